What follows belongs to an exercise in optimizing a design on an open flow for small area, a short achievable clock period and few clock cycles per item; a production flow would make more cautious choices. Function was checked by simulation only, so behaviour that the tests miss may differ from the original. Runs are listed by start time; runs that overlapped did not see each other's results, and the first one shown may already differ from the original design. The series may have gaps, and a smaller design here may also do less where the tests do not look.

==> flow/constraint.sdc <==
create_clock -name core_clock -period 9.5 [get_ports {clk}]
set_input_delay 1.9000 -clock core_clock [delete_from_list [all_inputs] [get_ports {clk}]]
set_output_delay 1.9000 -clock core_clock [all_outputs]
set_load 0.01 [all_outputs]
==> flow/design.v <==
module sin_coeff_lut #(parameter WIDTH = 16, parameter DEPTH = 8) (
    input  logic [$clog2(DEPTH)-1:0] addr,
    output logic [WIDTH-1:0]         data
);
logic  [WIDTH-1:0] data_temp;
always_comb begin 
    case (addr)
        0: data_temp = 16'h7FFF; 
        1: data_temp = 16'h1555; 
        2: data_temp = 16'h0666; 
        3: data_temp = 16'h030B; 
        4: data_temp = 16'h01C4; 
        5: data_temp = 16'h0126; 
        6: data_temp = 16'h00D1; 
        7: data_temp = 16'h009A; 
        default: data_temp = 16'h0000;
    endcase
end
assign data = data_temp;
endmodule
module sin_controller (
    input  logic        clk,
    input  logic        rst_n,
    input  logic        start,
    input  logic        co,
    output logic        done,
    output logic        load_xpowertwo,
    output logic        init_xpowertwo,
    output logic        load_mult_reg,
    output logic        init_mult_reg,
    output logic        load_result,
    output logic        init_result,
    output logic        inc_counter,
    output logic        init_counter,
    output logic        sel_mult_in
);
typedef enum logic [2:0] {
    idle,
    starting,
    init,
    mult1,
    mult2,
    add_sub
} state_t;
state_t current_state, next_state;
always_ff @(posedge clk or negedge rst_n) begin
    if (!rst_n) begin
        current_state <= idle;
    end else begin
        current_state <= next_state;
    end
end
always_comb begin
    next_state = idle;
    case (current_state)
        idle: next_state = start ? starting : idle;
        starting: next_state = start ? starting : init;
        init: next_state = mult1;
        mult1: next_state = mult2;
        mult2: next_state = add_sub;
        add_sub: next_state = co ? idle : mult1;
        default: next_state = idle;
    endcase
end
always_comb begin
    load_xpowertwo = 1'b0;
    init_xpowertwo = 1'b0;
    load_mult_reg = 1'b0;
    init_mult_reg = 1'b0;
    load_result = 1'b0;
    init_result = 1'b0;
    inc_counter = 1'b0;
    init_counter = 1'b0;
    sel_mult_in = 1'b0;
    done = 1'b0;
    case (current_state)
        idle: begin
            done = 1'b1;
            init_counter = 1'b1; 
            init_xpowertwo = 1'b1; 
        end
        starting: begin
            done = 1'b0;
        end
        init: begin
            init_mult_reg = 1'b1; 
            init_result = 1'b1;
            inc_counter = 1'b1;
            load_xpowertwo = 1'b1; 
        end
        mult1: begin
            load_mult_reg = 1'b1; 
            sel_mult_in = 1'b1;   
        end
        mult2: begin
            load_mult_reg = 1'b1; 
            sel_mult_in = 1'b0;   
        end
        add_sub: begin
            load_result = 1'b1;   
            inc_counter = 1'b1;
        end
        default: begin
            load_xpowertwo = 1'b0;
            init_xpowertwo = 1'b0;
            load_mult_reg = 1'b0;
            init_mult_reg = 1'b0;
            load_result = 1'b0;
            init_result = 1'b0;
            inc_counter = 1'b0;
            init_counter = 1'b0;
            sel_mult_in = 1'b0;
            done = 1'b0;
        end
    endcase
end
endmodule
module sin_datapath (
    input  logic                    clk,
    input  logic                    rst_n,
    input  logic                    load_xpowertwo,
    input  logic                    init_xpowertwo,
    input  logic                    load_mult_reg,
    input  logic                    init_mult_reg,
    input  logic                    load_result,
    input  logic                    init_result,
    input  logic                    inc_counter,
    input  logic                    init_counter,
    input  logic                    sel_mult_in,
    output logic                    co,
    input  logic [15:0]             x,
    output logic [15:0]             result
); 
logic [15:0] x_reg;
logic [15:0] xpowertwo_reg;
logic [15:0] mult_reg, mult_out,muxout;
logic [15:0] add_sub_out;
logic        add_sub;
logic [15:0] result_reg;
logic [2:0]  counter;
logic [15:0] coeff;
logic [31:0] xpowertwo, mult;
sin_coeff_lut #(.WIDTH(16), .DEPTH(8)) lut (
    .addr(counter),
    .data(coeff)
);
always_ff @(posedge clk or negedge rst_n) begin
    if (!rst_n) begin
        xpowertwo_reg <= 16'h0000;
    end else if (init_xpowertwo) begin
        xpowertwo_reg <= 16'h0000;
    end else if (load_xpowertwo) begin
        xpowertwo_reg <= xpowertwo[30:15];
    end
end
assign xpowertwo = x * x;
always_ff @(posedge clk or negedge rst_n) begin
    if (!rst_n) begin
        mult_reg <= 16'h0000;
    end else if (init_mult_reg) begin
        mult_reg <= x;
    end else if (load_mult_reg) begin
        mult_reg <= mult_out;
    end
end
always_ff @(posedge clk or negedge rst_n) begin
    if (!rst_n) begin
        result_reg <= 16'h0000;
    end else if (init_result) begin
        result_reg <= x;
    end else if (load_result) begin
        result_reg <= add_sub_out;
    end
end
always_ff @(posedge clk or negedge rst_n) begin
    if (!rst_n) begin
        counter <= 3'b000;
    end else if (init_counter) begin
        counter <= 3'b000;
    end else if (inc_counter) begin
        counter <= counter + 1;
    end
end 
assign co = &counter;
assign add_sub = counter[0];
assign muxout = (sel_mult_in) ? coeff : xpowertwo_reg;
assign mult = mult_reg * muxout;
assign add_sub_out = (~add_sub) ? (result_reg + mult_reg) : (result_reg - mult_reg);
assign mult_out = mult[30:15];
assign result = result_reg;
endmodule
module sin (
    input  logic        clk,
    input  logic        rst_n,
    input  logic [15:0] x,
    input  logic        start,
    output logic [15:0] result,
    output logic        done
);
logic        load_xpowertwo;
logic        init_xpowertwo;
logic        load_mult_reg;
logic        init_mult_reg;
logic        load_result;
logic        init_result;
logic        inc_counter;
logic        init_counter;
logic        sel_mult_in;
logic        co;
sin_controller controller (
    .clk(clk),
    .rst_n(rst_n),
    .start(start),
    .co(co),
    .done(done),
    .load_xpowertwo(load_xpowertwo),
    .init_xpowertwo(init_xpowertwo),
    .load_mult_reg(load_mult_reg),
    .init_mult_reg(init_mult_reg),
    .load_result(load_result),
    .init_result(init_result),
    .inc_counter(inc_counter),
    .init_counter(init_counter),
    .sel_mult_in(sel_mult_in)
);
sin_datapath datapath (
    .clk(clk),
    .rst_n(rst_n),
    .load_xpowertwo(load_xpowertwo),
    .init_xpowertwo(init_xpowertwo),
    .load_mult_reg(load_mult_reg),
    .init_mult_reg(init_mult_reg),
    .load_result(load_result),
    .init_result(init_result),
    .inc_counter(inc_counter),
    .init_counter(init_counter),
    .sel_mult_in(sel_mult_in),
    .co(co),
    .x(x),
    .result(result)
);
endmodule
==> flow/config.mk <==
export PLATFORM = sky130hd
export DESIGN_NAME = sin
export DESIGN_NICKNAME = sin
export VERILOG_FILES = /design/flow/design.v
export SDC_FILE = /design/flow/constraint.sdc
export NUM_CORES = 4
export LEC_CHECK = 0
export CAP_MARGIN = 20
export CORE_MARGIN = 2
export CORE_UTILIZATION = 40
export SLEW_MARGIN = 20
==> flow/run.sh <==
#!/bin/bash
# synth_recipe.tcl (not shown) runs the flow's synth.tcl, then flattens the netlist and writes it again
# the make line also repeats each setting of config.mk as NAME=value (left out here)
make -C /OpenROAD-flow-scripts/flow DESIGN_CONFIG=/design/flow/config.mk WORK_HOME=/design/flow/orfs CLKGATE_MAP_FILE= SYNTH_SCRIPT=/design/flow/synth_recipe.tcl finish
==> flow_results.org, run 1 <==
** Yosys
- Counting flops with a built-in enable in the synthesized netlist gives 0.
- For this run, the leading register cell type out of synthesis is sky130_fd_sc_hd__dfrtp_1.
- Avg Inst Size Synth :: 8.85 µm²
- Yosys mapped the design onto 62 distinct sky130hd cell types.
- After synthesis, the most frequently instantiated cells are sky130_fd_sc_hd__inv_1 (490), sky130_fd_sc_hd__fa_1 (357), sky130_fd_sc_hd__nand2_1 (243).
- Post-synth top area cell :: sky130_fd_sc_hd__fa_1
- For this run, the number of Yosys warnings is 3.
- For this run, asynchronously set or reset flops after synthesis account for 1.00.
- Most used standard cell by instance count after synthesis :: sky130_fd_sc_hd__inv_1
- Syn nets :: 2665
- Top area cells in the synthesized netlist :: sky130_fd_sc_hd__fa_1 (39%), sky130_fd_sc_hd__ha_1 (15%), sky130_fd_sc_hd__inv_1 (10%)
- Counting flops and latches in the post-synthesis netlist gives 54.
- Sequential area share after synthesis :: 0.0737
- Yosys top cell area share :: 0.390
- After synthesis the cells add up to 18300 µm².
- Cell count after synthesis :: 2070

** Critical path
- Across all register-to-register paths, the minimum setup slack is 1440 ps.
- Class of the most critical setup path :: in2reg
- Traced cell by cell, the critical path runs through clkdlybuf4s50_1 > nand2_1 > fa_1 > inv_1 > fa_1 > fa_1 > fa_1 > inv_1 > fa_1 > fa_1 > inv_1 > ha_1 > a211oi_2 > a32oi_1 > and4_1 > o21a_1 > o21ai_2 > a21oi_1 > or3_1 > and4_1 > a221o_1.
- Startpoint of the most critical register-to-register path :: datapath.counter[0]
- Cell mode on critical path :: sky130_fd_sc_hd__fa_1
- Counting both buffers and inverters, the worst setup path holds a total of 4.
- In this design, the largest share of critical-path delay is due to adder cells.
- The endpoint identified for the worst register-to-register timing path is datapath.mult_reg[11].
- Crit. path cell count :: 21
- Cells on worst reg2reg path :: 25
- The worst setup path is captured at a register.
- STA puts the critical path data required time at 9690 ps.
- Delay of the slowest critical-path stage :: 850 ps
- Crit path DAT :: 8530 ps
- Slowest stage cell, crit path :: sky130_fd_sc_hd__clkdlybuf4s50_1
- Top fanout value on the critical path :: 8
- Critical path origin :: x[3]
- Sort of element at the start of the critical path :: input port

** Clock tree
- TritonCTS created 5 clock buffers.
- The tree is rooted in a sky130_fd_sc_hd__clkbuf_16.
- Counting every sink on the clock net gives 54.
- After clock tree synthesis, the clock-pin slew on the worst setup and hold paths is 70 ps.
- The H-tree was split into 2 levels.
- In this run, post-CTS hold repair placed 0 buffers.
- Count of cells resized by post-cts repair :: 0
- Worst-case clock buffer depth :: 2
- The later pin in the worst-skew pair is clocked with a latency of 300 ps.
- TritonCTS clock tree :: yes
- Buffer count from post-CTS setup fixing :: 0

** Outcome
- Run status :: no timing/DRC/antenna violations

** Cells and area
- Syn-to-layout area delta :: 6.77%
- Summing all multi-input logic gate instances after layout gives 14800 µm².
- Fraction of final layout cells sized beyond drive strength 1 :: 0.0344
- Net count reported at finish :: 2656
- Across the whole layout, storage elements account for 1350 µm².
- The repair_antennas step left the layout with diodes totalling 0.
- Number of fill cells :: 4478

** Detailed routing
- The first routing iteration left 648 violations.
- Via count :: 13600
- In this run the remaining antenna-violating nets after routing total 0.
- After detailed routing, the average wire length per cell comes to 17.8 µm.
- DRC viols :: 0
- DR pass1 iterations :: 5
- In the routed layout, each cell is associated on average with a via count of 5.12.
- For this block, the routed nets add up to 47500 µm of wire.

** Timing
- Max Transition Viols Final :: 0
- For the final routed database, the setup TNS stands at 0 ps.
- The worst pin sits at a relative slew slack of 0.353.
- Number of failing hold endpoints at the final stage :: 0
- Derived from the worst setup path, the maximum achievable clock frequency is 120 MHz.
- Unrepaired setup endpoints after global routing :: no
- For the finished layout, the period the worst path requires is 8340 ps.
- Setup violations remaining at the end of the flow were counted as 0.
- For the final database, setup skew stands at 8.54 ps.
- Worst-margin pin slew :: 970 ps
- Final critical-path share of the clock period :: 0.878

** Floorplanning
- The die covers 47600 µm².
- Starting density of the core :: 0.405
- The floorplan has 78 rows.
- DIE HEIGHT :: 218 µm
- In this run the horizontal extent of the chip is 218 µm.
- Number of top-level pins :: 36
- Core Region :: 45300 µm²

** Min path
- Endpoint of the worst hold path :: datapath.xpowertwo_reg[1]
- The path class of the tightest hold or removal check is reg2reg.
- The worst hold path was traced through 2 stages.
- Hold Startpoint :: datapath.xpowertwo_reg[1]

** Placement
- GPL Wtd Cong :: 0.871
- Count of buffers from port buffering :: 35
- Summed over all nets, the half-perimeter wirelength after detailed placement is 38700 µm.

** Global route
- Wire length of the first global-routing pass :: 79300 µm
- The number of antenna violations at the first check in global routing is 0.
- The total overflow left after global routing is 0.
- Entering global routing, the biggest net connects 55 pins.
- The number of global-route vias before repair is 15000.
- Across every metal layer, demand over resource in global routing totals 0.210.

** Job
- Number of max-capacitance violations reported :: 0
area by class of cell:
class                           count  share of cell area
Clock buffer                        5             0.00639
Clock inverter                      3             0.00224
Inverter                          490              0.0940
Multi-Input combinational cell   1438               0.758
Sequential cell                    54              0.0690
Tap cell                          600              0.0384
Timing Repair Buffer               72              0.0318
worst max path at each step:
stage | endpoint | slack, ps
global placement | datapath.xpowertwo_reg[15] | 890
finish | datapath.xpowertwo_reg[15] | 1160
global route | datapath.xpowertwo_reg[15] | 840
floorplan | datapath.xpowertwo_reg[15] | 1750
CTS | datapath.xpowertwo_reg[15] | 1150
detailed placement | datapath.xpowertwo_reg[15] | 830
worst min-delay path, cell delays in order, from the launching register on:
cell                      delay [ps]
sky130_fd_sc_hd__dfrtp_1         350
sky130_fd_sc_hd__nand2_1          50
sky130_fd_sc_hd__o21ai_0          60
cell usage in the layout, fill, tap and decap left out, types with 3 or more instances in the layout:
master                            instances
sky130_fd_sc_hd__o21ai_0                 44
sky130_fd_sc_hd__ha_1                   219
sky130_fd_sc_hd__and4_1                   3
sky130_fd_sc_hd__o21ai_1                  9
sky130_fd_sc_hd__clkbuf_16                5
sky130_fd_sc_hd__o21a_1                   8
sky130_fd_sc_hd__a22oi_1                 27
sky130_fd_sc_hd__o31ai_4                  4
sky130_fd_sc_hd__a221oi_1                 3
sky130_fd_sc_hd__xor2_1                  21
sky130_fd_sc_hd__and2_1                 127
sky130_fd_sc_hd__a31oi_1                  8
sky130_fd_sc_hd__dfrtp_1                 54
sky130_fd_sc_hd__nand4_1                  5
sky130_fd_sc_hd__inv_1                  490
sky130_fd_sc_hd__mux2i_1                  4
sky130_fd_sc_hd__or3_1                    7
sky130_fd_sc_hd__o21bai_1                 3
sky130_fd_sc_hd__nand2b_1                12
sky130_fd_sc_hd__nor2b_1                 34
sky130_fd_sc_hd__xnor2_1                 46
sky130_fd_sc_hd__a211oi_1                 9
sky130_fd_sc_hd__and3_1                  11
sky130_fd_sc_hd__nor2_1                  76
sky130_fd_sc_hd__clkdlybuf4s50_1         34
sky130_fd_sc_hd__a21oi_1                 45
sky130_fd_sc_hd__buf_4                   37
sky130_fd_sc_hd__fa_1                   357
sky130_fd_sc_hd__nor3_1                  14
sky130_fd_sc_hd__o211ai_1                 7
sky130_fd_sc_hd__a21o_1                  31
sky130_fd_sc_hd__or2_2                    7
sky130_fd_sc_hd__o31ai_1                  4
sky130_fd_sc_hd__nand3_1                 11
sky130_fd_sc_hd__a22o_1                   5
sky130_fd_sc_hd__nand2_1                243
cells by family (layout without fill, tap and decap cells):
logic type                 after synthesis  in the layout  share of synthesized area
buffers and inverters                  578            570                      0.119
adders and majority gates              576            576                      0.539
and+or+nand+nor                        560            560                      0.149
AOI/OAI and AO/OA                      229            229                     0.0830
xor gates and xnor gates                67             67                     0.0320
DFF                                     54             54                     0.0737
muxes                                    6              6                    0.00341
stage by stage:
stage          std cells  utilization  setup WS (ps)  hold WS (ps)  area [µm²]
6_report            2662        0.432           1160           488       19600
5_1_grt             2662        0.432            843           515       19600
4_1_cts             2662        0.432           1150           489       19600
3_5_place_dp        2654        0.428            833           472       19400
3_3_place_gp        2654        0.428            890           461       19400
2_1_floorplan       2070            -           1750           438       18300
layer usage:
layer / vias to the layer above / GRT usage / share of wire
met1: 6936 / 0.290 / 0.45
met5: - / 0 / 0
li1: 6279 / - / -
met2: 357 / 0.367 / 0.49
met3: 52 / 0.0121 / 0.042
met4: 0 / 0.0413 / 0.017
Testbench counts, summed over its fixed seeds: cycles 9,216, items 384.
Power of run 1 is not shown: default switching activity piles up to over one toggle a cycle in this logic, so the estimate is an artifact.
==> run 2, diff against run 1 <==
==> flow/design.v (replaced) <==
module sin_coeff_lut (
    input  logic [14:0] x,
    output logic [15:0] m3
);
assign m3 = 16'(x >= 15'h657c) + 16'(x >= 15'h6df4) + 16'(x >= 15'h745c)
          + 16'(x >= 15'h799a) + 16'(x >= 15'h7e1c);
endmodule
module sin_controller (
    input  logic       clk,
    input  logic       rst_n,
    input  logic       start,
    output logic [4:1] st,
    output logic       done
);
always_ff @(posedge clk or negedge rst_n) begin
    if (!rst_n) begin
        st <= 4'b0000;
    end else begin
        st <= {st[3:1], done & start};
    end
end
assign done = ~|st;
endmodule
module sin_datapath (
    input  logic [14:0] ma,
    input  logic [14:0] mb,
    input  logic [15:0] acc,
    output logic [15:0] p,
    input  logic [14:0] a,
    output logic [12:0] t1
);
wire p1 = ma[0] & mb[0];
wire p2 = ma[0] & mb[1];
wire p3 = ma[0] & mb[2];
wire p4 = ma[0] & mb[3];
wire p5 = ma[0] & mb[4];
wire p6 = ma[0] & mb[5];
wire p7 = ma[0] & mb[6];
wire p8 = ma[0] & mb[7];
wire p9 = ma[0] & mb[8];
wire p10 = ma[0] & mb[9];
wire p11 = ma[0] & mb[10];
wire p12 = ma[0] & mb[11];
wire p13 = ma[0] & mb[12];
wire p14 = ma[0] & mb[13];
wire p15 = ma[0] & mb[14];
wire p16 = ma[1] & mb[0];
wire p17 = ma[1] & mb[1];
wire p18 = ma[1] & mb[2];
wire p19 = ma[1] & mb[3];
wire p20 = ma[1] & mb[4];
wire p21 = ma[1] & mb[5];
wire p22 = ma[1] & mb[6];
wire p23 = ma[1] & mb[7];
wire p24 = ma[1] & mb[8];
wire p25 = ma[1] & mb[9];
wire p26 = ma[1] & mb[10];
wire p27 = ma[1] & mb[11];
wire p28 = ma[1] & mb[12];
wire p29 = ma[1] & mb[13];
wire p30 = ma[1] & mb[14];
wire p31 = ma[2] & mb[0];
wire p32 = ma[2] & mb[1];
wire p33 = ma[2] & mb[2];
wire p34 = ma[2] & mb[3];
wire p35 = ma[2] & mb[4];
wire p36 = ma[2] & mb[5];
wire p37 = ma[2] & mb[6];
wire p38 = ma[2] & mb[7];
wire p39 = ma[2] & mb[8];
wire p40 = ma[2] & mb[9];
wire p41 = ma[2] & mb[10];
wire p42 = ma[2] & mb[11];
wire p43 = ma[2] & mb[12];
wire p44 = ma[2] & mb[13];
wire p45 = ma[2] & mb[14];
wire p46 = ma[3] & mb[0];
wire p47 = ma[3] & mb[1];
wire p48 = ma[3] & mb[2];
wire p49 = ma[3] & mb[3];
wire p50 = ma[3] & mb[4];
wire p51 = ma[3] & mb[5];
wire p52 = ma[3] & mb[6];
wire p53 = ma[3] & mb[7];
wire p54 = ma[3] & mb[8];
wire p55 = ma[3] & mb[9];
wire p56 = ma[3] & mb[10];
wire p57 = ma[3] & mb[11];
wire p58 = ma[3] & mb[12];
wire p59 = ma[3] & mb[13];
wire p60 = ma[3] & mb[14];
wire p61 = ma[4] & mb[0];
wire p62 = ma[4] & mb[1];
wire p63 = ma[4] & mb[2];
wire p64 = ma[4] & mb[3];
wire p65 = ma[4] & mb[4];
wire p66 = ma[4] & mb[5];
wire p67 = ma[4] & mb[6];
wire p68 = ma[4] & mb[7];
wire p69 = ma[4] & mb[8];
wire p70 = ma[4] & mb[9];
wire p71 = ma[4] & mb[10];
wire p72 = ma[4] & mb[11];
wire p73 = ma[4] & mb[12];
wire p74 = ma[4] & mb[13];
wire p75 = ma[4] & mb[14];
wire p76 = ma[5] & mb[0];
wire p77 = ma[5] & mb[1];
wire p78 = ma[5] & mb[2];
wire p79 = ma[5] & mb[3];
wire p80 = ma[5] & mb[4];
wire p81 = ma[5] & mb[5];
wire p82 = ma[5] & mb[6];
wire p83 = ma[5] & mb[7];
wire p84 = ma[5] & mb[8];
wire p85 = ma[5] & mb[9];
wire p86 = ma[5] & mb[10];
wire p87 = ma[5] & mb[11];
wire p88 = ma[5] & mb[12];
wire p89 = ma[5] & mb[13];
wire p90 = ma[5] & mb[14];
wire p91 = ma[6] & mb[0];
wire p92 = ma[6] & mb[1];
wire p93 = ma[6] & mb[2];
wire p94 = ma[6] & mb[3];
wire p95 = ma[6] & mb[4];
wire p96 = ma[6] & mb[5];
wire p97 = ma[6] & mb[6];
wire p98 = ma[6] & mb[7];
wire p99 = ma[6] & mb[8];
wire p100 = ma[6] & mb[9];
wire p101 = ma[6] & mb[10];
wire p102 = ma[6] & mb[11];
wire p103 = ma[6] & mb[12];
wire p104 = ma[6] & mb[13];
wire p105 = ma[6] & mb[14];
wire p106 = ma[7] & mb[0];
wire p107 = ma[7] & mb[1];
wire p108 = ma[7] & mb[2];
wire p109 = ma[7] & mb[3];
wire p110 = ma[7] & mb[4];
wire p111 = ma[7] & mb[5];
wire p112 = ma[7] & mb[6];
wire p113 = ma[7] & mb[7];
wire p114 = ma[7] & mb[8];
wire p115 = ma[7] & mb[9];
wire p116 = ma[7] & mb[10];
wire p117 = ma[7] & mb[11];
wire p118 = ma[7] & mb[12];
wire p119 = ma[7] & mb[13];
wire p120 = ma[7] & mb[14];
wire p121 = ma[8] & mb[0];
wire p122 = ma[8] & mb[1];
wire p123 = ma[8] & mb[2];
wire p124 = ma[8] & mb[3];
wire p125 = ma[8] & mb[4];
wire p126 = ma[8] & mb[5];
wire p127 = ma[8] & mb[6];
wire p128 = ma[8] & mb[7];
wire p129 = ma[8] & mb[8];
wire p130 = ma[8] & mb[9];
wire p131 = ma[8] & mb[10];
wire p132 = ma[8] & mb[11];
wire p133 = ma[8] & mb[12];
wire p134 = ma[8] & mb[13];
wire p135 = ma[8] & mb[14];
wire p136 = ma[9] & mb[0];
wire p137 = ma[9] & mb[1];
wire p138 = ma[9] & mb[2];
wire p139 = ma[9] & mb[3];
wire p140 = ma[9] & mb[4];
wire p141 = ma[9] & mb[5];
wire p142 = ma[9] & mb[6];
wire p143 = ma[9] & mb[7];
wire p144 = ma[9] & mb[8];
wire p145 = ma[9] & mb[9];
wire p146 = ma[9] & mb[10];
wire p147 = ma[9] & mb[11];
wire p148 = ma[9] & mb[12];
wire p149 = ma[9] & mb[13];
wire p150 = ma[9] & mb[14];
wire p151 = ma[10] & mb[0];
wire p152 = ma[10] & mb[1];
wire p153 = ma[10] & mb[2];
wire p154 = ma[10] & mb[3];
wire p155 = ma[10] & mb[4];
wire p156 = ma[10] & mb[5];
wire p157 = ma[10] & mb[6];
wire p158 = ma[10] & mb[7];
wire p159 = ma[10] & mb[8];
wire p160 = ma[10] & mb[9];
wire p161 = ma[10] & mb[10];
wire p162 = ma[10] & mb[11];
wire p163 = ma[10] & mb[12];
wire p164 = ma[10] & mb[13];
wire p165 = ma[10] & mb[14];
wire p166 = ma[11] & mb[0];
wire p167 = ma[11] & mb[1];
wire p168 = ma[11] & mb[2];
wire p169 = ma[11] & mb[3];
wire p170 = ma[11] & mb[4];
wire p171 = ma[11] & mb[5];
wire p172 = ma[11] & mb[6];
wire p173 = ma[11] & mb[7];
wire p174 = ma[11] & mb[8];
wire p175 = ma[11] & mb[9];
wire p176 = ma[11] & mb[10];
wire p177 = ma[11] & mb[11];
wire p178 = ma[11] & mb[12];
wire p179 = ma[11] & mb[13];
wire p180 = ma[11] & mb[14];
wire p181 = ma[12] & mb[0];
wire p182 = ma[12] & mb[1];
wire p183 = ma[12] & mb[2];
wire p184 = ma[12] & mb[3];
wire p185 = ma[12] & mb[4];
wire p186 = ma[12] & mb[5];
wire p187 = ma[12] & mb[6];
wire p188 = ma[12] & mb[7];
wire p189 = ma[12] & mb[8];
wire p190 = ma[12] & mb[9];
wire p191 = ma[12] & mb[10];
wire p192 = ma[12] & mb[11];
wire p193 = ma[12] & mb[12];
wire p194 = ma[12] & mb[13];
wire p195 = ma[12] & mb[14];
wire p196 = ma[13] & mb[0];
wire p197 = ma[13] & mb[1];
wire p198 = ma[13] & mb[2];
wire p199 = ma[13] & mb[3];
wire p200 = ma[13] & mb[4];
wire p201 = ma[13] & mb[5];
wire p202 = ma[13] & mb[6];
wire p203 = ma[13] & mb[7];
wire p204 = ma[13] & mb[8];
wire p205 = ma[13] & mb[9];
wire p206 = ma[13] & mb[10];
wire p207 = ma[13] & mb[11];
wire p208 = ma[13] & mb[12];
wire p209 = ma[13] & mb[13];
wire p210 = ma[13] & mb[14];
wire p211 = ma[14] & mb[0];
wire p212 = ma[14] & mb[1];
wire p213 = ma[14] & mb[2];
wire p214 = ma[14] & mb[3];
wire p215 = ma[14] & mb[4];
wire p216 = ma[14] & mb[5];
wire p217 = ma[14] & mb[6];
wire p218 = ma[14] & mb[7];
wire p219 = ma[14] & mb[8];
wire p220 = ma[14] & mb[9];
wire p221 = ma[14] & mb[10];
wire p222 = ma[14] & mb[11];
wire p223 = ma[14] & mb[12];
wire p224 = ma[14] & mb[13];
wire p225 = ma[14] & mb[14];
wire s226 = p14 ^ p28;
wire c227 = p14 & p28;
wire x228 = p15 ^ p29;
wire s229 = x228 ^ p43;
wire c230 = (p15 & p29) | (x228 & p43);
wire s231 = p57 ^ p71;
wire c232 = p57 & p71;
wire x233 = p30 ^ p44;
wire s234 = x233 ^ p58;
wire c235 = (p30 & p44) | (x233 & p58);
wire x236 = p72 ^ p86;
wire s237 = x236 ^ p100;
wire c238 = (p72 & p86) | (x236 & p100);
wire x239 = p45 ^ p59;
wire s240 = x239 ^ p73;
wire c241 = (p45 & p59) | (x239 & p73);
wire s242 = p87 ^ p101;
wire c243 = p87 & p101;
wire x244 = p60 ^ p74;
wire s245 = x244 ^ p88;
wire c246 = (p60 & p74) | (x244 & p88);
wire s247 = p10 ^ p24;
wire c248 = p10 & p24;
wire x249 = p11 ^ p25;
wire s250 = x249 ^ p39;
wire c251 = (p11 & p25) | (x249 & p39);
wire s252 = p53 ^ p67;
wire c253 = p53 & p67;
wire x254 = p12 ^ p26;
wire s255 = x254 ^ p40;
wire c256 = (p12 & p26) | (x254 & p40);
wire x257 = p54 ^ p68;
wire s258 = x257 ^ p82;
wire c259 = (p54 & p68) | (x257 & p82);
wire s260 = p96 ^ p110;
wire c261 = p96 & p110;
wire x262 = p13 ^ p27;
wire s263 = x262 ^ p41;
wire c264 = (p13 & p27) | (x262 & p41);
wire x265 = p55 ^ p69;
wire s266 = x265 ^ p83;
wire c267 = (p55 & p69) | (x265 & p83);
wire x268 = p97 ^ p111;
wire s269 = x268 ^ p125;
wire c270 = (p97 & p111) | (x268 & p125);
wire s271 = p139 ^ p153;
wire c272 = p139 & p153;
wire x273 = s226 ^ p42;
wire s274 = x273 ^ p56;
wire c275 = (s226 & p42) | (x273 & p56);
wire x276 = p70 ^ p84;
wire s277 = x276 ^ p98;
wire c278 = (p70 & p84) | (x276 & p98);
wire x279 = p112 ^ p126;
wire s280 = x279 ^ p140;
wire c281 = (p112 & p126) | (x279 & p140);
wire x282 = p154 ^ p168;
wire s283 = x282 ^ p182;
wire c284 = (p154 & p168) | (x282 & p182);
wire x285 = s229 ^ s231;
wire s286 = x285 ^ p85;
wire c287 = (s229 & s231) | (x285 & p85);
wire x288 = p99 ^ p113;
wire s289 = x288 ^ p127;
wire c290 = (p99 & p113) | (x288 & p127);
wire x291 = p141 ^ p155;
wire s292 = x291 ^ p169;
wire c293 = (p141 & p155) | (x291 & p169);
wire x294 = p183 ^ p197;
wire s295 = x294 ^ p211;
wire c296 = (p183 & p197) | (x294 & p211);
wire x297 = s234 ^ s237;
wire s298 = x297 ^ p114;
wire c299 = (s234 & s237) | (x297 & p114);
wire x300 = p128 ^ p142;
wire s301 = x300 ^ p156;
wire c302 = (p128 & p142) | (x300 & p156);
wire x303 = p170 ^ p184;
wire s304 = x303 ^ p198;
wire c305 = (p170 & p184) | (x303 & p198);
wire x306 = p212 ^ acc[0];
wire s307 = x306 ^ c230;
wire c308 = (p212 & acc[0]) | (x306 & c230);
wire x309 = s240 ^ s242;
wire s310 = x309 ^ p115;
wire c311 = (s240 & s242) | (x309 & p115);
wire x312 = p129 ^ p143;
wire s313 = x312 ^ p157;
wire c314 = (p129 & p143) | (x312 & p157);
wire x315 = p171 ^ p185;
wire s316 = x315 ^ p199;
wire c317 = (p171 & p185) | (x315 & p199);
wire x318 = p213 ^ acc[1];
wire s319 = x318 ^ c235;
wire c320 = (p213 & acc[1]) | (x318 & c235);
wire x321 = s245 ^ p102;
wire s322 = x321 ^ p116;
wire c323 = (s245 & p102) | (x321 & p116);
wire x324 = p130 ^ p144;
wire s325 = x324 ^ p158;
wire c326 = (p130 & p144) | (x324 & p158);
wire x327 = p172 ^ p186;
wire s328 = x327 ^ p200;
wire c329 = (p172 & p186) | (x327 & p200);
wire x330 = p214 ^ acc[2];
wire s331 = x330 ^ c241;
wire c332 = (p214 & acc[2]) | (x330 & c241);
wire x333 = p75 ^ p89;
wire s334 = x333 ^ p103;
wire c335 = (p75 & p89) | (x333 & p103);
wire x336 = p117 ^ p131;
wire s337 = x336 ^ p145;
wire c338 = (p117 & p131) | (x336 & p145);
wire x339 = p159 ^ p173;
wire s340 = x339 ^ p187;
wire c341 = (p159 & p173) | (x339 & p187);
wire x342 = p201 ^ p215;
wire s343 = x342 ^ acc[3];
wire c344 = (p201 & p215) | (x342 & acc[3]);
wire x345 = p90 ^ p104;
wire s346 = x345 ^ p118;
wire c347 = (p90 & p104) | (x345 & p118);
wire x348 = p132 ^ p146;
wire s349 = x348 ^ p160;
wire c350 = (p132 & p146) | (x348 & p160);
wire x351 = p174 ^ p188;
wire s352 = x351 ^ p202;
wire c353 = (p174 & p188) | (x351 & p202);
wire x354 = p105 ^ p119;
wire s355 = x354 ^ p133;
wire c356 = (p105 & p119) | (x354 & p133);
wire x357 = p147 ^ p161;
wire s358 = x357 ^ p175;
wire c359 = (p147 & p161) | (x357 & p175);
wire x360 = p120 ^ p134;
wire s361 = x360 ^ p148;
wire c362 = (p120 & p134) | (x360 & p148);
wire s363 = p7 ^ p21;
wire c364 = p7 & p21;
wire x365 = p8 ^ p22;
wire s366 = x365 ^ p36;
wire c367 = (p8 & p22) | (x365 & p36);
wire s368 = p50 ^ p64;
wire c369 = p50 & p64;
wire x370 = p9 ^ p23;
wire s371 = x370 ^ p37;
wire c372 = (p9 & p23) | (x370 & p37);
wire x373 = p51 ^ p65;
wire s374 = x373 ^ p79;
wire c375 = (p51 & p65) | (x373 & p79);
wire s376 = p93 ^ p107;
wire c377 = p93 & p107;
wire x378 = s247 ^ p38;
wire s379 = x378 ^ p52;
wire c380 = (s247 & p38) | (x378 & p52);
wire x381 = p66 ^ p80;
wire s382 = x381 ^ p94;
wire c383 = (p66 & p80) | (x381 & p94);
wire x384 = p108 ^ p122;
wire s385 = x384 ^ p136;
wire c386 = (p108 & p122) | (x384 & p136);
wire x387 = s250 ^ s252;
wire s388 = x387 ^ p81;
wire c389 = (s250 & s252) | (x387 & p81);
wire x390 = p95 ^ p109;
wire s391 = x390 ^ p123;
wire c392 = (p95 & p109) | (x390 & p123);
wire x393 = p137 ^ p151;
wire s394 = x393 ^ c248;
wire c395 = (p137 & p151) | (x393 & c248);
wire x396 = s255 ^ s258;
wire s397 = x396 ^ s260;
wire c398 = (s255 & s258) | (x396 & s260);
wire x399 = p124 ^ p138;
wire s400 = x399 ^ p152;
wire c401 = (p124 & p138) | (x399 & p152);
wire x402 = p166 ^ c251;
wire s403 = x402 ^ c253;
wire c404 = (p166 & c251) | (x402 & c253);
wire x405 = s263 ^ s266;
wire s406 = x405 ^ s269;
wire c407 = (s263 & s266) | (x405 & s269);
wire x408 = s271 ^ p167;
wire s409 = x408 ^ p181;
wire c410 = (s271 & p167) | (x408 & p181);
wire x411 = c256 ^ c259;
wire s412 = x411 ^ c261;
wire c413 = (c256 & c259) | (x411 & c261);
wire x414 = s274 ^ s277;
wire s415 = x414 ^ s280;
wire c416 = (s274 & s277) | (x414 & s280);
wire x417 = s283 ^ p196;
wire s418 = x417 ^ c264;
wire c419 = (s283 & p196) | (x417 & c264);
wire x420 = c267 ^ c270;
wire s421 = x420 ^ c272;
wire c422 = (c267 & c270) | (x420 & c272);
wire x423 = s286 ^ s289;
wire s424 = x423 ^ s292;
wire c425 = (s286 & s289) | (x423 & s292);
wire x426 = s295 ^ c227;
wire s427 = x426 ^ c275;
wire c428 = (s295 & c227) | (x426 & c275);
wire x429 = c278 ^ c281;
wire s430 = x429 ^ c284;
wire c431 = (c278 & c281) | (x429 & c284);
wire x432 = s298 ^ s301;
wire s433 = x432 ^ s304;
wire c434 = (s298 & s301) | (x432 & s304);
wire x435 = s307 ^ c232;
wire s436 = x435 ^ c287;
wire c437 = (s307 & c232) | (x435 & c287);
wire x438 = c290 ^ c293;
wire s439 = x438 ^ c296;
wire c440 = (c290 & c293) | (x438 & c296);
wire x441 = s310 ^ s313;
wire s442 = x441 ^ s316;
wire c443 = (s310 & s313) | (x441 & s316);
wire x444 = s319 ^ c238;
wire s445 = x444 ^ c299;
wire c446 = (s319 & c238) | (x444 & c299);
wire x447 = c302 ^ c305;
wire s448 = x447 ^ c308;
wire c449 = (c302 & c305) | (x447 & c308);
wire x450 = s322 ^ s325;
wire s451 = x450 ^ s328;
wire c452 = (s322 & s325) | (x450 & s328);
wire x453 = s331 ^ c243;
wire s454 = x453 ^ c311;
wire c455 = (s331 & c243) | (x453 & c311);
wire x456 = c314 ^ c317;
wire s457 = x456 ^ c320;
wire c458 = (c314 & c317) | (x456 & c320);
wire x459 = s334 ^ s337;
wire s460 = x459 ^ s340;
wire c461 = (s334 & s337) | (x459 & s340);
wire x462 = s343 ^ c246;
wire s463 = x462 ^ c323;
wire c464 = (s343 & c246) | (x462 & c323);
wire x465 = c326 ^ c329;
wire s466 = x465 ^ c332;
wire c467 = (c326 & c329) | (x465 & c332);
wire x468 = s346 ^ s349;
wire s469 = x468 ^ s352;
wire c470 = (s346 & s349) | (x468 & s352);
wire x471 = p216 ^ acc[4];
wire s472 = x471 ^ c335;
wire c473 = (p216 & acc[4]) | (x471 & c335);
wire x474 = c338 ^ c341;
wire s475 = x474 ^ c344;
wire c476 = (c338 & c341) | (x474 & c344);
wire x477 = s355 ^ s358;
wire s478 = x477 ^ p189;
wire c479 = (s355 & s358) | (x477 & p189);
wire x480 = p203 ^ p217;
wire s481 = x480 ^ acc[5];
wire c482 = (p203 & p217) | (x480 & acc[5]);
wire x483 = c347 ^ c350;
wire s484 = x483 ^ c353;
wire c485 = (c347 & c350) | (x483 & c353);
wire x486 = s361 ^ p162;
wire s487 = x486 ^ p176;
wire c488 = (s361 & p162) | (x486 & p176);
wire x489 = p190 ^ p204;
wire s490 = x489 ^ p218;
wire c491 = (p190 & p204) | (x489 & p218);
wire x492 = acc[6] ^ c356;
wire s493 = x492 ^ c359;
wire c494 = (acc[6] & c356) | (x492 & c359);
wire x495 = p135 ^ p149;
wire s496 = x495 ^ p163;
wire c497 = (p135 & p149) | (x495 & p163);
wire x498 = p177 ^ p191;
wire s499 = x498 ^ p205;
wire c500 = (p177 & p191) | (x498 & p205);
wire x501 = p219 ^ acc[7];
wire s502 = x501 ^ c362;
wire c503 = (p219 & acc[7]) | (x501 & c362);
wire x504 = p150 ^ p164;
wire s505 = x504 ^ p178;
wire c506 = (p150 & p164) | (x504 & p178);
wire x507 = p192 ^ p206;
wire s508 = x507 ^ p220;
wire c509 = (p192 & p206) | (x507 & p220);
wire x510 = p165 ^ p179;
wire s511 = x510 ^ p193;
wire c512 = (p165 & p179) | (x510 & p193);
wire s513 = p5 ^ p19;
wire c514 = p5 & p19;
wire x515 = p6 ^ p20;
wire s516 = x515 ^ p34;
wire c517 = (p6 & p20) | (x515 & p34);
wire s518 = p48 ^ p62;
wire c519 = p48 & p62;
wire x520 = s363 ^ p35;
wire s521 = x520 ^ p49;
wire c522 = (s363 & p35) | (x520 & p49);
wire x523 = p63 ^ p77;
wire s524 = x523 ^ p91;
wire c525 = (p63 & p77) | (x523 & p91);
wire x526 = s366 ^ s368;
wire s527 = x526 ^ p78;
wire c528 = (s366 & s368) | (x526 & p78);
wire x529 = p92 ^ p106;
wire s530 = x529 ^ c364;
wire c531 = (p92 & p106) | (x529 & c364);
wire x532 = s371 ^ s374;
wire s533 = x532 ^ s376;
wire c534 = (s371 & s374) | (x532 & s376);
wire x535 = p121 ^ c367;
wire s536 = x535 ^ c369;
wire c537 = (p121 & c367) | (x535 & c369);
wire x538 = s379 ^ s382;
wire s539 = x538 ^ s385;
wire c540 = (s379 & s382) | (x538 & s385);
wire x541 = c372 ^ c375;
wire s542 = x541 ^ c377;
wire c543 = (c372 & c375) | (x541 & c377);
wire x544 = s388 ^ s391;
wire s545 = x544 ^ s394;
wire c546 = (s388 & s391) | (x544 & s394);
wire x547 = c380 ^ c383;
wire s548 = x547 ^ c386;
wire c549 = (c380 & c383) | (x547 & c386);
wire x550 = s397 ^ s400;
wire s551 = x550 ^ s403;
wire c552 = (s397 & s400) | (x550 & s403);
wire x553 = c389 ^ c392;
wire s554 = x553 ^ c395;
wire c555 = (c389 & c392) | (x553 & c395);
wire x556 = s406 ^ s409;
wire s557 = x556 ^ s412;
wire c558 = (s406 & s409) | (x556 & s412);
wire x559 = c398 ^ c401;
wire s560 = x559 ^ c404;
wire c561 = (c398 & c401) | (x559 & c404);
wire x562 = s415 ^ s418;
wire s563 = x562 ^ s421;
wire c564 = (s415 & s418) | (x562 & s421);
wire x565 = c407 ^ c410;
wire s566 = x565 ^ c413;
wire c567 = (c407 & c410) | (x565 & c413);
wire x568 = s424 ^ s427;
wire s569 = x568 ^ s430;
wire c570 = (s424 & s427) | (x568 & s430);
wire x571 = c416 ^ c419;
wire s572 = x571 ^ c422;
wire c573 = (c416 & c419) | (x571 & c422);
wire x574 = s433 ^ s436;
wire s575 = x574 ^ s439;
wire c576 = (s433 & s436) | (x574 & s439);
wire x577 = c425 ^ c428;
wire s578 = x577 ^ c431;
wire c579 = (c425 & c428) | (x577 & c431);
wire x580 = s442 ^ s445;
wire s581 = x580 ^ s448;
wire c582 = (s442 & s445) | (x580 & s448);
wire x583 = c434 ^ c437;
wire s584 = x583 ^ c440;
wire c585 = (c434 & c437) | (x583 & c440);
wire x586 = s451 ^ s454;
wire s587 = x586 ^ s457;
wire c588 = (s451 & s454) | (x586 & s457);
wire x589 = c443 ^ c446;
wire s590 = x589 ^ c449;
wire c591 = (c443 & c446) | (x589 & c449);
wire x592 = s460 ^ s463;
wire s593 = x592 ^ s466;
wire c594 = (s460 & s463) | (x592 & s466);
wire x595 = c452 ^ c455;
wire s596 = x595 ^ c458;
wire c597 = (c452 & c455) | (x595 & c458);
wire x598 = s469 ^ s472;
wire s599 = x598 ^ s475;
wire c600 = (s469 & s472) | (x598 & s475);
wire x601 = c461 ^ c464;
wire s602 = x601 ^ c467;
wire c603 = (c461 & c464) | (x601 & c467);
wire x604 = s478 ^ s481;
wire s605 = x604 ^ s484;
wire c606 = (s478 & s481) | (x604 & s484);
wire x607 = c470 ^ c473;
wire s608 = x607 ^ c476;
wire c609 = (c470 & c473) | (x607 & c476);
wire x610 = s487 ^ s490;
wire s611 = x610 ^ s493;
wire c612 = (s487 & s490) | (x610 & s493);
wire x613 = c479 ^ c482;
wire s614 = x613 ^ c485;
wire c615 = (c479 & c482) | (x613 & c485);
wire x616 = s496 ^ s499;
wire s617 = x616 ^ s502;
wire c618 = (s496 & s499) | (x616 & s502);
wire x619 = c488 ^ c491;
wire s620 = x619 ^ c494;
wire c621 = (c488 & c491) | (x619 & c494);
wire x622 = s505 ^ s508;
wire s623 = x622 ^ acc[8];
wire c624 = (s505 & s508) | (x622 & acc[8]);
wire x625 = c497 ^ c500;
wire s626 = x625 ^ c503;
wire c627 = (c497 & c500) | (x625 & c503);
wire x628 = s511 ^ p207;
wire s629 = x628 ^ p221;
wire c630 = (s511 & p207) | (x628 & p221);
wire x631 = acc[9] ^ c506;
wire s632 = x631 ^ c509;
wire c633 = (acc[9] & c506) | (x631 & c509);
wire x634 = p180 ^ p194;
wire s635 = x634 ^ p208;
wire c636 = (p180 & p194) | (x634 & p208);
wire x637 = p222 ^ acc[10];
wire s638 = x637 ^ c512;
wire c639 = (p222 & acc[10]) | (x637 & c512);
wire x640 = p195 ^ p209;
wire s641 = x640 ^ p223;
wire c642 = (p195 & p209) | (x640 & p223);
wire s643 = p4 ^ p18;
wire c644 = p4 & p18;
wire x645 = s513 ^ p33;
wire s646 = x645 ^ p47;
wire c647 = (s513 & p33) | (x645 & p47);
wire x648 = s516 ^ s518;
wire s649 = x648 ^ p76;
wire c650 = (s516 & s518) | (x648 & p76);
wire x651 = s521 ^ s524;
wire s652 = x651 ^ c517;
wire c653 = (s521 & s524) | (x651 & c517);
wire x654 = s527 ^ s530;
wire s655 = x654 ^ c522;
wire c656 = (s527 & s530) | (x654 & c522);
wire x657 = s533 ^ s536;
wire s658 = x657 ^ c528;
wire c659 = (s533 & s536) | (x657 & c528);
wire x660 = s539 ^ s542;
wire s661 = x660 ^ c534;
wire c662 = (s539 & s542) | (x660 & c534);
wire x663 = s545 ^ s548;
wire s664 = x663 ^ c540;
wire c665 = (s545 & s548) | (x663 & c540);
wire x666 = s551 ^ s554;
wire s667 = x666 ^ c546;
wire c668 = (s551 & s554) | (x666 & c546);
wire x669 = s557 ^ s560;
wire s670 = x669 ^ c552;
wire c671 = (s557 & s560) | (x669 & c552);
wire x672 = s563 ^ s566;
wire s673 = x672 ^ c558;
wire c674 = (s563 & s566) | (x672 & c558);
wire x675 = s569 ^ s572;
wire s676 = x675 ^ c564;
wire c677 = (s569 & s572) | (x675 & c564);
wire x678 = s575 ^ s578;
wire s679 = x678 ^ c570;
wire c680 = (s575 & s578) | (x678 & c570);
wire x681 = s581 ^ s584;
wire s682 = x681 ^ c576;
wire c683 = (s581 & s584) | (x681 & c576);
wire x684 = s587 ^ s590;
wire s685 = x684 ^ c582;
wire c686 = (s587 & s590) | (x684 & c582);
wire x687 = s593 ^ s596;
wire s688 = x687 ^ c588;
wire c689 = (s593 & s596) | (x687 & c588);
wire x690 = s599 ^ s602;
wire s691 = x690 ^ c594;
wire c692 = (s599 & s602) | (x690 & c594);
wire x693 = s605 ^ s608;
wire s694 = x693 ^ c600;
wire c695 = (s605 & s608) | (x693 & c600);
wire x696 = s611 ^ s614;
wire s697 = x696 ^ c606;
wire c698 = (s611 & s614) | (x696 & c606);
wire x699 = s617 ^ s620;
wire s700 = x699 ^ c612;
wire c701 = (s617 & s620) | (x699 & c612);
wire x702 = s623 ^ s626;
wire s703 = x702 ^ c618;
wire c704 = (s623 & s626) | (x702 & c618);
wire x705 = s629 ^ s632;
wire s706 = x705 ^ c624;
wire c707 = (s629 & s632) | (x705 & c624);
wire x708 = s635 ^ s638;
wire s709 = x708 ^ c630;
wire c710 = (s635 & s638) | (x708 & c630);
wire x711 = s641 ^ acc[11];
wire s712 = x711 ^ c636;
wire c713 = (s641 & acc[11]) | (x711 & c636);
wire x714 = p210 ^ p224;
wire s715 = x714 ^ acc[12];
wire c716 = (p210 & p224) | (x714 & acc[12]);
wire s717 = p3 ^ p17;
wire c718 = p3 & p17;
wire x719 = s643 ^ p32;
wire s720 = x719 ^ p46;
wire c721 = (s643 & p32) | (x719 & p46);
wire x722 = s646 ^ p61;
wire s723 = x722 ^ c644;
wire c724 = (s646 & p61) | (x722 & c644);
wire x725 = s649 ^ c514;
wire s726 = x725 ^ c647;
wire c727 = (s649 & c514) | (x725 & c647);
wire x728 = s652 ^ c519;
wire s729 = x728 ^ c650;
wire c730 = (s652 & c519) | (x728 & c650);
wire x731 = s655 ^ c525;
wire s732 = x731 ^ c653;
wire c733 = (s655 & c525) | (x731 & c653);
wire x734 = s658 ^ c531;
wire s735 = x734 ^ c656;
wire c736 = (s658 & c531) | (x734 & c656);
wire x737 = s661 ^ c537;
wire s738 = x737 ^ c659;
wire c739 = (s661 & c537) | (x737 & c659);
wire x740 = s664 ^ c543;
wire s741 = x740 ^ c662;
wire c742 = (s664 & c543) | (x740 & c662);
wire x743 = s667 ^ c549;
wire s744 = x743 ^ c665;
wire c745 = (s667 & c549) | (x743 & c665);
wire x746 = s670 ^ c555;
wire s747 = x746 ^ c668;
wire c748 = (s670 & c555) | (x746 & c668);
wire x749 = s673 ^ c561;
wire s750 = x749 ^ c671;
wire c751 = (s673 & c561) | (x749 & c671);
wire x752 = s676 ^ c567;
wire s753 = x752 ^ c674;
wire c754 = (s676 & c567) | (x752 & c674);
wire x755 = s679 ^ c573;
wire s756 = x755 ^ c677;
wire c757 = (s679 & c573) | (x755 & c677);
wire x758 = s682 ^ c579;
wire s759 = x758 ^ c680;
wire c760 = (s682 & c579) | (x758 & c680);
wire x761 = s685 ^ c585;
wire s762 = x761 ^ c683;
wire c763 = (s685 & c585) | (x761 & c683);
wire x764 = s688 ^ c591;
wire s765 = x764 ^ c686;
wire c766 = (s688 & c591) | (x764 & c686);
wire x767 = s691 ^ c597;
wire s768 = x767 ^ c689;
wire c769 = (s691 & c597) | (x767 & c689);
wire x770 = s694 ^ c603;
wire s771 = x770 ^ c692;
wire c772 = (s694 & c603) | (x770 & c692);
wire x773 = s697 ^ c609;
wire s774 = x773 ^ c695;
wire c775 = (s697 & c609) | (x773 & c695);
wire x776 = s700 ^ c615;
wire s777 = x776 ^ c698;
wire c778 = (s700 & c615) | (x776 & c698);
wire x779 = s703 ^ c621;
wire s780 = x779 ^ c701;
wire c781 = (s703 & c621) | (x779 & c701);
wire x782 = s706 ^ c627;
wire s783 = x782 ^ c704;
wire c784 = (s706 & c627) | (x782 & c704);
wire x785 = s709 ^ c633;
wire s786 = x785 ^ c707;
wire c787 = (s709 & c633) | (x785 & c707);
wire x788 = s712 ^ c639;
wire s789 = x788 ^ c710;
wire c790 = (s712 & c639) | (x788 & c710);
wire x791 = s715 ^ c642;
wire s792 = x791 ^ c713;
wire c793 = (s715 & c642) | (x791 & c713);
wire x794 = p225 ^ acc[13];
wire s795 = x794 ^ c716;
wire c796 = (p225 & acc[13]) | (x794 & c716);
wire [30:0] pa = {acc[15], acc[14], s795, s792, s789, s786, s783, s780, s777, s774, s771, s768, s765, s762, s759, s756, s753, s750, s747, s744, s741, s738, s735, s732, s729, s726, s723, s720, s717, p2, p1};
wire [30:0] pb = {1'b0, c796, c793, c790, c787, c784, c781, c778, c775, c772, c769, c766, c763, c760, c757, c754, c751, c748, c745, c742, c739, c736, c733, c730, c727, c724, c721, c718, p31, p16, 1'b0};
wire [30:0] ps = pa + pb;
assign p = ps[30:15];
wire s100001 = a[12] ^ a[10];
wire c100002 = a[12] & a[10];
wire x100003 = a[13] ^ a[11];
wire s100004 = x100003 ^ a[9];
wire c100005 = (a[13] & a[11]) | (x100003 & a[9]);
wire x100006 = a[14] ^ a[12];
wire s100007 = x100006 ^ a[10];
wire c100008 = (a[14] & a[12]) | (x100006 & a[10]);
wire s100009 = a[13] ^ a[11];
wire c100010 = a[13] & a[11];
wire s100011 = a[14] ^ a[12];
wire c100012 = a[14] & a[12];
wire s100013 = a[8] ^ a[6];
wire c100014 = a[8] & a[6];
wire x100015 = a[9] ^ a[7];
wire s100016 = x100015 ^ a[5];
wire c100017 = (a[9] & a[7]) | (x100015 & a[5]);
wire x100018 = a[10] ^ a[8];
wire s100019 = x100018 ^ a[6];
wire c100020 = (a[10] & a[8]) | (x100018 & a[6]);
wire s100021 = a[4] ^ a[2];
wire c100022 = a[4] & a[2];
wire x100023 = a[11] ^ a[9];
wire s100024 = x100023 ^ a[7];
wire c100025 = (a[11] & a[9]) | (x100023 & a[7]);
wire x100026 = a[5] ^ a[3];
wire s100027 = x100026 ^ a[1];
wire c100028 = (a[5] & a[3]) | (x100026 & a[1]);
wire x100029 = s100001 ^ a[8];
wire s100030 = x100029 ^ a[6];
wire c100031 = (s100001 & a[8]) | (x100029 & a[6]);
wire x100032 = a[4] ^ a[2];
wire s100033 = x100032 ^ a[0];
wire c100034 = (a[4] & a[2]) | (x100032 & a[0]);
wire x100035 = s100004 ^ a[7];
wire s100036 = x100035 ^ a[5];
wire c100037 = (s100004 & a[7]) | (x100035 & a[5]);
wire x100038 = a[3] ^ a[1];
wire s100039 = x100038 ^ c100002;
wire c100040 = (a[3] & a[1]) | (x100038 & c100002);
wire x100041 = s100007 ^ a[8];
wire s100042 = x100041 ^ a[6];
wire c100043 = (s100007 & a[8]) | (x100041 & a[6]);
wire x100044 = a[4] ^ a[2];
wire s100045 = x100044 ^ c100005;
wire c100046 = (a[4] & a[2]) | (x100044 & c100005);
wire x100047 = s100009 ^ a[9];
wire s100048 = x100047 ^ a[7];
wire c100049 = (s100009 & a[9]) | (x100047 & a[7]);
wire x100050 = a[5] ^ a[3];
wire s100051 = x100050 ^ c100008;
wire c100052 = (a[5] & a[3]) | (x100050 & c100008);
wire x100053 = s100011 ^ a[10];
wire s100054 = x100053 ^ a[8];
wire c100055 = (s100011 & a[10]) | (x100053 & a[8]);
wire x100056 = a[6] ^ a[4];
wire s100057 = x100056 ^ c100010;
wire c100058 = (a[6] & a[4]) | (x100056 & c100010);
wire x100059 = a[13] ^ a[11];
wire s100060 = x100059 ^ a[9];
wire c100061 = (a[13] & a[11]) | (x100059 & a[9]);
wire x100062 = a[7] ^ a[5];
wire s100063 = x100062 ^ c100012;
wire c100064 = (a[7] & a[5]) | (x100062 & c100012);
wire x100065 = a[14] ^ a[12];
wire s100066 = x100065 ^ a[10];
wire c100067 = (a[14] & a[12]) | (x100065 & a[10]);
wire s100068 = a[8] ^ a[6];
wire c100069 = a[8] & a[6];
wire x100070 = a[13] ^ a[11];
wire s100071 = x100070 ^ a[9];
wire c100072 = (a[13] & a[11]) | (x100070 & a[9]);
wire s100073 = a[14] ^ a[12];
wire c100074 = a[14] & a[12];
wire s100075 = a[6] ^ a[4];
wire c100076 = a[6] & a[4];
wire x100077 = a[7] ^ a[5];
wire s100078 = x100077 ^ a[3];
wire c100079 = (a[7] & a[5]) | (x100077 & a[3]);
wire x100080 = s100013 ^ a[4];
wire s100081 = x100080 ^ a[2];
wire c100082 = (s100013 & a[4]) | (x100080 & a[2]);
wire x100083 = s100016 ^ a[3];
wire s100084 = x100083 ^ a[1];
wire c100085 = (s100016 & a[3]) | (x100083 & a[1]);
wire x100086 = s100019 ^ s100021;
wire s100087 = x100086 ^ a[0];
wire c100088 = (s100019 & s100021) | (x100086 & a[0]);
wire x100089 = s100024 ^ s100027;
wire s100090 = x100089 ^ c100020;
wire c100091 = (s100024 & s100027) | (x100089 & c100020);
wire x100092 = s100030 ^ s100033;
wire s100093 = x100092 ^ c100025;
wire c100094 = (s100030 & s100033) | (x100092 & c100025);
wire x100095 = s100036 ^ s100039;
wire s100096 = x100095 ^ c100031;
wire c100097 = (s100036 & s100039) | (x100095 & c100031);
wire x100098 = s100042 ^ s100045;
wire s100099 = x100098 ^ c100037;
wire c100100 = (s100042 & s100045) | (x100098 & c100037);
wire x100101 = s100048 ^ s100051;
wire s100102 = x100101 ^ c100043;
wire c100103 = (s100048 & s100051) | (x100101 & c100043);
wire x100104 = s100054 ^ s100057;
wire s100105 = x100104 ^ c100049;
wire c100106 = (s100054 & s100057) | (x100104 & c100049);
wire x100107 = s100060 ^ s100063;
wire s100108 = x100107 ^ c100055;
wire c100109 = (s100060 & s100063) | (x100107 & c100055);
wire x100110 = s100066 ^ s100068;
wire s100111 = x100110 ^ c100061;
wire c100112 = (s100066 & s100068) | (x100110 & c100061);
wire x100113 = s100071 ^ a[7];
wire s100114 = x100113 ^ c100067;
wire c100115 = (s100071 & a[7]) | (x100113 & c100067);
wire x100116 = s100073 ^ a[10];
wire s100117 = x100116 ^ a[8];
wire c100118 = (s100073 & a[10]) | (x100116 & a[8]);
wire x100119 = a[13] ^ a[11];
wire s100120 = x100119 ^ a[9];
wire c100121 = (a[13] & a[11]) | (x100119 & a[9]);
wire s100122 = a[14] ^ a[12];
wire c100123 = a[14] & a[12];
wire s100124 = a[4] ^ a[2];
wire c100125 = a[4] & a[2];
wire x100126 = a[5] ^ a[3];
wire s100127 = x100126 ^ a[1];
wire c100128 = (a[5] & a[3]) | (x100126 & a[1]);
wire x100129 = s100075 ^ a[2];
wire s100130 = x100129 ^ a[0];
wire c100131 = (s100075 & a[2]) | (x100129 & a[0]);
wire x100132 = s100078 ^ a[1];
wire s100133 = x100132 ^ c100076;
wire c100134 = (s100078 & a[1]) | (x100132 & c100076);
wire x100135 = s100081 ^ a[0];
wire s100136 = x100135 ^ c100079;
wire c100137 = (s100081 & a[0]) | (x100135 & c100079);
wire x100138 = s100084 ^ c100014;
wire s100139 = x100138 ^ c100082;
wire c100140 = (s100084 & c100014) | (x100138 & c100082);
wire x100141 = s100087 ^ c100017;
wire s100142 = x100141 ^ c100085;
wire c100143 = (s100087 & c100017) | (x100141 & c100085);
wire x100144 = s100090 ^ c100022;
wire s100145 = x100144 ^ c100088;
wire c100146 = (s100090 & c100022) | (x100144 & c100088);
wire x100147 = s100093 ^ c100028;
wire s100148 = x100147 ^ c100091;
wire c100149 = (s100093 & c100028) | (x100147 & c100091);
wire x100150 = s100096 ^ c100034;
wire s100151 = x100150 ^ c100094;
wire c100152 = (s100096 & c100034) | (x100150 & c100094);
wire x100153 = s100099 ^ c100040;
wire s100154 = x100153 ^ c100097;
wire c100155 = (s100099 & c100040) | (x100153 & c100097);
wire x100156 = s100102 ^ c100046;
wire s100157 = x100156 ^ c100100;
wire c100158 = (s100102 & c100046) | (x100156 & c100100);
wire x100159 = s100105 ^ c100052;
wire s100160 = x100159 ^ c100103;
wire c100161 = (s100105 & c100052) | (x100159 & c100103);
wire x100162 = s100108 ^ c100058;
wire s100163 = x100162 ^ c100106;
wire c100164 = (s100108 & c100058) | (x100162 & c100106);
wire x100165 = s100111 ^ c100064;
wire s100166 = x100165 ^ c100109;
wire c100167 = (s100111 & c100064) | (x100165 & c100109);
wire x100168 = s100114 ^ c100069;
wire s100169 = x100168 ^ c100112;
wire c100170 = (s100114 & c100069) | (x100168 & c100112);
wire x100171 = s100117 ^ c100072;
wire s100172 = x100171 ^ c100115;
wire c100173 = (s100117 & c100072) | (x100171 & c100115);
wire x100174 = s100120 ^ c100074;
wire s100175 = x100174 ^ c100118;
wire c100176 = (s100120 & c100074) | (x100174 & c100118);
wire x100177 = s100122 ^ a[10];
wire s100178 = x100177 ^ c100121;
wire c100179 = (s100122 & a[10]) | (x100177 & c100121);
wire x100180 = a[13] ^ a[11];
wire s100181 = x100180 ^ c100123;
wire c100182 = (a[13] & a[11]) | (x100180 & c100123);
wire s100183 = a[14] ^ a[12];
wire c100184 = a[14] & a[12];
wire [27:0] t1w_a = {1'b0, a[14], a[13], s100183, s100181, s100178, s100175, s100172, s100169, s100166, s100163, s100160, s100157, s100154, s100151, s100148, s100145, s100142, s100139, s100136, s100133, s100130, s100127, s100124, a[3], a[2], a[1], a[0]};
wire [27:0] t1w_b = {1'b0, 1'b0, c100184, c100182, c100179, c100176, c100173, c100170, c100167, c100164, c100161, c100158, c100155, c100152, c100149, c100146, c100143, c100140, c100137, c100134, c100131, c100128, c100125, a[0], a[1], a[0], 1'b0, 1'b0};
wire [27:0] t1w_s = t1w_a + t1w_b;
wire [12:0] t1w = t1w_s[27:15];
assign t1 = t1w;
endmodule
module sin (
    input  logic        clk,
    input  logic        rst_n,
    input  logic [15:0] x,
    input  logic        start,
    output logic [15:0] result,
    output logic        done
);
logic [4:1]  st;
logic [14:0] ra, rb, rx;
logic [12:0] t1;
logic [15:0] acc, p, m3;
sin_controller controller (.clk(clk), .rst_n(rst_n), .start(start), .st(st), .done(done));
sin_coeff_lut lut (.x(x[14:0]), .m3(m3));
assign acc = st[4] ? result : 16'h0000;
sin_datapath datapath (.ma(ra), .mb(rb), .acc(acc), .p(p), .a(x[14:0]), .t1(t1));
always_ff @(posedge clk) begin
    if (done) begin
        if (start) begin
            ra     <= x[14:0];
            rb     <= x[14:0];
            rx     <= {2'b00, t1};
            result <= {1'b0, x[14:0]} - m3;
        end
    end
    if (st[1]) begin
        ra <= rx;
        rb <= p[14:0];
        rx <= p[14:0];
    end
    if (st[2]) begin
        ra <= p[14:0];
        rb <= 15'h0666;
    end
    if (st[3]) begin
        ra     <= p[14:0];
        rb     <= rx;
        result <= result - {1'b0, ra};
    end
    if (st[4]) result <= p;
end
endmodule
==> run 2 against run 1 <==
  * Clock-buffer cell count is 4 higher
  * Worst setup slack better by 580 ps
  * Sequential share of layout area is 6.2 points higher
  * Final cell count is 27% lower
  * Largest cell class unchanged
  * Cell area is 25% lower
  * Still clean on timing, DRC and antenna
  * Critical path type unchanged
  * Synthesized cell count is 28% lower
  * Non-clock buffer count is 22 lower
  * Hold slack better by 95 ps
==> flow_results.org, run 2 <==
** Yosys
- Yosys top cell area share :: 0.346 (was 0.390)
- The number of flops mapped to enable cells by yosys was 61 (was 0).
- Asr flop ratio synth :: 0.0615 (was 1.00)
- The mean cell area of the mapped netlist is 9.14 µm² (was 8.85 µm²).
- Combined area of all synthesized cells :: 13600 µm² (was 18300 µm²)
- The synthesized netlist net count came to 1834 (was 2665).
- Flops & latches, synth :: 65 (was 54)
- Post-synth top area cell :: sky130_fd_sc_hd__fa_1 (unchanged)
- The sequential area share after synthesis is 0.142 (was 0.0737).
- Cell count after synthesis :: 1488 (was 2070)
- Leading register cell type out of synthesis :: sky130_fd_sc_hd__edfxtp_1 (was sky130_fd_sc_hd__dfrtp_1)
- The yosys synthesis warning count is 2 (was 3).
- Top area cells in the synthesized netlist: sky130_fd_sc_hd__fa_1 (35%), sky130_fd_sc_hd__edfxtp_1 (13%), sky130_fd_sc_hd__ha_1 (8.5%) (was sky130_fd_sc_hd__fa_1 (39%), sky130_fd_sc_hd__ha_1 (15%), sky130_fd_sc_hd__inv_1 (10%)).
- Most instantiated cells after synthesis: sky130_fd_sc_hd__inv_1 (286), sky130_fd_sc_hd__fa_1 (235), sky130_fd_sc_hd__and2_1 (177) (was sky130_fd_sc_hd__inv_1 (490), sky130_fd_sc_hd__fa_1 (357), sky130_fd_sc_hd__nand2_1 (243)).
- Count of distinct cell types in the synthesized netlist :: 76 (was 62)
- Most used standard cell by instance count after synthesis :: sky130_fd_sc_hd__inv_1 (unchanged)

** Detailed routing
- Antenna viol nets, final :: 0 (unchanged)
- The total via count after detailed routing was 10400 (was 13600).
- The routed length per instance came to 19.2 µm (was 17.8 µm).
- The DRC violation count after routing came to 0 (unchanged).
- Iteration-0 DRC count of the detailed router :: 713 (was 648)
- Via-per-instance ratio :: 5.35 (was 5.12)
- Total Routed Length :: 37200 µm (was 47500 µm)
- The length of the first detailed-routing pass in iterations is 6 (was 5).

** Critical path
- The path type of the worst setup path is in2reg (unchanged).
- The worst path required time came to 9690 ps (about the same).
- R2r setup slk :: 2690 ps (was 1440 ps)
- Delay of the slowest critical-path stage :: 890 ps (was 850 ps)
- Startpoint of the most critical register-to-register path :: ra[4] (was datapath.counter[0])
- The slowest cell on the critical path is sky130_fd_sc_hd__clkdlybuf4s50_1 (unchanged).
- The most frequent cell on the critical path is sky130_fd_sc_hd__fa_1 (unchanged).
- The largest fanout on the critical path came to 9 (was 8).
- The arrival time at the worst endpoint is 7950 ps (was 8530 ps).
- Sort of element at the start of the critical path :: input port (unchanged)
- Critical path origin :: x[7] (was x[3])
- Worst setup EP type :: register (unchanged)
- Critical path, cell by cell: clkdlybuf4s50_1 > inv_1 > nand3_1 > o21bai_1 > a21oi_1 > o21ai_0 > fa_1 > inv_1 > fa_1 > fa_1 > inv_1 > ha_1 > or2_2 > fa_1 > a211oi_2 > nand3_1 > nor3_1 > xor2_1 > nor2_1 > a311oi_1 > a31oi_1 > a21oi_1 (was clkdlybuf4s50_1 > nand2_1 > fa_1 > inv_1 > fa_1 > fa_1 > fa_1 > inv_1 > fa_1 > fa_1 > inv_1 > ha_1 > a211oi_2 > a32oi_1 > and4_1 > o21a_1 > o21ai_2 > a21oi_1 > or3_1 > and4_1 > a221o_1).

** Placement
- The last weighted congestion value of the routability-driven placer was 0.876 (was 0.871).
- The port buffer count was 34 (was 35).
- HPWL Detailed :: 27900 µm (was 38700 µm)

** Clock tree
- The number of H-tree branching levels came to 3 (was 2).
- The number of gates given a new drive strength after cts came to 0 (unchanged).
- The post-CTS repair timing setup buffer count is 0 (unchanged).
- TritonCTS clock tree :: yes (unchanged)
- Worst-case clock buffer depth :: 2 (unchanged)
- Num Clock Sinks :: 65 (was 54)
- Number of buffers created by CTS :: 9 (was 5)
- Number of hold buffers added after CTS :: 0 (unchanged)
- The clock latency on the worst-skew pair came to 340 ps (was 300 ps).
- The master cell of the clock root buffer is sky130_fd_sc_hd__clkbuf_16 (unchanged).
- Clock edge transition at the registers on the reported setup and hold paths :: 60 ps (was 70 ps)

** Timing
- Max Transition Viols Final :: 0 (unchanged)
- Unrepaired setup endpoints after global routing :: no (unchanged)
- Shortest clock period the worst path allows after layout :: 7760 ps (was 8340 ps)
- FMAX :: 129 MHz (was 120 MHz)
- Worst relative slew slack :: 0.385 (was 0.353)
- The setup TNS came to 0 ps (unchanged).
- The final setup violation count is 0 (unchanged).
- The actual slew at the worst max-slew pin was 922 ps (was 970 ps).
- Number of failing hold endpoints at the final stage :: 0 (unchanged)
- Final critical-path share of the clock period :: 0.817 (was 0.878)
- The post-route clock skew was 9.72 ps (was 8.54 ps).

** Global route
- The total congestion overflow came to 0 (unchanged).
- The total global-route track usage came to 0.217 (was 0.210).
- The number of global-route vias before repair came to 10700 (was 15000).
- Wire length of the first global-routing pass :: 59500 µm (was 79300 µm)
- The pin count of the biggest net entering global routing was 55 (unchanged).
- The number of antenna violations at the first check in global routing was 1 (was 0).

** Floorplanning
- The area of the die is 35500 µm² (was 47600 µm²).
- The number of cell rows was 67 (was 78).
- Number of top-level pins :: 36 (unchanged)
- The core area came to 33500 µm² (was 45300 µm²).
- The initial cell density of the core came to 0.406 (was 0.405).
- The die span in y came to 188 µm (was 218 µm).
- Horizontal die dimension :: 188 µm (was 218 µm)

** Job
- Number of max-capacitance violations reported :: 0 (unchanged)

** Cells and area
- The number of diodes was 0 (unchanged).
- The filler cell count is 3330 (was 4478).
- Flip-flop count of the largest register, all copies and words added :: 16
- result holds more flip-flops than any other register.
- The share of final-layout standard cells stronger than drive strength 1 came to 0.0409 (was 0.0344).
- Most common cell after layout, fill and taps aside :: sky130_fd_sc_hd__inv_1 (unchanged)
- Most frequent cells in the layout: sky130_fd_sc_hd__inv_1 (286), sky130_fd_sc_hd__fa_1 (235), sky130_fd_sc_hd__and2_1 (177), sky130_fd_sc_hd__nand2_1 (132), sky130_fd_sc_hd__ha_1 (92) (was sky130_fd_sc_hd__inv_1 (490), sky130_fd_sc_hd__fa_1 (357), sky130_fd_sc_hd__nand2_1 (243), sky130_fd_sc_hd__ha_1 (219), sky130_fd_sc_hd__and2_1 (127)).
- Syn-to-layout area delta :: 8.24% (was 6.77%)
- Net count reported at finish :: 1831 (was 2656)

** Min path
- Hold Startpoint :: rx[11] (was datapath.xpowertwo_reg[1])
- Hold Path Class :: reg2reg (unchanged)

** Outcome
- Run status :: no timing/DRC/antenna violations (unchanged)
## run 2: cell count changes in the layout (fill, tap and decap cells not counted), sizes merged, moves of 25 or more
cell    delta
fa       -122
nand2    -111
edfxtp    +61
dfrtp     -50
inv      -205
and2      +50
nor2b     -25
nor2      -27
ha       -127
## run 2: final timing paths
path | end | cells after the start
min in group asynchronous | controller.st[4] | 1
hold reg to reg | rb[11] | 2
hold / removal | rb[11] | 2
setup reg to reg | result[13] | 18
max in group asynchronous | controller.st[1] | 1
setup / recovery | result[14] | 22
## run 2: area by class of cell
type / instances / area [µm²] / area share
Tap cell: 448 / 561 / 0.0381
Multi-Input combinational cell: 1073 / 10400 / 0.703
Clock buffer: 9 / 225 / 0.0153
Timing Repair Buffer: 50 / 460 / 0.0313
Inverter: 286 / 1070 / 0.0729
Sequential cell: 65 / 1930 / 0.131
Clock inverter: 7 / 119 / 0.00807
## run 2: critical path, delay by kind of cell
| family | cells | cell delay [ps] |
|---|---|---|
| compound gates | 7 | 1240 |
| xor+xnor | 1 | 180 |
| fa+ha+maj | 5 | 2260 |
| buf+inv | 4 | 1320 |
| simple gates | 5 | 1050 |
## run 2: stage by stage
step / util / setup WS [ps] / hold WS (ps) / instance area, µm² / std cells
after global placement: 0.429 / 1520 / 542 / 14400 / 1922
after floorplan: - / 2870 / 352 / 13600 / 1488
after CTS: 0.439 / 1790 / 576 / 14700 / 1938
after detailed placement: 0.429 / 1460 / 559 / 14400 / 1922
final: 0.439 / 1740 / 583 / 14700 / 1938
after global routing: 0.439 / 1390 / 588 / 14700 / 1938
## run 2: metal layers
metal | vias to the layer above | global-route usage | part of all wire
li1 | 4743 | - | -
met1 | 5262 | 0.303 | 0.44
met2 | 327 | 0.368 | 0.49
met3 | 31 | 0.0196 | 0.051
met4 | 0 | 0.0457 | 0.016
met5 | - | 0 | 0
## run 2: kinds of logic after synthesis
family          count (synthesis)  share of synthesized area
mux                             9                    0.00671
compound gates                255                      0.127
simple gates                  440                      0.168
buf+inv                       350                     0.0969
fa+ha+maj                     327                      0.430
xor+xnor                       42                     0.0281
flops                          65                      0.142
Testbench counts for the RTL of run 2, summed over its fixed seeds: cycles 1,920, items 384.
Power of run 2 is left out for the same reason.
==> run 3, diff against run 2 <==
--- a/flow/design.v
+++ b/flow/design.v
@@ -1032,4 +1032,5 @@
 logic [12:0] t1;
 logic [15:0] acc, p, m3;
+logic [2:0]  m3r;
 sin_controller controller (.clk(clk), .rst_n(rst_n), .start(start), .st(st), .done(done));
 sin_coeff_lut lut (.x(x[14:0]), .m3(m3));
@@ -1042,5 +1043,6 @@
             rb     <= x[14:0];
             rx     <= {2'b00, t1};
-            result <= {1'b0, x[14:0]} - m3;
+            result <= {1'b0, x[14:0]};
+            m3r    <= m3[2:0];
         end
     end
@@ -1057,5 +1059,5 @@
         ra     <= p[14:0];
         rb     <= rx;
-        result <= result - {1'b0, ra};
+        result <= result - {1'b0, ra} - {13'b0, m3r};
     end
     if (st[4]) result <= p;
==> run 3 against run 2 <==
  * Sequential share of layout area up 1.0 points
  * Sequential cell count up 3
  * Worst setup slack better by 240 ps
  * Cell area down 2.8%
  * Critical endpoint is now rb[12]
  * Global-route usage up 0.10 points
  * Clock skew about the same
  * Clock-buffer cell count unchanged
  * Area after synthesis down 2.9%
  * Core utilization up 0.095 points
  * Largest cell class unchanged
  * Non-clock buffer count down 5
  * Register-to-register slack worse by 710 ps
  * First-iteration DRC count down 26%
==> flow_results.org, run 3 <==
** Outcome
- Run status: no timing/DRC/antenna violations (unchanged).

** Yosys
- The number of synthesized register bits came to 68 (was 65).
- Avg Inst Size Synth :: 9.32 µm² (was 9.14 µm²)
- Number of enable flip-flop cells after synthesis :: 64 (was 61)
- Combined area of all synthesized cells :: 13200 µm² (was 13600 µm²)
- Top area cells in the synthesized netlist :: sky130_fd_sc_hd__fa_1 (35%), sky130_fd_sc_hd__edfxtp_1 (15%), sky130_fd_sc_hd__ha_1 (9.7%) (was sky130_fd_sc_hd__fa_1 (35%), sky130_fd_sc_hd__edfxtp_1 (13%), sky130_fd_sc_hd__ha_1 (8.5%))
- Sequential area share after synthesis :: 0.153 (was 0.142)
- Asr flop ratio synth :: 0.0588 (was 0.0615)
- The number of library cell types mapped by synthesis is 62 (was 76).
- The synthesized netlist net count was 1773 (was 1834).
- The portion of synthesized cell area occupied by the leading cell type is 0.355 (was 0.346).
- Most used standard cell by instance count after synthesis :: sky130_fd_sc_hd__inv_1 (unchanged)
- The number of cells produced by synthesis came to 1418 (was 1488).
- Leading register cell type out of synthesis :: sky130_fd_sc_hd__edfxtp_1 (unchanged)
- Post-synth top area cell :: sky130_fd_sc_hd__fa_1 (unchanged)
- Most instantiated cells after synthesis: sky130_fd_sc_hd__inv_1 (304), sky130_fd_sc_hd__fa_1 (234), sky130_fd_sc_hd__and2_1 (178) (was sky130_fd_sc_hd__inv_1 (286), sky130_fd_sc_hd__fa_1 (235), sky130_fd_sc_hd__and2_1 (177)).
- Yosys warning total :: 2 (unchanged)

** Cells and area
- The area growth from synthesis to layout was 8.37% (was 8.24%).
- The area of all sequential standard cells came to 2020 µm² (was 1930 µm²).
- The multi-input gate area in the final layout was 9860 µm² (was 10400 µm²).
- The final non-filler cell area was 14300 µm² (was 14700 µm²).
- Antenna fix cells :: 0 (unchanged)
- Number of fill cells :: 3259 (was 3330)
- Fraction of final layout cells sized beyond drive strength 1 :: 0.0315 (was 0.0409)
- Most common cell after layout, fill and taps aside :: sky130_fd_sc_hd__inv_1 (unchanged)
- Most frequent cells in the layout: sky130_fd_sc_hd__inv_1 (304), sky130_fd_sc_hd__fa_1 (234), sky130_fd_sc_hd__and2_1 (178), sky130_fd_sc_hd__nand2_1 (111), sky130_fd_sc_hd__ha_1 (102) (was sky130_fd_sc_hd__inv_1 (286), sky130_fd_sc_hd__fa_1 (235), sky130_fd_sc_hd__and2_1 (177), sky130_fd_sc_hd__nand2_1 (132), sky130_fd_sc_hd__ha_1 (92)).
- The flip-flop count of the largest register, all copies and words added came to 16 (unchanged).
- Largest register by flop count :: result (unchanged)
- The number of nets at the end of the flow was 1779 (was 1831).

** Timing
- The final setup violation count was 0 (unchanged).
- Worst relative slew slack :: 0.336 (was 0.385)
- Shortest clock period the worst path allows after layout :: 7520 ps (was 7760 ps)
- The share of the clock period used by the worst path after layout was 0.792 (was 0.817).
- Unrepaired setup endpoints after global routing :: no (unchanged)
- The final count of hold timing violations was 0 (unchanged).
- Clock skew :: 9.38 ps (was 9.72 ps)
- The maximum clock frequency came to 133 MHz (was 129 MHz).
- The actual slew at the worst max-slew pin was 996 ps (was 922 ps).
- The setup TNS is 0 ps (unchanged).
- The max-slew violation count came to 0 (unchanged).

** Clock tree
- TritonCTS clock tree :: yes (unchanged)
- The master cell of the clock root buffer was sky130_fd_sc_hd__clkbuf_16 (unchanged).
- The clock edge transition at the registers on the reported setup and hold paths is 60 ps (about the same).
- Number of buffers created by CTS :: 9 (unchanged)
- Buffer count from post-CTS setup fixing :: 0 (unchanged)
- The total number of clock tree sinks came to 68 (was 65).
- Clock Latency Late Sink :: 330 ps (was 340 ps)
- The maximum number of buffers from clock root to sink came to 2 (unchanged).
- H-Tree Depth :: 3 (unchanged)
- Count of cells resized by post-cts repair :: 0 (unchanged)
- Number of hold buffers added after CTS :: 0 (unchanged)

** Floorplanning
- Horizontal die dimension :: 186 µm (was 188 µm)
- Die area :: 34500 µm² (was 35500 µm²)
- Starting density of the core :: 0.406 (about the same)
- Number of top-level pins :: 36 (unchanged)
- Core Region :: 32500 µm² (was 33500 µm²)
- DIE HEIGHT :: 186 µm (was 188 µm)
- Number of cell rows :: 66 (was 67)

** Global route
- The number of antenna violations at the first check in global routing is 0 (was 1).
- Aggregate global-route resource usage :: 0.218 (was 0.217)
- Via count of the first global-routing pass :: 10100 (was 10700)
- The total congestion overflow was 0 (unchanged).
- Wire length of the first global-routing pass :: 56800 µm (was 59500 µm)
- The pin count of the biggest net entering global routing is 51 (was 55).

** Critical path
- The delay of the slowest cell on the worst path is 880 ps (was 890 ps).
- The path type of the worst setup path was reg2reg (was in2reg).
- CP Data Required Time :: 9570 ps (was 9690 ps)
- Critical path, cell by cell: and2_1 > fa_1 > fa_1 > inv_1 > fa_1 > fa_1 > fa_1 > fa_1 > inv_1 > ha_1 > nand3_1 > or4_1 > or4_1 > nand3_1 > o21ai_1 > a21boi_0 > a21oi_1 > xor2_1 > o21ai_0 (was clkdlybuf4s50_1 > inv_1 > nand3_1 > o21bai_1 > a21oi_1 > o21ai_0 > fa_1 > inv_1 > fa_1 > fa_1 > inv_1 > ha_1 > or2_2 > fa_1 > a211oi_2 > nand3_1 > nor3_1 > xor2_1 > nor2_1 > a311oi_1 > a31oi_1 > a21oi_1).
- The arrival time at the worst endpoint was 7590 ps (was 7950 ps).
- The setup slack of the most critical reg-to-reg path was 1980 ps (was 2690 ps).
- The largest delay contributor family on the critical path is adder cells (unchanged).
- Count of buffer and inverter cells on the critical path :: 2 (was 4)
- Slowest stage cell, crit path :: sky130_fd_sc_hd__edfxtp_1 (was sky130_fd_sc_hd__clkdlybuf4s50_1)
- Cell mode on critical path :: sky130_fd_sc_hd__fa_1 (unchanged)
- The critical path capture point type is a register (unchanged).
- Top fanout value on the critical path :: 16 (was 9)
- Sort of element at the start of the critical path :: register (was input port)

** Placement
- Count of buffers from port buffering :: 34 (unchanged)
- The detailed placement HPWL came to 26400 µm (was 27900 µm).
- Area of placed instances :: 14000 µm² (was 14400 µm²)
- GPL Wtd Cong :: 0.896 (was 0.876)

** Detailed routing
- The length of the first detailed-routing pass in iterations was 5 (was 6).
- The DRC violation count after routing was 0 (unchanged).
- The total length of routed wires is 35400 µm (was 37200 µm).
- Via-per-instance ratio :: 5.18 (was 5.35)
- The total via count after detailed routing was 9695 (was 10400).
- Iteration-0 DRC count of the detailed router :: 529 (was 713)
- Antenna viol nets, final :: 0 (unchanged)
- The routed length per instance came to 18.9 µm (was 19.2 µm).

** Job
- The number of max-capacitance violations reported was 0 (unchanged).

** Min path
- The worst hold path class was reg2reg (unchanged).
## run 3: changes by cell type after synthesis, moves of 7 or more
cell                       delta
sky130_fd_sc_hd__nand2_1     -21
sky130_fd_sc_hd__nand3_1      -8
sky130_fd_sc_hd__a21o_1       -9
sky130_fd_sc_hd__o21ai_1      -8
sky130_fd_sc_hd__nor2_1       -9
sky130_fd_sc_hd__a211oi_1    +15
sky130_fd_sc_hd__xnor2_1      -7
sky130_fd_sc_hd__clkbuf_1     -9
sky130_fd_sc_hd__inv_1       +18
sky130_fd_sc_hd__ha_1        +10
## run 3: cells by family after synthesis
kind of cell             Yosys count  synth area share
AND/OR/NAND/NOR                  404             0.162
multiplexers                       9           0.00682
buffers and inverters            355             0.101
adder cells (fa/ha/maj)          336             0.451
AO/OA/AOI/OAI                    215             0.105
XOR/XNOR                          31            0.0205
flip-flops                        68             0.153
## run 3: layer usage
metal  vias to the layer above  part of all wire  routed length, µm  global-route usage
li1                       4494                 -                  -                   -
met5                         -                 0                  0                   0
met2                       262              0.48              16900               0.359
met1                      4888              0.45              15800               0.304
met3                        51             0.053               1860              0.0254
met4                         0             0.024                840              0.0567
## run 3: through the flow
step | instances | utilization | worst slack, ps | hold slack, ps
after global placement | 1855 | 0.430 | 2070 | 529
after global routing | 1871 | 0.440 | 1670 | 603
after CTS | 1871 | 0.440 | 2030 | 580
after detailed placement | 1855 | 0.430 | 2030 | 563
final | 1871 | 0.440 | 1980 | 581
after floorplan | 1418 | - | 2980 | 352
## run 3: tightest hold or removal path, stage by stage (launching register included)
cell                       delay [ps]
sky130_fd_sc_hd__edfxtp_1         350
sky130_fd_sc_hd__nand2_1           50
sky130_fd_sc_hd__o21ai_0           70
## run 3: path summary, 6_finish.rpt
check | startpoint | to | cells after the start
hold reg to reg | rx[3] | rb[3] | 2
hold / removal | rx[3] | rb[3] | 2
min in group asynchronous | rst_n | controller.st[1] | 1
setup reg to reg | ra[4] | rb[12] | 19
max in group asynchronous | rst_n | controller.st[4] | 1
setup / recovery | ra[4] | rb[12] | 19
## run 3: area by class of cell
type	count	area share
clock buffers	9	0.0157
repair buffers	45	0.0295
flip-flops and latches	68	0.141
inverters	305	0.0799
well taps	442	0.0386
clock inverters	7	0.00638
multi-input cells	995	0.689
Testbench counts for the RTL of run 3, summed over its fixed seeds: cycles 1,920, items 384.
Power of run 3 is left out for the same reason.
==> run 4, diff against run 3 <==
--- a/flow/config.mk
+++ b/flow/config.mk
@@ -9,3 +9,4 @@
 export CORE_MARGIN = 2
 export CORE_UTILIZATION = 40
+export SETUP_SLACK_MARGIN = 3.5
 export SLEW_MARGIN = 20
==> run 4 against run 3 <==
  * Sequential share of layout area decreased by 0.95 points
  * Non-clock buffer count grew 67
  * Maximum frequency increased by 17%
  * Wire length grew 3.0%
  * Hold slack worse by 11 ps
  * Clock-buffer cell count up 3
  * Critical path depth unchanged
  * Sequential cell count did not move
  * Area after synthesis stayed put
  * Synthesized cell count is the same
  * Clock skew fell by 2.8 ps
  * Critical path type unchanged
==> flow_results.org, run 4 <==
** Yosys
- The area of the mapped netlist came to 13200 µm² (unchanged).
- The XOR/XNOR share of the synthesized area is 0.0205 (unchanged).
- Number of enable flip-flop cells after synthesis :: 64 (unchanged)
- The synthesized netlist net count came to 1773 (unchanged).
- The number of synthesized register bits came to 68 (unchanged).
- The portion of synthesized cell area occupied by the leading cell type is 0.355 (unchanged).
- The basic-gate share of the synthesized area counting and, or, nand and nor cells was 0.162 (unchanged).
- Sequential area share after synthesis :: 0.153 (unchanged)
- Count of distinct cell types in the synthesized netlist :: 62 (unchanged)
- The largest area contributor in the synthesized netlist was sky130_fd_sc_hd__fa_1 (unchanged).
- Proportion of synthesized area in mux cells :: 0.00682 (unchanged)
- Largest family of logic cells by synthesized area :: adder cells (unchanged)
- Leading register cell type out of synthesis :: sky130_fd_sc_hd__edfxtp_1 (unchanged)
- The yosys synthesis warning count is 2 (unchanged).
- Top area cells in the synthesized netlist: sky130_fd_sc_hd__fa_1 (35%), sky130_fd_sc_hd__edfxtp_1 (15%), sky130_fd_sc_hd__ha_1 (9.7%) (unchanged).
- The mean cell area of the mapped netlist is 9.32 µm² (unchanged).
- Asr flop ratio synth :: 0.0588 (unchanged)
- Most used standard cell by instance count after synthesis :: sky130_fd_sc_hd__inv_1 (unchanged)
- Post-synthesis compound-gate area fraction :: 0.105 (unchanged)
- The number of cells produced by synthesis came to 1418 (unchanged).
- The adder-cell share of the synthesized area came to 0.451 (unchanged).
- Most instantiated cells after synthesis :: sky130_fd_sc_hd__inv_1 (304), sky130_fd_sc_hd__fa_1 (234), sky130_fd_sc_hd__and2_1 (178) (unchanged)

** Timing
- The worst-case setup margin in the final layout came to 3060 ps (was 1980 ps).
- The final count of hold timing violations was 0 (unchanged).
- FMAX :: 155 MHz (was 133 MHz)
- Final critical-path share of the clock period :: 0.678 (was 0.792)
- Worst relative slew slack :: 0.418 (was 0.336)
- The post-route clock skew is 6.59 ps (was 9.38 ps).
- Worst-margin pin slew :: 873 ps (was 996 ps)
- Count of endpoints failing setup in the final report :: 0 (unchanged)
- Total negative slack for setup checks :: 0 ps (unchanged)
- Unrepaired setup endpoints after global routing: yes (was no).
- Max Transition Viols Final :: 0 (unchanged)
- Shortest clock period the worst path allows after layout :: 6440 ps (was 7520 ps)

** Global route
- Grt ovf :: 0 (unchanged)
- The pin count of the biggest net entering global routing is 51 (unchanged).
- The total global-route track usage is 0.224 (was 0.218).
- The number of global-route vias before repair was 10700 (was 10100).
- The number of antenna violations at the first check in global routing came to 0 (unchanged).
- The global-route wire length before repair was 58600 µm (was 56800 µm).

** Clock tree
- The master cell of the clock root buffer is sky130_fd_sc_hd__clkbuf_16 (unchanged).
- The number of hold buffers added after cts was 0 (unchanged).
- H-Tree Depth :: 3 (unchanged)
- Num Clock Sinks :: 68 (unchanged)
- The CTS tree was yes (unchanged).
- The total CTS buffers came to 9 (unchanged).
- The clock edge transition at the registers on the reported setup and hold paths came to 60 ps (about the same).
- Clock Latency Late Sink :: 340 ps (was 330 ps)
- Worst-case clock buffer depth :: 2 (unchanged)

** Critical path
- Sort of element at the start of the critical path :: register (unchanged)
- The worst path required time was 9690 ps (was 9570 ps).
- Crit path DAT :: 6630 ps (was 7590 ps)
- Top fanout value on the critical path :: 5 (was 16)
- The path type of the worst setup path was reg2reg (unchanged).
- The critical path capture point type is a register (unchanged).

** Outcome
- Run status: no timing/DRC/antenna violations (unchanged).

** Floorplanning
- Starting density of the core :: 0.406 (unchanged)
- Horizontal die dimension :: 186 µm (unchanged)
- The number of top-level pins is 36 (unchanged).
- The core area was 32500 µm² (unchanged).
- Die area :: 34500 µm² (unchanged)
- The die span in y was 186 µm (unchanged).
- The number of cell rows came to 66 (unchanged).

** Cells and area
- The area growth from synthesis to layout is 16.1% (was 8.37%).
- Net count reported at finish :: 1846 (was 1779)
- Flip-flop count of the largest register, all copies and words added :: 16 (unchanged)
- Most frequent cells in the layout: sky130_fd_sc_hd__inv_1 (296), sky130_fd_sc_hd__fa_1 (230), sky130_fd_sc_hd__and2_1 (172), sky130_fd_sc_hd__nand2_1 (107), sky130_fd_sc_hd__ha_1 (97) (was sky130_fd_sc_hd__inv_1 (304), sky130_fd_sc_hd__fa_1 (234), sky130_fd_sc_hd__and2_1 (178), sky130_fd_sc_hd__nand2_1 (111), sky130_fd_sc_hd__ha_1 (102)).
- The share of final-layout standard cells stronger than drive strength 1 was 0.136 (was 0.0315).
- Final non-filler cell total :: 1939 (was 1871)
- The register name with the most flops is result (unchanged).
- Most common cell after layout, fill and taps aside :: sky130_fd_sc_hd__inv_1 (unchanged)

** Detailed routing
- Via-per-instance ratio :: 5.19 (was 5.18)
- The routed length per instance is 18.8 µm (was 18.9 µm).
- DRC viols :: 0 (unchanged)
- The total via count after detailed routing came to 10100 (was 9695).
- The total length of routed wires came to 36400 µm (was 35400 µm).
- The length of the first detailed-routing pass in iterations came to 7 (was 5).
- The initial DRC count came to 605 (was 529).
- The post-detailed-route count of antenna-violating nets was 0 (unchanged).

** Placement
- HPWL Detailed :: 25700 µm (was 26400 µm)
- The port buffer count was 34 (unchanged).
- The cell total after placement is 1851 (was 1855).
- GPL Wtd Cong :: 0.881 (was 0.896)
- The post-place setup slack is 2240 ps (was 2030 ps).

** Job
- The number of max-capacitance violations reported was 0 (unchanged).

** Min path
- The worst hold path class is reg2reg (unchanged).
run 4: logic make-up after synthesis:
logic type	count (synthesis)
DFF	68
AOI/OAI and AO/OA	215
buffers and inverters	355
xor gates and xnor gates	31
adders and majority gates	336
and+or+nand+nor	404
muxes	9
run 4: final timing paths:
check	startpoint	end	slack (ps)	cells after the start
max	ra[2]	rb[9]	3060	19
min	rx[3]	rb[3]	570	2
max reg2reg	ra[2]	rb[9]	3060	19
min reg2reg	rx[3]	rb[3]	570	2
max in group asynchronous	rst_n	controller.st[2]	7570	1
min in group asynchronous	rst_n	controller.st[1]	1760	1
run 4: critical path, stage by stage (launching register included):
cell and delay, ps:
sky130_fd_sc_hd__edfxtp_1 520, sky130_fd_sc_hd__and2_4 220, sky130_fd_sc_hd__fa_1 480, sky130_fd_sc_hd__fa_1 510, sky130_fd_sc_hd__inv_2 40, sky130_fd_sc_hd__fa_1 520, sky130_fd_sc_hd__fa_1 460, sky130_fd_sc_hd__fa_1 510
sky130_fd_sc_hd__fa_1 510, sky130_fd_sc_hd__inv_2 50, sky130_fd_sc_hd__ha_4 260, sky130_fd_sc_hd__nand3_2 70, sky130_fd_sc_hd__or4_1 480, sky130_fd_sc_hd__or4_4 450, sky130_fd_sc_hd__and3_4 190, sky130_fd_sc_hd__a211oi_4 280
sky130_fd_sc_hd__o31a_4 220, sky130_fd_sc_hd__mux2i_4 250, sky130_fd_sc_hd__o21ai_2 100, sky130_fd_sc_hd__a2bb2oi_1 160
run 4: stage by stage:
step	hold WS, ps	util	instance area (µm²)
floorplan	352	-	13400
global placement	542	0.432	14100
detailed placement	554	0.432	14100
CTS	567	0.464	15100
global route	587	0.472	15300
finish	570	0.472	15300
run 4: layout make-up:
type                       count  area [µm²]
inverter                     305        1150
timing repair buffer         112         927
multi-input combinational    995       10400
clock buffer                  12         246
tap                          442         553
antenna                        1        2.50
fill                        3153       17200
clock inverter                 4        72.6
sequential                    68        2020
run 4: layer usage:
metal	track usage	vias up	wire length, µm
li1	-	4617	-
met1	0.306	5101	16000
met2	0.381	276	17700
met3	0.0231	60	1760
met4	0.0611	0	952
met5	0	-	0
run 4: repair_timing:
item / CTS / global route
pin swaps: 39 / 22
resized for setup: 85 / 64
buffers inserted: 63 / 8
endpoints found under the setup margin: 60 / 61
Power of run 4 is left out for the same reason.
--- run 5: outline of the changes from run 4 ---
flow/design.v: 1065 -> 776 lines; modules unchanged: 2
  sin_datapath: edited, 998 -> 685 lines, shown in part
  sin: edited, 44 -> 52 lines, not shown
  sin_booth_enc: new, 16 lines
==> module sin_datapath as of run 5, first 18 of 685 lines <==
module sin_datapath (
    input  logic [14:0] ma,
    input  logic [7:0]  b_one,
    input  logic [7:0]  b_two,
    input  logic [6:0]  b_neg,
    input  logic [15:0] acc,
    output logic [15:0] p,
    input  logic [14:0] a,
    output logic [12:0] t1
);
wire pp1 = ((b_one[0] & ma[0])) ^ b_neg[0];
wire pp2 = ((b_one[0] & ma[1]) | (b_two[0] & ma[0])) ^ b_neg[0];
wire pp3 = ((b_one[0] & ma[2]) | (b_two[0] & ma[1])) ^ b_neg[0];
wire pp4 = ((b_one[0] & ma[3]) | (b_two[0] & ma[2])) ^ b_neg[0];
wire pp5 = ((b_one[0] & ma[4]) | (b_two[0] & ma[3])) ^ b_neg[0];
wire pp6 = ((b_one[0] & ma[5]) | (b_two[0] & ma[4])) ^ b_neg[0];
wire pp7 = ((b_one[0] & ma[6]) | (b_two[0] & ma[5])) ^ b_neg[0];
wire pp8 = ((b_one[0] & ma[7]) | (b_two[0] & ma[6])) ^ b_neg[0];
==> module sin_booth_enc as of run 5 <==
module sin_booth_enc (
    input  logic [14:0] b,
    output logic [7:0]  one,
    output logic [7:0]  two,
    output logic [6:0]  neg
);
logic [16:0] e;
assign e = {1'b0, b, 1'b0};
always_comb begin
    for (int i = 0; i < 8; i++) begin
        one[i] = e[2*i+1] ^ e[2*i];
        two[i] = (e[2*i+2] & ~e[2*i+1] & ~e[2*i]) | (~e[2*i+2] & e[2*i+1] & e[2*i]);
    end
    for (int i = 0; i < 7; i++) neg[i] = e[2*i+2];
end
endmodule
==> run 5 against run 4 <==
  * Still clean
  * Sequential share of layout area is 3.0 points higher
  * Wire length down 1.9%
  * Via count shrank 2.2%
  * Sequential cell count increased by 8
  * Cell area shrank 9.1%
  * Worst setup slack improved by 650 ps
  * Critical path depth stayed put
  * Clock skew is 3.7 ps higher
  * Die area down 5.8%
  * Register-to-register slack improved by 650 ps
  * Global-route usage about the same
  * Core utilization decreased by 1.6 points
  * Highest routed layer unchanged
==> flow_results.org, run 5 <==
** Outcome
- Run status: no timing/DRC/antenna violations (unchanged).

** Critical path
- Class of the most critical setup path :: reg2reg (unchanged)
- The slowest cell on the critical path is sky130_fd_sc_hd__fa_1 (was sky130_fd_sc_hd__edfxtp_1).
- The startpoint of the worst register-to-register path is ra[12] (was ra[2]).
- Cells on worst reg2reg path :: 19 (unchanged)
- Critical path, cell by cell :: buf_4 > a22oi_1 > xor2_1 > fa_1 > fa_1 > fa_1 > fa_1 > inv_1 > ha_1 > o21a_1 > o21bai_2 > o21bai_2 > o311ai_4 > a31oi_4 > a31oi_4 > a21oi_1 > nor2b_1 > o31ai_2 > a21oi_1 (was and2_4 > fa_1 > fa_1 > inv_2 > fa_1 > fa_1 > fa_1 > fa_1 > inv_2 > ha_4 > nand3_2 > or4_1 > or4_4 > and3_4 > a211oi_4 > o31a_4 > mux2i_4 > o21ai_2 > a2bb2oi_1)
- R2r setup slk :: 3710 ps (was 3060 ps)
- Crit path DAT :: 5870 ps (was 6630 ps)
- The critical path capture point type was a register (unchanged).
- The kind of start point of the critical path is a register (unchanged).
- The worst setup path endpoint was result[12] (was rb[9]).
- Critical path origin :: ra[12] (was ra[2])
- The delay of the slowest cell on the worst path was 550 ps (was 520 ps).
- The destination of the worst register-to-register timing path is result[12] (was rb[9]).
- The largest fanout on the critical path is 17 (was 5).
- CP Data Required Time :: 9580 ps (was 9690 ps)
- The largest delay contributor family on the critical path was adder cells (unchanged).
- The number of stages on the worst setup path is 19 (unchanged).
- Cell mode on critical path :: sky130_fd_sc_hd__fa_1 (unchanged)
- The buffer and inverter count on the worst path was 2 (unchanged).

** Detailed routing
- The average via count per standard cell was 5.55 (was 5.19).
- DR pass1 iterations :: 6 (was 7)
- The routed length per instance is 20.2 µm (was 18.8 µm).
- Via count :: 9834 (was 10100)
- Total Routed Length :: 35700 µm (was 36400 µm)
- Antenna viol nets, final :: 0 (unchanged)
- The initial DRC count came to 808 (was 605).
- DRC viols :: 0 (unchanged)

** Global route
- Via count of the first global-routing pass :: 10200 (was 10700)
- The total global-route track usage was 0.224 (about the same).
- The global-route wire length before repair came to 57300 µm (was 58600 µm).
- Antenna violations before repair :: 0 (unchanged)
- The total congestion overflow is 0 (unchanged).
- The pin count of the biggest net entering global routing came to 43 (was 51).

** Yosys
- Number of enable flip-flop cells after synthesis :: 72 (was 64)
- Syn nets :: 1598 (was 1773)
- Yosys warning total :: 3 (was 2)
- The sequential area share after synthesis is 0.182 (was 0.153).
- Asr flop ratio synth :: 0.0526 (was 0.0588)
- The number of synthesized register bits came to 76 (was 68).
- The area of the mapped netlist was 12400 µm² (was 13200 µm²).
- Most instantiated cells after synthesis :: sky130_fd_sc_hd__inv_1 (245), sky130_fd_sc_hd__fa_1 (150), sky130_fd_sc_hd__ha_1 (110) (was sky130_fd_sc_hd__inv_1 (304), sky130_fd_sc_hd__fa_1 (234), sky130_fd_sc_hd__and2_1 (178))
- Leading register cell type out of synthesis :: sky130_fd_sc_hd__edfxtp_1 (unchanged)
- Top area cells in the synthesized netlist :: sky130_fd_sc_hd__fa_1 (24%), sky130_fd_sc_hd__edfxtp_1 (17%), sky130_fd_sc_hd__ha_1 (11%) (was sky130_fd_sc_hd__fa_1 (35%), sky130_fd_sc_hd__edfxtp_1 (15%), sky130_fd_sc_hd__ha_1 (9.7%))
- The largest area contributor in the synthesized netlist is sky130_fd_sc_hd__fa_1 (unchanged).
- Yosys top cell area share :: 0.241 (was 0.355)
- The cell with the most instances after synthesis was sky130_fd_sc_hd__inv_1 (unchanged).
- The number of library cell types mapped by synthesis is 66 (was 62).
- The number of cells produced by synthesis is 1319 (was 1418).
- The mean cell area of the mapped netlist is 9.43 µm² (was 9.32 µm²).

** Timing
- The post-route clock skew came to 10.3 ps (was 6.59 ps).
- Worst relative slew slack :: 0.288 (was 0.418)
- The actual slew at the worst max-slew pin was 1070 ps (was 873 ps).
- The setup TNS came to 0 ps (unchanged).
- Hold Worst Slack :: 429 ps (was 570 ps)
- The share of the clock period used by the worst path after layout came to 0.610 (was 0.678).
- The final count of hold timing violations came to 0 (unchanged).
- The max-slew violation count came to 0 (unchanged).
- The final period demand of the worst path came to 5790 ps (was 6440 ps).
- Unrepaired setup endpoints after global routing :: yes (unchanged)
- Count of endpoints failing setup in the final report :: 0 (unchanged)
- The worst-case setup margin in the final layout is 3710 ps (was 3060 ps).
- The maximum clock frequency came to 173 MHz (was 155 MHz).

** Placement
- The port buffer count is 34 (unchanged).
- The last weighted congestion value of the routability-driven placer is 0.839 (was 0.881).
- The cell area after placement is 13200 µm² (was 14100 µm²).
- The post-place setup slack came to 3140 ps (was 2240 ps).
- The detailed placement HPWL is 25600 µm (was 25700 µm).

** Min path
- Hold Path Class :: reg2reg (unchanged)

** Floorplanning
- DIE HEIGHT :: 180 µm (was 186 µm)
- Number of cell rows :: 64 (was 66)
- Starting density of the core :: 0.406 (about the same)
- The core area was 30600 µm² (was 32500 µm²).
- Horizontal die dimension :: 180 µm (was 186 µm)
- Number of top-level pins :: 36 (unchanged)
- The area of the die came to 32500 µm² (was 34500 µm²).

** Cells and area
- Post-Layout Inst Area :: 13900 µm² (was 15300 µm²)
- Net count reported at finish :: 1648 (was 1846)
- Flip-flop count of the largest register, all copies and words added :: 16 (unchanged)
- Sequential cell area :: 2260 µm² (was 2020 µm²)
- Most frequent cells in the layout :: sky130_fd_sc_hd__inv_1 (244), sky130_fd_sc_hd__fa_1 (150), sky130_fd_sc_hd__ha_1 (110), sky130_fd_sc_hd__a22oi_1 (106), sky130_fd_sc_hd__xnor2_1 (81) (was sky130_fd_sc_hd__inv_1 (296), sky130_fd_sc_hd__fa_1 (230), sky130_fd_sc_hd__and2_1 (172), sky130_fd_sc_hd__nand2_1 (107), sky130_fd_sc_hd__ha_1 (97))
- The area growth from synthesis to layout was 12.1% (was 16.1%).
- The share of final-layout standard cells stronger than drive strength 1 is 0.0953 (was 0.136).
- Number of fill cells :: 2986 (was 3153)
- Multi-input gate area in the final layout :: 8990 µm² (was 10400 µm²)
- The register name with the most flops is result (unchanged).
- The most common cell after layout, fill and taps aside was sky130_fd_sc_hd__inv_1 (unchanged).

** Job
- The number of max-capacitance violations reported is 0 (unchanged).

** Clock tree
- The number of hold buffers added after cts was 0 (unchanged).
- Clock edge transition at the registers on the reported setup and hold paths :: 60 ps (about the same)
- Num Clock Sinks :: 76 (was 68)
- The clock latency on the worst-skew pair is 340 ps (about the same).
- TritonCTS clock tree :: yes (unchanged)
- The maximum number of buffers from clock root to sink is 2 (unchanged).
- H-Tree Depth :: 3 (unchanged)
- Number of buffers created by CTS :: 9 (unchanged)
- Clock Root Buffer :: sky130_fd_sc_hd__clkbuf_16 (unchanged)
[run 5: cell types whose count changed in the layout (fill, tap and decap cells not counted), moves of 14 or more]
cell / before / now
sky130_fd_sc_hd__xor2_1: 6 / 70
sky130_fd_sc_hd__nand2_1: 107 / 66
sky130_fd_sc_hd__mux2_2: 0 / 15
sky130_fd_sc_hd__fa_1: 230 / 150
sky130_fd_sc_hd__a211oi_1: 21 / 5
sky130_fd_sc_hd__inv_1: 296 / 244
sky130_fd_sc_hd__and2_1: 172 / 7
sky130_fd_sc_hd__clkdlybuf4s50_1: 20 / 34
sky130_fd_sc_hd__xnor2_1: 15 / 81
sky130_fd_sc_hd__a22oi_1: 5 / 106
[run 5: cell type report]
type,instances,share of cell area
inverter,247,0.0668
sequential,76,0.162
antenna,1,0.000179
clock buffer,10,0.0164
timing repair buffer,113,0.0713
tap,396,0.0355
multi-input combinational,922,0.645
clock inverter,6,0.00287
[run 5: worst min path at each step]
stage                startpoint  depth (start not counted)                to  slack (ps)
3_3_place_gp   controller.st[2]                          0  controller.st[3]         410
5_1_grt        controller.st[2]                          0  controller.st[3]         450
6_report       controller.st[2]                          0  controller.st[3]         430
2_1_floorplan  controller.st[3]                          0  controller.st[4]         370
4_1_cts        controller.st[2]                          0  controller.st[3]         430
3_5_place_dp   controller.st[2]                          0  controller.st[3]         430
[run 5: cells by family after synthesis]
| kind of cell | count (synthesis) | synth area share |
|---|---|---|
| buf+inv | 321 | 0.0983 |
| compound gates | 290 | 0.164 |
| fa+ha+maj | 260 | 0.352 |
| simple gates | 189 | 0.0706 |
| xor+xnor | 153 | 0.108 |
| flops | 76 | 0.182 |
| mux | 30 | 0.0257 |
[run 5: metrics by stage]
step	util	instances
final	0.456	1771
after detailed placement	0.430	1700
after global placement	0.430	1700
after floorplan	-	1319
after CTS	0.445	1732
after global routing	0.456	1770
[run 5: repair_timing]
item / 4_1_cts / 5_1_grt
buffers inserted: 16 / 38
resized for setup: 2 / 12
gates cloned: 0 / 0
endpoints found under the setup margin: 17 / 32
pin swaps: 0 / 3
[run 5: layer usage]
layer | GRT usage | up-vias | wire length [µm]
met3 | 0.0287 | 66 | 2870
met5 | 0 | - | 0
met2 | 0.365 | 419 | 16500
li1 | - | 4503 | -
met1 | 0.312 | 4846 | 15400
met4 | 0.0684 | 0 | 1050
Testbench counts for the RTL of run 5, summed over its fixed seeds: cycles 1,920, items 384.
Power of run 5 is left out for the same reason.
==> run 6, diff against run 5 <==
--- a/flow/config.mk
+++ b/flow/config.mk
@@ -9,4 +9,4 @@
 export CORE_MARGIN = 2
 export CORE_UTILIZATION = 40
-export SETUP_SLACK_MARGIN = 3.5
+export SETUP_SLACK_MARGIN = 4.5
 export SLEW_MARGIN = 20
==> run 6 against run 5 <==
  * Clock-buffer cell count is the same
  * Area after synthesis is the same
  * Hold slack gained 0.80 ps
  * Clock skew shrank 4.9 ps
  * Sequential share of layout area shrank 1.5 points
  * Critical endpoint is now ra[7]
==> flow_results.org, run 6 <==
** Timing
- Total negative slack for setup checks :: 0 ps (unchanged)
- Number of failing hold endpoints at the final stage :: 0 (unchanged)
- The final period demand of the worst path is 5540 ps (was 5790 ps).
- The actual slew at the worst max-slew pin was 1040 ps (was 1070 ps).
- The maximum clock frequency was 181 MHz (was 173 MHz).
- Worst relative slew slack :: 0.308 (was 0.288)
- Unrepaired setup endpoints after global routing :: yes (unchanged)
- Max Transition Viols Final :: 0 (unchanged)
- Count of endpoints failing setup in the final report :: 0 (unchanged)
- Final critical-path share of the clock period :: 0.583 (was 0.610)
- Clock skew :: 5.44 ps (was 10.3 ps)

** Critical path
- Cell family with most CP delay :: adder cells (unchanged)
- The arrival time at the worst endpoint was 5630 ps (was 5870 ps).
- The setup slack of the most critical reg-to-reg path was 3960 ps (was 3710 ps).
- The path type of the worst setup path is reg2reg (unchanged).
- The buffer and inverter count on the worst path is 7 (was 2).
- Critical path, cell by cell: buf_8 > clkinvlp_4 > nor2_1 > fa_1 > inv_1 > fa_1 > fa_1 > fa_1 > inv_1 > ha_4 > nand2_2 > o21bai_4 > o21bai_4 > o311ai_4 > buf_6 > buf_6 > buf_6 > a31o_4 > a21oi_4 > nor2b_2 > nor2_2 > xnor2_2 > mux2_4 (was buf_4 > a22oi_1 > xor2_1 > fa_1 > fa_1 > fa_1 > fa_1 > inv_1 > ha_1 > o21a_1 > o21bai_2 > o21bai_2 > o311ai_4 > a31oi_4 > a31oi_4 > a21oi_1 > nor2b_1 > o31ai_2 > a21oi_1).
- Slowest stage cell, crit path :: sky130_fd_sc_hd__fa_1 (unchanged)
- CP Data Required Time :: 9590 ps (was 9580 ps)
- The delay of the slowest cell on the worst path came to 570 ps (was 550 ps).
- The largest fanout on the critical path is 42 (was 17).
- Crit. path cell count :: 23 (was 19)
- Destination of the worst register-to-register timing path :: ra[7] (was result[12])
- Worst setup EP type :: register (unchanged)
- The kind of start point of the critical path is a register (unchanged).
- Startpoint of the most critical register-to-register path :: controller.st[4] (was ra[12])
- The most frequent cell on the critical path is sky130_fd_sc_hd__fa_1 (unchanged).
- Cells on worst reg2reg path :: 23 (was 19)

** Floorplanning
- Die area :: 32500 µm² (unchanged)
- The number of top-level pins is 36 (unchanged).
- Horizontal die dimension :: 180 µm (unchanged)
- DIE HEIGHT :: 180 µm (unchanged)
- The core area was 30600 µm² (unchanged).
- The initial cell density of the core came to 0.406 (unchanged).
- The number of cell rows is 64 (unchanged).

** Global route
- The number of antenna violations at the first check in global routing came to 0 (unchanged).
- The total global-route track usage came to 0.229 (was 0.224).
- The number of global-route vias before repair was 10300 (was 10200).
- Pin count of the biggest net entering global routing :: 43 (unchanged)
- The global-route wire length before repair was 57900 µm (was 57300 µm).
- The total congestion overflow is 0 (unchanged).

** Min path
- The worst hold path class is reg2reg (unchanged).
- The depth of the worst hold-timing path came to 0 (unchanged).
- Hold Startpoint :: controller.st[2] (unchanged)
- The terminating pin of the worst hold path was controller.st[3] (unchanged).

** Cells and area
- Largest register by flop count :: result (unchanged)
- The number of nets at the end of the flow came to 1707 (was 1648).
- The share of final-layout standard cells stronger than drive strength 1 was 0.207 (was 0.0953).
- The most common cell after layout, fill and taps aside is sky130_fd_sc_hd__inv_1 (unchanged).
- Most frequent cells in the layout: sky130_fd_sc_hd__inv_1 (238), sky130_fd_sc_hd__fa_1 (145), sky130_fd_sc_hd__ha_1 (101), sky130_fd_sc_hd__buf_4 (98), sky130_fd_sc_hd__a22oi_1 (83) (was sky130_fd_sc_hd__inv_1 (244), sky130_fd_sc_hd__fa_1 (150), sky130_fd_sc_hd__ha_1 (110), sky130_fd_sc_hd__a22oi_1 (106), sky130_fd_sc_hd__xnor2_1 (81)).
- The area growth from synthesis to layout came to 23.9% (was 12.1%).
- Antenna fix cells :: 0 (was 1)
- The final non-filler cell area is 15400 µm² (was 13900 µm²).
- Flip-flop count of the largest register, all copies and words added :: 16 (unchanged)

** Job
- The number of max-capacitance violations reported was 0 (unchanged).

** Yosys
- Combined area of all synthesized cells :: 12400 µm² (unchanged)
- Cell count after synthesis :: 1319 (unchanged)
- Most instantiated cells after synthesis :: sky130_fd_sc_hd__inv_1 (245), sky130_fd_sc_hd__fa_1 (150), sky130_fd_sc_hd__ha_1 (110) (unchanged)
- Post-synth top area cell :: sky130_fd_sc_hd__fa_1 (unchanged)
- The number of flops mapped to enable cells by yosys came to 72 (unchanged).
- Yosys warning total :: 3 (unchanged)
- Leading register cell type out of synthesis :: sky130_fd_sc_hd__edfxtp_1 (unchanged)
- Yosys top cell area share :: 0.241 (unchanged)
- The synthesized netlist net count came to 1598 (unchanged).
- The sequential area share after synthesis came to 0.182 (unchanged).
- Most used standard cell by instance count after synthesis :: sky130_fd_sc_hd__inv_1 (unchanged)
- The number of synthesized register bits came to 76 (unchanged).
- The proportion of register bits with asynchronous set or reset after synthesis is 0.0526 (unchanged).
- Top area cells in the synthesized netlist :: sky130_fd_sc_hd__fa_1 (24%), sky130_fd_sc_hd__edfxtp_1 (17%), sky130_fd_sc_hd__ha_1 (11%) (unchanged)
- Count of distinct cell types in the synthesized netlist :: 66 (unchanged)
- Avg Inst Size Synth :: 9.43 µm² (unchanged)

** Clock tree
- The number of hold buffers added after cts was 0 (unchanged).
- The master cell of the clock root buffer is sky130_fd_sc_hd__clkbuf_16 (unchanged).
- Clock Latency Late Sink :: 340 ps (about the same)
- Clock edge transition at the registers on the reported setup and hold paths :: 60 ps (about the same)
- Num Clock Sinks :: 76 (unchanged)
- The maximum number of buffers from clock root to sink was 2 (unchanged).
- H-Tree Depth :: 3 (unchanged)
- The CTS tree is yes (unchanged).
- Number of buffers created by CTS :: 9 (unchanged)

** Detailed routing
- Total Routed Length :: 36900 µm (was 35700 µm)
- The average via count per standard cell is 5.52 (was 5.55).
- Antenna viol nets, final :: 0 (unchanged)
- The initial DRC count was 682 (was 808).
- Via count :: 10100 (was 9834)
- The DRC violation count after routing came to 0 (unchanged).
- Drt wl/cell :: 20.2 µm (about the same)
- The length of the first detailed-routing pass in iterations was 6 (unchanged).

** Placement
- The port buffer count was 34 (unchanged).
- HPWL Detailed :: 25000 µm (was 25600 µm)
- The last weighted congestion value of the routability-driven placer was 0.855 (was 0.839).
- The cell area after placement was 13400 µm² (was 13200 µm²).

** Outcome
- Run status: no timing/DRC/antenna violations (unchanged).
==> run 6: cell counts after synthesis <==
No cell type changed its count.
==> run 6: logic make-up (layout without fill, tap and decap cells) <==
kind of cell,after synthesis,count (layout),share of synthesized area
buf+inv,321,435,0.0983
mux,30,30,0.0257
flops,76,76,0.182
xor+xnor,153,153,0.108
fa+ha+maj,260,260,0.352
compound gates,290,290,0.164
simple gates,189,189,0.0706
==> run 6: how the worst max path moves through the flow <==
stage	from	endpoint	slack, ps
global placement	ra[10]	result[13]	3430
floorplan	ra[7]	result[14]	4170
CTS	ra[8]	result[14]	3990
detailed placement	ra[10]	ra[12]	3440
global route	b_one[6]	result[14]	3740
finish	controller.st[4]	ra[7]	3960
==> run 6: final cells by class <==
class / count / area, µm²
clock buffers: 10 / 229
flip-flops and latches: 76 / 2260
well taps: 396 / 495
inverters: 247 / 931
clock inverters: 6 / 63.8
fillers: 2803 / 15200
repair buffers: 172 / 1730
multi-input cells: 922 / 9690
==> run 6: through the flow <==
step / std cells / worst slack [ps] / utilization / hold WS (ps)
4_1_cts: 1814 / 3990 / 0.490 / 436
3_3_place_gp: 1700 / 3430 / 0.437 / 417
6_report: 1829 / 3960 / 0.504 / 430
2_1_floorplan: 1319 / 4170 / - / 373
3_5_place_dp: 1700 / 3440 / 0.437 / 422
5_1_grt: 1829 / 3740 / 0.504 / 461
==> run 6: what timing repair did <==
item	CTS	global route
endpoints found under the setup margin	65	65
pin swaps	31	40
setup buffers	95	15
resized for setup	84	61
cloned	3	0
==> run 6: layer usage <==
layer,global-route usage,wire [µm],vias up
li1,-,-,4612
met1,0.303,15400,4960
met2,0.381,17400,422
met3,0.0344,2630,99
met4,0.0848,1500,0
met5,0,0,-
Power of run 6 is left out for the same reason.
==> run 7, diff against run 6 <==
--- a/flow/config.mk
+++ b/flow/config.mk
@@ -8,5 +8,5 @@
 export CAP_MARGIN = 20
 export CORE_MARGIN = 2
-export CORE_UTILIZATION = 40
-export SETUP_SLACK_MARGIN = 4.5
+export CORE_UTILIZATION = 65
+export SETUP_SLACK_MARGIN = 3.5
 export SLEW_MARGIN = 20
==> run 7 against run 6 <==
  * Still clean on timing, DRC and antenna
  * Clock-buffer cell count stayed put
  * Critical path depth is 3 lower
  * Cell area is 9.3% lower
  * Clock skew is 2.9 ps higher
  * Core utilization is 24 points higher
  * First-iteration DRC count is 41% higher
  * Hold slack better by 42 ps
  * Maximum frequency is 5.4% lower
  * Wire length is 5.8% lower
  * Area after synthesis stayed put
  * Sequential share of layout area is 1.5 points higher
==> flow_results.org, run 7 <==
** Outcome
- Run status: no timing/DRC/antenna violations (unchanged).

** Detailed routing
- Iteration-0 DRC count of the detailed router :: 962 (was 682)
- DRC viols :: 0 (unchanged)
- The length of the first detailed-routing pass in iterations is 6 (unchanged).
- Antenna viol nets, final :: 0 (unchanged)
- The routed length per instance came to 21.5 µm (was 20.2 µm).
- The average via count per standard cell was 6.14 (was 5.52).
- Via count :: 9912 (was 10100)
- Total Routed Length :: 34800 µm (was 36900 µm)

** Clock tree
- Number of hold buffers added after CTS :: 0 (unchanged)
- H-Tree Depth :: 3 (unchanged)
- Clock Latency Late Sink :: 350 ps (was 340 ps)
- The clock edge transition at the registers on the reported setup and hold paths was 70 ps (was 60 ps).
- The maximum number of buffers from clock root to sink was 2 (unchanged).
- TritonCTS clock tree :: yes (unchanged)
- The master cell of the clock root buffer is sky130_fd_sc_hd__clkbuf_16 (unchanged).
- Number of buffers created by CTS :: 9 (unchanged)
- Num Clock Sinks :: 76 (unchanged)

** Yosys
- Top area cells in the synthesized netlist: sky130_fd_sc_hd__fa_1 (24%), sky130_fd_sc_hd__edfxtp_1 (17%), sky130_fd_sc_hd__ha_1 (11%) (unchanged).
- The number of synthesized register bits was 76 (unchanged).
- The primary flip-flop cell chosen by synthesis mapping is sky130_fd_sc_hd__edfxtp_1 (unchanged).
- The portion of synthesized cell area occupied by the leading cell type came to 0.241 (unchanged).
- The number of cells produced by synthesis is 1319 (unchanged).
- Sequential area share after synthesis :: 0.182 (unchanged)
- Yosys warning total :: 3 (unchanged)
- The number of library cell types mapped by synthesis is 66 (unchanged).
- The proportion of register bits with asynchronous set or reset after synthesis was 0.0526 (unchanged).
- Combined area of all synthesized cells :: 12400 µm² (unchanged)
- Number of enable flip-flop cells after synthesis :: 72 (unchanged)
- Post-synth top area cell :: sky130_fd_sc_hd__fa_1 (unchanged)
- Most instantiated cells after synthesis: sky130_fd_sc_hd__inv_1 (245), sky130_fd_sc_hd__fa_1 (150), sky130_fd_sc_hd__ha_1 (110) (unchanged).
- Syn nets :: 1598 (unchanged)
- Most used standard cell by instance count after synthesis :: sky130_fd_sc_hd__inv_1 (unchanged)
- The mean cell area of the mapped netlist was 9.43 µm² (unchanged).

** Critical path
- The worst path required time was 9580 ps (was 9590 ps).
- Top fanout value on the critical path :: 20 (was 42)
- Crit path DAT :: 5940 ps (was 5630 ps)
- Sort of element at the start of the critical path :: register (unchanged)
- Class of the most critical setup path :: reg2reg (unchanged)
- Worst setup EP type :: register (unchanged)

** Global route
- Pin count of the biggest net entering global routing :: 43 (unchanged)
- Via count of the first global-routing pass :: 10300 (about the same)
- Aggregate global-route resource usage :: 0.359 (was 0.229)
- Grt ovf :: 0 (unchanged)
- Antenna violations before repair :: 0 (unchanged)
- Wire length of the first global-routing pass :: 55100 µm (was 57900 µm)

** Floorplanning
- Core Region :: 18800 µm² (was 30600 µm²)
- The initial cell density of the core came to 0.663 (was 0.406).
- The number of cell rows was 50 (was 64).
- Horizontal die dimension :: 142 µm (was 180 µm)
- The number of top-level pins is 36 (unchanged).
- Die area :: 20300 µm² (was 32500 µm²)
- The die span in y is 142 µm (was 180 µm).

** Timing
- The final period demand of the worst path was 5860 ps (was 5540 ps).
- Max Transition Viols Final :: 0 (unchanged)
- The worst slew margin relative to its limit was 0.309 (was 0.308).
- Total negative slack for setup checks :: 0 ps (unchanged)
- Number of failing hold endpoints at the final stage :: 0 (unchanged)
- Worst-margin pin slew :: 1030 ps (was 1040 ps)
- Unrepaired setup endpoints after global routing: yes (unchanged).
- Count of endpoints failing setup in the final report :: 0 (unchanged)
- FMAX :: 171 MHz (was 181 MHz)
- Clock skew :: 8.31 ps (was 5.44 ps)
- The share of the clock period used by the worst path after layout was 0.616 (was 0.583).

** Cells and area
- The multi-input gate area in the final layout is 9060 µm² (was 9690 µm²).
- Number of fill cells :: 1376 (was 2803)
- Syn-to-layout area delta :: 12.4% (was 23.9%)
- Largest register by flop count :: result (unchanged)
- The number of nets at the end of the flow was 1655 (was 1707).
- Antenna fix cells :: 0 (unchanged)
- The share of the core filled with cells in the final layout was 0.745 (was 0.504).
- Fraction of final layout cells sized beyond drive strength 1 :: 0.108 (was 0.207)
- The flip-flop count of the largest register, all copies and words added came to 16 (unchanged).
- Most common cell after layout, fill and taps aside :: sky130_fd_sc_hd__inv_1 (unchanged)
- Sequential cell area :: 2260 µm² (unchanged)
- Post-Layout Inst Area :: 14000 µm² (was 15400 µm²)
- Most frequent cells in the layout :: sky130_fd_sc_hd__inv_1 (244), sky130_fd_sc_hd__fa_1 (149), sky130_fd_sc_hd__ha_1 (109), sky130_fd_sc_hd__a22oi_1 (99), sky130_fd_sc_hd__xnor2_1 (81) (was sky130_fd_sc_hd__inv_1 (238), sky130_fd_sc_hd__fa_1 (145), sky130_fd_sc_hd__ha_1 (101), sky130_fd_sc_hd__buf_4 (98), sky130_fd_sc_hd__a22oi_1 (83))

** Placement
- HPWL Detailed :: 24600 µm (was 25000 µm)
- The last weighted congestion value of the routability-driven placer came to 0.839 (was 0.855).
- Count of buffers from port buffering :: 34 (unchanged)
- The cell area after placement is 12900 µm² (was 13400 µm²).

** Min path
- The worst hold path class is reg2reg (unchanged).

** Job
- The number of max-capacitance violations reported came to 0 (unchanged).
[run 7: final timing paths]
| path | from | depth (start not counted) | to | slack, ps |
|---|---|---|---|---|
| worst min-delay path | controller.st[2] | 0 | controller.st[3] | 470 |
| worst max-delay path | ra[8] | 20 | result[14] | 3640 |
| worst min register to register | controller.st[2] | 0 | controller.st[3] | 470 |
| max in group asynchronous | rst_n | 1 | controller.st[1] | 7600 |
| worst max register to register | ra[8] | 20 | result[14] | 3640 |
| min in group asynchronous | rst_n | 1 | controller.st[3] | 1740 |
[run 7: cell families (layout without fill, tap and decap cells)]
kind of cell,Yosys count,count (layout),share of synthesized area
multiplexers,30,30,0.0257
flip-flops,76,76,0.182
adder cells (fa/ha/maj),260,260,0.352
buffers and inverters,321,383,0.0983
AND/OR/NAND/NOR,189,189,0.0706
AO/OA/AOI/OAI,290,290,0.164
XOR/XNOR,153,153,0.108
[run 7: critical path, cell delays in order, from the launching register on]
cell,delay (ps)
sky130_fd_sc_hd__edfxtp_1,380
sky130_fd_sc_hd__buf_6,200
sky130_fd_sc_hd__a22oi_1,250
sky130_fd_sc_hd__xor2_1,240
sky130_fd_sc_hd__fa_1,480
sky130_fd_sc_hd__fa_1,520
sky130_fd_sc_hd__fa_1,520
sky130_fd_sc_hd__fa_1,550
sky130_fd_sc_hd__inv_1,40
sky130_fd_sc_hd__ha_1,310
sky130_fd_sc_hd__and4_1,250
sky130_fd_sc_hd__o2bb2ai_1,160
sky130_fd_sc_hd__o21bai_4,140
sky130_fd_sc_hd__o311ai_4,120
sky130_fd_sc_hd__buf_12,170
sky130_fd_sc_hd__a31oi_4,240
sky130_fd_sc_hd__a31oi_4,160
sky130_fd_sc_hd__a211oi_4,350
sky130_fd_sc_hd__o21bai_2,120
sky130_fd_sc_hd__xnor2_2,250
sky130_fd_sc_hd__a22oi_1,120
[run 7: layout make-up]
class / count / share of cell area
Multi-Input combinational cell: 922 / 0.648
Sequential cell: 76 / 0.162
Timing Repair Buffer: 120 / 0.0806
Inverter: 247 / 0.0666
Tap cell: 234 / 0.0209
Clock buffer: 10 / 0.0164
Clock inverter: 6 / 0.00510
[run 7: timing repair]
item / 4_1_cts / 5_1_grt
cloned: 0 / 0
pin swaps: 1 / 18
setup endpoints to repair: 16 / 22
gates resized for setup: 2 / 35
buffers inserted: 31 / 32
[run 7: stage by stage]
stage | hold slack (ps) | cells | setup WS [ps]
after detailed placement | 468 | 1536 | 3150
after global routing | 498 | 1615 | 3440
after CTS | 482 | 1583 | 3500
final | 472 | 1615 | 3640
after global placement | 466 | 1536 | 3220
after floorplan | 373 | 1319 | 3750
[run 7: metal layers]
metal | GRT usage | routed length, µm
met5 | 0 | 0
met4 | 0.182 | 1410
met3 | 0.0555 | 2650
met2 | 0.592 | 17000
met1 | 0.463 | 13700
Power of run 7 is left out for the same reason.
==> run 8, diff against run 7 <==
--- a/flow/config.mk
+++ b/flow/config.mk
@@ -8,5 +8,5 @@
 export CAP_MARGIN = 20
 export CORE_MARGIN = 2
-export CORE_UTILIZATION = 65
-export SETUP_SLACK_MARGIN = 3.5
+export CORE_UTILIZATION = 40
+export SETUP_SLACK_MARGIN = 3.0
 export SLEW_MARGIN = 20
==> run 8 against run 7 <==
  * Clock skew rose by 2.6 ps
  * Core utilization is 30 points lower
  * Highest routed layer unchanged
  * Critical path type unchanged
  * Wire length grew 1.1%
  * Non-clock buffer count shrank 50
  * Critical path depth is 1 lower
  * Sequential share of layout area rose by 0.54 points
  * Register-to-register slack got worse by 350 ps
  * Critical endpoint is now result[12]
  * Sequential cell count did not move
  * Maximum frequency down 5.7%
  * Via count shrank 3.3%
==> flow_results.org, run 8 <==
** Outcome
- Run status :: no timing/DRC/antenna violations (unchanged)

** Min path
- The terminating pin of the worst hold path is controller.st[3] (unchanged).
- Hold Startpoint :: controller.st[2] (unchanged)
- The worst hold path class is reg2reg (unchanged).
- Worst Hold Depth :: 0 (unchanged)

** Yosys
- The portion of synthesized cell area occupied by the leading cell type is 0.241 (unchanged).
- Leading register cell type out of synthesis :: sky130_fd_sc_hd__edfxtp_1 (unchanged)
- Most used standard cell by instance count after synthesis :: sky130_fd_sc_hd__inv_1 (unchanged)
- The number of library cell types mapped by synthesis is 66 (unchanged).
- The mean cell area of the mapped netlist is 9.43 µm² (unchanged).
- Combined area of all synthesized cells :: 12400 µm² (unchanged)
- The sequential area share after synthesis was 0.182 (unchanged).
- Most instantiated cells after synthesis: sky130_fd_sc_hd__inv_1 (245), sky130_fd_sc_hd__fa_1 (150), sky130_fd_sc_hd__ha_1 (110) (unchanged).
- The yosys synthesis warning count was 3 (unchanged).
- Syn nets :: 1598 (unchanged)
- Post-synth top area cell :: sky130_fd_sc_hd__fa_1 (unchanged)
- The proportion of register bits with asynchronous set or reset after synthesis is 0.0526 (unchanged).
- Flops & latches, synth :: 76 (unchanged)
- Top area cells in the synthesized netlist: sky130_fd_sc_hd__fa_1 (24%), sky130_fd_sc_hd__edfxtp_1 (17%), sky130_fd_sc_hd__ha_1 (11%) (unchanged).
- The number of cells produced by synthesis is 1319 (unchanged).
- The number of flops mapped to enable cells by yosys is 72 (unchanged).

** Clock tree
- H-Tree Depth :: 3 (unchanged)
- The total number of clock tree sinks came to 76 (unchanged).
- Clock Latency Late Sink :: 340 ps (was 350 ps)
- Number of hold buffers added after CTS :: 0 (unchanged)
- Worst-case clock buffer depth :: 2 (unchanged)
- TritonCTS clock tree :: yes (unchanged)
- Number of buffers created by CTS :: 9 (unchanged)
- The master cell of the clock root buffer is sky130_fd_sc_hd__clkbuf_16 (unchanged).
- The clock edge transition at the registers on the reported setup and hold paths was 60 ps (was 70 ps).

** Cells and area
- The count of placed standard cells in the final layout, fillers left out is 1727 (was 1615).
- The share of final-layout standard cells stronger than drive strength 1 came to 0.0601 (was 0.108).
- Post-Layout Inst Area :: 13500 µm² (was 14000 µm²)
- The share of the core filled with cells in the final layout is 0.442 (was 0.745).
- Syn-to-layout area delta :: 8.81% (was 12.4%)
- Multi-input gate area in the final layout :: 8950 µm² (was 9060 µm²)
- Sequential cell area :: 2260 µm² (unchanged)
- Most common cell after layout, fill and taps aside :: sky130_fd_sc_hd__inv_1 (unchanged)
- Flip-flop count of the largest register, all copies and words added :: 16 (unchanged)
- The number of nets at the end of the flow is 1605 (was 1655).
- The filler cell count is 3004 (was 1376).
- Antenna fix cells :: 0 (unchanged)
- Most frequent cells in the layout: sky130_fd_sc_hd__inv_1 (244), sky130_fd_sc_hd__fa_1 (150), sky130_fd_sc_hd__ha_1 (110), sky130_fd_sc_hd__a22oi_1 (106), sky130_fd_sc_hd__xnor2_1 (83) (was sky130_fd_sc_hd__inv_1 (244), sky130_fd_sc_hd__fa_1 (149), sky130_fd_sc_hd__ha_1 (109), sky130_fd_sc_hd__a22oi_1 (99), sky130_fd_sc_hd__xnor2_1 (81)).
- Largest register by flop count :: result (unchanged)

** Placement
- The port buffer count is 34 (unchanged).
- Area of placed instances :: 13200 µm² (was 12900 µm²)
- The detailed placement HPWL came to 25600 µm (was 24600 µm).
- GPL Wtd Cong :: 0.839 (about the same)
- Count of placed standard cells including taps :: 1700 (was 1536)

** Floorplanning
- Starting density of the core :: 0.406 (was 0.663)
- DIE HEIGHT :: 180 µm (was 142 µm)
- Horizontal die dimension :: 180 µm (was 142 µm)
- The number of cell rows came to 64 (was 50).
- Core Region :: 30600 µm² (was 18800 µm²)
- The area of the die was 32500 µm² (was 20300 µm²).
- The number of top-level pins came to 36 (unchanged).

** Job
- Number of max-capacitance violations reported :: 0 (unchanged)

** Global route
- The global-route wire length before repair is 56700 µm (was 55100 µm).
- Antenna violations before repair :: 0 (unchanged)
- The pin count of the biggest net entering global routing was 43 (unchanged).
- Grt ovf :: 0 (unchanged)
- Aggregate global-route resource usage :: 0.222 (was 0.359)
- Via count of the first global-routing pass :: 10000 (was 10300)

** Timing
- Shortest clock period the worst path allows after layout :: 6210 ps (was 5860 ps)
- Unrepaired setup endpoints after global routing :: no (was yes)
- Count of endpoints failing setup in the final report :: 0 (unchanged)
- Total negative slack for setup checks :: 0 ps (unchanged)
- FMAX :: 161 MHz (was 171 MHz)
- Number of failing hold endpoints at the final stage :: 0 (unchanged)
- The actual slew at the worst max-slew pin was 1040 ps (was 1030 ps).
- Max Transition Viols Final :: 0 (unchanged)
- Final critical-path share of the clock period :: 0.653 (was 0.616)
- The worst slew margin relative to its limit is 0.307 (was 0.309).
- Clock skew :: 10.9 ps (was 8.31 ps)

** Critical path
- Sort of element at the start of the critical path :: register (unchanged)
- The critical path capture point type is a register (unchanged).
- Destination of the worst register-to-register timing path :: result[12] (was result[14])
- The largest fanout on the critical path is 17 (was 20).
- R2r setup slk :: 3290 ps (was 3640 ps)
- The startpoint of the worst register-to-register path is ra[12] (was ra[8]).
- CP Data Required Time :: 9570 ps (was 9580 ps)
- The arrival time at the worst endpoint is 6280 ps (was 5940 ps).
- Class of the most critical setup path :: reg2reg (unchanged)
- Cells on worst reg2reg path :: 19 (was 20)

** Detailed routing
- Iteration-0 DRC count of the detailed router :: 658 (was 962)
- Via-per-instance ratio :: 5.55 (was 6.14)
- The total length of routed wires is 35200 µm (was 34800 µm).
- The post-detailed-route count of antenna-violating nets is 0 (unchanged).
- Via count :: 9587 (was 9912)
- The length of the first detailed-routing pass in iterations came to 7 (was 6).
- Drt wl/cell :: 20.4 µm (was 21.5 µm)
- DRC viols :: 0 (unchanged)
==> run 8: cell types whose count changed in the layout (fill, tap and decap cells not counted), moves of 3 or more <==
cell	delta
sky130_fd_sc_hd__buf_6	-5
sky130_fd_sc_hd__buf_8	-3
sky130_fd_sc_hd__buf_12	-7
sky130_fd_sc_hd__a22oi_1	+7
sky130_fd_sc_hd__a22oi_2	-7
sky130_fd_sc_hd__buf_4	-35
==> run 8: final cells by class <==
cell class	count	share of cell area
Inverter	247	0.0688
Sequential cell	76	0.167
Timing Repair Buffer	70	0.0461
Clock inverter	6	0.00296
Clock buffer	10	0.0169
Multi-Input combinational cell	922	0.661
Tap cell	396	0.0366
==> run 8: cells by family (layout without fill, tap and decap cells) <==
group	count (synthesis)	in the layout	synth area share
fa+ha+maj	260	260	0.352
simple gates	189	189	0.0706
buf+inv	321	333	0.0983
mux	30	30	0.0257
flops	76	76	0.182
xor+xnor	153	153	0.108
compound gates	290	290	0.164
==> run 8: worst max-delay path by stage <==
stage               cells past startpoint          to  slack (ps)     start
detailed placement                     19  result[12]        3140    ra[10]
floorplan                              20  result[12]        3750     ra[7]
global placement                       19      ra[12]        3200     ra[8]
CTS                                    19  result[12]        3140    ra[10]
global route                           17  result[12]        3030  b_neg[1]
finish                                 19  result[12]        3290    ra[12]
==> run 8: metal layers <==
metal	track usage	wire, µm	vias up
met5	0	0	-
met4	0.0690	1050	0
met3	0.0313	2690	67
met2	0.359	16200	417
met1	0.308	15200	4688
li1	-	-	4415
==> run 8: worst max-delay path, cell delays in order (launching register included) <==
cell                       delay [ps]
sky130_fd_sc_hd__edfxtp_1         550
sky130_fd_sc_hd__buf_4            300
sky130_fd_sc_hd__a22oi_1          230
sky130_fd_sc_hd__xor2_1           250
sky130_fd_sc_hd__fa_1             460
sky130_fd_sc_hd__fa_1             540
sky130_fd_sc_hd__fa_1             530
sky130_fd_sc_hd__fa_1             550
sky130_fd_sc_hd__inv_1             40
sky130_fd_sc_hd__ha_1             320
sky130_fd_sc_hd__o21a_1           190
sky130_fd_sc_hd__o21bai_1         240
sky130_fd_sc_hd__o21bai_1         200
sky130_fd_sc_hd__o311ai_4         220
sky130_fd_sc_hd__a31oi_4          230
sky130_fd_sc_hd__a31oi_4          150
sky130_fd_sc_hd__a21oi_1          260
sky130_fd_sc_hd__nor2b_1           80
sky130_fd_sc_hd__o31ai_1          440
sky130_fd_sc_hd__a21oi_1          140
==> run 8: repair_timing <==
item | CTS | global route
setup endpoints to repair | 0 | 5
gates resized for setup | 0 | 1
setup buffers | 0 | 11
==> run 8: through the flow <==
step | hold slack (ps) | worst slack (ps)
global placement | 409 | 3200
floorplan | 373 | 3750
detailed placement | 426 | 3140
finish | 429 | 3290
global route | 450 | 3030
CTS | 435 | 3140
Power of run 8 is left out for the same reason.
==> run 9, diff against run 8 <==
==> flow/design.v (replaced) <==
module sin_coeff_lut (
    input  logic [14:0] x,
    output logic [15:0] m3
);
assign m3 = 16'(x >= 15'h657c) + 16'(x >= 15'h6df4) + 16'(x >= 15'h745c)
          + 16'(x >= 15'h799a) + 16'(x >= 15'h7e1c);
endmodule
module sin_datapath (
    input  logic [14:0] ma,
    input  logic [7:0]  b_one,
    input  logic [7:0]  b_two,
    input  logic [6:0]  b_neg,
    input  logic [15:0] acc,
    output logic [15:0] p,
    input  logic [14:0] a,
    output logic [12:0] t1
);
wire pp1 = ((b_one[0] & ma[0])) ^ b_neg[0];
wire pp2 = ((b_one[0] & ma[1]) | (b_two[0] & ma[0])) ^ b_neg[0];
wire pp3 = ((b_one[0] & ma[2]) | (b_two[0] & ma[1])) ^ b_neg[0];
wire pp4 = ((b_one[0] & ma[3]) | (b_two[0] & ma[2])) ^ b_neg[0];
wire pp5 = ((b_one[0] & ma[4]) | (b_two[0] & ma[3])) ^ b_neg[0];
wire pp6 = ((b_one[0] & ma[5]) | (b_two[0] & ma[4])) ^ b_neg[0];
wire pp7 = ((b_one[0] & ma[6]) | (b_two[0] & ma[5])) ^ b_neg[0];
wire pp8 = ((b_one[0] & ma[7]) | (b_two[0] & ma[6])) ^ b_neg[0];
wire pp9 = ((b_one[0] & ma[8]) | (b_two[0] & ma[7])) ^ b_neg[0];
wire pp10 = ((b_one[0] & ma[9]) | (b_two[0] & ma[8])) ^ b_neg[0];
wire pp11 = ((b_one[0] & ma[10]) | (b_two[0] & ma[9])) ^ b_neg[0];
wire pp12 = ((b_one[0] & ma[11]) | (b_two[0] & ma[10])) ^ b_neg[0];
wire pp13 = ((b_one[0] & ma[12]) | (b_two[0] & ma[11])) ^ b_neg[0];
wire pp14 = ((b_one[0] & ma[13]) | (b_two[0] & ma[12])) ^ b_neg[0];
wire pp15 = ((b_one[0] & ma[14]) | (b_two[0] & ma[13])) ^ b_neg[0];
wire pp16 = ((b_two[0] & ma[14])) ^ b_neg[0];
wire pp17 = ((b_one[1] & ma[0])) ^ b_neg[1];
wire pp18 = ((b_one[1] & ma[1]) | (b_two[1] & ma[0])) ^ b_neg[1];
wire pp19 = ((b_one[1] & ma[2]) | (b_two[1] & ma[1])) ^ b_neg[1];
wire pp20 = ((b_one[1] & ma[3]) | (b_two[1] & ma[2])) ^ b_neg[1];
wire pp21 = ((b_one[1] & ma[4]) | (b_two[1] & ma[3])) ^ b_neg[1];
wire pp22 = ((b_one[1] & ma[5]) | (b_two[1] & ma[4])) ^ b_neg[1];
wire pp23 = ((b_one[1] & ma[6]) | (b_two[1] & ma[5])) ^ b_neg[1];
wire pp24 = ((b_one[1] & ma[7]) | (b_two[1] & ma[6])) ^ b_neg[1];
wire pp25 = ((b_one[1] & ma[8]) | (b_two[1] & ma[7])) ^ b_neg[1];
wire pp26 = ((b_one[1] & ma[9]) | (b_two[1] & ma[8])) ^ b_neg[1];
wire pp27 = ((b_one[1] & ma[10]) | (b_two[1] & ma[9])) ^ b_neg[1];
wire pp28 = ((b_one[1] & ma[11]) | (b_two[1] & ma[10])) ^ b_neg[1];
wire pp29 = ((b_one[1] & ma[12]) | (b_two[1] & ma[11])) ^ b_neg[1];
wire pp30 = ((b_one[1] & ma[13]) | (b_two[1] & ma[12])) ^ b_neg[1];
wire pp31 = ((b_one[1] & ma[14]) | (b_two[1] & ma[13])) ^ b_neg[1];
wire pp32 = ((b_two[1] & ma[14])) ^ b_neg[1];
wire pp33 = ((b_one[2] & ma[0])) ^ b_neg[2];
wire pp34 = ((b_one[2] & ma[1]) | (b_two[2] & ma[0])) ^ b_neg[2];
wire pp35 = ((b_one[2] & ma[2]) | (b_two[2] & ma[1])) ^ b_neg[2];
wire pp36 = ((b_one[2] & ma[3]) | (b_two[2] & ma[2])) ^ b_neg[2];
wire pp37 = ((b_one[2] & ma[4]) | (b_two[2] & ma[3])) ^ b_neg[2];
wire pp38 = ((b_one[2] & ma[5]) | (b_two[2] & ma[4])) ^ b_neg[2];
wire pp39 = ((b_one[2] & ma[6]) | (b_two[2] & ma[5])) ^ b_neg[2];
wire pp40 = ((b_one[2] & ma[7]) | (b_two[2] & ma[6])) ^ b_neg[2];
wire pp41 = ((b_one[2] & ma[8]) | (b_two[2] & ma[7])) ^ b_neg[2];
wire pp42 = ((b_one[2] & ma[9]) | (b_two[2] & ma[8])) ^ b_neg[2];
wire pp43 = ((b_one[2] & ma[10]) | (b_two[2] & ma[9])) ^ b_neg[2];
wire pp44 = ((b_one[2] & ma[11]) | (b_two[2] & ma[10])) ^ b_neg[2];
wire pp45 = ((b_one[2] & ma[12]) | (b_two[2] & ma[11])) ^ b_neg[2];
wire pp46 = ((b_one[2] & ma[13]) | (b_two[2] & ma[12])) ^ b_neg[2];
wire pp47 = ((b_one[2] & ma[14]) | (b_two[2] & ma[13])) ^ b_neg[2];
wire pp48 = ((b_two[2] & ma[14])) ^ b_neg[2];
wire pp49 = ((b_one[3] & ma[0])) ^ b_neg[3];
wire pp50 = ((b_one[3] & ma[1]) | (b_two[3] & ma[0])) ^ b_neg[3];
wire pp51 = ((b_one[3] & ma[2]) | (b_two[3] & ma[1])) ^ b_neg[3];
wire pp52 = ((b_one[3] & ma[3]) | (b_two[3] & ma[2])) ^ b_neg[3];
wire pp53 = ((b_one[3] & ma[4]) | (b_two[3] & ma[3])) ^ b_neg[3];
wire pp54 = ((b_one[3] & ma[5]) | (b_two[3] & ma[4])) ^ b_neg[3];
wire pp55 = ((b_one[3] & ma[6]) | (b_two[3] & ma[5])) ^ b_neg[3];
wire pp56 = ((b_one[3] & ma[7]) | (b_two[3] & ma[6])) ^ b_neg[3];
wire pp57 = ((b_one[3] & ma[8]) | (b_two[3] & ma[7])) ^ b_neg[3];
wire pp58 = ((b_one[3] & ma[9]) | (b_two[3] & ma[8])) ^ b_neg[3];
wire pp59 = ((b_one[3] & ma[10]) | (b_two[3] & ma[9])) ^ b_neg[3];
wire pp60 = ((b_one[3] & ma[11]) | (b_two[3] & ma[10])) ^ b_neg[3];
wire pp61 = ((b_one[3] & ma[12]) | (b_two[3] & ma[11])) ^ b_neg[3];
wire pp62 = ((b_one[3] & ma[13]) | (b_two[3] & ma[12])) ^ b_neg[3];
wire pp63 = ((b_one[3] & ma[14]) | (b_two[3] & ma[13])) ^ b_neg[3];
wire pp64 = ((b_two[3] & ma[14])) ^ b_neg[3];
wire pp65 = ((b_one[4] & ma[0])) ^ b_neg[4];
wire pp66 = ((b_one[4] & ma[1]) | (b_two[4] & ma[0])) ^ b_neg[4];
wire pp67 = ((b_one[4] & ma[2]) | (b_two[4] & ma[1])) ^ b_neg[4];
wire pp68 = ((b_one[4] & ma[3]) | (b_two[4] & ma[2])) ^ b_neg[4];
wire pp69 = ((b_one[4] & ma[4]) | (b_two[4] & ma[3])) ^ b_neg[4];
wire pp70 = ((b_one[4] & ma[5]) | (b_two[4] & ma[4])) ^ b_neg[4];
wire pp71 = ((b_one[4] & ma[6]) | (b_two[4] & ma[5])) ^ b_neg[4];
wire pp72 = ((b_one[4] & ma[7]) | (b_two[4] & ma[6])) ^ b_neg[4];
wire pp73 = ((b_one[4] & ma[8]) | (b_two[4] & ma[7])) ^ b_neg[4];
wire pp74 = ((b_one[4] & ma[9]) | (b_two[4] & ma[8])) ^ b_neg[4];
wire pp75 = ((b_one[4] & ma[10]) | (b_two[4] & ma[9])) ^ b_neg[4];
wire pp76 = ((b_one[4] & ma[11]) | (b_two[4] & ma[10])) ^ b_neg[4];
wire pp77 = ((b_one[4] & ma[12]) | (b_two[4] & ma[11])) ^ b_neg[4];
wire pp78 = ((b_one[4] & ma[13]) | (b_two[4] & ma[12])) ^ b_neg[4];
wire pp79 = ((b_one[4] & ma[14]) | (b_two[4] & ma[13])) ^ b_neg[4];
wire pp80 = ((b_two[4] & ma[14])) ^ b_neg[4];
wire pp81 = ((b_one[5] & ma[0])) ^ b_neg[5];
wire pp82 = ((b_one[5] & ma[1]) | (b_two[5] & ma[0])) ^ b_neg[5];
wire pp83 = ((b_one[5] & ma[2]) | (b_two[5] & ma[1])) ^ b_neg[5];
wire pp84 = ((b_one[5] & ma[3]) | (b_two[5] & ma[2])) ^ b_neg[5];
wire pp85 = ((b_one[5] & ma[4]) | (b_two[5] & ma[3])) ^ b_neg[5];
wire pp86 = ((b_one[5] & ma[5]) | (b_two[5] & ma[4])) ^ b_neg[5];
wire pp87 = ((b_one[5] & ma[6]) | (b_two[5] & ma[5])) ^ b_neg[5];
wire pp88 = ((b_one[5] & ma[7]) | (b_two[5] & ma[6])) ^ b_neg[5];
wire pp89 = ((b_one[5] & ma[8]) | (b_two[5] & ma[7])) ^ b_neg[5];
wire pp90 = ((b_one[5] & ma[9]) | (b_two[5] & ma[8])) ^ b_neg[5];
wire pp91 = ((b_one[5] & ma[10]) | (b_two[5] & ma[9])) ^ b_neg[5];
wire pp92 = ((b_one[5] & ma[11]) | (b_two[5] & ma[10])) ^ b_neg[5];
wire pp93 = ((b_one[5] & ma[12]) | (b_two[5] & ma[11])) ^ b_neg[5];
wire pp94 = ((b_one[5] & ma[13]) | (b_two[5] & ma[12])) ^ b_neg[5];
wire pp95 = ((b_one[5] & ma[14]) | (b_two[5] & ma[13])) ^ b_neg[5];
wire pp96 = ((b_two[5] & ma[14])) ^ b_neg[5];
wire pp97 = ((b_one[6] & ma[0])) ^ b_neg[6];
wire pp98 = ((b_one[6] & ma[1]) | (b_two[6] & ma[0])) ^ b_neg[6];
wire pp99 = ((b_one[6] & ma[2]) | (b_two[6] & ma[1])) ^ b_neg[6];
wire pp100 = ((b_one[6] & ma[3]) | (b_two[6] & ma[2])) ^ b_neg[6];
wire pp101 = ((b_one[6] & ma[4]) | (b_two[6] & ma[3])) ^ b_neg[6];
wire pp102 = ((b_one[6] & ma[5]) | (b_two[6] & ma[4])) ^ b_neg[6];
wire pp103 = ((b_one[6] & ma[6]) | (b_two[6] & ma[5])) ^ b_neg[6];
wire pp104 = ((b_one[6] & ma[7]) | (b_two[6] & ma[6])) ^ b_neg[6];
wire pp105 = ((b_one[6] & ma[8]) | (b_two[6] & ma[7])) ^ b_neg[6];
wire pp106 = ((b_one[6] & ma[9]) | (b_two[6] & ma[8])) ^ b_neg[6];
wire pp107 = ((b_one[6] & ma[10]) | (b_two[6] & ma[9])) ^ b_neg[6];
wire pp108 = ((b_one[6] & ma[11]) | (b_two[6] & ma[10])) ^ b_neg[6];
wire pp109 = ((b_one[6] & ma[12]) | (b_two[6] & ma[11])) ^ b_neg[6];
wire pp110 = ((b_one[6] & ma[13]) | (b_two[6] & ma[12])) ^ b_neg[6];
wire pp111 = ((b_one[6] & ma[14]) | (b_two[6] & ma[13])) ^ b_neg[6];
wire pp112 = ((b_two[6] & ma[14])) ^ b_neg[6];
wire pp113 = (b_one[7] & ma[0]);
wire pp114 = (b_one[7] & ma[1]) | (b_two[7] & ma[0]);
wire pp115 = (b_one[7] & ma[2]) | (b_two[7] & ma[1]);
wire pp116 = (b_one[7] & ma[3]) | (b_two[7] & ma[2]);
wire pp117 = (b_one[7] & ma[4]) | (b_two[7] & ma[3]);
wire pp118 = (b_one[7] & ma[5]) | (b_two[7] & ma[4]);
wire pp119 = (b_one[7] & ma[6]) | (b_two[7] & ma[5]);
wire pp120 = (b_one[7] & ma[7]) | (b_two[7] & ma[6]);
wire pp121 = (b_one[7] & ma[8]) | (b_two[7] & ma[7]);
wire pp122 = (b_one[7] & ma[9]) | (b_two[7] & ma[8]);
wire pp123 = (b_one[7] & ma[10]) | (b_two[7] & ma[9]);
wire pp124 = (b_one[7] & ma[11]) | (b_two[7] & ma[10]);
wire pp125 = (b_one[7] & ma[12]) | (b_two[7] & ma[11]);
wire pp126 = (b_one[7] & ma[13]) | (b_two[7] & ma[12]);
wire pp127 = (b_one[7] & ma[14]) | (b_two[7] & ma[13]);
wire pp128 = (b_two[7] & ma[14]);
wire s129, c129;
sin_ha u129 (.a(pp11), .b(pp25), .s(s129), .co(c129));
wire s130, c130;
sin_ha u130 (.a(pp12), .b(pp26), .s(s130), .co(c130));
wire s131, c131;
sin_fa u131 (.a(pp13), .b(pp27), .c(pp41), .s(s131), .co(c131));
wire s132, c132;
sin_ha u132 (.a(pp55), .b(pp69), .s(s132), .co(c132));
wire s133, c133;
sin_fa u133 (.a(pp14), .b(pp28), .c(pp42), .s(s133), .co(c133));
wire s134, c134;
sin_ha u134 (.a(pp56), .b(pp70), .s(s134), .co(c134));
wire s135, c135;
sin_fa u135 (.a(pp15), .b(pp29), .c(pp43), .s(s135), .co(c135));
wire s136, c136;
sin_fa u136 (.a(pp57), .b(pp71), .c(pp85), .s(s136), .co(c136));
wire s137, c137;
sin_fa u137 (.a(pp16), .b(pp30), .c(pp44), .s(s137), .co(c137));
wire s138, c138;
sin_fa u138 (.a(pp58), .b(pp72), .c(pp86), .s(s138), .co(c138));
wire s139, c139;
sin_ha u139 (.a(pp100), .b(pp114), .s(s139), .co(c139));
wire s140, c140;
sin_fa u140 (.a(b_neg[0]), .b(pp31), .c(pp45), .s(s140), .co(c140));
wire s141, c141;
sin_fa u141 (.a(pp59), .b(pp73), .c(pp87), .s(s141), .co(c141));
wire s142, c142;
sin_fa u142 (.a(pp101), .b(pp115), .c(acc[1]), .s(s142), .co(c142));
wire s143, c143;
sin_fa u143 (.a(b_neg[0]), .b(pp32), .c(pp46), .s(s143), .co(c143));
wire s144, c144;
sin_fa u144 (.a(pp60), .b(pp74), .c(pp88), .s(s144), .co(c144));
wire s145, c145;
sin_fa u145 (.a(pp102), .b(pp116), .c(acc[2]), .s(s145), .co(c145));
wire s146, c146;
sin_fa u146 (.a(~b_neg[0]), .b(~b_neg[1]), .c(pp47), .s(s146), .co(c146));
wire s147, c147;
sin_fa u147 (.a(pp61), .b(pp75), .c(pp89), .s(s147), .co(c147));
wire s148, c148;
sin_fa u148 (.a(pp103), .b(pp117), .c(acc[3]), .s(s148), .co(c148));
wire s149, c149;
sin_fa u149 (.a(pp48), .b(pp62), .c(pp76), .s(s149), .co(c149));
wire s150, c150;
sin_fa u150 (.a(pp90), .b(pp104), .c(pp118), .s(s150), .co(c150));
wire s151 = ~acc[4];
wire s152, c152;
sin_fa u152 (.a(~b_neg[2]), .b(pp63), .c(pp77), .s(s152), .co(c152));
wire s153, c153;
sin_fa u153 (.a(pp91), .b(pp105), .c(pp119), .s(s153), .co(c153));
wire s154, c154;
sin_fa u154 (.a(pp64), .b(pp78), .c(pp92), .s(s154), .co(c154));
wire s155, c155;
sin_ha u155 (.a(pp106), .b(pp120), .s(s155), .co(c155));
wire s156, c156;
sin_fa u156 (.a(~b_neg[3]), .b(pp79), .c(pp93), .s(s156), .co(c156));
wire s157, c157;
sin_ha u157 (.a(pp80), .b(pp94), .s(s157), .co(c157));
wire s158, c158;
sin_ha u158 (.a(pp7), .b(pp21), .s(s158), .co(c158));
wire s159, c159;
sin_ha u159 (.a(pp8), .b(pp22), .s(s159), .co(c159));
wire s160, c160;
sin_fa u160 (.a(pp9), .b(pp23), .c(pp37), .s(s160), .co(c160));
wire s161, c161;
sin_ha u161 (.a(pp51), .b(pp65), .s(s161), .co(c161));
wire s162, c162;
sin_fa u162 (.a(pp10), .b(pp24), .c(pp38), .s(s162), .co(c162));
wire s163, c163;
sin_ha u163 (.a(pp52), .b(pp66), .s(s163), .co(c163));
wire s164, c164;
sin_fa u164 (.a(s129), .b(pp39), .c(pp53), .s(s164), .co(c164));
wire s165, c165;
sin_fa u165 (.a(pp67), .b(pp81), .c(b_neg[5]), .s(s165), .co(c165));
wire s166, c166;
sin_fa u166 (.a(s130), .b(pp40), .c(pp54), .s(s166), .co(c166));
wire s167, c167;
sin_fa u167 (.a(pp68), .b(pp82), .c(c129), .s(s167), .co(c167));
wire s168, c168;
sin_fa u168 (.a(s131), .b(s132), .c(pp83), .s(s168), .co(c168));
wire s169, c169;
sin_fa u169 (.a(pp97), .b(b_neg[6]), .c(c130), .s(s169), .co(c169));
wire s170, c170;
sin_fa u170 (.a(s133), .b(s134), .c(pp84), .s(s170), .co(c170));
wire s171, c171;
sin_fa u171 (.a(pp98), .b(c131), .c(c132), .s(s171), .co(c171));
wire s172, c172;
sin_fa u172 (.a(s135), .b(s136), .c(pp99), .s(s172), .co(c172));
wire s173, c173;
sin_fa u173 (.a(pp113), .b(c133), .c(c134), .s(s173), .co(c173));
wire s174, c174;
sin_fa u174 (.a(s137), .b(s138), .c(s139), .s(s174), .co(c174));
wire s175, c175;
sin_fa u175 (.a(acc[0]), .b(c135), .c(c136), .s(s175), .co(c175));
wire s176, c176;
sin_fa u176 (.a(s140), .b(s141), .c(s142), .s(s176), .co(c176));
wire s177, c177;
sin_fa u177 (.a(c137), .b(c138), .c(c139), .s(s177), .co(c177));
wire s178, c178;
sin_fa u178 (.a(s143), .b(s144), .c(s145), .s(s178), .co(c178));
wire s179, c179;
sin_fa u179 (.a(c140), .b(c141), .c(c142), .s(s179), .co(c179));
wire s180, c180;
sin_fa u180 (.a(s146), .b(s147), .c(s148), .s(s180), .co(c180));
wire s181, c181;
sin_fa u181 (.a(c143), .b(c144), .c(c145), .s(s181), .co(c181));
wire s182, c182;
sin_fa u182 (.a(s149), .b(s150), .c(s151), .s(s182), .co(c182));
wire s183, c183;
sin_fa u183 (.a(c146), .b(c147), .c(c148), .s(s183), .co(c183));
wire s184, c184;
sin_fa u184 (.a(s152), .b(s153), .c(acc[5]), .s(s184), .co(c184));
wire s185, c185;
sin_fa u185 (.a(c149), .b(c150), .c(acc[4]), .s(s185), .co(c185));
wire s186, c186;
sin_fa u186 (.a(s154), .b(s155), .c(acc[6]), .s(s186), .co(c186));
wire s187 = ~(c152 ^ c153);
wire c188 = c152 | c153;
wire s189, c189;
sin_fa u189 (.a(s156), .b(pp107), .c(pp121), .s(s189), .co(c189));
wire s190, c190;
sin_fa u190 (.a(acc[7]), .b(c154), .c(c155), .s(s190), .co(c190));
wire s191, c191;
sin_fa u191 (.a(s157), .b(pp108), .c(pp122), .s(s191), .co(c191));
wire s192 = ~(acc[8] ^ c156);
wire c193 = acc[8] | c156;
wire s194, c194;
sin_fa u194 (.a(~b_neg[4]), .b(pp95), .c(pp109), .s(s194), .co(c194));
wire s195, c195;
sin_fa u195 (.a(pp123), .b(acc[9]), .c(c157), .s(s195), .co(c195));
wire s196, c196;
sin_fa u196 (.a(pp96), .b(pp110), .c(pp124), .s(s196), .co(c196));
wire s197 = ~acc[10];
wire s198, c198;
sin_fa u198 (.a(~b_neg[5]), .b(pp111), .c(pp125), .s(s198), .co(c198));
wire s199, c199;
sin_ha u199 (.a(pp112), .b(pp126), .s(s199), .co(c199));
wire s200, c200;
sin_ha u200 (.a(pp5), .b(pp19), .s(s200), .co(c200));
wire s201, c201;
sin_ha u201 (.a(pp6), .b(pp20), .s(s201), .co(c201));
wire s202, c202;
sin_fa u202 (.a(s158), .b(pp35), .c(pp49), .s(s202), .co(c202));
wire s203, c203;
sin_fa u203 (.a(s159), .b(pp36), .c(pp50), .s(s203), .co(c203));
wire s204, c204;
sin_fa u204 (.a(s160), .b(s161), .c(b_neg[4]), .s(s204), .co(c204));
wire s205, c205;
sin_fa u205 (.a(s162), .b(s163), .c(c160), .s(s205), .co(c205));
wire s206, c206;
sin_fa u206 (.a(s164), .b(s165), .c(c162), .s(s206), .co(c206));
wire s207, c207;
sin_fa u207 (.a(s166), .b(s167), .c(c164), .s(s207), .co(c207));
wire s208, c208;
sin_fa u208 (.a(s168), .b(s169), .c(c166), .s(s208), .co(c208));
wire s209, c209;
sin_fa u209 (.a(s170), .b(s171), .c(c168), .s(s209), .co(c209));
wire s210, c210;
sin_fa u210 (.a(s172), .b(s173), .c(c170), .s(s210), .co(c210));
wire s211, c211;
sin_fa u211 (.a(s174), .b(s175), .c(c172), .s(s211), .co(c211));
wire s212, c212;
sin_fa u212 (.a(s176), .b(s177), .c(c174), .s(s212), .co(c212));
wire s213, c213;
sin_fa u213 (.a(s178), .b(s179), .c(c176), .s(s213), .co(c213));
wire s214, c214;
sin_fa u214 (.a(s180), .b(s181), .c(c178), .s(s214), .co(c214));
wire s215, c215;
sin_fa u215 (.a(s182), .b(s183), .c(c180), .s(s215), .co(c215));
wire s216, c216;
sin_fa u216 (.a(s184), .b(s185), .c(c182), .s(s216), .co(c216));
wire s217, c217;
sin_fa u217 (.a(s186), .b(s187), .c(c184), .s(s217), .co(c217));
wire s218, c218;
sin_fa u218 (.a(s189), .b(s190), .c(c186), .s(s218), .co(c218));
wire s219, c219;
sin_fa u219 (.a(s191), .b(s192), .c(c189), .s(s219), .co(c219));
wire s220, c220;
sin_fa u220 (.a(s194), .b(s195), .c(c191), .s(s220), .co(c220));
wire s221, c221;
sin_fa u221 (.a(s196), .b(s197), .c(c194), .s(s221), .co(c221));
wire s222, c222;
sin_fa u222 (.a(s198), .b(acc[11]), .c(c196), .s(s222), .co(c222));
wire s223 = ~(s199 ^ acc[12]);
wire c224 = s199 | acc[12];
wire s225, c225;
sin_fa u225 (.a(~b_neg[6]), .b(pp127), .c(acc[13]), .s(s225), .co(c225));
wire s226, c226;
sin_ha u226 (.a(pp128), .b(acc[14]), .s(s226), .co(c226));
wire s227, c227;
sin_ha u227 (.a(pp3), .b(pp17), .s(s227), .co(c227));
wire s228, c228;
sin_ha u228 (.a(pp4), .b(pp18), .s(s228), .co(c228));
wire s229, c229;
sin_fa u229 (.a(s200), .b(pp33), .c(b_neg[2]), .s(s229), .co(c229));
wire s230, c230;
sin_fa u230 (.a(s201), .b(pp34), .c(c200), .s(s230), .co(c230));
wire s231, c231;
sin_fa u231 (.a(s202), .b(b_neg[3]), .c(c201), .s(s231), .co(c231));
wire s232, c232;
sin_fa u232 (.a(s203), .b(c158), .c(c202), .s(s232), .co(c232));
wire s233, c233;
sin_fa u233 (.a(s204), .b(c159), .c(c203), .s(s233), .co(c233));
wire s234, c234;
sin_fa u234 (.a(s205), .b(c161), .c(c204), .s(s234), .co(c234));
wire s235, c235;
sin_fa u235 (.a(s206), .b(c163), .c(c205), .s(s235), .co(c235));
wire s236, c236;
sin_fa u236 (.a(s207), .b(c165), .c(c206), .s(s236), .co(c236));
wire s237, c237;
sin_fa u237 (.a(s208), .b(c167), .c(c207), .s(s237), .co(c237));
wire s238, c238;
sin_fa u238 (.a(s209), .b(c169), .c(c208), .s(s238), .co(c238));
wire s239, c239;
sin_fa u239 (.a(s210), .b(c171), .c(c209), .s(s239), .co(c239));
wire s240, c240;
sin_fa u240 (.a(s211), .b(c173), .c(c210), .s(s240), .co(c240));
wire s241, c241;
sin_fa u241 (.a(s212), .b(c175), .c(c211), .s(s241), .co(c241));
wire s242, c242;
sin_fa u242 (.a(s213), .b(c177), .c(c212), .s(s242), .co(c242));
wire s243, c243;
sin_fa u243 (.a(s214), .b(c179), .c(c213), .s(s243), .co(c243));
wire s244, c244;
sin_fa u244 (.a(s215), .b(c181), .c(c214), .s(s244), .co(c244));
wire s245, c245;
sin_fa u245 (.a(s216), .b(c183), .c(c215), .s(s245), .co(c245));
wire s246, c246;
sin_fa u246 (.a(s217), .b(c185), .c(c216), .s(s246), .co(c246));
wire s247, c247;
sin_fa u247 (.a(s218), .b(c188), .c(c217), .s(s247), .co(c247));
wire s248, c248;
sin_fa u248 (.a(s219), .b(c190), .c(c218), .s(s248), .co(c248));
wire s249, c249;
sin_fa u249 (.a(s220), .b(c193), .c(c219), .s(s249), .co(c249));
wire s250, c250;
sin_fa u250 (.a(s221), .b(c195), .c(c220), .s(s250), .co(c250));
wire s251, c251;
sin_fa u251 (.a(s222), .b(acc[10]), .c(c221), .s(s251), .co(c251));
wire s252, c252;
sin_fa u252 (.a(s223), .b(c198), .c(c222), .s(s252), .co(c252));
wire s253, c253;
sin_fa u253 (.a(s225), .b(c199), .c(c224), .s(s253), .co(c253));
wire s254 = ~(s226 ^ c225);
wire c255 = s226 | c225;
wire s256 = ~(acc[15] ^ c226);
wire c257 = acc[15] | c226;
wire [30:0] pa = {s256, s254, s253, s252, s251, s250, s249, s248, s247, s246, s245, s244, s243, s242, s241, s240, s239, s238, s237, s236, s235, s234, s233, s232, s231, s230, s229, s228, s227, pp2, pp1};
wire [30:0] pb = {c255, c253, c252, c251, c250, c249, c248, c247, c246, c245, c244, c243, c242, c241, c240, c239, c238, c237, c236, c235, c234, c233, c232, c231, c230, c229, c228, c227, b_neg[1], 1'b0, b_neg[0]};
wire [30:0] ps = pa + pb;
assign p = ps[30:15];
wire s100001, c100001;
sin_ha u100001 (.a(a[12]), .b(a[10]), .s(s100001), .co(c100001));
wire s100002, c100002;
sin_fa u100002 (.a(a[13]), .b(a[11]), .c(a[9]), .s(s100002), .co(c100002));
wire s100003, c100003;
sin_fa u100003 (.a(a[14]), .b(a[12]), .c(a[10]), .s(s100003), .co(c100003));
wire s100004, c100004;
sin_ha u100004 (.a(a[13]), .b(a[11]), .s(s100004), .co(c100004));
wire s100005, c100005;
sin_ha u100005 (.a(a[14]), .b(a[12]), .s(s100005), .co(c100005));
wire s100006, c100006;
sin_ha u100006 (.a(a[8]), .b(a[6]), .s(s100006), .co(c100006));
wire s100007, c100007;
sin_fa u100007 (.a(a[9]), .b(a[7]), .c(a[5]), .s(s100007), .co(c100007));
wire s100008, c100008;
sin_fa u100008 (.a(a[10]), .b(a[8]), .c(a[6]), .s(s100008), .co(c100008));
wire s100009, c100009;
sin_ha u100009 (.a(a[4]), .b(a[2]), .s(s100009), .co(c100009));
wire s100010, c100010;
sin_fa u100010 (.a(a[11]), .b(a[9]), .c(a[7]), .s(s100010), .co(c100010));
wire s100011, c100011;
sin_fa u100011 (.a(a[5]), .b(a[3]), .c(a[1]), .s(s100011), .co(c100011));
wire s100012, c100012;
sin_fa u100012 (.a(s100001), .b(a[8]), .c(a[6]), .s(s100012), .co(c100012));
wire s100013, c100013;
sin_fa u100013 (.a(a[4]), .b(a[2]), .c(a[0]), .s(s100013), .co(c100013));
wire s100014, c100014;
sin_fa u100014 (.a(s100002), .b(a[7]), .c(a[5]), .s(s100014), .co(c100014));
wire s100015, c100015;
sin_fa u100015 (.a(a[3]), .b(a[1]), .c(c100001), .s(s100015), .co(c100015));
wire s100016, c100016;
sin_fa u100016 (.a(s100003), .b(a[8]), .c(a[6]), .s(s100016), .co(c100016));
wire s100017, c100017;
sin_fa u100017 (.a(a[4]), .b(a[2]), .c(c100002), .s(s100017), .co(c100017));
wire s100018, c100018;
sin_fa u100018 (.a(s100004), .b(a[9]), .c(a[7]), .s(s100018), .co(c100018));
wire s100019, c100019;
sin_fa u100019 (.a(a[5]), .b(a[3]), .c(c100003), .s(s100019), .co(c100019));
wire s100020, c100020;
sin_fa u100020 (.a(s100005), .b(a[10]), .c(a[8]), .s(s100020), .co(c100020));
wire s100021, c100021;
sin_fa u100021 (.a(a[6]), .b(a[4]), .c(c100004), .s(s100021), .co(c100021));
wire s100022, c100022;
sin_fa u100022 (.a(a[13]), .b(a[11]), .c(a[9]), .s(s100022), .co(c100022));
wire s100023, c100023;
sin_fa u100023 (.a(a[7]), .b(a[5]), .c(c100005), .s(s100023), .co(c100023));
wire s100024, c100024;
sin_fa u100024 (.a(a[14]), .b(a[12]), .c(a[10]), .s(s100024), .co(c100024));
wire s100025, c100025;
sin_ha u100025 (.a(a[8]), .b(a[6]), .s(s100025), .co(c100025));
wire s100026, c100026;
sin_fa u100026 (.a(a[13]), .b(a[11]), .c(a[9]), .s(s100026), .co(c100026));
wire s100027, c100027;
sin_ha u100027 (.a(a[14]), .b(a[12]), .s(s100027), .co(c100027));
wire s100028, c100028;
sin_ha u100028 (.a(a[6]), .b(a[4]), .s(s100028), .co(c100028));
wire s100029, c100029;
sin_fa u100029 (.a(a[7]), .b(a[5]), .c(a[3]), .s(s100029), .co(c100029));
wire s100030, c100030;
sin_fa u100030 (.a(s100006), .b(a[4]), .c(a[2]), .s(s100030), .co(c100030));
wire s100031, c100031;
sin_fa u100031 (.a(s100007), .b(a[3]), .c(a[1]), .s(s100031), .co(c100031));
wire s100032, c100032;
sin_fa u100032 (.a(s100008), .b(s100009), .c(a[0]), .s(s100032), .co(c100032));
wire s100033, c100033;
sin_fa u100033 (.a(s100010), .b(s100011), .c(c100008), .s(s100033), .co(c100033));
wire s100034, c100034;
sin_fa u100034 (.a(s100012), .b(s100013), .c(c100010), .s(s100034), .co(c100034));
wire s100035, c100035;
sin_fa u100035 (.a(s100014), .b(s100015), .c(c100012), .s(s100035), .co(c100035));
wire s100036, c100036;
sin_fa u100036 (.a(s100016), .b(s100017), .c(c100014), .s(s100036), .co(c100036));
wire s100037, c100037;
sin_fa u100037 (.a(s100018), .b(s100019), .c(c100016), .s(s100037), .co(c100037));
wire s100038, c100038;
sin_fa u100038 (.a(s100020), .b(s100021), .c(c100018), .s(s100038), .co(c100038));
wire s100039, c100039;
sin_fa u100039 (.a(s100022), .b(s100023), .c(c100020), .s(s100039), .co(c100039));
wire s100040, c100040;
sin_fa u100040 (.a(s100024), .b(s100025), .c(c100022), .s(s100040), .co(c100040));
wire s100041, c100041;
sin_fa u100041 (.a(s100026), .b(a[7]), .c(c100024), .s(s100041), .co(c100041));
wire s100042, c100042;
sin_fa u100042 (.a(s100027), .b(a[10]), .c(a[8]), .s(s100042), .co(c100042));
wire s100043, c100043;
sin_fa u100043 (.a(a[13]), .b(a[11]), .c(a[9]), .s(s100043), .co(c100043));
wire s100044, c100044;
sin_ha u100044 (.a(a[14]), .b(a[12]), .s(s100044), .co(c100044));
wire s100045, c100045;
sin_ha u100045 (.a(a[4]), .b(a[2]), .s(s100045), .co(c100045));
wire s100046, c100046;
sin_fa u100046 (.a(a[5]), .b(a[3]), .c(a[1]), .s(s100046), .co(c100046));
wire s100047, c100047;
sin_fa u100047 (.a(s100028), .b(a[2]), .c(a[0]), .s(s100047), .co(c100047));
wire s100048, c100048;
sin_fa u100048 (.a(s100029), .b(a[1]), .c(c100028), .s(s100048), .co(c100048));
wire s100049, c100049;
sin_fa u100049 (.a(s100030), .b(a[0]), .c(c100029), .s(s100049), .co(c100049));
wire s100050, c100050;
sin_fa u100050 (.a(s100031), .b(c100006), .c(c100030), .s(s100050), .co(c100050));
wire s100051, c100051;
sin_fa u100051 (.a(s100032), .b(c100007), .c(c100031), .s(s100051), .co(c100051));
wire s100052, c100052;
sin_fa u100052 (.a(s100033), .b(c100009), .c(c100032), .s(s100052), .co(c100052));
wire s100053, c100053;
sin_fa u100053 (.a(s100034), .b(c100011), .c(c100033), .s(s100053), .co(c100053));
wire s100054, c100054;
sin_fa u100054 (.a(s100035), .b(c100013), .c(c100034), .s(s100054), .co(c100054));
wire s100055, c100055;
sin_fa u100055 (.a(s100036), .b(c100015), .c(c100035), .s(s100055), .co(c100055));
wire s100056, c100056;
sin_fa u100056 (.a(s100037), .b(c100017), .c(c100036), .s(s100056), .co(c100056));
wire s100057, c100057;
sin_fa u100057 (.a(s100038), .b(c100019), .c(c100037), .s(s100057), .co(c100057));
wire s100058, c100058;
sin_fa u100058 (.a(s100039), .b(c100021), .c(c100038), .s(s100058), .co(c100058));
wire s100059, c100059;
sin_fa u100059 (.a(s100040), .b(c100023), .c(c100039), .s(s100059), .co(c100059));
wire s100060, c100060;
sin_fa u100060 (.a(s100041), .b(c100025), .c(c100040), .s(s100060), .co(c100060));
wire s100061, c100061;
sin_fa u100061 (.a(s100042), .b(c100026), .c(c100041), .s(s100061), .co(c100061));
wire s100062, c100062;
sin_fa u100062 (.a(s100043), .b(c100027), .c(c100042), .s(s100062), .co(c100062));
wire s100063, c100063;
sin_fa u100063 (.a(s100044), .b(a[10]), .c(c100043), .s(s100063), .co(c100063));
wire s100064, c100064;
sin_fa u100064 (.a(a[13]), .b(a[11]), .c(c100044), .s(s100064), .co(c100064));
wire s100065, c100065;
sin_ha u100065 (.a(a[14]), .b(a[12]), .s(s100065), .co(c100065));
wire [27:0] t1w_a = {1'b0, a[14], a[13], s100065, s100064, s100063, s100062, s100061, s100060, s100059, s100058, s100057, s100056, s100055, s100054, s100053, s100052, s100051, s100050, s100049, s100048, s100047, s100046, s100045, a[3], a[2], a[1], a[0]};
wire [27:0] t1w_b = {1'b0, 1'b0, c100065, c100064, c100063, c100062, c100061, c100060, c100059, c100058, c100057, c100056, c100055, c100054, c100053, c100052, c100051, c100050, c100049, c100048, c100047, c100046, c100045, a[0], a[1], a[0], 1'b0, 1'b0};
wire [27:0] t1w_s = t1w_a + t1w_b;
wire [12:0] t1w = t1w_s[27:15];
assign t1 = t1w;
endmodule
module sin_fa (
    input  logic a,
    input  logic b,
    input  logic c,
    output logic s,
    output logic co
);
assign s  = a ^ b ^ c;
assign co = (a & b) | (a & c) | (b & c);
endmodule
module sin_ha (
    input  logic a,
    input  logic b,
    output logic s,
    output logic co
);
assign s  = a ^ b;
assign co = a & b;
endmodule
module sin (
    input  logic        clk,
    input  logic        rst_n,
    input  logic [15:0] x,
    input  logic        start,
    output logic [15:0] result,
    output logic        done
);
logic [4:1]  st;
logic [14:0] ra, rx, bnext;
logic [7:0]  b_one, b_two, n_one, n_two;
logic [6:0]  b_neg, n_neg;
logic [12:0] t1;
logic [15:0] acc, p, m3;
logic [2:0]  m3r;
always_ff @(posedge clk or negedge rst_n) begin
    if (!rst_n) begin
        st <= 4'b0000;
    end else begin
        st <= {st[3:1], done & start};
    end
end
assign done = ~|st;
sin_coeff_lut lut (.x(x[14:0]), .m3(m3));
assign acc = st[4] ? result : 16'h0000;
sin_datapath datapath (.ma(ra), .b_one(b_one), .b_two(b_two), .b_neg(b_neg), .acc(acc), .p(p),
                       .a(ra), .t1(t1));
always_comb begin
    if (st[1])      bnext = {2'b00, t1};
    else if (st[2]) bnext = 15'h0666;
    else if (done)  bnext = x[14:0];
    else            bnext = rx;
end
sin_booth_enc enc (.b(bnext), .one(n_one), .two(n_two), .neg(n_neg));
always_ff @(posedge clk) begin
    if (done) begin
        if (start) begin
            ra     <= x[14:0];
            result <= {1'b0, x[14:0]};
            m3r    <= m3[2:0];
        end
    end
    if ((done & start) | st[1] | st[2] | st[3]) begin
        b_one <= n_one;
        b_two <= n_two;
        b_neg <= n_neg;
    end
    if (st[1]) begin
        ra <= p[14:0];
        rx <= p[14:0];
    end
    if (st[2]) ra <= p[14:0];
    if (st[3]) begin
        ra     <= p[14:0];
        result <= result - {1'b0, ra} - {13'b0, m3r};
    end
    if (st[4]) result <= p;
end
endmodule
module sin_booth_enc (
    input  logic [14:0] b,
    output logic [7:0]  one,
    output logic [7:0]  two,
    output logic [6:0]  neg
);
logic [16:0] e;
assign e = {1'b0, b, 1'b0};
always_comb begin
    for (int i = 0; i < 8; i++) begin
        one[i] = e[2*i+1] ^ e[2*i];
        two[i] = (e[2*i+2] & ~e[2*i+1] & ~e[2*i]) | (~e[2*i+2] & e[2*i+1] & e[2*i]);
    end
    for (int i = 0; i < 7; i++) neg[i] = e[2*i+2];
end
endmodule
--- a/flow/config.mk
+++ b/flow/config.mk
@@ -9,4 +9,6 @@
 export CORE_MARGIN = 2
 export CORE_UTILIZATION = 40
-export SETUP_SLACK_MARGIN = 3.0
+export SETUP_SLACK_MARGIN = 3.5
 export SLEW_MARGIN = 20
+export SYNTH_HIERARCHICAL = 1
+export SYNTH_MINIMUM_KEEP_SIZE = 0
==> run 9 against run 8 <==
  * Die area grew 1.1%
  * Worst setup slack gained 420 ps
  * Via count grew 4.3%
  * Register-to-register slack gained 420 ps
  * Maximum frequency grew 7.3%
  * Non-clock buffer count grew 46
  * Clock skew is essentially flat
  * Cell area grew 4.9%
  * Sequential share of layout area shrank 0.78 points
  * Critical endpoint is now result[15]
  * Largest cell class unchanged
==> flow_results.org, run 9 <==
** Floorplanning
- Core Region :: 30700 µm² (was 30600 µm²)
- Number of top-level pins :: 36 (unchanged)
- The initial cell density of the core is 0.409 (was 0.406).
- The area of the die came to 32900 µm² (was 32500 µm²).
- The width of the die came to 181 µm (was 180 µm).
- The die span in y is 181 µm (was 180 µm).
- The number of cell rows was 64 (unchanged).

** Critical path
- The path type of the worst setup path was reg2reg (unchanged).
- Slowest stage cell, crit path :: sky130_fd_sc_hd__fa_1 (was sky130_fd_sc_hd__edfxtp_1)
- CP Data Required Time :: 9600 ps (was 9570 ps)
- R2r setup slk :: 3710 ps (was 3290 ps)
- Top fanout value on the critical path :: 16 (was 17)
- Delay of the slowest critical-path stage :: 550 ps (about the same)
- Count of buffer and inverter cells on the critical path :: 2 (unchanged)
- Critical path origin :: ra[7] (was ra[12])
- Startpoint of the most critical register-to-register path :: ra[7] (was ra[12])
- The number of stages on the worst setup path was 17 (was 19).
- Cell family with most CP delay :: adder cells (unchanged)
- The worst-case reg-to-reg path depth is 17 (was 19).
- The worst setup path endpoint is result[15] (was result[12]).
- Critical path, cell by cell :: buf_4 > a22oi_1 > xnor2_1 > fa_1 > fa_1 > fa_1 > fa_1 > ha_2 > nand3_1 > or3_1 > nor3_1 > o21ai_0 > o21ai_2 > buf_4 > a31oi_1 > xnor2_1 > a221o_1 (was buf_4 > a22oi_1 > xor2_1 > fa_1 > fa_1 > fa_1 > fa_1 > inv_1 > ha_1 > o21a_1 > o21bai_1 > o21bai_1 > o311ai_4 > a31oi_4 > a31oi_4 > a21oi_1 > nor2b_1 > o31ai_1 > a21oi_1)
- The destination of the worst register-to-register timing path is result[15] (was result[12]).
- Worst setup EP type :: register (unchanged)
- The arrival time at the worst endpoint was 5890 ps (was 6280 ps).
- Cell mode on critical path :: sky130_fd_sc_hd__fa_1 (unchanged)
- Sort of element at the start of the critical path :: register (unchanged)

** Yosys
- Avg Inst Size Synth :: 10.1 µm² (was 9.43 µm²)
- The number of cells produced by synthesis was 1246 (was 1319).
- The area of the mapped netlist was 12600 µm² (was 12400 µm²).
- The synthesized netlist net count is 1538 (was 1598).
- The yosys synthesis warning count came to 8 (was 3).

** Global route
- The number of antenna violations at the first check in global routing is 0 (unchanged).
- Via count of the first global-routing pass :: 10300 (was 10000)
- The total congestion overflow was 0 (unchanged).
- The global-route wire length before repair came to 58000 µm (was 56700 µm).
- The pin count of the biggest net entering global routing came to 32 (was 43).
- Aggregate global-route resource usage :: 0.229 (was 0.222)

** Detailed routing
- The wire length on met2 came to 17500 µm (was 16200 µm).
- The met1 routed wirelength after detailed routing is 14800 µm (was 15200 µm).
- Total Routed Length :: 36700 µm (was 35200 µm)
- The total length of routed met3 wires is 2960 µm (was 2690 µm).
- The length of the first detailed-routing pass in iterations is 7 (unchanged).
- The highest routed metal layer is met4 (unchanged).
- The average via count per standard cell is 5.91 (was 5.55).
- DRC viols :: 0 (unchanged)
- Iteration-0 DRC count of the detailed router :: 1011 (was 658)
- The post-detailed-route count of antenna-violating nets came to 0 (unchanged).
- The total via count after detailed routing is 9995 (was 9587).
- Drt wl/cell :: 21.7 µm (was 20.4 µm)

** Timing
- The final setup violation count was 0 (unchanged).
- Worst relative slew slack :: 0.269 (was 0.307)
- Unrepaired setup endpoints after global routing: yes (was no).
- The maximum clock frequency came to 173 MHz (was 161 MHz).
- The share of the clock period used by the worst path after layout was 0.609 (was 0.653).
- Crit path setup slack, layout :: 3710 ps (was 3290 ps)
- Worst-margin pin slew :: 1100 ps (was 1040 ps)
- The max-slew violation count came to 0 (unchanged).
- Number of failing hold endpoints at the final stage :: 0 (unchanged)
- Shortest clock period the worst path allows after layout :: 5790 ps (was 6210 ps)
- The post-route clock skew came to 10.7 ps (was 10.9 ps).
- Total negative slack for setup checks :: 0 ps (unchanged)

** Placement
- Post-Place Setup Slack :: 2950 ps (was 3140 ps)
- The port buffer count came to 34 (unchanged).
- HPWL Detailed :: 26800 µm (was 25600 µm)
- The last weighted congestion value of the routability-driven placer came to 0.854 (was 0.839).
- Count of placed standard cells including taps :: 1613 (was 1700)

** Cells and area
- The number of nets at the end of the flow came to 1583 (was 1605).
- Final non-filler cell total :: 1692 (was 1727)
- Flip-flop count of the largest register, all copies and words added :: 16 (unchanged)
- Most frequent cells in the layout :: sky130_fd_sc_hd__fa_1 (159), sky130_fd_sc_hd__xnor2_1 (137), sky130_fd_sc_hd__ha_1 (112), sky130_fd_sc_hd__a22oi_1 (100), sky130_fd_sc_hd__nand2_1 (88) (was sky130_fd_sc_hd__inv_1 (244), sky130_fd_sc_hd__fa_1 (150), sky130_fd_sc_hd__ha_1 (110), sky130_fd_sc_hd__a22oi_1 (106), sky130_fd_sc_hd__xnor2_1 (83))
- Fraction of final layout cells sized beyond drive strength 1 :: 0.104 (was 0.0601)
- The register name with the most flops is result (unchanged).
- Most common cell after layout, fill and taps aside :: sky130_fd_sc_hd__fa_1 (was sky130_fd_sc_hd__inv_1)
- The area growth from synthesis to layout was 13.0% (was 8.81%).
- The filler cell count came to 2930 (was 3004).
- Post-layout utilization of the core :: 0.462 (was 0.442)
- Antenna fix cells :: 0 (unchanged)

** Outcome
- Run status :: no timing/DRC/antenna violations (unchanged)

** Job
- The number of max-capacitance violations reported was 0 (unchanged).

** Clock tree
- The total CTS buffers was 9 (unchanged).
- The master cell of the clock root buffer is sky130_fd_sc_hd__clkbuf_16 (unchanged).
- The clock latency on the worst-skew pair came to 350 ps (was 340 ps).
- Number of hold buffers added after CTS :: 0 (unchanged)
- The maximum number of buffers from clock root to sink came to 2 (unchanged).
- Clock edge transition at the registers on the reported setup and hold paths :: 60 ps (about the same)
- TritonCTS clock tree :: yes (unchanged)
- Num Clock Sinks :: 76 (unchanged)
- H-Tree Depth :: 3 (unchanged)

** Min path
- The worst hold path class is reg2reg (unchanged).
## run 9: stage by stage
stage	hold slack, ps	instance area, µm²
2_1_floorplan	367	12600
3_3_place_gp	372	13200
3_5_place_dp	377	13200
4_1_cts	392	13900
5_1_grt	403	14200
6_report	392	14200
## run 9: timing repair
| item | 4_1_cts | 5_1_grt |
|---|---|---|
| endpoints found under the setup margin | 23 | 19 |
| pin swaps | 0 | 1 |
| gates resized for setup | 3 | 11 |
| setup buffers | 35 | 28 |
## run 9: layout make-up
| cell class | count | area (µm²) | share of cell area |
|---|---|---|---|
| Timing Repair Buffer | 116 | 1080 | 0.0763 |
| Multi-Input combinational cell | 1001 | 9700 | 0.684 |
| Clock inverter | 7 | 97.6 | 0.00687 |
| Inverter | 87 | 327 | 0.0230 |
| Clock buffer | 9 | 225 | 0.0159 |
| Sequential cell | 76 | 2260 | 0.159 |
| Tap cell | 396 | 495 | 0.0349 |
## run 9: worst min-delay path by stage
stage	cells after the start	to	slack (ps)	from
floorplan	0	st[3]	370	st[2]
global placement	0	st[3]	370	st[2]
detailed placement	0	st[3]	380	st[2]
CTS	0	st[3]	390	st[2]
global route	0	st[3]	400	st[2]
finish	0	st[3]	390	st[2]
## run 9: worst reg2reg max path, stage by stage, from the launching register on
cell and delay (ps):
sky130_fd_sc_hd__edfxtp_1 480, sky130_fd_sc_hd__buf_4 260, sky130_fd_sc_hd__a22oi_1 220, sky130_fd_sc_hd__xnor2_1 170
sky130_fd_sc_hd__fa_1 470, sky130_fd_sc_hd__fa_1 520, sky130_fd_sc_hd__fa_1 530, sky130_fd_sc_hd__fa_1 550
sky130_fd_sc_hd__ha_2 420, sky130_fd_sc_hd__nand3_1 150, sky130_fd_sc_hd__or3_1 440, sky130_fd_sc_hd__nor3_1 220
sky130_fd_sc_hd__o21ai_0 160, sky130_fd_sc_hd__o21ai_2 160, sky130_fd_sc_hd__buf_4 170, sky130_fd_sc_hd__a31oi_1 120
sky130_fd_sc_hd__xnor2_1 150, sky130_fd_sc_hd__a221o_1 360
## run 9: metal layers
layer,vias to the layer above,GRT usage
met2,437,0.382
met5,-,0
li1,4525,-
met4,0,0.0842
met1,4951,0.295
met3,82,0.0443
Testbench counts for the RTL of run 9, summed over its fixed seeds: cycles 1,920, items 384.
Power of run 9 is left out for the same reason.
==> run 10, diff against run 9 <==
--- a/flow/design.v
+++ b/flow/design.v
@@ -584,25 +584,16 @@
 sin_booth_enc enc (.b(bnext), .one(n_one), .two(n_two), .neg(n_neg));
 always_ff @(posedge clk) begin
+    ra    <= done ? x[14:0] : p[14:0];
+    b_one <= n_one;
+    b_two <= n_two;
+    b_neg <= n_neg;
+    m3r   <= m3[2:0];
+end
+always_ff @(posedge clk) begin
     if (done) begin
-        if (start) begin
-            ra     <= x[14:0];
-            result <= {1'b0, x[14:0]};
-            m3r    <= m3[2:0];
-        end
-    end
-    if ((done & start) | st[1] | st[2] | st[3]) begin
-        b_one <= n_one;
-        b_two <= n_two;
-        b_neg <= n_neg;
-    end
-    if (st[1]) begin
-        ra <= p[14:0];
-        rx <= p[14:0];
-    end
-    if (st[2]) ra <= p[14:0];
-    if (st[3]) begin
-        ra     <= p[14:0];
-        result <= result - {1'b0, ra} - {13'b0, m3r};
+        if (start) result <= {1'b0, x[14:0]};
     end
+    if (st[1]) rx <= p[14:0];
+    if (st[3]) result <= result - {1'b0, ra} - {13'b0, m3r};
     if (st[4]) result <= p;
 end
==> run 10 against run 9 <==
  * Worst setup slack lost 33 ps
  * Highest routed layer unchanged
  * Critical endpoint is now result[13]
  * Global-route usage grew 0.058 points
  * Still clean on timing, DRC and antenna
  * Sequential cell count is the same
  * Die area shrank 2.6%
  * Area after synthesis shrank 2.6%
  * Critical path type unchanged
  * Cell area shrank 6.2%
==> flow_results.org, run 10 <==
** Timing
- Clock skew :: 13.6 ps (was 10.7 ps)
- The actual slew at the worst max-slew pin was 991 ps (was 1100 ps).
- Shortest clock period the worst path allows after layout :: 5820 ps (was 5790 ps)
- The final count of hold timing violations came to 0 (unchanged).
- The max-slew violation count was 0 (unchanged).
- Worst relative slew slack :: 0.339 (was 0.269)
- FMAX :: 172 MHz (was 173 MHz)
- Final critical-path share of the clock period :: 0.613 (was 0.609)
- The final setup violation count is 0 (unchanged).
- Unrepaired setup endpoints after global routing :: yes (unchanged)
- Total negative slack for setup checks :: 0 ps (unchanged)

** Job
- The number of max-capacitance violations reported was 0 (unchanged).

** Min path
- The terminating pin of the worst hold path was st[3] (unchanged).
- Hold Startpoint :: st[2] (unchanged)
- The depth of the worst hold-timing path was 0 (unchanged).
- The worst hold path class is reg2reg (unchanged).

** Critical path
- The startpoint of the worst register-to-register path was ra[3] (was ra[7]).
- Sort of element at the start of the critical path :: register (unchanged)
- The critical path capture point type is a register (unchanged).
- Cells on worst reg2reg path :: 17 (unchanged)
- CP Data Required Time :: 9680 ps (was 9600 ps)
- The largest fanout on the critical path was 19 (was 16).
- The setup slack of the most critical reg-to-reg path is 3680 ps (was 3710 ps).
- The path type of the worst setup path is reg2reg (unchanged).
- The arrival time at the worst endpoint came to 6000 ps (was 5890 ps).
- The destination of the worst register-to-register timing path is result[13] (was result[15]).

** Detailed routing
- The total via count after detailed routing is 9646 (was 9995).
- Total Routed Length :: 34500 µm (was 36700 µm)
- The length of the first detailed-routing pass in iterations is 5 (was 7).
- Via-per-instance ratio :: 5.85 (was 5.91)
- The post-detailed-route count of antenna-violating nets is 0 (unchanged).
- The DRC violation count after routing is 0 (unchanged).
- Drt wl/cell :: 20.9 µm (was 21.7 µm)
- Iteration-0 DRC count of the detailed router :: 783 (was 1011)

** Global route
- Pin count of the biggest net entering global routing :: 44 (was 32)
- The number of antenna violations at the first check in global routing is 0 (unchanged).
- The global-route wire length before repair was 55900 µm (was 58000 µm).
- Via count of the first global-routing pass :: 9826 (was 10300)
- Aggregate global-route resource usage :: 0.229 (about the same)
- The total congestion overflow is 0 (unchanged).

** Clock tree
- Worst-case clock buffer depth :: 2 (unchanged)
- TritonCTS clock tree :: yes (unchanged)
- Num Clock Sinks :: 76 (unchanged)
- The total CTS buffers is 9 (unchanged).
- The clock latency on the worst-skew pair was 340 ps (was 350 ps).
- Clock edge transition at the registers on the reported setup and hold paths :: 70 ps (was 60 ps)
- Clock Root Buffer :: sky130_fd_sc_hd__clkbuf_16 (unchanged)
- The number of H-tree branching levels is 3 (unchanged).

** Cells and area
- Syn-to-layout area delta :: 8.74% (was 13.0%)
- The number of diodes came to 0 (unchanged).
- Most frequent cells in the layout: sky130_fd_sc_hd__fa_1 (159), sky130_fd_sc_hd__xnor2_1 (130), sky130_fd_sc_hd__ha_1 (114), sky130_fd_sc_hd__nand2_1 (100), sky130_fd_sc_hd__a22oi_1 (100) (was sky130_fd_sc_hd__fa_1 (159), sky130_fd_sc_hd__xnor2_1 (137), sky130_fd_sc_hd__ha_1 (112), sky130_fd_sc_hd__a22oi_1 (100), sky130_fd_sc_hd__nand2_1 (88)).
- The share of final-layout standard cells stronger than drive strength 1 came to 0.0813 (was 0.104).
- Largest register by flop count :: result (unchanged)
- Flip-flop count of the largest register, all copies and words added :: 16 (unchanged)
- The most common cell after layout, fill and taps aside is sky130_fd_sc_hd__fa_1 (unchanged).
- Net count reported at finish :: 1541 (was 1583)
- Number of fill cells :: 2913 (was 2930)
- Multi-input gate area in the final layout :: 9730 µm² (was 9700 µm²)
- Sequential cell area :: 1880 µm² (was 2260 µm²)

** Placement
- The port buffer count is 34 (unchanged).
- GPL Wtd Cong :: 0.892 (was 0.854)
- The detailed placement HPWL was 25300 µm (was 26800 µm).

** Floorplanning
- The number of cell rows came to 64 (unchanged).
- The number of top-level pins was 36 (unchanged).
- The area of the die is 32000 µm² (was 32900 µm²).
- The initial cell density of the core was 0.403 (was 0.409).
- The core area is 30300 µm² (was 30700 µm²).
- The die span in y came to 179 µm (was 181 µm).
- Horizontal die dimension :: 179 µm (was 181 µm)

** Outcome
- Run status: no timing/DRC/antenna violations (unchanged).

** Yosys
- Yosys warning total :: 8 (unchanged)
- Cell count after synthesis :: 1264 (was 1246)
- The mean cell area of the mapped netlist came to 9.68 µm² (was 10.1 µm²).
- The synthesized netlist net count came to 1556 (was 1538).
- Combined area of all synthesized cells :: 12200 µm² (was 12600 µm²)
==> run 10: per-stage QoR <==
stage                     hold WS, ps  utilization  instance area (µm²)  worst slack, ps  cells
after detailed placement          381        0.425                12900             2880   1634
after CTS                         395        0.436                13200             3510   1650
after global placement            382        0.425                12900             2870   1634
final                             392        0.439                13300             3680   1650
after floorplan                   368            -                12200             3970   1264
after global routing              403        0.439                13300             3420   1650
==> run 10: timing repair <==
action / CTS / global route
setup buffers: 0 / 0
resized for setup: 7 / 30
hold buffers: 0 / 0
gates cloned: 0 / 0
endpoints found under the setup margin: 12 / 13
==> run 10: how the worst max path moves through the flow <==
stage	cells past startpoint	to	start	slack, ps
detailed placement	17	result[13]	ra[13]	2880
floorplan	18	result[13]	ra[13]	3970
CTS	15	result[13]	b_neg[2]	3510
global route	17	result[13]	ra[13]	3420
global placement	17	result[13]	ra[13]	2870
finish	17	result[13]	ra[3]	3680
==> run 10: final cells by class <==
type | count | area share
flip-flops and latches | 76 | 0.141
clock buffers | 13 | 0.0220
well taps | 396 | 0.0372
repair buffers | 58 | 0.0411
clock inverters | 3 | 0.00179
inverters | 89 | 0.0251
multi-input cells | 1015 | 0.731
==> run 10: layer usage <==
| layer | GRT usage | routed length, µm | vias up |
|---|---|---|---|
| met2 | 0.374 | 16200 | 352 |
| li1 | - | - | 4409 |
| met5 | 0 | 0 | - |
| met3 | 0.0348 | 2210 | 55 |
| met1 | 0.314 | 15000 | 4830 |
| met4 | 0.0674 | 1020 | 0 |
==> run 10: worst max-delay path: stages, from the launching register on <==
cell and delay (ps):
sky130_fd_sc_hd__dfxtp_2 470, sky130_fd_sc_hd__buf_4 340, sky130_fd_sc_hd__a22oi_1 130, sky130_fd_sc_hd__xnor2_1 200, sky130_fd_sc_hd__fa_1 480, sky130_fd_sc_hd__fa_1 540
sky130_fd_sc_hd__fa_1 530, sky130_fd_sc_hd__fa_1 490, sky130_fd_sc_hd__ha_1 390, sky130_fd_sc_hd__nand2_1 90, sky130_fd_sc_hd__a21oi_1 260, sky130_fd_sc_hd__nand2_1 90
sky130_fd_sc_hd__o311a_1 360, sky130_fd_sc_hd__o311ai_2 430, sky130_fd_sc_hd__a41oi_1 280, sky130_fd_sc_hd__nor3_4 310, sky130_fd_sc_hd__a22oi_1 150, sky130_fd_sc_hd__o211ai_1 110
Testbench counts for the RTL of run 10, summed over its fixed seeds: cycles 1,920, items 384.
Power of run 10 is left out for the same reason.
==> run 11: too many edits to list; what changed since run 10 <==
flow/design.v: 616 -> 758 lines; modules unchanged: 3
  sin_datapath: edited, 524 -> 685 lines, shown in part
  removed: sin_fa, sin_ha
==> module sin_datapath as of run 11, first 22 of 685 lines <==
module sin_datapath (
    input  logic [14:0] ma,
    input  logic [7:0]  b_one,
    input  logic [7:0]  b_two,
    input  logic [6:0]  b_neg,
    input  logic [15:0] acc,
    output logic [15:0] p,
    input  logic [14:0] a,
    output logic [12:0] t1
);
wire pp1 = ((b_one[0] & ma[0])) ^ b_neg[0];
wire pp2 = ((b_one[0] & ma[1]) | (b_two[0] & ma[0])) ^ b_neg[0];
wire pp3 = ((b_one[0] & ma[2]) | (b_two[0] & ma[1])) ^ b_neg[0];
wire pp4 = ((b_one[0] & ma[3]) | (b_two[0] & ma[2])) ^ b_neg[0];
wire pp5 = ((b_one[0] & ma[4]) | (b_two[0] & ma[3])) ^ b_neg[0];
wire pp6 = ((b_one[0] & ma[5]) | (b_two[0] & ma[4])) ^ b_neg[0];
wire pp7 = ((b_one[0] & ma[6]) | (b_two[0] & ma[5])) ^ b_neg[0];
wire pp8 = ((b_one[0] & ma[7]) | (b_two[0] & ma[6])) ^ b_neg[0];
wire pp9 = ((b_one[0] & ma[8]) | (b_two[0] & ma[7])) ^ b_neg[0];
wire pp10 = ((b_one[0] & ma[9]) | (b_two[0] & ma[8])) ^ b_neg[0];
wire pp11 = ((b_one[0] & ma[10]) | (b_two[0] & ma[9])) ^ b_neg[0];
wire pp12 = ((b_one[0] & ma[11]) | (b_two[0] & ma[10])) ^ b_neg[0];
--- a/flow/config.mk
+++ b/flow/config.mk
@@ -11,4 +11,2 @@
 export SETUP_SLACK_MARGIN = 3.5
 export SLEW_MARGIN = 20
-export SYNTH_HIERARCHICAL = 1
-export SYNTH_MINIMUM_KEEP_SIZE = 0
==> run 11 against run 10 <==
  * Sequential share of layout area down 0.15 points
  * First-iteration DRC count shrank 23%
  * Clock skew down 7.2 ps
==> flow_results.org, run 11 <==
** Cells and area
- The share of final-layout standard cells stronger than drive strength 1 was 0.0784 (was 0.0813).
- The multi-input gate area in the final layout was 9220 µm² (was 9730 µm²).
- The number of diodes is 0 (unchanged).
- The number of nets at the end of the flow is 1664 (was 1541).
- The most common cell after layout, fill and taps aside is sky130_fd_sc_hd__inv_1 (was sky130_fd_sc_hd__fa_1).
- Most frequent cells in the layout :: sky130_fd_sc_hd__inv_1 (262), sky130_fd_sc_hd__fa_1 (150), sky130_fd_sc_hd__ha_1 (110), sky130_fd_sc_hd__a22oi_1 (104), sky130_fd_sc_hd__nand2_1 (87) (was sky130_fd_sc_hd__fa_1 (159), sky130_fd_sc_hd__xnor2_1 (130), sky130_fd_sc_hd__ha_1 (114), sky130_fd_sc_hd__nand2_1 (100), sky130_fd_sc_hd__a22oi_1 (100))
- Sequential cell area :: 1890 µm² (was 1880 µm²)
- The area growth from synthesis to layout came to 9.67% (was 8.74%).
- Largest register by flop count :: result (unchanged)
- Flip-flop count of the largest register, all copies and words added :: 16 (unchanged)
- Number of fill cells :: 3002 (was 2913)

** Detailed routing
- DR pass1 iterations :: 5 (unchanged)
- Antenna viol nets, final :: 0 (unchanged)
- The DRC violation count after routing is 0 (unchanged).
- The routed length per instance came to 19.3 µm (was 20.9 µm).
- The total length of routed wires was 34400 µm (was 34500 µm).
- Via count :: 9853 (was 9646)
- The average via count per standard cell is 5.52 (was 5.85).
- Iteration-0 DRC count of the detailed router :: 604 (was 783)

** Yosys
- Yosys top cell area share :: 0.244
- Flops & latches, synth :: 76
- In the synthesized netlist, the cells that appear most often are sky130_fd_sc_hd__inv_1 (263), sky130_fd_sc_hd__fa_1 (150), sky130_fd_sc_hd__ha_1 (110).
- Sequential area share after synthesis :: 0.150
- The synthesized netlist net count is 1665 (was 1556).
- In this run, distinct cell masters in the synthesized netlist total 80.
- The area of the mapped netlist came to 12300 µm² (was 12200 µm²).
- Asr flop ratio synth :: 0.0526
- In the post-synthesis netlist, the cell with the most instances is sky130_fd_sc_hd__inv_1.
- The most used flip-flop cell after synthesis is sky130_fd_sc_hd__dfxtp_1.
- Post-synth top area cell :: sky130_fd_sc_hd__fa_1
- By area the synthesized netlist is led by sky130_fd_sc_hd__fa_1 (24%), sky130_fd_sc_hd__ha_1 (11%), sky130_fd_sc_hd__inv_1 (8.0%).
- The mean cell area of the mapped netlist came to 8.89 µm² (was 9.68 µm²).
- The yosys synthesis warning count was 2 (was 8).
- Number of enable flip-flop cells after synthesis :: 31
- The number of cells produced by synthesis came to 1386 (was 1264).

** Global route
- Wire length of the first global-routing pass :: 55200 µm (was 55900 µm)
- The number of antenna violations at the first check in global routing came to 0 (unchanged).
- The total congestion overflow came to 0 (unchanged).
- The pin count of the biggest net entering global routing is 46 (was 44).
- The number of global-route vias before repair was 9782 (was 9826).
- Aggregate global-route resource usage :: 0.217 (was 0.229)

** Critical path
- Delay of the slowest critical-path stage :: 540 ps (about the same)
- The largest fanout on the critical path was 12 (was 19).
- Slowest stage cell, crit path :: sky130_fd_sc_hd__fa_1 (unchanged)
- The buffer and inverter count on the worst path was 4 (was 1).
- Crit path DAT :: 5870 ps (was 6000 ps)
- Sort of element at the start of the critical path :: register (unchanged)
- The worst path required time was 9600 ps (was 9680 ps).
- Critical path, cell by cell: buf_4 > a22oi_1 > xor2_1 > fa_1 > fa_1 > fa_1 > fa_1 > inv_1 > ha_1 > a21o_1 > or4b_1 > o211ai_1 > buf_4 > buf_4 > a21oi_1 > nor4bb_2 > xnor2_1 > a22o_1 (was buf_4 > a22oi_1 > xnor2_1 > fa_1 > fa_1 > fa_1 > fa_1 > ha_1 > nand2_1 > a21oi_1 > nand2_1 > o311a_1 > o311ai_2 > a41oi_1 > nor3_4 > a22oi_1 > o211ai_1).
- Worst setup EP type :: register (unchanged)
- Cell family with most CP delay :: adder cells (unchanged)
- Cell mode on critical path :: sky130_fd_sc_hd__fa_1 (unchanged)
- The path type of the worst setup path is reg2reg (unchanged).

** Timing
- Final critical-path share of the clock period :: 0.607 (was 0.613)
- Total negative slack for setup checks :: 0 ps (unchanged)
- Number of failing hold endpoints at the final stage :: 0 (unchanged)
- Max Transition Viols Final :: 0 (unchanged)
- The final setup violation count is 0 (unchanged).
- The final period demand of the worst path was 5770 ps (was 5820 ps).
- Unrepaired setup endpoints after global routing: yes (unchanged).
- The post-route clock skew was 6.39 ps (was 13.6 ps).
- The actual slew at the worst max-slew pin came to 852 ps (was 991 ps).
- The maximum clock frequency is 173 MHz (was 172 MHz).
- The worst slew margin relative to its limit was 0.431 (was 0.339).

** Clock tree
- The maximum number of buffers from clock root to sink is 2 (unchanged).
- Num Clock Sinks :: 76 (unchanged)
- Clock Root Buffer :: sky130_fd_sc_hd__clkbuf_16 (unchanged)
- The clock latency on the worst-skew pair is 350 ps (was 340 ps).
- Number of buffers created by CTS :: 9 (unchanged)
- H-Tree Depth :: 3 (unchanged)
- The CTS tree is yes (unchanged).
- Clock edge transition at the registers on the reported setup and hold paths :: 60 ps (was 70 ps)

** Floorplanning
- The width of the die came to 179 µm (about the same).
- The core area was 30400 µm² (was 30300 µm²).
- The die span in y came to 179 µm (about the same).
- The initial cell density of the core is 0.405 (was 0.403).
- The number of top-level pins came to 36 (unchanged).
- Die area :: 32200 µm² (was 32000 µm²)
- Number of cell rows :: 64 (unchanged)

** Placement
- HPWL Detailed :: 25700 µm (was 25300 µm)
- The last weighted congestion value of the routability-driven placer is 0.870 (was 0.892).
- The port buffer count was 34 (unchanged).

** Job
- The number of max-capacitance violations reported came to 0 (unchanged).

** Outcome
- Run status: no timing/DRC/antenna violations (unchanged).

** Min path
- Hold Path Class :: reg2reg (unchanged)
-- run 11: timing repair --
action / CTS / global route
pin swaps: 1 / 0
buffers inserted: 2 / 5
hold buffers: 0 / 0
gates resized for setup: 9 / 31
endpoints found under the setup margin: 46 / 40
-- run 11: area by class of cell --
class                      count  share of cell area
multi-input combinational    966               0.683
clock buffer                  11              0.0204
sequential                    76               0.140
inverter                     266              0.0742
clock inverter                 5             0.00296
tap                          396              0.0367
timing repair buffer          66              0.0433
-- run 11: cell families after synthesis --
kind of cell,share of synthesized area
XOR/XNOR,0.105
AND/OR/NAND/NOR,0.0939
buffers and inverters,0.105
flip-flops,0.150
multiplexers,0.00975
AO/OA/AOI/OAI,0.180
adder cells (fa/ha/maj),0.356
-- run 11: metal layers --
| metal | share of wire | global-route usage | vias up |
|---|---|---|---|
| met2 | 0.45 | 0.342 | 328 |
| met3 | 0.064 | 0.0344 | 42 |
| met5 | 0 | 0 | - |
| met1 | 0.46 | 0.315 | 4877 |
| li1 | - | - | 4606 |
| met4 | 0.017 | 0.0446 | 0 |
-- run 11: metrics by stage --
| step | utilization | setup WS [ps] | cell area (µm²) | std cells | hold WS, ps |
|---|---|---|---|---|---|
| after floorplan | - | 3820 | 12300 | 1386 | 389 |
| after global placement | 0.429 | 2950 | 13000 | 1763 | 424 |
| after detailed placement | 0.429 | 3010 | 13000 | 1763 | 423 |
| after CTS | 0.440 | 3520 | 13400 | 1781 | 449 |
| after global routing | 0.444 | 3460 | 13500 | 1786 | 468 |
| final | 0.444 | 3730 | 13500 | 1786 | 442 |
-- run 11: final timing paths --
kind	from	to	slack (ps)	cells past startpoint
max	ra[10]	result[15]	3730	18
min	st[2]	st[3]	440	0
max reg2reg	ra[10]	result[15]	3730	18
min reg2reg	st[2]	st[3]	440	0
max in group asynchronous	rst_n	st[1]	7570	1
min in group asynchronous	rst_n	st[2]	1760	1
-- run 11: worst register-to-register path: stages (launching register included) --
cell and delay, ps:
sky130_fd_sc_hd__dfxtp_4 490, sky130_fd_sc_hd__buf_4 270, sky130_fd_sc_hd__a22oi_1 110, sky130_fd_sc_hd__xor2_1 180, sky130_fd_sc_hd__fa_1 520, sky130_fd_sc_hd__fa_1 530, sky130_fd_sc_hd__fa_1 520, sky130_fd_sc_hd__fa_1 540
sky130_fd_sc_hd__inv_1 40, sky130_fd_sc_hd__ha_1 280, sky130_fd_sc_hd__a21o_1 170, sky130_fd_sc_hd__or4b_1 540, sky130_fd_sc_hd__o211ai_1 210, sky130_fd_sc_hd__buf_4 180, sky130_fd_sc_hd__buf_4 120, sky130_fd_sc_hd__a21oi_1 80
sky130_fd_sc_hd__nor4bb_2 360, sky130_fd_sc_hd__xnor2_1 150, sky130_fd_sc_hd__a22o_1 240
Testbench counts for the RTL of run 11, summed over its fixed seeds: cycles 1,920, items 384.
Power of run 11 is left out for the same reason.
==> run 12, diff against run 11 <==
==> flow/design.v (replaced) <==
module sin_coeff_lut (
    input  logic [14:0] x,
    output logic [15:0] m3
);
assign m3 = 16'(x >= 15'h657c) + 16'(x >= 15'h6df4) + 16'(x >= 15'h745c)
          + 16'(x >= 15'h799a) + 16'(x >= 15'h7e1c);
endmodule
module sin_datapath (
    input  logic [14:0] ma,
    input  logic [7:0]  b_one,
    input  logic [7:0]  b_two,
    input  logic [6:0]  b_neg,
    input  logic [15:0] acc,
    output logic [15:0] p,
    input  logic [14:0] a,
    output logic [12:0] t1
);
wire pp1 = ((b_one[0] & ma[0])) ^ b_neg[0];
wire pp2 = ((b_one[0] & ma[1]) | (b_two[0] & ma[0])) ^ b_neg[0];
wire pp3 = ((b_one[0] & ma[2]) | (b_two[0] & ma[1])) ^ b_neg[0];
wire pp4 = ((b_one[0] & ma[3]) | (b_two[0] & ma[2])) ^ b_neg[0];
wire pp5 = ((b_one[0] & ma[4]) | (b_two[0] & ma[3])) ^ b_neg[0];
wire pp6 = ((b_one[0] & ma[5]) | (b_two[0] & ma[4])) ^ b_neg[0];
wire pp7 = ((b_one[0] & ma[6]) | (b_two[0] & ma[5])) ^ b_neg[0];
wire pp8 = ((b_one[0] & ma[7]) | (b_two[0] & ma[6])) ^ b_neg[0];
wire pp9 = ((b_one[0] & ma[8]) | (b_two[0] & ma[7])) ^ b_neg[0];
wire pp10 = ((b_one[0] & ma[9]) | (b_two[0] & ma[8])) ^ b_neg[0];
wire pp11 = ((b_one[0] & ma[10]) | (b_two[0] & ma[9])) ^ b_neg[0];
wire pp12 = ((b_one[0] & ma[11]) | (b_two[0] & ma[10])) ^ b_neg[0];
wire pp13 = ((b_one[0] & ma[12]) | (b_two[0] & ma[11])) ^ b_neg[0];
wire pp14 = ((b_one[0] & ma[13]) | (b_two[0] & ma[12])) ^ b_neg[0];
wire pp15 = ((b_one[0] & ma[14]) | (b_two[0] & ma[13])) ^ b_neg[0];
wire pp16 = ((b_two[0] & ma[14])) ^ b_neg[0];
wire pp17 = ((b_one[1] & ma[0])) ^ b_neg[1];
wire pp18 = ((b_one[1] & ma[1]) | (b_two[1] & ma[0])) ^ b_neg[1];
wire pp19 = ((b_one[1] & ma[2]) | (b_two[1] & ma[1])) ^ b_neg[1];
wire pp20 = ((b_one[1] & ma[3]) | (b_two[1] & ma[2])) ^ b_neg[1];
wire pp21 = ((b_one[1] & ma[4]) | (b_two[1] & ma[3])) ^ b_neg[1];
wire pp22 = ((b_one[1] & ma[5]) | (b_two[1] & ma[4])) ^ b_neg[1];
wire pp23 = ((b_one[1] & ma[6]) | (b_two[1] & ma[5])) ^ b_neg[1];
wire pp24 = ((b_one[1] & ma[7]) | (b_two[1] & ma[6])) ^ b_neg[1];
wire pp25 = ((b_one[1] & ma[8]) | (b_two[1] & ma[7])) ^ b_neg[1];
wire pp26 = ((b_one[1] & ma[9]) | (b_two[1] & ma[8])) ^ b_neg[1];
wire pp27 = ((b_one[1] & ma[10]) | (b_two[1] & ma[9])) ^ b_neg[1];
wire pp28 = ((b_one[1] & ma[11]) | (b_two[1] & ma[10])) ^ b_neg[1];
wire pp29 = ((b_one[1] & ma[12]) | (b_two[1] & ma[11])) ^ b_neg[1];
wire pp30 = ((b_one[1] & ma[13]) | (b_two[1] & ma[12])) ^ b_neg[1];
wire pp31 = ((b_one[1] & ma[14]) | (b_two[1] & ma[13])) ^ b_neg[1];
wire pp32 = ((b_two[1] & ma[14])) ^ b_neg[1];
wire pp33 = ((b_one[2] & ma[0])) ^ b_neg[2];
wire pp34 = ((b_one[2] & ma[1]) | (b_two[2] & ma[0])) ^ b_neg[2];
wire pp35 = ((b_one[2] & ma[2]) | (b_two[2] & ma[1])) ^ b_neg[2];
wire pp36 = ((b_one[2] & ma[3]) | (b_two[2] & ma[2])) ^ b_neg[2];
wire pp37 = ((b_one[2] & ma[4]) | (b_two[2] & ma[3])) ^ b_neg[2];
wire pp38 = ((b_one[2] & ma[5]) | (b_two[2] & ma[4])) ^ b_neg[2];
wire pp39 = ((b_one[2] & ma[6]) | (b_two[2] & ma[5])) ^ b_neg[2];
wire pp40 = ((b_one[2] & ma[7]) | (b_two[2] & ma[6])) ^ b_neg[2];
wire pp41 = ((b_one[2] & ma[8]) | (b_two[2] & ma[7])) ^ b_neg[2];
wire pp42 = ((b_one[2] & ma[9]) | (b_two[2] & ma[8])) ^ b_neg[2];
wire pp43 = ((b_one[2] & ma[10]) | (b_two[2] & ma[9])) ^ b_neg[2];
wire pp44 = ((b_one[2] & ma[11]) | (b_two[2] & ma[10])) ^ b_neg[2];
wire pp45 = ((b_one[2] & ma[12]) | (b_two[2] & ma[11])) ^ b_neg[2];
wire pp46 = ((b_one[2] & ma[13]) | (b_two[2] & ma[12])) ^ b_neg[2];
wire pp47 = ((b_one[2] & ma[14]) | (b_two[2] & ma[13])) ^ b_neg[2];
wire pp48 = ((b_two[2] & ma[14])) ^ b_neg[2];
wire pp49 = ((b_one[3] & ma[0])) ^ b_neg[3];
wire pp50 = ((b_one[3] & ma[1]) | (b_two[3] & ma[0])) ^ b_neg[3];
wire pp51 = ((b_one[3] & ma[2]) | (b_two[3] & ma[1])) ^ b_neg[3];
wire pp52 = ((b_one[3] & ma[3]) | (b_two[3] & ma[2])) ^ b_neg[3];
wire pp53 = ((b_one[3] & ma[4]) | (b_two[3] & ma[3])) ^ b_neg[3];
wire pp54 = ((b_one[3] & ma[5]) | (b_two[3] & ma[4])) ^ b_neg[3];
wire pp55 = ((b_one[3] & ma[6]) | (b_two[3] & ma[5])) ^ b_neg[3];
wire pp56 = ((b_one[3] & ma[7]) | (b_two[3] & ma[6])) ^ b_neg[3];
wire pp57 = ((b_one[3] & ma[8]) | (b_two[3] & ma[7])) ^ b_neg[3];
wire pp58 = ((b_one[3] & ma[9]) | (b_two[3] & ma[8])) ^ b_neg[3];
wire pp59 = ((b_one[3] & ma[10]) | (b_two[3] & ma[9])) ^ b_neg[3];
wire pp60 = ((b_one[3] & ma[11]) | (b_two[3] & ma[10])) ^ b_neg[3];
wire pp61 = ((b_one[3] & ma[12]) | (b_two[3] & ma[11])) ^ b_neg[3];
wire pp62 = ((b_one[3] & ma[13]) | (b_two[3] & ma[12])) ^ b_neg[3];
wire pp63 = ((b_one[3] & ma[14]) | (b_two[3] & ma[13])) ^ b_neg[3];
wire pp64 = ((b_two[3] & ma[14])) ^ b_neg[3];
wire pp65 = ((b_one[4] & ma[0])) ^ b_neg[4];
wire pp66 = ((b_one[4] & ma[1]) | (b_two[4] & ma[0])) ^ b_neg[4];
wire pp67 = ((b_one[4] & ma[2]) | (b_two[4] & ma[1])) ^ b_neg[4];
wire pp68 = ((b_one[4] & ma[3]) | (b_two[4] & ma[2])) ^ b_neg[4];
wire pp69 = ((b_one[4] & ma[4]) | (b_two[4] & ma[3])) ^ b_neg[4];
wire pp70 = ((b_one[4] & ma[5]) | (b_two[4] & ma[4])) ^ b_neg[4];
wire pp71 = ((b_one[4] & ma[6]) | (b_two[4] & ma[5])) ^ b_neg[4];
wire pp72 = ((b_one[4] & ma[7]) | (b_two[4] & ma[6])) ^ b_neg[4];
wire pp73 = ((b_one[4] & ma[8]) | (b_two[4] & ma[7])) ^ b_neg[4];
wire pp74 = ((b_one[4] & ma[9]) | (b_two[4] & ma[8])) ^ b_neg[4];
wire pp75 = ((b_one[4] & ma[10]) | (b_two[4] & ma[9])) ^ b_neg[4];
wire pp76 = ((b_one[4] & ma[11]) | (b_two[4] & ma[10])) ^ b_neg[4];
wire pp77 = ((b_one[4] & ma[12]) | (b_two[4] & ma[11])) ^ b_neg[4];
wire pp78 = ((b_one[4] & ma[13]) | (b_two[4] & ma[12])) ^ b_neg[4];
wire pp79 = ((b_one[4] & ma[14]) | (b_two[4] & ma[13])) ^ b_neg[4];
wire pp80 = ((b_two[4] & ma[14])) ^ b_neg[4];
wire pp81 = ((b_one[5] & ma[0])) ^ b_neg[5];
wire pp82 = ((b_one[5] & ma[1]) | (b_two[5] & ma[0])) ^ b_neg[5];
wire pp83 = ((b_one[5] & ma[2]) | (b_two[5] & ma[1])) ^ b_neg[5];
wire pp84 = ((b_one[5] & ma[3]) | (b_two[5] & ma[2])) ^ b_neg[5];
wire pp85 = ((b_one[5] & ma[4]) | (b_two[5] & ma[3])) ^ b_neg[5];
wire pp86 = ((b_one[5] & ma[5]) | (b_two[5] & ma[4])) ^ b_neg[5];
wire pp87 = ((b_one[5] & ma[6]) | (b_two[5] & ma[5])) ^ b_neg[5];
wire pp88 = ((b_one[5] & ma[7]) | (b_two[5] & ma[6])) ^ b_neg[5];
wire pp89 = ((b_one[5] & ma[8]) | (b_two[5] & ma[7])) ^ b_neg[5];
wire pp90 = ((b_one[5] & ma[9]) | (b_two[5] & ma[8])) ^ b_neg[5];
wire pp91 = ((b_one[5] & ma[10]) | (b_two[5] & ma[9])) ^ b_neg[5];
wire pp92 = ((b_one[5] & ma[11]) | (b_two[5] & ma[10])) ^ b_neg[5];
wire pp93 = ((b_one[5] & ma[12]) | (b_two[5] & ma[11])) ^ b_neg[5];
wire pp94 = ((b_one[5] & ma[13]) | (b_two[5] & ma[12])) ^ b_neg[5];
wire pp95 = ((b_one[5] & ma[14]) | (b_two[5] & ma[13])) ^ b_neg[5];
wire pp96 = ((b_two[5] & ma[14])) ^ b_neg[5];
wire pp97 = ((b_one[6] & ma[0])) ^ b_neg[6];
wire pp98 = ((b_one[6] & ma[1]) | (b_two[6] & ma[0])) ^ b_neg[6];
wire pp99 = ((b_one[6] & ma[2]) | (b_two[6] & ma[1])) ^ b_neg[6];
wire pp100 = ((b_one[6] & ma[3]) | (b_two[6] & ma[2])) ^ b_neg[6];
wire pp101 = ((b_one[6] & ma[4]) | (b_two[6] & ma[3])) ^ b_neg[6];
wire pp102 = ((b_one[6] & ma[5]) | (b_two[6] & ma[4])) ^ b_neg[6];
wire pp103 = ((b_one[6] & ma[6]) | (b_two[6] & ma[5])) ^ b_neg[6];
wire pp104 = ((b_one[6] & ma[7]) | (b_two[6] & ma[6])) ^ b_neg[6];
wire pp105 = ((b_one[6] & ma[8]) | (b_two[6] & ma[7])) ^ b_neg[6];
wire pp106 = ((b_one[6] & ma[9]) | (b_two[6] & ma[8])) ^ b_neg[6];
wire pp107 = ((b_one[6] & ma[10]) | (b_two[6] & ma[9])) ^ b_neg[6];
wire pp108 = ((b_one[6] & ma[11]) | (b_two[6] & ma[10])) ^ b_neg[6];
wire pp109 = ((b_one[6] & ma[12]) | (b_two[6] & ma[11])) ^ b_neg[6];
wire pp110 = ((b_one[6] & ma[13]) | (b_two[6] & ma[12])) ^ b_neg[6];
wire pp111 = ((b_one[6] & ma[14]) | (b_two[6] & ma[13])) ^ b_neg[6];
wire pp112 = ((b_two[6] & ma[14])) ^ b_neg[6];
wire pp113 = (b_one[7] & ma[0]);
wire pp114 = (b_one[7] & ma[1]) | (b_two[7] & ma[0]);
wire pp115 = (b_one[7] & ma[2]) | (b_two[7] & ma[1]);
wire pp116 = (b_one[7] & ma[3]) | (b_two[7] & ma[2]);
wire pp117 = (b_one[7] & ma[4]) | (b_two[7] & ma[3]);
wire pp118 = (b_one[7] & ma[5]) | (b_two[7] & ma[4]);
wire pp119 = (b_one[7] & ma[6]) | (b_two[7] & ma[5]);
wire pp120 = (b_one[7] & ma[7]) | (b_two[7] & ma[6]);
wire pp121 = (b_one[7] & ma[8]) | (b_two[7] & ma[7]);
wire pp122 = (b_one[7] & ma[9]) | (b_two[7] & ma[8]);
wire pp123 = (b_one[7] & ma[10]) | (b_two[7] & ma[9]);
wire pp124 = (b_one[7] & ma[11]) | (b_two[7] & ma[10]);
wire pp125 = (b_one[7] & ma[12]) | (b_two[7] & ma[11]);
wire pp126 = (b_one[7] & ma[13]) | (b_two[7] & ma[12]);
wire pp127 = (b_one[7] & ma[14]) | (b_two[7] & ma[13]);
wire pp128 = (b_two[7] & ma[14]);
wire s129, c129;
sin_ha u129 (.a(pp11), .b(pp25), .s(s129), .co(c129));
wire s130, c130;
sin_ha u130 (.a(pp12), .b(pp26), .s(s130), .co(c130));
wire s131, c131;
sin_fa u131 (.a(pp13), .b(pp27), .c(pp41), .s(s131), .co(c131));
wire s132, c132;
sin_ha u132 (.a(pp55), .b(pp69), .s(s132), .co(c132));
wire s133, c133;
sin_fa u133 (.a(pp14), .b(pp28), .c(pp42), .s(s133), .co(c133));
wire s134, c134;
sin_ha u134 (.a(pp56), .b(pp70), .s(s134), .co(c134));
wire s135, c135;
sin_fa u135 (.a(pp15), .b(pp29), .c(pp43), .s(s135), .co(c135));
wire s136, c136;
sin_fa u136 (.a(pp57), .b(pp71), .c(pp85), .s(s136), .co(c136));
wire s137, c137;
sin_fa u137 (.a(pp16), .b(pp30), .c(pp44), .s(s137), .co(c137));
wire s138, c138;
sin_fa u138 (.a(pp58), .b(pp72), .c(pp86), .s(s138), .co(c138));
wire s139, c139;
sin_ha u139 (.a(pp100), .b(pp114), .s(s139), .co(c139));
wire s140, c140;
sin_fa u140 (.a(b_neg[0]), .b(pp31), .c(pp45), .s(s140), .co(c140));
wire s141, c141;
sin_fa u141 (.a(pp59), .b(pp73), .c(pp87), .s(s141), .co(c141));
wire s142, c142;
sin_fa u142 (.a(pp101), .b(pp115), .c(acc[1]), .s(s142), .co(c142));
wire s143, c143;
sin_fa u143 (.a(b_neg[0]), .b(pp32), .c(pp46), .s(s143), .co(c143));
wire s144, c144;
sin_fa u144 (.a(pp60), .b(pp74), .c(pp88), .s(s144), .co(c144));
wire s145, c145;
sin_fa u145 (.a(pp102), .b(pp116), .c(acc[2]), .s(s145), .co(c145));
wire s146, c146;
sin_fa u146 (.a(~b_neg[0]), .b(~b_neg[1]), .c(pp47), .s(s146), .co(c146));
wire s147, c147;
sin_fa u147 (.a(pp61), .b(pp75), .c(pp89), .s(s147), .co(c147));
wire s148, c148;
sin_fa u148 (.a(pp103), .b(pp117), .c(acc[3]), .s(s148), .co(c148));
wire s149, c149;
sin_fa u149 (.a(pp48), .b(pp62), .c(pp76), .s(s149), .co(c149));
wire s150, c150;
sin_fa u150 (.a(pp90), .b(pp104), .c(pp118), .s(s150), .co(c150));
wire s151 = ~acc[4];
wire s152, c152;
sin_fa u152 (.a(~b_neg[2]), .b(pp63), .c(pp77), .s(s152), .co(c152));
wire s153, c153;
sin_fa u153 (.a(pp91), .b(pp105), .c(pp119), .s(s153), .co(c153));
wire s154, c154;
sin_fa u154 (.a(pp64), .b(pp78), .c(pp92), .s(s154), .co(c154));
wire s155, c155;
sin_ha u155 (.a(pp106), .b(pp120), .s(s155), .co(c155));
wire s156, c156;
sin_fa u156 (.a(~b_neg[3]), .b(pp79), .c(pp93), .s(s156), .co(c156));
wire s157, c157;
sin_ha u157 (.a(pp80), .b(pp94), .s(s157), .co(c157));
wire s158, c158;
sin_ha u158 (.a(pp7), .b(pp21), .s(s158), .co(c158));
wire s159, c159;
sin_ha u159 (.a(pp8), .b(pp22), .s(s159), .co(c159));
wire s160, c160;
sin_fa u160 (.a(pp9), .b(pp23), .c(pp37), .s(s160), .co(c160));
wire s161, c161;
sin_ha u161 (.a(pp51), .b(pp65), .s(s161), .co(c161));
wire s162, c162;
sin_fa u162 (.a(pp10), .b(pp24), .c(pp38), .s(s162), .co(c162));
wire s163, c163;
sin_ha u163 (.a(pp52), .b(pp66), .s(s163), .co(c163));
wire s164, c164;
sin_fa u164 (.a(s129), .b(pp39), .c(pp53), .s(s164), .co(c164));
wire s165, c165;
sin_fa u165 (.a(pp67), .b(pp81), .c(b_neg[5]), .s(s165), .co(c165));
wire s166, c166;
sin_fa u166 (.a(s130), .b(pp40), .c(pp54), .s(s166), .co(c166));
wire s167, c167;
sin_fa u167 (.a(pp68), .b(pp82), .c(c129), .s(s167), .co(c167));
wire s168, c168;
sin_fa u168 (.a(s131), .b(s132), .c(pp83), .s(s168), .co(c168));
wire s169, c169;
sin_fa u169 (.a(pp97), .b(b_neg[6]), .c(c130), .s(s169), .co(c169));
wire s170, c170;
sin_fa u170 (.a(s133), .b(s134), .c(pp84), .s(s170), .co(c170));
wire s171, c171;
sin_fa u171 (.a(pp98), .b(c131), .c(c132), .s(s171), .co(c171));
wire s172, c172;
sin_fa u172 (.a(s135), .b(s136), .c(pp99), .s(s172), .co(c172));
wire s173, c173;
sin_fa u173 (.a(pp113), .b(c133), .c(c134), .s(s173), .co(c173));
wire s174, c174;
sin_fa u174 (.a(s137), .b(s138), .c(s139), .s(s174), .co(c174));
wire s175, c175;
sin_fa u175 (.a(acc[0]), .b(c135), .c(c136), .s(s175), .co(c175));
wire s176, c176;
sin_fa u176 (.a(s140), .b(s141), .c(s142), .s(s176), .co(c176));
wire s177, c177;
sin_fa u177 (.a(c137), .b(c138), .c(c139), .s(s177), .co(c177));
wire s178, c178;
sin_fa u178 (.a(s143), .b(s144), .c(s145), .s(s178), .co(c178));
wire s179, c179;
sin_fa u179 (.a(c140), .b(c141), .c(c142), .s(s179), .co(c179));
wire s180, c180;
sin_fa u180 (.a(s146), .b(s147), .c(s148), .s(s180), .co(c180));
wire s181, c181;
sin_fa u181 (.a(c143), .b(c144), .c(c145), .s(s181), .co(c181));
wire s182, c182;
sin_fa u182 (.a(s149), .b(s150), .c(s151), .s(s182), .co(c182));
wire s183, c183;
sin_fa u183 (.a(c146), .b(c147), .c(c148), .s(s183), .co(c183));
wire s184, c184;
sin_fa u184 (.a(s152), .b(s153), .c(acc[5]), .s(s184), .co(c184));
wire s185, c185;
sin_fa u185 (.a(c149), .b(c150), .c(acc[4]), .s(s185), .co(c185));
wire s186, c186;
sin_fa u186 (.a(s154), .b(s155), .c(acc[6]), .s(s186), .co(c186));
wire s187 = ~(c152 ^ c153);
wire c188 = c152 | c153;
wire s189, c189;
sin_fa u189 (.a(s156), .b(pp107), .c(pp121), .s(s189), .co(c189));
wire s190, c190;
sin_fa u190 (.a(acc[7]), .b(c154), .c(c155), .s(s190), .co(c190));
wire s191, c191;
sin_fa u191 (.a(s157), .b(pp108), .c(pp122), .s(s191), .co(c191));
wire s192 = ~(acc[8] ^ c156);
wire c193 = acc[8] | c156;
wire s194, c194;
sin_fa u194 (.a(~b_neg[4]), .b(pp95), .c(pp109), .s(s194), .co(c194));
wire s195, c195;
sin_fa u195 (.a(pp123), .b(acc[9]), .c(c157), .s(s195), .co(c195));
wire s196, c196;
sin_fa u196 (.a(pp96), .b(pp110), .c(pp124), .s(s196), .co(c196));
wire s197 = ~acc[10];
wire s198, c198;
sin_fa u198 (.a(~b_neg[5]), .b(pp111), .c(pp125), .s(s198), .co(c198));
wire s199, c199;
sin_ha u199 (.a(pp112), .b(pp126), .s(s199), .co(c199));
wire s200, c200;
sin_ha u200 (.a(pp5), .b(pp19), .s(s200), .co(c200));
wire s201, c201;
sin_ha u201 (.a(pp6), .b(pp20), .s(s201), .co(c201));
wire s202, c202;
sin_fa u202 (.a(s158), .b(pp35), .c(pp49), .s(s202), .co(c202));
wire s203, c203;
sin_fa u203 (.a(s159), .b(pp36), .c(pp50), .s(s203), .co(c203));
wire s204, c204;
sin_fa u204 (.a(s160), .b(s161), .c(b_neg[4]), .s(s204), .co(c204));
wire s205, c205;
sin_fa u205 (.a(s162), .b(s163), .c(c160), .s(s205), .co(c205));
wire s206, c206;
sin_fa u206 (.a(s164), .b(s165), .c(c162), .s(s206), .co(c206));
wire s207, c207;
sin_fa u207 (.a(s166), .b(s167), .c(c164), .s(s207), .co(c207));
wire s208, c208;
sin_fa u208 (.a(s168), .b(s169), .c(c166), .s(s208), .co(c208));
wire s209, c209;
sin_fa u209 (.a(s170), .b(s171), .c(c168), .s(s209), .co(c209));
wire s210, c210;
sin_fa u210 (.a(s172), .b(s173), .c(c170), .s(s210), .co(c210));
wire s211, c211;
sin_fa u211 (.a(s174), .b(s175), .c(c172), .s(s211), .co(c211));
wire s212, c212;
sin_fa u212 (.a(s176), .b(s177), .c(c174), .s(s212), .co(c212));
wire s213, c213;
sin_fa u213 (.a(s178), .b(s179), .c(c176), .s(s213), .co(c213));
wire s214, c214;
sin_fa u214 (.a(s180), .b(s181), .c(c178), .s(s214), .co(c214));
wire s215, c215;
sin_fa u215 (.a(s182), .b(s183), .c(c180), .s(s215), .co(c215));
wire s216, c216;
sin_fa u216 (.a(s184), .b(s185), .c(c182), .s(s216), .co(c216));
wire s217, c217;
sin_fa u217 (.a(s186), .b(s187), .c(c184), .s(s217), .co(c217));
wire s218, c218;
sin_fa u218 (.a(s189), .b(s190), .c(c186), .s(s218), .co(c218));
wire s219, c219;
sin_fa u219 (.a(s191), .b(s192), .c(c189), .s(s219), .co(c219));
wire s220, c220;
sin_fa u220 (.a(s194), .b(s195), .c(c191), .s(s220), .co(c220));
wire s221, c221;
sin_fa u221 (.a(s196), .b(s197), .c(c194), .s(s221), .co(c221));
wire s222, c222;
sin_fa u222 (.a(s198), .b(acc[11]), .c(c196), .s(s222), .co(c222));
wire s223 = ~(s199 ^ acc[12]);
wire c224 = s199 | acc[12];
wire s225, c225;
sin_fa u225 (.a(~b_neg[6]), .b(pp127), .c(acc[13]), .s(s225), .co(c225));
wire s226, c226;
sin_ha u226 (.a(pp128), .b(acc[14]), .s(s226), .co(c226));
wire s227, c227;
sin_ha u227 (.a(pp3), .b(pp17), .s(s227), .co(c227));
wire s228, c228;
sin_ha u228 (.a(pp4), .b(pp18), .s(s228), .co(c228));
wire s229, c229;
sin_fa u229 (.a(s200), .b(pp33), .c(b_neg[2]), .s(s229), .co(c229));
wire s230, c230;
sin_fa u230 (.a(s201), .b(pp34), .c(c200), .s(s230), .co(c230));
wire s231, c231;
sin_fa u231 (.a(s202), .b(b_neg[3]), .c(c201), .s(s231), .co(c231));
wire s232, c232;
sin_fa u232 (.a(s203), .b(c158), .c(c202), .s(s232), .co(c232));
wire s233, c233;
sin_fa u233 (.a(s204), .b(c159), .c(c203), .s(s233), .co(c233));
wire s234, c234;
sin_fa u234 (.a(s205), .b(c161), .c(c204), .s(s234), .co(c234));
wire s235, c235;
sin_fa u235 (.a(s206), .b(c163), .c(c205), .s(s235), .co(c235));
wire s236, c236;
sin_fa u236 (.a(s207), .b(c165), .c(c206), .s(s236), .co(c236));
wire s237, c237;
sin_fa u237 (.a(s208), .b(c167), .c(c207), .s(s237), .co(c237));
wire s238, c238;
sin_fa u238 (.a(s209), .b(c169), .c(c208), .s(s238), .co(c238));
wire s239, c239;
sin_fa u239 (.a(s210), .b(c171), .c(c209), .s(s239), .co(c239));
wire s240, c240;
sin_fa u240 (.a(s211), .b(c173), .c(c210), .s(s240), .co(c240));
wire s241, c241;
sin_fa u241 (.a(s212), .b(c175), .c(c211), .s(s241), .co(c241));
wire s242, c242;
sin_fa u242 (.a(s213), .b(c177), .c(c212), .s(s242), .co(c242));
wire s243, c243;
sin_fa u243 (.a(s214), .b(c179), .c(c213), .s(s243), .co(c243));
wire s244, c244;
sin_fa u244 (.a(s215), .b(c181), .c(c214), .s(s244), .co(c244));
wire s245, c245;
sin_fa u245 (.a(s216), .b(c183), .c(c215), .s(s245), .co(c245));
wire s246, c246;
sin_fa u246 (.a(s217), .b(c185), .c(c216), .s(s246), .co(c246));
wire s247, c247;
sin_fa u247 (.a(s218), .b(c188), .c(c217), .s(s247), .co(c247));
wire s248, c248;
sin_fa u248 (.a(s219), .b(c190), .c(c218), .s(s248), .co(c248));
wire s249, c249;
sin_fa u249 (.a(s220), .b(c193), .c(c219), .s(s249), .co(c249));
wire s250, c250;
sin_fa u250 (.a(s221), .b(c195), .c(c220), .s(s250), .co(c250));
wire s251, c251;
sin_fa u251 (.a(s222), .b(acc[10]), .c(c221), .s(s251), .co(c251));
wire s252, c252;
sin_fa u252 (.a(s223), .b(c198), .c(c222), .s(s252), .co(c252));
wire s253, c253;
sin_fa u253 (.a(s225), .b(c199), .c(c224), .s(s253), .co(c253));
wire s254 = ~(s226 ^ c225);
wire c255 = s226 | c225;
wire s256 = ~(acc[15] ^ c226);
wire c257 = acc[15] | c226;
wire [30:0] pa = {s256, s254, s253, s252, s251, s250, s249, s248, s247, s246, s245, s244, s243, s242, s241, s240, s239, s238, s237, s236, s235, s234, s233, s232, s231, s230, s229, s228, s227, pp2, pp1};
wire [30:0] pb = {c255, c253, c252, c251, c250, c249, c248, c247, c246, c245, c244, c243, c242, c241, c240, c239, c238, c237, c236, c235, c234, c233, c232, c231, c230, c229, c228, c227, b_neg[1], 1'b0, b_neg[0]};
wire [30:0] ps;
assign ps[14:0] = 15'd0;
sin_add31 add (.a(pa), .b(pb), .s(ps[30:15]));
assign p = ps[30:15];
wire s100001, c100001;
sin_ha u100001 (.a(a[12]), .b(a[10]), .s(s100001), .co(c100001));
wire s100002, c100002;
sin_fa u100002 (.a(a[13]), .b(a[11]), .c(a[9]), .s(s100002), .co(c100002));
wire s100003, c100003;
sin_fa u100003 (.a(a[14]), .b(a[12]), .c(a[10]), .s(s100003), .co(c100003));
wire s100004, c100004;
sin_ha u100004 (.a(a[13]), .b(a[11]), .s(s100004), .co(c100004));
wire s100005, c100005;
sin_ha u100005 (.a(a[14]), .b(a[12]), .s(s100005), .co(c100005));
wire s100006, c100006;
sin_ha u100006 (.a(a[8]), .b(a[6]), .s(s100006), .co(c100006));
wire s100007, c100007;
sin_fa u100007 (.a(a[9]), .b(a[7]), .c(a[5]), .s(s100007), .co(c100007));
wire s100008, c100008;
sin_fa u100008 (.a(a[10]), .b(a[8]), .c(a[6]), .s(s100008), .co(c100008));
wire s100009, c100009;
sin_ha u100009 (.a(a[4]), .b(a[2]), .s(s100009), .co(c100009));
wire s100010, c100010;
sin_fa u100010 (.a(a[11]), .b(a[9]), .c(a[7]), .s(s100010), .co(c100010));
wire s100011, c100011;
sin_fa u100011 (.a(a[5]), .b(a[3]), .c(a[1]), .s(s100011), .co(c100011));
wire s100012, c100012;
sin_fa u100012 (.a(s100001), .b(a[8]), .c(a[6]), .s(s100012), .co(c100012));
wire s100013, c100013;
sin_fa u100013 (.a(a[4]), .b(a[2]), .c(a[0]), .s(s100013), .co(c100013));
wire s100014, c100014;
sin_fa u100014 (.a(s100002), .b(a[7]), .c(a[5]), .s(s100014), .co(c100014));
wire s100015, c100015;
sin_fa u100015 (.a(a[3]), .b(a[1]), .c(c100001), .s(s100015), .co(c100015));
wire s100016, c100016;
sin_fa u100016 (.a(s100003), .b(a[8]), .c(a[6]), .s(s100016), .co(c100016));
wire s100017, c100017;
sin_fa u100017 (.a(a[4]), .b(a[2]), .c(c100002), .s(s100017), .co(c100017));
wire s100018, c100018;
sin_fa u100018 (.a(s100004), .b(a[9]), .c(a[7]), .s(s100018), .co(c100018));
wire s100019, c100019;
sin_fa u100019 (.a(a[5]), .b(a[3]), .c(c100003), .s(s100019), .co(c100019));
wire s100020, c100020;
sin_fa u100020 (.a(s100005), .b(a[10]), .c(a[8]), .s(s100020), .co(c100020));
wire s100021, c100021;
sin_fa u100021 (.a(a[6]), .b(a[4]), .c(c100004), .s(s100021), .co(c100021));
wire s100022, c100022;
sin_fa u100022 (.a(a[13]), .b(a[11]), .c(a[9]), .s(s100022), .co(c100022));
wire s100023, c100023;
sin_fa u100023 (.a(a[7]), .b(a[5]), .c(c100005), .s(s100023), .co(c100023));
wire s100024, c100024;
sin_fa u100024 (.a(a[14]), .b(a[12]), .c(a[10]), .s(s100024), .co(c100024));
wire s100025, c100025;
sin_ha u100025 (.a(a[8]), .b(a[6]), .s(s100025), .co(c100025));
wire s100026, c100026;
sin_fa u100026 (.a(a[13]), .b(a[11]), .c(a[9]), .s(s100026), .co(c100026));
wire s100027, c100027;
sin_ha u100027 (.a(a[14]), .b(a[12]), .s(s100027), .co(c100027));
wire s100028, c100028;
sin_ha u100028 (.a(a[6]), .b(a[4]), .s(s100028), .co(c100028));
wire s100029, c100029;
sin_fa u100029 (.a(a[7]), .b(a[5]), .c(a[3]), .s(s100029), .co(c100029));
wire s100030, c100030;
sin_fa u100030 (.a(s100006), .b(a[4]), .c(a[2]), .s(s100030), .co(c100030));
wire s100031, c100031;
sin_fa u100031 (.a(s100007), .b(a[3]), .c(a[1]), .s(s100031), .co(c100031));
wire s100032, c100032;
sin_fa u100032 (.a(s100008), .b(s100009), .c(a[0]), .s(s100032), .co(c100032));
wire s100033, c100033;
sin_fa u100033 (.a(s100010), .b(s100011), .c(c100008), .s(s100033), .co(c100033));
wire s100034, c100034;
sin_fa u100034 (.a(s100012), .b(s100013), .c(c100010), .s(s100034), .co(c100034));
wire s100035, c100035;
sin_fa u100035 (.a(s100014), .b(s100015), .c(c100012), .s(s100035), .co(c100035));
wire s100036, c100036;
sin_fa u100036 (.a(s100016), .b(s100017), .c(c100014), .s(s100036), .co(c100036));
wire s100037, c100037;
sin_fa u100037 (.a(s100018), .b(s100019), .c(c100016), .s(s100037), .co(c100037));
wire s100038, c100038;
sin_fa u100038 (.a(s100020), .b(s100021), .c(c100018), .s(s100038), .co(c100038));
wire s100039, c100039;
sin_fa u100039 (.a(s100022), .b(s100023), .c(c100020), .s(s100039), .co(c100039));
wire s100040, c100040;
sin_fa u100040 (.a(s100024), .b(s100025), .c(c100022), .s(s100040), .co(c100040));
wire s100041, c100041;
sin_fa u100041 (.a(s100026), .b(a[7]), .c(c100024), .s(s100041), .co(c100041));
wire s100042, c100042;
sin_fa u100042 (.a(s100027), .b(a[10]), .c(a[8]), .s(s100042), .co(c100042));
wire s100043, c100043;
sin_fa u100043 (.a(a[13]), .b(a[11]), .c(a[9]), .s(s100043), .co(c100043));
wire s100044, c100044;
sin_ha u100044 (.a(a[14]), .b(a[12]), .s(s100044), .co(c100044));
wire s100045, c100045;
sin_ha u100045 (.a(a[4]), .b(a[2]), .s(s100045), .co(c100045));
wire s100046, c100046;
sin_fa u100046 (.a(a[5]), .b(a[3]), .c(a[1]), .s(s100046), .co(c100046));
wire s100047, c100047;
sin_fa u100047 (.a(s100028), .b(a[2]), .c(a[0]), .s(s100047), .co(c100047));
wire s100048, c100048;
sin_fa u100048 (.a(s100029), .b(a[1]), .c(c100028), .s(s100048), .co(c100048));
wire s100049, c100049;
sin_fa u100049 (.a(s100030), .b(a[0]), .c(c100029), .s(s100049), .co(c100049));
wire s100050, c100050;
sin_fa u100050 (.a(s100031), .b(c100006), .c(c100030), .s(s100050), .co(c100050));
wire s100051, c100051;
sin_fa u100051 (.a(s100032), .b(c100007), .c(c100031), .s(s100051), .co(c100051));
wire s100052, c100052;
sin_fa u100052 (.a(s100033), .b(c100009), .c(c100032), .s(s100052), .co(c100052));
wire s100053, c100053;
sin_fa u100053 (.a(s100034), .b(c100011), .c(c100033), .s(s100053), .co(c100053));
wire s100054, c100054;
sin_fa u100054 (.a(s100035), .b(c100013), .c(c100034), .s(s100054), .co(c100054));
wire s100055, c100055;
sin_fa u100055 (.a(s100036), .b(c100015), .c(c100035), .s(s100055), .co(c100055));
wire s100056, c100056;
sin_fa u100056 (.a(s100037), .b(c100017), .c(c100036), .s(s100056), .co(c100056));
wire s100057, c100057;
sin_fa u100057 (.a(s100038), .b(c100019), .c(c100037), .s(s100057), .co(c100057));
wire s100058, c100058;
sin_fa u100058 (.a(s100039), .b(c100021), .c(c100038), .s(s100058), .co(c100058));
wire s100059, c100059;
sin_fa u100059 (.a(s100040), .b(c100023), .c(c100039), .s(s100059), .co(c100059));
wire s100060, c100060;
sin_fa u100060 (.a(s100041), .b(c100025), .c(c100040), .s(s100060), .co(c100060));
wire s100061, c100061;
sin_fa u100061 (.a(s100042), .b(c100026), .c(c100041), .s(s100061), .co(c100061));
wire s100062, c100062;
sin_fa u100062 (.a(s100043), .b(c100027), .c(c100042), .s(s100062), .co(c100062));
wire s100063, c100063;
sin_fa u100063 (.a(s100044), .b(a[10]), .c(c100043), .s(s100063), .co(c100063));
wire s100064, c100064;
sin_fa u100064 (.a(a[13]), .b(a[11]), .c(c100044), .s(s100064), .co(c100064));
wire s100065, c100065;
sin_ha u100065 (.a(a[14]), .b(a[12]), .s(s100065), .co(c100065));
wire [27:0] t1w_a = {1'b0, a[14], a[13], s100065, s100064, s100063, s100062, s100061, s100060, s100059, s100058, s100057, s100056, s100055, s100054, s100053, s100052, s100051, s100050, s100049, s100048, s100047, s100046, s100045, a[3], a[2], a[1], a[0]};
wire [27:0] t1w_b = {1'b0, 1'b0, c100065, c100064, c100063, c100062, c100061, c100060, c100059, c100058, c100057, c100056, c100055, c100054, c100053, c100052, c100051, c100050, c100049, c100048, c100047, c100046, c100045, a[0], a[1], a[0], 1'b0, 1'b0};
wire [27:0] t1w_s = t1w_a + t1w_b;
wire [12:0] t1w = t1w_s[27:15];
assign t1 = t1w;
endmodule
module sin_fa (
    input  logic a,
    input  logic b,
    input  logic c,
    output logic s,
    output logic co
);
assign s  = a ^ b ^ c;
assign co = (a & b) | (a & c) | (b & c);
endmodule
module sin_ha (
    input  logic a,
    input  logic b,
    output logic s,
    output logic co
);
assign s  = a ^ b;
assign co = a & b;
endmodule
module sin_add31 (
    input  logic [30:0] a,
    input  logic [30:0] b,
    output logic [15:0] s
);
logic [30:0] sum;
assign sum = a + b;
assign s = sum[30:15];
endmodule
module sin (
    input  logic        clk,
    input  logic        rst_n,
    input  logic [15:0] x,
    input  logic        start,
    output logic [15:0] result,
    output logic        done
);
logic [4:1]  st;
logic [14:0] ra, rx, bnext;
logic [7:0]  b_one, b_two, n_one, n_two;
logic [6:0]  b_neg, n_neg;
logic [12:0] t1;
logic [15:0] acc, p, m3;
logic [2:0]  m3r;
always_ff @(posedge clk or negedge rst_n) begin
    if (!rst_n) begin
        st <= 4'b0000;
    end else begin
        st <= {st[3:1], done & start};
    end
end
assign done = ~|st;
sin_coeff_lut lut (.x(x[14:0]), .m3(m3));
assign acc = st[4] ? result : 16'h0000;
sin_datapath datapath (.ma(ra), .b_one(b_one), .b_two(b_two), .b_neg(b_neg), .acc(acc), .p(p),
                       .a(ra), .t1(t1));
always_comb begin
    if (st[1])      bnext = {2'b00, t1};
    else if (st[2]) bnext = 15'h0666;
    else if (done)  bnext = x[14:0];
    else            bnext = rx;
end
sin_booth_enc enc (.b(bnext), .one(n_one), .two(n_two), .neg(n_neg));
always_ff @(posedge clk) begin
    ra    <= done ? x[14:0] : p[14:0];
    b_one <= n_one;
    b_two <= n_two;
    b_neg <= n_neg;
    m3r   <= m3[2:0];
end
always_ff @(posedge clk) begin
    if (done) begin
        if (start) result <= {1'b0, x[14:0]};
    end
    if (st[1]) rx <= p[14:0];
    if (st[3]) result <= result - {1'b0, ra} - {13'b0, m3r};
    if (st[4]) result <= p;
end
endmodule
module sin_booth_enc (
    input  logic [14:0] b,
    output logic [7:0]  one,
    output logic [7:0]  two,
    output logic [6:0]  neg
);
logic [16:0] e;
assign e = {1'b0, b, 1'b0};
always_comb begin
    for (int i = 0; i < 8; i++) begin
        one[i] = e[2*i+1] ^ e[2*i];
        two[i] = (e[2*i+2] & ~e[2*i+1] & ~e[2*i]) | (~e[2*i+2] & e[2*i+1] & e[2*i]);
    end
    for (int i = 0; i < 7; i++) neg[i] = e[2*i+2];
end
endmodule
--- a/flow/config.mk
+++ b/flow/config.mk
@@ -11,2 +11,4 @@
 export SETUP_SLACK_MARGIN = 3.5
 export SLEW_MARGIN = 20
+export SYNTH_HIERARCHICAL = 1
+export SYNTH_MINIMUM_KEEP_SIZE = 0
==> run 12 against run 11 <==
  * Still clean on timing, DRC and antenna
  * Global-route usage is 0.39 points higher
  * Clock-buffer cell count fell by 2
  * Final cell count is 6.9% lower
  * Die area increased by 0.22%
  * Register-to-register slack barely moved
  * Synthesized cell count down 7.9%
  * Clock skew grew 6.5 ps
  * Non-clock buffer count decreased by 7
  * Critical path depth fell by 2
  * Wire length increased by 2.4%
  * Hold slack got worse by 34 ps
  * Worst setup slack improved by 6.5 ps
  * Highest routed layer unchanged
==> flow_results.org, run 12 <==
** Outcome
- Run status :: no timing/DRC/antenna violations (unchanged)

** Timing
- The post-route clock skew is 12.9 ps (was 6.39 ps).
- The maximum clock frequency came to 174 MHz (was 173 MHz).
- The setup TNS came to 0 ps (unchanged).
- Unrepaired setup endpoints after global routing :: no (was yes)
- The actual slew at the worst max-slew pin was 938 ps (was 852 ps).
- The final period demand of the worst path was 5760 ps (was 5770 ps).
- Final critical-path share of the clock period :: 0.606 (was 0.607)
- Worst relative slew slack :: 0.373 (was 0.431)
- The final setup violation count was 0 (unchanged).
- The post-route worst hold slack came to 407 ps (was 442 ps).
- The max-slew violation count was 0 (unchanged).
- Number of failing hold endpoints at the final stage :: 0 (unchanged)

** Clock tree
- The master cell of the clock root buffer was sky130_fd_sc_hd__clkbuf_16 (unchanged).
- The CTS tree was yes (unchanged).
- Num Clock Sinks :: 76 (unchanged)
- Clock Latency Late Sink :: 350 ps (about the same)
- Worst-case clock buffer depth :: 2 (unchanged)
- H-Tree Depth :: 3 (unchanged)
- The total CTS buffers came to 9 (unchanged).
- The post-CTS repair timing setup buffer count was 0 (was 2).
- Clock edge transition at the registers on the reported setup and hold paths :: 70 ps (was 60 ps)

** Critical path
- The largest delay contributor family on the critical path is adder cells (unchanged).
- The buffer and inverter count on the worst path came to 1 (was 4).
- Sort of element at the start of the critical path :: register (unchanged)
- Critical path, cell by cell: buf_4 > a22oi_1 > xnor2_1 > fa_1 > fa_1 > fa_1 > fa_1 > ha_1 > nand4_1 > nor2_1 > o311ai_1 > nand3_2 > a21oi_1 > nor2_1 > xor2_1 > a221o_1 (was buf_4 > a22oi_1 > xor2_1 > fa_1 > fa_1 > fa_1 > fa_1 > inv_1 > ha_1 > a21o_1 > or4b_1 > o211ai_1 > buf_4 > buf_4 > a21oi_1 > nor4bb_2 > xnor2_1 > a22o_1).
- The destination of the worst register-to-register timing path is result[11] (was result[15]).
- The path type of the worst setup path is reg2reg (unchanged).
- Cells on worst reg2reg path :: 16 (was 18)
- The worst path required time is 9600 ps (about the same).
- Delay of the slowest critical-path stage :: 610 ps (was 540 ps)
- The number of stages on the worst setup path came to 16 (was 18).
- The slowest cell on the critical path is sky130_fd_sc_hd__dfxtp_2 (was sky130_fd_sc_hd__fa_1).
- The startpoint of the worst register-to-register path is ra[10] (unchanged).
- Worst setup EP type :: register (unchanged)
- The setup slack of the most critical reg-to-reg path came to 3740 ps (was 3730 ps).
- Crit path DAT :: 5860 ps (was 5870 ps)
- The largest fanout on the critical path is 16 (was 12).
- The most frequent cell on the critical path is sky130_fd_sc_hd__fa_1 (unchanged).

** Cells and area
- Sequential cell area :: 1860 µm² (was 1890 µm²)
- The register name with the most flops is result (unchanged).
- Number of fill cells :: 2958 (was 3002)
- Most frequent cells in the layout :: sky130_fd_sc_hd__fa_1 (159), sky130_fd_sc_hd__xnor2_1 (135), sky130_fd_sc_hd__ha_1 (115), sky130_fd_sc_hd__a22oi_1 (102), sky130_fd_sc_hd__nand2_1 (93) (was sky130_fd_sc_hd__inv_1 (262), sky130_fd_sc_hd__fa_1 (150), sky130_fd_sc_hd__ha_1 (110), sky130_fd_sc_hd__a22oi_1 (104), sky130_fd_sc_hd__nand2_1 (87))
- The most common cell after layout, fill and taps aside is sky130_fd_sc_hd__fa_1 (was sky130_fd_sc_hd__inv_1).
- Flip-flop count of the largest register, all copies and words added :: 16 (unchanged)
- The multi-input gate area in the final layout was 9800 µm² (was 9220 µm²).
- Syn-to-layout area delta :: 7.94% (was 9.67%)
- The share of the core filled with cells in the final layout came to 0.437 (was 0.444).
- The number of nets at the end of the flow was 1553 (was 1664).
- The share of final-layout standard cells stronger than drive strength 1 was 0.0759 (was 0.0784).

** Placement
- The detailed placement HPWL was 26100 µm (was 25700 µm).
- The last weighted congestion value of the routability-driven placer came to 0.870 (about the same).
- Count of buffers from port buffering :: 34 (unchanged)

** Yosys
- Avg Inst Size Synth :: 9.67 µm² (was 8.89 µm²)
- The yosys synthesis warning count was 8 (was 2).
- Cell count after synthesis :: 1277 (was 1386)
- The area of the mapped netlist came to 12300 µm² (about the same).
- The synthesized netlist net count is 1570 (was 1665).

** Detailed routing
- The initial DRC count is 888 (was 604).
- The DRC violation count after routing was 0 (unchanged).
- The length of the first detailed-routing pass in iterations is 6 (was 5).
- The total via count after detailed routing came to 9722 (was 9853).
- Drt wl/cell :: 21.2 µm (was 19.3 µm)
- The post-detailed-route count of antenna-violating nets was 0 (unchanged).
- The total length of routed wires is 35200 µm (was 34400 µm).
- Via-per-instance ratio :: 5.85 (was 5.52)

** Job
- Number of max-capacitance violations reported :: 0 (unchanged)

** Floorplanning
- Number of top-level pins :: 36 (unchanged)
- Starting density of the core :: 0.405 (about the same)
- Die area :: 32300 µm² (was 32200 µm²)
- The width of the die came to 180 µm (was 179 µm).
- Number of cell rows :: 64 (unchanged)
- Core Region :: 30500 µm² (was 30400 µm²)
- DIE HEIGHT :: 180 µm (was 179 µm)

** Global route
- Wire length of the first global-routing pass :: 56100 µm (was 55200 µm)
- Via count of the first global-routing pass :: 9909 (was 9782)
- Grt ovf :: 0 (unchanged)
- The pin count of the biggest net entering global routing is 32 (was 46).
- The total global-route track usage was 0.221 (was 0.217).
- The number of antenna violations at the first check in global routing came to 0 (unchanged).

** Min path
- The worst hold path class is reg2reg (unchanged).
- The terminating pin of the worst hold path is st[3] (unchanged).
- Worst Hold Depth :: 0 (unchanged)
- The origin of the worst min-delay path was st[2] (unchanged).
-- run 12: per-layer routing --
metal | part of all wire | global-route usage
met5 | 0 | 0
met4 | 0.029 | 0.0673
met3 | 0.069 | 0.0310
met2 | 0.47 | 0.358
met1 | 0.44 | 0.306
-- run 12: metrics by stage --
step	area [µm²]	setup WS [ps]	std cells
after floorplan	12300	4100	1277
after global placement	13000	3480	1645
after detailed placement	13000	3450	1645
after CTS	13300	3510	1661
after global routing	13300	3510	1661
final	13300	3740	1662
-- run 12: layout make-up --
cell class / instances / area share
tap: 396 / 0.0372
antenna: 1 / 0.000188
multi-input combinational: 1027 / 0.736
clock buffer: 9 / 0.0169
clock inverter: 7 / 0.00554
inverter: 87 / 0.0245
sequential: 76 / 0.140
timing repair buffer: 59 / 0.0399
-- run 12: how the worst max path moves through the flow --
stage,end,from
after floorplan,result[13],ra[9]
after global placement,result[8],ra[10]
after detailed placement,result[8],ra[10]
after CTS,result[13],ra[14]
after global routing,result[8],ra[12]
final,result[11],ra[10]
-- run 12: repair_timing --
item,in CTS,in global routing
hold buffers,0,0
endpoints found under the setup margin,3,36
pin swaps,0,1
resized for setup,2,11
Testbench counts for the RTL of run 12, summed over its fixed seeds: cycles 1,920, items 384.
Power of run 12 is left out for the same reason.
==> run 13, diff against run 12 <==
--- a/flow/config.mk
+++ b/flow/config.mk
@@ -9,4 +9,5 @@
 export CORE_MARGIN = 2
 export CORE_UTILIZATION = 40
+export CTS_BUF_LIST = sky130_fd_sc_hd__clkbuf_4 sky130_fd_sc_hd__clkbuf_8
 export SETUP_SLACK_MARGIN = 3.5
 export SLEW_MARGIN = 20
==> run 13 against run 12 <==
  * Register-to-register slack worse by 20 ps
  * Worst setup slack got worse by 21 ps
  * Hold slack improved by 10 ps
  * Clock-buffer cell count did not move
  * Final cell count hardly changed
  * Via count about the same
  * Die area did not move
  * Sequential cell count unchanged
==> flow_results.org, run 13 <==
** Outcome
- Run status :: no timing/DRC/antenna violations (unchanged)

** Min path
- The worst hold path class is reg2reg (unchanged).
- Worst Hold Depth :: 0 (unchanged)

** Clock tree
- Clock Root Buffer :: sky130_fd_sc_hd__clkbuf_8 (was sky130_fd_sc_hd__clkbuf_16)
- Clock Latency Late Sink :: 380 ps (was 350 ps)
- TritonCTS clock tree :: yes (unchanged)
- The clock edge transition at the registers on the reported setup and hold paths was 100 ps (was 70 ps).
- The number of H-tree branching levels is 3 (unchanged).
- Number of buffers created by CTS :: 9 (unchanged)
- The post-CTS repair timing setup buffer count came to 0 (unchanged).
- Worst-case clock buffer depth :: 2 (unchanged)
- Num Clock Sinks :: 76 (unchanged)

** Cells and area
- The number of nets at the end of the flow was 1553 (unchanged).
- Most frequent cells in the layout: sky130_fd_sc_hd__fa_1 (159), sky130_fd_sc_hd__xnor2_1 (135), sky130_fd_sc_hd__ha_1 (115), sky130_fd_sc_hd__a22oi_1 (102), sky130_fd_sc_hd__nand2_1 (93) (unchanged).
- Fraction of final layout cells sized beyond drive strength 1 :: 0.0767 (was 0.0759)
- Antenna fix cells :: 0 (was 1)
- Syn-to-layout area delta :: 7.15% (was 7.94%)
- The most common cell after layout, fill and taps aside is sky130_fd_sc_hd__fa_1 (unchanged).
- The register name with the most flops is result (unchanged).
- The flip-flop count of the largest register, all copies and words added was 16 (unchanged).

** Floorplanning
- Horizontal die dimension :: 180 µm (unchanged)
- The die span in y is 180 µm (unchanged).
- Number of top-level pins :: 36 (unchanged)
- Number of cell rows :: 64 (unchanged)
- The core area came to 30500 µm² (unchanged).
- The area of the die is 32300 µm² (unchanged).
- The initial cell density of the core is 0.405 (unchanged).

** Global route
- Antenna violations before repair :: 0 (unchanged)
- The total global-route track usage came to 0.220 (was 0.221).
- Grt ovf :: 0 (unchanged)
- The number of global-route vias before repair was 9895 (was 9909).
- The pin count of the biggest net entering global routing came to 32 (unchanged).
- The global-route wire length before repair is 56000 µm (was 56100 µm).

** Timing
- Final critical-path share of the clock period :: 0.608 (was 0.606)
- Unrepaired setup endpoints after global routing: no (unchanged).
- The worst slew margin relative to its limit was 0.372 (was 0.373).
- FMAX :: 173 MHz (was 174 MHz)
- The post-route clock skew is 17.6 ps (was 12.9 ps).
- Count of endpoints failing setup in the final report :: 0 (unchanged)
- The final count of hold timing violations is 0 (unchanged).
- Total negative slack for setup checks :: 0 ps (unchanged)
- Max Transition Viols Final :: 0 (unchanged)
- The final period demand of the worst path was 5780 ps (was 5760 ps).
- The actual slew at the worst max-slew pin came to 939 ps (was 938 ps).

** Detailed routing
- Via count :: 9716 (was 9722)
- DRC viols :: 0 (unchanged)
- The total length of routed wires is 35200 µm (about the same).
- The post-detailed-route count of antenna-violating nets is 0 (unchanged).
- Iteration-0 DRC count of the detailed router :: 819 (was 888)
- The average via count per standard cell was 5.85 (about the same).
- Drt wl/cell :: 21.2 µm (about the same)
- The length of the first detailed-routing pass in iterations is 6 (unchanged).

** Critical path
- Top fanout value on the critical path :: 15 (was 16)
- The worst-case reg-to-reg path depth is 15 (was 16).
- The critical path capture point type was a register (unchanged).
- The arrival time at the worst endpoint is 5920 ps (was 5860 ps).
- Class of the most critical setup path :: reg2reg (unchanged)
- The worst path required time is 9640 ps (was 9600 ps).
- Sort of element at the start of the critical path :: register (unchanged)

** Placement
- HPWL Detailed :: 26100 µm (unchanged)
- GPL Wtd Cong :: 0.870 (unchanged)
- Count of buffers from port buffering :: 34 (unchanged)

** Yosys
- The mean cell area of the mapped netlist came to 9.67 µm² (unchanged).
- Cell count after synthesis :: 1277 (unchanged)
- The synthesized netlist net count came to 1570 (unchanged).
- Yosys warning total :: 8 (unchanged)
- The area of the mapped netlist is 12300 µm² (unchanged).

** Job
- The number of max-capacitance violations reported was 0 (unchanged).
[run 13: final timing paths]
path                       slack (ps)          to      from
setup / recovery                 3720  result[11]  b_one[3]
hold / removal                    420       st[3]     st[2]
setup reg to reg                 3720  result[11]  b_one[3]
hold reg to reg                   420       st[3]     st[2]
max in group asynchronous        7630       st[1]     rst_n
min in group asynchronous        1700       st[3]     rst_n
[run 13: critical path, stage by stage (launching register included)]
cell,delay [ps]
sky130_fd_sc_hd__dfxtp_1,790
sky130_fd_sc_hd__a22oi_1,220
sky130_fd_sc_hd__xnor2_1,200
sky130_fd_sc_hd__fa_1,610
sky130_fd_sc_hd__fa_1,510
sky130_fd_sc_hd__fa_1,530
sky130_fd_sc_hd__fa_1,490
sky130_fd_sc_hd__ha_1,360
sky130_fd_sc_hd__nand4_1,250
sky130_fd_sc_hd__nor2_1,110
sky130_fd_sc_hd__o311ai_1,140
sky130_fd_sc_hd__nand3_1,300
sky130_fd_sc_hd__a21oi_1,340
sky130_fd_sc_hd__nor2_1,90
sky130_fd_sc_hd__xor2_1,210
sky130_fd_sc_hd__a221o_1,390
[run 13: through the flow]
| stage | cells | utilization | hold WS, ps | worst slack [ps] | cell area [µm²] |
|---|---|---|---|---|---|
| 6_report | 1661 | 0.433 | 417 | 3720 | 13200 |
| 5_1_grt | 1661 | 0.433 | 433 | 3500 | 13200 |
| 4_1_cts | 1661 | 0.432 | 418 | 3500 | 13200 |
| 3_5_place_dp | 1645 | 0.426 | 395 | 3450 | 13000 |
| 3_3_place_gp | 1645 | 0.426 | 394 | 3480 | 13000 |
| 2_1_floorplan | 1277 | - | 368 | 4100 | 12300 |
[run 13: routing by layer]
layer,vias to the layer above,track usage,part of all wire
li1,4434,-,-
met2,396,0.358,0.47
met5,-,0,0
met4,0,0.0663,0.028
met3,61,0.0288,0.057
met1,4825,0.307,0.44
[run 13: cell type report]
| class | instances | area, µm² |
|---|---|---|
| Tap cell | 396 | 495 |
| Inverter | 87 | 327 |
| Sequential cell | 76 | 1870 |
| Timing Repair Buffer | 59 | 536 |
| Clock buffer | 9 | 124 |
| Fill cell | 2973 | 17300 |
| Multi-Input combinational cell | 1027 | 9800 |
| Clock inverter | 7 | 73.8 |
[run 13: repair_timing]
action	4_1_cts	5_1_grt
endpoints found under the setup margin	3	37
hold buffers	0	0
gates resized for setup	2	15
Power of run 13 is left out for the same reason.
==> run 14, diff against run 13 <==
--- a/flow/design.v
+++ b/flow/design.v
@@ -569,5 +569,5 @@
 );
 logic [4:1]  st;
-logic [14:0] ra, rx, bnext;
+logic [14:0] ra, bnext;
 logic [7:0]  b_one, b_two, n_one, n_two;
 logic [6:0]  b_neg, n_neg;
@@ -591,5 +591,5 @@
     else if (st[2]) bnext = 15'h0666;
     else if (done)  bnext = x[14:0];
-    else            bnext = rx;
+    else            bnext = result[14:0];
 end
 sin_booth_enc enc (.b(bnext), .one(n_one), .two(n_two), .neg(n_neg));
@@ -602,10 +602,6 @@
 end
 always_ff @(posedge clk) begin
-    if (done) begin
-        if (start) result <= {1'b0, x[14:0]};
-    end
-    if (st[1]) rx <= p[14:0];
-    if (st[3]) result <= result - {1'b0, ra} - {13'b0, m3r};
-    if (st[4]) result <= p;
+    if (st[1] | st[4]) result <= p;
+    if (st[3])         result <= {1'b0, x[14:0]} - {1'b0, ra} - {13'b0, m3r};
 end
 endmodule
--- a/flow/config.mk
+++ b/flow/config.mk
@@ -9,5 +9,4 @@
 export CORE_MARGIN = 2
 export CORE_UTILIZATION = 40
-export CTS_BUF_LIST = sky130_fd_sc_hd__clkbuf_4 sky130_fd_sc_hd__clkbuf_8
 export SETUP_SLACK_MARGIN = 3.5
 export SLEW_MARGIN = 20
==> run 14 against run 13 <==
  * Global-route usage hardly changed
  * Core utilization is 0.56 points higher
  * Via count is 4.8% lower
  * Largest cell class unchanged
==> flow_results.org, run 14 <==
** Floorplanning
- The width of the die was 176 µm (was 180 µm).
- Number of top-level pins :: 36 (unchanged)
- The core area was 28900 µm² (was 30500 µm²).
- The initial cell density of the core was 0.409 (was 0.405).
- Die area :: 30900 µm² (was 32300 µm²)
- Number of cell rows :: 62 (was 64)
- DIE HEIGHT :: 176 µm (was 180 µm)

** Clock tree
- The master cell of the clock root buffer is sky130_fd_sc_hd__clkbuf_16 (was sky130_fd_sc_hd__clkbuf_8).
- The maximum number of buffers from clock root to sink is 2 (unchanged).
- The post-CTS repair timing setup buffer count came to 0 (unchanged).
- The total CTS buffers is 9 (unchanged).
- The clock edge transition at the registers on the reported setup and hold paths was 50 ps (was 100 ps).
- The total number of clock tree sinks was 61 (was 76).
- H-Tree Depth :: 3 (unchanged)
- The CTS tree is yes (unchanged).
- The clock latency on the worst-skew pair was 330 ps (was 380 ps).

** Placement
- Count of buffers from port buffering :: 34 (unchanged)
- The cell total after placement is 1585 (was 1645).
- HPWL Detailed :: 25200 µm (was 26100 µm)
- GPL Wtd Cong :: 0.860 (was 0.870)

** Min path
- The worst hold path class is reg2reg (unchanged).

** Critical path
- Cell mode on critical path :: sky130_fd_sc_hd__fa_1 (unchanged)
- Delay of the slowest critical-path stage :: 1010 ps (was 790 ps)
- The path type of the worst setup path was reg2reg (unchanged).
- The arrival time at the worst endpoint came to 5780 ps (was 5920 ps).
- Sort of element at the start of the critical path :: register (unchanged)
- The slowest cell on the critical path is sky130_fd_sc_hd__dfxtp_1 (unchanged).
- Critical path, cell by cell :: xnor2_1 > fa_1 > fa_1 > fa_1 > fa_1 > ha_1 > a21oi_2 > o21ai_1 > or4_1 > nand4_1 > nand3_1 > xor2_1 > a211o_1 (was a22oi_1 > xnor2_1 > fa_1 > fa_1 > fa_1 > fa_1 > ha_1 > nand4_1 > nor2_1 > o311ai_1 > nand3_1 > a21oi_1 > nor2_1 > xor2_1 > a221o_1)
- CP Data Required Time :: 9580 ps (was 9640 ps)
- Worst setup EP type :: register (unchanged)
- Top fanout value on the critical path :: 18 (was 15)

** Timing
- Worst-margin pin slew :: 1050 ps (was 939 ps)
- Shortest clock period the worst path allows after layout :: 5690 ps (was 5780 ps)
- Hold Worst Slack :: 379 ps (was 417 ps)
- The share of the clock period used by the worst path after layout was 0.599 (was 0.608).
- The final setup violation count was 0 (unchanged).
- Worst relative slew slack :: 0.301 (was 0.372)
- Unrepaired setup endpoints after global routing: no (unchanged).
- Total negative slack for setup checks :: 0 ps (unchanged)
- Clock skew :: 12.7 ps (was 17.6 ps)
- The final count of hold timing violations is 0 (unchanged).
- Max Transition Viols Final :: 0 (unchanged)
- FMAX :: 176 MHz (was 173 MHz)

** Cells and area
- The share of final-layout standard cells stronger than drive strength 1 came to 0.0756 (was 0.0767).
- Net count reported at finish :: 1505 (was 1553)
- The area growth from synthesis to layout was 7.49% (was 7.15%).
- Antenna fix cells :: 0 (unchanged)
- Final non-filler cell total :: 1601 (was 1661)
- Post-layout utilization of the core :: 0.439 (was 0.433)
- The flip-flop count of the largest register, all copies and words added came to 16 (unchanged).
- Most frequent cells in the layout: sky130_fd_sc_hd__fa_1 (159), sky130_fd_sc_hd__xnor2_1 (137), sky130_fd_sc_hd__ha_1 (115), sky130_fd_sc_hd__a22oi_1 (100), sky130_fd_sc_hd__inv_1 (88) (was sky130_fd_sc_hd__fa_1 (159), sky130_fd_sc_hd__xnor2_1 (135), sky130_fd_sc_hd__ha_1 (115), sky130_fd_sc_hd__a22oi_1 (102), sky130_fd_sc_hd__nand2_1 (93)).
- Most common cell after layout, fill and taps aside :: sky130_fd_sc_hd__fa_1 (unchanged)
- The filler cell count is 2860 (was 2973).
- The register name with the most flops is result (unchanged).

** Yosys
- The yosys synthesis warning count came to 8 (unchanged).
- Syn nets :: 1524 (was 1570)
- The area of the mapped netlist is 11800 µm² (was 12300 µm²).
- The number of cells produced by synthesis is 1231 (was 1277).
- Avg Inst Size Synth :: 9.58 µm² (was 9.67 µm²)

** Global route
- Grt ovf :: 0 (unchanged)
- Via count of the first global-routing pass :: 9551 (was 9895)
- Pin count of the biggest net entering global routing :: 25 (was 32)
- The total global-route track usage came to 0.221 (was 0.220).
- The number of antenna violations at the first check in global routing was 0 (unchanged).
- Wire length of the first global-routing pass :: 52900 µm (was 56000 µm)

** Detailed routing
- The average via count per standard cell came to 5.77 (was 5.85).
- DR pass1 iterations :: 7 (was 6)
- The total via count after detailed routing is 9245 (was 9716).
- The initial DRC count is 736 (was 819).
- The post-detailed-route count of antenna-violating nets is 0 (unchanged).
- The total length of routed wires was 32900 µm (was 35200 µm).
- The routed length per instance came to 20.5 µm (was 21.2 µm).
- The DRC violation count after routing was 0 (unchanged).

** Outcome
- Run status: no timing/DRC/antenna violations (unchanged).

** Job
- The number of max-capacitance violations reported came to 0 (unchanged).
[run 14: critical path: cells and delay by family (launching register included)]
kind	cells	cell delay, ps
fa+ha+maj	5	2430
flops	1	1010
simple gates	3	940
compound gates	3	630
xor+xnor	2	440
[run 14: layer usage]
| metal | up-vias | global-route usage | part of all wire |
|---|---|---|---|
| li1 | 4243 | - | - |
| met3 | 62 | 0.0314 | 0.063 |
| met5 | - | 0 | 0 |
| met2 | 361 | 0.369 | 0.47 |
| met1 | 4579 | 0.293 | 0.42 |
| met4 | 0 | 0.0768 | 0.038 |
[run 14: metrics by stage]
stage          setup WS (ps)  instance area (µm²)
6_report                3810                12700
5_1_grt                 3520                12700
4_1_cts                 3570                12700
3_5_place_dp            3600                12400
3_3_place_gp            3650                12400
2_1_floorplan           4050                11800
[run 14: path summary, 6_finish.rpt]
kind                                from          to  slack [ps]  cells past startpoint
min in group asynchronous          rst_n       st[3]        1760                      1
max in group asynchronous          rst_n       st[4]        7580                      1
worst max register to register  b_neg[1]  result[14]        3810                     13
worst min-delay path               st[2]       st[3]         380                      0
worst min register to register     st[2]       st[3]         380                      0
worst max-delay path            b_neg[1]  result[14]        3810                     13
[run 14: cell type report]
type	instances	area (µm²)	area share
Clock buffer	12	246	0.0195
Sequential cell	61	1410	0.111
Timing Repair Buffer	56	505	0.0399
Clock inverter	4	25.0	0.00197
Multi-Input combinational cell	996	9670	0.763
Inverter	88	330	0.0261
Tap cell	384	480	0.0379
[run 14: repair_timing]
item | in CTS | in global routing
hold endpoints to repair | 0 | 0
hold buffers | 0 | 0
setup endpoints to repair | 0 | 26
resized for setup | 0 | 7
Testbench counts for the RTL of run 14, summed over its fixed seeds: cycles 1,920, items 384.
Power of run 14 is left out for the same reason.
==> run 15, diff against run 14 <==
--- a/flow/config.mk
+++ b/flow/config.mk
@@ -9,5 +9,5 @@
 export CORE_MARGIN = 2
 export CORE_UTILIZATION = 40
-export SETUP_SLACK_MARGIN = 3.5
+export SETUP_SLACK_MARGIN = 4.0
 export SLEW_MARGIN = 20
 export SYNTH_HIERARCHICAL = 1
==> run 15 against run 14 <==
  * Critical path depth rose by 2
  * Still clean on timing, DRC and antenna
  * Global-route usage up 0.077 points
  * First-iteration DRC count down 8.0%
  * Sequential cell count is the same
  * Maximum frequency is 7.1% higher
  * Cell area is 1.8% higher
  * Via count grew 0.58%
==> flow_results.org, run 15 <==
** Critical path
- The largest delay contributor family on the critical path is adder cells (unchanged).
- Top fanout value on the critical path :: 19 (was 18)
- Delay of the slowest critical-path stage :: 540 ps (was 1010 ps)
- Critical path, cell by cell: buf_12 > a22oi_1 > xnor2_1 > fa_1 > fa_1 > fa_1 > fa_1 > ha_1 > a21oi_2 > o21ai_1 > or4_4 > nand4_1 > nand3_1 > xor2_1 > a211o_1 (was xnor2_1 > fa_1 > fa_1 > fa_1 > fa_1 > ha_1 > a21oi_2 > o21ai_1 > or4_1 > nand4_1 > nand3_1 > xor2_1 > a211o_1).
- The critical path capture point type is a register (unchanged).
- The kind of start point of the critical path was a register (unchanged).
- R2r setup slk :: 4180 ps (was 3810 ps)
- Crit path DAT :: 5400 ps (was 5780 ps)
- The slowest cell on the critical path is sky130_fd_sc_hd__or4_4 (was sky130_fd_sc_hd__dfxtp_1).
- Class of the most critical setup path :: reg2reg (unchanged)
- The buffer and inverter count on the worst path is 1 (was 0).
- CP Data Required Time :: 9580 ps (about the same)
- Cell mode on critical path :: sky130_fd_sc_hd__fa_1 (unchanged)

** Floorplanning
- Horizontal die dimension :: 176 µm (unchanged)
- The number of cell rows came to 62 (unchanged).
- DIE HEIGHT :: 176 µm (unchanged)
- Core Region :: 28900 µm² (unchanged)
- Die area :: 30900 µm² (unchanged)
- The number of top-level pins came to 36 (unchanged).
- Starting density of the core :: 0.409 (unchanged)

** Timing
- Shortest clock period the worst path allows after layout :: 5320 ps (was 5690 ps)
- The worst slew margin relative to its limit came to 0.390 (was 0.301).
- Unrepaired setup endpoints after global routing :: no (unchanged)
- The post-route worst hold slack is 380 ps (was 379 ps).
- Count of endpoints failing setup in the final report :: 0 (unchanged)
- The post-route clock skew is 10.9 ps (was 12.7 ps).
- Total negative slack for setup checks :: 0 ps (unchanged)
- The share of the clock period used by the worst path after layout is 0.560 (was 0.599).
- Worst-margin pin slew :: 911 ps (was 1050 ps)
- Number of failing hold endpoints at the final stage :: 0 (unchanged)
- The max-slew violation count is 0 (unchanged).
- FMAX :: 188 MHz (was 176 MHz)

** Yosys
- Cell count after synthesis :: 1231 (unchanged)
- The yosys synthesis warning count was 8 (unchanged).
- The synthesized netlist net count came to 1524 (unchanged).
- Combined area of all synthesized cells :: 11800 µm² (unchanged)
- Avg Inst Size Synth :: 9.58 µm² (unchanged)

** Cells and area
- The most common cell after layout, fill and taps aside is sky130_fd_sc_hd__fa_1 (unchanged).
- The number of diodes is 0 (unchanged).
- Fraction of final layout cells sized beyond drive strength 1 :: 0.108 (was 0.0756)
- Largest register by flop count :: result (unchanged)
- Post-Layout Inst Area :: 12900 µm² (was 12700 µm²)
- Most frequent cells in the layout :: sky130_fd_sc_hd__fa_1 (159), sky130_fd_sc_hd__xnor2_1 (137), sky130_fd_sc_hd__ha_1 (113), sky130_fd_sc_hd__a22oi_1 (100), sky130_fd_sc_hd__inv_1 (88) (was sky130_fd_sc_hd__fa_1 (159), sky130_fd_sc_hd__xnor2_1 (137), sky130_fd_sc_hd__ha_1 (115), sky130_fd_sc_hd__a22oi_1 (100), sky130_fd_sc_hd__inv_1 (88))
- The filler cell count was 2854 (was 2860).
- The area growth from synthesis to layout was 9.40% (was 7.49%).
- Net count reported at finish :: 1511 (was 1505)
- Flip-flop count of the largest register, all copies and words added :: 16 (unchanged)
- The share of the core filled with cells in the final layout is 0.447 (was 0.439).

** Detailed routing
- The length of the first detailed-routing pass in iterations is 6 (was 7).
- Drt wl/cell :: 20.6 µm (was 20.5 µm)
- Antenna viol nets, final :: 0 (unchanged)
- Via count :: 9299 (was 9245)
- The total length of routed wires was 33100 µm (was 32900 µm).
- The initial DRC count was 677 (was 736).
- The DRC violation count after routing came to 0 (unchanged).
- The average via count per standard cell is 5.79 (was 5.77).

** Clock tree
- Clock Latency Late Sink :: 330 ps (about the same)
- TritonCTS clock tree :: yes (unchanged)
- Clock Root Buffer :: sky130_fd_sc_hd__clkbuf_16 (unchanged)
- H-Tree Depth :: 3 (unchanged)
- The maximum number of buffers from clock root to sink is 2 (unchanged).
- The clock edge transition at the registers on the reported setup and hold paths came to 60 ps (was 50 ps).
- Num Clock Sinks :: 61 (unchanged)
- Number of buffers created by CTS :: 9 (unchanged)

** Placement
- The cell area after placement was 12400 µm² (unchanged).
- The detailed placement HPWL was 25200 µm (unchanged).
- GPL Wtd Cong :: 0.860 (unchanged)
- The port buffer count came to 34 (unchanged).

** Global route
- The number of global-route vias before repair is 9560 (was 9551).
- The total global-route track usage came to 0.221 (about the same).
- The total congestion overflow came to 0 (unchanged).
- The number of antenna violations at the first check in global routing came to 0 (unchanged).
- The global-route wire length before repair came to 53100 µm (was 52900 µm).
- The pin count of the biggest net entering global routing was 25 (unchanged).

** Min path
- The worst hold path class is reg2reg (unchanged).

** Outcome
- Run status :: no timing/DRC/antenna violations (unchanged)

** Job
- Number of max-capacitance violations reported :: 0 (unchanged)
## run 15: through the flow
stage | worst slack [ps] | instances
floorplan | 4050 | 1231
global placement | 3650 | 1585
detailed placement | 3600 | 1585
CTS | 4010 | 1601
global route | 4000 | 1607
finish | 4180 | 1607
## run 15: area by class of cell
cell class,instances,area [µm²],share of cell area
clock buffer,12,246,0.0191
clock inverter,4,25.0,0.00194
inverter,88,330,0.0256
multi-input combinational,996,9730,0.754
sequential,61,1460,0.113
tap,384,480,0.0373
timing repair buffer,62,627,0.0486
## run 15: worst reg2reg max path, delay by kind of cell (launching register included)
kind                     cells  cell delay, ps
AO/OA/AOI/OAI                4             770
XOR/XNOR                     2             440
adder cells (fa/ha/maj)      5            2370
buffers and inverters        1             210
flip-flops                   1             400
AND/OR/NAND/NOR              3             880
## run 15: per-layer routing
metal  track usage  part of all wire
met1         0.294              0.42
met2         0.370              0.48
met3        0.0312             0.066
met4        0.0761             0.038
met5             0                 0
## run 15: final timing paths
kind | startpoint | to | cells after the start
worst max-delay path | ra[10] | result[14] | 15
worst min-delay path | st[2] | st[3] | 0
worst max register to register | ra[10] | result[14] | 15
worst min register to register | st[2] | st[3] | 0
max in group asynchronous | rst_n | st[4] | 1
min in group asynchronous | rst_n | st[3] | 1
## run 15: what timing repair did
item / CTS / global route
gates resized for setup: 30 / 41
pin swaps: 0 / 6
endpoints found under the setup margin: 39 / 37
hold buffers: 0 / 0
cloned: 0 / 0
setup buffers: 0 / 6
hold endpoints to repair: 0 / 0
Power of run 15 is left out for the same reason.
==> run 16, diff against run 15 <==
--- a/flow/config.mk
+++ b/flow/config.mk
@@ -9,5 +9,5 @@
 export CORE_MARGIN = 2
 export CORE_UTILIZATION = 40
-export SETUP_SLACK_MARGIN = 4.0
+export SETUP_SLACK_MARGIN = 4.5
 export SLEW_MARGIN = 20
 export SYNTH_HIERARCHICAL = 1
==> run 16 against run 15 <==
  * Still clean
  * Cell area rose by 10%
  * Core utilization rose by 4.7 points
  * Critical path depth increased by 2
  * Largest cell class unchanged
  * Highest routed layer unchanged
  * Maximum frequency is 6.2% higher
  * Hold slack got worse by 2.2 ps
  * Sequential share of layout area decreased by 0.68 points
  * Global-route usage is 1.9 points higher
  * Critical endpoint is now result[9]
  * First-iteration DRC count increased by 20%
  * Synthesized cell count did not move
  * Critical path type unchanged
  * Die area is the same
==> flow_results.org, run 16 <==
** Outcome
- Run status: no timing/DRC/antenna violations (unchanged).

** Yosys
- The synthesized netlist net count is 1524 (unchanged).
- The area of the mapped netlist was 11800 µm² (unchanged).
- Cell count after synthesis :: 1231 (unchanged)
- The mean cell area of the mapped netlist came to 9.58 µm² (unchanged).
- Yosys warning total :: 8 (unchanged)

** Detailed routing
- The total length of routed wires is 36600 µm (was 33100 µm).
- The length of the first detailed-routing pass in iterations was 8 (was 6).
- Via-per-instance ratio :: 5.83 (was 5.79)
- DRC viols :: 0 (unchanged)
- The total via count after detailed routing came to 9693 (was 9299).
- Antenna viol nets, final :: 0 (unchanged)
- The initial DRC count was 810 (was 677).
- Drt wl/cell :: 22.0 µm (was 20.6 µm)

** Timing
- The actual slew at the worst max-slew pin came to 780 ps (was 911 ps).
- Unrepaired setup endpoints after global routing :: yes (was no)
- The max-slew violation count is 0 (unchanged).
- Clock skew :: 8.25 ps (was 10.9 ps)
- The share of the clock period used by the worst path after layout came to 0.527 (was 0.560).
- Total negative slack for setup checks :: 0 ps (unchanged)
- Worst relative slew slack :: 0.480 (was 0.390)
- Number of failing hold endpoints at the final stage :: 0 (unchanged)
- The maximum clock frequency came to 200 MHz (was 188 MHz).
- Count of endpoints failing setup in the final report :: 0 (unchanged)
- Shortest clock period the worst path allows after layout :: 5000 ps (was 5320 ps)

** Clock tree
- Clock Root Buffer :: sky130_fd_sc_hd__clkbuf_16 (unchanged)
- The clock edge transition at the registers on the reported setup and hold paths came to 60 ps (about the same).
- Worst-case clock buffer depth :: 2 (unchanged)
- H-Tree Depth :: 3 (unchanged)
- Number of buffers created by CTS :: 9 (unchanged)
- TritonCTS clock tree :: yes (unchanged)
- The clock latency on the worst-skew pair was 330 ps (about the same).
- Num Clock Sinks :: 61 (unchanged)

** Min path
- The depth of the worst hold-timing path was 0 (unchanged).
- The terminating pin of the worst hold path is st[3] (unchanged).
- The worst hold path class is reg2reg (unchanged).
- The origin of the worst min-delay path is st[2] (unchanged).

** Cells and area
- Flip-flop count of the largest register, all copies and words added :: 16 (unchanged)
- Largest register by flop count :: result (unchanged)
- The area growth from synthesis to layout came to 20.9% (was 9.40%).
- The most common cell after layout, fill and taps aside is sky130_fd_sc_hd__fa_1 (unchanged).
- Antenna fix cells :: 0 (unchanged)
- Net count reported at finish :: 1568 (was 1511)
- The filler cell count is 2674 (was 2854).
- The share of final-layout standard cells stronger than drive strength 1 was 0.220 (was 0.108).
- Most frequent cells in the layout :: sky130_fd_sc_hd__fa_1 (150), sky130_fd_sc_hd__xnor2_1 (128), sky130_fd_sc_hd__ha_1 (96), sky130_fd_sc_hd__inv_1 (87), sky130_fd_sc_hd__a22oi_1 (84) (was sky130_fd_sc_hd__fa_1 (159), sky130_fd_sc_hd__xnor2_1 (137), sky130_fd_sc_hd__ha_1 (113), sky130_fd_sc_hd__a22oi_1 (100), sky130_fd_sc_hd__inv_1 (88))

** Global route
- The pin count of the biggest net entering global routing is 25 (unchanged).
- Fraction of met2 tracks used by global routing :: 0.396 (was 0.370)
- Grt ovf :: 0 (unchanged)
- The global-route wire length before repair is 57200 µm (was 53100 µm).
- The global routing usage on met3 was 0.0377 (was 0.0312).
- Grt peak-use layer :: met2 (unchanged)
- The number of global-route vias before repair was 10100 (was 9560).
- Global Route met1 Usage :: 0.315 (was 0.294)
- The number of antenna violations at the first check in global routing came to 0 (unchanged).
- Aggregate global-route resource usage :: 0.241 (was 0.221)

** Critical path
- The arrival time at the worst endpoint came to 5090 ps (was 5400 ps).
- The critical path capture point type is a register (unchanged).
- Top fanout value on the critical path :: 6 (was 19)
- The destination of the worst register-to-register timing path was result[9] (was result[14]).
- The startpoint of the worst register-to-register path is ra[11] (was ra[10]).
- The path type of the worst setup path is reg2reg (unchanged).
- The kind of start point of the critical path was a register (unchanged).
- R2r setup slk :: 4500 ps (was 4180 ps)
- The worst path required time came to 9590 ps (was 9580 ps).
- The worst-case reg-to-reg path depth is 17 (was 15).

** Floorplanning
- Core Region :: 28900 µm² (unchanged)
- The number of cell rows is 62 (unchanged).
- Number of top-level pins :: 36 (unchanged)
- The area of the die was 30900 µm² (unchanged).
- Starting density of the core :: 0.409 (unchanged)
- The die span in y came to 176 µm (unchanged).
- Horizontal die dimension :: 176 µm (unchanged)

** Placement
- GPL Wtd Cong :: 0.855 (was 0.860)
- Count of buffers from port buffering :: 34 (unchanged)
- The detailed placement HPWL is 24200 µm (was 25200 µm).

** Job
- The number of max-capacitance violations reported was 0 (unchanged).
==> run 16: cell types whose count changed in the layout (fill, tap and decap cells not counted), moves of 8 or more <==
| cell | previous run | this run |
|---|---|---|
| sky130_fd_sc_hd__a22oi_1 | 100 | 84 |
| sky130_fd_sc_hd__a22oi_2 | 0 | 16 |
| sky130_fd_sc_hd__dfxtp_2 | 18 | 3 |
| sky130_fd_sc_hd__ha_4 | 0 | 18 |
| sky130_fd_sc_hd__xnor2_2 | 0 | 9 |
| sky130_fd_sc_hd__a21oi_1 | 68 | 60 |
| sky130_fd_sc_hd__xnor2_1 | 137 | 128 |
| sky130_fd_sc_hd__ha_1 | 113 | 96 |
| sky130_fd_sc_hd__fa_2 | 0 | 9 |
| sky130_fd_sc_hd__buf_4 | 19 | 59 |
| sky130_fd_sc_hd__dfxtp_4 | 10 | 30 |
| sky130_fd_sc_hd__fa_1 | 159 | 150 |
==> run 16: how the worst max path moves through the flow <==
| stage | endpoint | start | cells past startpoint | slack [ps] |
|---|---|---|---|---|
| detailed placement | result[10] | b_neg[2] | 14 | 3780 |
| floorplan | result[10] | ra[7] | 17 | 4470 |
| global placement | result[14] | b_neg[2] | 13 | 3800 |
| CTS | result[14] | ra[11] | 17 | 4500 |
| finish | result[9] | ra[11] | 17 | 4500 |
| global route | result[15] | ra[11] | 18 | 4360 |
==> run 16: repair_timing <==
action,in CTS,in global routing
pin swaps,30,70
setup buffers,57,17
hold buffers,0,0
gates resized for setup,102,88
setup endpoints to repair,47,40
==> run 16: routing by layer <==
metal	share of wire	routed length, µm
met5	0	0
met4	0.049	1780
met3	0.062	2260
met2	0.47	17100
met1	0.42	15500
==> run 16: through the flow <==
step,hold slack [ps],util,worst slack (ps),instances,cell area (µm²)
after detailed placement,359,0.427,3780,1574,12300
after floorplan,347,-,4470,1231,11900
after global routing,393,0.494,4360,1664,14200
after CTS,378,0.472,4500,1647,13600
after global placement,362,0.427,3800,1574,12300
final,378,0.494,4500,1664,14200
==> run 16: final cells by class <==
class	count	area, µm²	area share
Sequential cell	61	1520	0.107
Timing Repair Buffer	119	1250	0.0878
Inverter	88	330	0.0232
Clock inverter	5	35.0	0.00246
Tap cell	384	480	0.0337
Multi-Input combinational cell	996	10400	0.729
Clock buffer	11	243	0.0170
==> run 16: worst max-delay path: stages (launching register included) <==
cell and delay (ps):
sky130_fd_sc_hd__dfxtp_4 440, sky130_fd_sc_hd__buf_8 170, sky130_fd_sc_hd__a22oi_2 90, sky130_fd_sc_hd__xnor2_1 210, sky130_fd_sc_hd__fa_1 490, sky130_fd_sc_hd__fa_2 630, sky130_fd_sc_hd__fa_1 440, sky130_fd_sc_hd__fa_1 530
sky130_fd_sc_hd__ha_4 310, sky130_fd_sc_hd__a21oi_2 60, sky130_fd_sc_hd__o21ai_2 190, sky130_fd_sc_hd__nand4_1 140, sky130_fd_sc_hd__a32oi_2 270, sky130_fd_sc_hd__a41oi_2 60, sky130_fd_sc_hd__buf_6 160, sky130_fd_sc_hd__buf_4 140
sky130_fd_sc_hd__xnor2_2 150, sky130_fd_sc_hd__mux2_2 270
Power of run 16 is left out for the same reason.
==> run 17, diff against run 16 <==
--- a/flow/config.mk
+++ b/flow/config.mk
@@ -9,5 +9,5 @@
 export CORE_MARGIN = 2
 export CORE_UTILIZATION = 40
-export SETUP_SLACK_MARGIN = 4.5
+export SETUP_SLACK_MARGIN = 5.0
 export SLEW_MARGIN = 20
 export SYNTH_HIERARCHICAL = 1
==> run 17 against run 16 <==
  * Cell area up 8.7%
  * Critical path type unchanged
  * Wire length up 5.3%
  * Critical path depth down 1
  * Critical endpoint is now result[5]
  * First-iteration DRC count up 3.8%
==> flow_results.org, run 17 <==
** Cells and area
- Most common cell after layout, fill and taps aside :: sky130_fd_sc_hd__fa_1 (unchanged)
- Flip-flop count of the largest register, all copies and words added :: 16 (unchanged)
- Most frequent cells in the layout: sky130_fd_sc_hd__fa_1 (141), sky130_fd_sc_hd__xnor2_1 (118), sky130_fd_sc_hd__ha_1 (94), sky130_fd_sc_hd__buf_4 (93), sky130_fd_sc_hd__inv_1 (87) (was sky130_fd_sc_hd__fa_1 (150), sky130_fd_sc_hd__xnor2_1 (128), sky130_fd_sc_hd__ha_1 (96), sky130_fd_sc_hd__inv_1 (87), sky130_fd_sc_hd__a22oi_1 (84)).
- Largest register by flop count :: result (unchanged)
- Syn-to-layout area delta :: 31.4% (was 20.9%)
- Fraction of final layout cells sized beyond drive strength 1 :: 0.313 (was 0.220)
- The number of diodes was 0 (unchanged).
- Final non-filler cell total :: 1722 (was 1664)
- Net count reported at finish :: 1626 (was 1568)

** Timing
- Max Transition Viols Final :: 0 (unchanged)
- Worst-margin pin slew :: 806 ps (was 780 ps)
- Final critical-path share of the clock period :: 0.526 (was 0.527)
- The worst slew margin relative to its limit came to 0.462 (was 0.480).
- Unrepaired setup endpoints after global routing: yes (unchanged).
- The maximum clock frequency was 200 MHz (about the same).
- Hold Worst Slack :: 376 ps (was 378 ps)
- Clock skew :: 6.60 ps (was 8.25 ps)
- Shortest clock period the worst path allows after layout :: 5000 ps (about the same)
- The setup TNS was 0 ps (unchanged).
- The final count of hold timing violations is 0 (unchanged).
- Count of endpoints failing setup in the final report :: 0 (unchanged)

** Clock tree
- Clock Latency Late Sink :: 330 ps (about the same)
- Num Clock Sinks :: 61 (unchanged)
- Number of buffers created by CTS :: 9 (unchanged)
- The clock edge transition at the registers on the reported setup and hold paths was 60 ps (about the same).
- The master cell of the clock root buffer is sky130_fd_sc_hd__clkbuf_16 (unchanged).
- TritonCTS clock tree :: yes (unchanged)
- The number of H-tree branching levels is 3 (unchanged).
- The maximum number of buffers from clock root to sink came to 2 (unchanged).

** Critical path
- The critical path capture point type is a register (unchanged).
- The worst-case reg-to-reg path depth was 16 (was 17).
- The buffer and inverter count on the worst path is 1 (was 3).
- Startpoint of the most critical register-to-register path :: ra[12] (was ra[11])
- Critical path, cell by cell: buf_8 > a22oi_2 > xnor2_2 > fa_2 > fa_2 > fa_2 > fa_1 > ha_4 > nand4_1 > nor2_4 > o311ai_4 > nand3_4 > a21o_1 > a21oi_2 > xnor2_2 > mux2_2 (was buf_8 > a22oi_2 > xnor2_1 > fa_1 > fa_2 > fa_1 > fa_1 > ha_4 > a21oi_2 > o21ai_2 > nand4_1 > a32oi_2 > a41oi_2 > buf_6 > buf_4 > xnor2_2 > mux2_2).
- CP Data Required Time :: 9590 ps (about the same)
- Critical path origin :: ra[12] (was ra[11])
- The path type of the worst setup path is reg2reg (unchanged).
- Sort of element at the start of the critical path :: register (unchanged)
- Cell family with most CP delay :: adder cells (unchanged)
- Delay of the slowest critical-path stage :: 580 ps (was 630 ps)
- The number of stages on the worst setup path came to 16 (was 17).
- The arrival time at the worst endpoint was 5080 ps (was 5090 ps).
- Slowest stage cell, crit path :: sky130_fd_sc_hd__fa_2 (unchanged)
- The most frequent cell on the critical path is sky130_fd_sc_hd__fa_2 (was sky130_fd_sc_hd__fa_1).
- Top fanout value on the critical path :: 6 (unchanged)

** Floorplanning
- Number of cell rows :: 62 (unchanged)
- The area of the die is 30900 µm² (unchanged).
- Number of top-level pins :: 36 (unchanged)
- The initial cell density of the core is 0.409 (unchanged).
- DIE HEIGHT :: 176 µm (unchanged)
- The width of the die was 176 µm (unchanged).
- Core Region :: 28900 µm² (unchanged)

** Global route
- Via count of the first global-routing pass :: 10400 (was 10100)
- The number of antenna violations at the first check in global routing is 0 (unchanged).
- The total congestion overflow came to 0 (unchanged).
- Pin count of the biggest net entering global routing :: 26 (was 25)
- Aggregate global-route resource usage :: 0.252 (was 0.241)
- Wire length of the first global-routing pass :: 59900 µm (was 57200 µm)

** Yosys
- The yosys synthesis warning count was 8 (unchanged).
- The area of the mapped netlist was 11800 µm² (unchanged).
- Avg Inst Size Synth :: 9.58 µm² (unchanged)
- The number of cells produced by synthesis came to 1231 (unchanged).
- The synthesized netlist net count was 1524 (unchanged).

** Detailed routing
- Antenna viol nets, final :: 0 (unchanged)
- The length of the first detailed-routing pass in iterations was 5 (was 8).
- Via-per-instance ratio :: 5.83 (about the same)
- Iteration-0 DRC count of the detailed router :: 841 (was 810)
- Via count :: 10000 (was 9693)
- Total Routed Length :: 38500 µm (was 36600 µm)
- The routed length per instance is 22.4 µm (was 22.0 µm).
- The DRC violation count after routing is 0 (unchanged).

** Min path
- The depth of the worst hold-timing path was 0 (unchanged).
- Hold Path Class :: reg2reg (unchanged)
- Hold Startpoint :: st[2] (unchanged)

** Placement
- The cell total after placement came to 1570 (was 1574).
- GPL Wtd Cong :: 0.872 (was 0.855)
- The detailed placement HPWL came to 24300 µm (was 24200 µm).
- Count of buffers from port buffering :: 34 (unchanged)

** Outcome
- Run status :: no timing/DRC/antenna violations (unchanged)

** Job
- The number of max-capacitance violations reported is 0 (unchanged).
-- run 17: cell count changes in the layout (fill, tap and decap cells not counted), sizes merged --
cell and change:
bufinv +1, inv -2, buf +58, clkinv -1
clkbuf -1, clkinvlp +3
-- run 17: stage by stage --
stage,instance area (µm²),setup WS [ps],utilization
4_1_cts,14800,4550,0.512
3_3_place_gp,12600,3870,0.437
2_1_floorplan,12400,4760,-
3_5_place_dp,12600,3860,0.437
6_report,15500,4500,0.537
5_1_grt,15500,4420,0.537
-- run 17: what timing repair did --
item / CTS / global route
hold buffers: 0 / 0
gates resized for setup: 176 / 100
endpoints found under the setup margin: 50 / 51
setup buffers: 104 / 32
pin swaps: 85 / 99
-- run 17: final timing paths --
path	endpoint	slack, ps
max in group asynchronous	st[4]	7440
setup reg to reg	result[5]	4500
min in group asynchronous	st[3]	1820
setup / recovery	result[5]	4500
hold / removal	st[3]	380
hold reg to reg	st[3]	380
-- run 17: area by class of cell --
| cell class | instances | area, µm² |
|---|---|---|
| flip-flops and latches | 61 | 1520 |
| clock buffers | 10 | 229 |
| clock inverters | 6 | 62.6 |
| repair buffers | 177 | 1840 |
| multi-input cells | 996 | 11000 |
| fillers | 2566 | 13400 |
| inverters | 88 | 334 |
| well taps | 384 | 480 |
-- run 17: layer usage --
metal	wire (µm)	GRT usage	up-vias	share of wire
met2	18200	0.409	380	0.47
met3	2710	0.0429	87	0.070
met1	16000	0.336	5089	0.41
li1	-	-	4479	-
met5	0	0	-	0
met4	1640	0.101	0	0.043
-- run 17: worst register-to-register path, cell delays in order (launching register included) --
cell and delay [ps]:
sky130_fd_sc_hd__dfxtp_4 390, sky130_fd_sc_hd__buf_8 160, sky130_fd_sc_hd__a22oi_2 210, sky130_fd_sc_hd__xnor2_2 150, sky130_fd_sc_hd__fa_2 500, sky130_fd_sc_hd__fa_2 510, sky130_fd_sc_hd__fa_2 580, sky130_fd_sc_hd__fa_1 450
sky130_fd_sc_hd__ha_4 330, sky130_fd_sc_hd__nand4_1 220, sky130_fd_sc_hd__nor2_4 230, sky130_fd_sc_hd__o311ai_4 150, sky130_fd_sc_hd__nand3_4 140, sky130_fd_sc_hd__a21o_1 200, sky130_fd_sc_hd__a21oi_2 90, sky130_fd_sc_hd__xnor2_2 180
sky130_fd_sc_hd__mux2_2 280
Power of run 17 is left out for the same reason.
==> run 18, diff against run 17 <==
--- a/flow/design.v
+++ b/flow/design.v
@@ -556,7 +556,128 @@
     output logic [15:0] s
 );
-logic [30:0] sum;
-assign sum = a + b;
-assign s = sum[30:15];
+logic [30:0] p, g;
+assign p = a ^ b;
+assign g = a & b;
+wire gg1 = g[1] | (p[1] & g[0]);
+wire gg2 = g[3] | (p[3] & g[2]);
+wire pp2 = p[3] & p[2];
+wire gg3 = g[5] | (p[5] & g[4]);
+wire pp3 = p[5] & p[4];
+wire gg4 = g[7] | (p[7] & g[6]);
+wire pp4 = p[7] & p[6];
+wire gg5 = g[9] | (p[9] & g[8]);
+wire pp5 = p[9] & p[8];
+wire gg6 = g[11] | (p[11] & g[10]);
+wire pp6 = p[11] & p[10];
+wire gg7 = g[13] | (p[13] & g[12]);
+wire pp7 = p[13] & p[12];
+wire gg8 = g[15] | (p[15] & g[14]);
+wire pp8 = p[15] & p[14];
+wire gg9 = g[17] | (p[17] & g[16]);
+wire pp9 = p[17] & p[16];
+wire gg10 = g[19] | (p[19] & g[18]);
+wire pp10 = p[19] & p[18];
+wire gg11 = g[21] | (p[21] & g[20]);
+wire pp11 = p[21] & p[20];
+wire gg12 = g[23] | (p[23] & g[22]);
+wire pp12 = p[23] & p[22];
+wire gg13 = g[25] | (p[25] & g[24]);
+wire pp13 = p[25] & p[24];
+wire gg14 = g[27] | (p[27] & g[26]);
+wire pp14 = p[27] & p[26];
+wire gg15 = g[29] | (p[29] & g[28]);
+wire pp15 = p[29] & p[28];
+wire gg16 = g[2] | (p[2] & gg1);
+wire gg17 = gg2 | (pp2 & gg1);
+wire gg18 = g[6] | (p[6] & gg3);
+wire pp18 = p[6] & pp3;
+wire gg19 = gg4 | (pp4 & gg3);
+wire pp19 = pp4 & pp3;
+wire gg20 = g[10] | (p[10] & gg5);
+wire pp20 = p[10] & pp5;
+wire gg21 = gg6 | (pp6 & gg5);
+wire pp21 = pp6 & pp5;
+wire gg22 = g[14] | (p[14] & gg7);
+wire pp22 = p[14] & pp7;
+wire gg23 = gg8 | (pp8 & gg7);
+wire pp23 = pp8 & pp7;
+wire gg24 = g[18] | (p[18] & gg9);
+wire pp24 = p[18] & pp9;
+wire gg25 = gg10 | (pp10 & gg9);
+wire pp25 = pp10 & pp9;
+wire gg26 = g[22] | (p[22] & gg11);
+wire pp26 = p[22] & pp11;
+wire gg27 = gg12 | (pp12 & gg11);
+wire pp27 = pp12 & pp11;
+wire gg28 = g[26] | (p[26] & gg13);
+wire pp28 = p[26] & pp13;
+wire gg29 = gg14 | (pp14 & gg13);
+wire pp29 = pp14 & pp13;
+wire gg30 = g[30] | (p[30] & gg15);
+wire pp30 = p[30] & pp15;
+wire gg31 = g[4] | (p[4] & gg17);
+wire gg32 = gg3 | (pp3 & gg17);
+wire gg33 = gg18 | (pp18 & gg17);
+wire gg34 = gg19 | (pp19 & gg17);
+wire gg35 = g[12] | (p[12] & gg21);
+wire pp35 = p[12] & pp21;
+wire gg36 = gg7 | (pp7 & gg21);
+wire pp36 = pp7 & pp21;
+wire gg37 = gg22 | (pp22 & gg21);
+wire pp37 = pp22 & pp21;
+wire gg38 = gg23 | (pp23 & gg21);
+wire pp38 = pp23 & pp21;
+wire gg39 = g[20] | (p[20] & gg25);
+wire pp39 = p[20] & pp25;
+wire gg40 = gg11 | (pp11 & gg25);
+wire pp40 = pp11 & pp25;
+wire gg41 = gg26 | (pp26 & gg25);
+wire pp41 = pp26 & pp25;
+wire gg42 = gg27 | (pp27 & gg25);
+wire pp42 = pp27 & pp25;
+wire gg43 = g[28] | (p[28] & gg29);
+wire pp43 = p[28] & pp29;
+wire gg44 = gg15 | (pp15 & gg29);
+wire pp44 = pp15 & pp29;
+wire gg45 = gg30 | (pp30 & gg29);
+wire pp45 = pp30 & pp29;
+wire gg46 = g[8] | (p[8] & gg34);
+wire gg47 = gg5 | (pp5 & gg34);
+wire gg48 = gg20 | (pp20 & gg34);
+wire gg49 = gg21 | (pp21 & gg34);
+wire gg50 = gg35 | (pp35 & gg34);
+wire gg51 = gg36 | (pp36 & gg34);
+wire gg52 = gg37 | (pp37 & gg34);
+wire gg53 = gg38 | (pp38 & gg34);
+wire gg54 = g[24] | (p[24] & gg42);
+wire pp54 = p[24] & pp42;
+wire gg55 = gg13 | (pp13 & gg42);
+wire pp55 = pp13 & pp42;
+wire gg56 = gg28 | (pp28 & gg42);
+wire pp56 = pp28 & pp42;
+wire gg57 = gg29 | (pp29 & gg42);
+wire pp57 = pp29 & pp42;
+wire gg58 = gg43 | (pp43 & gg42);
+wire pp58 = pp43 & pp42;
+wire gg59 = gg44 | (pp44 & gg42);
+wire pp59 = pp44 & pp42;
+wire gg60 = gg45 | (pp45 & gg42);
+wire pp60 = pp45 & pp42;
+wire gg61 = g[16] | (p[16] & gg53);
+wire gg62 = gg9 | (pp9 & gg53);
+wire gg63 = gg24 | (pp24 & gg53);
+wire gg64 = gg25 | (pp25 & gg53);
+wire gg65 = gg39 | (pp39 & gg53);
+wire gg66 = gg40 | (pp40 & gg53);
+wire gg67 = gg41 | (pp41 & gg53);
+wire gg68 = gg42 | (pp42 & gg53);
+wire gg69 = gg54 | (pp54 & gg53);
+wire gg70 = gg55 | (pp55 & gg53);
+wire gg71 = gg56 | (pp56 & gg53);
+wire gg72 = gg57 | (pp57 & gg53);
+wire gg73 = gg58 | (pp58 & gg53);
+wire gg74 = gg59 | (pp59 & gg53);
+wire gg75 = gg60 | (pp60 & gg53);
+assign s = {p[30] ^ gg74, p[29] ^ gg73, p[28] ^ gg72, p[27] ^ gg71, p[26] ^ gg70, p[25] ^ gg69, p[24] ^ gg68, p[23] ^ gg67, p[22] ^ gg66, p[21] ^ gg65, p[20] ^ gg64, p[19] ^ gg63, p[18] ^ gg62, p[17] ^ gg61, p[16] ^ gg53, p[15] ^ gg52};
 endmodule
 module sin (
--- a/flow/config.mk
+++ b/flow/config.mk
@@ -9,5 +9,5 @@
 export CORE_MARGIN = 2
 export CORE_UTILIZATION = 40
-export SETUP_SLACK_MARGIN = 5.0
+export SETUP_SLACK_MARGIN = 4.0
 export SLEW_MARGIN = 20
 export SYNTH_HIERARCHICAL = 1
==> run 18 against run 17 <==
  * Clock-buffer cell count did not move
  * Final cell count fell by 9.5%
  * Critical path type unchanged
  * Maximum frequency fell by 5.3%
  * Critical endpoint is now result[11]
  * Via count fell by 11%
  * Area after synthesis fell by 2.2%
  * Clock skew fell by 0.71 ps
  * Sequential share of layout area rose by 1.6 points
==> flow_results.org, run 18 <==
** Timing
- Total negative slack for setup checks :: 0 ps (unchanged)
- The max-slew violation count is 0 (unchanged).
- FMAX :: 189 MHz (was 200 MHz)
- Shortest clock period the worst path allows after layout :: 5280 ps (was 5000 ps)
- Worst-margin pin slew :: 837 ps (was 806 ps)
- Count of endpoints failing setup in the final report :: 0 (unchanged)
- Unrepaired setup endpoints after global routing: yes (unchanged).
- Worst relative slew slack :: 0.442 (was 0.462)
- Final critical-path share of the clock period :: 0.556 (was 0.526)
- Number of failing hold endpoints at the final stage :: 0 (unchanged)
- The post-route clock skew was 5.89 ps (was 6.60 ps).

** Placement
- The port buffer count came to 34 (unchanged).
- The detailed placement HPWL is 22500 µm (was 24300 µm).
- The last weighted congestion value of the routability-driven placer was 0.862 (was 0.872).

** Critical path
- The startpoint of the worst register-to-register path was st[4] (was ra[12]).
- The critical path capture point type was a register (unchanged).
- Sort of element at the start of the critical path :: register (unchanged)
- The slowest cell on the critical path is sky130_fd_sc_hd__dfrtp_1 (was sky130_fd_sc_hd__fa_2).
- CP Data Required Time :: 9580 ps (was 9590 ps)
- Class of the most critical setup path :: reg2reg (unchanged)
- Critical path, cell by cell :: and2_1 > fa_1 > fa_1 > fa_1 > fa_1 > ha_1 > a21o_1 > a21oi_1 > o221ai_1 > nand2_1 > o21a_1 > a21oi_1 > xor2_1 > mux2_2 (was buf_8 > a22oi_2 > xnor2_2 > fa_2 > fa_2 > fa_2 > fa_1 > ha_4 > nand4_1 > nor2_4 > o311ai_4 > nand3_4 > a21o_1 > a21oi_2 > xnor2_2 > mux2_2)
- Cell mode on critical path :: sky130_fd_sc_hd__fa_1 (was sky130_fd_sc_hd__fa_2)
- Top fanout value on the critical path :: 21 (was 6)
- The delay of the slowest cell on the worst path came to 760 ps (was 580 ps).
- Crit path DAT :: 5360 ps (was 5080 ps)
- Critical path origin :: st[4] (was ra[12])

** Detailed routing
- Total Routed Length :: 32300 µm (was 38500 µm)
- The initial DRC count came to 664 (was 841).
- DR pass1 iterations :: 6 (was 5)
- The post-detailed-route count of antenna-violating nets came to 0 (unchanged).
- Via-per-instance ratio :: 5.72 (was 5.83)
- The total via count after detailed routing was 8912 (was 10000).
- DRC viols :: 0 (unchanged)
- The routed length per instance was 20.7 µm (was 22.4 µm).

** Cells and area
- The share of final-layout standard cells stronger than drive strength 1 was 0.104 (was 0.313).
- The flip-flop count of the largest register, all copies and words added came to 16 (unchanged).
- The number of nets at the end of the flow is 1463 (was 1626).
- The area growth from synthesis to layout is 11.4% (was 31.4%).
- The most common cell after layout, fill and taps aside is sky130_fd_sc_hd__fa_1 (unchanged).
- Antenna fix cells :: 0 (unchanged)
- Largest register by flop count :: result (unchanged)
- Most frequent cells in the layout :: sky130_fd_sc_hd__fa_1 (160), sky130_fd_sc_hd__xnor2_1 (135), sky130_fd_sc_hd__ha_1 (115), sky130_fd_sc_hd__a22oi_1 (100), sky130_fd_sc_hd__inv_1 (91) (was sky130_fd_sc_hd__fa_1 (141), sky130_fd_sc_hd__xnor2_1 (118), sky130_fd_sc_hd__ha_1 (94), sky130_fd_sc_hd__buf_4 (93), sky130_fd_sc_hd__inv_1 (87))

** Min path
- Hold Path Class :: reg2reg (unchanged)
- Hold Startpoint :: st[2] (unchanged)

** Clock tree
- The CTS tree was yes (unchanged).
- The master cell of the clock root buffer is sky130_fd_sc_hd__clkbuf_16 (unchanged).
- The number of H-tree branching levels came to 3 (unchanged).
- The clock latency on the worst-skew pair came to 330 ps (about the same).
- The maximum number of buffers from clock root to sink is 2 (unchanged).
- The total number of clock tree sinks came to 61 (unchanged).
- The total CTS buffers is 9 (unchanged).
- Clock edge transition at the registers on the reported setup and hold paths :: 60 ps (about the same)

** Outcome
- Run status :: no timing/DRC/antenna violations (unchanged)

** Floorplanning
- The die span in y was 174 µm (was 176 µm).
- Number of top-level pins :: 36 (unchanged)
- Starting density of the core :: 0.404 (was 0.409)
- Number of cell rows :: 62 (unchanged)
- Die area :: 30200 µm² (was 30900 µm²)
- The width of the die is 174 µm (was 176 µm).
- The core area is 28500 µm² (was 28900 µm²).

** Yosys
- The number of cells produced by synthesis is 1179 (was 1231).
- Combined area of all synthesized cells :: 11500 µm² (was 11800 µm²)
- The yosys synthesis warning count is 8 (unchanged).
- Avg Inst Size Synth :: 9.78 µm² (was 9.58 µm²)
- Syn nets :: 1473 (was 1524)

** Global route
- Via count of the first global-routing pass :: 9333 (was 10400)
- The pin count of the biggest net entering global routing is 27 (was 26).
- Antenna violations before repair :: 0 (unchanged)
- Grt ovf :: 0 (unchanged)
- The total global-route track usage was 0.213 (was 0.252).
- The global-route wire length before repair is 51000 µm (was 59900 µm).

** Job
- The number of max-capacitance violations reported came to 0 (unchanged).
## run 18: final timing paths
check                             endpoint  slack (ps)  depth (start not counted)
worst max register to register  result[11]        4220                         14
max in group asynchronous            st[3]        7570                          1
worst min-delay path                 st[3]         380                          0
worst min register to register       st[3]         380                          0
min in group asynchronous            st[2]        1760                          1
worst max-delay path            result[11]        4220                         14
## run 18: repair_timing
action / 4_1_cts / 5_1_grt
hold buffers: 0 / 0
setup buffers: 0 / 1
endpoints found under the hold margin: 0 / 0
pin swaps: 0 / 8
gates cloned: 0 / 4
setup endpoints to repair: 25 / 31
resized for setup: 25 / 59
## run 18: layer usage
layer | GRT usage | share of wire
met1 | 0.294 | 0.43
met2 | 0.363 | 0.48
met3 | 0.0219 | 0.066
met4 | 0.0441 | 0.017
met5 | 0 | 0
## run 18: through the flow
step,instances,cell area [µm²],hold slack [ps],utilization,setup slack (ps)
2_1_floorplan,1179,11500,347,-,4080
4_1_cts,1553,12500,379,0.439,4000
3_3_place_gp,1537,12100,356,0.425,3580
5_1_grt,1558,12800,383,0.450,3980
3_5_place_dp,1537,12100,366,0.425,3530
6_report,1558,12800,376,0.450,4220
## run 18: area by class of cell
| class | instances | area (µm²) |
|---|---|---|
| inverters | 91 | 342 |
| clock inverters | 6 | 92.6 |
| multi-input cells | 944 | 9470 |
| fillers | 2785 | 15700 |
| clock buffers | 10 | 239 |
| repair buffers | 62 | 744 |
| well taps | 384 | 480 |
| flip-flops and latches | 61 | 1460 |
## run 18: critical path, delay by kind of cell (launching register included)
family,cells,cell delay (ps)
compound gates,5,1020
mux,1,290
fa+ha+maj,5,2350
flops,1,760
xor+xnor,1,190
simple gates,2,410
Testbench counts for the RTL of run 18, summed over its fixed seeds: cycles 1,920, items 384.
Power of run 18 is left out for the same reason.
==> run 19, diff against run 18 <==
--- a/flow/design.v
+++ b/flow/design.v
@@ -696,9 +696,12 @@
 logic [15:0] acc, p, m3;
 logic [2:0]  m3r;
+logic        zero, lng;
+assign zero = x[14:0] < 15'h0748;     
+assign lng  = x[14:0] >= 15'h2a96;    
 always_ff @(posedge clk or negedge rst_n) begin
     if (!rst_n) begin
         st <= 4'b0000;
     end else begin
-        st <= {st[3:1], done & start};
+        st <= {st[3] & lng, st[2:1], done & start & ~zero};
     end
 end
@@ -723,4 +726,5 @@
 end
 always_ff @(posedge clk) begin
+    if (done & start & zero) result <= {1'b0, x[14:0]};
     if (st[1] | st[4]) result <= p;
     if (st[3])         result <= {1'b0, x[14:0]} - {1'b0, ra} - {13'b0, m3r};
==> run 19 against run 18 <==
  * Still clean on timing, DRC and antenna
  * Global-route usage grew 0.94 points
  * Area after synthesis is 2.4% higher
  * Sequential share of layout area down 0.25 points
  * Clock skew grew 1.8 ps
  * Highest routed layer unchanged
==> flow_results.org, run 19 <==
** Yosys
- Combined area of all synthesized cells :: 11800 µm² (was 11500 µm²)
- Avg Inst Size Synth :: 9.60 µm² (was 9.78 µm²)
- The yosys synthesis warning count came to 8 (unchanged).
- The synthesized netlist net count came to 1524 (was 1473).
- Cell count after synthesis :: 1230 (was 1179)

** Job
- Number of max-capacitance violations reported :: 0 (unchanged)

** Timing
- Worst relative slew slack :: 0.327 (was 0.442)
- Unrepaired setup endpoints after global routing: no (was yes).
- Hold Worst Slack :: 485 ps (was 376 ps)
- FMAX :: 187 MHz (was 189 MHz)
- The share of the clock period used by the worst path after layout came to 0.563 (was 0.556).
- Total negative slack for setup checks :: 0 ps (unchanged)
- The max-slew violation count came to 0 (unchanged).
- Clock skew :: 7.66 ps (was 5.89 ps)
- The actual slew at the worst max-slew pin is 1010 ps (was 837 ps).
- Count of endpoints failing setup in the final report :: 0 (unchanged)
- The final period demand of the worst path came to 5350 ps (was 5280 ps).
- The final count of hold timing violations came to 0 (unchanged).

** Critical path
- CP Data Required Time :: 9570 ps (was 9580 ps)
- The kind of start point of the critical path was a register (unchanged).
- Critical path, cell by cell: buf_12 > a22oi_1 > xnor2_1 > fa_1 > fa_1 > fa_1 > fa_1 > ha_4 > nand3_2 > nor2_1 > o211ai_1 > o211a_4 > o21ai_4 > a21oi_2 > xnor2_2 > nor2b_1 > a211o_1 > o311ai_0 > nor3_1 (was and2_1 > fa_1 > fa_1 > fa_1 > fa_1 > ha_1 > a21o_1 > a21oi_1 > o221ai_1 > nand2_1 > o21a_1 > a21oi_1 > xor2_1 > mux2_2).
- The largest fanout on the critical path came to 13 (was 21).
- Slowest stage cell, crit path :: sky130_fd_sc_hd__fa_1 (was sky130_fd_sc_hd__dfrtp_1)
- The critical path capture point type was a register (unchanged).
- The most frequent cell on the critical path is sky130_fd_sc_hd__fa_1 (unchanged).
- The largest delay contributor family on the critical path was adder cells (unchanged).
- The path type of the worst setup path is reg2reg (unchanged).
- The buffer and inverter count on the worst path is 1 (was 0).
- The arrival time at the worst endpoint was 5410 ps (was 5360 ps).
- The delay of the slowest cell on the worst path was 560 ps (was 760 ps).

** Floorplanning
- The initial cell density of the core is 0.409 (was 0.404).
- The number of top-level pins was 36 (unchanged).
- DIE HEIGHT :: 176 µm (was 174 µm)
- Horizontal die dimension :: 176 µm (was 174 µm)
- The number of cell rows came to 62 (unchanged).
- Die area :: 30900 µm² (was 30200 µm²)
- The core area came to 28900 µm² (was 28500 µm²).

** Cells and area
- Antenna fix cells :: 0 (unchanged)
- The area growth from synthesis to layout was 14.3% (was 11.4%).
- Most frequent cells in the layout :: sky130_fd_sc_hd__fa_1 (160), sky130_fd_sc_hd__xnor2_1 (128), sky130_fd_sc_hd__ha_1 (108), sky130_fd_sc_hd__a22oi_1 (97), sky130_fd_sc_hd__inv_1 (93) (was sky130_fd_sc_hd__fa_1 (160), sky130_fd_sc_hd__xnor2_1 (135), sky130_fd_sc_hd__ha_1 (115), sky130_fd_sc_hd__a22oi_1 (100), sky130_fd_sc_hd__inv_1 (91))
- Most common cell after layout, fill and taps aside :: sky130_fd_sc_hd__fa_1 (unchanged)
- Largest register by flop count :: result (unchanged)
- The count of placed standard cells in the final layout, fillers left out is 1630 (was 1558).
- The share of final-layout standard cells stronger than drive strength 1 was 0.136 (was 0.104).
- The final non-filler cell area was 13500 µm² (was 12800 µm²).
- Net count reported at finish :: 1535 (was 1463)
- The flip-flop count of the largest register, all copies and words added is 16 (unchanged).

** Global route
- The met2 layer usage reported by global route is 0.366 (was 0.363).
- The pin count of the biggest net entering global routing is 43 (was 27).
- Antenna violations before repair :: 0 (unchanged)
- The total global-route track usage came to 0.222 (was 0.213).
- The total congestion overflow came to 0 (unchanged).
- The number of global-route vias before repair came to 9687 (was 9333).
- Met3 global-route usage :: 0.0214 (was 0.0219)
- Global Route met1 Usage :: 0.311 (was 0.294)
- Grt peak-use layer :: met2 (unchanged)
- Wire length of the first global-routing pass :: 53700 µm (was 51000 µm)

** Clock tree
- Num Clock Sinks :: 61 (unchanged)
- H-Tree Depth :: 3 (unchanged)
- Clock Root Buffer :: sky130_fd_sc_hd__clkbuf_16 (unchanged)
- Worst-case clock buffer depth :: 2 (unchanged)
- Clock Latency Late Sink :: 330 ps (about the same)
- The clock edge transition at the registers on the reported setup and hold paths is 50 ps (was 60 ps).
- The CTS tree was yes (unchanged).
- Number of buffers created by CTS :: 9 (unchanged)
- Number of hold buffers added after CTS :: 0 (unchanged)

** Detailed routing
- Via count :: 9465 (was 8912)
- The DRC violation count after routing came to 0 (unchanged).
- The post-detailed-route count of antenna-violating nets is 0 (unchanged).
- The average via count per standard cell was 5.81 (was 5.72).
- The length of the first detailed-routing pass in iterations was 5 (was 6).
- The routed length per instance is 20.9 µm (was 20.7 µm).
- The initial DRC count is 594 (was 664).
- Total Routed Length :: 34100 µm (was 32300 µm)

** Outcome
- Run status: no timing/DRC/antenna violations (unchanged).

** Placement
- Area of placed instances :: 12400 µm² (was 12100 µm²)
- Count of placed standard cells including taps :: 1580 (was 1537)
- The port buffer count came to 34 (unchanged).
- The detailed placement HPWL was 23600 µm (was 22500 µm).
- GPL Wtd Cong :: 0.878 (was 0.862)

** Min path
- The worst hold path class is reg2reg (unchanged).
[run 19: what timing repair did]
action | in CTS | in global routing
endpoints found under the hold margin | 0 | 0
gates resized for setup | 49 | 68
endpoints found under the setup margin | 43 | 20
gates cloned | 0 | 0
pin swaps | 0 | 38
buffers inserted | 9 | 25
[run 19: layout make-up]
type / count / area, µm²
repair buffers: 84 / 927
clock inverters: 4 / 21.3
clock buffers: 12 / 256
multi-input cells: 992 / 9950
well taps: 384 / 480
flip-flops and latches: 61 / 1510
inverters: 93 / 349
fillers: 2762 / 15400
[run 19: worst paths after layout]
kind	startpoint	end	slack, ps	cells after the start
max	ra[13]	result[12]	4150	19
min	st[2]	st[3]	480	0
max reg2reg	ra[13]	result[12]	4150	19
min reg2reg	st[2]	st[3]	480	0
max in group asynchronous	rst_n	st[4]	7510	1
min in group asynchronous	rst_n	st[2]	1780	1
[run 19: worst register-to-register path, cell delays in order, from the launching register on]
cell and delay [ps]:
sky130_fd_sc_hd__dfxtp_4 370, sky130_fd_sc_hd__buf_12 160, sky130_fd_sc_hd__a22oi_1 200, sky130_fd_sc_hd__xnor2_1 160
sky130_fd_sc_hd__fa_1 480, sky130_fd_sc_hd__fa_1 520, sky130_fd_sc_hd__fa_1 560, sky130_fd_sc_hd__fa_1 470
sky130_fd_sc_hd__ha_4 310, sky130_fd_sc_hd__nand3_2 90, sky130_fd_sc_hd__nor2_1 120, sky130_fd_sc_hd__o211ai_1 190
sky130_fd_sc_hd__o211a_4 350, sky130_fd_sc_hd__o21ai_4 210, sky130_fd_sc_hd__a21oi_2 100, sky130_fd_sc_hd__xnor2_2 160
sky130_fd_sc_hd__nor2b_1 150, sky130_fd_sc_hd__a211o_1 290, sky130_fd_sc_hd__o311ai_0 100, sky130_fd_sc_hd__nor3_1 90
[run 19: stage by stage]
step / setup slack (ps) / util
floorplan: 4010 / -
global placement: 3220 / 0.429
detailed placement: 3180 / 0.429
CTS: 3930 / 0.451
global route: 3980 / 0.467
finish: 4150 / 0.467
[run 19: per-layer routing]
metal	share of wire	wire length [µm]
met1	0.44	15000
met4	0.035	1190
met3	0.061	2090
met2	0.46	15800
met5	0	0
Testbench counts for the RTL of run 19, summed over its fixed seeds: cycles 1,704, items 384.
Power of run 19 is left out for the same reason.
==> run 20, diff against run 19 <==
--- a/flow/design.v
+++ b/flow/design.v
@@ -12,4 +12,5 @@
     input  logic [6:0]  b_neg,
     input  logic [15:0] acc,
+    input  logic        cadd,
     output logic [15:0] p,
     input  logic [14:0] a,
@@ -145,251 +146,281 @@
 wire pp128 = (b_two[7] & ma[14]);
 wire s129, c129;
-sin_ha u129 (.a(pp11), .b(pp25), .s(s129), .co(c129));
+sin_ha u129 (.a(pp9), .b(pp23), .s(s129), .co(c129));
 wire s130, c130;
-sin_ha u130 (.a(pp12), .b(pp26), .s(s130), .co(c130));
+sin_ha u130 (.a(pp10), .b(pp24), .s(s130), .co(c130));
 wire s131, c131;
-sin_fa u131 (.a(pp13), .b(pp27), .c(pp41), .s(s131), .co(c131));
+sin_fa u131 (.a(pp11), .b(pp25), .c(pp39), .s(s131), .co(c131));
 wire s132, c132;
-sin_ha u132 (.a(pp55), .b(pp69), .s(s132), .co(c132));
+sin_ha u132 (.a(pp53), .b(pp67), .s(s132), .co(c132));
 wire s133, c133;
-sin_fa u133 (.a(pp14), .b(pp28), .c(pp42), .s(s133), .co(c133));
+sin_fa u133 (.a(pp12), .b(pp26), .c(pp40), .s(s133), .co(c133));
 wire s134, c134;
-sin_ha u134 (.a(pp56), .b(pp70), .s(s134), .co(c134));
+sin_ha u134 (.a(pp54), .b(pp68), .s(s134), .co(c134));
 wire s135, c135;
-sin_fa u135 (.a(pp15), .b(pp29), .c(pp43), .s(s135), .co(c135));
+sin_fa u135 (.a(pp13), .b(pp27), .c(pp41), .s(s135), .co(c135));
 wire s136, c136;
-sin_fa u136 (.a(pp57), .b(pp71), .c(pp85), .s(s136), .co(c136));
+sin_fa u136 (.a(pp55), .b(pp69), .c(pp83), .s(s136), .co(c136));
 wire s137, c137;
-sin_fa u137 (.a(pp16), .b(pp30), .c(pp44), .s(s137), .co(c137));
+sin_ha u137 (.a(pp97), .b(b_neg[6]), .s(s137), .co(c137));
 wire s138, c138;
-sin_fa u138 (.a(pp58), .b(pp72), .c(pp86), .s(s138), .co(c138));
+sin_fa u138 (.a(pp14), .b(pp28), .c(pp42), .s(s138), .co(c138));
 wire s139, c139;
-sin_ha u139 (.a(pp100), .b(pp114), .s(s139), .co(c139));
+sin_fa u139 (.a(pp56), .b(pp70), .c(pp84), .s(s139), .co(c139));
 wire s140, c140;
-sin_fa u140 (.a(b_neg[0]), .b(pp31), .c(pp45), .s(s140), .co(c140));
+sin_ha u140 (.a(pp98), .b(cadd), .s(s140), .co(c140));
 wire s141, c141;
-sin_fa u141 (.a(pp59), .b(pp73), .c(pp87), .s(s141), .co(c141));
+sin_fa u141 (.a(pp15), .b(pp29), .c(pp43), .s(s141), .co(c141));
 wire s142, c142;
-sin_fa u142 (.a(pp101), .b(pp115), .c(acc[1]), .s(s142), .co(c142));
+sin_fa u142 (.a(pp57), .b(pp71), .c(pp85), .s(s142), .co(c142));
 wire s143, c143;
-sin_fa u143 (.a(b_neg[0]), .b(pp32), .c(pp46), .s(s143), .co(c143));
+sin_fa u143 (.a(pp99), .b(pp113), .c(cadd), .s(s143), .co(c143));
 wire s144, c144;
-sin_fa u144 (.a(pp60), .b(pp74), .c(pp88), .s(s144), .co(c144));
+sin_fa u144 (.a(pp16), .b(pp30), .c(pp44), .s(s144), .co(c144));
 wire s145, c145;
-sin_fa u145 (.a(pp102), .b(pp116), .c(acc[2]), .s(s145), .co(c145));
+sin_fa u145 (.a(pp58), .b(pp72), .c(pp86), .s(s145), .co(c145));
 wire s146, c146;
-sin_fa u146 (.a(~b_neg[0]), .b(~b_neg[1]), .c(pp47), .s(s146), .co(c146));
+sin_fa u146 (.a(pp100), .b(pp114), .c(acc[0]), .s(s146), .co(c146));
 wire s147, c147;
-sin_fa u147 (.a(pp61), .b(pp75), .c(pp89), .s(s147), .co(c147));
+sin_fa u147 (.a(b_neg[0]), .b(pp31), .c(pp45), .s(s147), .co(c147));
 wire s148, c148;
-sin_fa u148 (.a(pp103), .b(pp117), .c(acc[3]), .s(s148), .co(c148));
+sin_fa u148 (.a(pp59), .b(pp73), .c(pp87), .s(s148), .co(c148));
 wire s149, c149;
-sin_fa u149 (.a(pp48), .b(pp62), .c(pp76), .s(s149), .co(c149));
+sin_fa u149 (.a(pp101), .b(pp115), .c(acc[1]), .s(s149), .co(c149));
 wire s150, c150;
-sin_fa u150 (.a(pp90), .b(pp104), .c(pp118), .s(s150), .co(c150));
-wire s151 = ~acc[4];
+sin_fa u150 (.a(b_neg[0]), .b(pp32), .c(pp46), .s(s150), .co(c150));
+wire s151, c151;
+sin_fa u151 (.a(pp60), .b(pp74), .c(pp88), .s(s151), .co(c151));
 wire s152, c152;
-sin_fa u152 (.a(~b_neg[2]), .b(pp63), .c(pp77), .s(s152), .co(c152));
+sin_fa u152 (.a(pp102), .b(pp116), .c(acc[2]), .s(s152), .co(c152));
 wire s153, c153;
-sin_fa u153 (.a(pp91), .b(pp105), .c(pp119), .s(s153), .co(c153));
+sin_fa u153 (.a(~b_neg[0]), .b(~b_neg[1]), .c(pp47), .s(s153), .co(c153));
 wire s154, c154;
-sin_fa u154 (.a(pp64), .b(pp78), .c(pp92), .s(s154), .co(c154));
+sin_fa u154 (.a(pp61), .b(pp75), .c(pp89), .s(s154), .co(c154));
 wire s155, c155;
-sin_ha u155 (.a(pp106), .b(pp120), .s(s155), .co(c155));
+sin_fa u155 (.a(pp103), .b(pp117), .c(acc[3]), .s(s155), .co(c155));
 wire s156, c156;
-sin_fa u156 (.a(~b_neg[3]), .b(pp79), .c(pp93), .s(s156), .co(c156));
+sin_fa u156 (.a(pp48), .b(pp62), .c(pp76), .s(s156), .co(c156));
 wire s157, c157;
-sin_ha u157 (.a(pp80), .b(pp94), .s(s157), .co(c157));
-wire s158, c158;
-sin_ha u158 (.a(pp7), .b(pp21), .s(s158), .co(c158));
+sin_fa u157 (.a(pp90), .b(pp104), .c(pp118), .s(s157), .co(c157));
+wire s158 = ~acc[4];
 wire s159, c159;
-sin_ha u159 (.a(pp8), .b(pp22), .s(s159), .co(c159));
+sin_fa u159 (.a(~b_neg[2]), .b(pp63), .c(pp77), .s(s159), .co(c159));
 wire s160, c160;
-sin_fa u160 (.a(pp9), .b(pp23), .c(pp37), .s(s160), .co(c160));
+sin_fa u160 (.a(pp91), .b(pp105), .c(pp119), .s(s160), .co(c160));
 wire s161, c161;
-sin_ha u161 (.a(pp51), .b(pp65), .s(s161), .co(c161));
+sin_fa u161 (.a(pp64), .b(pp78), .c(pp92), .s(s161), .co(c161));
 wire s162, c162;
-sin_fa u162 (.a(pp10), .b(pp24), .c(pp38), .s(s162), .co(c162));
+sin_ha u162 (.a(pp106), .b(pp120), .s(s162), .co(c162));
 wire s163, c163;
-sin_ha u163 (.a(pp52), .b(pp66), .s(s163), .co(c163));
+sin_fa u163 (.a(~b_neg[3]), .b(pp79), .c(pp93), .s(s163), .co(c163));
 wire s164, c164;
-sin_fa u164 (.a(s129), .b(pp39), .c(pp53), .s(s164), .co(c164));
+sin_ha u164 (.a(pp80), .b(pp94), .s(s164), .co(c164));
 wire s165, c165;
-sin_fa u165 (.a(pp67), .b(pp81), .c(b_neg[5]), .s(s165), .co(c165));
+sin_ha u165 (.a(pp5), .b(pp19), .s(s165), .co(c165));
 wire s166, c166;
-sin_fa u166 (.a(s130), .b(pp40), .c(pp54), .s(s166), .co(c166));
+sin_ha u166 (.a(pp6), .b(pp20), .s(s166), .co(c166));
 wire s167, c167;
-sin_fa u167 (.a(pp68), .b(pp82), .c(c129), .s(s167), .co(c167));
+sin_fa u167 (.a(pp7), .b(pp21), .c(pp35), .s(s167), .co(c167));
 wire s168, c168;
-sin_fa u168 (.a(s131), .b(s132), .c(pp83), .s(s168), .co(c168));
+sin_ha u168 (.a(pp49), .b(b_neg[3]), .s(s168), .co(c168));
 wire s169, c169;
-sin_fa u169 (.a(pp97), .b(b_neg[6]), .c(c130), .s(s169), .co(c169));
+sin_fa u169 (.a(pp8), .b(pp22), .c(pp36), .s(s169), .co(c169));
 wire s170, c170;
-sin_fa u170 (.a(s133), .b(s134), .c(pp84), .s(s170), .co(c170));
+sin_ha u170 (.a(pp50), .b(cadd), .s(s170), .co(c170));
 wire s171, c171;
-sin_fa u171 (.a(pp98), .b(c131), .c(c132), .s(s171), .co(c171));
+sin_fa u171 (.a(s129), .b(pp37), .c(pp51), .s(s171), .co(c171));
 wire s172, c172;
-sin_fa u172 (.a(s135), .b(s136), .c(pp99), .s(s172), .co(c172));
+sin_fa u172 (.a(pp65), .b(b_neg[4]), .c(cadd), .s(s172), .co(c172));
 wire s173, c173;
-sin_fa u173 (.a(pp113), .b(c133), .c(c134), .s(s173), .co(c173));
+sin_fa u173 (.a(s130), .b(pp38), .c(pp52), .s(s173), .co(c173));
 wire s174, c174;
-sin_fa u174 (.a(s137), .b(s138), .c(s139), .s(s174), .co(c174));
+sin_fa u174 (.a(pp66), .b(cadd), .c(c129), .s(s174), .co(c174));
 wire s175, c175;
-sin_fa u175 (.a(acc[0]), .b(c135), .c(c136), .s(s175), .co(c175));
+sin_fa u175 (.a(s131), .b(s132), .c(pp81), .s(s175), .co(c175));
 wire s176, c176;
-sin_fa u176 (.a(s140), .b(s141), .c(s142), .s(s176), .co(c176));
+sin_fa u176 (.a(b_neg[5]), .b(cadd), .c(c130), .s(s176), .co(c176));
 wire s177, c177;
-sin_fa u177 (.a(c137), .b(c138), .c(c139), .s(s177), .co(c177));
+sin_fa u177 (.a(s133), .b(s134), .c(pp82), .s(s177), .co(c177));
 wire s178, c178;
-sin_fa u178 (.a(s143), .b(s144), .c(s145), .s(s178), .co(c178));
+sin_fa u178 (.a(cadd), .b(c131), .c(c132), .s(s178), .co(c178));
 wire s179, c179;
-sin_fa u179 (.a(c140), .b(c141), .c(c142), .s(s179), .co(c179));
+sin_fa u179 (.a(s135), .b(s136), .c(s137), .s(s179), .co(c179));
 wire s180, c180;
-sin_fa u180 (.a(s146), .b(s147), .c(s148), .s(s180), .co(c180));
+sin_fa u180 (.a(cadd), .b(c133), .c(c134), .s(s180), .co(c180));
 wire s181, c181;
-sin_fa u181 (.a(c143), .b(c144), .c(c145), .s(s181), .co(c181));
+sin_fa u181 (.a(s138), .b(s139), .c(s140), .s(s181), .co(c181));
 wire s182, c182;
-sin_fa u182 (.a(s149), .b(s150), .c(s151), .s(s182), .co(c182));
+sin_fa u182 (.a(c135), .b(c136), .c(c137), .s(s182), .co(c182));
 wire s183, c183;
-sin_fa u183 (.a(c146), .b(c147), .c(c148), .s(s183), .co(c183));
+sin_fa u183 (.a(s141), .b(s142), .c(s143), .s(s183), .co(c183));
 wire s184, c184;
-sin_fa u184 (.a(s152), .b(s153), .c(acc[5]), .s(s184), .co(c184));
+sin_fa u184 (.a(c138), .b(c139), .c(c140), .s(s184), .co(c184));
 wire s185, c185;
-sin_fa u185 (.a(c149), .b(c150), .c(acc[4]), .s(s185), .co(c185));
+sin_fa u185 (.a(s144), .b(s145), .c(s146), .s(s185), .co(c185));
 wire s186, c186;
-sin_fa u186 (.a(s154), .b(s155), .c(acc[6]), .s(s186), .co(c186));
-wire s187 = ~(c152 ^ c153);
-wire c188 = c152 | c153;
+sin_fa u186 (.a(c141), .b(c142), .c(c143), .s(s186), .co(c186));
+wire s187, c187;
+sin_fa u187 (.a(s147), .b(s148), .c(s149), .s(s187), .co(c187));
+wire s188, c188;
+sin_fa u188 (.a(c144), .b(c145), .c(c146), .s(s188), .co(c188));
 wire s189, c189;
-sin_fa u189 (.a(s156), .b(pp107), .c(pp121), .s(s189), .co(c189));
+sin_fa u189 (.a(s150), .b(s151), .c(s152), .s(s189), .co(c189));
 wire s190, c190;
-sin_fa u190 (.a(acc[7]), .b(c154), .c(c155), .s(s190), .co(c190));
+sin_fa u190 (.a(c147), .b(c148), .c(c149), .s(s190), .co(c190));
 wire s191, c191;
-sin_fa u191 (.a(s157), .b(pp108), .c(pp122), .s(s191), .co(c191));
-wire s192 = ~(acc[8] ^ c156);
-wire c193 = acc[8] | c156;
+sin_fa u191 (.a(s153), .b(s154), .c(s155), .s(s191), .co(c191));
+wire s192, c192;
+sin_fa u192 (.a(c150), .b(c151), .c(c152), .s(s192), .co(c192));
+wire s193, c193;
+sin_fa u193 (.a(s156), .b(s157), .c(s158), .s(s193), .co(c193));
 wire s194, c194;
-sin_fa u194 (.a(~b_neg[4]), .b(pp95), .c(pp109), .s(s194), .co(c194));
+sin_fa u194 (.a(c153), .b(c154), .c(c155), .s(s194), .co(c194));
 wire s195, c195;
-sin_fa u195 (.a(pp123), .b(acc[9]), .c(c157), .s(s195), .co(c195));
+sin_fa u195 (.a(s159), .b(s160), .c(acc[5]), .s(s195), .co(c195));
 wire s196, c196;
-sin_fa u196 (.a(pp96), .b(pp110), .c(pp124), .s(s196), .co(c196));
-wire s197 = ~acc[10];
-wire s198, c198;
-sin_fa u198 (.a(~b_neg[5]), .b(pp111), .c(pp125), .s(s198), .co(c198));
-wire s199, c199;
-sin_ha u199 (.a(pp112), .b(pp126), .s(s199), .co(c199));
+sin_fa u196 (.a(c156), .b(c157), .c(acc[4]), .s(s196), .co(c196));
+wire s197, c197;
+sin_fa u197 (.a(s161), .b(s162), .c(acc[6]), .s(s197), .co(c197));
+wire s198 = ~(c159 ^ c160);
+wire c199 = c159 | c160;
 wire s200, c200;
-sin_ha u200 (.a(pp5), .b(pp19), .s(s200), .co(c200));
+sin_fa u200 (.a(s163), .b(pp107), .c(pp121), .s(s200), .co(c200));
 wire s201, c201;
-sin_ha u201 (.a(pp6), .b(pp20), .s(s201), .co(c201));
+sin_fa u201 (.a(acc[7]), .b(c161), .c(c162), .s(s201), .co(c201));
 wire s202, c202;
-sin_fa u202 (.a(s158), .b(pp35), .c(pp49), .s(s202), .co(c202));
-wire s203, c203;
-sin_fa u203 (.a(s159), .b(pp36), .c(pp50), .s(s203), .co(c203));
-wire s204, c204;
-sin_fa u204 (.a(s160), .b(s161), .c(b_neg[4]), .s(s204), .co(c204));
+sin_fa u202 (.a(s164), .b(pp108), .c(pp122), .s(s202), .co(c202));
+wire s203 = ~(acc[8] ^ c163);
+wire c204 = acc[8] | c163;
 wire s205, c205;
-sin_fa u205 (.a(s162), .b(s163), .c(c160), .s(s205), .co(c205));
+sin_fa u205 (.a(~b_neg[4]), .b(pp95), .c(pp109), .s(s205), .co(c205));
 wire s206, c206;
-sin_fa u206 (.a(s164), .b(s165), .c(c162), .s(s206), .co(c206));
+sin_fa u206 (.a(pp123), .b(acc[9]), .c(c164), .s(s206), .co(c206));
 wire s207, c207;
-sin_fa u207 (.a(s166), .b(s167), .c(c164), .s(s207), .co(c207));
-wire s208, c208;
-sin_fa u208 (.a(s168), .b(s169), .c(c166), .s(s208), .co(c208));
+sin_fa u207 (.a(pp96), .b(pp110), .c(pp124), .s(s207), .co(c207));
+wire s208 = ~acc[10];
 wire s209, c209;
-sin_fa u209 (.a(s170), .b(s171), .c(c168), .s(s209), .co(c209));
+sin_fa u209 (.a(~b_neg[5]), .b(pp111), .c(pp125), .s(s209), .co(c209));
 wire s210, c210;
-sin_fa u210 (.a(s172), .b(s173), .c(c170), .s(s210), .co(c210));
+sin_ha u210 (.a(pp112), .b(pp126), .s(s210), .co(c210));
 wire s211, c211;
-sin_fa u211 (.a(s174), .b(s175), .c(c172), .s(s211), .co(c211));
+sin_ha u211 (.a(pp3), .b(pp17), .s(s211), .co(c211));
 wire s212, c212;
-sin_fa u212 (.a(s176), .b(s177), .c(c174), .s(s212), .co(c212));
+sin_ha u212 (.a(pp4), .b(pp18), .s(s212), .co(c212));
 wire s213, c213;
-sin_fa u213 (.a(s178), .b(s179), .c(c176), .s(s213), .co(c213));
+sin_fa u213 (.a(s165), .b(pp33), .c(b_neg[2]), .s(s213), .co(c213));
 wire s214, c214;
-sin_fa u214 (.a(s180), .b(s181), .c(c178), .s(s214), .co(c214));
+sin_fa u214 (.a(s166), .b(pp34), .c(cadd), .s(s214), .co(c214));
 wire s215, c215;
-sin_fa u215 (.a(s182), .b(s183), .c(c180), .s(s215), .co(c215));
+sin_fa u215 (.a(s167), .b(s168), .c(cadd), .s(s215), .co(c215));
 wire s216, c216;
-sin_fa u216 (.a(s184), .b(s185), .c(c182), .s(s216), .co(c216));
+sin_fa u216 (.a(s169), .b(s170), .c(c167), .s(s216), .co(c216));
 wire s217, c217;
-sin_fa u217 (.a(s186), .b(s187), .c(c184), .s(s217), .co(c217));
+sin_fa u217 (.a(s171), .b(s172), .c(c169), .s(s217), .co(c217));
 wire s218, c218;
-sin_fa u218 (.a(s189), .b(s190), .c(c186), .s(s218), .co(c218));
+sin_fa u218 (.a(s173), .b(s174), .c(c171), .s(s218), .co(c218));
 wire s219, c219;
-sin_fa u219 (.a(s191), .b(s192), .c(c189), .s(s219), .co(c219));
+sin_fa u219 (.a(s175), .b(s176), .c(c173), .s(s219), .co(c219));
 wire s220, c220;
-sin_fa u220 (.a(s194), .b(s195), .c(c191), .s(s220), .co(c220));
+sin_fa u220 (.a(s177), .b(s178), .c(c175), .s(s220), .co(c220));
 wire s221, c221;
-sin_fa u221 (.a(s196), .b(s197), .c(c194), .s(s221), .co(c221));
+sin_fa u221 (.a(s179), .b(s180), .c(c177), .s(s221), .co(c221));
 wire s222, c222;
-sin_fa u222 (.a(s198), .b(acc[11]), .c(c196), .s(s222), .co(c222));
-wire s223 = ~(s199 ^ acc[12]);
-wire c224 = s199 | acc[12];
+sin_fa u222 (.a(s181), .b(s182), .c(c179), .s(s222), .co(c222));
+wire s223, c223;
+sin_fa u223 (.a(s183), .b(s184), .c(c181), .s(s223), .co(c223));
+wire s224, c224;
+sin_fa u224 (.a(s185), .b(s186), .c(c183), .s(s224), .co(c224));
 wire s225, c225;
-sin_fa u225 (.a(~b_neg[6]), .b(pp127), .c(acc[13]), .s(s225), .co(c225));
+sin_fa u225 (.a(s187), .b(s188), .c(c185), .s(s225), .co(c225));
 wire s226, c226;
-sin_ha u226 (.a(pp128), .b(acc[14]), .s(s226), .co(c226));
+sin_fa u226 (.a(s189), .b(s190), .c(c187), .s(s226), .co(c226));
 wire s227, c227;
-sin_ha u227 (.a(pp3), .b(pp17), .s(s227), .co(c227));
+sin_fa u227 (.a(s191), .b(s192), .c(c189), .s(s227), .co(c227));
 wire s228, c228;
-sin_ha u228 (.a(pp4), .b(pp18), .s(s228), .co(c228));
+sin_fa u228 (.a(s193), .b(s194), .c(c191), .s(s228), .co(c228));
 wire s229, c229;
-sin_fa u229 (.a(s200), .b(pp33), .c(b_neg[2]), .s(s229), .co(c229));
+sin_fa u229 (.a(s195), .b(s196), .c(c193), .s(s229), .co(c229));
 wire s230, c230;
-sin_fa u230 (.a(s201), .b(pp34), .c(c200), .s(s230), .co(c230));
+sin_fa u230 (.a(s197), .b(s198), .c(c195), .s(s230), .co(c230));
 wire s231, c231;
-sin_fa u231 (.a(s202), .b(b_neg[3]), .c(c201), .s(s231), .co(c231));
+sin_fa u231 (.a(s200), .b(s201), .c(c197), .s(s231), .co(c231));
 wire s232, c232;
-sin_fa u232 (.a(s203), .b(c158), .c(c202), .s(s232), .co(c232));
+sin_fa u232 (.a(s202), .b(s203), .c(c200), .s(s232), .co(c232));
 wire s233, c233;
-sin_fa u233 (.a(s204), .b(c159), .c(c203), .s(s233), .co(c233));
+sin_fa u233 (.a(s205), .b(s206), .c(c202), .s(s233), .co(c233));
 wire s234, c234;
-sin_fa u234 (.a(s205), .b(c161), .c(c204), .s(s234), .co(c234));
+sin_fa u234 (.a(s207), .b(s208), .c(c205), .s(s234), .co(c234));
 wire s235, c235;
-sin_fa u235 (.a(s206), .b(c163), .c(c205), .s(s235), .co(c235));
-wire s236, c236;
-sin_fa u236 (.a(s207), .b(c165), .c(c206), .s(s236), .co(c236));
-wire s237, c237;
-sin_fa u237 (.a(s208), .b(c167), .c(c207), .s(s237), .co(c237));
+sin_fa u235 (.a(s209), .b(acc[11]), .c(c207), .s(s235), .co(c235));
+wire s236 = ~(s210 ^ acc[12]);
+wire c237 = s210 | acc[12];
 wire s238, c238;
-sin_fa u238 (.a(s209), .b(c169), .c(c208), .s(s238), .co(c238));
+sin_fa u238 (.a(~b_neg[6]), .b(pp127), .c(acc[13]), .s(s238), .co(c238));
 wire s239, c239;
-sin_fa u239 (.a(s210), .b(c171), .c(c209), .s(s239), .co(c239));
+sin_ha u239 (.a(pp128), .b(acc[14]), .s(s239), .co(c239));
 wire s240, c240;
-sin_fa u240 (.a(s211), .b(c173), .c(c210), .s(s240), .co(c240));
+sin_ha u240 (.a(pp1), .b(b_neg[0]), .s(s240), .co(c240));
 wire s241, c241;
-sin_fa u241 (.a(s212), .b(c175), .c(c211), .s(s241), .co(c241));
+sin_ha u241 (.a(pp2), .b(cadd), .s(s241), .co(c241));
 wire s242, c242;
-sin_fa u242 (.a(s213), .b(c177), .c(c212), .s(s242), .co(c242));
+sin_fa u242 (.a(s211), .b(b_neg[1]), .c(cadd), .s(s242), .co(c242));
 wire s243, c243;
-sin_fa u243 (.a(s214), .b(c179), .c(c213), .s(s243), .co(c243));
+sin_fa u243 (.a(s212), .b(cadd), .c(c211), .s(s243), .co(c243));
 wire s244, c244;
-sin_fa u244 (.a(s215), .b(c181), .c(c214), .s(s244), .co(c244));
+sin_fa u244 (.a(s213), .b(cadd), .c(c212), .s(s244), .co(c244));
 wire s245, c245;
-sin_fa u245 (.a(s216), .b(c183), .c(c215), .s(s245), .co(c245));
+sin_fa u245 (.a(s214), .b(c165), .c(c213), .s(s245), .co(c245));
 wire s246, c246;
-sin_fa u246 (.a(s217), .b(c185), .c(c216), .s(s246), .co(c246));
+sin_fa u246 (.a(s215), .b(c166), .c(c214), .s(s246), .co(c246));
 wire s247, c247;
-sin_fa u247 (.a(s218), .b(c188), .c(c217), .s(s247), .co(c247));
+sin_fa u247 (.a(s216), .b(c168), .c(c215), .s(s247), .co(c247));
 wire s248, c248;
-sin_fa u248 (.a(s219), .b(c190), .c(c218), .s(s248), .co(c248));
+sin_fa u248 (.a(s217), .b(c170), .c(c216), .s(s248), .co(c248));
 wire s249, c249;
-sin_fa u249 (.a(s220), .b(c193), .c(c219), .s(s249), .co(c249));
+sin_fa u249 (.a(s218), .b(c172), .c(c217), .s(s249), .co(c249));
 wire s250, c250;
-sin_fa u250 (.a(s221), .b(c195), .c(c220), .s(s250), .co(c250));
+sin_fa u250 (.a(s219), .b(c174), .c(c218), .s(s250), .co(c250));
 wire s251, c251;
-sin_fa u251 (.a(s222), .b(acc[10]), .c(c221), .s(s251), .co(c251));
+sin_fa u251 (.a(s220), .b(c176), .c(c219), .s(s251), .co(c251));
 wire s252, c252;
-sin_fa u252 (.a(s223), .b(c198), .c(c222), .s(s252), .co(c252));
+sin_fa u252 (.a(s221), .b(c178), .c(c220), .s(s252), .co(c252));
 wire s253, c253;
-sin_fa u253 (.a(s225), .b(c199), .c(c224), .s(s253), .co(c253));
-wire s254 = ~(s226 ^ c225);
-wire c255 = s226 | c225;
-wire s256 = ~(acc[15] ^ c226);
-wire c257 = acc[15] | c226;
-wire [30:0] pa = {s256, s254, s253, s252, s251, s250, s249, s248, s247, s246, s245, s244, s243, s242, s241, s240, s239, s238, s237, s236, s235, s234, s233, s232, s231, s230, s229, s228, s227, pp2, pp1};
-wire [30:0] pb = {c255, c253, c252, c251, c250, c249, c248, c247, c246, c245, c244, c243, c242, c241, c240, c239, c238, c237, c236, c235, c234, c233, c232, c231, c230, c229, c228, c227, b_neg[1], 1'b0, b_neg[0]};
+sin_fa u253 (.a(s222), .b(c180), .c(c221), .s(s253), .co(c253));
+wire s254, c254;
+sin_fa u254 (.a(s223), .b(c182), .c(c222), .s(s254), .co(c254));
+wire s255, c255;
+sin_fa u255 (.a(s224), .b(c184), .c(c223), .s(s255), .co(c255));
+wire s256, c256;
+sin_fa u256 (.a(s225), .b(c186), .c(c224), .s(s256), .co(c256));
+wire s257, c257;
+sin_fa u257 (.a(s226), .b(c188), .c(c225), .s(s257), .co(c257));
+wire s258, c258;
+sin_fa u258 (.a(s227), .b(c190), .c(c226), .s(s258), .co(c258));
+wire s259, c259;
+sin_fa u259 (.a(s228), .b(c192), .c(c227), .s(s259), .co(c259));
+wire s260, c260;
+sin_fa u260 (.a(s229), .b(c194), .c(c228), .s(s260), .co(c260));
+wire s261, c261;
+sin_fa u261 (.a(s230), .b(c196), .c(c229), .s(s261), .co(c261));
+wire s262, c262;
+sin_fa u262 (.a(s231), .b(c199), .c(c230), .s(s262), .co(c262));
+wire s263, c263;
+sin_fa u263 (.a(s232), .b(c201), .c(c231), .s(s263), .co(c263));
+wire s264, c264;
+sin_fa u264 (.a(s233), .b(c204), .c(c232), .s(s264), .co(c264));
+wire s265, c265;
+sin_fa u265 (.a(s234), .b(c206), .c(c233), .s(s265), .co(c265));
+wire s266, c266;
+sin_fa u266 (.a(s235), .b(acc[10]), .c(c234), .s(s266), .co(c266));
+wire s267, c267;
+sin_fa u267 (.a(s236), .b(c209), .c(c235), .s(s267), .co(c267));
+wire s268, c268;
+sin_fa u268 (.a(s238), .b(c210), .c(c237), .s(s268), .co(c268));
+wire s269 = ~(s239 ^ c238);
+wire c270 = s239 | c238;
+wire s271 = ~(acc[15] ^ c239);
+wire c272 = acc[15] | c239;
+wire [30:0] pa = {s271, s269, s268, s267, s266, s265, s264, s263, s262, s261, s260, s259, s258, s257, s256, s255, s254, s253, s252, s251, s250, s249, s248, s247, s246, s245, s244, s243, s242, s241, s240};
+wire [30:0] pb = {c270, c268, c267, c266, c265, c264, c263, c262, c261, c260, c259, c258, c257, c256, c255, c254, c253, c252, c251, c250, c249, c248, c247, c246, c245, c244, c243, c242, c241, c240, cadd};
 wire [30:0] ps;
 assign ps[14:0] = 15'd0;
@@ -696,18 +727,23 @@
 logic [15:0] acc, p, m3;
 logic [2:0]  m3r;
-logic        zero, lng;
+logic        zero, lng, med, lngr, medr;
 assign zero = x[14:0] < 15'h0748;     
 assign lng  = x[14:0] >= 15'h2a96;    
+assign med  = ~zero & ~lng;           
+always_ff @(posedge clk) begin
+    lngr <= lng;
+    medr <= med;
+end
 always_ff @(posedge clk or negedge rst_n) begin
     if (!rst_n) begin
         st <= 4'b0000;
     end else begin
-        st <= {st[3] & lng, st[2:1], done & start & ~zero};
+        st <= {st[3], st[2] & lngr, st[1], done & start & ~zero};
     end
 end
 assign done = ~|st;
 sin_coeff_lut lut (.x(x[14:0]), .m3(m3));
-assign acc = st[4] ? result : 16'h0000;
-sin_datapath datapath (.ma(ra), .b_one(b_one), .b_two(b_two), .b_neg(b_neg), .acc(acc), .p(p),
+assign acc = (st[4] | (st[2] & medr)) ? result : 16'h0000;
+sin_datapath datapath (.ma(ra), .b_one(b_one), .b_two(b_two), .b_neg(b_neg), .acc(acc), .cadd(st[2] & medr), .p(p),
                        .a(ra), .t1(t1));
 always_comb begin
@@ -722,10 +758,10 @@
     b_one <= n_one;
     b_two <= n_two;
-    b_neg <= n_neg;
+    b_neg <= n_neg ^ {7{st[1] & medr}};    
     m3r   <= m3[2:0];
 end
 always_ff @(posedge clk) begin
-    if (done & start & zero) result <= {1'b0, x[14:0]};
-    if (st[1] | st[4]) result <= p;
+    if (done & start) result <= {1'b0, x[14:0]};
+    if ((st[1] & lngr) | (st[2] & medr) | st[4]) result <= p;
     if (st[3])         result <= {1'b0, x[14:0]} - {1'b0, ra} - {13'b0, m3r};
 end
==> run 20 against run 19 <==
  * Still clean on timing, DRC and antenna
  * Hold slack gained 55 ps
  * Sequential cell count increased by 2
  * Maximum frequency down 0.81%
  * Sequential share of layout area shrank 0.21 points
  * Area after synthesis up 2.8%
  * Synthesized cell count is 2.4% higher
  * Worst setup slack worse by 44 ps
  * Register-to-register slack got worse by 40 ps
  * Cell area is 4.7% higher
  * Die area is 2.8% higher
  * Via count increased by 4.5%
==> flow_results.org, run 20 <==
** Outcome
- Run status: no timing/DRC/antenna violations (unchanged).

** Placement
- The detailed placement HPWL came to 24900 µm (was 23600 µm).
- Count of buffers from port buffering :: 34 (unchanged)
- GPL Wtd Cong :: 0.845 (was 0.878)

** Global route
- Aggregate global-route resource usage :: 0.237 (was 0.222)
- The global-route wire length before repair was 57400 µm (was 53700 µm).
- The number of antenna violations at the first check in global routing came to 0 (unchanged).
- Pin count of the biggest net entering global routing :: 38 (was 43)
- The number of global-route vias before repair is 9918 (was 9687).
- Grt ovf :: 0 (unchanged)

** Floorplanning
- The area of the die is 31800 µm² (was 30900 µm²).
- The number of cell rows came to 63 (was 62).
- Starting density of the core :: 0.407 (was 0.409)
- The core area is 29800 µm² (was 28900 µm²).
- The width of the die is 178 µm (was 176 µm).
- DIE HEIGHT :: 178 µm (was 176 µm)
- Number of top-level pins :: 36 (unchanged)

** Cells and area
- The number of diodes came to 0 (unchanged).
- Multi-input gate area in the final layout :: 10300 µm² (was 9950 µm²)
- The share of final-layout standard cells stronger than drive strength 1 is 0.144 (was 0.136).
- Net count reported at finish :: 1585 (was 1535)
- Most frequent cells in the layout: sky130_fd_sc_hd__fa_1 (167), sky130_fd_sc_hd__xnor2_1 (133), sky130_fd_sc_hd__ha_1 (105), sky130_fd_sc_hd__inv_1 (97), sky130_fd_sc_hd__a22oi_1 (89) (was sky130_fd_sc_hd__fa_1 (160), sky130_fd_sc_hd__xnor2_1 (128), sky130_fd_sc_hd__ha_1 (108), sky130_fd_sc_hd__a22oi_1 (97), sky130_fd_sc_hd__inv_1 (93)).
- The area of all sequential standard cells came to 1550 µm² (was 1510 µm²).
- Most common cell after layout, fill and taps aside :: sky130_fd_sc_hd__fa_1 (unchanged)
- The area growth from synthesis to layout is 16.3% (was 14.3%).
- Largest register by flop count :: result (unchanged)
- Number of fill cells :: 2823 (was 2762)
- The flip-flop count of the largest register, all copies and words added is 16 (unchanged).

** Clock tree
- The total CTS buffers came to 9 (unchanged).
- The master cell of the clock root buffer was sky130_fd_sc_hd__clkbuf_16 (unchanged).
- Num Clock Sinks :: 63 (was 61)
- The clock latency on the worst-skew pair came to 340 ps (was 330 ps).
- TritonCTS clock tree :: yes (unchanged)
- The number of H-tree branching levels is 3 (unchanged).
- Clock edge transition at the registers on the reported setup and hold paths :: 60 ps (was 50 ps)
- Worst-case clock buffer depth :: 2 (unchanged)

** Critical path
- The destination of the worst register-to-register timing path is result[7] (was result[12]).
- Class of the most critical setup path :: reg2reg (unchanged)
- The kind of start point of the critical path is a register (unchanged).
- The worst-case reg-to-reg path depth is 18 (was 19).
- The largest fanout on the critical path came to 9 (was 13).
- Crit path DAT :: 5550 ps (was 5410 ps)
- Startpoint of the most critical register-to-register path :: ra[13] (unchanged)
- The setup slack of the most critical reg-to-reg path was 4110 ps (was 4150 ps).
- Worst setup EP type :: register (unchanged)
- The worst path required time was 9660 ps (was 9570 ps).

** Timing
- Final critical-path share of the clock period :: 0.567 (was 0.563)
- Count of endpoints failing setup in the final report :: 0 (unchanged)
- The final period demand of the worst path came to 5390 ps (was 5350 ps).
- Number of failing hold endpoints at the final stage :: 0 (unchanged)
- Unrepaired setup endpoints after global routing :: yes (was no)
- The actual slew at the worst max-slew pin was 967 ps (was 1010 ps).
- Worst relative slew slack :: 0.353 (was 0.327)
- The maximum clock frequency is 186 MHz (was 187 MHz).
- The setup TNS was 0 ps (unchanged).
- Max Transition Viols Final :: 0 (unchanged)
- Clock skew :: 8.34 ps (was 7.66 ps)

** Detailed routing
- The routed length per instance came to 22.3 µm (was 20.9 µm).
- The initial DRC count came to 756 (was 594).
- Antenna viol nets, final :: 0 (unchanged)
- Via-per-instance ratio :: 5.92 (was 5.81)
- Total Routed Length :: 37300 µm (was 34100 µm)
- DRC viols :: 0 (unchanged)
- Via count :: 9891 (was 9465)
- DR pass1 iterations :: 5 (unchanged)

** Min path
- Hold Startpoint :: lngr (was st[2])
- Worst Hold Depth :: 1 (was 0)
- Hold Path Class :: reg2reg (unchanged)
- Endpoint of the worst hold path :: st[3] (unchanged)

** Yosys
- Cell count after synthesis :: 1260 (was 1230)
- The area of the mapped netlist came to 12100 µm² (was 11800 µm²).
- The mean cell area of the mapped netlist came to 9.63 µm² (was 9.60 µm²).
- The synthesized netlist net count was 1569 (was 1524).
- The yosys synthesis warning count was 8 (unchanged).

** Job
- Number of max-capacitance violations reported :: 0 (unchanged)
run 20: critical path, cell delays in order, from the launching register on:
cell and delay, ps:
sky130_fd_sc_hd__dfxtp_4 410, sky130_fd_sc_hd__buf_4 170, sky130_fd_sc_hd__a22oi_1 230, sky130_fd_sc_hd__xnor2_1 170, sky130_fd_sc_hd__fa_1 470, sky130_fd_sc_hd__fa_1 550
sky130_fd_sc_hd__fa_1 530, sky130_fd_sc_hd__fa_1 570, sky130_fd_sc_hd__ha_2 320, sky130_fd_sc_hd__a21o_1 200, sky130_fd_sc_hd__a21oi_4 200, sky130_fd_sc_hd__nor2_1 70
sky130_fd_sc_hd__a21oi_1 220, sky130_fd_sc_hd__o31ai_4 130, sky130_fd_sc_hd__or4_1 460, sky130_fd_sc_hd__o311ai_2 140, sky130_fd_sc_hd__mux2_2 220, sky130_fd_sc_hd__nand2_1 60
sky130_fd_sc_hd__o31ai_1 90
run 20: worst max path at each step:
stage | start | end | slack, ps | depth (start not counted)
global route | ra[10] | b_two[5] | 3930 | 18
finish | ra[13] | result[7] | 4110 | 18
global placement | ra[14] | result[14] | 3240 | 18
CTS | ra[12] | result[8] | 3980 | 18
floorplan | ra[8] | result[14] | 4000 | 19
detailed placement | ra[14] | result[14] | 3230 | 18
run 20: through the flow:
stage / hold WS, ps / utilization / instance area [µm²] / setup slack, ps / std cells
floorplan: 374 / - / 12200 / 4000 / 1260
global placement: 517 / 0.426 / 12700 / 3240 / 1614
detailed placement: 519 / 0.426 / 12700 / 3230 / 1614
CTS: 532 / 0.453 / 13500 / 3980 / 1647
global route: 552 / 0.474 / 14100 / 3930 / 1671
finish: 540 / 0.474 / 14100 / 4110 / 1671
run 20: metal layers:
layer	vias up	routed length (µm)	global-route usage
met3	80	2280	0.0258
met5	-	0	0
met4	0	1450	0.0854
li1	4443	-	-
met2	400	17400	0.385
met1	4968	16200	0.329
run 20: layout make-up:
type,instances,share of cell area
inverter,98,0.0261
tap,390,0.0346
clock buffer,9,0.0159
multi-input combinational,1013,0.731
timing repair buffer,91,0.0782
clock inverter,7,0.00505
sequential,63,0.110
run 20: repair_timing:
item,CTS,global route
hold buffers,0,0
pin swaps,11,43
setup endpoints to repair,36,21
buffers inserted,14,23
resized for setup,65,71
gates cloned,3,1
Testbench counts for the RTL of run 20, summed over its fixed seeds: cycles 1,600, items 384.
Power of run 20 is left out for the same reason.
==> run 21, diff against run 20 <==
--- a/flow/design.v
+++ b/flow/design.v
@@ -1,8 +1,31 @@
 module sin_coeff_lut (
     input  logic [14:0] x,
-    output logic [15:0] m3
+    output logic [15:0] m3,
+    output logic [3:0]  m2,
+    output logic        m2ok
 );
 assign m3 = 16'(x >= 15'h657c) + 16'(x >= 15'h6df4) + 16'(x >= 15'h745c)
           + 16'(x >= 15'h799a) + 16'(x >= 15'h7e1c);
+logic [15:1] t;
+assign t[1] = x >= 15'h2a96;
+assign t[2] = x >= 15'h3063;
+assign t[3] = x >= 15'h3443;
+assign t[4] = x >= 15'h3756;
+assign t[5] = x >= 15'h39bc;
+assign t[6] = x >= 15'h3bf5;
+assign t[7] = x >= 15'h3dd5;
+assign t[8] = x >= 15'h3f54;
+assign t[9] = x >= 15'h40ea;
+assign t[10] = x >= 15'h425e;
+assign t[11] = x >= 15'h4382;
+assign t[12] = x >= 15'h449e;
+assign t[13] = x >= 15'h45b0;
+assign t[14] = x >= 15'h46ba;
+assign t[15] = x >= 15'h47bc;
+assign m2[0] = (t[1] & ~t[2]) | (t[3] & ~t[4]) | (t[5] & ~t[6]) | (t[7] & ~t[8]) | (t[9] & ~t[10]) | (t[11] & ~t[12]) | (t[13] & ~t[14]) | t[15];
+assign m2[1] = (t[2] & ~t[4]) | (t[6] & ~t[8]) | (t[10] & ~t[12]) | t[14];
+assign m2[2] = (t[4] & ~t[8]) | t[12];
+assign m2[3] = t[8];
+assign m2ok = x < 15'h48b8;
 endmodule
 module sin_datapath (
@@ -727,7 +750,9 @@
 logic [15:0] acc, p, m3;
 logic [2:0]  m3r;
+logic [3:0]  m2s, m2r;
+logic        m2ok;
 logic        zero, lng, med, lngr, medr;
 assign zero = x[14:0] < 15'h0748;     
-assign lng  = x[14:0] >= 15'h2a96;    
+assign lng  = ~m2ok;                  
 assign med  = ~zero & ~lng;           
 always_ff @(posedge clk) begin
@@ -743,5 +768,5 @@
 end
 assign done = ~|st;
-sin_coeff_lut lut (.x(x[14:0]), .m3(m3));
+sin_coeff_lut lut (.x(x[14:0]), .m3(m3), .m2(m2s), .m2ok(m2ok));
 assign acc = (st[4] | (st[2] & medr)) ? result : 16'h0000;
 sin_datapath datapath (.ma(ra), .b_one(b_one), .b_two(b_two), .b_neg(b_neg), .acc(acc), .cadd(st[2] & medr), .p(p),
@@ -760,7 +785,9 @@
     b_neg <= n_neg ^ {7{st[1] & medr}};    
     m3r   <= m3[2:0];
+    m2r   <= m2s;
 end
 always_ff @(posedge clk) begin
     if (done & start) result <= {1'b0, x[14:0]};
+    if (st[1] & medr) result <= result + {12'b0, m2r};
     if ((st[1] & lngr) | (st[2] & medr) | st[4]) result <= p;
     if (st[3])         result <= {1'b0, x[14:0]} - {1'b0, ra} - {13'b0, m3r};
--- a/flow/config.mk
+++ b/flow/config.mk
@@ -9,6 +9,3 @@
 export CORE_MARGIN = 2
 export CORE_UTILIZATION = 40
-export SETUP_SLACK_MARGIN = 4.0
 export SLEW_MARGIN = 20
-export SYNTH_HIERARCHICAL = 1
-export SYNTH_MINIMUM_KEEP_SIZE = 0
==> run 21 against run 20 <==
  * Synthesized cell count rose by 20%
  * Sequential cell count rose by 4
  * First-iteration DRC count rose by 15%
  * Critical path depth rose by 2
  * Final cell count rose by 16%
  * Clock skew fell by 3.8 ps
  * Critical endpoint unchanged
  * Highest routed layer unchanged
==> flow_results.org, run 21 <==
** Timing
- The worst slew margin relative to its limit is 0.284 (was 0.353).
- Number of failing hold endpoints at the final stage :: 0 (unchanged)
- Crit path setup slack, layout :: 2520 ps (was 4110 ps)
- The max-slew violation count is 0 (unchanged).
- The post-route clock skew is 4.49 ps (was 8.34 ps).
- Unrepaired setup endpoints after global routing: no (was yes).
- The actual slew at the worst max-slew pin was 1070 ps (was 967 ps).
- The share of the clock period used by the worst path after layout came to 0.735 (was 0.567).
- Shortest clock period the worst path allows after layout :: 6980 ps (was 5390 ps)
- The setup TNS was 0 ps (unchanged).
- FMAX :: 143 MHz (was 186 MHz)
- Count of endpoints failing setup in the final report :: 0 (unchanged)

** Critical path
- Critical path, cell by cell: buf_4 > a22oi_1 > xnor2_1 > fa_1 > fa_1 > inv_1 > fa_1 > inv_1 > fa_1 > ha_1 > a21o_1 > a21oi_1 > o221a_2 > o41ai_2 > a21o_1 > a21oi_1 > o21ai_0 > o41ai_1 > mux2_2 > a211oi_1 (was buf_4 > a22oi_1 > xnor2_1 > fa_1 > fa_1 > fa_1 > fa_1 > ha_2 > a21o_1 > a21oi_4 > nor2_1 > a21oi_1 > o31ai_4 > or4_1 > o311ai_2 > mux2_2 > nand2_1 > o31ai_1).
- The setup slack of the most critical reg-to-reg path was 2520 ps (was 4110 ps).
- The largest fanout on the critical path is 15 (was 9).
- The startpoint of the worst register-to-register path is ra[5] (was ra[13]).
- The path type of the worst setup path is reg2reg (unchanged).
- Slowest stage cell, crit path :: sky130_fd_sc_hd__dfxtp_1 (was sky130_fd_sc_hd__fa_1)
- Destination of the worst register-to-register timing path :: result[7] (unchanged)
- Cells on worst reg2reg path :: 20 (was 18)
- The worst path required time came to 9670 ps (was 9660 ps).
- Cell mode on critical path :: sky130_fd_sc_hd__fa_1 (unchanged)
- Crit path DAT :: 7150 ps (was 5550 ps)
- Sort of element at the start of the critical path :: register (unchanged)
- The critical path capture point type is a register (unchanged).
- Delay of the slowest critical-path stage :: 950 ps (was 570 ps)

** Clock tree
- The post-CTS repair timing setup buffer count came to 0 (was 14).
- The total number of clock tree sinks came to 67 (was 63).
- The number of H-tree branching levels is 3 (unchanged).
- Clock Root Buffer :: sky130_fd_sc_hd__clkbuf_16 (unchanged)
- Number of hold buffers added after CTS :: 0 (unchanged)
- Worst-case clock buffer depth :: 2 (unchanged)
- Clock edge transition at the registers on the reported setup and hold paths :: 60 ps (about the same)
- Count of cells resized by post-cts repair :: 0 (was 65)
- Clock Latency Late Sink :: 340 ps (about the same)
- The CTS tree is yes (unchanged).
- Number of buffers created by CTS :: 9 (unchanged)

** Global route
- Via count of the first global-routing pass :: 11000 (was 9918)
- Wire length of the first global-routing pass :: 61700 µm (was 57400 µm)
- The total global-route track usage was 0.237 (about the same).
- The number of antenna violations at the first check in global routing is 0 (unchanged).
- The total congestion overflow came to 0 (unchanged).
- The pin count of the biggest net entering global routing came to 29 (was 38).

** Job
- Number of max-capacitance violations reported :: 0 (unchanged)

** Detailed routing
- The total via count after detailed routing was 11000 (was 9891).
- Wire length on met2 :: 18900 µm (was 17400 µm)
- Total Routed Length :: 39100 µm (was 37300 µm)
- The average via count per standard cell is 5.69 (was 5.92).
- The total length of routed met3 wires is 2720 µm (was 2280 µm).
- The length of the first detailed-routing pass in iterations came to 7 (was 5).
- The highest routed metal layer was met4 (unchanged).
- DRC viols :: 0 (unchanged)
- The met1 routed wirelength after detailed routing came to 16600 µm (was 16200 µm).
- The post-detailed-route count of antenna-violating nets was 0 (unchanged).
- Iteration-0 DRC count of the detailed router :: 868 (was 756)
- The routed length per instance came to 20.2 µm (was 22.3 µm).

** Cells and area
- Antenna fix cells :: 0 (unchanged)
- The area growth from synthesis to layout is 7.75% (was 16.3%).
- Flip-flop count of the largest register, all copies and words added :: 16 (unchanged)
- Multi-input gate area in the final layout :: 10100 µm² (was 10300 µm²)
- Most common cell after layout, fill and taps aside :: sky130_fd_sc_hd__inv_1 (was sky130_fd_sc_hd__fa_1)
- Largest register by flop count :: result (unchanged)
- Most frequent cells in the layout :: sky130_fd_sc_hd__inv_1 (266), sky130_fd_sc_hd__fa_1 (167), sky130_fd_sc_hd__xnor2_1 (125), sky130_fd_sc_hd__ha_1 (113), sky130_fd_sc_hd__a22oi_1 (110) (was sky130_fd_sc_hd__fa_1 (167), sky130_fd_sc_hd__xnor2_1 (133), sky130_fd_sc_hd__ha_1 (105), sky130_fd_sc_hd__inv_1 (97), sky130_fd_sc_hd__a22oi_1 (89))
- Number of fill cells :: 3204 (was 2823)
- Fraction of final layout cells sized beyond drive strength 1 :: 0.0427 (was 0.144)
- The area of all sequential standard cells is 1520 µm² (was 1550 µm²).
- The number of nets at the end of the flow was 1792 (was 1585).

** Yosys
- Number of enable flip-flop cells after synthesis :: 16
- The mean cell area of the mapped netlist came to 8.56 µm² (was 9.63 µm²).
- Yosys warning total :: 2 (was 8)
- Most instantiated cells after synthesis :: sky130_fd_sc_hd__inv_1 (266), sky130_fd_sc_hd__fa_1 (167), sky130_fd_sc_hd__xnor2_1 (125)
- Syn nets :: 1817 (was 1569)
- Most used standard cell by instance count after synthesis :: sky130_fd_sc_hd__inv_1
- Count of distinct cell types in the synthesized netlist :: 76
- Cell count after synthesis :: 1518 (was 1260)
- Asr flop ratio synth :: 0.0597
- Summed over all instances, the cell type with the most area after synthesis is sky130_fd_sc_hd__fa_1.
- Sequential area share after synthesis :: 0.117
- The most used flip-flop cell after synthesis is sky130_fd_sc_hd__dfxtp_1.
- Top area cells in the synthesized netlist :: sky130_fd_sc_hd__fa_1 (26%), sky130_fd_sc_hd__ha_1 (11%), sky130_fd_sc_hd__xnor2_1 (8.4%)
- Yosys top cell area share :: 0.257
- Combined area of all synthesized cells :: 13000 µm² (was 12100 µm²)
- Synthesis inferred 67 register bits.

** Floorplanning
- The initial cell density of the core was 0.408 (was 0.407).
- Horizontal die dimension :: 184 µm (was 178 µm)
- Core Region :: 31800 µm² (was 29800 µm²)
- The number of top-level pins is 36 (unchanged).
- The number of cell rows is 65 (was 63).
- The area of the die is 33900 µm² (was 31800 µm²).
- The die span in y was 184 µm (was 178 µm).

** Min path
- Endpoint of the worst hold path :: st[3] (unchanged)
- The worst hold path class is reg2reg (unchanged).
- Worst Hold Depth :: 1 (unchanged)
- Hold Startpoint :: lngr (unchanged)

** Outcome
- Run status :: no timing/DRC/antenna violations (unchanged)

** Placement
- HPWL Detailed :: 29500 µm (was 24900 µm)
- Post-Place Setup Slack :: 2580 ps (was 3230 ps)
- The port buffer count came to 34 (unchanged).
- GPL Wtd Cong :: 0.927 (was 0.845)
## run 21: metal layers
layer / vias to the layer above / global-route usage
met2: 451 / 0.410
met5: - / 0
met3: 60 / 0.0288
li1: 5028 / -
met4: 0 / 0.0586
met1: 5464 / 0.314
## run 21: kinds of logic after synthesis
logic type | count (synthesis) | share of synthesized area
flops | 67 | 0.117
fa+ha+maj | 280 | 0.366
xor+xnor | 159 | 0.107
buf+inv | 361 | 0.105
simple gates | 279 | 0.104
compound gates | 365 | 0.195
mux | 7 | 0.00578
## run 21: cell type report
type / instances / share of cell area
multi-input cells: 1090 / 0.722
flip-flops and latches: 67 / 0.109
inverters: 268 / 0.0719
well taps: 435 / 0.0389
repair buffers: 57 / 0.0367
clock buffers: 12 / 0.0198
clock inverters: 4 / 0.00206
## run 21: how the worst max path moves through the flow
stage	startpoint	endpoint	slack, ps	cells after the start
6_report	ra[5]	result[7]	2520	20
5_1_grt	ra[5]	result[7]	2280	20
4_1_cts	ra[5]	result[7]	2560	20
3_5_place_dp	ra[5]	result[7]	2580	20
3_3_place_gp	ra[5]	result[7]	2650	20
2_1_floorplan	b_neg[0]	result[7]	3310	20
## run 21: worst max-delay path, delay by kind of cell, from the launching register on
family | cells | cell delay (ps)
AOI/OAI and AO/OA | 10 | 2370
muxes | 1 | 410
adders and majority gates | 5 | 2330
DFF | 1 | 950
buffers and inverters | 3 | 480
xor gates and xnor gates | 1 | 260
## run 21: metrics by stage
stage	utilization	hold slack (ps)	instance area [µm²]	std cells
after floorplan	-	352	13000	1518
after global placement	0.430	485	13700	1917
after detailed placement	0.430	480	13700	1917
after CTS	0.440	492	14000	1933
after global routing	0.440	513	14000	1933
final	0.440	494	14000	1933
Testbench counts for the RTL of run 21, summed over its fixed seeds: cycles 1,428, items 384.
Power of run 21 is left out for the same reason.
==> run 22, diff against run 21 <==
--- a/flow/design.v
+++ b/flow/design.v
@@ -748,5 +748,5 @@
 logic [6:0]  b_neg, n_neg;
 logic [12:0] t1;
-logic [15:0] acc, p, m3;
+logic [15:0] acc, p, m3, xsum, koff;
 logic [2:0]  m3r;
 logic [3:0]  m2s, m2r;
@@ -779,4 +779,6 @@
 end
 sin_booth_enc enc (.b(bnext), .one(n_one), .two(n_two), .neg(n_neg));
+sin_offset offset (.m2(m2r), .m1({1'b0, ra} & {16{st[3]}}), .m3(m3r), .k(koff));
+assign xsum = {1'b0, x[14:0]} + koff;
 always_ff @(posedge clk) begin
     ra    <= done ? x[14:0] : p[14:0];
@@ -785,11 +787,10 @@
     b_neg <= n_neg ^ {7{st[1] & medr}};    
     m3r   <= m3[2:0];
-    m2r   <= m2s;
+    m2r   <= m2ok ? m2s : 4'd0;
 end
 always_ff @(posedge clk) begin
     if (done & start) result <= {1'b0, x[14:0]};
-    if (st[1] & medr) result <= result + {12'b0, m2r};
+    if ((st[1] & medr) | st[3]) result <= xsum;
     if ((st[1] & lngr) | (st[2] & medr) | st[4]) result <= p;
-    if (st[3])         result <= {1'b0, x[14:0]} - {1'b0, ra} - {13'b0, m3r};
 end
 endmodule
@@ -810,2 +811,10 @@
 end
 endmodule
+module sin_offset (
+    input  logic [3:0]  m2,
+    input  logic [15:0] m1,
+    input  logic [2:0]  m3,
+    output logic [15:0] k
+);
+assign k = {12'b0, m2} - m1 - {13'b0, m3};
+endmodule
--- a/flow/config.mk
+++ b/flow/config.mk
@@ -9,3 +9,6 @@
 export CORE_MARGIN = 2
 export CORE_UTILIZATION = 40
+export SETUP_SLACK_MARGIN = 4.0
 export SLEW_MARGIN = 20
+export SYNTH_HIERARCHICAL = 1
+export SYNTH_MINIMUM_KEEP_SIZE = 0
==> run 22 against run 21 <==
  * Non-clock buffer count up 40
  * Clock skew up 4.4 ps
  * Maximum frequency up 30%
  * Worst setup slack better by 1600 ps
  * Synthesized cell count decreased by 3.0%
  * Still clean on timing, DRC and antenna
  * Sequential share of layout area fell by 0.19 points
==> flow_results.org, run 22 <==
** Yosys
- Syn nets :: 1787 (was 1817)
- Combined area of all synthesized cells :: 13500 µm² (was 13000 µm²)
- The mean cell area of the mapped netlist came to 9.15 µm² (was 8.56 µm²).
- Yosys warning total :: 8 (was 2)
- The number of cells produced by synthesis is 1473 (was 1518).

** Job
- Number of max-capacitance violations reported :: 0 (unchanged)

** Cells and area
- The share of final-layout standard cells stronger than drive strength 1 was 0.123 (was 0.0427).
- Post-layout utilization of the core :: 0.456 (was 0.440)
- The area growth from synthesis to layout is 12.8% (was 7.75%).
- Antenna fix cells :: 0 (unchanged)
- The count of placed standard cells in the final layout, fillers left out was 1927 (was 1933).
- Most frequent cells in the layout :: sky130_fd_sc_hd__fa_1 (172), sky130_fd_sc_hd__xnor2_1 (146), sky130_fd_sc_hd__nand2_1 (117), sky130_fd_sc_hd__ha_1 (112), sky130_fd_sc_hd__a22oi_1 (92) (was sky130_fd_sc_hd__inv_1 (266), sky130_fd_sc_hd__fa_1 (167), sky130_fd_sc_hd__xnor2_1 (125), sky130_fd_sc_hd__ha_1 (113), sky130_fd_sc_hd__a22oi_1 (110))
- Largest register by flop count :: result (unchanged)
- Sequential cell area :: 1620 µm² (was 1520 µm²)
- Net count reported at finish :: 1788 (was 1792)
- Most common cell after layout, fill and taps aside :: sky130_fd_sc_hd__fa_1 (was sky130_fd_sc_hd__inv_1)
- Flip-flop count of the largest register, all copies and words added :: 16 (unchanged)
- The multi-input gate area in the final layout is 11400 µm² (was 10100 µm²).
- The filler cell count is 3273 (was 3204).

** Placement
- The last weighted congestion value of the routability-driven placer came to 0.880 (was 0.927).
- The detailed placement HPWL was 28800 µm (was 29500 µm).
- The port buffer count came to 34 (unchanged).
- The cell total after placement came to 1876 (was 1917).

** Timing
- Count of endpoints failing setup in the final report :: 0 (unchanged)
- Shortest clock period the worst path allows after layout :: 5350 ps (was 6980 ps)
- The actual slew at the worst max-slew pin is 914 ps (was 1070 ps).
- The setup TNS was 0 ps (unchanged).
- The maximum clock frequency was 187 MHz (was 143 MHz).
- Final critical-path share of the clock period :: 0.563 (was 0.735)
- Clock skew :: 8.85 ps (was 4.49 ps)
- Unrepaired setup endpoints after global routing: yes (was no).
- The worst slew margin relative to its limit is 0.389 (was 0.284).
- The final count of hold timing violations came to 0 (unchanged).
- Max Transition Viols Final :: 0 (unchanged)
- Hold Worst Slack :: 477 ps (was 494 ps)

** Global route
- The number of global-route vias before repair came to 11400 (was 11000).
- The total congestion overflow is 0 (unchanged).
- The total global-route track usage is 0.229 (was 0.237).
- Wire length of the first global-routing pass :: 63400 µm (was 61700 µm)
- Antenna violations before repair :: 0 (unchanged)
- The pin count of the biggest net entering global routing is 29 (unchanged).

** Critical path
- Crit path DAT :: 5440 ps (was 7150 ps)
- Top fanout value on the critical path :: 7 (was 15)
- The kind of start point of the critical path is a register (unchanged).
- The path type of the worst setup path was reg2reg (unchanged).
- The critical path capture point type is a register (unchanged).
- The worst path required time was 9590 ps (was 9670 ps).

** Clock tree
- The total number of clock tree sinks came to 67 (unchanged).
- TritonCTS clock tree :: yes (unchanged)
- The clock edge transition at the registers on the reported setup and hold paths is 60 ps (about the same).
- Worst-case clock buffer depth :: 2 (unchanged)
- Number of buffers created by CTS :: 9 (unchanged)
- The master cell of the clock root buffer is sky130_fd_sc_hd__clkbuf_16 (unchanged).
- The clock latency on the worst-skew pair came to 350 ps (was 340 ps).
- The number of H-tree branching levels is 3 (unchanged).

** Detailed routing
- The post-detailed-route count of antenna-violating nets was 0 (unchanged).
- Via-per-instance ratio :: 5.91 (was 5.69)
- Iteration-0 DRC count of the detailed router :: 993 (was 868)
- The length of the first detailed-routing pass in iterations is 6 (was 7).
- Total Routed Length :: 40800 µm (was 39100 µm)
- The total via count after detailed routing was 11400 (was 11000).
- The DRC violation count after routing is 0 (unchanged).
- The routed length per instance came to 21.2 µm (was 20.2 µm).

** Floorplanning
- Starting density of the core :: 0.404 (was 0.408)
- Number of cell rows :: 67 (was 65)
- DIE HEIGHT :: 188 µm (was 184 µm)
- Core Region :: 33400 µm² (was 31800 µm²)
- Horizontal die dimension :: 188 µm (was 184 µm)
- Number of top-level pins :: 36 (unchanged)
- The area of the die was 35200 µm² (was 33900 µm²).

** Min path
- Hold Path Class :: reg2reg (unchanged)

** Outcome
- Run status: no timing/DRC/antenna violations (unchanged).
[run 22: changes by cell type in the layout (fill, tap and decap cells not counted), moves of 21 or more]
cell                      change
sky130_fd_sc_hd__xnor2_1     +21
sky130_fd_sc_hd__nand2_1     +27
sky130_fd_sc_hd__inv_1      -189
sky130_fd_sc_hd__dfxtp_4     +26
sky130_fd_sc_hd__a21oi_1     +28
sky130_fd_sc_hd__dfxtp_1     -30
[run 22: stage by stage]
| step | area [µm²] | setup slack (ps) |
|---|---|---|
| global placement | 14100 | 3460 |
| floorplan | 13500 | 4030 |
| CTS | 14500 | 4000 |
| global route | 15200 | 3940 |
| detailed placement | 14100 | 3400 |
| finish | 15200 | 4150 |
[run 22: worst paths after layout]
path,start,end,slack (ps),cells after the start
setup / recovery,ra[9],result[15],4150,20
hold / removal,lngr,st[3],480,1
setup reg to reg,ra[9],result[15],4150,20
hold reg to reg,lngr,st[3],480,1
max in group asynchronous,rst_n,st[2],7490,1
min in group asynchronous,rst_n,st[3],1790,1
[run 22: layer usage]
| metal | wire length, µm | up-vias | GRT usage |
|---|---|---|---|
| met5 | 0 | - | 0 |
| met4 | 999 | 0 | 0.0678 |
| met3 | 2900 | 77 | 0.0301 |
| met2 | 18900 | 479 | 0.367 |
| met1 | 18000 | 5633 | 0.322 |
| li1 | - | 5205 | - |
[run 22: layout make-up]
type                       count  area share
inverter                      79      0.0203
clock inverter                 6     0.00263
clock buffer                  10      0.0151
multi-input combinational   1220       0.748
tap                          448      0.0369
sequential                    67       0.107
timing repair buffer          97      0.0707
[run 22: repair_timing]
| action | CTS | global route |
|---|---|---|
| setup buffers | 2 | 28 |
| setup endpoints to repair | 40 | 24 |
| gates resized for setup | 52 | 78 |
| pin swaps | 2 | 42 |
| hold buffers | 0 | 0 |
| gates cloned | 0 | 5 |
[run 22: critical path, stage by stage, from the launching register on]
cell                       delay, ps
sky130_fd_sc_hd__dfxtp_4         390
sky130_fd_sc_hd__clkbuf_4        220
sky130_fd_sc_hd__buf_4           170
sky130_fd_sc_hd__a22oi_1         200
sky130_fd_sc_hd__xnor2_1         120
sky130_fd_sc_hd__fa_1            590
sky130_fd_sc_hd__fa_1            460
sky130_fd_sc_hd__fa_1            530
sky130_fd_sc_hd__fa_1            490
sky130_fd_sc_hd__ha_1            230
sky130_fd_sc_hd__a21o_1          190
sky130_fd_sc_hd__a21oi_2         210
sky130_fd_sc_hd__o221ai_1        180
sky130_fd_sc_hd__nand2_1         170
sky130_fd_sc_hd__o21a_2          210
sky130_fd_sc_hd__o21ai_1          90
sky130_fd_sc_hd__xnor2_1         150
sky130_fd_sc_hd__nand2_1          90
sky130_fd_sc_hd__o41ai_1         100
sky130_fd_sc_hd__a31oi_1         180
sky130_fd_sc_hd__nand3_1         120
Testbench counts for the RTL of run 22, summed over its fixed seeds: cycles 1,428, items 384.
Power of run 22 is left out for the same reason.
==> run 23, diff against run 22 <==
--- a/flow/design.v
+++ b/flow/design.v
@@ -748,5 +748,5 @@
 logic [6:0]  b_neg, n_neg;
 logic [12:0] t1;
-logic [15:0] acc, p, m3, xsum, koff;
+logic [15:0] acc, p, m3;
 logic [2:0]  m3r;
 logic [3:0]  m2s, m2r;
@@ -779,6 +779,4 @@
 end
 sin_booth_enc enc (.b(bnext), .one(n_one), .two(n_two), .neg(n_neg));
-sin_offset offset (.m2(m2r), .m1({1'b0, ra} & {16{st[3]}}), .m3(m3r), .k(koff));
-assign xsum = {1'b0, x[14:0]} + koff;
 always_ff @(posedge clk) begin
     ra    <= done ? x[14:0] : p[14:0];
@@ -787,10 +785,11 @@
     b_neg <= n_neg ^ {7{st[1] & medr}};    
     m3r   <= m3[2:0];
-    m2r   <= m2ok ? m2s : 4'd0;
+    m2r   <= m2s;
 end
 always_ff @(posedge clk) begin
     if (done & start) result <= {1'b0, x[14:0]};
-    if ((st[1] & medr) | st[3]) result <= xsum;
+    if (st[1] & medr) result <= result + {12'b0, m2r};
     if ((st[1] & lngr) | (st[2] & medr) | st[4]) result <= p;
+    if (st[3])         result <= {1'b0, x[14:0]} - {1'b0, ra} - {13'b0, m3r};
 end
 endmodule
@@ -811,10 +810,2 @@
 end
 endmodule
-module sin_offset (
-    input  logic [3:0]  m2,
-    input  logic [15:0] m1,
-    input  logic [2:0]  m3,
-    output logic [15:0] k
-);
-assign k = {12'b0, m2} - m1 - {13'b0, m3};
-endmodule
==> run 23 against run 22 <==
  * Non-clock buffer count increased by 3
  * Still clean on timing, DRC and antenna
  * Via count fell by 2.3%
  * Sequential share of layout area up 0.089 points
  * Core utilization up 1.0 points
  * First-iteration DRC count increased by 1.7%
  * Critical path type unchanged
==> flow_results.org, run 23 <==
** Timing
- The share of the clock period used by the worst path after layout is 0.562 (was 0.563).
- Unrepaired setup endpoints after global routing: no (was yes).
- Max Transition Viols Final :: 0 (unchanged)
- Crit path setup slack, layout :: 4170 ps (was 4150 ps)
- Shortest clock period the worst path allows after layout :: 5330 ps (was 5350 ps)
- Count of endpoints failing setup in the final report :: 0 (unchanged)
- Total negative slack for setup checks :: 0 ps (unchanged)
- The actual slew at the worst max-slew pin was 1140 ps (was 914 ps).
- Clock skew :: 7.68 ps (was 8.85 ps)
- Number of failing hold endpoints at the final stage :: 0 (unchanged)
- FMAX :: 187 MHz (about the same)
- Worst relative slew slack :: 0.237 (was 0.389)

** Floorplanning
- Core Region :: 32500 µm² (was 33400 µm²)
- The area of the die was 34300 µm² (was 35200 µm²).
- The width of the die was 185 µm (was 188 µm).
- DIE HEIGHT :: 185 µm (was 188 µm)
- Starting density of the core :: 0.404 (about the same)
- Number of cell rows :: 66 (was 67)
- Number of top-level pins :: 36 (unchanged)

** Clock tree
- The number of hold buffers added after cts was 0 (unchanged).
- Clock Root Buffer :: sky130_fd_sc_hd__clkbuf_16 (unchanged)
- The clock edge transition at the registers on the reported setup and hold paths came to 60 ps (about the same).
- Number of buffers created by CTS :: 9 (unchanged)
- Num Clock Sinks :: 67 (unchanged)
- Worst-case clock buffer depth :: 2 (unchanged)
- H-Tree Depth :: 3 (unchanged)
- TritonCTS clock tree :: yes (unchanged)
- Clock Latency Late Sink :: 340 ps (was 350 ps)

** Global route
- Pin count of the biggest net entering global routing :: 39 (was 29)
- The global-route wire length before repair is 64300 µm (was 63400 µm).
- Grt ovf :: 0 (unchanged)
- The number of antenna violations at the first check in global routing came to 0 (unchanged).
- Aggregate global-route resource usage :: 0.245 (was 0.229)
- Via count of the first global-routing pass :: 11400 (about the same)

** Critical path
- Slowest stage cell, crit path :: sky130_fd_sc_hd__fa_1 (unchanged)
- R2r setup slk :: 4170 ps (was 4150 ps)
- CP Data Required Time :: 9710 ps (was 9590 ps)
- Top fanout value on the critical path :: 13 (was 7)
- Cell mode on critical path :: sky130_fd_sc_hd__fa_1 (unchanged)
- Crit path DAT :: 5540 ps (was 5440 ps)
- The path type of the worst setup path is reg2reg (unchanged).
- Critical path, cell by cell :: buf_12 > a22oi_2 > xnor2_1 > fa_1 > fa_1 > fa_1 > fa_1 > ha_1 > nand3_2 > nor2_2 > o211ai_1 > o211a_4 > o21a_4 > a21oi_2 > xor2_1 > nor2_1 > a311oi_2 > a22o_1 (was clkbuf_4 > buf_4 > a22oi_1 > xnor2_1 > fa_1 > fa_1 > fa_1 > fa_1 > ha_1 > a21o_1 > a21oi_2 > o221ai_1 > nand2_1 > o21a_2 > o21ai_1 > xnor2_1 > nand2_1 > o41ai_1 > a31oi_1 > nand3_1)
- The kind of start point of the critical path is a register (unchanged).
- The delay of the slowest cell on the worst path is 590 ps (about the same).
- Worst setup EP type :: register (unchanged)

** Cells and area
- The register name with the most flops is result (unchanged).
- The most common cell after layout, fill and taps aside is sky130_fd_sc_hd__fa_1 (unchanged).
- The number of nets at the end of the flow came to 1741 (was 1788).
- Fraction of final layout cells sized beyond drive strength 1 :: 0.127 (was 0.123)
- The area growth from synthesis to layout came to 15.2% (was 12.8%).
- Most frequent cells in the layout :: sky130_fd_sc_hd__fa_1 (171), sky130_fd_sc_hd__xnor2_1 (145), sky130_fd_sc_hd__ha_1 (115), sky130_fd_sc_hd__inv_1 (101), sky130_fd_sc_hd__nand2_1 (88) (was sky130_fd_sc_hd__fa_1 (172), sky130_fd_sc_hd__xnor2_1 (146), sky130_fd_sc_hd__nand2_1 (117), sky130_fd_sc_hd__ha_1 (112), sky130_fd_sc_hd__a22oi_1 (92))
- The number of diodes came to 0 (unchanged).
- Flip-flop count of the largest register, all copies and words added :: 16 (unchanged)
- Final non-filler cell total :: 1874 (was 1927)
- The filler cell count came to 3058 (was 3273).

** Detailed routing
- Drt wl/cell :: 22.4 µm (was 21.2 µm)
- The average via count per standard cell was 5.94 (was 5.91).
- Total Routed Length :: 42000 µm (was 40800 µm)
- The length of the first detailed-routing pass in iterations came to 6 (unchanged).
- Via count :: 11100 (was 11400)
- Iteration-0 DRC count of the detailed router :: 1010 (was 993)
- DRC viols :: 0 (unchanged)
- Antenna viol nets, final :: 0 (unchanged)

** Placement
- The detailed placement HPWL was 27500 µm (was 28800 µm).
- The cell total after placement is 1818 (was 1876).
- Post-Place Setup Slack :: 3220 ps (was 3400 ps)
- The last weighted congestion value of the routability-driven placer is 0.885 (was 0.880).
- The port buffer count was 34 (unchanged).

** Yosys
- Combined area of all synthesized cells :: 13100 µm² (was 13500 µm²)
- The mean cell area of the mapped netlist was 9.23 µm² (was 9.15 µm²).
- The number of cells produced by synthesis is 1422 (was 1473).
- The yosys synthesis warning count came to 8 (unchanged).
- Syn nets :: 1736 (was 1787)

** Outcome
- Run status: no timing/DRC/antenna violations (unchanged).

** Job
- The number of max-capacitance violations reported came to 0 (unchanged).

** Min path
- The worst hold path class was reg2reg (unchanged).
run 23: worst paths after layout:
path                       startpoint         end  cells past startpoint
setup / recovery                ra[2]  result[11]                     18
hold / removal                   lngr       st[3]                      1
setup reg to reg                ra[2]  result[11]                     18
hold reg to reg                  lngr       st[3]                      1
max in group asynchronous       rst_n       st[3]                      1
min in group asynchronous       rst_n       st[1]                      1
run 23: layout make-up:
cell class / instances / area [µm²] / share of cell area
Tap cell: 442 / 553 / 0.0366
Timing Repair Buffer: 100 / 1210 / 0.0804
Clock buffer: 10 / 229 / 0.0151
Inverter: 102 / 383 / 0.0253
Multi-Input combinational cell: 1147 / 11000 / 0.730
Clock inverter: 6 / 73.8 / 0.00488
Sequential cell: 67 / 1630 / 0.108
run 23: per-stage QoR:
stage | instance area, µm² | util | hold WS, ps
floorplan | 13100 | - | 349
global placement | 13700 | 0.424 | 458
detailed placement | 13700 | 0.424 | 468
CTS | 14500 | 0.445 | 485
global route | 15100 | 0.466 | 506
finish | 15100 | 0.466 | 489
run 23: what timing repair did:
action                                  4_1_cts  5_1_grt
resized for setup                            60       77
cloned                                        1        5
buffers inserted                             11       22
pin swaps                                     4       43
endpoints found under the setup margin       42       33
endpoints found under the hold margin         0        0
run 23: layer usage:
metal / track usage / routed length [µm] / vias up
li1: - / - / 5042
met3: 0.0433 / 3420 / 105
met1: 0.328 / 17900 / 5511
met2: 0.398 / 19100 / 478
met5: 0 / 0 / -
met4: 0.0867 / 1600 / 0
run 23: critical path: cells and delay by family (launching register included):
| kind | cells | cell delay [ps] |
|---|---|---|
| fa+ha+maj | 5 | 2400 |
| compound gates | 7 | 1400 |
| xor+xnor | 2 | 450 |
| flops | 1 | 440 |
| simple gates | 3 | 330 |
| buf+inv | 1 | 180 |
Testbench counts for the RTL of run 23, summed over its fixed seeds: cycles 1,428, items 384.
Power of run 23 is left out for the same reason.
==> run 24, diff against run 23 <==
--- a/flow/config.mk
+++ b/flow/config.mk
@@ -9,5 +9,5 @@
 export CORE_MARGIN = 2
 export CORE_UTILIZATION = 40
-export SETUP_SLACK_MARGIN = 4.0
+export SETUP_SLACK_MARGIN = 4.25
 export SLEW_MARGIN = 20
 export SYNTH_HIERARCHICAL = 1
==> run 24 against run 23 <==
  * Die area is the same
  * Hold slack improved by 9.6 ps
  * Sequential share of layout area down 0.50 points
  * Largest cell class unchanged
  * Still clean
  * Critical path depth up 2
  * Clock skew shrank 1.0 ps
  * Synthesized cell count did not move
  * Sequential cell count unchanged
  * First-iteration DRC count decreased by 4.2%
  * Non-clock buffer count is 60 higher
  * Wire length rose by 4.5%
  * Via count rose by 3.8%
==> flow_results.org, run 24 <==
** Detailed routing
- DRC viols :: 0 (unchanged)
- Drt wl/cell :: 22.7 µm (was 22.4 µm)
- The total length of routed wires came to 43900 µm (was 42000 µm).
- The average via count per standard cell is 5.97 (was 5.94).
- The total via count after detailed routing was 11600 (was 11100).
- Iteration-0 DRC count of the detailed router :: 968 (was 1010)
- Antenna viol nets, final :: 0 (unchanged)
- DR pass1 iterations :: 7 (was 6)

** Clock tree
- The master cell of the clock root buffer was sky130_fd_sc_hd__clkbuf_16 (unchanged).
- The CTS tree is yes (unchanged).
- Number of buffers created by CTS :: 9 (unchanged)
- The maximum number of buffers from clock root to sink was 2 (unchanged).
- The number of H-tree branching levels was 3 (unchanged).
- The total number of clock tree sinks came to 67 (unchanged).
- The number of hold buffers added after cts came to 0 (unchanged).
- The clock latency on the worst-skew pair is 340 ps (about the same).
- The clock edge transition at the registers on the reported setup and hold paths came to 60 ps (about the same).

** Timing
- Hold Worst Slack :: 499 ps (was 489 ps)
- The worst slew margin relative to its limit is 0.263 (was 0.237).
- The share of the clock period used by the worst path after layout is 0.551 (was 0.562).
- Shortest clock period the worst path allows after layout :: 5240 ps (was 5330 ps)
- The setup TNS is 0 ps (unchanged).
- The max-slew violation count came to 0 (unchanged).
- Unrepaired setup endpoints after global routing: yes (was no).
- Clock skew :: 6.68 ps (was 7.68 ps)
- Count of endpoints failing setup in the final report :: 0 (unchanged)
- Number of failing hold endpoints at the final stage :: 0 (unchanged)
- FMAX :: 191 MHz (was 187 MHz)
- The actual slew at the worst max-slew pin came to 1100 ps (was 1140 ps).

** Yosys
- Combined area of all synthesized cells :: 13100 µm² (unchanged)
- The yosys synthesis warning count was 8 (unchanged).
- The number of cells produced by synthesis is 1422 (unchanged).
- Syn nets :: 1736 (unchanged)
- Avg Inst Size Synth :: 9.23 µm² (unchanged)

** Min path
- Hold Path Class :: reg2reg (unchanged)
- The origin of the worst min-delay path is lngr (unchanged).

** Placement
- The cell area after placement came to 13700 µm² (about the same).
- The port buffer count came to 34 (unchanged).
- The cell total after placement was 1810 (was 1818).
- HPWL Detailed :: 27000 µm (was 27500 µm)
- The last weighted congestion value of the routability-driven placer was 0.873 (was 0.885).

** Critical path
- Startpoint of the most critical register-to-register path :: ra[8] (was ra[2])
- The delay of the slowest cell on the worst path came to 520 ps (was 590 ps).
- Crit path DAT :: 5410 ps (was 5540 ps)
- The most frequent cell on the critical path is sky130_fd_sc_hd__fa_1 (unchanged).
- The largest fanout on the critical path is 12 (was 13).
- Class of the most critical setup path :: reg2reg (unchanged)
- The worst path required time was 9670 ps (was 9710 ps).
- Worst setup EP type :: register (unchanged)
- Slowest stage cell, crit path :: sky130_fd_sc_hd__fa_1 (unchanged)
- Sort of element at the start of the critical path :: register (unchanged)
- Critical path, cell by cell: buf_12 > buf_16 > a22oi_2 > xnor2_1 > ha_1 > fa_1 > fa_1 > fa_1 > ha_1 > nand4_1 > a31oi_2 > a211oi_2 > o211a_4 > buf_6 > o21a_4 > nor2_4 > o311ai_4 > a21oi_2 > o21a_1 > a221oi_2 (was buf_12 > a22oi_2 > xnor2_1 > fa_1 > fa_1 > fa_1 > fa_1 > ha_1 > nand3_2 > nor2_2 > o211ai_1 > o211a_4 > o21a_4 > a21oi_2 > xor2_1 > nor2_1 > a311oi_2 > a22o_1).
- The source of the critical timing path is ra[8] (was ra[2]).

** Cells and area
- Antenna fix cells :: 0 (unchanged)
- Most common cell after layout, fill and taps aside :: sky130_fd_sc_hd__fa_1 (unchanged)
- Final non-filler cell total :: 1934 (was 1874)
- Net count reported at finish :: 1801 (was 1741)
- The share of final-layout standard cells stronger than drive strength 1 came to 0.186 (was 0.127).
- Flip-flop count of the largest register, all copies and words added :: 16 (unchanged)
- Post-Layout Inst Area :: 15900 µm² (was 15100 µm²)
- Syn-to-layout area delta :: 21.2% (was 15.2%)
- Largest register by flop count :: result (unchanged)
- Most frequent cells in the layout :: sky130_fd_sc_hd__fa_1 (168), sky130_fd_sc_hd__xnor2_1 (141), sky130_fd_sc_hd__ha_1 (105), sky130_fd_sc_hd__inv_1 (101), sky130_fd_sc_hd__buf_4 (88) (was sky130_fd_sc_hd__fa_1 (171), sky130_fd_sc_hd__xnor2_1 (145), sky130_fd_sc_hd__ha_1 (115), sky130_fd_sc_hd__inv_1 (101), sky130_fd_sc_hd__nand2_1 (88))

** Global route
- The total global-route track usage was 0.250 (was 0.245).
- Via count of the first global-routing pass :: 11400 (about the same)
- The global-route wire length before repair is 65700 µm (was 64300 µm).
- Grt ovf :: 0 (unchanged)
- The number of antenna violations at the first check in global routing came to 0 (unchanged).
- Pin count of the biggest net entering global routing :: 39 (unchanged)

** Floorplanning
- Starting density of the core :: 0.404 (unchanged)
- Number of cell rows :: 66 (unchanged)
- The core area came to 32500 µm² (unchanged).
- DIE HEIGHT :: 185 µm (unchanged)
- Number of top-level pins :: 36 (unchanged)
- Horizontal die dimension :: 185 µm (unchanged)
- Die area :: 34300 µm² (unchanged)

** Outcome
- Run status: no timing/DRC/antenna violations (unchanged).

** Job
- Number of max-capacitance violations reported :: 0 (unchanged)
-- run 24: cell type report --
cell class	count	area [µm²]
clock inverters	7	81.3
flip-flops and latches	67	1630
multi-input cells	1147	11300
repair buffers	160	1680
fillers	2930	16600
clock buffers	9	225
inverters	102	383
well taps	442	553
-- run 24: worst max-delay path, delay by kind of cell, from the launching register on --
kind                     cells  cell delay, ps
adder cells (fa/ha/maj)      5            2110
AO/OA/AOI/OAI                9            1740
buffers and inverters        3             480
flip-flops                   1             460
AND/OR/NAND/NOR              2             160
XOR/XNOR                     1             130
-- run 24: worst paths after layout --
check	to	slack, ps	cells after the start
hold / removal	st[3]	500	1
setup reg to reg	result[13]	4260	20
max in group asynchronous	st[2]	7510	1
setup / recovery	result[13]	4260	20
min in group asynchronous	st[4]	1790	1
hold reg to reg	st[3]	500	1
-- run 24: through the flow --
step / util / worst slack (ps)
global placement: 0.422 / 3460
floorplan: - / 4250
global route: 0.490 / 4100
finish: 0.490 / 4260
CTS: 0.454 / 4160
detailed placement: 0.422 / 3390
-- run 24: what timing repair did --
action,in CTS,in global routing
gates resized for setup,62,111
pin swaps,16,102
endpoints found under the setup margin,46,34
buffers inserted,38,70
endpoints found under the hold margin,0,0
-- run 24: layer usage --
| layer | share of wire | routed length, µm | track usage |
|---|---|---|---|
| met2 | 0.47 | 20600 | 0.408 |
| met4 | 0.032 | 1400 | 0.0740 |
| met5 | 0 | 0 | 0 |
| met1 | 0.42 | 18300 | 0.341 |
| met3 | 0.082 | 3600 | 0.0413 |
Power of run 24 is left out for the same reason.
==> run 25, diff against run 24 <==
--- a/flow/config.mk
+++ b/flow/config.mk
@@ -8,6 +8,6 @@
 export CAP_MARGIN = 20
 export CORE_MARGIN = 2
-export CORE_UTILIZATION = 40
-export SETUP_SLACK_MARGIN = 4.25
+export CORE_UTILIZATION = 50
+export SETUP_SLACK_MARGIN = 4.0
 export SLEW_MARGIN = 20
 export SYNTH_HIERARCHICAL = 1
==> run 25 against run 24 <==
  * Core utilization is 8.5 points higher
  * Die area is 20% lower
  * Cell area is 6.3% lower
  * Final cell count is 8.7% lower
  * Critical path depth is 2 lower
  * Sequential share of layout area is 0.60 points higher
  * Hold slack worse by 24 ps
  * Global-route usage is 4.5 points higher
==> flow_results.org, run 25 <==
** Timing
- Max Transition Viols Final :: 0 (unchanged)
- The setup TNS is 0 ps (unchanged).
- The share of the clock period used by the worst path after layout came to 0.564 (was 0.551).
- The final setup violation count was 0 (unchanged).
- Unrepaired setup endpoints after global routing: yes (unchanged).
- Number of failing hold endpoints at the final stage :: 0 (unchanged)
- The worst slew margin relative to its limit came to 0.400 (was 0.263).
- The final period demand of the worst path came to 5360 ps (was 5240 ps).
- The worst-case setup margin in the final layout is 4140 ps (was 4260 ps).
- The actual slew at the worst max-slew pin is 897 ps (was 1100 ps).
- Clock skew :: 9.98 ps (was 6.68 ps)
- The maximum clock frequency came to 186 MHz (was 191 MHz).

** Placement
- The detailed placement HPWL was 27500 µm (was 27000 µm).
- The last weighted congestion value of the routability-driven placer was 0.904 (was 0.873).
- The port buffer count is 34 (unchanged).
- The post-place setup slack was 3210 ps (was 3390 ps).

** Global route
- Aggregate global-route resource usage :: 0.296 (was 0.250)
- The layer carrying the most global-route usage was met2 (unchanged).
- The global-route wire length before repair was 64000 µm (was 65700 µm).
- The global routing usage on met3 came to 0.0396 (was 0.0413).
- Grt ovf :: 0 (unchanged)
- The number of global-route vias before repair came to 11200 (was 11400).
- The pin count of the biggest net entering global routing came to 39 (unchanged).
- The number of antenna violations at the first check in global routing was 0 (unchanged).
- Fraction of met2 tracks used by global routing :: 0.489 (was 0.408)
- Global Route met1 Usage :: 0.403 (was 0.341)

** Yosys
- The area of the mapped netlist was 13100 µm² (unchanged).
- Avg Inst Size Synth :: 9.23 µm² (unchanged)
- Yosys warning total :: 8 (unchanged)
- The synthesized netlist net count came to 1736 (unchanged).
- The number of cells produced by synthesis is 1422 (unchanged).

** Cells and area
- Most frequent cells in the layout: sky130_fd_sc_hd__fa_1 (174), sky130_fd_sc_hd__xnor2_1 (142), sky130_fd_sc_hd__ha_1 (114), sky130_fd_sc_hd__inv_1 (101), sky130_fd_sc_hd__a22oi_1 (99) (was sky130_fd_sc_hd__fa_1 (168), sky130_fd_sc_hd__xnor2_1 (141), sky130_fd_sc_hd__ha_1 (105), sky130_fd_sc_hd__inv_1 (101), sky130_fd_sc_hd__buf_4 (88)).
- The most common cell after layout, fill and taps aside is sky130_fd_sc_hd__fa_1 (unchanged).
- Syn-to-layout area delta :: 13.5% (was 21.2%)
- Largest register by flop count :: result (unchanged)
- The flip-flop count of the largest register, all copies and words added came to 16 (unchanged).
- The number of diodes was 0 (unchanged).
- Net count reported at finish :: 1739 (was 1801)
- Fraction of final layout cells sized beyond drive strength 1 :: 0.120 (was 0.186)

** Floorplanning
- Number of top-level pins :: 36 (unchanged)
- The width of the die was 166 µm (was 185 µm).
- The die span in y was 166 µm (was 185 µm).
- The core area was 25900 µm² (was 32500 µm²).
- Starting density of the core :: 0.506 (was 0.404)
- The area of the die came to 27600 µm² (was 34300 µm²).
- The number of cell rows is 59 (was 66).

** Clock tree
- The maximum number of buffers from clock root to sink was 2 (unchanged).
- H-Tree Depth :: 3 (unchanged)
- Clock Root Buffer :: sky130_fd_sc_hd__clkbuf_16 (unchanged)
- TritonCTS clock tree :: yes (unchanged)
- The clock edge transition at the registers on the reported setup and hold paths was 60 ps (about the same).
- Number of buffers created by CTS :: 9 (unchanged)
- The clock latency on the worst-skew pair came to 340 ps (about the same).
- Num Clock Sinks :: 67 (unchanged)

** Critical path
- Cells on worst reg2reg path :: 18 (was 20)
- Delay of the slowest critical-path stage :: 580 ps (was 520 ps)
- The slowest cell on the critical path is sky130_fd_sc_hd__fa_1 (unchanged).
- The worst path required time came to 9670 ps (about the same).
- Crit path DAT :: 5530 ps (was 5410 ps)
- The critical path capture point type was a register (unchanged).
- The largest fanout on the critical path was 6 (was 12).
- The path type of the worst setup path is reg2reg (unchanged).
- The most frequent cell on the critical path is sky130_fd_sc_hd__fa_1 (unchanged).
- The kind of start point of the critical path was a register (unchanged).
- Critical path, cell by cell :: buf_4 > a22oi_2 > xnor2_2 > fa_1 > fa_1 > fa_1 > fa_1 > ha_4 > a21oi_1 > a31oi_1 > a211oi_2 > o211a_4 > o21a_4 > nor2_1 > o311ai_2 > a21oi_1 > o21a_1 > a221oi_2 (was buf_12 > buf_16 > a22oi_2 > xnor2_1 > ha_1 > fa_1 > fa_1 > fa_1 > ha_1 > nand4_1 > a31oi_2 > a211oi_2 > o211a_4 > buf_6 > o21a_4 > nor2_4 > o311ai_4 > a21oi_2 > o21a_1 > a221oi_2)

** Outcome
- Run status :: no timing/DRC/antenna violations (unchanged)

** Detailed routing
- DR pass1 iterations :: 5 (was 7)
- Antenna viol nets, final :: 0 (unchanged)
- Iteration-0 DRC count of the detailed router :: 913 (was 968)
- DRC viols :: 0 (unchanged)
- Via count :: 11100 (was 11600)
- Total Routed Length :: 40800 µm (was 43900 µm)
- Drt wl/cell :: 23.1 µm (was 22.7 µm)
- Via-per-instance ratio :: 6.28 (was 5.97)

** Min path
- The worst hold path class is reg2reg (unchanged).
- The depth of the worst hold-timing path came to 1 (unchanged).

** Job
- The number of max-capacitance violations reported was 0 (unchanged).
run 25: area by class of cell:
class / instances / area [µm²]
clock buffer: 10 / 229
clock inverter: 6 / 46.3
fill: 2322 / 11000
inverter: 102 / 383
multi-input combinational: 1147 / 11100
sequential: 67 / 1620
tap: 335 / 419
timing repair buffer: 98 / 1140
run 25: per-layer routing:
layer  vias up  wire, µm
met4         0      1260
met1      5499     17600
met5         -         0
met2       463     19300
li1       5027         -
met3        89      2720
run 25: final timing paths:
kind                            startpoint         end  slack, ps
worst max register to register      ra[10]  result[13]       4140
worst min register to register        lngr       st[3]        480
worst min-delay path                  lngr       st[3]        480
min in group asynchronous            rst_n       st[2]       1790
max in group asynchronous            rst_n       st[1]       7510
worst max-delay path                ra[10]  result[13]       4140
run 25: worst max-delay path: cells and delay by family, from the launching register on:
family / cells / cell delay [ps]
adder cells (fa/ha/maj): 5 / 2290
AO/OA/AOI/OAI: 10 / 2130
flip-flops: 1 / 400
buffers and inverters: 1 / 190
XOR/XNOR: 1 / 140
AND/OR/NAND/NOR: 1 / 60
run 25: timing repair:
action | 4_1_cts | 5_1_grt
hold buffers | 0 | 0
pin swaps | 5 | 38
buffers inserted | 11 | 17
cloned | 2 | 3
resized for setup | 57 | 69
setup endpoints to repair | 40 | 28
run 25: per-stage QoR:
step | std cells | instance area [µm²] | hold WS [ps] | util
4_1_cts | 1744 | 14300 | 481 | 0.554
6_report | 1765 | 14900 | 475 | 0.575
3_3_place_gp | 1715 | 13600 | 454 | 0.527
2_1_floorplan | 1422 | 13100 | 349 | -
3_5_place_dp | 1715 | 13600 | 463 | 0.527
5_1_grt | 1765 | 14900 | 518 | 0.575
Power of run 25 is left out for the same reason.
==> run 26, diff against run 25 <==
--- a/flow/design.v
+++ b/flow/design.v
@@ -748,5 +748,6 @@
 logic [6:0]  b_neg, n_neg;
 logic [12:0] t1;
-logic [15:0] acc, p, m3;
+logic [15:0] acc, p, m3, rslow;
+logic        selp;
 logic [2:0]  m3r;
 logic [3:0]  m2s, m2r;
@@ -779,4 +780,7 @@
 end
 sin_booth_enc enc (.b(bnext), .one(n_one), .two(n_two), .neg(n_neg));
+assign selp = (st[1] & lngr) | (st[2] & medr) | st[4];
+sin_rsel rsel (.start(done & start), .med(st[1] & medr), .x(x[14:0]), .result(result), .ra(ra),
+               .m2(m2r), .m3(m3r), .r(rslow));
 always_ff @(posedge clk) begin
     ra    <= done ? x[14:0] : p[14:0];
@@ -788,8 +792,5 @@
 end
 always_ff @(posedge clk) begin
-    if (done & start) result <= {1'b0, x[14:0]};
-    if (st[1] & medr) result <= result + {12'b0, m2r};
-    if ((st[1] & lngr) | (st[2] & medr) | st[4]) result <= p;
-    if (st[3])         result <= {1'b0, x[14:0]} - {1'b0, ra} - {13'b0, m3r};
+    if ((done & start) | (st[1] & medr) | st[3] | selp) result <= selp ? p : rslow;
 end
 endmodule
@@ -810,2 +811,18 @@
 end
 endmodule
+module sin_rsel (
+    input  logic        start,
+    input  logic        med,
+    input  logic [14:0] x,
+    input  logic [15:0] result,
+    input  logic [14:0] ra,
+    input  logic [3:0]  m2,
+    input  logic [2:0]  m3,
+    output logic [15:0] r
+);
+always_comb begin
+    if (start)    r = {1'b0, x};
+    else if (med) r = result + {12'b0, m2};
+    else          r = {1'b0, x} - {1'b0, ra} - {13'b0, m3};
+end
+endmodule
--- a/flow/config.mk
+++ b/flow/config.mk
@@ -8,5 +8,5 @@
 export CAP_MARGIN = 20
 export CORE_MARGIN = 2
-export CORE_UTILIZATION = 50
+export CORE_UTILIZATION = 40
 export SETUP_SLACK_MARGIN = 4.0
 export SLEW_MARGIN = 20
==> run 26 against run 25 <==
  * Clock-buffer cell count increased by 2
  * Global-route usage fell by 7.6 points
  * Register-to-register slack worse by 30 ps
  * Critical endpoint is now result[11]
  * Wire length fell by 5.5%
  * Still clean
  * Core utilization shrank 12 points
  * Cell area down 0.65%
  * Non-clock buffer count decreased by 20
  * Via count is 5.0% lower
  * Maximum frequency down 0.48%
==> flow_results.org, run 26 <==
** Critical path
- CP Data Required Time :: 9590 ps (was 9670 ps)
- Critical path, cell by cell: a22o_1 > fa_1 > fa_1 > fa_1 > fa_1 > ha_1 > a21o_1 > a21oi_1 > o221ai_1 > nand2_1 > o21a_1 > a21oi_1 > xor2_1 > mux2_4 (was buf_4 > a22oi_2 > xnor2_2 > fa_1 > fa_1 > fa_1 > fa_1 > ha_4 > a21oi_1 > a31oi_1 > a211oi_2 > o211a_4 > o21a_4 > nor2_1 > o311ai_2 > a21oi_1 > o21a_1 > a221oi_2).
- The most frequent cell on the critical path is sky130_fd_sc_hd__fa_1 (unchanged).
- Delay of the slowest critical-path stage :: 760 ps (was 580 ps)
- The path type of the worst setup path is reg2reg (unchanged).
- The critical path capture point type is a register (unchanged).
- Slowest stage cell, crit path :: sky130_fd_sc_hd__dfxtp_1 (was sky130_fd_sc_hd__fa_1)
- The kind of start point of the critical path is a register (unchanged).
- Top fanout value on the critical path :: 15 (was 6)
- Cells on worst reg2reg path :: 14 (was 18)
- The arrival time at the worst endpoint was 5470 ps (was 5530 ps).

** Timing
- FMAX :: 186 MHz (about the same)
- Max Transition Viols Final :: 0 (unchanged)
- Number of failing hold endpoints at the final stage :: 0 (unchanged)
- Unrepaired setup endpoints after global routing :: yes (unchanged)
- The final period demand of the worst path is 5390 ps (was 5360 ps).
- Count of endpoints failing setup in the final report :: 0 (unchanged)
- Total negative slack for setup checks :: 0 ps (unchanged)
- The actual slew at the worst max-slew pin is 949 ps (was 897 ps).
- Worst relative slew slack :: 0.364 (was 0.400)
- Clock skew :: 7.52 ps (was 9.98 ps)
- The share of the clock period used by the worst path after layout is 0.567 (was 0.564).

** Clock tree
- TritonCTS clock tree :: yes (unchanged)
- Clock edge transition at the registers on the reported setup and hold paths :: 60 ps (about the same)
- The number of hold buffers added after cts came to 0 (unchanged).
- H-Tree Depth :: 3 (unchanged)
- The maximum number of buffers from clock root to sink was 2 (unchanged).
- The total number of clock tree sinks came to 67 (unchanged).
- Clock Root Buffer :: sky130_fd_sc_hd__clkbuf_16 (unchanged)
- The total CTS buffers is 9 (unchanged).
- Clock Latency Late Sink :: 330 ps (was 340 ps)

** Floorplanning
- Starting density of the core :: 0.408 (was 0.506)
- Horizontal die dimension :: 186 µm (was 166 µm)
- Die area :: 34800 µm² (was 27600 µm²)
- Core Region :: 32600 µm² (was 25900 µm²)
- The number of cell rows is 66 (was 59).
- The die span in y is 186 µm (was 166 µm).
- Number of top-level pins :: 36 (unchanged)

** Detailed routing
- DR pass1 iterations :: 5 (unchanged)
- The post-detailed-route count of antenna-violating nets was 0 (unchanged).
- Iteration-0 DRC count of the detailed router :: 829 (was 913)
- The routed length per instance is 21.1 µm (was 23.1 µm).
- Via count :: 10500 (was 11100)
- DRC viols :: 0 (unchanged)
- Total Routed Length :: 38600 µm (was 40800 µm)
- Via-per-instance ratio :: 5.76 (was 6.28)

** Cells and area
- Fraction of final layout cells sized beyond drive strength 1 :: 0.113 (was 0.120)
- The most common cell after layout, fill and taps aside was sky130_fd_sc_hd__fa_1 (unchanged).
- The number of nets at the end of the flow was 1693 (was 1739).
- The flip-flop count of the largest register, all copies and words added came to 16 (unchanged).
- Post-layout utilization of the core :: 0.454 (was 0.575)
- The multi-input gate area in the final layout came to 11100 µm² (about the same).
- Most frequent cells in the layout: sky130_fd_sc_hd__fa_1 (175), sky130_fd_sc_hd__xnor2_1 (150), sky130_fd_sc_hd__ha_1 (120), sky130_fd_sc_hd__a22oi_1 (102), sky130_fd_sc_hd__inv_1 (95) (was sky130_fd_sc_hd__fa_1 (174), sky130_fd_sc_hd__xnor2_1 (142), sky130_fd_sc_hd__ha_1 (114), sky130_fd_sc_hd__inv_1 (101), sky130_fd_sc_hd__a22oi_1 (99)).
- The filler cell count came to 3105 (was 2322).
- The number of diodes came to 0 (unchanged).
- Post-Layout Inst Area :: 14800 µm² (was 14900 µm²)
- The register name with the most flops is result (unchanged).
- The area growth from synthesis to layout came to 11.2% (was 13.5%).
- Sequential cell area :: 1590 µm² (was 1620 µm²)

** Yosys
- The yosys synthesis warning count was 9 (was 8).
- Combined area of all synthesized cells :: 13300 µm² (was 13100 µm²)
- The mean cell area of the mapped netlist came to 9.63 µm² (was 9.23 µm²).
- The synthesized netlist net count is 1697 (was 1736).
- The number of cells produced by synthesis was 1383 (was 1422).

** Job
- The number of max-capacitance violations reported is 0 (unchanged).

** Global route
- The global-route wire length before repair is 60700 µm (was 64000 µm).
- Pin count of the biggest net entering global routing :: 25 (was 39)
- Via count of the first global-routing pass :: 10900 (was 11200)
- The total global-route track usage was 0.219 (was 0.296).
- The number of antenna violations at the first check in global routing was 0 (unchanged).
- The total congestion overflow was 0 (unchanged).

** Placement
- The port buffer count came to 34 (unchanged).
- The cell area after placement was 14000 µm² (was 13600 µm²).
- The detailed placement HPWL came to 27700 µm (was 27500 µm).
- GPL Wtd Cong :: 0.879 (was 0.904)

** Min path
- Hold Path Class :: reg2reg (unchanged)
- The depth of the worst hold-timing path came to 0 (was 1).

** Outcome
- Run status: no timing/DRC/antenna violations (unchanged).
run 26: timing repair:
action | 4_1_cts | 5_1_grt
gates cloned | 0 | 3
resized for setup | 40 | 61
pin swaps | 0 | 10
endpoints found under the setup margin | 46 | 41
setup buffers | 0 | 11
run 26: worst paths after layout:
path                          start         end  slack, ps
max                        b_two[7]  result[11]       4110
min in group asynchronous     rst_n       st[2]       1800
max reg2reg                b_two[7]  result[11]       4110
max in group asynchronous     rst_n       st[4]       7490
min                           st[3]       st[4]        430
min reg2reg                   st[3]       st[4]        430
run 26: final cells by class:
cell class | instances | share of cell area
Clock buffer | 12 | 0.0181
Inverter | 96 | 0.0243
Multi-Input combinational cell | 1127 | 0.748
Timing Repair Buffer | 78 | 0.0610
Clock inverter | 4 | 0.00363
Sequential cell | 67 | 0.108
Tap cell | 442 | 0.0374
run 26: critical path: cells and delay by family (launching register included):
kind,cells,cell delay (ps)
fa+ha+maj,5,2430
compound gates,6,1320
flops,1,760
mux,1,290
xor+xnor,1,210
simple gates,1,130
run 26: routing by layer:
layer | share of wire | vias to the layer above | wire (µm) | global-route usage
li1 | - | 4888 | - | -
met1 | 0.45 | 5192 | 17300 | 0.305
met2 | 0.47 | 385 | 17900 | 0.358
met3 | 0.062 | 61 | 2390 | 0.0222
met4 | 0.025 | 0 | 977 | 0.0733
met5 | 0 | - | 0 | 0
run 26: metrics by stage:
step | setup WS, ps | std cells | hold WS [ps]
finish | 4110 | 1826 | 434
global placement | 3270 | 1796 | 410
global route | 3940 | 1826 | 446
detailed placement | 3290 | 1796 | 417
CTS | 3990 | 1812 | 433
floorplan | 4090 | 1383 | 349
Testbench counts for the RTL of run 26, summed over its fixed seeds: cycles 1,428, items 384.
Power of run 26 is left out for the same reason.
==> run 27, diff against run 26 <==
--- a/flow/config.mk
+++ b/flow/config.mk
@@ -6,4 +6,5 @@
 export NUM_CORES = 4
 export LEC_CHECK = 0
+export ABC_AREA = 1
 export CAP_MARGIN = 20
 export CORE_MARGIN = 2
==> run 27 against run 26 <==
  * Still clean on timing, DRC and antenna
  * Clock-buffer cell count fell by 1
  * Clock skew grew 0.87 ps
  * Hold slack worse by 56 ps
  * Die area grew 11%
  * Critical path depth is 4 higher
  * Final cell count up 40%
  * Cell area rose by 9.6%
  * Non-clock buffer count grew 13
  * Wire length grew 18%
  * Register-to-register slack improved by 96 ps
  * Global-route usage rose by 2.5 points
  * Maximum frequency grew 1.8%
  * Largest cell class unchanged
==> flow_results.org, run 27 <==
** Floorplanning
- The number of top-level pins is 36 (unchanged).
- Core Region :: 36600 µm² (was 32600 µm²)
- DIE HEIGHT :: 197 µm (was 186 µm)
- Number of cell rows :: 70 (was 66)
- The area of the die came to 38700 µm² (was 34800 µm²).
- Horizontal die dimension :: 197 µm (was 186 µm)
- Starting density of the core :: 0.405 (was 0.408)

** Global route
- The number of antenna violations at the first check in global routing came to 0 (unchanged).
- The total global-route track usage is 0.244 (was 0.219).
- The global-route wire length before repair was 73800 µm (was 60700 µm).
- The total congestion overflow was 0 (unchanged).
- Via count of the first global-routing pass :: 13600 (was 10900)
- Pin count of the biggest net entering global routing :: 33 (was 25)

** Placement
- The post-place setup slack is 3350 ps (was 3290 ps).
- The last weighted congestion value of the routability-driven placer is 0.934 (was 0.879).
- The port buffer count is 34 (unchanged).
- HPWL Detailed :: 36200 µm (was 27700 µm)
- The cell area after placement was 15400 µm² (was 14000 µm²).
- Count of placed standard cells including taps :: 2490 (was 1796)

** Detailed routing
- The DRC violation count after routing came to 0 (unchanged).
- The initial DRC count came to 1139 (was 829).
- The total length of routed wires was 45700 µm (was 38600 µm).
- Via count :: 13600 (was 10500)
- The post-detailed-route count of antenna-violating nets came to 0 (unchanged).
- The routed length per instance came to 17.9 µm (was 21.1 µm).
- Via-per-instance ratio :: 5.33 (was 5.76)
- The length of the first detailed-routing pass in iterations is 6 (was 5).

** Clock tree
- The clock edge transition at the registers on the reported setup and hold paths is 60 ps (about the same).
- Clock Root Buffer :: sky130_fd_sc_hd__clkbuf_16 (unchanged)
- The total number of clock tree sinks was 67 (unchanged).
- Clock Latency Late Sink :: 340 ps (was 330 ps)
- H-Tree Depth :: 3 (unchanged)
- The maximum number of buffers from clock root to sink came to 2 (unchanged).
- TritonCTS clock tree :: yes (unchanged)
- Number of buffers created by CTS :: 9 (unchanged)

** Timing
- The final period demand of the worst path came to 5290 ps (was 5390 ps).
- The max-slew violation count came to 0 (unchanged).
- The final setup violation count came to 0 (unchanged).
- Total negative slack for setup checks :: 0 ps (unchanged)
- Worst relative slew slack :: 0.378 (was 0.364)
- Worst-margin pin slew :: 931 ps (was 949 ps)
- Unrepaired setup endpoints after global routing: yes (unchanged).
- The maximum clock frequency came to 189 MHz (was 186 MHz).
- Clock skew :: 8.39 ps (was 7.52 ps)
- Crit path setup slack, layout :: 4210 ps (was 4110 ps)
- Number of failing hold endpoints at the final stage :: 0 (unchanged)
- The share of the clock period used by the worst path after layout was 0.557 (was 0.567).

** Critical path
- The kind of start point of the critical path is a register (unchanged).
- The largest delay contributor family on the critical path was adder cells (unchanged).
- The largest fanout on the critical path came to 18 (was 15).
- The slowest cell on the critical path is sky130_fd_sc_hd__fa_1 (was sky130_fd_sc_hd__dfxtp_1).
- CP Data Required Time :: 9680 ps (was 9590 ps)
- The destination of the worst register-to-register timing path was result[2] (was result[11]).
- Cell mode on critical path :: sky130_fd_sc_hd__fa_1 (unchanged)
- Crit. path cell count :: 18 (was 14)
- The buffer and inverter count on the worst path was 4 (was 0).
- Startpoint of the most critical register-to-register path :: ra[14] (was b_two[7])
- Crit path DAT :: 5480 ps (was 5470 ps)
- The setup slack of the most critical reg-to-reg path is 4210 ps (was 4110 ps).
- The worst-case reg-to-reg path depth came to 18 (was 14).
- The path type of the worst setup path is reg2reg (unchanged).
- Delay of the slowest critical-path stage :: 520 ps (was 760 ps)
- Critical path, cell by cell: buf_8 > clkinvlp_4 > o22ai_1 > xor2_1 > fa_1 > fa_1 > fa_1 > fa_1 > ha_1 > nand3_2 > nor3_2 > nand2_1 > nand2_4 > inv_1 > fa_1 > xnor2_1 > inv_1 > o21ai_0 (was a22o_1 > fa_1 > fa_1 > fa_1 > fa_1 > ha_1 > a21o_1 > a21oi_1 > o221ai_1 > nand2_1 > o21a_1 > a21oi_1 > xor2_1 > mux2_4).
- Worst setup EP type :: register (unchanged)
- The worst setup path endpoint is result[2] (was result[11]).
- Critical path origin :: ra[14] (was b_two[7])

** Yosys
- The area of the mapped netlist came to 14800 µm² (was 13300 µm²).
- Yosys warning total :: 9 (unchanged)
- Avg Inst Size Synth :: 7.23 µm² (was 9.63 µm²)
- The number of cells produced by synthesis was 2052 (was 1383).
- The synthesized netlist net count came to 2366 (was 1697).

** Cells and area
- Post-Layout Inst Area :: 16200 µm² (was 14800 µm²)
- The flip-flop count of the largest register, all copies and words added came to 16 (unchanged).
- The most common cell after layout, fill and taps aside is sky130_fd_sc_hd__nand2_1 (was sky130_fd_sc_hd__fa_1).
- Syn-to-layout area delta :: 9.26% (was 11.2%)
- Most frequent cells in the layout: sky130_fd_sc_hd__nand2_1 (483), sky130_fd_sc_hd__inv_1 (321), sky130_fd_sc_hd__fa_1 (175), sky130_fd_sc_hd__nor2_1 (156), sky130_fd_sc_hd__xor2_1 (126) (was sky130_fd_sc_hd__fa_1 (175), sky130_fd_sc_hd__xnor2_1 (150), sky130_fd_sc_hd__ha_1 (120), sky130_fd_sc_hd__a22oi_1 (102), sky130_fd_sc_hd__inv_1 (95)).
- Antenna fix cells :: 0 (unchanged)
- The count of placed standard cells in the final layout, fillers left out is 2555 (was 1826).
- The share of final-layout standard cells stronger than drive strength 1 was 0.101 (was 0.113).
- The register name with the most flops is result (unchanged).
- The number of nets at the end of the flow came to 2396 (was 1693).

** Min path
- The origin of the worst min-delay path is st[3] (unchanged).
- The worst hold path class is reg2reg (unchanged).

** Outcome
- Run status: no timing/DRC/antenna violations (unchanged).

** Job
- Number of max-capacitance violations reported :: 0 (unchanged)
## run 27: timing repair
action                     CTS  global route
hold buffers                 0             0
resized for setup           42             6
setup endpoints to repair   27            20
pin swaps                    1             1
buffers inserted            31            18
## run 27: worst min path at each step
| stage | to | cells past startpoint |
|---|---|---|
| after floorplan | st[4] | 0 |
| after global placement | st[4] | 0 |
| after detailed placement | st[4] | 0 |
| after CTS | st[4] | 0 |
| after global routing | st[4] | 0 |
| final | st[4] | 0 |
## run 27: metrics by stage
step	hold slack [ps]	utilization
floorplan	354	-
global placement	361	0.422
detailed placement	363	0.422
CTS	375	0.439
global route	392	0.443
finish	378	0.443
## run 27: worst reg2reg max path, stage by stage, from the launching register on
cell and delay (ps):
sky130_fd_sc_hd__dfxtp_1 340, sky130_fd_sc_hd__buf_8 210, sky130_fd_sc_hd__clkinvlp_4 190, sky130_fd_sc_hd__o22ai_1 240, sky130_fd_sc_hd__xor2_1 220, sky130_fd_sc_hd__fa_1 460, sky130_fd_sc_hd__fa_1 520, sky130_fd_sc_hd__fa_1 510
sky130_fd_sc_hd__fa_1 490, sky130_fd_sc_hd__ha_1 380, sky130_fd_sc_hd__nand3_2 120, sky130_fd_sc_hd__nor3_2 160, sky130_fd_sc_hd__nand2_1 110, sky130_fd_sc_hd__nand2_4 100, sky130_fd_sc_hd__inv_1 50, sky130_fd_sc_hd__fa_1 370
sky130_fd_sc_hd__xnor2_1 280, sky130_fd_sc_hd__inv_1 190, sky130_fd_sc_hd__o21ai_0 180
## run 27: layer usage
layer  wire length (µm)  up-vias  GRT usage  share of wire
met4               1530        0     0.0808          0.034
met3               2910       84     0.0245          0.064
met1              19700     6488      0.326           0.43
met5                  0        -          0              0
met2              21600      494      0.416           0.47
li1                   -     6554          -              -
## run 27: area by class of cell
class                   count  area [µm²]
multi-input cells        1559       11600
clock inverters             5        31.3
well taps                 468         586
repair buffers             91         779
fillers                  3735       20400
clock buffers              11         264
flip-flops and latches     67        1570
inverters                 354        1390
Power of run 27 is left out for the same reason.
==> run 28, diff against run 27 <==
--- a/flow/config.mk
+++ b/flow/config.mk
@@ -6,8 +6,8 @@
 export NUM_CORES = 4
 export LEC_CHECK = 0
-export ABC_AREA = 1
 export CAP_MARGIN = 20
 export CORE_MARGIN = 2
 export CORE_UTILIZATION = 40
+export CTS_BUF_LIST = sky130_fd_sc_hd__clkbuf_4 sky130_fd_sc_hd__clkbuf_8
 export SETUP_SLACK_MARGIN = 4.0
 export SLEW_MARGIN = 20
==> run 28 against run 27 <==
  * Die area shrank 10%
  * Wire length shrank 17%
  * Sequential share of layout area grew 1.1 points
  * Area after synthesis shrank 10%
  * Clock-buffer cell count is the same
  * Core utilization grew 0.34 points
  * Register-to-register slack lost 90 ps
  * Critical path type unchanged
  * Critical endpoint is now result[8]
==> flow_results.org, run 28 <==
** Critical path
- Top fanout value on the critical path :: 23 (was 18)
- The critical path capture point type was a register (unchanged).
- The worst-case reg-to-reg path depth came to 16 (was 18).
- Sort of element at the start of the critical path :: register (unchanged)
- The startpoint of the worst register-to-register path is ra[4] (was ra[14]).
- The setup slack of the most critical reg-to-reg path was 4110 ps (was 4210 ps).
- Class of the most critical setup path :: reg2reg (unchanged)
- The arrival time at the worst endpoint came to 5500 ps (was 5480 ps).
- The destination of the worst register-to-register timing path was result[8] (was result[2]).
- The worst path required time came to 9610 ps (was 9680 ps).

** Detailed routing
- The total length of routed wires came to 38100 µm (was 45700 µm).
- DRC viols :: 0 (unchanged)
- The total via count after detailed routing came to 10500 (was 13600).
- Drt wl/cell :: 20.9 µm (was 17.9 µm)
- Antenna viol nets, final :: 0 (unchanged)
- The length of the first detailed-routing pass in iterations was 5 (was 6).
- Iteration-0 DRC count of the detailed router :: 830 (was 1139)
- The average via count per standard cell was 5.78 (was 5.33).

** Timing
- The final setup violation count came to 0 (unchanged).
- The post-route clock skew was 14.5 ps (was 8.39 ps).
- The setup TNS is 0 ps (unchanged).
- Worst relative slew slack :: 0.368 (was 0.378)
- FMAX :: 186 MHz (was 189 MHz)
- Final critical-path share of the clock period :: 0.567 (was 0.557)
- Unrepaired setup endpoints after global routing :: yes (unchanged)
- The final count of hold timing violations came to 0 (unchanged).
- Max Transition Viols Final :: 0 (unchanged)
- The actual slew at the worst max-slew pin was 945 ps (was 931 ps).
- The final period demand of the worst path is 5390 ps (was 5290 ps).

** Min path
- The depth of the worst hold-timing path was 0 (unchanged).
- Hold Startpoint :: st[3] (unchanged)
- The worst hold path class is reg2reg (unchanged).
- The terminating pin of the worst hold path is st[4] (unchanged).

** Clock tree
- Clock edge transition at the registers on the reported setup and hold paths :: 80 ps (was 60 ps)
- The number of H-tree branching levels came to 3 (unchanged).
- The number of hold buffers added after cts came to 0 (unchanged).
- TritonCTS clock tree :: yes (unchanged)
- The total number of clock tree sinks came to 67 (unchanged).
- Clock Root Buffer :: sky130_fd_sc_hd__clkbuf_8 (was sky130_fd_sc_hd__clkbuf_16)
- The maximum number of buffers from clock root to sink is 2 (unchanged).
- Number of buffers created by CTS :: 9 (unchanged)
- The clock latency on the worst-skew pair came to 350 ps (was 340 ps).

** Cells and area
- The number of nets at the end of the flow came to 1690 (was 2396).
- Post-Layout Inst Area :: 14600 µm² (was 16200 µm²)
- Fraction of final layout cells sized beyond drive strength 1 :: 0.109 (was 0.101)
- The area of all sequential standard cells came to 1570 µm² (about the same).
- Largest register by flop count :: result (unchanged)
- The most common cell after layout, fill and taps aside is sky130_fd_sc_hd__fa_1 (was sky130_fd_sc_hd__nand2_1).
- The flip-flop count of the largest register, all copies and words added was 16 (unchanged).
- Antenna fix cells :: 0 (unchanged)
- Syn-to-layout area delta :: 9.35% (was 9.26%)
- Number of fill cells :: 3148 (was 3735)
- Most frequent cells in the layout :: sky130_fd_sc_hd__fa_1 (175), sky130_fd_sc_hd__xnor2_1 (150), sky130_fd_sc_hd__ha_1 (120), sky130_fd_sc_hd__a22oi_1 (103), sky130_fd_sc_hd__inv_1 (95) (was sky130_fd_sc_hd__nand2_1 (483), sky130_fd_sc_hd__inv_1 (321), sky130_fd_sc_hd__fa_1 (175), sky130_fd_sc_hd__nor2_1 (156), sky130_fd_sc_hd__xor2_1 (126))
- Multi-input gate area in the final layout :: 11100 µm² (was 11600 µm²)

** Placement
- The last weighted congestion value of the routability-driven placer was 0.879 (was 0.934).
- HPWL Detailed :: 27700 µm (was 36200 µm)
- Area of placed instances :: 14000 µm² (was 15400 µm²)
- The port buffer count is 34 (unchanged).

** Yosys
- Avg Inst Size Synth :: 9.63 µm² (was 7.23 µm²)
- The number of cells produced by synthesis is 1383 (was 2052).
- Combined area of all synthesized cells :: 13300 µm² (was 14800 µm²)
- Yosys warning total :: 9 (unchanged)
- The synthesized netlist net count was 1697 (was 2366).

** Floorplanning
- The die span in y was 186 µm (was 197 µm).
- Number of cell rows :: 66 (was 70)
- Starting density of the core :: 0.408 (was 0.405)
- Die area :: 34800 µm² (was 38700 µm²)
- Core Region :: 32600 µm² (was 36600 µm²)
- The number of top-level pins came to 36 (unchanged).
- Horizontal die dimension :: 186 µm (was 197 µm)

** Global route
- Pin count of the biggest net entering global routing :: 25 (was 33)
- The number of global-route vias before repair came to 10900 (was 13600).
- The total congestion overflow came to 0 (unchanged).
- Antenna violations before repair :: 0 (unchanged)
- Wire length of the first global-routing pass :: 60800 µm (was 73800 µm)
- Aggregate global-route resource usage :: 0.219 (was 0.244)

** Outcome
- Run status: no timing/DRC/antenna violations (unchanged).

** Job
- The number of max-capacitance violations reported is 0 (unchanged).
[run 28: metal layers]
metal | vias up | track usage | share of wire
met3 | 62 | 0.0275 | 0.064
met2 | 395 | 0.358 | 0.46
li1 | 4883 | - | -
met1 | 5203 | 0.303 | 0.45
met4 | 0 | 0.0705 | 0.029
met5 | - | 0 | 0
[run 28: what timing repair did]
action                                  in CTS  in global routing
endpoints found under the hold margin        0                  0
gates resized for setup                     41                 37
cloned                                       0                  1
endpoints found under the setup margin      46                 35
setup buffers                                2                  8
pin swaps                                    0                  5
[run 28: critical path: stages, from the launching register on]
cell and delay, ps:
sky130_fd_sc_hd__dfxtp_1 390, sky130_fd_sc_hd__buf_8 250, sky130_fd_sc_hd__a22oi_1 140, sky130_fd_sc_hd__xnor2_1 220, sky130_fd_sc_hd__fa_1 470, sky130_fd_sc_hd__fa_1 510
sky130_fd_sc_hd__fa_1 530, sky130_fd_sc_hd__fa_1 530, sky130_fd_sc_hd__ha_1 340, sky130_fd_sc_hd__nand3_1 110, sky130_fd_sc_hd__nor2_1 130, sky130_fd_sc_hd__o211ai_1 180
sky130_fd_sc_hd__o211a_4 350, sky130_fd_sc_hd__o31ai_4 310, sky130_fd_sc_hd__o21ai_0 160, sky130_fd_sc_hd__xnor2_1 220, sky130_fd_sc_hd__mux2_4 290
[run 28: metrics by stage]
| stage | hold WS, ps | utilization | std cells | setup slack (ps) |
|---|---|---|---|---|
| finish | 437 | 0.446 | 1823 | 4110 |
| CTS | 437 | 0.440 | 1814 | 4010 |
| detailed placement | 417 | 0.429 | 1796 | 3290 |
| global placement | 410 | 0.429 | 1796 | 3270 |
| floorplan | 349 | - | 1383 | 4090 |
| global route | 452 | 0.446 | 1823 | 3900 |
[run 28: layout make-up]
class	count	area share
Timing Repair Buffer	75	0.0541
Clock buffer	11	0.00997
Sequential cell	67	0.108
Inverter	96	0.0247
Clock inverter	5	0.00576
Tap cell	442	0.0380
Multi-Input combinational cell	1127	0.759
[run 28: how the worst max path moves through the flow]
stage	from	end	slack, ps	cells past startpoint
final	ra[4]	result[8]	4110	16
after global routing	b_one[0]	result[5]	3900	15
after floorplan	ra[5]	result[8]	4090	17
after detailed placement	ra[10]	result[13]	3290	15
after global placement	ra[10]	result[13]	3270	16
after CTS	ra[14]	b_two[5]	4010	16
Power of run 28 is left out for the same reason.
==> run 29, diff against run 28 <==
--- a/flow/config.mk
+++ b/flow/config.mk
@@ -8,5 +8,5 @@
 export CAP_MARGIN = 20
 export CORE_MARGIN = 2
-export CORE_UTILIZATION = 40
+export CORE_UTILIZATION = 50
 export CTS_BUF_LIST = sky130_fd_sc_hd__clkbuf_4 sky130_fd_sc_hd__clkbuf_8
 export SETUP_SLACK_MARGIN = 4.0
==> run 29 against run 28 <==
  * Still clean
  * Wire length grew 3.8%
  * Worst setup slack gained 51 ps
  * Clock skew shrank 4.8 ps
  * First-iteration DRC count grew 26%
  * Hold slack lost 1.2 ps
  * Maximum frequency grew 0.95%
  * Synthesized cell count is the same
  * Core utilization grew 11 points
  * Cell area grew 0.58%
  * Register-to-register slack gained 50 ps
==> flow_results.org, run 29 <==
** Detailed routing
- Iteration-0 DRC count of the detailed router :: 1048 (was 830)
- The total length of routed wires is 39500 µm (was 38100 µm).
- Via count :: 10800 (was 10500)
- DR pass1 iterations :: 5 (unchanged)
- Drt wl/cell :: 22.9 µm (was 20.9 µm)
- Antenna viol nets, final :: 0 (unchanged)
- The average via count per standard cell is 6.26 (was 5.78).
- The DRC violation count after routing came to 0 (unchanged).

** Global route
- Via count of the first global-routing pass :: 10900 (about the same)
- Pin count of the biggest net entering global routing :: 29 (was 25)
- Aggregate global-route resource usage :: 0.282 (was 0.219)
- Antenna violations before repair :: 0 (unchanged)
- Grt ovf :: 0 (unchanged)
- Wire length of the first global-routing pass :: 61500 µm (was 60800 µm)

** Cells and area
- The register name with the most flops was result (unchanged).
- The number of diodes came to 0 (unchanged).
- The number of nets at the end of the flow came to 1698 (was 1690).
- Most frequent cells in the layout: sky130_fd_sc_hd__fa_1 (175), sky130_fd_sc_hd__xnor2_1 (151), sky130_fd_sc_hd__ha_1 (119), sky130_fd_sc_hd__a22oi_1 (103), sky130_fd_sc_hd__inv_1 (95) (was sky130_fd_sc_hd__fa_1 (175), sky130_fd_sc_hd__xnor2_1 (150), sky130_fd_sc_hd__ha_1 (120), sky130_fd_sc_hd__a22oi_1 (103), sky130_fd_sc_hd__inv_1 (95)).
- Number of fill cells :: 2395 (was 3148)
- Most common cell after layout, fill and taps aside :: sky130_fd_sc_hd__fa_1 (unchanged)
- Flip-flop count of the largest register, all copies and words added :: 16 (unchanged)
- The share of final-layout standard cells stronger than drive strength 1 came to 0.122 (was 0.109).
- The area growth from synthesis to layout was 9.99% (was 9.35%).

** Min path
- The terminating pin of the worst hold path was st[4] (unchanged).
- Hold Startpoint :: st[3] (unchanged)
- Hold Path Class :: reg2reg (unchanged)
- Worst Hold Depth :: 0 (unchanged)

** Timing
- Number of failing hold endpoints at the final stage :: 0 (unchanged)
- The share of the clock period used by the worst path after layout came to 0.562 (was 0.567).
- The max-slew violation count was 0 (unchanged).
- Unrepaired setup endpoints after global routing :: yes (unchanged)
- The setup TNS is 0 ps (unchanged).
- The actual slew at the worst max-slew pin was 923 ps (was 945 ps).
- The final setup violation count is 0 (unchanged).
- Clock skew :: 9.76 ps (was 14.5 ps)
- The final period demand of the worst path is 5340 ps (was 5390 ps).
- Worst relative slew slack :: 0.382 (was 0.368)
- FMAX :: 187 MHz (was 186 MHz)

** Clock tree
- The clock edge transition at the registers on the reported setup and hold paths came to 90 ps (was 80 ps).
- The total number of clock tree sinks came to 67 (unchanged).
- The maximum number of buffers from clock root to sink came to 2 (unchanged).
- The number of H-tree branching levels came to 3 (unchanged).
- The total CTS buffers was 9 (unchanged).
- The master cell of the clock root buffer is sky130_fd_sc_hd__clkbuf_8 (unchanged).
- Clock Latency Late Sink :: 370 ps (was 350 ps)
- TritonCTS clock tree :: yes (unchanged)

** Critical path
- Slowest stage cell, crit path :: sky130_fd_sc_hd__fa_1 (unchanged)
- The destination of the worst register-to-register timing path is result[8] (unchanged).
- Sort of element at the start of the critical path :: register (unchanged)
- The arrival time at the worst endpoint came to 5470 ps (was 5500 ps).
- The largest fanout on the critical path is 22 (was 23).
- The most frequent cell on the critical path is sky130_fd_sc_hd__fa_1 (unchanged).
- Count of buffer and inverter cells on the critical path :: 1 (unchanged)
- The delay of the slowest cell on the worst path came to 570 ps (was 530 ps).
- Critical path, cell by cell :: buf_12 > a22oi_1 > xnor2_1 > fa_1 > fa_1 > fa_1 > fa_1 > ha_1 > nand3_1 > nor2_1 > o211ai_1 > o211a_4 > o31ai_4 > o21ai_0 > xnor2_1 > mux2_4 (was buf_8 > a22oi_1 > xnor2_1 > fa_1 > fa_1 > fa_1 > fa_1 > ha_1 > nand3_1 > nor2_1 > o211ai_1 > o211a_4 > o31ai_4 > o21ai_0 > xnor2_1 > mux2_4)
- Cells on worst reg2reg path :: 16 (unchanged)
- The setup slack of the most critical reg-to-reg path was 4160 ps (was 4110 ps).
- The critical path capture point type was a register (unchanged).
- The largest delay contributor family on the critical path is adder cells (unchanged).
- The startpoint of the worst register-to-register path is ra[1] (was ra[4]).
- Class of the most critical setup path :: reg2reg (unchanged)
- The worst path required time came to 9630 ps (was 9610 ps).

** Job
- Number of max-capacitance violations reported :: 0 (unchanged)

** Floorplanning
- The core area came to 26100 µm² (was 32600 µm²).
- The number of cell rows came to 59 (was 66).
- The die span in y was 167 µm (was 186 µm).
- The number of top-level pins was 36 (unchanged).
- Horizontal die dimension :: 167 µm (was 186 µm)
- The initial cell density of the core is 0.510 (was 0.408).
- The area of the die was 28000 µm² (was 34800 µm²).

** Outcome
- Run status: no timing/DRC/antenna violations (unchanged).

** Yosys
- The area of the mapped netlist is 13300 µm² (unchanged).
- The number of cells produced by synthesis is 1383 (unchanged).
- The mean cell area of the mapped netlist is 9.63 µm² (unchanged).
- The synthesized netlist net count is 1697 (unchanged).
- Yosys warning total :: 9 (unchanged)

** Placement
- HPWL Detailed :: 27600 µm (was 27700 µm)
- The port buffer count came to 34 (unchanged).
- GPL Wtd Cong :: 0.895 (was 0.879)
[run 29: changes by cell type in the layout (fill, tap and decap cells not counted), sizes merged]
cell / before / now
buf: 40 / 41
bufinv: 2 / 1
clkbuf: 12 / 17
clkinv: 1 / 0
clkinvlp: 0 / 2
inv: 98 / 100
[run 29: worst reg2reg max path, cell delays in order (launching register included)]
cell and delay (ps):
sky130_fd_sc_hd__dfxtp_1 440, sky130_fd_sc_hd__buf_12 230, sky130_fd_sc_hd__a22oi_1 120, sky130_fd_sc_hd__xnor2_1 180, sky130_fd_sc_hd__fa_1 570, sky130_fd_sc_hd__fa_1 460
sky130_fd_sc_hd__fa_1 520, sky130_fd_sc_hd__fa_1 510, sky130_fd_sc_hd__ha_1 330, sky130_fd_sc_hd__nand3_1 140, sky130_fd_sc_hd__nor2_1 150, sky130_fd_sc_hd__o211ai_1 150
sky130_fd_sc_hd__o211a_4 340, sky130_fd_sc_hd__o31ai_4 260, sky130_fd_sc_hd__o21ai_0 180, sky130_fd_sc_hd__xnor2_1 220, sky130_fd_sc_hd__mux2_4 290
[run 29: metrics by stage]
step | hold slack [ps] | cell area, µm² | cells | utilization | setup WS (ps)
detailed placement | 417 | 13900 | 1695 | 0.532 | 3390
global placement | 419 | 13900 | 1695 | 0.532 | 3470
floorplan | 349 | 13300 | 1383 | - | 4090
CTS | 440 | 14200 | 1713 | 0.545 | 4000
global route | 476 | 14600 | 1724 | 0.560 | 3920
finish | 436 | 14600 | 1724 | 0.560 | 4160
[run 29: worst max path at each step]
stage               startpoint         end  cells past startpoint
floorplan                ra[5]   result[8]                     17
global placement        ra[12]  result[12]                     16
detailed placement      ra[12]  result[12]                     16
CTS                      ra[7]   result[8]                     16
global route            ra[11]    b_two[4]                     17
finish                   ra[1]   result[8]                     16
[run 29: cell type report]
type                            instances  area [µm²]  share of cell area
Multi-Input combinational cell       1127       11100               0.755
Sequential cell                        67        1590               0.109
Timing Repair Buffer                   83        1010              0.0689
Tap cell                              335         419              0.0286
Inverter                               96         360              0.0246
Clock buffer                            9         124             0.00846
Clock inverter                          7        82.6             0.00564
[run 29: per-layer routing]
metal,track usage,share of wire,up-vias
li1,-,-,4890
met1,0.397,0.43,5365
met2,0.458,0.47,475
met3,0.0428,0.074,54
met4,0.0673,0.019,0
met5,0,0,-
[run 29: what timing repair did]
item,4_1_cts,5_1_grt
hold buffers,0,0
gates resized for setup,44,54
setup buffers,2,3
cloned,0,8
setup endpoints to repair,46,40
pin swaps,2,7
Power of run 29 is left out for the same reason.
==> run 30, diff against run 29 <==
--- a/flow/design.v
+++ b/flow/design.v
@@ -31,4 +31,5 @@
 module sin_datapath (
     input  logic [14:0] ma,
+    input  logic [14:0] man,
     input  logic [7:0]  b_one,
     input  logic [7:0]  b_two,
@@ -104,68 +105,68 @@
 wire pp63 = ((b_one[3] & ma[14]) | (b_two[3] & ma[13])) ^ b_neg[3];
 wire pp64 = ((b_two[3] & ma[14])) ^ b_neg[3];
-wire pp65 = ((b_one[4] & ma[0])) ^ b_neg[4];
-wire pp66 = ((b_one[4] & ma[1]) | (b_two[4] & ma[0])) ^ b_neg[4];
-wire pp67 = ((b_one[4] & ma[2]) | (b_two[4] & ma[1])) ^ b_neg[4];
-wire pp68 = ((b_one[4] & ma[3]) | (b_two[4] & ma[2])) ^ b_neg[4];
-wire pp69 = ((b_one[4] & ma[4]) | (b_two[4] & ma[3])) ^ b_neg[4];
-wire pp70 = ((b_one[4] & ma[5]) | (b_two[4] & ma[4])) ^ b_neg[4];
-wire pp71 = ((b_one[4] & ma[6]) | (b_two[4] & ma[5])) ^ b_neg[4];
-wire pp72 = ((b_one[4] & ma[7]) | (b_two[4] & ma[6])) ^ b_neg[4];
-wire pp73 = ((b_one[4] & ma[8]) | (b_two[4] & ma[7])) ^ b_neg[4];
-wire pp74 = ((b_one[4] & ma[9]) | (b_two[4] & ma[8])) ^ b_neg[4];
-wire pp75 = ((b_one[4] & ma[10]) | (b_two[4] & ma[9])) ^ b_neg[4];
-wire pp76 = ((b_one[4] & ma[11]) | (b_two[4] & ma[10])) ^ b_neg[4];
-wire pp77 = ((b_one[4] & ma[12]) | (b_two[4] & ma[11])) ^ b_neg[4];
-wire pp78 = ((b_one[4] & ma[13]) | (b_two[4] & ma[12])) ^ b_neg[4];
-wire pp79 = ((b_one[4] & ma[14]) | (b_two[4] & ma[13])) ^ b_neg[4];
-wire pp80 = ((b_two[4] & ma[14])) ^ b_neg[4];
-wire pp81 = ((b_one[5] & ma[0])) ^ b_neg[5];
-wire pp82 = ((b_one[5] & ma[1]) | (b_two[5] & ma[0])) ^ b_neg[5];
-wire pp83 = ((b_one[5] & ma[2]) | (b_two[5] & ma[1])) ^ b_neg[5];
-wire pp84 = ((b_one[5] & ma[3]) | (b_two[5] & ma[2])) ^ b_neg[5];
-wire pp85 = ((b_one[5] & ma[4]) | (b_two[5] & ma[3])) ^ b_neg[5];
-wire pp86 = ((b_one[5] & ma[5]) | (b_two[5] & ma[4])) ^ b_neg[5];
-wire pp87 = ((b_one[5] & ma[6]) | (b_two[5] & ma[5])) ^ b_neg[5];
-wire pp88 = ((b_one[5] & ma[7]) | (b_two[5] & ma[6])) ^ b_neg[5];
-wire pp89 = ((b_one[5] & ma[8]) | (b_two[5] & ma[7])) ^ b_neg[5];
-wire pp90 = ((b_one[5] & ma[9]) | (b_two[5] & ma[8])) ^ b_neg[5];
-wire pp91 = ((b_one[5] & ma[10]) | (b_two[5] & ma[9])) ^ b_neg[5];
-wire pp92 = ((b_one[5] & ma[11]) | (b_two[5] & ma[10])) ^ b_neg[5];
-wire pp93 = ((b_one[5] & ma[12]) | (b_two[5] & ma[11])) ^ b_neg[5];
-wire pp94 = ((b_one[5] & ma[13]) | (b_two[5] & ma[12])) ^ b_neg[5];
-wire pp95 = ((b_one[5] & ma[14]) | (b_two[5] & ma[13])) ^ b_neg[5];
-wire pp96 = ((b_two[5] & ma[14])) ^ b_neg[5];
-wire pp97 = ((b_one[6] & ma[0])) ^ b_neg[6];
-wire pp98 = ((b_one[6] & ma[1]) | (b_two[6] & ma[0])) ^ b_neg[6];
-wire pp99 = ((b_one[6] & ma[2]) | (b_two[6] & ma[1])) ^ b_neg[6];
-wire pp100 = ((b_one[6] & ma[3]) | (b_two[6] & ma[2])) ^ b_neg[6];
-wire pp101 = ((b_one[6] & ma[4]) | (b_two[6] & ma[3])) ^ b_neg[6];
-wire pp102 = ((b_one[6] & ma[5]) | (b_two[6] & ma[4])) ^ b_neg[6];
-wire pp103 = ((b_one[6] & ma[6]) | (b_two[6] & ma[5])) ^ b_neg[6];
-wire pp104 = ((b_one[6] & ma[7]) | (b_two[6] & ma[6])) ^ b_neg[6];
-wire pp105 = ((b_one[6] & ma[8]) | (b_two[6] & ma[7])) ^ b_neg[6];
-wire pp106 = ((b_one[6] & ma[9]) | (b_two[6] & ma[8])) ^ b_neg[6];
-wire pp107 = ((b_one[6] & ma[10]) | (b_two[6] & ma[9])) ^ b_neg[6];
-wire pp108 = ((b_one[6] & ma[11]) | (b_two[6] & ma[10])) ^ b_neg[6];
-wire pp109 = ((b_one[6] & ma[12]) | (b_two[6] & ma[11])) ^ b_neg[6];
-wire pp110 = ((b_one[6] & ma[13]) | (b_two[6] & ma[12])) ^ b_neg[6];
-wire pp111 = ((b_one[6] & ma[14]) | (b_two[6] & ma[13])) ^ b_neg[6];
-wire pp112 = ((b_two[6] & ma[14])) ^ b_neg[6];
-wire pp113 = (b_one[7] & ma[0]);
-wire pp114 = (b_one[7] & ma[1]) | (b_two[7] & ma[0]);
-wire pp115 = (b_one[7] & ma[2]) | (b_two[7] & ma[1]);
-wire pp116 = (b_one[7] & ma[3]) | (b_two[7] & ma[2]);
-wire pp117 = (b_one[7] & ma[4]) | (b_two[7] & ma[3]);
-wire pp118 = (b_one[7] & ma[5]) | (b_two[7] & ma[4]);
-wire pp119 = (b_one[7] & ma[6]) | (b_two[7] & ma[5]);
-wire pp120 = (b_one[7] & ma[7]) | (b_two[7] & ma[6]);
-wire pp121 = (b_one[7] & ma[8]) | (b_two[7] & ma[7]);
-wire pp122 = (b_one[7] & ma[9]) | (b_two[7] & ma[8]);
-wire pp123 = (b_one[7] & ma[10]) | (b_two[7] & ma[9]);
-wire pp124 = (b_one[7] & ma[11]) | (b_two[7] & ma[10]);
-wire pp125 = (b_one[7] & ma[12]) | (b_two[7] & ma[11]);
-wire pp126 = (b_one[7] & ma[13]) | (b_two[7] & ma[12]);
-wire pp127 = (b_one[7] & ma[14]) | (b_two[7] & ma[13]);
-wire pp128 = (b_two[7] & ma[14]);
+wire pp65 = ((b_one[4] & ~man[0])) ^ b_neg[4];
+wire pp66 = ((b_one[4] & ~man[1]) | (b_two[4] & ~man[0])) ^ b_neg[4];
+wire pp67 = ((b_one[4] & ~man[2]) | (b_two[4] & ~man[1])) ^ b_neg[4];
+wire pp68 = ((b_one[4] & ~man[3]) | (b_two[4] & ~man[2])) ^ b_neg[4];
+wire pp69 = ((b_one[4] & ~man[4]) | (b_two[4] & ~man[3])) ^ b_neg[4];
+wire pp70 = ((b_one[4] & ~man[5]) | (b_two[4] & ~man[4])) ^ b_neg[4];
+wire pp71 = ((b_one[4] & ~man[6]) | (b_two[4] & ~man[5])) ^ b_neg[4];
+wire pp72 = ((b_one[4] & ~man[7]) | (b_two[4] & ~man[6])) ^ b_neg[4];
+wire pp73 = ((b_one[4] & ~man[8]) | (b_two[4] & ~man[7])) ^ b_neg[4];
+wire pp74 = ((b_one[4] & ~man[9]) | (b_two[4] & ~man[8])) ^ b_neg[4];
+wire pp75 = ((b_one[4] & ~man[10]) | (b_two[4] & ~man[9])) ^ b_neg[4];
+wire pp76 = ((b_one[4] & ~man[11]) | (b_two[4] & ~man[10])) ^ b_neg[4];
+wire pp77 = ((b_one[4] & ~man[12]) | (b_two[4] & ~man[11])) ^ b_neg[4];
+wire pp78 = ((b_one[4] & ~man[13]) | (b_two[4] & ~man[12])) ^ b_neg[4];
+wire pp79 = ((b_one[4] & ~man[14]) | (b_two[4] & ~man[13])) ^ b_neg[4];
+wire pp80 = ((b_two[4] & ~man[14])) ^ b_neg[4];
+wire pp81 = ((b_one[5] & ~man[0])) ^ b_neg[5];
+wire pp82 = ((b_one[5] & ~man[1]) | (b_two[5] & ~man[0])) ^ b_neg[5];
+wire pp83 = ((b_one[5] & ~man[2]) | (b_two[5] & ~man[1])) ^ b_neg[5];
+wire pp84 = ((b_one[5] & ~man[3]) | (b_two[5] & ~man[2])) ^ b_neg[5];
+wire pp85 = ((b_one[5] & ~man[4]) | (b_two[5] & ~man[3])) ^ b_neg[5];
+wire pp86 = ((b_one[5] & ~man[5]) | (b_two[5] & ~man[4])) ^ b_neg[5];
+wire pp87 = ((b_one[5] & ~man[6]) | (b_two[5] & ~man[5])) ^ b_neg[5];
+wire pp88 = ((b_one[5] & ~man[7]) | (b_two[5] & ~man[6])) ^ b_neg[5];
+wire pp89 = ((b_one[5] & ~man[8]) | (b_two[5] & ~man[7])) ^ b_neg[5];
+wire pp90 = ((b_one[5] & ~man[9]) | (b_two[5] & ~man[8])) ^ b_neg[5];
+wire pp91 = ((b_one[5] & ~man[10]) | (b_two[5] & ~man[9])) ^ b_neg[5];
+wire pp92 = ((b_one[5] & ~man[11]) | (b_two[5] & ~man[10])) ^ b_neg[5];
+wire pp93 = ((b_one[5] & ~man[12]) | (b_two[5] & ~man[11])) ^ b_neg[5];
+wire pp94 = ((b_one[5] & ~man[13]) | (b_two[5] & ~man[12])) ^ b_neg[5];
+wire pp95 = ((b_one[5] & ~man[14]) | (b_two[5] & ~man[13])) ^ b_neg[5];
+wire pp96 = ((b_two[5] & ~man[14])) ^ b_neg[5];
+wire pp97 = ((b_one[6] & ~man[0])) ^ b_neg[6];
+wire pp98 = ((b_one[6] & ~man[1]) | (b_two[6] & ~man[0])) ^ b_neg[6];
+wire pp99 = ((b_one[6] & ~man[2]) | (b_two[6] & ~man[1])) ^ b_neg[6];
+wire pp100 = ((b_one[6] & ~man[3]) | (b_two[6] & ~man[2])) ^ b_neg[6];
+wire pp101 = ((b_one[6] & ~man[4]) | (b_two[6] & ~man[3])) ^ b_neg[6];
+wire pp102 = ((b_one[6] & ~man[5]) | (b_two[6] & ~man[4])) ^ b_neg[6];
+wire pp103 = ((b_one[6] & ~man[6]) | (b_two[6] & ~man[5])) ^ b_neg[6];
+wire pp104 = ((b_one[6] & ~man[7]) | (b_two[6] & ~man[6])) ^ b_neg[6];
+wire pp105 = ((b_one[6] & ~man[8]) | (b_two[6] & ~man[7])) ^ b_neg[6];
+wire pp106 = ((b_one[6] & ~man[9]) | (b_two[6] & ~man[8])) ^ b_neg[6];
+wire pp107 = ((b_one[6] & ~man[10]) | (b_two[6] & ~man[9])) ^ b_neg[6];
+wire pp108 = ((b_one[6] & ~man[11]) | (b_two[6] & ~man[10])) ^ b_neg[6];
+wire pp109 = ((b_one[6] & ~man[12]) | (b_two[6] & ~man[11])) ^ b_neg[6];
+wire pp110 = ((b_one[6] & ~man[13]) | (b_two[6] & ~man[12])) ^ b_neg[6];
+wire pp111 = ((b_one[6] & ~man[14]) | (b_two[6] & ~man[13])) ^ b_neg[6];
+wire pp112 = ((b_two[6] & ~man[14])) ^ b_neg[6];
+wire pp113 = (b_one[7] & ~man[0]);
+wire pp114 = (b_one[7] & ~man[1]) | (b_two[7] & ~man[0]);
+wire pp115 = (b_one[7] & ~man[2]) | (b_two[7] & ~man[1]);
+wire pp116 = (b_one[7] & ~man[3]) | (b_two[7] & ~man[2]);
+wire pp117 = (b_one[7] & ~man[4]) | (b_two[7] & ~man[3]);
+wire pp118 = (b_one[7] & ~man[5]) | (b_two[7] & ~man[4]);
+wire pp119 = (b_one[7] & ~man[6]) | (b_two[7] & ~man[5]);
+wire pp120 = (b_one[7] & ~man[7]) | (b_two[7] & ~man[6]);
+wire pp121 = (b_one[7] & ~man[8]) | (b_two[7] & ~man[7]);
+wire pp122 = (b_one[7] & ~man[9]) | (b_two[7] & ~man[8]);
+wire pp123 = (b_one[7] & ~man[10]) | (b_two[7] & ~man[9]);
+wire pp124 = (b_one[7] & ~man[11]) | (b_two[7] & ~man[10]);
+wire pp125 = (b_one[7] & ~man[12]) | (b_two[7] & ~man[11]);
+wire pp126 = (b_one[7] & ~man[13]) | (b_two[7] & ~man[12]);
+wire pp127 = (b_one[7] & ~man[14]) | (b_two[7] & ~man[13]);
+wire pp128 = (b_two[7] & ~man[14]);
 wire s129, c129;
 sin_ha u129 (.a(pp9), .b(pp23), .s(s129), .co(c129));
@@ -744,5 +745,5 @@
 );
 logic [4:1]  st;
-logic [14:0] ra, bnext;
+logic [14:0] ra, ran, bnext;
 logic [7:0]  b_one, b_two, n_one, n_two;
 logic [6:0]  b_neg, n_neg;
@@ -771,5 +772,5 @@
 sin_coeff_lut lut (.x(x[14:0]), .m3(m3), .m2(m2s), .m2ok(m2ok));
 assign acc = (st[4] | (st[2] & medr)) ? result : 16'h0000;
-sin_datapath datapath (.ma(ra), .b_one(b_one), .b_two(b_two), .b_neg(b_neg), .acc(acc), .cadd(st[2] & medr), .p(p),
+sin_datapath datapath (.ma(ra), .man(ran), .b_one(b_one), .b_two(b_two), .b_neg(b_neg), .acc(acc), .cadd(st[2] & medr), .p(p),
                        .a(ra), .t1(t1));
 always_comb begin
@@ -785,4 +786,5 @@
 always_ff @(posedge clk) begin
     ra    <= done ? x[14:0] : p[14:0];
+    ran   <= ~(done ? x[14:0] : p[14:0]);   
     b_one <= n_one;
     b_two <= n_two;
--- a/flow/config.mk
+++ b/flow/config.mk
@@ -8,5 +8,5 @@
 export CAP_MARGIN = 20
 export CORE_MARGIN = 2
-export CORE_UTILIZATION = 50
+export CORE_UTILIZATION = 40
 export CTS_BUF_LIST = sky130_fd_sc_hd__clkbuf_4 sky130_fd_sc_hd__clkbuf_8
 export SETUP_SLACK_MARGIN = 4.0
==> run 30 against run 29 <==
  * Worst setup slack improved by 8.2 ps
  * Non-clock buffer count decreased by 10
  * Die area increased by 27%
  * Cell area increased by 0.96%
==> flow_results.org, run 30 <==
** Placement
- GPL Wtd Cong :: 0.886 (was 0.895)
- HPWL Detailed :: 29300 µm (was 27600 µm)
- The port buffer count came to 34 (unchanged).
- The post-place setup slack was 3310 ps (was 3390 ps).

** Critical path
- Class of the most critical setup path :: reg2reg (unchanged)
- Top fanout value on the critical path :: 5 (was 22)
- The worst path required time was 9620 ps (was 9630 ps).
- The worst-case reg-to-reg path depth was 17 (was 16).
- The critical path capture point type is a register (unchanged).
- Sort of element at the start of the critical path :: register (unchanged)
- The arrival time at the worst endpoint was 5440 ps (was 5470 ps).
- The setup slack of the most critical reg-to-reg path was 4170 ps (was 4160 ps).

** Yosys
- Avg Inst Size Synth :: 9.60 µm² (was 9.63 µm²)
- The number of cells produced by synthesis was 1418 (was 1383).
- Combined area of all synthesized cells :: 13600 µm² (was 13300 µm²)
- The yosys synthesis warning count is 9 (unchanged).
- The synthesized netlist net count came to 1732 (was 1697).

** Timing
- The worst slew margin relative to its limit came to 0.356 (was 0.382).
- The post-route clock skew came to 7.59 ps (was 9.76 ps).
- The worst-case setup margin in the final layout is 4170 ps (was 4160 ps).
- The final setup violation count is 0 (unchanged).
- Final critical-path share of the clock period :: 0.561 (was 0.562)
- Number of failing hold endpoints at the final stage :: 0 (unchanged)
- Unrepaired setup endpoints after global routing: no (was yes).
- Total negative slack for setup checks :: 0 ps (unchanged)
- The max-slew violation count was 0 (unchanged).
- The final period demand of the worst path was 5330 ps (was 5340 ps).
- The maximum clock frequency came to 188 MHz (was 187 MHz).
- Worst-margin pin slew :: 963 ps (was 923 ps)

** Cells and area
- Number of fill cells :: 3267 (was 2395)
- Multi-input gate area in the final layout :: 11000 µm² (was 11100 µm²)
- The area growth from synthesis to layout is 8.62% (was 9.99%).
- The number of nets at the end of the flow came to 1725 (was 1698).
- The flip-flop count of the largest register, all copies and words added was 16 (unchanged).
- The number of diodes was 0 (unchanged).
- The area of all sequential standard cells was 1870 µm² (was 1590 µm²).
- Largest register by flop count :: result (unchanged)
- Most frequent cells in the layout :: sky130_fd_sc_hd__fa_1 (175), sky130_fd_sc_hd__xnor2_1 (148), sky130_fd_sc_hd__ha_1 (119), sky130_fd_sc_hd__inv_1 (107), sky130_fd_sc_hd__nand2_1 (66) (was sky130_fd_sc_hd__fa_1 (175), sky130_fd_sc_hd__xnor2_1 (151), sky130_fd_sc_hd__ha_1 (119), sky130_fd_sc_hd__a22oi_1 (103), sky130_fd_sc_hd__inv_1 (95))
- The share of final-layout standard cells stronger than drive strength 1 was 0.118 (was 0.122).
- The most common cell after layout, fill and taps aside is sky130_fd_sc_hd__fa_1 (unchanged).

** Detailed routing
- Iteration-0 DRC count of the detailed router :: 856 (was 1048)
- Via count :: 10800 (about the same)
- Drt wl/cell :: 20.9 µm (was 22.9 µm)
- The length of the first detailed-routing pass in iterations was 6 (was 5).
- Total Routed Length :: 39000 µm (was 39500 µm)
- The post-detailed-route count of antenna-violating nets is 0 (unchanged).
- Via-per-instance ratio :: 5.80 (was 6.26)
- The DRC violation count after routing came to 0 (unchanged).

** Global route
- Via count of the first global-routing pass :: 11200 (was 10900)
- The global-route wire length before repair was 63100 µm (was 61500 µm).
- Aggregate global-route resource usage :: 0.226 (was 0.282)
- The pin count of the biggest net entering global routing was 29 (unchanged).
- The total congestion overflow is 0 (unchanged).
- The number of antenna violations at the first check in global routing came to 0 (unchanged).

** Clock tree
- Worst-case clock buffer depth :: 2 (unchanged)
- The clock edge transition at the registers on the reported setup and hold paths was 90 ps (about the same).
- The CTS tree is yes (unchanged).
- Clock Root Buffer :: sky130_fd_sc_hd__clkbuf_8 (unchanged)
- The total CTS buffers is 9 (unchanged).
- The number of hold buffers added after cts is 0 (unchanged).
- The clock latency on the worst-skew pair is 370 ps (about the same).
- The total number of clock tree sinks is 82 (was 67).
- The number of H-tree branching levels came to 3 (unchanged).

** Min path
- Worst Hold Depth :: 0 (unchanged)
- The worst hold path class was reg2reg (unchanged).

** Floorplanning
- The number of top-level pins was 36 (unchanged).
- The core area came to 33500 µm² (was 26100 µm²).
- The area of the die is 35500 µm² (was 28000 µm²).
- Number of cell rows :: 67 (was 59)
- The die span in y came to 188 µm (was 167 µm).
- Horizontal die dimension :: 188 µm (was 167 µm)
- The initial cell density of the core came to 0.406 (was 0.510).

** Outcome
- Run status: no timing/DRC/antenna violations (unchanged).

** Job
- Number of max-capacitance violations reported :: 0 (unchanged)
==> run 30: worst paths after layout <==
kind                                from          to
worst min-delay path               st[3]       st[4]
max in group asynchronous          rst_n       st[2]
worst max register to register  b_one[5]  result[12]
min in group asynchronous          rst_n       st[3]
worst max-delay path            b_one[5]  result[12]
worst min register to register     st[3]       st[4]
==> run 30: what timing repair did <==
| action | in CTS | in global routing |
|---|---|---|
| resized for setup | 47 | 36 |
| setup buffers | 13 | 8 |
| cloned | 0 | 1 |
| pin swaps | 0 | 13 |
| setup endpoints to repair | 47 | 36 |
==> run 30: through the flow <==
step | cell area [µm²] | instances | hold slack, ps | util
global placement | 14200 | 1826 | 413 | 0.423
floorplan | 13600 | 1418 | 349 | -
global route | 14800 | 1864 | 466 | 0.441
detailed placement | 14200 | 1826 | 412 | 0.423
finish | 14800 | 1864 | 438 | 0.441
CTS | 14600 | 1855 | 441 | 0.436
==> run 30: metal layers <==
layer	global-route usage	part of all wire
met1	0.316	0.45
met2	0.367	0.47
met3	0.0304	0.060
met4	0.0643	0.023
met5	0	0
==> run 30: final cells by class <==
class,instances,share of cell area
Clock buffer,11,0.0102
Clock inverter,5,0.00237
Inverter,117,0.0317
Multi-Input combinational cell,1127,0.742
Sequential cell,82,0.126
Tap cell,448,0.0379
Timing Repair Buffer,73,0.0489
Timing Repair inverter,1,0.000338
==> run 30: critical path: stages, from the launching register on <==
cell	delay (ps)
sky130_fd_sc_hd__dfxtp_2	390
sky130_fd_sc_hd__clkinvlp_4	180
sky130_fd_sc_hd__buf_4	190
sky130_fd_sc_hd__o22ai_1	180
sky130_fd_sc_hd__xnor2_1	120
sky130_fd_sc_hd__fa_1	590
sky130_fd_sc_hd__fa_1	460
sky130_fd_sc_hd__fa_1	520
sky130_fd_sc_hd__fa_1	550
sky130_fd_sc_hd__ha_1	380
sky130_fd_sc_hd__a21o_1	180
sky130_fd_sc_hd__a211oi_1	290
sky130_fd_sc_hd__o221ai_2	150
sky130_fd_sc_hd__nand2_1	130
sky130_fd_sc_hd__o21ai_2	100
sky130_fd_sc_hd__a21oi_1	170
sky130_fd_sc_hd__xnor2_1	190
sky130_fd_sc_hd__mux2_4	310
Testbench counts for the RTL of run 30, summed over its fixed seeds: cycles 1,428, items 384.
Power of run 30 is left out for the same reason.
==> run 31, diff against run 30 <==
--- a/flow/design.v
+++ b/flow/design.v
@@ -31,5 +31,4 @@
 module sin_datapath (
     input  logic [14:0] ma,
-    input  logic [14:0] man,
     input  logic [7:0]  b_one,
     input  logic [7:0]  b_two,
@@ -105,68 +104,68 @@
 wire pp63 = ((b_one[3] & ma[14]) | (b_two[3] & ma[13])) ^ b_neg[3];
 wire pp64 = ((b_two[3] & ma[14])) ^ b_neg[3];
-wire pp65 = ((b_one[4] & ~man[0])) ^ b_neg[4];
-wire pp66 = ((b_one[4] & ~man[1]) | (b_two[4] & ~man[0])) ^ b_neg[4];
-wire pp67 = ((b_one[4] & ~man[2]) | (b_two[4] & ~man[1])) ^ b_neg[4];
-wire pp68 = ((b_one[4] & ~man[3]) | (b_two[4] & ~man[2])) ^ b_neg[4];
-wire pp69 = ((b_one[4] & ~man[4]) | (b_two[4] & ~man[3])) ^ b_neg[4];
-wire pp70 = ((b_one[4] & ~man[5]) | (b_two[4] & ~man[4])) ^ b_neg[4];
-wire pp71 = ((b_one[4] & ~man[6]) | (b_two[4] & ~man[5])) ^ b_neg[4];
-wire pp72 = ((b_one[4] & ~man[7]) | (b_two[4] & ~man[6])) ^ b_neg[4];
-wire pp73 = ((b_one[4] & ~man[8]) | (b_two[4] & ~man[7])) ^ b_neg[4];
-wire pp74 = ((b_one[4] & ~man[9]) | (b_two[4] & ~man[8])) ^ b_neg[4];
-wire pp75 = ((b_one[4] & ~man[10]) | (b_two[4] & ~man[9])) ^ b_neg[4];
-wire pp76 = ((b_one[4] & ~man[11]) | (b_two[4] & ~man[10])) ^ b_neg[4];
-wire pp77 = ((b_one[4] & ~man[12]) | (b_two[4] & ~man[11])) ^ b_neg[4];
-wire pp78 = ((b_one[4] & ~man[13]) | (b_two[4] & ~man[12])) ^ b_neg[4];
-wire pp79 = ((b_one[4] & ~man[14]) | (b_two[4] & ~man[13])) ^ b_neg[4];
-wire pp80 = ((b_two[4] & ~man[14])) ^ b_neg[4];
-wire pp81 = ((b_one[5] & ~man[0])) ^ b_neg[5];
-wire pp82 = ((b_one[5] & ~man[1]) | (b_two[5] & ~man[0])) ^ b_neg[5];
-wire pp83 = ((b_one[5] & ~man[2]) | (b_two[5] & ~man[1])) ^ b_neg[5];
-wire pp84 = ((b_one[5] & ~man[3]) | (b_two[5] & ~man[2])) ^ b_neg[5];
-wire pp85 = ((b_one[5] & ~man[4]) | (b_two[5] & ~man[3])) ^ b_neg[5];
-wire pp86 = ((b_one[5] & ~man[5]) | (b_two[5] & ~man[4])) ^ b_neg[5];
-wire pp87 = ((b_one[5] & ~man[6]) | (b_two[5] & ~man[5])) ^ b_neg[5];
-wire pp88 = ((b_one[5] & ~man[7]) | (b_two[5] & ~man[6])) ^ b_neg[5];
-wire pp89 = ((b_one[5] & ~man[8]) | (b_two[5] & ~man[7])) ^ b_neg[5];
-wire pp90 = ((b_one[5] & ~man[9]) | (b_two[5] & ~man[8])) ^ b_neg[5];
-wire pp91 = ((b_one[5] & ~man[10]) | (b_two[5] & ~man[9])) ^ b_neg[5];
-wire pp92 = ((b_one[5] & ~man[11]) | (b_two[5] & ~man[10])) ^ b_neg[5];
-wire pp93 = ((b_one[5] & ~man[12]) | (b_two[5] & ~man[11])) ^ b_neg[5];
-wire pp94 = ((b_one[5] & ~man[13]) | (b_two[5] & ~man[12])) ^ b_neg[5];
-wire pp95 = ((b_one[5] & ~man[14]) | (b_two[5] & ~man[13])) ^ b_neg[5];
-wire pp96 = ((b_two[5] & ~man[14])) ^ b_neg[5];
-wire pp97 = ((b_one[6] & ~man[0])) ^ b_neg[6];
-wire pp98 = ((b_one[6] & ~man[1]) | (b_two[6] & ~man[0])) ^ b_neg[6];
-wire pp99 = ((b_one[6] & ~man[2]) | (b_two[6] & ~man[1])) ^ b_neg[6];
-wire pp100 = ((b_one[6] & ~man[3]) | (b_two[6] & ~man[2])) ^ b_neg[6];
-wire pp101 = ((b_one[6] & ~man[4]) | (b_two[6] & ~man[3])) ^ b_neg[6];
-wire pp102 = ((b_one[6] & ~man[5]) | (b_two[6] & ~man[4])) ^ b_neg[6];
-wire pp103 = ((b_one[6] & ~man[6]) | (b_two[6] & ~man[5])) ^ b_neg[6];
-wire pp104 = ((b_one[6] & ~man[7]) | (b_two[6] & ~man[6])) ^ b_neg[6];
-wire pp105 = ((b_one[6] & ~man[8]) | (b_two[6] & ~man[7])) ^ b_neg[6];
-wire pp106 = ((b_one[6] & ~man[9]) | (b_two[6] & ~man[8])) ^ b_neg[6];
-wire pp107 = ((b_one[6] & ~man[10]) | (b_two[6] & ~man[9])) ^ b_neg[6];
-wire pp108 = ((b_one[6] & ~man[11]) | (b_two[6] & ~man[10])) ^ b_neg[6];
-wire pp109 = ((b_one[6] & ~man[12]) | (b_two[6] & ~man[11])) ^ b_neg[6];
-wire pp110 = ((b_one[6] & ~man[13]) | (b_two[6] & ~man[12])) ^ b_neg[6];
-wire pp111 = ((b_one[6] & ~man[14]) | (b_two[6] & ~man[13])) ^ b_neg[6];
-wire pp112 = ((b_two[6] & ~man[14])) ^ b_neg[6];
-wire pp113 = (b_one[7] & ~man[0]);
-wire pp114 = (b_one[7] & ~man[1]) | (b_two[7] & ~man[0]);
-wire pp115 = (b_one[7] & ~man[2]) | (b_two[7] & ~man[1]);
-wire pp116 = (b_one[7] & ~man[3]) | (b_two[7] & ~man[2]);
-wire pp117 = (b_one[7] & ~man[4]) | (b_two[7] & ~man[3]);
-wire pp118 = (b_one[7] & ~man[5]) | (b_two[7] & ~man[4]);
-wire pp119 = (b_one[7] & ~man[6]) | (b_two[7] & ~man[5]);
-wire pp120 = (b_one[7] & ~man[7]) | (b_two[7] & ~man[6]);
-wire pp121 = (b_one[7] & ~man[8]) | (b_two[7] & ~man[7]);
-wire pp122 = (b_one[7] & ~man[9]) | (b_two[7] & ~man[8]);
-wire pp123 = (b_one[7] & ~man[10]) | (b_two[7] & ~man[9]);
-wire pp124 = (b_one[7] & ~man[11]) | (b_two[7] & ~man[10]);
-wire pp125 = (b_one[7] & ~man[12]) | (b_two[7] & ~man[11]);
-wire pp126 = (b_one[7] & ~man[13]) | (b_two[7] & ~man[12]);
-wire pp127 = (b_one[7] & ~man[14]) | (b_two[7] & ~man[13]);
-wire pp128 = (b_two[7] & ~man[14]);
+wire pp65 = ((b_one[4] & ma[0])) ^ b_neg[4];
+wire pp66 = ((b_one[4] & ma[1]) | (b_two[4] & ma[0])) ^ b_neg[4];
+wire pp67 = ((b_one[4] & ma[2]) | (b_two[4] & ma[1])) ^ b_neg[4];
+wire pp68 = ((b_one[4] & ma[3]) | (b_two[4] & ma[2])) ^ b_neg[4];
+wire pp69 = ((b_one[4] & ma[4]) | (b_two[4] & ma[3])) ^ b_neg[4];
+wire pp70 = ((b_one[4] & ma[5]) | (b_two[4] & ma[4])) ^ b_neg[4];
+wire pp71 = ((b_one[4] & ma[6]) | (b_two[4] & ma[5])) ^ b_neg[4];
+wire pp72 = ((b_one[4] & ma[7]) | (b_two[4] & ma[6])) ^ b_neg[4];
+wire pp73 = ((b_one[4] & ma[8]) | (b_two[4] & ma[7])) ^ b_neg[4];
+wire pp74 = ((b_one[4] & ma[9]) | (b_two[4] & ma[8])) ^ b_neg[4];
+wire pp75 = ((b_one[4] & ma[10]) | (b_two[4] & ma[9])) ^ b_neg[4];
+wire pp76 = ((b_one[4] & ma[11]) | (b_two[4] & ma[10])) ^ b_neg[4];
+wire pp77 = ((b_one[4] & ma[12]) | (b_two[4] & ma[11])) ^ b_neg[4];
+wire pp78 = ((b_one[4] & ma[13]) | (b_two[4] & ma[12])) ^ b_neg[4];
+wire pp79 = ((b_one[4] & ma[14]) | (b_two[4] & ma[13])) ^ b_neg[4];
+wire pp80 = ((b_two[4] & ma[14])) ^ b_neg[4];
+wire pp81 = ((b_one[5] & ma[0])) ^ b_neg[5];
+wire pp82 = ((b_one[5] & ma[1]) | (b_two[5] & ma[0])) ^ b_neg[5];
+wire pp83 = ((b_one[5] & ma[2]) | (b_two[5] & ma[1])) ^ b_neg[5];
+wire pp84 = ((b_one[5] & ma[3]) | (b_two[5] & ma[2])) ^ b_neg[5];
+wire pp85 = ((b_one[5] & ma[4]) | (b_two[5] & ma[3])) ^ b_neg[5];
+wire pp86 = ((b_one[5] & ma[5]) | (b_two[5] & ma[4])) ^ b_neg[5];
+wire pp87 = ((b_one[5] & ma[6]) | (b_two[5] & ma[5])) ^ b_neg[5];
+wire pp88 = ((b_one[5] & ma[7]) | (b_two[5] & ma[6])) ^ b_neg[5];
+wire pp89 = ((b_one[5] & ma[8]) | (b_two[5] & ma[7])) ^ b_neg[5];
+wire pp90 = ((b_one[5] & ma[9]) | (b_two[5] & ma[8])) ^ b_neg[5];
+wire pp91 = ((b_one[5] & ma[10]) | (b_two[5] & ma[9])) ^ b_neg[5];
+wire pp92 = ((b_one[5] & ma[11]) | (b_two[5] & ma[10])) ^ b_neg[5];
+wire pp93 = ((b_one[5] & ma[12]) | (b_two[5] & ma[11])) ^ b_neg[5];
+wire pp94 = ((b_one[5] & ma[13]) | (b_two[5] & ma[12])) ^ b_neg[5];
+wire pp95 = ((b_one[5] & ma[14]) | (b_two[5] & ma[13])) ^ b_neg[5];
+wire pp96 = ((b_two[5] & ma[14])) ^ b_neg[5];
+wire pp97 = ((b_one[6] & ma[0])) ^ b_neg[6];
+wire pp98 = ((b_one[6] & ma[1]) | (b_two[6] & ma[0])) ^ b_neg[6];
+wire pp99 = ((b_one[6] & ma[2]) | (b_two[6] & ma[1])) ^ b_neg[6];
+wire pp100 = ((b_one[6] & ma[3]) | (b_two[6] & ma[2])) ^ b_neg[6];
+wire pp101 = ((b_one[6] & ma[4]) | (b_two[6] & ma[3])) ^ b_neg[6];
+wire pp102 = ((b_one[6] & ma[5]) | (b_two[6] & ma[4])) ^ b_neg[6];
+wire pp103 = ((b_one[6] & ma[6]) | (b_two[6] & ma[5])) ^ b_neg[6];
+wire pp104 = ((b_one[6] & ma[7]) | (b_two[6] & ma[6])) ^ b_neg[6];
+wire pp105 = ((b_one[6] & ma[8]) | (b_two[6] & ma[7])) ^ b_neg[6];
+wire pp106 = ((b_one[6] & ma[9]) | (b_two[6] & ma[8])) ^ b_neg[6];
+wire pp107 = ((b_one[6] & ma[10]) | (b_two[6] & ma[9])) ^ b_neg[6];
+wire pp108 = ((b_one[6] & ma[11]) | (b_two[6] & ma[10])) ^ b_neg[6];
+wire pp109 = ((b_one[6] & ma[12]) | (b_two[6] & ma[11])) ^ b_neg[6];
+wire pp110 = ((b_one[6] & ma[13]) | (b_two[6] & ma[12])) ^ b_neg[6];
+wire pp111 = ((b_one[6] & ma[14]) | (b_two[6] & ma[13])) ^ b_neg[6];
+wire pp112 = ((b_two[6] & ma[14])) ^ b_neg[6];
+wire pp113 = (b_one[7] & ma[0]);
+wire pp114 = (b_one[7] & ma[1]) | (b_two[7] & ma[0]);
+wire pp115 = (b_one[7] & ma[2]) | (b_two[7] & ma[1]);
+wire pp116 = (b_one[7] & ma[3]) | (b_two[7] & ma[2]);
+wire pp117 = (b_one[7] & ma[4]) | (b_two[7] & ma[3]);
+wire pp118 = (b_one[7] & ma[5]) | (b_two[7] & ma[4]);
+wire pp119 = (b_one[7] & ma[6]) | (b_two[7] & ma[5]);
+wire pp120 = (b_one[7] & ma[7]) | (b_two[7] & ma[6]);
+wire pp121 = (b_one[7] & ma[8]) | (b_two[7] & ma[7]);
+wire pp122 = (b_one[7] & ma[9]) | (b_two[7] & ma[8]);
+wire pp123 = (b_one[7] & ma[10]) | (b_two[7] & ma[9]);
+wire pp124 = (b_one[7] & ma[11]) | (b_two[7] & ma[10]);
+wire pp125 = (b_one[7] & ma[12]) | (b_two[7] & ma[11]);
+wire pp126 = (b_one[7] & ma[13]) | (b_two[7] & ma[12]);
+wire pp127 = (b_one[7] & ma[14]) | (b_two[7] & ma[13]);
+wire pp128 = (b_two[7] & ma[14]);
 wire s129, c129;
 sin_ha u129 (.a(pp9), .b(pp23), .s(s129), .co(c129));
@@ -745,5 +744,5 @@
 );
 logic [4:1]  st;
-logic [14:0] ra, ran, bnext;
+logic [14:0] ra, bnext;
 logic [7:0]  b_one, b_two, n_one, n_two;
 logic [6:0]  b_neg, n_neg;
@@ -751,13 +750,10 @@
 logic [15:0] acc, p, m3, rslow;
 logic        selp;
-logic [2:0]  m3r;
-logic [3:0]  m2s, m2r;
+logic [3:0]  m2s, mr;
 logic        m2ok;
-logic        zero, lng, med, lngr, medr;
+logic        zero, med, medr;
 assign zero = x[14:0] < 15'h0748;     
-assign lng  = ~m2ok;                  
-assign med  = ~zero & ~lng;           
+assign med  = ~zero & m2ok;           
 always_ff @(posedge clk) begin
-    lngr <= lng;
     medr <= med;
 end
@@ -766,5 +762,5 @@
         st <= 4'b0000;
     end else begin
-        st <= {st[3], st[2] & lngr, st[1], done & start & ~zero};
+        st <= {st[3], st[2] & ~medr, st[1], done & start & ~zero};
     end
 end
@@ -772,5 +768,5 @@
 sin_coeff_lut lut (.x(x[14:0]), .m3(m3), .m2(m2s), .m2ok(m2ok));
 assign acc = (st[4] | (st[2] & medr)) ? result : 16'h0000;
-sin_datapath datapath (.ma(ra), .man(ran), .b_one(b_one), .b_two(b_two), .b_neg(b_neg), .acc(acc), .cadd(st[2] & medr), .p(p),
+sin_datapath datapath (.ma(ra), .b_one(b_one), .b_two(b_two), .b_neg(b_neg), .acc(acc), .cadd(st[2] & medr), .p(p),
                        .a(ra), .t1(t1));
 always_comb begin
@@ -781,15 +777,12 @@
 end
 sin_booth_enc enc (.b(bnext), .one(n_one), .two(n_two), .neg(n_neg));
-assign selp = (st[1] & lngr) | (st[2] & medr) | st[4];
-sin_rsel rsel (.start(done & start), .med(st[1] & medr), .x(x[14:0]), .result(result), .ra(ra),
-               .m2(m2r), .m3(m3r), .r(rslow));
+assign selp = (st[1] & ~medr) | (st[2] & medr) | st[4];
+sin_rsel rsel (.med(st[1] & medr), .sub(st[3]), .x(x[14:0]), .ra(ra), .mr(mr), .r(rslow));
 always_ff @(posedge clk) begin
     ra    <= done ? x[14:0] : p[14:0];
-    ran   <= ~(done ? x[14:0] : p[14:0]);   
     b_one <= n_one;
     b_two <= n_two;
     b_neg <= n_neg ^ {7{st[1] & medr}};    
-    m3r   <= m3[2:0];
-    m2r   <= m2s;
+    mr    <= med ? m2s : {1'b0, m3[2:0]};
 end
 always_ff @(posedge clk) begin
@@ -814,17 +807,18 @@
 endmodule
 module sin_rsel (
-    input  logic        start,
     input  logic        med,
+    input  logic        sub,
     input  logic [14:0] x,
-    input  logic [15:0] result,
     input  logic [14:0] ra,
-    input  logic [3:0]  m2,
-    input  logic [2:0]  m3,
+    input  logic [3:0]  mr,
     output logic [15:0] r
 );
+logic [15:0] am, z;
+assign am = {1'b0, ra} + {12'b0, mr};      
 always_comb begin
-    if (start)    r = {1'b0, x};
-    else if (med) r = result + {12'b0, m2};
-    else          r = {1'b0, x} - {1'b0, ra} - {13'b0, m3};
+    if (med)      z = {12'b0, mr};         
+    else if (sub) z = ~am;                 
+    else          z = 16'h0000;
 end
+assign r = {1'b0, x} + z + {15'b0, sub & ~med};
 endmodule
==> run 31 against run 30 <==
  * Area after synthesis decreased by 5.9%
  * Hold slack improved by 31 ps
  * Highest routed layer is now met5
  * Critical path depth decreased by 1
  * Final cell count decreased by 5.4%
  * Register-to-register slack about the same
  * Die area decreased by 5.8%
  * Worst setup slack improved by 4.8 ps
  * Global-route usage about the same
==> flow_results.org, run 31 <==
** Outcome
- Run status: no timing/DRC/antenna violations (unchanged).

** Timing
- Number of failing hold endpoints at the final stage :: 0 (unchanged)
- The final period demand of the worst path is 5320 ps (was 5330 ps).
- FMAX :: 188 MHz (about the same)
- The worst slew margin relative to its limit is 0.377 (was 0.356).
- Final critical-path share of the clock period :: 0.560 (was 0.561)
- The max-slew violation count was 0 (unchanged).
- Worst-margin pin slew :: 931 ps (was 963 ps)
- Unrepaired setup endpoints after global routing :: yes (was no)
- The post-route clock skew was 18.8 ps (was 7.59 ps).
- Total negative slack for setup checks :: 0 ps (unchanged)
- The final setup violation count was 0 (unchanged).

** Cells and area
- Number of fill cells :: 3048 (was 3267)
- The number of diodes was 0 (unchanged).
- The most common cell after layout, fill and taps aside is sky130_fd_sc_hd__fa_1 (unchanged).
- Syn-to-layout area delta :: 9.85% (was 8.62%)
- Most frequent cells in the layout: sky130_fd_sc_hd__fa_1 (174), sky130_fd_sc_hd__xnor2_1 (150), sky130_fd_sc_hd__nand2_1 (129), sky130_fd_sc_hd__ha_1 (105), sky130_fd_sc_hd__a22oi_1 (99) (was sky130_fd_sc_hd__fa_1 (175), sky130_fd_sc_hd__xnor2_1 (148), sky130_fd_sc_hd__ha_1 (119), sky130_fd_sc_hd__inv_1 (107), sky130_fd_sc_hd__nand2_1 (66)).
- The share of final-layout standard cells stronger than drive strength 1 came to 0.115 (was 0.118).
- The flip-flop count of the largest register, all copies and words added came to 16 (unchanged).
- The register name with the most flops is result (unchanged).
- Net count reported at finish :: 1654 (was 1725)

** Global route
- The global-route wire length before repair was 59200 µm (was 63100 µm).
- The total global-route track usage was 0.226 (about the same).
- The total congestion overflow is 0 (unchanged).
- The number of antenna violations at the first check in global routing is 1 (was 0).
- Via count of the first global-routing pass :: 10700 (was 11200)
- Pin count of the biggest net entering global routing :: 27 (was 29)

** Critical path
- The largest fanout on the critical path was 23 (was 5).
- The path type of the worst setup path was reg2reg (unchanged).
- The setup slack of the most critical reg-to-reg path is 4180 ps (was 4170 ps).
- The arrival time at the worst endpoint was 5440 ps (about the same).
- CP Data Required Time :: 9610 ps (was 9620 ps)
- The startpoint of the worst register-to-register path is ra[3] (was b_one[5]).
- Worst setup EP type :: register (unchanged)
- The kind of start point of the critical path is a register (unchanged).
- Critical path origin :: ra[3] (was b_one[5])

** Clock tree
- The clock edge transition at the registers on the reported setup and hold paths was 70 ps (was 90 ps).
- Num Clock Sinks :: 63 (was 82)
- Clock Root Buffer :: sky130_fd_sc_hd__clkbuf_8 (unchanged)
- Clock Latency Late Sink :: 370 ps (about the same)
- The CTS tree was yes (unchanged).
- The number of H-tree branching levels came to 3 (unchanged).
- The total CTS buffers was 9 (unchanged).
- The maximum number of buffers from clock root to sink was 2 (unchanged).

** Floorplanning
- The number of top-level pins is 36 (unchanged).
- The number of cell rows was 65 (was 67).
- Die area :: 33500 µm² (was 35500 µm²)
- The die span in y came to 183 µm (was 188 µm).
- The width of the die was 183 µm (was 188 µm).
- Starting density of the core :: 0.406 (about the same)
- The core area was 31600 µm² (was 33500 µm²).

** Detailed routing
- The initial DRC count is 956 (was 856).
- Drt wl/cell :: 21.0 µm (was 20.9 µm)
- DR pass1 iterations :: 5 (was 6)
- The average via count per standard cell is 5.91 (was 5.80).
- The DRC violation count after routing is 0 (unchanged).
- The post-detailed-route count of antenna-violating nets came to 0 (unchanged).
- Via count :: 10400 (was 10800)
- The total length of routed wires was 37100 µm (was 39000 µm).

** Yosys
- The yosys synthesis warning count came to 9 (unchanged).
- Cell count after synthesis :: 1356 (was 1418)
- The synthesized netlist net count is 1654 (was 1732).
- Combined area of all synthesized cells :: 12800 µm² (was 13600 µm²)
- The mean cell area of the mapped netlist was 9.44 µm² (was 9.60 µm²).

** Min path
- Hold Startpoint :: st[3] (unchanged)
- Hold Path Class :: reg2reg (unchanged)

** Placement
- Count of buffers from port buffering :: 34 (unchanged)
- The detailed placement HPWL was 26500 µm (was 29300 µm).
- GPL Wtd Cong :: 0.878 (was 0.886)

** Job
- The number of max-capacitance violations reported was 0 (unchanged).
==> run 31: path summary, 6_finish.rpt <==
| check | cells past startpoint | end |
|---|---|---|
| worst max-delay path | 16 | result[8] |
| worst min-delay path | 0 | st[4] |
| worst max register to register | 16 | result[8] |
| worst min register to register | 0 | st[4] |
| max in group asynchronous | 1 | st[3] |
| min in group asynchronous | 1 | st[2] |
==> run 31: layout make-up <==
cell class              count  area, µm²  share of cell area
multi-input cells        1140      10700               0.762
flip-flops and latches     63       1510               0.108
repair buffers             83        881              0.0626
well taps                 402        503              0.0358
clock buffers              12        159              0.0113
clock inverters             4       68.8             0.00489
inverters                  59        229              0.0163
==> run 31: stage by stage <==
stage	hold slack (ps)	setup slack, ps	instances	instance area, µm²	util
2_1_floorplan	388	4030	1356	12800	-
3_3_place_gp	453	3320	1734	13400	0.426
3_5_place_dp	447	3250	1734	13400	0.426
4_1_cts	470	4020	1755	13800	0.438
5_1_grt	498	3960	1763	14100	0.446
6_report	469	4180	1763	14100	0.446
==> run 31: what timing repair did <==
| action | 4_1_cts | 5_1_grt |
|---|---|---|
| buffers inserted | 5 | 5 |
| endpoints found under the setup margin | 46 | 21 |
| hold buffers | 0 | 0 |
| cloned | 0 | 3 |
| pin swaps | 0 | 8 |
| endpoints found under the hold margin | 0 | 0 |
| gates resized for setup | 47 | 38 |
==> run 31: metal layers <==
layer,wire (µm),global-route usage,up-vias,part of all wire
met4,586,0.0506,2,0.016
met2,17200,0.364,399,0.46
met3,2450,0.0351,41,0.066
met5,13,0,-,0.00035
li1,-,-,4764,-
met1,16800,0.320,5209,0.45
==> run 31: critical path: stages (launching register included) <==
cell and delay (ps):
sky130_fd_sc_hd__dfxtp_1 440, sky130_fd_sc_hd__buf_12 230, sky130_fd_sc_hd__a22oi_1 140, sky130_fd_sc_hd__xnor2_1 220
sky130_fd_sc_hd__fa_1 470, sky130_fd_sc_hd__fa_1 490, sky130_fd_sc_hd__fa_1 510, sky130_fd_sc_hd__fa_1 490
sky130_fd_sc_hd__ha_1 310, sky130_fd_sc_hd__nand3_1 150, sky130_fd_sc_hd__nor2_2 170, sky130_fd_sc_hd__o211ai_1 170
sky130_fd_sc_hd__o211a_4 330, sky130_fd_sc_hd__o31ai_4 260, sky130_fd_sc_hd__o21ai_0 170, sky130_fd_sc_hd__xnor2_1 210
sky130_fd_sc_hd__mux2_2 290
Testbench counts for the RTL of run 31, summed over its fixed seeds: cycles 1,428, items 384.
Power of run 31 is left out for the same reason.
==> run 32, diff against run 31 <==
--- a/flow/config.mk
+++ b/flow/config.mk
@@ -10,5 +10,5 @@
 export CORE_UTILIZATION = 40
 export CTS_BUF_LIST = sky130_fd_sc_hd__clkbuf_4 sky130_fd_sc_hd__clkbuf_8
-export SETUP_SLACK_MARGIN = 4.0
+export SETUP_SLACK_MARGIN = 3.75
 export SLEW_MARGIN = 20
 export SYNTH_HIERARCHICAL = 1
==> run 32 against run 31 <==
  * Sequential cell count is the same
  * Register-to-register slack got worse by 270 ps
  * Wire length is 1.2% lower
  * Die area unchanged
  * Sequential share of layout area about the same
  * Clock skew down 1.6 ps
  * Synthesized cell count stayed put
  * Worst setup slack worse by 270 ps
  * Non-clock buffer count decreased by 8
  * First-iteration DRC count shrank 16%
  * Area after synthesis stayed put
  * Still clean
  * Cell area down 1.8%
==> flow_results.org, run 32 <==
** Cells and area
- The number of nets at the end of the flow is 1646 (was 1654).
- Antenna fix cells :: 0 (unchanged)
- The most common cell after layout, fill and taps aside is sky130_fd_sc_hd__fa_1 (unchanged).
- Fraction of final layout cells sized beyond drive strength 1 :: 0.101 (was 0.115)
- Most frequent cells in the layout :: sky130_fd_sc_hd__fa_1 (174), sky130_fd_sc_hd__xnor2_1 (151), sky130_fd_sc_hd__nand2_1 (129), sky130_fd_sc_hd__ha_1 (105), sky130_fd_sc_hd__a22oi_1 (100) (was sky130_fd_sc_hd__fa_1 (174), sky130_fd_sc_hd__xnor2_1 (150), sky130_fd_sc_hd__nand2_1 (129), sky130_fd_sc_hd__ha_1 (105), sky130_fd_sc_hd__a22oi_1 (99))
- The register name with the most flops is result (unchanged).
- Number of fill cells :: 3071 (was 3048)
- The area growth from synthesis to layout is 7.91% (was 9.85%).
- Flip-flop count of the largest register, all copies and words added :: 16 (unchanged)

** Placement
- The port buffer count is 34 (unchanged).
- GPL Wtd Cong :: 0.878 (unchanged)
- The detailed placement HPWL came to 26500 µm (unchanged).
- The post-place setup slack was 3250 ps (unchanged).

** Yosys
- Avg Inst Size Synth :: 9.44 µm² (unchanged)
- Yosys warning total :: 9 (unchanged)
- Cell count after synthesis :: 1356 (unchanged)
- The area of the mapped netlist is 12800 µm² (unchanged).
- Syn nets :: 1654 (unchanged)

** Critical path
- Class of the most critical setup path :: reg2reg (unchanged)
- Cell mode on critical path :: sky130_fd_sc_hd__fa_1 (unchanged)
- The critical path capture point type is a register (unchanged).
- The delay of the slowest cell on the worst path was 550 ps (was 510 ps).
- Sort of element at the start of the critical path :: register (unchanged)
- Critical path, cell by cell :: buf_6 > a22oi_1 > xnor2_1 > fa_1 > fa_1 > fa_1 > fa_1 > ha_1 > nand3_1 > nor2_1 > o211ai_1 > o211a_4 > o31ai_4 > o21ai_0 > xnor2_1 > mux2_2 (was buf_12 > a22oi_1 > xnor2_1 > fa_1 > fa_1 > fa_1 > fa_1 > ha_1 > nand3_1 > nor2_2 > o211ai_1 > o211a_4 > o31ai_4 > o21ai_0 > xnor2_1 > mux2_2)
- The largest fanout on the critical path came to 15 (was 23).
- The slowest cell on the critical path is sky130_fd_sc_hd__fa_1 (unchanged).
- CP Data Required Time :: 9610 ps (about the same)
- Crit path DAT :: 5700 ps (was 5440 ps)

** Detailed routing
- The DRC violation count after routing is 0 (unchanged).
- Via count :: 10300 (was 10400)
- Total Routed Length :: 36600 µm (was 37100 µm)
- The initial DRC count is 804 (was 956).
- Drt wl/cell :: 20.9 µm (was 21.0 µm)
- Via-per-instance ratio :: 5.89 (was 5.91)
- DR pass1 iterations :: 6 (was 5)
- Antenna viol nets, final :: 0 (unchanged)

** Clock tree
- The CTS tree is yes (unchanged).
- The master cell of the clock root buffer is sky130_fd_sc_hd__clkbuf_8 (unchanged).
- Number of buffers created by CTS :: 9 (unchanged)
- Clock Latency Late Sink :: 360 ps (was 370 ps)
- The number of hold buffers added after cts came to 0 (unchanged).
- H-Tree Depth :: 3 (unchanged)
- The maximum number of buffers from clock root to sink is 2 (unchanged).
- The clock edge transition at the registers on the reported setup and hold paths came to 80 ps (was 70 ps).
- The total number of clock tree sinks came to 63 (unchanged).

** Global route
- The global routing usage on met3 is 0.0336 (was 0.0351).
- Grt peak-use layer :: met2 (unchanged)
- Wire length of the first global-routing pass :: 59000 µm (was 59200 µm)
- Grt ovf :: 0 (unchanged)
- Aggregate global-route resource usage :: 0.225 (was 0.226)
- Global Route met1 Usage :: 0.321 (was 0.320)
- Antenna violations before repair :: 0 (was 1)
- Fraction of met2 tracks used by global routing :: 0.362 (was 0.364)
- The pin count of the biggest net entering global routing came to 27 (unchanged).
- The number of global-route vias before repair came to 10600 (was 10700).

** Timing
- The setup TNS was 0 ps (unchanged).
- Unrepaired setup endpoints after global routing :: yes (unchanged)
- Worst-margin pin slew :: 945 ps (was 931 ps)
- Max Transition Viols Final :: 0 (unchanged)
- Crit path setup slack, layout :: 3910 ps (was 4180 ps)
- The worst slew margin relative to its limit came to 0.368 (was 0.377).
- FMAX :: 179 MHz (was 188 MHz)
- Shortest clock period the worst path allows after layout :: 5590 ps (was 5320 ps)
- The post-route clock skew came to 17.2 ps (was 18.8 ps).
- The share of the clock period used by the worst path after layout was 0.588 (was 0.560).
- The final count of hold timing violations is 0 (unchanged).
- The final setup violation count is 0 (unchanged).

** Floorplanning
- Horizontal die dimension :: 183 µm (unchanged)
- The die span in y was 183 µm (unchanged).
- The core area came to 31600 µm² (unchanged).
- The initial cell density of the core came to 0.406 (unchanged).
- Number of top-level pins :: 36 (unchanged)
- Die area :: 33500 µm² (unchanged)
- Number of cell rows :: 65 (unchanged)

** Outcome
- Run status: no timing/DRC/antenna violations (unchanged).

** Min path
- The worst hold path class is reg2reg (unchanged).

** Job
- The number of max-capacitance violations reported came to 0 (unchanged).
run 32: cell count changes in the layout (fill, tap and decap cells not counted), sizes merged:
cell | before | now
buf | 46 | 41
clkbuf | 15 | 12
run 32: what timing repair did:
| action | 4_1_cts | 5_1_grt |
|---|---|---|
| gates resized for setup | 16 | 31 |
| setup endpoints to repair | 30 | 23 |
| pin swaps | 0 | 1 |
| setup buffers | 0 | 5 |
run 32: per-stage QoR:
step	cell area, µm²	util	instances	hold WS (ps)
after CTS	13700	0.434	1750	470
after floorplan	12800	-	1356	388
after detailed placement	13400	0.426	1734	447
after global placement	13400	0.426	1734	453
final	13800	0.438	1755	470
after global routing	13800	0.438	1755	498
run 32: path summary, 6_finish.rpt:
path                            start   endpoint  slack, ps  cells after the start
worst max-delay path            ra[9]  result[8]       3910                     16
worst min-delay path            st[3]      st[4]        470                      0
worst max register to register  ra[9]  result[8]       3910                     16
worst min register to register  st[3]      st[4]        470                      0
max in group asynchronous       rst_n      st[3]       7600                      1
min in group asynchronous       rst_n      st[2]       1740                      1
run 32: area by class of cell:
cell class              count  area [µm²]  area share
clock buffers              12         159      0.0115
clock inverters             4        68.8     0.00498
inverters                  59         229      0.0166
multi-input cells        1140       10700       0.773
flip-flops and latches     63        1480       0.107
well taps                 402         503      0.0364
repair buffers             75         702      0.0508
run 32: worst max-delay path: cells and delay by family, from the launching register on:
family | cells | cell delay (ps)
flip-flops | 1 | 500
AND/OR/NAND/NOR | 2 | 340
AO/OA/AOI/OAI | 5 | 1180
XOR/XNOR | 2 | 400
buffers and inverters | 1 | 240
multiplexers | 1 | 280
adder cells (fa/ha/maj) | 5 | 2380
run 32: routing by layer:
metal / part of all wire / up-vias
met4: 0.020 / 0
li1: - / 4748
met3: 0.067 / 53
met2: 0.46 / 392
met1: 0.45 / 5150
met5: 0 / -
Power of run 32 is left out for the same reason.
==> run 33, diff against run 32 <==
--- a/flow/config.mk
+++ b/flow/config.mk
@@ -10,5 +10,5 @@
 export CORE_UTILIZATION = 40
 export CTS_BUF_LIST = sky130_fd_sc_hd__clkbuf_4 sky130_fd_sc_hd__clkbuf_8
-export SETUP_SLACK_MARGIN = 3.75
+export SETUP_SLACK_MARGIN = 4.25
 export SLEW_MARGIN = 20
 export SYNTH_HIERARCHICAL = 1
==> run 33 against run 32 <==
  * Area after synthesis is the same
  * Sequential share of layout area decreased by 0.28 points
  * Final cell count is 2.3% higher
  * Synthesized cell count stayed put
  * Core utilization increased by 2.9 points
  * Register-to-register slack gained 460 ps
  * Sequential cell count did not move
  * Critical path depth is the same
  * Global-route usage rose by 1.1 points
  * Highest routed layer unchanged
  * Critical path type unchanged
  * Maximum frequency grew 8.9%
  * Non-clock buffer count rose by 40
  * Wire length rose by 5.7%
  * Critical endpoint is now result[14]
==> flow_results.org, run 33 <==
** Detailed routing
- The total via count after detailed routing came to 10700 (was 10300).
- Antenna viol nets, final :: 0 (unchanged)
- The average via count per standard cell came to 5.95 (was 5.89).
- Drt wl/cell :: 21.6 µm (was 20.9 µm)
- The length of the first detailed-routing pass in iterations was 6 (unchanged).
- The initial DRC count was 736 (was 804).
- DRC viols :: 0 (unchanged)
- Total Routed Length :: 38700 µm (was 36600 µm)

** Floorplanning
- DIE HEIGHT :: 183 µm (unchanged)
- Horizontal die dimension :: 183 µm (unchanged)
- The initial cell density of the core is 0.406 (unchanged).
- Core Region :: 31600 µm² (unchanged)
- The number of cell rows came to 65 (unchanged).
- The number of top-level pins was 36 (unchanged).
- Die area :: 33500 µm² (unchanged)

** Global route
- Via count of the first global-routing pass :: 11000 (was 10600)
- Antenna violations before repair :: 0 (unchanged)
- Grt ovf :: 0 (unchanged)
- Pin count of the biggest net entering global routing :: 27 (unchanged)
- The total global-route track usage was 0.236 (was 0.225).
- The global-route wire length before repair came to 61700 µm (was 59000 µm).

** Cells and area
- The share of the core filled with cells in the final layout is 0.467 (was 0.438).
- Number of fill cells :: 2985 (was 3071)
- The flip-flop count of the largest register, all copies and words added is 16 (unchanged).
- The share of final-layout standard cells stronger than drive strength 1 came to 0.166 (was 0.101).
- The count of placed standard cells in the final layout, fillers left out came to 1795 (was 1755).
- Antenna fix cells :: 0 (unchanged)
- The area growth from synthesis to layout was 15.0% (was 7.91%).
- The number of nets at the end of the flow is 1686 (was 1646).
- The register name with the most flops is result (unchanged).
- Most frequent cells in the layout :: sky130_fd_sc_hd__fa_1 (171), sky130_fd_sc_hd__xnor2_1 (149), sky130_fd_sc_hd__nand2_1 (129), sky130_fd_sc_hd__ha_1 (93), sky130_fd_sc_hd__a22oi_1 (91) (was sky130_fd_sc_hd__fa_1 (174), sky130_fd_sc_hd__xnor2_1 (151), sky130_fd_sc_hd__nand2_1 (129), sky130_fd_sc_hd__ha_1 (105), sky130_fd_sc_hd__a22oi_1 (100))
- Most common cell after layout, fill and taps aside :: sky130_fd_sc_hd__fa_1 (unchanged)

** Critical path
- Cell mode on critical path :: sky130_fd_sc_hd__fa_1 (unchanged)
- The largest fanout on the critical path was 6 (was 15).
- Slowest stage cell, crit path :: sky130_fd_sc_hd__fa_1 (unchanged)
- Critical path, cell by cell :: buf_12 > a22oi_1 > xnor2_1 > fa_1 > fa_1 > fa_1 > fa_1 > ha_4 > a21oi_2 > a31oi_2 > a211oi_2 > o211a_4 > o21ai_2 > a31oi_1 > xnor2_1 > mux2_2 (was buf_6 > a22oi_1 > xnor2_1 > fa_1 > fa_1 > fa_1 > fa_1 > ha_1 > nand3_1 > nor2_1 > o211ai_1 > o211a_4 > o31ai_4 > o21ai_0 > xnor2_1 > mux2_2)
- The kind of start point of the critical path was a register (unchanged).
- The worst path required time was 9610 ps (about the same).
- The path type of the worst setup path was reg2reg (unchanged).
- Delay of the slowest critical-path stage :: 570 ps (was 550 ps)
- Worst setup EP type :: register (unchanged)
- The arrival time at the worst endpoint is 5240 ps (was 5700 ps).

** Placement
- Count of placed standard cells including taps :: 1725 (was 1734)
- GPL Wtd Cong :: 0.901 (was 0.878)
- Count of buffers from port buffering :: 34 (unchanged)
- HPWL Detailed :: 26200 µm (was 26500 µm)

** Timing
- The final count of hold timing violations was 0 (unchanged).
- The final period demand of the worst path was 5130 ps (was 5590 ps).
- Count of endpoints failing setup in the final report :: 0 (unchanged)
- The max-slew violation count was 0 (unchanged).
- Unrepaired setup endpoints after global routing: yes (unchanged).
- The share of the clock period used by the worst path after layout was 0.540 (was 0.588).
- Total negative slack for setup checks :: 0 ps (unchanged)
- The worst slew margin relative to its limit came to 0.357 (was 0.368).
- Clock skew :: 10.0 ps (was 17.2 ps)
- FMAX :: 195 MHz (was 179 MHz)
- Worst-margin pin slew :: 964 ps (was 945 ps)

** Clock tree
- Number of buffers created by CTS :: 9 (unchanged)
- The CTS tree is yes (unchanged).
- The number of hold buffers added after cts came to 0 (unchanged).
- The clock latency on the worst-skew pair came to 360 ps (about the same).
- The number of H-tree branching levels is 3 (unchanged).
- Clock Root Buffer :: sky130_fd_sc_hd__clkbuf_8 (unchanged)
- The clock edge transition at the registers on the reported setup and hold paths was 70 ps (was 80 ps).
- Worst-case clock buffer depth :: 2 (unchanged)
- Num Clock Sinks :: 63 (unchanged)

** Min path
- Hold Path Class :: reg2reg (unchanged)

** Outcome
- Run status :: no timing/DRC/antenna violations (unchanged)

** Yosys
- The yosys synthesis warning count came to 9 (unchanged).
- Syn nets :: 1654 (unchanged)
- Cell count after synthesis :: 1356 (unchanged)
- The area of the mapped netlist came to 12800 µm² (unchanged).
- The mean cell area of the mapped netlist was 9.44 µm² (unchanged).

** Job
- Number of max-capacitance violations reported :: 0 (unchanged)
-- run 33: timing repair --
action | 4_1_cts | 5_1_grt
endpoints found under the setup margin | 49 | 40
gates resized for setup | 61 | 69
pin swaps | 4 | 46
buffers inserted | 23 | 29
gates cloned | 1 | 1
-- run 33: layout make-up --
class,count,area [µm²],area share
clock buffer,13,160,0.0109
clock inverter,3,42.5,0.00289
inverter,59,229,0.0155
multi-input combinational,1140,11000,0.746
sequential,63,1540,0.104
tap,402,503,0.0341
timing repair buffer,115,1260,0.0858
-- run 33: metrics by stage --
step                      hold WS (ps)  setup WS [ps]  cell area (µm²)
after CTS                          466           4170            14100
after global placement             439           3560            13400
after global routing               471           4230            14700
final                              467           4370            14700
after detailed placement           451           3520            13400
after floorplan                    388           4250            12800
-- run 33: worst max-delay path: cells and delay by family (launching register included) --
kind / cells / cell delay (ps)
AOI/OAI and AO/OA: 7 / 1460
DFF: 1 / 380
buffers and inverters: 1 / 130
xor gates and xnor gates: 2 / 320
muxes: 1 / 280
adders and majority gates: 5 / 2300
-- run 33: metal layers --
layer	global-route usage	vias to the layer above	share of wire
met5	0	-	0
met4	0.0637	0	0.029
met3	0.0375	79	0.056
met2	0.392	392	0.47
met1	0.321	5382	0.44
li1	-	4834	-
-- run 33: worst paths after layout --
| path | end | depth (start not counted) | slack, ps | from |
|---|---|---|---|---|
| worst max-delay path | result[14] | 16 | 4370 | ra[11] |
| worst min-delay path | st[4] | 0 | 470 | st[3] |
| worst max register to register | result[14] | 16 | 4370 | ra[11] |
| worst min register to register | st[4] | 0 | 470 | st[3] |
| max in group asynchronous | st[1] | 1 | 7580 | rst_n |
| min in group asynchronous | st[4] | 1 | 1750 | rst_n |
Power of run 33 is left out for the same reason.
==> run 34, diff against run 33 <==
--- a/flow/design.v
+++ b/flow/design.v
@@ -580,8 +580,175 @@
 wire s100065, c100065;
 sin_ha u100065 (.a(a[14]), .b(a[12]), .s(s100065), .co(c100065));
-wire [27:0] t1w_a = {1'b0, a[14], a[13], s100065, s100064, s100063, s100062, s100061, s100060, s100059, s100058, s100057, s100056, s100055, s100054, s100053, s100052, s100051, s100050, s100049, s100048, s100047, s100046, s100045, a[3], a[2], a[1], a[0]};
-wire [27:0] t1w_b = {1'b0, 1'b0, c100065, c100064, c100063, c100062, c100061, c100060, c100059, c100058, c100057, c100056, c100055, c100054, c100053, c100052, c100051, c100050, c100049, c100048, c100047, c100046, c100045, a[0], a[1], a[0], 1'b0, 1'b0};
-wire [27:0] t1w_s = t1w_a + t1w_b;
-wire [12:0] t1w = t1w_s[27:15];
+wire qp100066 = a[0] ^ 1'b0;
+wire qp100067 = a[1] ^ 1'b0;
+wire qp100068 = a[2] ^ a[0];
+wire qp100069 = a[3] ^ a[1];
+wire qp100070 = s100045 ^ a[0];
+wire qp100071 = s100046 ^ c100045;
+wire qp100072 = s100047 ^ c100046;
+wire qp100073 = s100048 ^ c100047;
+wire qp100074 = s100049 ^ c100048;
+wire qp100075 = s100050 ^ c100049;
+wire qp100076 = s100051 ^ c100050;
+wire qp100077 = s100052 ^ c100051;
+wire qp100078 = s100053 ^ c100052;
+wire qp100079 = s100054 ^ c100053;
+wire qp100080 = s100055 ^ c100054;
+wire qp100081 = s100056 ^ c100055;
+wire qp100082 = s100057 ^ c100056;
+wire qp100083 = s100058 ^ c100057;
+wire qp100084 = s100059 ^ c100058;
+wire qp100085 = s100060 ^ c100059;
+wire qp100086 = s100061 ^ c100060;
+wire qp100087 = s100062 ^ c100061;
+wire qp100088 = s100063 ^ c100062;
+wire qp100089 = s100064 ^ c100063;
+wire qp100090 = s100065 ^ c100064;
+wire qp100091 = a[13] ^ c100065;
+wire qp100092 = a[14] ^ 1'b0;
+wire qp100093 = 1'b0 ^ 1'b0;
+wire qg100094 = a[0] & 1'b0;
+wire qg100095 = a[1] & 1'b0;
+wire qg100096 = a[2] & a[0];
+wire qg100097 = a[3] & a[1];
+wire qg100098 = s100045 & a[0];
+wire qg100099 = s100046 & c100045;
+wire qg100100 = s100047 & c100046;
+wire qg100101 = s100048 & c100047;
+wire qg100102 = s100049 & c100048;
+wire qg100103 = s100050 & c100049;
+wire qg100104 = s100051 & c100050;
+wire qg100105 = s100052 & c100051;
+wire qg100106 = s100053 & c100052;
+wire qg100107 = s100054 & c100053;
+wire qg100108 = s100055 & c100054;
+wire qg100109 = s100056 & c100055;
+wire qg100110 = s100057 & c100056;
+wire qg100111 = s100058 & c100057;
+wire qg100112 = s100059 & c100058;
+wire qg100113 = s100060 & c100059;
+wire qg100114 = s100061 & c100060;
+wire qg100115 = s100062 & c100061;
+wire qg100116 = s100063 & c100062;
+wire qg100117 = s100064 & c100063;
+wire qg100118 = s100065 & c100064;
+wire qg100119 = a[13] & c100065;
+wire qg100120 = a[14] & 1'b0;
+wire qg100121 = 1'b0 & 1'b0;
+wire qG100122 = qg100095 | (qp100067 & qg100094);
+wire qG100123 = qg100097 | (qp100069 & qg100096);
+wire qP100124 = qp100069 & qp100068;
+wire qG100125 = qg100099 | (qp100071 & qg100098);
+wire qP100126 = qp100071 & qp100070;
+wire qG100127 = qg100101 | (qp100073 & qg100100);
+wire qP100128 = qp100073 & qp100072;
+wire qG100129 = qg100103 | (qp100075 & qg100102);
+wire qP100130 = qp100075 & qp100074;
+wire qG100131 = qg100105 | (qp100077 & qg100104);
+wire qP100132 = qp100077 & qp100076;
+wire qG100133 = qg100107 | (qp100079 & qg100106);
+wire qP100134 = qp100079 & qp100078;
+wire qG100135 = qg100109 | (qp100081 & qg100108);
+wire qP100136 = qp100081 & qp100080;
+wire qG100137 = qg100111 | (qp100083 & qg100110);
+wire qP100138 = qp100083 & qp100082;
+wire qG100139 = qg100113 | (qp100085 & qg100112);
+wire qP100140 = qp100085 & qp100084;
+wire qG100141 = qg100115 | (qp100087 & qg100114);
+wire qP100142 = qp100087 & qp100086;
+wire qG100143 = qg100117 | (qp100089 & qg100116);
+wire qP100144 = qp100089 & qp100088;
+wire qG100145 = qg100119 | (qp100091 & qg100118);
+wire qP100146 = qp100091 & qp100090;
+wire qG100147 = qg100121 | (qp100093 & qg100120);
+wire qP100148 = qp100093 & qp100092;
+wire qG100149 = qg100096 | (qp100068 & qG100122);
+wire qG100150 = qG100123 | (qP100124 & qG100122);
+wire qG100151 = qg100100 | (qp100072 & qG100125);
+wire qP100152 = qp100072 & qP100126;
+wire qG100153 = qG100127 | (qP100128 & qG100125);
+wire qP100154 = qP100128 & qP100126;
+wire qG100155 = qg100104 | (qp100076 & qG100129);
+wire qP100156 = qp100076 & qP100130;
+wire qG100157 = qG100131 | (qP100132 & qG100129);
+wire qP100158 = qP100132 & qP100130;
+wire qG100159 = qg100108 | (qp100080 & qG100133);
+wire qP100160 = qp100080 & qP100134;
+wire qG100161 = qG100135 | (qP100136 & qG100133);
+wire qP100162 = qP100136 & qP100134;
+wire qG100163 = qg100112 | (qp100084 & qG100137);
+wire qP100164 = qp100084 & qP100138;
+wire qG100165 = qG100139 | (qP100140 & qG100137);
+wire qP100166 = qP100140 & qP100138;
+wire qG100167 = qg100116 | (qp100088 & qG100141);
+wire qP100168 = qp100088 & qP100142;
+wire qG100169 = qG100143 | (qP100144 & qG100141);
+wire qP100170 = qP100144 & qP100142;
+wire qG100171 = qg100120 | (qp100092 & qG100145);
+wire qP100172 = qp100092 & qP100146;
+wire qG100173 = qG100147 | (qP100148 & qG100145);
+wire qP100174 = qP100148 & qP100146;
+wire qG100175 = qg100098 | (qp100070 & qG100150);
+wire qG100176 = qG100125 | (qP100126 & qG100150);
+wire qG100177 = qG100151 | (qP100152 & qG100150);
+wire qG100178 = qG100153 | (qP100154 & qG100150);
+wire qG100179 = qg100106 | (qp100078 & qG100157);
+wire qP100180 = qp100078 & qP100158;
+wire qG100181 = qG100133 | (qP100134 & qG100157);
+wire qP100182 = qP100134 & qP100158;
+wire qG100183 = qG100159 | (qP100160 & qG100157);
+wire qP100184 = qP100160 & qP100158;
+wire qG100185 = qG100161 | (qP100162 & qG100157);
+wire qP100186 = qP100162 & qP100158;
+wire qG100187 = qg100114 | (qp100086 & qG100165);
+wire qP100188 = qp100086 & qP100166;
+wire qG100189 = qG100141 | (qP100142 & qG100165);
+wire qP100190 = qP100142 & qP100166;
+wire qG100191 = qG100167 | (qP100168 & qG100165);
+wire qP100192 = qP100168 & qP100166;
+wire qG100193 = qG100169 | (qP100170 & qG100165);
+wire qP100194 = qP100170 & qP100166;
+wire qG100195 = qg100102 | (qp100074 & qG100178);
+wire qG100196 = qG100129 | (qP100130 & qG100178);
+wire qG100197 = qG100155 | (qP100156 & qG100178);
+wire qG100198 = qG100157 | (qP100158 & qG100178);
+wire qG100199 = qG100179 | (qP100180 & qG100178);
+wire qG100200 = qG100181 | (qP100182 & qG100178);
+wire qG100201 = qG100183 | (qP100184 & qG100178);
+wire qG100202 = qG100185 | (qP100186 & qG100178);
+wire qG100203 = qg100118 | (qp100090 & qG100193);
+wire qP100204 = qp100090 & qP100194;
+wire qG100205 = qG100145 | (qP100146 & qG100193);
+wire qP100206 = qP100146 & qP100194;
+wire qG100207 = qG100171 | (qP100172 & qG100193);
+wire qP100208 = qP100172 & qP100194;
+wire qG100209 = qG100173 | (qP100174 & qG100193);
+wire qP100210 = qP100174 & qP100194;
+wire qG100211 = qg100110 | (qp100082 & qG100202);
+wire qG100212 = qG100137 | (qP100138 & qG100202);
+wire qG100213 = qG100163 | (qP100164 & qG100202);
+wire qG100214 = qG100165 | (qP100166 & qG100202);
+wire qG100215 = qG100187 | (qP100188 & qG100202);
+wire qG100216 = qG100189 | (qP100190 & qG100202);
+wire qG100217 = qG100191 | (qP100192 & qG100202);
+wire qG100218 = qG100193 | (qP100194 & qG100202);
+wire qG100219 = qG100203 | (qP100204 & qG100202);
+wire qG100220 = qG100205 | (qP100206 & qG100202);
+wire qG100221 = qG100207 | (qP100208 & qG100202);
+wire qG100222 = qG100209 | (qP100210 & qG100202);
+wire qs100223 = qp100081 ^ qG100201;
+wire qs100224 = qp100082 ^ qG100202;
+wire qs100225 = qp100083 ^ qG100211;
+wire qs100226 = qp100084 ^ qG100212;
+wire qs100227 = qp100085 ^ qG100213;
+wire qs100228 = qp100086 ^ qG100214;
+wire qs100229 = qp100087 ^ qG100215;
+wire qs100230 = qp100088 ^ qG100216;
+wire qs100231 = qp100089 ^ qG100217;
+wire qs100232 = qp100090 ^ qG100218;
+wire qs100233 = qp100091 ^ qG100219;
+wire qs100234 = qp100092 ^ qG100220;
+wire qs100235 = qp100093 ^ qG100221;
+wire [12:0] t1w = {qs100235, qs100234, qs100233, qs100232, qs100231, qs100230, qs100229, qs100228, qs100227, qs100226, qs100225, qs100224, qs100223};
 assign t1 = t1w;
 endmodule
--- a/flow/config.mk
+++ b/flow/config.mk
@@ -10,5 +10,5 @@
 export CORE_UTILIZATION = 40
 export CTS_BUF_LIST = sky130_fd_sc_hd__clkbuf_4 sky130_fd_sc_hd__clkbuf_8
-export SETUP_SLACK_MARGIN = 4.25
+export SETUP_SLACK_MARGIN = 4.0
 export SLEW_MARGIN = 20
 export SYNTH_HIERARCHICAL = 1
==> run 34 against run 33 <==
  * Maximum frequency down 3.3%
  * Non-clock buffer count is 37 lower
  * Die area fell by 0.44%
  * Sequential cell count unchanged
  * Area after synthesis down 0.45%
  * Still clean on timing, DRC and antenna
  * First-iteration DRC count grew 6.9%
  * Worst setup slack got worse by 180 ps
==> flow_results.org, run 34 <==
** Clock tree
- Worst-case clock buffer depth :: 2 (unchanged)
- Clock Latency Late Sink :: 360 ps (about the same)
- H-Tree Depth :: 3 (unchanged)
- Clock edge transition at the registers on the reported setup and hold paths :: 80 ps (was 70 ps)
- The total number of clock tree sinks was 63 (unchanged).
- Number of buffers created by CTS :: 9 (unchanged)
- TritonCTS clock tree :: yes (unchanged)
- The master cell of the clock root buffer is sky130_fd_sc_hd__clkbuf_8 (unchanged).

** Critical path
- The arrival time at the worst endpoint came to 5410 ps (was 5240 ps).
- Top fanout value on the critical path :: 15 (was 6)
- The path type of the worst setup path is reg2reg (unchanged).
- The worst path required time came to 9610 ps (about the same).
- The critical path capture point type was a register (unchanged).
- The kind of start point of the critical path was a register (unchanged).

** Job
- Number of max-capacitance violations reported :: 0 (unchanged)

** Cells and area
- The area growth from synthesis to layout is 8.95% (was 15.0%).
- Most common cell after layout, fill and taps aside :: sky130_fd_sc_hd__fa_1 (unchanged)
- Net count reported at finish :: 1624 (was 1686)
- Most frequent cells in the layout: sky130_fd_sc_hd__fa_1 (174), sky130_fd_sc_hd__xnor2_1 (151), sky130_fd_sc_hd__nand2_1 (125), sky130_fd_sc_hd__ha_1 (105), sky130_fd_sc_hd__a22oi_1 (98) (was sky130_fd_sc_hd__fa_1 (171), sky130_fd_sc_hd__xnor2_1 (149), sky130_fd_sc_hd__nand2_1 (129), sky130_fd_sc_hd__ha_1 (93), sky130_fd_sc_hd__a22oi_1 (91)).
- The number of diodes came to 0 (unchanged).
- Fraction of final layout cells sized beyond drive strength 1 :: 0.116 (was 0.166)
- Flip-flop count of the largest register, all copies and words added :: 16 (unchanged)
- The register name with the most flops is result (unchanged).

** Timing
- The share of the clock period used by the worst path after layout is 0.559 (was 0.540).
- Count of endpoints failing setup in the final report :: 0 (unchanged)
- Worst relative slew slack :: 0.383 (was 0.357)
- Worst-margin pin slew :: 922 ps (was 964 ps)
- The final period demand of the worst path came to 5310 ps (was 5130 ps).
- The max-slew violation count came to 0 (unchanged).
- Total negative slack for setup checks :: 0 ps (unchanged)
- Number of failing hold endpoints at the final stage :: 0 (unchanged)
- Clock skew :: 13.1 ps (was 10.0 ps)
- Unrepaired setup endpoints after global routing :: no (was yes)
- FMAX :: 188 MHz (was 195 MHz)

** Yosys
- The mean cell area of the mapped netlist was 9.49 µm² (was 9.44 µm²).
- The area of the mapped netlist is 12700 µm² (was 12800 µm²).
- The yosys synthesis warning count came to 9 (unchanged).
- Cell count after synthesis :: 1344 (was 1356)
- The synthesized netlist net count came to 1642 (was 1654).

** Floorplanning
- The die span in y came to 183 µm (about the same).
- The area of the die is 33300 µm² (was 33500 µm²).
- The width of the die was 183 µm (about the same).
- The core area came to 31500 µm² (was 31600 µm²).
- The initial cell density of the core came to 0.405 (was 0.406).
- The number of cell rows is 65 (unchanged).
- Number of top-level pins :: 36 (unchanged)

** Placement
- The detailed placement HPWL came to 26100 µm (was 26200 µm).
- The port buffer count was 34 (unchanged).
- The last weighted congestion value of the routability-driven placer is 0.874 (was 0.901).

** Global route
- The total global-route track usage came to 0.221 (was 0.236).
- The total congestion overflow was 0 (unchanged).
- The number of antenna violations at the first check in global routing came to 0 (unchanged).
- The global-route wire length before repair came to 58000 µm (was 61700 µm).
- Pin count of the biggest net entering global routing :: 27 (unchanged)
- The number of global-route vias before repair is 10400 (was 11000).

** Detailed routing
- Iteration-0 DRC count of the detailed router :: 787 (was 736)
- Via count :: 10100 (was 10700)
- The average via count per standard cell came to 5.84 (was 5.95).
- The routed length per instance came to 20.8 µm (was 21.6 µm).
- DRC viols :: 0 (unchanged)
- Antenna viol nets, final :: 0 (unchanged)
- The length of the first detailed-routing pass in iterations is 5 (was 6).
- Total Routed Length :: 36100 µm (was 38700 µm)

** Outcome
- Run status: no timing/DRC/antenna violations (unchanged).

** Min path
- Hold Path Class :: reg2reg (unchanged)
run 34: timing repair:
item,CTS,global route
pin swaps,0,12
gates resized for setup,48,41
setup endpoints to repair,47,29
setup buffers,5,1
hold buffers,0,0
cloned,0,4
run 34: cell type report:
class / instances / area [µm²]
clock buffer: 10 / 131
inverter: 56 / 218
tap: 402 / 503
sequential: 63 / 1510
clock inverter: 6 / 61.3
timing repair buffer: 78 / 858
fill: 3040 / 17600
multi-input combinational: 1118 / 10600
run 34: final timing paths:
path	startpoint	to	slack [ps]	cells after the start
setup / recovery	b_two[5]	result[2]	4190	16
hold / removal	medr	st[3]	480	1
setup reg to reg	b_two[5]	result[2]	4190	16
hold reg to reg	medr	st[3]	480	1
max in group asynchronous	rst_n	st[2]	7590	1
min in group asynchronous	rst_n	st[4]	1740	1
run 34: through the flow:
| stage | cell area, µm² | cells | hold WS (ps) | setup slack, ps | utilization |
|---|---|---|---|---|---|
| after global routing | 13900 | 1733 | 504 | 4000 | 0.441 |
| after floorplan | 12700 | 1344 | 388 | 4030 | - |
| after detailed placement | 13300 | 1707 | 477 | 3210 | 0.422 |
| final | 13900 | 1733 | 485 | 4190 | 0.441 |
| after CTS | 13600 | 1728 | 484 | 4010 | 0.433 |
| after global placement | 13300 | 1707 | 470 | 3290 | 0.422 |
run 34: critical path: stages, from the launching register on:
cell                       delay [ps]
sky130_fd_sc_hd__dfxtp_2          590
sky130_fd_sc_hd__a22oi_1          140
sky130_fd_sc_hd__xnor2_1          200
sky130_fd_sc_hd__fa_1             460
sky130_fd_sc_hd__fa_1             540
sky130_fd_sc_hd__fa_1             530
sky130_fd_sc_hd__fa_1             500
sky130_fd_sc_hd__ha_1             330
sky130_fd_sc_hd__nand3_1          140
sky130_fd_sc_hd__a31oi_1          280
sky130_fd_sc_hd__a211oi_2         100
sky130_fd_sc_hd__buf_4            150
sky130_fd_sc_hd__o21ai_2           90
sky130_fd_sc_hd__a21oi_1          130
sky130_fd_sc_hd__fa_1             390
sky130_fd_sc_hd__xnor2_1          170
sky130_fd_sc_hd__mux2_2           280
run 34: metal layers:
metal / vias up / part of all wire / wire, µm / track usage
met5: - / 0 / 0 / 0
met1: 5096 / 0.46 / 16600 / 0.310
met2: 310 / 0.47 / 16900 / 0.366
met4: 0 / 0.015 / 549 / 0.0471
li1: 4671 / - / - / -
met3: 43 / 0.055 / 1970 / 0.0291
Testbench counts for the RTL of run 34, summed over its fixed seeds: cycles 1,428, items 384.
Power of run 34 is left out for the same reason.

## port drivers added, routing unchanged
The flow's constraints put no driver on any port. The routed layouts listed below were extracted and timed again, unchanged, in two steps.
Step 1 (the two cells are an assumption about what drives the block):
set clk [get_ports {clk}]
set_driving_cell -lib_cell sky130_fd_sc_hd__clkbuf_16 $clk
set_driving_cell -lib_cell sky130_fd_sc_hd__buf_2 [delete_from_list [all_inputs] $clk]
Step 2 adds t to the input delays and takes it off the output delays; t is the mean of the earliest and latest rising clock arrival at the registers after step 1. Input paths then give back, and output paths get back, about the clock's delay inside the block.
Slacks: ideal ports / drivers / drivers and shift; pairs: ideal ports / drivers.
run | t, ns | setup slack, ns | clock arrival spread, ns | slew at the worst register clock pin (ns)
run 1 | 0.336 | 1.164 / 1.126 / 0.790 | 0.009 / 0.008 | 0.08 / 0.08
run 2 | 0.383 | 1.742 / 1.765 / 1.382 | 0.010 / 0.010 | 0.06 / 0.06
run 3 | 0.372 | 1.977 / 1.977 / 1.977 | 0.010 / 0.010 | 0.06 / 0.06
run 4 | 0.378 | 3.064 / 3.064 / 2.950 | 0.007 / 0.006 | 0.06 / 0.06
run 5 | 0.370 | 3.710 / 3.710 / 3.710 | 0.011 / 0.010 | 0.06 / 0.06
run 6 | 0.377 | 3.962 / 3.962 / 3.962 | 0.005 / 0.005 | 0.06 / 0.06
run 7 | 0.390 | 3.645 / 3.645 / 3.645 | 0.008 / 0.008 | 0.07 / 0.07
run 8 | 0.370 | 3.293 / 3.293 / 3.293 | 0.011 / 0.011 | 0.06 / 0.06
run 9 | 0.387 | 3.713 / 3.713 / 3.713 | 0.011 / 0.011 | 0.06 / 0.06
run 10 | 0.377 | 3.680 / 3.680 / 3.680 | 0.013 / 0.014 | 0.07 / 0.07
run 11 | 0.385 | 3.735 / 3.735 / 3.735 | 0.007 / 0.007 | 0.06 / 0.06
run 12 | 0.390 | 3.741 / 3.741 / 3.741 | 0.013 / 0.013 | 0.07 / 0.07
run 13 | 0.413 | 3.720 / 3.720 / 3.720 | 0.017 / 0.017 | 0.10 / 0.10
run 14 | 0.366 | 3.807 / 3.807 / 3.807 | 0.013 / 0.013 | 0.06 / 0.06
run 15 | 0.367 | 4.183 / 4.183 / 4.183 | 0.010 / 0.011 | 0.06 / 0.06
run 16 | 0.371 | 4.495 / 4.495 / 4.495 | 0.008 / 0.009 | 0.06 / 0.06
run 17 | 0.369 | 4.500 / 4.500 / 4.500 | 0.006 / 0.006 | 0.06 / 0.06
run 18 | 0.362 | 4.220 / 4.220 / 4.220 | 0.006 / 0.006 | 0.06 / 0.06
run 19 | 0.366 | 4.155 / 4.155 / 4.155 | 0.008 / 0.008 | 0.05 / 0.05
run 20 | 0.381 | 4.111 / 4.111 / 4.111 | 0.009 / 0.008 | 0.06 / 0.06
run 21 | 0.376 | 2.521 / 2.521 / 2.521 | 0.005 / 0.004 | 0.06 / 0.06
run 22 | 0.395 | 4.151 / 4.151 / 4.151 | 0.009 / 0.009 | 0.06 / 0.06
run 23 | 0.374 | 4.166 / 4.166 / 4.148 | 0.008 / 0.008 | 0.06 / 0.06
run 24 | 0.379 | 4.264 / 4.264 / 4.123 | 0.007 / 0.007 | 0.06 / 0.06
run 25 | 0.382 | 4.137 / 4.137 / 4.072 | 0.011 / 0.010 | 0.06 / 0.06
run 26 | 0.370 | 4.111 / 4.111 / 4.015 | 0.008 / 0.008 | 0.06 / 0.06
run 27 | 0.381 | 4.207 / 4.207 / 4.207 | 0.009 / 0.009 | 0.06 / 0.06
run 28 | 0.383 | 4.113 / 4.113 / 4.035 | 0.014 / 0.014 | 0.08 / 0.08
run 29 | 0.406 | 4.164 / 4.164 / 3.973 | 0.010 / 0.010 | 0.09 / 0.09
run 30 | 0.409 | 4.172 / 4.172 / 3.795 | 0.008 / 0.008 | 0.09 / 0.09
run 31 | 0.394 | 4.177 / 4.177 / 3.985 | 0.019 / 0.019 | 0.08 / 0.08
run 32 | 0.388 | 3.910 / 3.910 / 3.910 | 0.018 / 0.018 | 0.08 / 0.08
run 33 | 0.392 | 4.368 / 4.368 / 4.017 | 0.010 / 0.010 | 0.08 / 0.08
run 34 | 0.385 | 4.193 / 4.193 / 3.990 | 0.014 / 0.013 | 0.08 / 0.08
After both steps every run listed still meets setup and hold. The setup slack of run 30, which loses most, moves by 0.000 ns with the drivers and by -0.377 ns with both steps.
